From an optimization exercise on the open Yosys and OpenROAD flow, aimed at small area; shortcuts taken in it are not production practice.
RTL that was checked went through simulation tests only; none was proved equivalent to the original.
The runs stand in the order in which they began. Some may have run side by side, so a run need not build on the results above it, and the first need not be the original design.
Not every run is shown, and edits may drop behaviour that the tests do not exercise.
The RTL of runs 1, 12 and 13 was laid out without a check of its function.

**design/flow/design.v**
```verilog
module rom256x12 (
	address,
	clock,
	q);
	input	[7:0]  address;
	input	  clock;
	output	[11:0]  q;
	reg [11:0] mem [0:255];
	initial $readmemh("sine256.hex", mem);
	reg [7:0] address_reg;
	always @(posedge clock)
		address_reg <= address;
	assign q = mem[address_reg];
endmodule
module audio_generator_12b_unsigned (Clock, nStart, Select, Out);
	input Clock, nStart;
	input 	   [11:0] Select;
	output reg [11:0] Out;
	parameter C    = 32'd22474, C_sh = 32'd23810, D    = 32'd25225, D_sh = 32'd26726, E    = 32'd28315, F = 32'd29999, 
			  F_sh = 32'd31782, G    = 32'd33673, G_sh = 32'd35674, A    = 32'd37796, A_sh = 32'd40043, B = 32'd42424;
	reg [3:0] sum;
	integer i;
	always@(*)
	begin
		sum = 0;
		for (i = 0; i < 12; i = i + 1)
			sum = sum + Select[i];
	end
	wire signed [11:0] amplitude [11:0];
	waveform_generator_12b W1  (Clock, nStart, C,    amplitude[0]);
	waveform_generator_12b W2  (Clock, nStart, C_sh, amplitude[1]);
	waveform_generator_12b W3  (Clock, nStart, D,    amplitude[2]);
	waveform_generator_12b W4  (Clock, nStart, D_sh, amplitude[3]);
	waveform_generator_12b W5  (Clock, nStart, E,    amplitude[4]);
	waveform_generator_12b W6  (Clock, nStart, F,    amplitude[5]);
	waveform_generator_12b W7  (Clock, nStart, F_sh, amplitude[6]);
	waveform_generator_12b W8  (Clock, nStart, G,    amplitude[7]);
	waveform_generator_12b W9  (Clock, nStart, G_sh, amplitude[8]);
	waveform_generator_12b W10 (Clock, nStart, A,    amplitude[9]);
	waveform_generator_12b W11 (Clock, nStart, A_sh, amplitude[10]);
	waveform_generator_12b W12 (Clock, nStart, B,    amplitude[11]);
	reg signed [31:0] amplitude_sum;
	integer j;
	always@(posedge Clock)
	begin
		amplitude_sum = 0;
		for (j = 0; j < 12; j = j + 1)
		begin
			if (Select[j]) amplitude_sum = amplitude_sum + amplitude[j];
		end
		if (sum != 0) Out <= amplitude_sum >>> 1;
		else Out <= 0;
	end
endmodule
module waveform_generator_12b (Clock, nStart, phase_increment, amplitude);
	input Clock, nStart;
	input [31:0] phase_increment;
	output signed [31:0] amplitude;
	wire [31:0] phase_angle;
	numerically_controlled_oscillator_12b N1 (Clock, nStart, phase_increment, phase_angle);
	rom256x12 U1 (phase_angle[31:20], Clock, amplitude);
endmodule
module numerically_controlled_oscillator_12b (Clock, nStart, phase_increment, phase_angle);
	input Clock, nStart;
	input [31:0] phase_increment;
	output reg [31:0] phase_angle;
	always@(posedge Clock, negedge nStart)
		if (!nStart)
			phase_angle <= 0;
		else
			phase_angle <= phase_angle + phase_increment;
endmodule
```
**design/flow/sine256.hex**
```
7ff
831
863
896
8c8
8fa
92b
95d
98e
9c0
9f1
a21
a51
a81
ab1
ae0
b0f
b3d
b6a
b98
bc4
bf0
c1c
c46
c71
c9a
cc3
ceb
d12
d38
d5e
d83
da7
dca
dec
e0d
e2e
e4d
e6c
e89
ea5
ec1
edb
ef5
f0d
f24
f3a
f4f
f63
f75
f87
f97
fa6
fb4
fc1
fcd
fd7
fe0
fe8
fef
ff5
ff9
ffc
ffe
fff
ffe
ffc
ff9
ff5
fef
fe8
fe0
fd7
fcd
fc1
fb4
fa6
f97
f87
f75
f63
f4f
f3a
f24
f0d
ef5
edb
ec1
ea5
e89
e6c
e4d
e2e
e0d
dec
dca
da7
d83
d5e
d38
d12
ceb
cc3
c9a
c71
c46
c1c
bf0
bc4
b98
b6a
b3d
b0f
ae0
ab1
a81
a51
a21
9f1
9c0
98e
95d
92b
8fa
8c8
896
863
831
7ff
7cd
79b
768
736
704
6d3
6a1
670
63e
60d
5dd
5ad
57d
54d
51e
4ef
4c1
494
466
43a
40e
3e2
3b8
38d
364
33b
313
2ec
2c6
2a0
27b
257
234
212
1f1
1d0
1b1
192
175
159
13d
123
109
0f1
0da
0c4
0af
09b
089
077
067
058
04a
03d
031
027
01e
016
00f
009
005
002
000
000
000
002
005
009
00f
016
01e
027
031
03d
04a
058
067
077
089
09b
0af
0c4
0da
0f1
109
123
13d
159
175
192
1b1
1d0
1f1
212
234
257
27b
2a0
2c6
2ec
313
33b
364
38d
3b8
3e2
40e
43a
466
494
4c1
4ef
51e
54d
57d
5ad
5dd
60d
63e
670
6a1
6d3
704
736
768
79b
7cd
```
**design/flow/run.sh**
```bash
#!/bin/bash
# synth_recipe.tcl (not shown) runs the flow's synth.tcl, then flattens the netlist and writes it again
# the make line also repeats each setting of config.mk as NAME=value (left out here)
make -C /OpenROAD-flow-scripts/flow DESIGN_CONFIG=/design/flow/config.mk WORK_HOME=/design/flow/orfs CLKGATE_MAP_FILE= SYNTH_SCRIPT=/design/flow/synth_recipe.tcl finish
```
**design/flow/config.mk**
```make
export PLATFORM = sky130hd
export DESIGN_NAME = audio_generator_12b_unsigned
export DESIGN_NICKNAME = audio_generator_12b_unsigned
export VERILOG_FILES = /design/flow/design.v
export SDC_FILE = /design/flow/constraint.sdc
export NUM_CORES = 8
export LEC_CHECK = 0
export ABC_AREA = 1
export CAP_MARGIN = 20
export CORE_MARGIN = 2
export CORE_UTILIZATION = 40
export SLEW_MARGIN = 20
```
**design/flow/constraint.sdc**
```tcl
create_clock -name core_clock -period 20.0 [get_ports {Clock}]
set_input_delay 4.0000 -clock core_clock [delete_from_list [all_inputs] [get_ports {Clock}]]
set_output_delay 4.0000 -clock core_clock [all_outputs]
set_load 0.01 [all_outputs]
```
==> results.yml, run 1 <==
run_status:
  status: "no timing/DRC/antenna violations"
worst_setup_path:
  max_stage_delay_ns: 0.93
  critPathMaxFanout: 15
  required_ns: 20.60
  path_buf_inv: 10
  critPathArrivalTime_ns: 16.75
  crit_slowest_cell: "clkdlybuf4s50_1"
  path_class: "in -> reg"
  critical_path.top_delay_family: "simple AND/OR/NAND/NOR gates"
  start_kind: "input pin"
  crit_path_end_kind: "register"
  crit_top_cell: "nand2_1"
timing:
  tns_ns: 0
  clock_skew_ns: 0.0407
  timing.final.crit_period_ns: 16.15
  setup_viol: 0
  fmax_ghz: 0.0619
  hold_viol: 0
  slew_headroom_pct: 18.3
  rsz0062_at_grt: "no"
  period_share_pct: 80.7
  worstMarginPinSlew_ns: 1.22
  fin_ws_ns: 3.85
  slew_viol_final: 0
clocking:
  clock-sinks: 482
  cts_tree: "built"
  cts_buffers: 59
  cts_setup_buffers: 0
  cts-root-buf: "clkbuf_16"
  hold_buffers: 0
  cts_resized: 0
  cts-htree-levels: 2
  cts_buffer_depth: 3
  path_clk_slew_ns: 0.06
  clock_latency_ns: 0.70
job:
  drv_cap: 0
layout:
  layout-drive-gt1-share_pct: 3.94
  fillers: 15300
  final_nets: 9377
  multi_input_area_um2: 39300
  mostFrequentLayoutCell: "nand2_1"
  stdcell_area_um2: 60900
  regArea_um2: 11300
  area_growth_pct: 7.39
  final_util_pct: 43.1
  layout_common_cells: "nand2_1 (1708), nor2_1 (1249), inv_1 (1162)"
placed_design:
  dpl_cell_area_um2: 58700
  dpl.hpwl_um: 203000
  gp_congestion: 1.06
  post-place-ws_ns: 3.30
  numPortBuffers: 25
logic_synthesis:
  synth_edf_count: 0
  ys.flop_type: "dfrtp_1"
  async_flop_share_pct: 67.6
  ys_seq_area_share_pct: 19.9
  syn_area_um2: 56700
  yosys_warnings: 5
  yosysTopAreaCell: "dfrtp_1"
  synthTopCellsByArea: "dfrtp_1 (14%), nand2_1 (11%), nor2_1 (8.3%), inv_1 (7.7%), o21ai_0 (7.2%)"
  ys_seq_elements: 482
  syn-instance-count: 9209
  synth_top_area_share_pct: 14.4
  synth_cell_types: 80
  syn_avg_cell_area_um2: 6.15
  syn_nets: 9558
global_route:
  grt_max_degree: 94
  grt_pass1_vias: 66200
  antenna_found_initial: 8
  grt_pass1_wl_um: 414000
  grt_overflow: 0
  grtUsageTotal_pct: 36.1
min_path:
  hold_path.class: "reg -> reg"
floorplanning:
  io_pins: 26
  die_h_um: 380
  die_area_um2: 145000
  start_util_pct: 40.2
  core_area_um2: 141000
  rows: 138
  die_x_um: 380
detailed_routing:
  viasPerCell: 6.43
  num_vias: 70500
  drt_first_pass_iters: 12
  antenna_left: 0
  drtIter0Drc: 11900
  finalWirelength_um: 274000
  drc: 0
  detail_route.wl_per_cell_um: 25.0
[cells in the mapped netlist (41+ instances only)]
library cell     n
nand3_1        521
a21oi_1        651
a31oi_1        136
nand4_1         78
o311ai_0        85
a211oi_1        44
o31ai_1         69
ha_1           318
dfrtp_1        326
clkinv_1        41
a221oi_1        62
nor2_1        1250
o2111ai_1       67
clkbuf_1       325
o22ai_1        117
o211ai_1       131
xnor2_1         86
o21ai_0        820
nor3_1         164
nand2_1       1708
buf_1           47
o221ai_1        78
dfxtp_1        156
xor2_1         258
inv_1         1163
[path summary, 6_finish.rpt]
path	start	end	slack, ns	depth (start not counted)
hold / removal	W12.N1.phase_angle[3]$_DFF_PN0_	W12.N1.phase_angle[3]$_DFF_PN0_	0.42	1
setup reg to reg	amplitude[1][1]$_DFF_P_	Out[11]$_SDFF_PN0_	7.59	79
setup / recovery	Select[0]	Out[11]$_SDFF_PN0_	3.85	80
max in group asynchronous	nStart	W8.N1.phase_angle[27]$_DFF_PN0_	14.61	3
hold reg to reg	W12.N1.phase_angle[3]$_DFF_PN0_	W12.N1.phase_angle[3]$_DFF_PN0_	0.42	1
min in group asynchronous	nStart	W1.N1.phase_angle[11]$_DFF_PN0_	3.29	1
[routing by layer]
metal	up-vias	routed length [µm]	track usage [%]
met2	5624	113000	54.2
met3	1362	35400	9.97
li1	31200	-	-
met5	-	41	0.0331
met4	6	17000	17.1
met1	32400	108000	47.7
[worst reg2reg max path: cells and delay by family (launching register included)]
kind | cells | cell delay, ns
flip-flops | 1 | 0.57
buffers and inverters | 9 | 0.68
adder cells (fa/ha/maj) | 11 | 3.41
AND/OR/NAND/NOR | 37 | 4.04
AO/OA/AOI/OAI | 18 | 2.95
XOR/XNOR | 4 | 0.65
[final cells by class]
| type | instances | area share (%) |
|---|---|---|
| sequential | 482 | 18.5 |
| tap | 1890 | 3.89 |
| clock inverter | 35 | 0.730 |
| inverter | 1214 | 7.49 |
| multi-input combinational | 7114 | 64.6 |
| clock buffer | 76 | 2.71 |
| timing repair buffer | 157 | 2.08 |
| antenna | 3 | 0.0123 |
[flip-flops by register name (all words and copies together), names as in the netlist, 25 cells and up]
name                cells
W1.N1.phase_angle      27
W10.N1.phase_angle     26
W11.N1.phase_angle     28
W12.N1.phase_angle     25
W2.N1.phase_angle      27
W3.N1.phase_angle      28
W4.N1.phase_angle      27
W5.N1.phase_angle      28
W6.N1.phase_angle      28
W7.N1.phase_angle      27
W8.N1.phase_angle      28
W9.N1.phase_angle      27
amplitude             132
[metrics by stage]
stage | hold slack, ns | instances
after global placement | 0.416 | 10900
after CTS | 0.425 | 11000
after global routing | 0.440 | 11000
final | 0.421 | 11000
after floorplan | 0.397 | 9209
after detailed placement | 0.417 | 10900
[cells by family after synthesis]
group	share of synthesized area (%)
adders and majority gates	7.62
DFF	19.9
buffers and inverters	10.8
and+or+nand+nor	28.4
AOI/OAI and AO/OA	28.0
xor gates and xnor gates	5.32
Power of run 1 is not shown: the default activity estimate is doubtful for this run.
==> run 2: changes to the inputs <==
==> design/flow/design.v (replaced) <==
module sine_quarter (x, z);
	input [5:0] x;
	output [10:0] z;
	wire n18, n19, n20, n21, n22, n23, n24,
	n25, n26, n27, n28, n29, n30, n31, n32,
	n33, n34, n35, n36, n37, n38, n39, n40,
	n41, n42, n43, n44, n45, n46, n47, n48,
	n49, n50, n51, n52, n53, n54, n55, n56,
	n57, n58, n59, n60, n61, n62, n63, n64,
	n65, n66, n67, n68, n69, n70, n71, n72,
	n73, n74, n75, n76, n77, n78, n79, n80,
	n81, n82, n83, n84, n85, n87, n88, n89,
	n90, n91, n92, n93, n94, n95, n96, n97,
	n98, n99, n100, n101, n102, n103, n105,
	n106, n107, n108, n109, n110, n111, n112,
	n113, n114, n115, n117, n118, n119, n120,
	n121, n122, n123, n124, n125, n126, n127,
	n128, n129, n130, n131, n132, n133, n134,
	n135, n137, n138, n139, n140, n141, n142,
	n143, n144, n145, n146, n147, n148, n150,
	n151, n152, n153, n154, n155, n156, n158,
	n159, n160, n161, n162, n163, n164, n165,
	n166, n167, n168, n169, n170, n171, n172,
	n174, n175, n176, n177, n178, n179, n180,
	n181, n182, n183, n184, n185, n186, n187,
	n188, n189, n190, n192, n193, n194, n195,
	n196, n198, n199;
	assign n18 = x[4] & x[5];
	assign n19 = x[1] & x[4];
	assign n20 = ~x[3] & ~n19;
	assign n21 = n18 & n20;
	assign n22 = ~x[4] & x[5];
	assign n23 = ~n21 & ~n22;
	assign n24 = x[1] & x[2];
	assign n25 = ~x[1] & ~x[2];
	assign n26 = ~n24 & ~n25;
	assign n27 = x[3] & ~x[4];
	assign n28 = x[3] & x[5];
	assign n29 = x[4] & ~n28;
	assign n30 = ~n27 & ~n29;
	assign n31 = ~x[0] & n25;
	assign n32 = ~x[0] & x[5];
	assign n33 = x[0] & x[4];
	assign n34 = ~n32 & ~n33;
	assign n35 = ~n31 & ~n34;
	assign n36 = n30 & n35;
	assign n37 = ~n21 & ~n36;
	assign n38 = ~n26 & n37;
	assign n39 = ~n23 & ~n38;
	assign n40 = ~x[0] & n39;
	assign n41 = x[0] & ~x[2];
	assign n42 = ~x[1] & n41;
	assign n43 = ~n40 & ~n42;
	assign n44 = ~x[3] & ~x[5];
	assign n45 = ~x[3] & x[4];
	assign n46 = ~n27 & ~n45;
	assign n47 = ~n44 & n46;
	assign n48 = ~n43 & n47;
	assign n49 = ~x[4] & ~x[5];
	assign n50 = ~n18 & ~n49;
	assign n51 = x[2] & n50;
	assign n52 = ~n30 & n51;
	assign n53 = ~n44 & ~n52;
	assign n54 = x[4] & n24;
	assign n55 = x[0] & ~x[1];
	assign n56 = ~x[0] & x[1];
	assign n57 = ~n55 & ~n56;
	assign n58 = ~n54 & ~n57;
	assign n59 = ~n53 & n58;
	assign n60 = x[5] & n59;
	assign n61 = n30 & ~n41;
	assign n62 = ~n44 & ~n61;
	assign n63 = ~x[4] & ~n41;
	assign n64 = x[1] & ~n63;
	assign n65 = ~n62 & n64;
	assign n66 = x[0] & n27;
	assign n67 = x[0] & x[1];
	assign n68 = x[1] & ~x[4];
	assign n69 = ~n67 & ~n68;
	assign n70 = ~n66 & ~n69;
	assign n71 = x[2] & ~x[5];
	assign n72 = ~x[1] & n27;
	assign n73 = n71 & ~n72;
	assign n74 = ~n70 & n73;
	assign n75 = x[2] & ~x[3];
	assign n76 = ~x[1] & x[4];
	assign n77 = n75 & n76;
	assign n78 = ~x[2] & x[3];
	assign n79 = ~x[1] & ~x[5];
	assign n80 = ~x[4] & n79;
	assign n81 = n78 & n80;
	assign n82 = ~n77 & ~n81;
	assign n83 = ~n74 & n82;
	assign n84 = ~n65 & n83;
	assign n85 = ~n60 & n84;
	assign z[0] = n48 | ~n85;
	assign n87 = ~n51 & ~n73;
	assign n88 = x[3] & ~n87;
	assign n89 = n82 & ~n88;
	assign n90 = x[0] & ~n89;
	assign n91 = x[1] & n30;
	assign n92 = x[1] & ~x[5];
	assign n93 = ~x[2] & ~n92;
	assign n94 = ~n71 & ~n93;
	assign n95 = ~x[3] & ~n94;
	assign n96 = ~n91 & ~n95;
	assign n97 = ~x[0] & ~n96;
	assign n98 = x[3] & x[4];
	assign n99 = x[1] & ~n34;
	assign n100 = ~n98 & ~n99;
	assign n101 = ~x[2] & ~n79;
	assign n102 = ~n100 & n101;
	assign n103 = ~n97 & ~n102;
	assign z[1] = ~n90 & n103;
	assign n105 = ~n28 & ~n44;
	assign n106 = ~x[0] & n105;
	assign n107 = x[2] & x[4];
	assign n108 = ~n55 & n107;
	assign n109 = ~n106 & n108;
	assign n110 = n42 & n45;
	assign n111 = n27 & n31;
	assign n112 = n46 & n92;
	assign n113 = ~n111 & ~n112;
	assign n114 = ~n110 & n113;
	assign n115 = ~n109 & n114;
	assign z[2] = n39 | ~n115;
	assign n117 = ~x[2] & ~n33;
	assign n118 = n46 & n117;
	assign n119 = ~n25 & n27;
	assign n120 = n67 & n107;
	assign n121 = ~n119 & ~n120;
	assign n122 = ~n118 & n121;
	assign n123 = x[5] & n78;
	assign n124 = n122 & n123;
	assign n125 = ~n66 & ~n77;
	assign n126 = ~n21 & n125;
	assign n127 = ~n124 & n126;
	assign n128 = ~x[5] & ~n122;
	assign n129 = ~x[5] & n76;
	assign n130 = x[2] & n18;
	assign n131 = ~n129 & ~n130;
	assign n132 = ~x[0] & ~n131;
	assign n133 = x[1] & x[3];
	assign n134 = n132 & ~n133;
	assign n135 = ~n128 & ~n134;
	assign z[3] = n127 & n135;
	assign n137 = ~n68 & ~n71;
	assign n138 = ~n76 & n137;
	assign n139 = ~x[0] & ~n20;
	assign n140 = ~n138 & n139;
	assign n141 = x[0] & ~x[3];
	assign n142 = ~n22 & n141;
	assign n143 = ~n54 & n142;
	assign n144 = ~n75 & n129;
	assign n145 = ~n67 & ~n107;
	assign n146 = n28 & ~n145;
	assign n147 = ~n144 & ~n146;
	assign n148 = ~n143 & n147;
	assign z[4] = n140 | ~n148;
	assign n150 = ~x[5] & ~n98;
	assign n151 = ~n18 & n31;
	assign n152 = ~n150 & n151;
	assign n153 = ~n41 & ~n49;
	assign n154 = n133 & ~n153;
	assign n155 = ~n152 & ~n154;
	assign n156 = n37 & n155;
	assign z[5] = n59 | ~n156;
	assign n158 = ~n56 & n71;
	assign n159 = ~n98 & ~n158;
	assign n160 = x[4] & n158;
	assign n161 = ~n159 & ~n160;
	assign n162 = n55 & ~n161;
	assign n163 = ~z[5] & n162;
	assign n164 = ~n18 & n56;
	assign n165 = ~n38 & n164;
	assign n166 = ~n55 & n161;
	assign n167 = ~x[3] & n158;
	assign n168 = n18 & ~n26;
	assign n169 = ~n146 & ~n168;
	assign n170 = ~n167 & n169;
	assign n171 = ~n166 & n170;
	assign n172 = ~n165 & n171;
	assign z[6] = n163 | ~n172;
	assign n174 = n75 & ~n92;
	assign n175 = ~n39 & n174;
	assign n176 = ~n45 & ~n132;
	assign n177 = ~x[1] & ~n176;
	assign n178 = ~x[0] & ~x[2];
	assign n179 = ~x[4] & ~n25;
	assign n180 = ~n178 & n179;
	assign n181 = n105 & n180;
	assign n182 = n44 & ~n67;
	assign n183 = ~x[2] & ~n182;
	assign n184 = ~n181 & n183;
	assign n185 = ~n177 & n184;
	assign n186 = x[3] & ~n69;
	assign n187 = ~n66 & ~n186;
	assign n188 = n71 & ~n187;
	assign n189 = ~n130 & ~n188;
	assign n190 = ~n185 & n189;
	assign z[7] = n175 | ~n190;
	assign n192 = ~x[4] & ~n24;
	assign n193 = ~n54 & ~n192;
	assign n194 = n44 & ~n193;
	assign n195 = n50 & n78;
	assign n196 = ~n181 & ~n195;
	assign z[8] = ~n194 & n196;
	assign n198 = ~n28 & ~n45;
	assign n199 = ~n181 & n198;
	assign z[9] = ~n194 & ~n199;
	assign z[10] = n54 | ~n150;
endmodule
module phase_carry (x, z);
	input [6:0] x;
	output [11:0] z;
	wire n20, n21, n22, n23, n24, n25, n26,
	n27, n28, n29, n30, n31, n32, n33, n34,
	n35, n36, n37, n38, n39, n40, n41, n42,
	n43, n44, n45, n46, n47, n48, n49, n51,
	n52, n53, n55, n56, n58, n59, n60, n61,
	n62, n63, n64, n65, n66, n67, n68, n69,
	n70, n71, n72, n73, n74, n75, n76, n77,
	n78, n79, n80, n81, n82, n83, n84, n85,
	n86, n87, n88, n89, n90, n91, n94, n95,
	n96, n97, n98, n99, n100, n101, n102,
	n103, n104, n105, n106, n107, n109, n110,
	n111, n112, n114, n115, n116, n117, n118,
	n119, n120, n121, n122, n124, n126, n127,
	n128, n129, n130, n131, n132, n133, n134,
	n135, n136, n137, n138, n139, n140, n142;
	assign n20 = x[1] & ~x[3];
	assign n21 = x[4] & n20;
	assign n22 = x[5] & n21;
	assign n23 = x[0] & ~x[5];
	assign n24 = ~x[0] & x[5];
	assign n25 = ~n23 & ~n24;
	assign n26 = x[1] & x[4];
	assign n27 = x[3] & ~n26;
	assign n28 = ~x[1] & ~x[4];
	assign n29 = x[2] & ~n28;
	assign n30 = ~n27 & ~n29;
	assign n31 = n25 & n30;
	assign n32 = ~n22 & n31;
	assign n33 = ~x[0] & ~x[2];
	assign n34 = x[0] & x[2];
	assign n35 = ~n33 & ~n34;
	assign n36 = n27 & ~n35;
	assign n37 = ~x[0] & ~x[3];
	assign n38 = x[2] & x[4];
	assign n39 = n37 & n38;
	assign n40 = ~n36 & ~n39;
	assign n41 = x[5] & ~n40;
	assign n42 = x[0] & x[3];
	assign n43 = ~n37 & ~n42;
	assign n44 = ~x[2] & ~x[4];
	assign n45 = ~n43 & ~n44;
	assign n46 = ~n29 & n43;
	assign n47 = ~x[5] & ~n46;
	assign n48 = ~n45 & n47;
	assign n49 = ~n41 & ~n48;
	assign z[0] = ~n32 & n49;
	assign n51 = x[0] & n26;
	assign n52 = x[2] & x[3];
	assign n53 = n51 & n52;
	assign z[1] = x[5] & n53;
	assign n55 = ~n26 & ~n28;
	assign n56 = n43 & n55;
	assign z[9] = n53 | n56;
	assign n58 = ~x[2] & x[6];
	assign n59 = n21 & ~n58;
	assign n60 = ~x[5] & ~x[6];
	assign n61 = ~x[1] & x[3];
	assign n62 = ~x[4] & n61;
	assign n63 = ~n60 & n62;
	assign n64 = ~n59 & ~n63;
	assign n65 = x[5] & ~x[6];
	assign n66 = ~n23 & ~n65;
	assign n67 = x[0] & ~x[6];
	assign n68 = ~n28 & n67;
	assign n69 = ~n66 & ~n68;
	assign n70 = ~n64 & n69;
	assign n71 = n64 & ~n69;
	assign n72 = ~n70 & ~n71;
	assign n73 = n25 & n55;
	assign n74 = x[2] & ~x[6];
	assign n75 = ~n58 & ~n74;
	assign n76 = n73 & ~n75;
	assign n77 = ~x[3] & ~x[5];
	assign n78 = x[3] & x[5];
	assign n79 = ~n77 & ~n78;
	assign n80 = x[0] & x[6];
	assign n81 = n79 & n80;
	assign n82 = n37 & n60;
	assign n83 = ~n81 & ~n82;
	assign n84 = n74 & ~n83;
	assign n85 = ~n76 & ~n84;
	assign n86 = ~n72 & n85;
	assign n87 = ~z[0] & ~n86;
	assign n88 = ~n20 & ~n61;
	assign n89 = n25 & n88;
	assign n90 = x[6] & n26;
	assign n91 = n89 & n90;
	assign z[4] = n87 | n91;
	assign z[2] = z[9] & z[4];
	assign n94 = ~n35 & n89;
	assign n95 = ~n37 & n94;
	assign n96 = ~n21 & ~n62;
	assign n97 = ~n25 & ~n96;
	assign n98 = ~n35 & n97;
	assign n99 = n55 & ~n88;
	assign n100 = n35 & ~n79;
	assign n101 = n99 & n100;
	assign n102 = x[0] & ~x[4];
	assign n103 = ~x[0] & x[4];
	assign n104 = ~n102 & ~n103;
	assign n105 = n89 & ~n104;
	assign n106 = ~n101 & ~n105;
	assign n107 = ~n98 & n106;
	assign z[6] = n95 | ~n107;
	assign n109 = ~n89 & ~n97;
	assign n110 = ~z[6] & ~n109;
	assign n111 = ~n35 & n79;
	assign n112 = n99 & n111;
	assign z[3] = ~n110 & ~n112;
	assign n114 = ~x[1] & n23;
	assign n115 = x[1] & n24;
	assign n116 = ~n75 & ~n115;
	assign n117 = ~n114 & n116;
	assign n118 = ~x[0] & n28;
	assign n119 = n83 & n118;
	assign n120 = ~n51 & n75;
	assign n121 = ~n73 & n120;
	assign n122 = ~n119 & n121;
	assign z[5] = ~n117 & ~n122;
	assign n124 = ~n52 & n94;
	assign z[8] = n107 & ~n124;
	assign n126 = ~n38 & ~n44;
	assign n127 = ~x[1] & n126;
	assign n128 = ~n28 & ~n126;
	assign n129 = ~n127 & ~n128;
	assign n130 = ~n83 & n129;
	assign n131 = n26 & n74;
	assign n132 = ~n127 & ~n131;
	assign n133 = ~n79 & ~n80;
	assign n134 = ~x[0] & ~x[6];
	assign n135 = ~n78 & ~n134;
	assign n136 = ~n133 & ~n135;
	assign n137 = ~n132 & n136;
	assign n138 = n56 & ~n126;
	assign n139 = n69 & n138;
	assign n140 = ~n137 & ~n139;
	assign z[10] = ~n130 & n140;
	assign n142 = ~x[1] & n33;
	assign z[11] = ~n43 & ~n142;
	assign z[7] = z[2];
endmodule
module audio_generator_12b_unsigned (Clock, nStart, Select, Out);
	input Clock, nStart;
	input [11:0] Select;
	output reg [11:0] Out;
	reg run;
	always @(posedge Clock, negedge nStart)
		if (!nStart) run <= 1'b0;
		else run <= 1'b1;
	reg [6:0] e;
	wire [6:0] e_next;
	always @(posedge Clock) e <= e_next;
	wire [11:0] cy;
	phase_carry pc (e, cy);
	reg [20:0] d0;	 
	wire [20:0] d0_next;
	always @(posedge Clock) d0 <= d0_next;
	wire [11:0] op0;
	wire cr0;
	tone_term t0 (Select[0], d0[20:13], op0, cr0);
	reg [20:0] d1;	 
	wire [20:0] d1_next;
	always @(posedge Clock) d1 <= d1_next;
	wire [11:0] op1;
	wire cr1;
	tone_term t1 (Select[1], d1[20:13], op1, cr1);
	reg [20:0] d2;	 
	wire [20:0] d2_next;
	always @(posedge Clock) d2 <= d2_next;
	wire [11:0] op2;
	wire cr2;
	tone_term t2 (Select[2], d2[20:13], op2, cr2);
	reg [20:0] d3;	 
	wire [20:0] d3_next;
	always @(posedge Clock) d3 <= d3_next;
	wire [11:0] op3;
	wire cr3;
	tone_term t3 (Select[3], d3[20:13], op3, cr3);
	reg [20:0] d4;	 
	wire [20:0] d4_next;
	always @(posedge Clock) d4 <= d4_next;
	wire [11:0] op4;
	wire cr4;
	tone_term t4 (Select[4], d4[20:13], op4, cr4);
	reg [20:0] d5;	 
	wire [20:0] d5_next;
	always @(posedge Clock) d5 <= d5_next;
	wire [11:0] op5;
	wire cr5;
	tone_term t5 (Select[5], d5[20:13], op5, cr5);
	reg [20:0] d6;	 
	wire [20:0] d6_next;
	always @(posedge Clock) d6 <= d6_next;
	wire [11:0] op6;
	wire cr6;
	tone_term t6 (Select[6], d6[20:13], op6, cr6);
	reg [20:0] d7;	 
	wire [20:0] d7_next;
	always @(posedge Clock) d7 <= d7_next;
	wire [11:0] op7;
	wire cr7;
	tone_term t7 (Select[7], d7[20:13], op7, cr7);
	reg [20:0] d8;	 
	wire [20:0] d8_next;
	always @(posedge Clock) d8 <= d8_next;
	wire [11:0] op8;
	wire cr8;
	tone_term t8 (Select[8], d8[20:13], op8, cr8);
	reg [20:0] d9;	 
	wire [20:0] d9_next;
	always @(posedge Clock) d9 <= d9_next;
	wire [11:0] op9;
	wire cr9;
	tone_term t9 (Select[9], d9[20:13], op9, cr9);
	reg [20:0] d10;	 
	wire [20:0] d10_next;
	always @(posedge Clock) d10 <= d10_next;
	wire [11:0] op10;
	wire cr10;
	tone_term t10 (Select[10], d10[20:13], op10, cr10);
	reg [20:0] d11;	 
	wire [20:0] d11_next;
	always @(posedge Clock) d11 <= d11_next;
	wire [11:0] op11;
	wire cr11;
	tone_term t11 (Select[11], d11[20:13], op11, cr11);
	wire [12:0] mix;
	wire m0, m1, m2, m3, m4, m5, m6, m7, m8, m9, m10, m11, m12, m13, m14, m15;
	wire m16, m17, m18, m19, m20, m21, m22, m23, m24, m25, m26, m27, m28, m29, m30, m31;
	wire m32, m33, m34, m35, m36, m37, m38, m39, m40, m41, m42, m43, m44, m45, m46, m47;
	wire m48, m49, m50, m51, m52, m53, m54, m55, m56, m57, m58, m59, m60, m61, m62, m63;
	wire m64, m65, m66, m67, m68, m69, m70, m71, m72, m73, m74, m75, m76, m77, m78, m79;
	wire m80, m81, m82, m83, m84, m85, m86, m87, m88, m89, m90, m91, m92, m93, m94, m95;
	wire m96, m97, m98, m99, m100, m101, m102, m103, m104, m105, m106, m107, m108, m109, m110, m111;
	wire m112, m113, m114, m115, m116, m117, m118, m119, m120, m121, m122, m123, m124, m125, m126, m127;
	wire m128, m129, m130, m131, m132, m133, m134, m135, m136, m137, m138, m139, m140, m141, m142, m143;
	wire m144, m145, m146, m147, m148, m149, m150, m151, m152, m153, m154, m155, m156, m157, m158, m159;
	wire m160, m161, m162, m163, m164, m165, m166, m167, m168, m169, m170, m171, m172, m173, m174, m175;
	wire m176, m177, m178, m179, m180, m181, m182, m183, m184, m185, m186, m187, m188, m189, m190, m191;
	wire m192, m193, m194, m195, m196, m197, m198, m199, m200, m201, m202, m203, m204, m205, m206, m207;
	wire m208, m209, m210, m211, m212, m213, m214, m215, m216, m217, m218, m219, m220, m221, m222, m223;
	wire m224, m225, m226, m227, m228, m229, m230, m231, m232, m233, m234, m235, m236, m237, m238, m239;
	wire m240, m241, m242, m243, m244, m245, m246, m247, m248, m249, m250, m251, m252, m253, m254, m255;
	wire m256, m257, m258, m259, m260, m261, m262, m263, m264, m265, m266, m267, m268, m269, m270, m271;
	wire m272, m273, m274, m275, m276, m277, m278, m279, m280, m281, m282, m283, m284, m285, m286, m287;
	wire m288, m289, m290, m291, m292, m293, m294, m295, m296, m297, m298, m299, m300, m301, m302, m303;
	wire m304, m305, m306, m307, m308, m309, m310, m311, m312, m313, m314, m315, m316, m317, m318, m319;
	wire m320, m321, m322, m323, m324, m325, m326, m327, m328, m329, m330, m331, m332, m333, m334, m335;
	wire m336, m337, m338, m339, m340, m341, m342, m343, m344, m345, m346, m347, m348, m349, m350, m351;
	wire m352, m353, m354, m355, m356, m357, m358, m359, m360, m361, m362, m363, m364, m365, m366, m367;
	wire m368, m369, m370, m371, m372, m373, m374, m375, m376, m377, m378, m379, m380, m381, m382, m383;
	wire m384, m385, m386, m387, m388, m389, m390, m391, m392, m393, m394, m395, m396, m397, m398, m399;
	wire m400, m401, m402, m403, m404, m405, m406, m407, m408, m409, m410, m411, m412, m413, m414, m415;
	wire m416, m417, m418, m419, m420, m421, m422, m423, m424, m425, m426, m427, m428, m429, m430, m431;
	wire m432, m433, m434, m435, m436, m437, m438, m439, m440, m441, m442, m443, m444, m445, m446, m447;
	wire m448, m449, m450, m451, m452, m453, m454, m455, m456, m457, m458, m459, m460, m461, m462, m463;
	wire m464, m465, m466, m467, m468, m469, m470, m471, m472, m473, m474, m475, m476, m477, m478, m479;
	wire m480, m481, m482, m483, m484, m485, m486, m487, m488, m489, m490, m491, m492, m493, m494, m495;
	wire m496, m497, m498, m499, m500, m501, m502, m503, m504, m505, m506, m507, m508, m509, m510, m511;
	wire m512, m513, m514, m515, m516, m517, m518, m519, m520, m521, m522, m523, m524, m525, m526, m527;
	wire m528, m529, m530, m531, m532, m533, m534, m535, m536, m537, m538;
	assign e_next[0] = run & (e[0] ^ 1'b1);
	assign e_next[1] = run & (e[1] ^ e[0]);
	assign m0 = e[1] & e[0];
	assign e_next[2] = run & (e[2] ^ m0);
	assign m1 = e[2] & m0;
	assign e_next[3] = run & (e[3] ^ m1);
	assign m2 = e[3] & m1;
	assign e_next[4] = run & (e[4] ^ m2);
	assign m3 = e[4] & m2;
	assign e_next[5] = run & (e[5] ^ m3);
	assign m4 = e[5] & m3;
	assign e_next[6] = run & (e[6] ^ m4);
	assign d0_next[0] = run & ~(d0[0] ^ cy[0]);
	assign m5 = d0[0] | cy[0];
	assign d0_next[1] = run & ~(d0[1] ^ m5);
	assign m6 = d0[1] | m5;
	assign d0_next[2] = run & ~(d0[2] ^ m6);
	assign m7 = d0[2] | m6;
	assign d0_next[3] = run & ~(d0[3] ^ m7);
	assign m8 = d0[3] | m7;
	assign d0_next[4] = run & (d0[4] ^ m8);
	assign m9 = d0[4] & m8;
	assign d0_next[5] = run & ~(d0[5] ^ m9);
	assign m10 = d0[5] | m9;
	assign d0_next[6] = run & (d0[6] ^ m10);
	assign m11 = d0[6] & m10;
	assign d0_next[7] = run & ~(d0[7] ^ m11);
	assign m12 = d0[7] | m11;
	assign d0_next[8] = run & (d0[8] ^ m12);
	assign m13 = d0[8] & m12;
	assign d0_next[9] = run & (d0[9] ^ m13);
	assign m14 = d0[9] & m13;
	assign d0_next[10] = run & (d0[10] ^ m14);
	assign m15 = d0[10] & m14;
	assign d0_next[11] = run & (d0[11] ^ m15);
	assign m16 = d0[11] & m15;
	assign d0_next[12] = run & (d0[12] ^ m16);
	assign m17 = d0[12] & m16;
	assign d0_next[13] = run & (d0[13] ^ m17);
	assign m18 = d0[13] & m17;
	assign d0_next[14] = run & (d0[14] ^ m18);
	assign m19 = d0[14] & m18;
	assign d0_next[15] = run & (d0[15] ^ m19);
	assign m20 = d0[15] & m19;
	assign d0_next[16] = run & (d0[16] ^ m20);
	assign m21 = d0[16] & m20;
	assign d0_next[17] = run & (d0[17] ^ m21);
	assign m22 = d0[17] & m21;
	assign d0_next[18] = run & (d0[18] ^ m22);
	assign m23 = d0[18] & m22;
	assign d0_next[19] = run & (d0[19] ^ m23);
	assign m24 = d0[19] & m23;
	assign d0_next[20] = run & (d0[20] ^ m24);
	assign d1_next[0] = run & (d1[0] ^ cy[1]);
	assign m25 = d1[0] & cy[1];
	assign d1_next[1] = run & ~(d1[1] ^ m25);
	assign m26 = d1[1] | m25;
	assign d1_next[2] = run & (d1[2] ^ m26);
	assign m27 = d1[2] & m26;
	assign d1_next[3] = run & ~(d1[3] ^ m27);
	assign m28 = d1[3] | m27;
	assign d1_next[4] = run & ~(d1[4] ^ m28);
	assign m29 = d1[4] | m28;
	assign d1_next[5] = run & ~(d1[5] ^ m29);
	assign m30 = d1[5] | m29;
	assign d1_next[6] = run & (d1[6] ^ m30);
	assign m31 = d1[6] & m30;
	assign d1_next[7] = run & ~(d1[7] ^ m31);
	assign m32 = d1[7] | m31;
	assign d1_next[8] = run & (d1[8] ^ m32);
	assign m33 = d1[8] & m32;
	assign d1_next[9] = run & (d1[9] ^ m33);
	assign m34 = d1[9] & m33;
	assign d1_next[10] = run & (d1[10] ^ m34);
	assign m35 = d1[10] & m34;
	assign d1_next[11] = run & (d1[11] ^ m35);
	assign m36 = d1[11] & m35;
	assign d1_next[12] = run & (d1[12] ^ m36);
	assign m37 = d1[12] & m36;
	assign d1_next[13] = run & (d1[13] ^ m37);
	assign m38 = d1[13] & m37;
	assign d1_next[14] = run & (d1[14] ^ m38);
	assign m39 = d1[14] & m38;
	assign d1_next[15] = run & (d1[15] ^ m39);
	assign m40 = d1[15] & m39;
	assign d1_next[16] = run & (d1[16] ^ m40);
	assign m41 = d1[16] & m40;
	assign d1_next[17] = run & (d1[17] ^ m41);
	assign m42 = d1[17] & m41;
	assign d1_next[18] = run & (d1[18] ^ m42);
	assign m43 = d1[18] & m42;
	assign d1_next[19] = run & (d1[19] ^ m43);
	assign m44 = d1[19] & m43;
	assign d1_next[20] = run & (d1[20] ^ m44);
	assign d2_next[0] = run & ~(d2[0] ^ cy[2]);
	assign m45 = d2[0] | cy[2];
	assign d2_next[1] = run & (d2[1] ^ m45);
	assign m46 = d2[1] & m45;
	assign d2_next[2] = run & ~(d2[2] ^ m46);
	assign m47 = d2[2] | m46;
	assign d2_next[3] = run & (d2[3] ^ m47);
	assign m48 = d2[3] & m47;
	assign d2_next[4] = run & (d2[4] ^ m48);
	assign m49 = d2[4] & m48;
	assign d2_next[5] = run & (d2[5] ^ m49);
	assign m50 = d2[5] & m49;
	assign d2_next[6] = run & ~(d2[6] ^ m50);
	assign m51 = d2[6] | m50;
	assign d2_next[7] = run & ~(d2[7] ^ m51);
	assign m52 = d2[7] | m51;
	assign d2_next[8] = run & (d2[8] ^ m52);
	assign m53 = d2[8] & m52;
	assign d2_next[9] = run & (d2[9] ^ m53);
	assign m54 = d2[9] & m53;
	assign d2_next[10] = run & (d2[10] ^ m54);
	assign m55 = d2[10] & m54;
	assign d2_next[11] = run & (d2[11] ^ m55);
	assign m56 = d2[11] & m55;
	assign d2_next[12] = run & (d2[12] ^ m56);
	assign m57 = d2[12] & m56;
	assign d2_next[13] = run & (d2[13] ^ m57);
	assign m58 = d2[13] & m57;
	assign d2_next[14] = run & (d2[14] ^ m58);
	assign m59 = d2[14] & m58;
	assign d2_next[15] = run & (d2[15] ^ m59);
	assign m60 = d2[15] & m59;
	assign d2_next[16] = run & (d2[16] ^ m60);
	assign m61 = d2[16] & m60;
	assign d2_next[17] = run & (d2[17] ^ m61);
	assign m62 = d2[17] & m61;
	assign d2_next[18] = run & (d2[18] ^ m62);
	assign m63 = d2[18] & m62;
	assign d2_next[19] = run & (d2[19] ^ m63);
	assign m64 = d2[19] & m63;
	assign d2_next[20] = run & (d2[20] ^ m64);
	assign d3_next[0] = run & (d3[0] ^ cy[3]);
	assign m65 = d3[0] & cy[3];
	assign d3_next[1] = run & (d3[1] ^ m65);
	assign m66 = d3[1] & m65;
	assign d3_next[2] = run & (d3[2] ^ m66);
	assign m67 = d3[2] & m66;
	assign d3_next[3] = run & (d3[3] ^ m67);
	assign m68 = d3[3] & m67;
	assign d3_next[4] = run & ~(d3[4] ^ m68);
	assign m69 = d3[4] | m68;
	assign d3_next[5] = run & (d3[5] ^ m69);
	assign m70 = d3[5] & m69;
	assign d3_next[6] = run & ~(d3[6] ^ m70);
	assign m71 = d3[6] | m70;
	assign d3_next[7] = run & ~(d3[7] ^ m71);
	assign m72 = d3[7] | m71;
	assign d3_next[8] = run & (d3[8] ^ m72);
	assign m73 = d3[8] & m72;
	assign d3_next[9] = run & (d3[9] ^ m73);
	assign m74 = d3[9] & m73;
	assign d3_next[10] = run & (d3[10] ^ m74);
	assign m75 = d3[10] & m74;
	assign d3_next[11] = run & (d3[11] ^ m75);
	assign m76 = d3[11] & m75;
	assign d3_next[12] = run & (d3[12] ^ m76);
	assign m77 = d3[12] & m76;
	assign d3_next[13] = run & (d3[13] ^ m77);
	assign m78 = d3[13] & m77;
	assign d3_next[14] = run & (d3[14] ^ m78);
	assign m79 = d3[14] & m78;
	assign d3_next[15] = run & (d3[15] ^ m79);
	assign m80 = d3[15] & m79;
	assign d3_next[16] = run & (d3[16] ^ m80);
	assign m81 = d3[16] & m80;
	assign d3_next[17] = run & (d3[17] ^ m81);
	assign m82 = d3[17] & m81;
	assign d3_next[18] = run & (d3[18] ^ m82);
	assign m83 = d3[18] & m82;
	assign d3_next[19] = run & (d3[19] ^ m83);
	assign m84 = d3[19] & m83;
	assign d3_next[20] = run & (d3[20] ^ m84);
	assign d4_next[0] = run & ~(d4[0] ^ cy[4]);
	assign m85 = d4[0] | cy[4];
	assign d4_next[1] = run & (d4[1] ^ m85);
	assign m86 = d4[1] & m85;
	assign d4_next[2] = run & ~(d4[2] ^ m86);
	assign m87 = d4[2] | m86;
	assign d4_next[3] = run & ~(d4[3] ^ m87);
	assign m88 = d4[3] | m87;
	assign d4_next[4] = run & ~(d4[4] ^ m88);
	assign m89 = d4[4] | m88;
	assign d4_next[5] = run & (d4[5] ^ m89);
	assign m90 = d4[5] & m89;
	assign d4_next[6] = run & ~(d4[6] ^ m90);
	assign m91 = d4[6] | m90;
	assign d4_next[7] = run & ~(d4[7] ^ m91);
	assign m92 = d4[7] | m91;
	assign d4_next[8] = run & (d4[8] ^ m92);
	assign m93 = d4[8] & m92;
	assign d4_next[9] = run & (d4[9] ^ m93);
	assign m94 = d4[9] & m93;
	assign d4_next[10] = run & (d4[10] ^ m94);
	assign m95 = d4[10] & m94;
	assign d4_next[11] = run & (d4[11] ^ m95);
	assign m96 = d4[11] & m95;
	assign d4_next[12] = run & (d4[12] ^ m96);
	assign m97 = d4[12] & m96;
	assign d4_next[13] = run & (d4[13] ^ m97);
	assign m98 = d4[13] & m97;
	assign d4_next[14] = run & (d4[14] ^ m98);
	assign m99 = d4[14] & m98;
	assign d4_next[15] = run & (d4[15] ^ m99);
	assign m100 = d4[15] & m99;
	assign d4_next[16] = run & (d4[16] ^ m100);
	assign m101 = d4[16] & m100;
	assign d4_next[17] = run & (d4[17] ^ m101);
	assign m102 = d4[17] & m101;
	assign d4_next[18] = run & (d4[18] ^ m102);
	assign m103 = d4[18] & m102;
	assign d4_next[19] = run & (d4[19] ^ m103);
	assign m104 = d4[19] & m103;
	assign d4_next[20] = run & (d4[20] ^ m104);
	assign d5_next[0] = run & (d5[0] ^ cy[5]);
	assign m105 = d5[0] & cy[5];
	assign d5_next[1] = run & ~(d5[1] ^ m105);
	assign m106 = d5[1] | m105;
	assign d5_next[2] = run & (d5[2] ^ m106);
	assign m107 = d5[2] & m106;
	assign d5_next[3] = run & ~(d5[3] ^ m107);
	assign m108 = d5[3] | m107;
	assign d5_next[4] = run & (d5[4] ^ m108);
	assign m109 = d5[4] & m108;
	assign d5_next[5] = run & ~(d5[5] ^ m109);
	assign m110 = d5[5] | m109;
	assign d5_next[6] = run & ~(d5[6] ^ m110);
	assign m111 = d5[6] | m110;
	assign d5_next[7] = run & ~(d5[7] ^ m111);
	assign m112 = d5[7] | m111;
	assign d5_next[8] = run & (d5[8] ^ m112);
	assign m113 = d5[8] & m112;
	assign d5_next[9] = run & (d5[9] ^ m113);
	assign m114 = d5[9] & m113;
	assign d5_next[10] = run & (d5[10] ^ m114);
	assign m115 = d5[10] & m114;
	assign d5_next[11] = run & (d5[11] ^ m115);
	assign m116 = d5[11] & m115;
	assign d5_next[12] = run & (d5[12] ^ m116);
	assign m117 = d5[12] & m116;
	assign d5_next[13] = run & (d5[13] ^ m117);
	assign m118 = d5[13] & m117;
	assign d5_next[14] = run & (d5[14] ^ m118);
	assign m119 = d5[14] & m118;
	assign d5_next[15] = run & (d5[15] ^ m119);
	assign m120 = d5[15] & m119;
	assign d5_next[16] = run & (d5[16] ^ m120);
	assign m121 = d5[16] & m120;
	assign d5_next[17] = run & (d5[17] ^ m121);
	assign m122 = d5[17] & m121;
	assign d5_next[18] = run & (d5[18] ^ m122);
	assign m123 = d5[18] & m122;
	assign d5_next[19] = run & (d5[19] ^ m123);
	assign m124 = d5[19] & m123;
	assign d5_next[20] = run & (d5[20] ^ m124);
	assign d6_next[0] = run & (d6[0] ^ cy[6]);
	assign m125 = d6[0] & cy[6];
	assign d6_next[1] = run & (d6[1] ^ m125);
	assign m126 = d6[1] & m125;
	assign d6_next[2] = run & (d6[2] ^ m126);
	assign m127 = d6[2] & m126;
	assign d6_next[3] = run & ~(d6[3] ^ m127);
	assign m128 = d6[3] | m127;
	assign d6_next[4] = run & ~(d6[4] ^ m128);
	assign m129 = d6[4] | m128;
	assign d6_next[5] = run & ~(d6[5] ^ m129);
	assign m130 = d6[5] | m129;
	assign d6_next[6] = run & ~(d6[6] ^ m130);
	assign m131 = d6[6] | m130;
	assign d6_next[7] = run & ~(d6[7] ^ m131);
	assign m132 = d6[7] | m131;
	assign d6_next[8] = run & (d6[8] ^ m132);
	assign m133 = d6[8] & m132;
	assign d6_next[9] = run & (d6[9] ^ m133);
	assign m134 = d6[9] & m133;
	assign d6_next[10] = run & (d6[10] ^ m134);
	assign m135 = d6[10] & m134;
	assign d6_next[11] = run & (d6[11] ^ m135);
	assign m136 = d6[11] & m135;
	assign d6_next[12] = run & (d6[12] ^ m136);
	assign m137 = d6[12] & m136;
	assign d6_next[13] = run & (d6[13] ^ m137);
	assign m138 = d6[13] & m137;
	assign d6_next[14] = run & (d6[14] ^ m138);
	assign m139 = d6[14] & m138;
	assign d6_next[15] = run & (d6[15] ^ m139);
	assign m140 = d6[15] & m139;
	assign d6_next[16] = run & (d6[16] ^ m140);
	assign m141 = d6[16] & m140;
	assign d6_next[17] = run & (d6[17] ^ m141);
	assign m142 = d6[17] & m141;
	assign d6_next[18] = run & (d6[18] ^ m142);
	assign m143 = d6[18] & m142;
	assign d6_next[19] = run & (d6[19] ^ m143);
	assign m144 = d6[19] & m143;
	assign d6_next[20] = run & (d6[20] ^ m144);
	assign d7_next[0] = run & ~(d7[0] ^ cy[7]);
	assign m145 = d7[0] | cy[7];
	assign d7_next[1] = run & ~(d7[1] ^ m145);
	assign m146 = d7[1] | m145;
	assign d7_next[2] = run & ~(d7[2] ^ m146);
	assign m147 = d7[2] | m146;
	assign d7_next[3] = run & (d7[3] ^ m147);
	assign m148 = d7[3] & m147;
	assign d7_next[4] = run & (d7[4] ^ m148);
	assign m149 = d7[4] & m148;
	assign d7_next[5] = run & (d7[5] ^ m149);
	assign m150 = d7[5] & m149;
	assign d7_next[6] = run & (d7[6] ^ m150);
	assign m151 = d7[6] & m150;
	assign d7_next[7] = run & (d7[7] ^ m151);
	assign m152 = d7[7] & m151;
	assign d7_next[8] = run & ~(d7[8] ^ m152);
	assign m153 = d7[8] | m152;
	assign d7_next[9] = run & (d7[9] ^ m153);
	assign m154 = d7[9] & m153;
	assign d7_next[10] = run & (d7[10] ^ m154);
	assign m155 = d7[10] & m154;
	assign d7_next[11] = run & (d7[11] ^ m155);
	assign m156 = d7[11] & m155;
	assign d7_next[12] = run & (d7[12] ^ m156);
	assign m157 = d7[12] & m156;
	assign d7_next[13] = run & (d7[13] ^ m157);
	assign m158 = d7[13] & m157;
	assign d7_next[14] = run & (d7[14] ^ m158);
	assign m159 = d7[14] & m158;
	assign d7_next[15] = run & (d7[15] ^ m159);
	assign m160 = d7[15] & m159;
	assign d7_next[16] = run & (d7[16] ^ m160);
	assign m161 = d7[16] & m160;
	assign d7_next[17] = run & (d7[17] ^ m161);
	assign m162 = d7[17] & m161;
	assign d7_next[18] = run & (d7[18] ^ m162);
	assign m163 = d7[18] & m162;
	assign d7_next[19] = run & (d7[19] ^ m163);
	assign m164 = d7[19] & m163;
	assign d7_next[20] = run & (d7[20] ^ m164);
	assign d8_next[0] = run & (d8[0] ^ cy[8]);
	assign m165 = d8[0] & cy[8];
	assign d8_next[1] = run & ~(d8[1] ^ m165);
	assign m166 = d8[1] | m165;
	assign d8_next[2] = run & ~(d8[2] ^ m166);
	assign m167 = d8[2] | m166;
	assign d8_next[3] = run & (d8[3] ^ m167);
	assign m168 = d8[3] & m167;
	assign d8_next[4] = run & ~(d8[4] ^ m168);
	assign m169 = d8[4] | m168;
	assign d8_next[5] = run & (d8[5] ^ m169);
	assign m170 = d8[5] & m169;
	assign d8_next[6] = run & (d8[6] ^ m170);
	assign m171 = d8[6] & m170;
	assign d8_next[7] = run & (d8[7] ^ m171);
	assign m172 = d8[7] & m171;
	assign d8_next[8] = run & ~(d8[8] ^ m172);
	assign m173 = d8[8] | m172;
	assign d8_next[9] = run & (d8[9] ^ m173);
	assign m174 = d8[9] & m173;
	assign d8_next[10] = run & (d8[10] ^ m174);
	assign m175 = d8[10] & m174;
	assign d8_next[11] = run & (d8[11] ^ m175);
	assign m176 = d8[11] & m175;
	assign d8_next[12] = run & (d8[12] ^ m176);
	assign m177 = d8[12] & m176;
	assign d8_next[13] = run & (d8[13] ^ m177);
	assign m178 = d8[13] & m177;
	assign d8_next[14] = run & (d8[14] ^ m178);
	assign m179 = d8[14] & m178;
	assign d8_next[15] = run & (d8[15] ^ m179);
	assign m180 = d8[15] & m179;
	assign d8_next[16] = run & (d8[16] ^ m180);
	assign m181 = d8[16] & m180;
	assign d8_next[17] = run & (d8[17] ^ m181);
	assign m182 = d8[17] & m181;
	assign d8_next[18] = run & (d8[18] ^ m182);
	assign m183 = d8[18] & m182;
	assign d8_next[19] = run & (d8[19] ^ m183);
	assign m184 = d8[19] & m183;
	assign d8_next[20] = run & (d8[20] ^ m184);
	assign d9_next[0] = run & ~(d9[0] ^ cy[9]);
	assign m185 = d9[0] | cy[9];
	assign d9_next[1] = run & ~(d9[1] ^ m185);
	assign m186 = d9[1] | m185;
	assign d9_next[2] = run & ~(d9[2] ^ m186);
	assign m187 = d9[2] | m186;
	assign d9_next[3] = run & (d9[3] ^ m187);
	assign m188 = d9[3] & m187;
	assign d9_next[4] = run & (d9[4] ^ m188);
	assign m189 = d9[4] & m188;
	assign d9_next[5] = run & ~(d9[5] ^ m189);
	assign m190 = d9[5] | m189;
	assign d9_next[6] = run & (d9[6] ^ m190);
	assign m191 = d9[6] & m190;
	assign d9_next[7] = run & (d9[7] ^ m191);
	assign m192 = d9[7] & m191;
	assign d9_next[8] = run & ~(d9[8] ^ m192);
	assign m193 = d9[8] | m192;
	assign d9_next[9] = run & (d9[9] ^ m193);
	assign m194 = d9[9] & m193;
	assign d9_next[10] = run & (d9[10] ^ m194);
	assign m195 = d9[10] & m194;
	assign d9_next[11] = run & (d9[11] ^ m195);
	assign m196 = d9[11] & m195;
	assign d9_next[12] = run & (d9[12] ^ m196);
	assign m197 = d9[12] & m196;
	assign d9_next[13] = run & (d9[13] ^ m197);
	assign m198 = d9[13] & m197;
	assign d9_next[14] = run & (d9[14] ^ m198);
	assign m199 = d9[14] & m198;
	assign d9_next[15] = run & (d9[15] ^ m199);
	assign m200 = d9[15] & m199;
	assign d9_next[16] = run & (d9[16] ^ m200);
	assign m201 = d9[16] & m200;
	assign d9_next[17] = run & (d9[17] ^ m201);
	assign m202 = d9[17] & m201;
	assign d9_next[18] = run & (d9[18] ^ m202);
	assign m203 = d9[18] & m202;
	assign d9_next[19] = run & (d9[19] ^ m203);
	assign m204 = d9[19] & m203;
	assign d9_next[20] = run & (d9[20] ^ m204);
	assign d10_next[0] = run & (d10[0] ^ cy[10]);
	assign m205 = d10[0] & cy[10];
	assign d10_next[1] = run & (d10[1] ^ m205);
	assign m206 = d10[1] & m205;
	assign d10_next[2] = run & (d10[2] ^ m206);
	assign m207 = d10[2] & m206;
	assign d10_next[3] = run & ~(d10[3] ^ m207);
	assign m208 = d10[3] | m207;
	assign d10_next[4] = run & ~(d10[4] ^ m208);
	assign m209 = d10[4] | m208;
	assign d10_next[5] = run & ~(d10[5] ^ m209);
	assign m210 = d10[5] | m209;
	assign d10_next[6] = run & (d10[6] ^ m210);
	assign m211 = d10[6] & m210;
	assign d10_next[7] = run & (d10[7] ^ m211);
	assign m212 = d10[7] & m211;
	assign d10_next[8] = run & ~(d10[8] ^ m212);
	assign m213 = d10[8] | m212;
	assign d10_next[9] = run & (d10[9] ^ m213);
	assign m214 = d10[9] & m213;
	assign d10_next[10] = run & (d10[10] ^ m214);
	assign m215 = d10[10] & m214;
	assign d10_next[11] = run & (d10[11] ^ m215);
	assign m216 = d10[11] & m215;
	assign d10_next[12] = run & (d10[12] ^ m216);
	assign m217 = d10[12] & m216;
	assign d10_next[13] = run & (d10[13] ^ m217);
	assign m218 = d10[13] & m217;
	assign d10_next[14] = run & (d10[14] ^ m218);
	assign m219 = d10[14] & m218;
	assign d10_next[15] = run & (d10[15] ^ m219);
	assign m220 = d10[15] & m219;
	assign d10_next[16] = run & (d10[16] ^ m220);
	assign m221 = d10[16] & m220;
	assign d10_next[17] = run & (d10[17] ^ m221);
	assign m222 = d10[17] & m221;
	assign d10_next[18] = run & (d10[18] ^ m222);
	assign m223 = d10[18] & m222;
	assign d10_next[19] = run & (d10[19] ^ m223);
	assign m224 = d10[19] & m223;
	assign d10_next[20] = run & (d10[20] ^ m224);
	assign d11_next[0] = run & ~(d11[0] ^ cy[11]);
	assign m225 = d11[0] | cy[11];
	assign d11_next[1] = run & ~(d11[1] ^ m225);
	assign m226 = d11[1] | m225;
	assign d11_next[2] = run & (d11[2] ^ m226);
	assign m227 = d11[2] & m226;
	assign d11_next[3] = run & ~(d11[3] ^ m227);
	assign m228 = d11[3] | m227;
	assign d11_next[4] = run & (d11[4] ^ m228);
	assign m229 = d11[4] & m228;
	assign d11_next[5] = run & (d11[5] ^ m229);
	assign m230 = d11[5] & m229;
	assign d11_next[6] = run & ~(d11[6] ^ m230);
	assign m231 = d11[6] | m230;
	assign d11_next[7] = run & (d11[7] ^ m231);
	assign m232 = d11[7] & m231;
	assign d11_next[8] = run & ~(d11[8] ^ m232);
	assign m233 = d11[8] | m232;
	assign d11_next[9] = run & (d11[9] ^ m233);
	assign m234 = d11[9] & m233;
	assign d11_next[10] = run & (d11[10] ^ m234);
	assign m235 = d11[10] & m234;
	assign d11_next[11] = run & (d11[11] ^ m235);
	assign m236 = d11[11] & m235;
	assign d11_next[12] = run & (d11[12] ^ m236);
	assign m237 = d11[12] & m236;
	assign d11_next[13] = run & (d11[13] ^ m237);
	assign m238 = d11[13] & m237;
	assign d11_next[14] = run & (d11[14] ^ m238);
	assign m239 = d11[14] & m238;
	assign d11_next[15] = run & (d11[15] ^ m239);
	assign m240 = d11[15] & m239;
	assign d11_next[16] = run & (d11[16] ^ m240);
	assign m241 = d11[16] & m240;
	assign d11_next[17] = run & (d11[17] ^ m241);
	assign m242 = d11[17] & m241;
	assign d11_next[18] = run & (d11[18] ^ m242);
	assign m243 = d11[18] & m242;
	assign d11_next[19] = run & (d11[19] ^ m243);
	assign m244 = d11[19] & m243;
	assign d11_next[20] = run & (d11[20] ^ m244);
	assign m245 = op0[0] ^ ~cr0 ^ op1[0];
	assign m246 = (op0[0] & ~cr0) | (op0[0] & op1[0]) | (~cr0 & op1[0]);
	assign m247 = ~cr1 ^ op2[0] ^ ~cr2;
	assign m248 = (~cr1 & op2[0]) | (~cr1 & ~cr2) | (op2[0] & ~cr2);
	assign m249 = op3[0] ^ ~cr3 ^ op4[0];
	assign m250 = (op3[0] & ~cr3) | (op3[0] & op4[0]) | (~cr3 & op4[0]);
	assign m251 = ~cr4 ^ op5[0] ^ ~cr5;
	assign m252 = (~cr4 & op5[0]) | (~cr4 & ~cr5) | (op5[0] & ~cr5);
	assign m253 = op6[0] ^ ~cr6 ^ op7[0];
	assign m254 = (op6[0] & ~cr6) | (op6[0] & op7[0]) | (~cr6 & op7[0]);
	assign m255 = ~cr7 ^ op8[0] ^ ~cr8;
	assign m256 = (~cr7 & op8[0]) | (~cr7 & ~cr8) | (op8[0] & ~cr8);
	assign m257 = op9[0] ^ ~cr9 ^ op10[0];
	assign m258 = (op9[0] & ~cr9) | (op9[0] & op10[0]) | (~cr9 & op10[0]);
	assign m259 = ~cr10 ^ op11[0] ^ ~cr11;
	assign m260 = (~cr10 & op11[0]) | (~cr10 & ~cr11) | (op11[0] & ~cr11);
	assign m261 = m245 ^ m247 ^ m249;
	assign m262 = (m245 & m247) | (m245 & m249) | (m247 & m249);
	assign m263 = m251 ^ m253 ^ m255;
	assign m264 = (m251 & m253) | (m251 & m255) | (m253 & m255);
	assign m265 = m257 ^ m259 ^ m261;
	assign m266 = (m257 & m259) | (m257 & m261) | (m259 & m261);
	assign m267 = m263 ^ m265;
	assign m268 = m263 & m265;
	assign m269 = op0[1] ^ op1[1] ^ op2[1];
	assign m270 = (op0[1] & op1[1]) | (op0[1] & op2[1]) | (op1[1] & op2[1]);
	assign m271 = op3[1] ^ op4[1] ^ op5[1];
	assign m272 = (op3[1] & op4[1]) | (op3[1] & op5[1]) | (op4[1] & op5[1]);
	assign m273 = op6[1] ^ op7[1] ^ op8[1];
	assign m274 = (op6[1] & op7[1]) | (op6[1] & op8[1]) | (op7[1] & op8[1]);
	assign m275 = op9[1] ^ op10[1] ^ op11[1];
	assign m276 = (op9[1] & op10[1]) | (op9[1] & op11[1]) | (op10[1] & op11[1]);
	assign m277 = m246 ^ m248 ^ m250;
	assign m278 = (m246 & m248) | (m246 & m250) | (m248 & m250);
	assign m279 = m252 ^ m254 ^ m256;
	assign m280 = (m252 & m254) | (m252 & m256) | (m254 & m256);
	assign m281 = m258 ^ m260 ^ m269;
	assign m282 = (m258 & m260) | (m258 & m269) | (m260 & m269);
	assign m283 = m271 ^ m273 ^ m275;
	assign m284 = (m271 & m273) | (m271 & m275) | (m273 & m275);
	assign m285 = m262 ^ m264 ^ m277;
	assign m286 = (m262 & m264) | (m262 & m277) | (m264 & m277);
	assign m287 = m279 ^ m281 ^ m283;
	assign m288 = (m279 & m281) | (m279 & m283) | (m281 & m283);
	assign m289 = m266 ^ m285 ^ m287;
	assign m290 = (m266 & m285) | (m266 & m287) | (m285 & m287);
	assign m291 = m268 ^ m289;
	assign m292 = m268 & m289;
	assign m293 = op0[2] ^ op1[2] ^ op2[2];
	assign m294 = (op0[2] & op1[2]) | (op0[2] & op2[2]) | (op1[2] & op2[2]);
	assign m295 = op3[2] ^ op4[2] ^ op5[2];
	assign m296 = (op3[2] & op4[2]) | (op3[2] & op5[2]) | (op4[2] & op5[2]);
	assign m297 = op6[2] ^ op7[2] ^ op8[2];
	assign m298 = (op6[2] & op7[2]) | (op6[2] & op8[2]) | (op7[2] & op8[2]);
	assign m299 = op9[2] ^ op10[2] ^ op11[2];
	assign m300 = (op9[2] & op10[2]) | (op9[2] & op11[2]) | (op10[2] & op11[2]);
	assign m301 = 1'b1 ^ m270 ^ m272;
	assign m302 = (1'b1 & m270) | (1'b1 & m272) | (m270 & m272);
	assign m303 = m274 ^ m276 ^ m293;
	assign m304 = (m274 & m276) | (m274 & m293) | (m276 & m293);
	assign m305 = m295 ^ m297 ^ m299;
	assign m306 = (m295 & m297) | (m295 & m299) | (m297 & m299);
	assign m307 = m278 ^ m280 ^ m282;
	assign m308 = (m278 & m280) | (m278 & m282) | (m280 & m282);
	assign m309 = m284 ^ m301 ^ m303;
	assign m310 = (m284 & m301) | (m284 & m303) | (m301 & m303);
	assign m311 = m305 ^ m286 ^ m288;
	assign m312 = (m305 & m286) | (m305 & m288) | (m286 & m288);
	assign m313 = m307 ^ m309 ^ m290;
	assign m314 = (m307 & m309) | (m307 & m290) | (m309 & m290);
	assign m315 = m311 ^ m292 ^ m313;
	assign m316 = (m311 & m292) | (m311 & m313) | (m292 & m313);
	assign m317 = op0[3] ^ op1[3] ^ op2[3];
	assign m318 = (op0[3] & op1[3]) | (op0[3] & op2[3]) | (op1[3] & op2[3]);
	assign m319 = op3[3] ^ op4[3] ^ op5[3];
	assign m320 = (op3[3] & op4[3]) | (op3[3] & op5[3]) | (op4[3] & op5[3]);
	assign m321 = op6[3] ^ op7[3] ^ op8[3];
	assign m322 = (op6[3] & op7[3]) | (op6[3] & op8[3]) | (op7[3] & op8[3]);
	assign m323 = op9[3] ^ op10[3] ^ op11[3];
	assign m324 = (op9[3] & op10[3]) | (op9[3] & op11[3]) | (op10[3] & op11[3]);
	assign m325 = m294 ^ m296 ^ m298;
	assign m326 = (m294 & m296) | (m294 & m298) | (m296 & m298);
	assign m327 = m300 ^ m317 ^ m319;
	assign m328 = (m300 & m317) | (m300 & m319) | (m317 & m319);
	assign m329 = m321 ^ m323 ^ m302;
	assign m330 = (m321 & m323) | (m321 & m302) | (m323 & m302);
	assign m331 = m304 ^ m306 ^ m325;
	assign m332 = (m304 & m306) | (m304 & m325) | (m306 & m325);
	assign m333 = m327 ^ m308 ^ m310;
	assign m334 = (m327 & m308) | (m327 & m310) | (m308 & m310);
	assign m335 = m329 ^ m331 ^ m312;
	assign m336 = (m329 & m331) | (m329 & m312) | (m331 & m312);
	assign m337 = m333 ^ m314 ^ m335;
	assign m338 = (m333 & m314) | (m333 & m335) | (m314 & m335);
	assign m339 = m316 ^ m337;
	assign m340 = m316 & m337;
	assign m341 = op0[4] ^ op1[4] ^ op2[4];
	assign m342 = (op0[4] & op1[4]) | (op0[4] & op2[4]) | (op1[4] & op2[4]);
	assign m343 = op3[4] ^ op4[4] ^ op5[4];
	assign m344 = (op3[4] & op4[4]) | (op3[4] & op5[4]) | (op4[4] & op5[4]);
	assign m345 = op6[4] ^ op7[4] ^ op8[4];
	assign m346 = (op6[4] & op7[4]) | (op6[4] & op8[4]) | (op7[4] & op8[4]);
	assign m347 = op9[4] ^ op10[4] ^ op11[4];
	assign m348 = (op9[4] & op10[4]) | (op9[4] & op11[4]) | (op10[4] & op11[4]);
	assign m349 = 1'b1 ^ m318 ^ m320;
	assign m350 = (1'b1 & m318) | (1'b1 & m320) | (m318 & m320);
	assign m351 = m322 ^ m324 ^ m341;
	assign m352 = (m322 & m324) | (m322 & m341) | (m324 & m341);
	assign m353 = m343 ^ m345 ^ m347;
	assign m354 = (m343 & m345) | (m343 & m347) | (m345 & m347);
	assign m355 = m326 ^ m328 ^ m349;
	assign m356 = (m326 & m328) | (m326 & m349) | (m328 & m349);
	assign m357 = m351 ^ m353 ^ m330;
	assign m358 = (m351 & m353) | (m351 & m330) | (m353 & m330);
	assign m359 = m332 ^ m355 ^ m334;
	assign m360 = (m332 & m355) | (m332 & m334) | (m355 & m334);
	assign m361 = m357 ^ m336 ^ m359;
	assign m362 = (m357 & m336) | (m357 & m359) | (m336 & m359);
	assign m363 = m338 ^ m361 ^ m340;
	assign m364 = (m338 & m361) | (m338 & m340) | (m361 & m340);
	assign m365 = op0[5] ^ op1[5] ^ op2[5];
	assign m366 = (op0[5] & op1[5]) | (op0[5] & op2[5]) | (op1[5] & op2[5]);
	assign m367 = op3[5] ^ op4[5] ^ op5[5];
	assign m368 = (op3[5] & op4[5]) | (op3[5] & op5[5]) | (op4[5] & op5[5]);
	assign m369 = op6[5] ^ op7[5] ^ op8[5];
	assign m370 = (op6[5] & op7[5]) | (op6[5] & op8[5]) | (op7[5] & op8[5]);
	assign m371 = op9[5] ^ op10[5] ^ op11[5];
	assign m372 = (op9[5] & op10[5]) | (op9[5] & op11[5]) | (op10[5] & op11[5]);
	assign m373 = 1'b1 ^ m342 ^ m344;
	assign m374 = (1'b1 & m342) | (1'b1 & m344) | (m342 & m344);
	assign m375 = m346 ^ m348 ^ m365;
	assign m376 = (m346 & m348) | (m346 & m365) | (m348 & m365);
	assign m377 = m367 ^ m369 ^ m371;
	assign m378 = (m367 & m369) | (m367 & m371) | (m369 & m371);
	assign m379 = m350 ^ m352 ^ m354;
	assign m380 = (m350 & m352) | (m350 & m354) | (m352 & m354);
	assign m381 = m373 ^ m375 ^ m377;
	assign m382 = (m373 & m375) | (m373 & m377) | (m375 & m377);
	assign m383 = m356 ^ m379 ^ m381;
	assign m384 = (m356 & m379) | (m356 & m381) | (m379 & m381);
	assign m385 = m358 ^ m383 ^ m360;
	assign m386 = (m358 & m383) | (m358 & m360) | (m383 & m360);
	assign m387 = m362 ^ m385 ^ m364;
	assign m388 = (m362 & m385) | (m362 & m364) | (m385 & m364);
	assign m389 = op0[6] ^ op1[6] ^ op2[6];
	assign m390 = (op0[6] & op1[6]) | (op0[6] & op2[6]) | (op1[6] & op2[6]);
	assign m391 = op3[6] ^ op4[6] ^ op5[6];
	assign m392 = (op3[6] & op4[6]) | (op3[6] & op5[6]) | (op4[6] & op5[6]);
	assign m393 = op6[6] ^ op7[6] ^ op8[6];
	assign m394 = (op6[6] & op7[6]) | (op6[6] & op8[6]) | (op7[6] & op8[6]);
	assign m395 = op9[6] ^ op10[6] ^ op11[6];
	assign m396 = (op9[6] & op10[6]) | (op9[6] & op11[6]) | (op10[6] & op11[6]);
	assign m397 = 1'b1 ^ m366 ^ m368;
	assign m398 = (1'b1 & m366) | (1'b1 & m368) | (m366 & m368);
	assign m399 = m370 ^ m372 ^ m389;
	assign m400 = (m370 & m372) | (m370 & m389) | (m372 & m389);
	assign m401 = m391 ^ m393 ^ m395;
	assign m402 = (m391 & m393) | (m391 & m395) | (m393 & m395);
	assign m403 = m374 ^ m376 ^ m378;
	assign m404 = (m374 & m376) | (m374 & m378) | (m376 & m378);
	assign m405 = m397 ^ m399 ^ m401;
	assign m406 = (m397 & m399) | (m397 & m401) | (m399 & m401);
	assign m407 = m380 ^ m382 ^ m403;
	assign m408 = (m380 & m382) | (m380 & m403) | (m382 & m403);
	assign m409 = m405 ^ m384 ^ m407;
	assign m410 = (m405 & m384) | (m405 & m407) | (m384 & m407);
	assign m411 = m409 ^ m386 ^ m388;
	assign m412 = (m409 & m386) | (m409 & m388) | (m386 & m388);
	assign m413 = op0[7] ^ op1[7] ^ op2[7];
	assign m414 = (op0[7] & op1[7]) | (op0[7] & op2[7]) | (op1[7] & op2[7]);
	assign m415 = op3[7] ^ op4[7] ^ op5[7];
	assign m416 = (op3[7] & op4[7]) | (op3[7] & op5[7]) | (op4[7] & op5[7]);
	assign m417 = op6[7] ^ op7[7] ^ op8[7];
	assign m418 = (op6[7] & op7[7]) | (op6[7] & op8[7]) | (op7[7] & op8[7]);
	assign m419 = op9[7] ^ op10[7] ^ op11[7];
	assign m420 = (op9[7] & op10[7]) | (op9[7] & op11[7]) | (op10[7] & op11[7]);
	assign m421 = 1'b1 ^ m390 ^ m392;
	assign m422 = (1'b1 & m390) | (1'b1 & m392) | (m390 & m392);
	assign m423 = m394 ^ m396 ^ m413;
	assign m424 = (m394 & m396) | (m394 & m413) | (m396 & m413);
	assign m425 = m415 ^ m417 ^ m419;
	assign m426 = (m415 & m417) | (m415 & m419) | (m417 & m419);
	assign m427 = m398 ^ m400 ^ m402;
	assign m428 = (m398 & m400) | (m398 & m402) | (m400 & m402);
	assign m429 = m421 ^ m423 ^ m425;
	assign m430 = (m421 & m423) | (m421 & m425) | (m423 & m425);
	assign m431 = m404 ^ m406 ^ m427;
	assign m432 = (m404 & m406) | (m404 & m427) | (m406 & m427);
	assign m433 = m429 ^ m408 ^ m431;
	assign m434 = (m429 & m408) | (m429 & m431) | (m408 & m431);
	assign m435 = m410 ^ m433 ^ m412;
	assign m436 = (m410 & m433) | (m410 & m412) | (m433 & m412);
	assign m437 = op0[8] ^ op1[8] ^ op2[8];
	assign m438 = (op0[8] & op1[8]) | (op0[8] & op2[8]) | (op1[8] & op2[8]);
	assign m439 = op3[8] ^ op4[8] ^ op5[8];
	assign m440 = (op3[8] & op4[8]) | (op3[8] & op5[8]) | (op4[8] & op5[8]);
	assign m441 = op6[8] ^ op7[8] ^ op8[8];
	assign m442 = (op6[8] & op7[8]) | (op6[8] & op8[8]) | (op7[8] & op8[8]);
	assign m443 = op9[8] ^ op10[8] ^ op11[8];
	assign m444 = (op9[8] & op10[8]) | (op9[8] & op11[8]) | (op10[8] & op11[8]);
	assign m445 = 1'b1 ^ m414 ^ m416;
	assign m446 = (1'b1 & m414) | (1'b1 & m416) | (m414 & m416);
	assign m447 = m418 ^ m420 ^ m437;
	assign m448 = (m418 & m420) | (m418 & m437) | (m420 & m437);
	assign m449 = m439 ^ m441 ^ m443;
	assign m450 = (m439 & m441) | (m439 & m443) | (m441 & m443);
	assign m451 = m422 ^ m424 ^ m426;
	assign m452 = (m422 & m424) | (m422 & m426) | (m424 & m426);
	assign m453 = m445 ^ m447 ^ m449;
	assign m454 = (m445 & m447) | (m445 & m449) | (m447 & m449);
	assign m455 = m428 ^ m430 ^ m451;
	assign m456 = (m428 & m430) | (m428 & m451) | (m430 & m451);
	assign m457 = m453 ^ m432 ^ m455;
	assign m458 = (m453 & m432) | (m453 & m455) | (m432 & m455);
	assign m459 = m434 ^ m457 ^ m436;
	assign m460 = (m434 & m457) | (m434 & m436) | (m457 & m436);
	assign m461 = op0[9] ^ op1[9] ^ op2[9];
	assign m462 = (op0[9] & op1[9]) | (op0[9] & op2[9]) | (op1[9] & op2[9]);
	assign m463 = op3[9] ^ op4[9] ^ op5[9];
	assign m464 = (op3[9] & op4[9]) | (op3[9] & op5[9]) | (op4[9] & op5[9]);
	assign m465 = op6[9] ^ op7[9] ^ op8[9];
	assign m466 = (op6[9] & op7[9]) | (op6[9] & op8[9]) | (op7[9] & op8[9]);
	assign m467 = op9[9] ^ op10[9] ^ op11[9];
	assign m468 = (op9[9] & op10[9]) | (op9[9] & op11[9]) | (op10[9] & op11[9]);
	assign m469 = 1'b1 ^ m438 ^ m440;
	assign m470 = (1'b1 & m438) | (1'b1 & m440) | (m438 & m440);
	assign m471 = m442 ^ m444 ^ m461;
	assign m472 = (m442 & m444) | (m442 & m461) | (m444 & m461);
	assign m473 = m463 ^ m465 ^ m467;
	assign m474 = (m463 & m465) | (m463 & m467) | (m465 & m467);
	assign m475 = m446 ^ m448 ^ m450;
	assign m476 = (m446 & m448) | (m446 & m450) | (m448 & m450);
	assign m477 = m469 ^ m471 ^ m473;
	assign m478 = (m469 & m471) | (m469 & m473) | (m471 & m473);
	assign m479 = m452 ^ m454 ^ m475;
	assign m480 = (m452 & m454) | (m452 & m475) | (m454 & m475);
	assign m481 = m477 ^ m456 ^ m479;
	assign m482 = (m477 & m456) | (m477 & m479) | (m456 & m479);
	assign m483 = m458 ^ m481 ^ m460;
	assign m484 = (m458 & m481) | (m458 & m460) | (m481 & m460);
	assign m485 = op0[10] ^ op1[10] ^ op2[10];
	assign m486 = (op0[10] & op1[10]) | (op0[10] & op2[10]) | (op1[10] & op2[10]);
	assign m487 = op3[10] ^ op4[10] ^ op5[10];
	assign m488 = (op3[10] & op4[10]) | (op3[10] & op5[10]) | (op4[10] & op5[10]);
	assign m489 = op6[10] ^ op7[10] ^ op8[10];
	assign m490 = (op6[10] & op7[10]) | (op6[10] & op8[10]) | (op7[10] & op8[10]);
	assign m491 = op9[10] ^ op10[10] ^ op11[10];
	assign m492 = (op9[10] & op10[10]) | (op9[10] & op11[10]) | (op10[10] & op11[10]);
	assign m493 = 1'b1 ^ m462 ^ m464;
	assign m494 = (1'b1 & m462) | (1'b1 & m464) | (m462 & m464);
	assign m495 = m466 ^ m468 ^ m485;
	assign m496 = (m466 & m468) | (m466 & m485) | (m468 & m485);
	assign m497 = m487 ^ m489 ^ m491;
	assign m498 = (m487 & m489) | (m487 & m491) | (m489 & m491);
	assign m499 = m470 ^ m472 ^ m474;
	assign m500 = (m470 & m472) | (m470 & m474) | (m472 & m474);
	assign m501 = m493 ^ m495 ^ m497;
	assign m502 = (m493 & m495) | (m493 & m497) | (m495 & m497);
	assign m503 = m476 ^ m478 ^ m499;
	assign m504 = (m476 & m478) | (m476 & m499) | (m478 & m499);
	assign m505 = m501 ^ m480 ^ m503;
	assign m506 = (m501 & m480) | (m501 & m503) | (m480 & m503);
	assign m507 = m482 ^ m505 ^ m484;
	assign m508 = (m482 & m505) | (m482 & m484) | (m505 & m484);
	assign m509 = op0[11] ^ op1[11] ^ op2[11];
	assign m510 = (op0[11] & op1[11]) | (op0[11] & op2[11]) | (op1[11] & op2[11]);
	assign m511 = op3[11] ^ op4[11] ^ op5[11];
	assign m512 = (op3[11] & op4[11]) | (op3[11] & op5[11]) | (op4[11] & op5[11]);
	assign m513 = op6[11] ^ op7[11] ^ op8[11];
	assign m514 = (op6[11] & op7[11]) | (op6[11] & op8[11]) | (op7[11] & op8[11]);
	assign m515 = op9[11] ^ op10[11] ^ op11[11];
	assign m516 = (op9[11] & op10[11]) | (op9[11] & op11[11]) | (op10[11] & op11[11]);
	assign m517 = 1'b1 ^ m486 ^ m488;
	assign m518 = (1'b1 & m486) | (1'b1 & m488) | (m486 & m488);
	assign m519 = m490 ^ m492 ^ m509;
	assign m520 = (m490 & m492) | (m490 & m509) | (m492 & m509);
	assign m521 = m511 ^ m513 ^ m515;
	assign m522 = (m511 & m513) | (m511 & m515) | (m513 & m515);
	assign m523 = m494 ^ m496 ^ m498;
	assign m524 = (m494 & m496) | (m494 & m498) | (m496 & m498);
	assign m525 = m517 ^ m519 ^ m521;
	assign m526 = (m517 & m519) | (m517 & m521) | (m519 & m521);
	assign m527 = m500 ^ m502 ^ m523;
	assign m528 = (m500 & m502) | (m500 & m523) | (m502 & m523);
	assign m529 = m525 ^ m504 ^ m527;
	assign m530 = (m525 & m504) | (m525 & m527) | (m504 & m527);
	assign m531 = m506 ^ m529 ^ m508;
	assign m532 = (m506 & m529) | (m506 & m508) | (m529 & m508);
	assign m533 = 1'b1 ^ m510 ^ m512;
	assign m534 = m514 ^ m516 ^ m518;
	assign m535 = m520 ^ m522 ^ m533;
	assign m536 = m524 ^ m526 ^ m534;
	assign m537 = m535 ^ m528 ^ m536;
	assign m538 = m530 ^ m537 ^ m532;
	assign mix[0] = m267;
	assign mix[1] = m291;
	assign mix[2] = m315;
	assign mix[3] = m339;
	assign mix[4] = m363;
	assign mix[5] = m387;
	assign mix[6] = m411;
	assign mix[7] = m435;
	assign mix[8] = m459;
	assign mix[9] = m483;
	assign mix[10] = m507;
	assign mix[11] = m531;
	assign mix[12] = m538;
	always @(posedge Clock) Out <= mix[12:1];
endmodule
module tone_term (sel, a_in, op, cr);
	input sel;
	input [7:0] a_in;
	output [11:0] op;
	output cr;
	wire [7:0] a = {a_in[7] | !sel, a_in[6] | !sel, a_in[5:0] & {6{sel}}};
	wire h = a[7];
	wire z = (a[5:0] == 6'd0);
	wire [5:0] m = a[5:0] ^ {6{a[6]}};
	wire [5:0] j;
	assign j[0] = m[0] ^ a[6];
	wire k0 = m[0] & a[6];
	assign j[1] = m[1] ^ k0;
	wire k1 = m[1] & k0;
	assign j[2] = m[2] ^ k1;
	wire k2 = m[2] & k1;
	assign j[3] = m[3] ^ k2;
	wire k3 = m[3] & k2;
	assign j[4] = m[4] ^ k3;
	wire k4 = m[4] & k3;
	assign j[5] = m[5] ^ k4;
	wire [10:0] c;
	sine_quarter q (j, c);
	wire f = z ? !a[6] : h;
	wire s = !h & !z;
	assign op = {!s, c ^ {11{f}}};
	assign cr = !h & !(z & !a[6]);
endmodule
removed: design/flow/sine256.hex
==> run 2 against run 1 <==
Net effect: still clean on timing, DRC and antenna; via count decreased by 64%; sequential share of layout area decreased by 0.96 points; worst hold slack improved by 0.10 ns; utilization increased by 0.11 points; global-route usage decreased by 16 points; final area decreased by 49%; maximum frequency increased by 14%; cell count decreased by 53%; setup slack improved by 2.0 ns; synthesized area decreased by 49%.
==> results.yml, run 2 <==
global_route:
  grt_pass1_vias: 23600
  grt_pass1_wl_um: 123000
  grt_overflow: 0
  grtUsageTotal_pct: 20.0
  antenna_found_initial: 0
  grt_max_degree: 90
timing:
  tns_ns: 0
  timing.final.crit_period_ns: 14.15
  period_share_pct: 70.8
  fmax_ghz: 0.0707
  fin_ws_ns: 5.85
  slew_headroom_pct: 35.8
  worstMarginPinSlew_ns: 0.964
  hold_slack_ns: 0.521
  slew_viol_final: 0
  setup_viol: 0
  rsz0062_at_grt: "no"
  hold_viol: 0
  clock_skew_ns: 0.0266
floorplanning:
  core_area_um2: 71700
  start_util_pct: 40.5
  io_pins: 26
  die_x_um: 274
  rows: 98
  die_h_um: 274
  die_area_um2: 74900
run_status:
  status: "no timing/DRC/antenna violations"
clocking:
  hold_buffers: 0
  cts_resized: 0
  cts_setup_buffers: 0
  path_clk_slew_ns: 0.07
  cts_buffers: 34
  cts-htree-levels: 2
  clock-sinks: 272
  cts_tree: "built"
  cts_buffer_depth: 3
  cts-root-buf: "clkbuf_16"
  clock_latency_ns: 0.56
layout:
  layout-drive-gt1-share_pct: 4.41
  antennaDiodeCount: 0
  final_nets: 4757
  stdcell_area_um2: 31000
  fillers: 7484
  layout_common_cells: "nand2_1 (938), inv_1 (801), ha_1 (438)"
  area_growth_pct: 6.72
  mostFrequentLayoutCell: "nand2_1"
worst_setup_path:
  crit_top_cell: "fa_1"
  max_stage_delay_ns: 0.62
  start_kind: "input pin"
  required_ns: 20.49
  critPathMaxFanout: 14
  critPathArrivalTime_ns: 14.64
  path_buf_inv: 9
  crit_path_end_kind: "register"
  r2r_cells: 44
  crit_slowest_cell: "clkdlybuf4s50_1"
  path_class: "in -> reg"
  critical_path.top_delay_family: "adder cells"
  cp_num_cells: 45
detailed_routing:
  antenna_left: 0
  drc: 0
  num_vias: 25600
  finalWirelength_um: 74600
  viasPerCell: 4.98
  drt_first_pass_iters: 6
  drtIter0Drc: 2560
  detail_route.wl_per_cell_um: 14.5
logic_synthesis:
  synthTopCellsByCount: "nand2_1 (938), inv_1 (801), ha_1 (438)"
  synth_edf_count: 0
  ys_seq_area_share_pct: 18.7
  synthTopCellsByArea: "ha_1 (19%), dfxtp_1 (19%), nand2_1 (12%), inv_1 (10%), fa_1 (9.1%)"
  synth_cell_types: 54
  ys_seq_elements: 272
  syn_nets: 4801
  syn-instance-count: 4217
  syn_area_um2: 29100
  synth_top_area_share_pct: 18.9
  async_flop_share_pct: 0.368
  yosys_warnings: 1
  ys.flop_type: "dfxtp_1"
  synth.most_common_cell: "nand2_1"
  yosysTopAreaCell: "ha_1"
  syn_avg_cell_area_um2: 6.89
min_path:
  hold_path.class: "reg -> reg"
  holdPathStages: 2
placed_design:
  numPortBuffers: 25
  gp_congestion: 0.955
  dpl.hpwl_um: 59100
  dpl_cell_area_um2: 29900
  post-place-ws_ns: 5.37
job:
  drv_cap: 0
[run 2: changes by cell type after synthesis, sizes merged, moves of 160 or more]
cell	delta
nor2	-844
nand2	-745
o21ai	-658
a21oi	-525
inv	-352
dfrtp	-325
clkbuf	-289
xor2	-184
nand3	-160
[run 2: final timing paths]
path                                startpoint              end  slack, ns
worst max register to register  d4[13]$_DFF_P_  Out[11]$_DFF_P_       9.62
worst max-delay path                 Select[4]  Out[11]$_DFF_P_       5.85
max in group asynchronous               nStart    run$_DFF_PN0_      16.30
worst min-delay path            d1[20]$_DFF_P_   d1[20]$_DFF_P_       0.52
worst min register to register  d1[20]$_DFF_P_   d1[20]$_DFF_P_       0.52
min in group asynchronous               nStart    run$_DFF_PN0_       3.59
[run 2: worst min-delay path: stages, from the launching register on]
cell	delay [ns]
dfxtp_1	0.35
xnor2_1	0.07
nor2_1	0.07
[run 2: per-stage QoR]
stage	util [%]	std cells
after global placement	41.7	5087
after CTS	43.3	5148
after floorplan	-	4217
final	43.3	5148
after global routing	43.3	5148
after detailed placement	41.7	5087
[run 2: final cells by class]
| cell class | count | area [µm²] | area share [%] |
|---|---|---|---|
| Tap cell | 950 | 1190 | 3.83 |
| Multi-Input combinational cell | 2999 | 19800 | 64.0 |
| Inverter | 835 | 3140 | 10.1 |
| Sequential cell | 272 | 5450 | 17.6 |
| Clock inverter | 11 | 92.6 | 0.298 |
| Timing Repair Buffer | 31 | 295 | 0.952 |
| Clock buffer | 50 | 1010 | 3.26 |
[run 2: cells by family (layout without fill, tap and decap cells)]
family	count (synthesis)	after routing	synth area share [%]
AOI/OAI and AO/OA	450	450	8.99
DFF	272	272	18.7
and+or+nand+nor	1863	1863	27.9
adders and majority gates	570	570	27.9
other	1	1	0.0129
buffers and inverters	946	927	13.0
xor gates and xnor gates	115	115	3.46
[run 2: routing by layer]
metal | vias to the layer above | wire, µm | GRT usage (%)
met5 | - | 0 | 0
met3 | 121 | 3870 | 2.38
li1 | 13200 | - | -
met4 | 0 | 2230 | 6.08
met2 | 724 | 33500 | 32.4
met1 | 11600 | 35000 | 27.6
Power of run 2 is not shown: the default activity estimate is doubtful for this run.
==> run 3: changes to the inputs <==
--- a/design/flow/design.v
+++ b/design/flow/design.v
@@ -369,74 +369,182 @@
 	phase_carry pc (e, cy);
-	reg [20:0] d0;	 
-	wire [20:0] d0_next;
-	always @(posedge Clock) d0 <= d0_next;
+	reg [12:0] d0;	 
+	reg h0, u0;	 
+	reg [5:0] j0;	 
+	wire [12:0] d0_next;
+	wire h0_next, u0_next;
+	wire [5:0] j0_next;
+	always @(posedge Clock) begin
+		d0 <= d0_next;
+		h0 <= h0_next;
+		u0 <= u0_next;
+		j0 <= j0_next;
+	end
 	wire [11:0] op0;
 	wire cr0;
-	tone_term t0 (Select[0], d0[20:13], op0, cr0);
-	reg [20:0] d1;	 
-	wire [20:0] d1_next;
-	always @(posedge Clock) d1 <= d1_next;
+	tone_term t0 (Select[0], h0, u0, j0, op0, cr0);
+	reg [12:0] d1;	 
+	reg h1, u1;	 
+	reg [5:0] j1;	 
+	wire [12:0] d1_next;
+	wire h1_next, u1_next;
+	wire [5:0] j1_next;
+	always @(posedge Clock) begin
+		d1 <= d1_next;
+		h1 <= h1_next;
+		u1 <= u1_next;
+		j1 <= j1_next;
+	end
 	wire [11:0] op1;
 	wire cr1;
-	tone_term t1 (Select[1], d1[20:13], op1, cr1);
-	reg [20:0] d2;	 
-	wire [20:0] d2_next;
-	always @(posedge Clock) d2 <= d2_next;
+	tone_term t1 (Select[1], h1, u1, j1, op1, cr1);
+	reg [12:0] d2;	 
+	reg h2, u2;	 
+	reg [5:0] j2;	 
+	wire [12:0] d2_next;
+	wire h2_next, u2_next;
+	wire [5:0] j2_next;
+	always @(posedge Clock) begin
+		d2 <= d2_next;
+		h2 <= h2_next;
+		u2 <= u2_next;
+		j2 <= j2_next;
+	end
 	wire [11:0] op2;
 	wire cr2;
-	tone_term t2 (Select[2], d2[20:13], op2, cr2);
-	reg [20:0] d3;	 
-	wire [20:0] d3_next;
-	always @(posedge Clock) d3 <= d3_next;
+	tone_term t2 (Select[2], h2, u2, j2, op2, cr2);
+	reg [12:0] d3;	 
+	reg h3, u3;	 
+	reg [5:0] j3;	 
+	wire [12:0] d3_next;
+	wire h3_next, u3_next;
+	wire [5:0] j3_next;
+	always @(posedge Clock) begin
+		d3 <= d3_next;
+		h3 <= h3_next;
+		u3 <= u3_next;
+		j3 <= j3_next;
+	end
 	wire [11:0] op3;
 	wire cr3;
-	tone_term t3 (Select[3], d3[20:13], op3, cr3);
-	reg [20:0] d4;	 
-	wire [20:0] d4_next;
-	always @(posedge Clock) d4 <= d4_next;
+	tone_term t3 (Select[3], h3, u3, j3, op3, cr3);
+	reg [12:0] d4;	 
+	reg h4, u4;	 
+	reg [5:0] j4;	 
+	wire [12:0] d4_next;
+	wire h4_next, u4_next;
+	wire [5:0] j4_next;
+	always @(posedge Clock) begin
+		d4 <= d4_next;
+		h4 <= h4_next;
+		u4 <= u4_next;
+		j4 <= j4_next;
+	end
 	wire [11:0] op4;
 	wire cr4;
-	tone_term t4 (Select[4], d4[20:13], op4, cr4);
-	reg [20:0] d5;	 
-	wire [20:0] d5_next;
-	always @(posedge Clock) d5 <= d5_next;
+	tone_term t4 (Select[4], h4, u4, j4, op4, cr4);
+	reg [12:0] d5;	 
+	reg h5, u5;	 
+	reg [5:0] j5;	 
+	wire [12:0] d5_next;
+	wire h5_next, u5_next;
+	wire [5:0] j5_next;
+	always @(posedge Clock) begin
+		d5 <= d5_next;
+		h5 <= h5_next;
+		u5 <= u5_next;
+		j5 <= j5_next;
+	end
 	wire [11:0] op5;
 	wire cr5;
-	tone_term t5 (Select[5], d5[20:13], op5, cr5);
-	reg [20:0] d6;	 
-	wire [20:0] d6_next;
-	always @(posedge Clock) d6 <= d6_next;
+	tone_term t5 (Select[5], h5, u5, j5, op5, cr5);
+	reg [12:0] d6;	 
+	reg h6, u6;	 
+	reg [5:0] j6;	 
+	wire [12:0] d6_next;
+	wire h6_next, u6_next;
+	wire [5:0] j6_next;
+	always @(posedge Clock) begin
+		d6 <= d6_next;
+		h6 <= h6_next;
+		u6 <= u6_next;
+		j6 <= j6_next;
+	end
 	wire [11:0] op6;
 	wire cr6;
-	tone_term t6 (Select[6], d6[20:13], op6, cr6);
-	reg [20:0] d7;	 
-	wire [20:0] d7_next;
-	always @(posedge Clock) d7 <= d7_next;
+	tone_term t6 (Select[6], h6, u6, j6, op6, cr6);
+	reg [12:0] d7;	 
+	reg h7, u7;	 
+	reg [5:0] j7;	 
+	wire [12:0] d7_next;
+	wire h7_next, u7_next;
+	wire [5:0] j7_next;
+	always @(posedge Clock) begin
+		d7 <= d7_next;
+		h7 <= h7_next;
+		u7 <= u7_next;
+		j7 <= j7_next;
+	end
 	wire [11:0] op7;
 	wire cr7;
-	tone_term t7 (Select[7], d7[20:13], op7, cr7);
-	reg [20:0] d8;	 
-	wire [20:0] d8_next;
-	always @(posedge Clock) d8 <= d8_next;
+	tone_term t7 (Select[7], h7, u7, j7, op7, cr7);
+	reg [12:0] d8;	 
+	reg h8, u8;	 
+	reg [5:0] j8;	 
+	wire [12:0] d8_next;
+	wire h8_next, u8_next;
+	wire [5:0] j8_next;
+	always @(posedge Clock) begin
+		d8 <= d8_next;
+		h8 <= h8_next;
+		u8 <= u8_next;
+		j8 <= j8_next;
+	end
 	wire [11:0] op8;
 	wire cr8;
-	tone_term t8 (Select[8], d8[20:13], op8, cr8);
-	reg [20:0] d9;	 
-	wire [20:0] d9_next;
-	always @(posedge Clock) d9 <= d9_next;
+	tone_term t8 (Select[8], h8, u8, j8, op8, cr8);
+	reg [12:0] d9;	 
+	reg h9, u9;	 
+	reg [5:0] j9;	 
+	wire [12:0] d9_next;
+	wire h9_next, u9_next;
+	wire [5:0] j9_next;
+	always @(posedge Clock) begin
+		d9 <= d9_next;
+		h9 <= h9_next;
+		u9 <= u9_next;
+		j9 <= j9_next;
+	end
 	wire [11:0] op9;
 	wire cr9;
-	tone_term t9 (Select[9], d9[20:13], op9, cr9);
-	reg [20:0] d10;	 
-	wire [20:0] d10_next;
-	always @(posedge Clock) d10 <= d10_next;
+	tone_term t9 (Select[9], h9, u9, j9, op9, cr9);
+	reg [12:0] d10;	 
+	reg h10, u10;	 
+	reg [5:0] j10;	 
+	wire [12:0] d10_next;
+	wire h10_next, u10_next;
+	wire [5:0] j10_next;
+	always @(posedge Clock) begin
+		d10 <= d10_next;
+		h10 <= h10_next;
+		u10 <= u10_next;
+		j10 <= j10_next;
+	end
 	wire [11:0] op10;
 	wire cr10;
-	tone_term t10 (Select[10], d10[20:13], op10, cr10);
-	reg [20:0] d11;	 
-	wire [20:0] d11_next;
-	always @(posedge Clock) d11 <= d11_next;
+	tone_term t10 (Select[10], h10, u10, j10, op10, cr10);
+	reg [12:0] d11;	 
+	reg h11, u11;	 
+	reg [5:0] j11;	 
+	wire [12:0] d11_next;
+	wire h11_next, u11_next;
+	wire [5:0] j11_next;
+	always @(posedge Clock) begin
+		d11 <= d11_next;
+		h11 <= h11_next;
+		u11 <= u11_next;
+		j11 <= j11_next;
+	end
 	wire [11:0] op11;
 	wire cr11;
-	tone_term t11 (Select[11], d11[20:13], op11, cr11);
+	tone_term t11 (Select[11], h11, u11, j11, op11, cr11);
 	wire [12:0] mix;
@@ -514,17 +622,17 @@
 	assign m17 = d0[12] & m16;
-	assign d0_next[13] = run & (d0[13] ^ m17);
-	assign m18 = d0[13] & m17;
-	assign d0_next[14] = run & (d0[14] ^ m18);
-	assign m19 = d0[14] & m18;
-	assign d0_next[15] = run & (d0[15] ^ m19);
-	assign m20 = d0[15] & m19;
-	assign d0_next[16] = run & (d0[16] ^ m20);
-	assign m21 = d0[16] & m20;
-	assign d0_next[17] = run & (d0[17] ^ m21);
-	assign m22 = d0[17] & m21;
-	assign d0_next[18] = run & (d0[18] ^ m22);
-	assign m23 = d0[18] & m22;
-	assign d0_next[19] = run & (d0[19] ^ m23);
-	assign m24 = d0[19] & m23;
-	assign d0_next[20] = run & (d0[20] ^ m24);
+	assign j0_next[0] = run & (j0[0] ^ m17);
+	assign m18 = m17 & (j0[0] ^ u0);
+	assign j0_next[1] = run & (j0[1] ^ m18);
+	assign m19 = m18 & (j0[1] ^ u0);
+	assign j0_next[2] = run & (j0[2] ^ m19);
+	assign m20 = m19 & (j0[2] ^ u0);
+	assign j0_next[3] = run & (j0[3] ^ m20);
+	assign m21 = m20 & (j0[3] ^ u0);
+	assign j0_next[4] = run & (j0[4] ^ m21);
+	assign m22 = m21 & (j0[4] ^ u0);
+	assign j0_next[5] = run & (j0[5] ^ m22);
+	assign m23 = m17 & ~u0 & (&j0);
+	assign m24 = m17 & u0 & (j0 == 6'd1);
+	assign u0_next = run & (u0 ^ (m23 | m24));
+	assign h0_next = run & (h0 ^ m24);
 	assign d1_next[0] = run & (d1[0] ^ cy[1]);
@@ -555,17 +663,17 @@
 	assign m37 = d1[12] & m36;
-	assign d1_next[13] = run & (d1[13] ^ m37);
-	assign m38 = d1[13] & m37;
-	assign d1_next[14] = run & (d1[14] ^ m38);
-	assign m39 = d1[14] & m38;
-	assign d1_next[15] = run & (d1[15] ^ m39);
-	assign m40 = d1[15] & m39;
-	assign d1_next[16] = run & (d1[16] ^ m40);
-	assign m41 = d1[16] & m40;
-	assign d1_next[17] = run & (d1[17] ^ m41);
-	assign m42 = d1[17] & m41;
-	assign d1_next[18] = run & (d1[18] ^ m42);
-	assign m43 = d1[18] & m42;
-	assign d1_next[19] = run & (d1[19] ^ m43);
-	assign m44 = d1[19] & m43;
-	assign d1_next[20] = run & (d1[20] ^ m44);
+	assign j1_next[0] = run & (j1[0] ^ m37);
+	assign m38 = m37 & (j1[0] ^ u1);
+	assign j1_next[1] = run & (j1[1] ^ m38);
+	assign m39 = m38 & (j1[1] ^ u1);
+	assign j1_next[2] = run & (j1[2] ^ m39);
+	assign m40 = m39 & (j1[2] ^ u1);
+	assign j1_next[3] = run & (j1[3] ^ m40);
+	assign m41 = m40 & (j1[3] ^ u1);
+	assign j1_next[4] = run & (j1[4] ^ m41);
+	assign m42 = m41 & (j1[4] ^ u1);
+	assign j1_next[5] = run & (j1[5] ^ m42);
+	assign m43 = m37 & ~u1 & (&j1);
+	assign m44 = m37 & u1 & (j1 == 6'd1);
+	assign u1_next = run & (u1 ^ (m43 | m44));
+	assign h1_next = run & (h1 ^ m44);
 	assign d2_next[0] = run & ~(d2[0] ^ cy[2]);
@@ -596,17 +704,17 @@
 	assign m57 = d2[12] & m56;
-	assign d2_next[13] = run & (d2[13] ^ m57);
-	assign m58 = d2[13] & m57;
-	assign d2_next[14] = run & (d2[14] ^ m58);
-	assign m59 = d2[14] & m58;
-	assign d2_next[15] = run & (d2[15] ^ m59);
-	assign m60 = d2[15] & m59;
-	assign d2_next[16] = run & (d2[16] ^ m60);
-	assign m61 = d2[16] & m60;
-	assign d2_next[17] = run & (d2[17] ^ m61);
-	assign m62 = d2[17] & m61;
-	assign d2_next[18] = run & (d2[18] ^ m62);
-	assign m63 = d2[18] & m62;
-	assign d2_next[19] = run & (d2[19] ^ m63);
-	assign m64 = d2[19] & m63;
-	assign d2_next[20] = run & (d2[20] ^ m64);
+	assign j2_next[0] = run & (j2[0] ^ m57);
+	assign m58 = m57 & (j2[0] ^ u2);
+	assign j2_next[1] = run & (j2[1] ^ m58);
+	assign m59 = m58 & (j2[1] ^ u2);
+	assign j2_next[2] = run & (j2[2] ^ m59);
+	assign m60 = m59 & (j2[2] ^ u2);
+	assign j2_next[3] = run & (j2[3] ^ m60);
+	assign m61 = m60 & (j2[3] ^ u2);
+	assign j2_next[4] = run & (j2[4] ^ m61);
+	assign m62 = m61 & (j2[4] ^ u2);
+	assign j2_next[5] = run & (j2[5] ^ m62);
+	assign m63 = m57 & ~u2 & (&j2);
+	assign m64 = m57 & u2 & (j2 == 6'd1);
+	assign u2_next = run & (u2 ^ (m63 | m64));
+	assign h2_next = run & (h2 ^ m64);
 	assign d3_next[0] = run & (d3[0] ^ cy[3]);
@@ -637,17 +745,17 @@
 	assign m77 = d3[12] & m76;
-	assign d3_next[13] = run & (d3[13] ^ m77);
-	assign m78 = d3[13] & m77;
-	assign d3_next[14] = run & (d3[14] ^ m78);
-	assign m79 = d3[14] & m78;
-	assign d3_next[15] = run & (d3[15] ^ m79);
-	assign m80 = d3[15] & m79;
-	assign d3_next[16] = run & (d3[16] ^ m80);
-	assign m81 = d3[16] & m80;
-	assign d3_next[17] = run & (d3[17] ^ m81);
-	assign m82 = d3[17] & m81;
-	assign d3_next[18] = run & (d3[18] ^ m82);
-	assign m83 = d3[18] & m82;
-	assign d3_next[19] = run & (d3[19] ^ m83);
-	assign m84 = d3[19] & m83;
-	assign d3_next[20] = run & (d3[20] ^ m84);
+	assign j3_next[0] = run & (j3[0] ^ m77);
+	assign m78 = m77 & (j3[0] ^ u3);
+	assign j3_next[1] = run & (j3[1] ^ m78);
+	assign m79 = m78 & (j3[1] ^ u3);
+	assign j3_next[2] = run & (j3[2] ^ m79);
+	assign m80 = m79 & (j3[2] ^ u3);
+	assign j3_next[3] = run & (j3[3] ^ m80);
+	assign m81 = m80 & (j3[3] ^ u3);
+	assign j3_next[4] = run & (j3[4] ^ m81);
+	assign m82 = m81 & (j3[4] ^ u3);
+	assign j3_next[5] = run & (j3[5] ^ m82);
+	assign m83 = m77 & ~u3 & (&j3);
+	assign m84 = m77 & u3 & (j3 == 6'd1);
+	assign u3_next = run & (u3 ^ (m83 | m84));
+	assign h3_next = run & (h3 ^ m84);
 	assign d4_next[0] = run & ~(d4[0] ^ cy[4]);
@@ -678,17 +786,17 @@
 	assign m97 = d4[12] & m96;
-	assign d4_next[13] = run & (d4[13] ^ m97);
-	assign m98 = d4[13] & m97;
-	assign d4_next[14] = run & (d4[14] ^ m98);
-	assign m99 = d4[14] & m98;
-	assign d4_next[15] = run & (d4[15] ^ m99);
-	assign m100 = d4[15] & m99;
-	assign d4_next[16] = run & (d4[16] ^ m100);
-	assign m101 = d4[16] & m100;
-	assign d4_next[17] = run & (d4[17] ^ m101);
-	assign m102 = d4[17] & m101;
-	assign d4_next[18] = run & (d4[18] ^ m102);
-	assign m103 = d4[18] & m102;
-	assign d4_next[19] = run & (d4[19] ^ m103);
-	assign m104 = d4[19] & m103;
-	assign d4_next[20] = run & (d4[20] ^ m104);
+	assign j4_next[0] = run & (j4[0] ^ m97);
+	assign m98 = m97 & (j4[0] ^ u4);
+	assign j4_next[1] = run & (j4[1] ^ m98);
+	assign m99 = m98 & (j4[1] ^ u4);
+	assign j4_next[2] = run & (j4[2] ^ m99);
+	assign m100 = m99 & (j4[2] ^ u4);
+	assign j4_next[3] = run & (j4[3] ^ m100);
+	assign m101 = m100 & (j4[3] ^ u4);
+	assign j4_next[4] = run & (j4[4] ^ m101);
+	assign m102 = m101 & (j4[4] ^ u4);
+	assign j4_next[5] = run & (j4[5] ^ m102);
+	assign m103 = m97 & ~u4 & (&j4);
+	assign m104 = m97 & u4 & (j4 == 6'd1);
+	assign u4_next = run & (u4 ^ (m103 | m104));
+	assign h4_next = run & (h4 ^ m104);
 	assign d5_next[0] = run & (d5[0] ^ cy[5]);
@@ -719,17 +827,17 @@
 	assign m117 = d5[12] & m116;
-	assign d5_next[13] = run & (d5[13] ^ m117);
-	assign m118 = d5[13] & m117;
-	assign d5_next[14] = run & (d5[14] ^ m118);
-	assign m119 = d5[14] & m118;
-	assign d5_next[15] = run & (d5[15] ^ m119);
-	assign m120 = d5[15] & m119;
-	assign d5_next[16] = run & (d5[16] ^ m120);
-	assign m121 = d5[16] & m120;
-	assign d5_next[17] = run & (d5[17] ^ m121);
-	assign m122 = d5[17] & m121;
-	assign d5_next[18] = run & (d5[18] ^ m122);
-	assign m123 = d5[18] & m122;
-	assign d5_next[19] = run & (d5[19] ^ m123);
-	assign m124 = d5[19] & m123;
-	assign d5_next[20] = run & (d5[20] ^ m124);
+	assign j5_next[0] = run & (j5[0] ^ m117);
+	assign m118 = m117 & (j5[0] ^ u5);
+	assign j5_next[1] = run & (j5[1] ^ m118);
+	assign m119 = m118 & (j5[1] ^ u5);
+	assign j5_next[2] = run & (j5[2] ^ m119);
+	assign m120 = m119 & (j5[2] ^ u5);
+	assign j5_next[3] = run & (j5[3] ^ m120);
+	assign m121 = m120 & (j5[3] ^ u5);
+	assign j5_next[4] = run & (j5[4] ^ m121);
+	assign m122 = m121 & (j5[4] ^ u5);
+	assign j5_next[5] = run & (j5[5] ^ m122);
+	assign m123 = m117 & ~u5 & (&j5);
+	assign m124 = m117 & u5 & (j5 == 6'd1);
+	assign u5_next = run & (u5 ^ (m123 | m124));
+	assign h5_next = run & (h5 ^ m124);
 	assign d6_next[0] = run & (d6[0] ^ cy[6]);
@@ -760,17 +868,17 @@
 	assign m137 = d6[12] & m136;
-	assign d6_next[13] = run & (d6[13] ^ m137);
-	assign m138 = d6[13] & m137;
-	assign d6_next[14] = run & (d6[14] ^ m138);
-	assign m139 = d6[14] & m138;
-	assign d6_next[15] = run & (d6[15] ^ m139);
-	assign m140 = d6[15] & m139;
-	assign d6_next[16] = run & (d6[16] ^ m140);
-	assign m141 = d6[16] & m140;
-	assign d6_next[17] = run & (d6[17] ^ m141);
-	assign m142 = d6[17] & m141;
-	assign d6_next[18] = run & (d6[18] ^ m142);
-	assign m143 = d6[18] & m142;
-	assign d6_next[19] = run & (d6[19] ^ m143);
-	assign m144 = d6[19] & m143;
-	assign d6_next[20] = run & (d6[20] ^ m144);
+	assign j6_next[0] = run & (j6[0] ^ m137);
+	assign m138 = m137 & (j6[0] ^ u6);
+	assign j6_next[1] = run & (j6[1] ^ m138);
+	assign m139 = m138 & (j6[1] ^ u6);
+	assign j6_next[2] = run & (j6[2] ^ m139);
+	assign m140 = m139 & (j6[2] ^ u6);
+	assign j6_next[3] = run & (j6[3] ^ m140);
+	assign m141 = m140 & (j6[3] ^ u6);
+	assign j6_next[4] = run & (j6[4] ^ m141);
+	assign m142 = m141 & (j6[4] ^ u6);
+	assign j6_next[5] = run & (j6[5] ^ m142);
+	assign m143 = m137 & ~u6 & (&j6);
+	assign m144 = m137 & u6 & (j6 == 6'd1);
+	assign u6_next = run & (u6 ^ (m143 | m144));
+	assign h6_next = run & (h6 ^ m144);
 	assign d7_next[0] = run & ~(d7[0] ^ cy[7]);
@@ -801,17 +909,17 @@
 	assign m157 = d7[12] & m156;
-	assign d7_next[13] = run & (d7[13] ^ m157);
-	assign m158 = d7[13] & m157;
-	assign d7_next[14] = run & (d7[14] ^ m158);
-	assign m159 = d7[14] & m158;
-	assign d7_next[15] = run & (d7[15] ^ m159);
-	assign m160 = d7[15] & m159;
-	assign d7_next[16] = run & (d7[16] ^ m160);
-	assign m161 = d7[16] & m160;
-	assign d7_next[17] = run & (d7[17] ^ m161);
-	assign m162 = d7[17] & m161;
-	assign d7_next[18] = run & (d7[18] ^ m162);
-	assign m163 = d7[18] & m162;
-	assign d7_next[19] = run & (d7[19] ^ m163);
-	assign m164 = d7[19] & m163;
-	assign d7_next[20] = run & (d7[20] ^ m164);
+	assign j7_next[0] = run & (j7[0] ^ m157);
+	assign m158 = m157 & (j7[0] ^ u7);
+	assign j7_next[1] = run & (j7[1] ^ m158);
+	assign m159 = m158 & (j7[1] ^ u7);
+	assign j7_next[2] = run & (j7[2] ^ m159);
+	assign m160 = m159 & (j7[2] ^ u7);
+	assign j7_next[3] = run & (j7[3] ^ m160);
+	assign m161 = m160 & (j7[3] ^ u7);
+	assign j7_next[4] = run & (j7[4] ^ m161);
+	assign m162 = m161 & (j7[4] ^ u7);
+	assign j7_next[5] = run & (j7[5] ^ m162);
+	assign m163 = m157 & ~u7 & (&j7);
+	assign m164 = m157 & u7 & (j7 == 6'd1);
+	assign u7_next = run & (u7 ^ (m163 | m164));
+	assign h7_next = run & (h7 ^ m164);
 	assign d8_next[0] = run & (d8[0] ^ cy[8]);
@@ -842,17 +950,17 @@
 	assign m177 = d8[12] & m176;
-	assign d8_next[13] = run & (d8[13] ^ m177);
-	assign m178 = d8[13] & m177;
-	assign d8_next[14] = run & (d8[14] ^ m178);
-	assign m179 = d8[14] & m178;
-	assign d8_next[15] = run & (d8[15] ^ m179);
-	assign m180 = d8[15] & m179;
-	assign d8_next[16] = run & (d8[16] ^ m180);
-	assign m181 = d8[16] & m180;
-	assign d8_next[17] = run & (d8[17] ^ m181);
-	assign m182 = d8[17] & m181;
-	assign d8_next[18] = run & (d8[18] ^ m182);
-	assign m183 = d8[18] & m182;
-	assign d8_next[19] = run & (d8[19] ^ m183);
-	assign m184 = d8[19] & m183;
-	assign d8_next[20] = run & (d8[20] ^ m184);
+	assign j8_next[0] = run & (j8[0] ^ m177);
+	assign m178 = m177 & (j8[0] ^ u8);
+	assign j8_next[1] = run & (j8[1] ^ m178);
+	assign m179 = m178 & (j8[1] ^ u8);
+	assign j8_next[2] = run & (j8[2] ^ m179);
+	assign m180 = m179 & (j8[2] ^ u8);
+	assign j8_next[3] = run & (j8[3] ^ m180);
+	assign m181 = m180 & (j8[3] ^ u8);
+	assign j8_next[4] = run & (j8[4] ^ m181);
+	assign m182 = m181 & (j8[4] ^ u8);
+	assign j8_next[5] = run & (j8[5] ^ m182);
+	assign m183 = m177 & ~u8 & (&j8);
+	assign m184 = m177 & u8 & (j8 == 6'd1);
+	assign u8_next = run & (u8 ^ (m183 | m184));
+	assign h8_next = run & (h8 ^ m184);
 	assign d9_next[0] = run & ~(d9[0] ^ cy[9]);
@@ -883,17 +991,17 @@
 	assign m197 = d9[12] & m196;
-	assign d9_next[13] = run & (d9[13] ^ m197);
-	assign m198 = d9[13] & m197;
-	assign d9_next[14] = run & (d9[14] ^ m198);
-	assign m199 = d9[14] & m198;
-	assign d9_next[15] = run & (d9[15] ^ m199);
-	assign m200 = d9[15] & m199;
-	assign d9_next[16] = run & (d9[16] ^ m200);
-	assign m201 = d9[16] & m200;
-	assign d9_next[17] = run & (d9[17] ^ m201);
-	assign m202 = d9[17] & m201;
-	assign d9_next[18] = run & (d9[18] ^ m202);
-	assign m203 = d9[18] & m202;
-	assign d9_next[19] = run & (d9[19] ^ m203);
-	assign m204 = d9[19] & m203;
-	assign d9_next[20] = run & (d9[20] ^ m204);
+	assign j9_next[0] = run & (j9[0] ^ m197);
+	assign m198 = m197 & (j9[0] ^ u9);
+	assign j9_next[1] = run & (j9[1] ^ m198);
+	assign m199 = m198 & (j9[1] ^ u9);
+	assign j9_next[2] = run & (j9[2] ^ m199);
+	assign m200 = m199 & (j9[2] ^ u9);
+	assign j9_next[3] = run & (j9[3] ^ m200);
+	assign m201 = m200 & (j9[3] ^ u9);
+	assign j9_next[4] = run & (j9[4] ^ m201);
+	assign m202 = m201 & (j9[4] ^ u9);
+	assign j9_next[5] = run & (j9[5] ^ m202);
+	assign m203 = m197 & ~u9 & (&j9);
+	assign m204 = m197 & u9 & (j9 == 6'd1);
+	assign u9_next = run & (u9 ^ (m203 | m204));
+	assign h9_next = run & (h9 ^ m204);
 	assign d10_next[0] = run & (d10[0] ^ cy[10]);
@@ -924,17 +1032,17 @@
 	assign m217 = d10[12] & m216;
-	assign d10_next[13] = run & (d10[13] ^ m217);
-	assign m218 = d10[13] & m217;
-	assign d10_next[14] = run & (d10[14] ^ m218);
-	assign m219 = d10[14] & m218;
-	assign d10_next[15] = run & (d10[15] ^ m219);
-	assign m220 = d10[15] & m219;
-	assign d10_next[16] = run & (d10[16] ^ m220);
-	assign m221 = d10[16] & m220;
-	assign d10_next[17] = run & (d10[17] ^ m221);
-	assign m222 = d10[17] & m221;
-	assign d10_next[18] = run & (d10[18] ^ m222);
-	assign m223 = d10[18] & m222;
-	assign d10_next[19] = run & (d10[19] ^ m223);
-	assign m224 = d10[19] & m223;
-	assign d10_next[20] = run & (d10[20] ^ m224);
+	assign j10_next[0] = run & (j10[0] ^ m217);
+	assign m218 = m217 & (j10[0] ^ u10);
+	assign j10_next[1] = run & (j10[1] ^ m218);
+	assign m219 = m218 & (j10[1] ^ u10);
+	assign j10_next[2] = run & (j10[2] ^ m219);
+	assign m220 = m219 & (j10[2] ^ u10);
+	assign j10_next[3] = run & (j10[3] ^ m220);
+	assign m221 = m220 & (j10[3] ^ u10);
+	assign j10_next[4] = run & (j10[4] ^ m221);
+	assign m222 = m221 & (j10[4] ^ u10);
+	assign j10_next[5] = run & (j10[5] ^ m222);
+	assign m223 = m217 & ~u10 & (&j10);
+	assign m224 = m217 & u10 & (j10 == 6'd1);
+	assign u10_next = run & (u10 ^ (m223 | m224));
+	assign h10_next = run & (h10 ^ m224);
 	assign d11_next[0] = run & ~(d11[0] ^ cy[11]);
@@ -965,17 +1073,17 @@
 	assign m237 = d11[12] & m236;
-	assign d11_next[13] = run & (d11[13] ^ m237);
-	assign m238 = d11[13] & m237;
-	assign d11_next[14] = run & (d11[14] ^ m238);
-	assign m239 = d11[14] & m238;
-	assign d11_next[15] = run & (d11[15] ^ m239);
-	assign m240 = d11[15] & m239;
-	assign d11_next[16] = run & (d11[16] ^ m240);
-	assign m241 = d11[16] & m240;
-	assign d11_next[17] = run & (d11[17] ^ m241);
-	assign m242 = d11[17] & m241;
-	assign d11_next[18] = run & (d11[18] ^ m242);
-	assign m243 = d11[18] & m242;
-	assign d11_next[19] = run & (d11[19] ^ m243);
-	assign m244 = d11[19] & m243;
-	assign d11_next[20] = run & (d11[20] ^ m244);
+	assign j11_next[0] = run & (j11[0] ^ m237);
+	assign m238 = m237 & (j11[0] ^ u11);
+	assign j11_next[1] = run & (j11[1] ^ m238);
+	assign m239 = m238 & (j11[1] ^ u11);
+	assign j11_next[2] = run & (j11[2] ^ m239);
+	assign m240 = m239 & (j11[2] ^ u11);
+	assign j11_next[3] = run & (j11[3] ^ m240);
+	assign m241 = m240 & (j11[3] ^ u11);
+	assign j11_next[4] = run & (j11[4] ^ m241);
+	assign m242 = m241 & (j11[4] ^ u11);
+	assign j11_next[5] = run & (j11[5] ^ m242);
+	assign m243 = m237 & ~u11 & (&j11);
+	assign m244 = m237 & u11 & (j11 == 6'd1);
+	assign u11_next = run & (u11 ^ (m243 | m244));
+	assign h11_next = run & (h11 ^ m244);
 	assign m245 = op0[0] ^ ~cr0 ^ op1[0];
@@ -1289,29 +1397,17 @@
 endmodule
-module tone_term (sel, a_in, op, cr);
-	input sel;
-	input [7:0] a_in;
+module tone_term (sel, h_in, u_in, j_in, op, cr);
+	input sel, h_in, u_in;
+	input [5:0] j_in;
 	output [11:0] op;
 	output cr;
-	wire [7:0] a = {a_in[7] | !sel, a_in[6] | !sel, a_in[5:0] & {6{sel}}};
-	wire h = a[7];
-	wire z = (a[5:0] == 6'd0);
-	wire [5:0] m = a[5:0] ^ {6{a[6]}};
-	wire [5:0] j;
-	assign j[0] = m[0] ^ a[6];
-	wire k0 = m[0] & a[6];
-	assign j[1] = m[1] ^ k0;
-	wire k1 = m[1] & k0;
-	assign j[2] = m[2] ^ k1;
-	wire k2 = m[2] & k1;
-	assign j[3] = m[3] ^ k2;
-	wire k3 = m[3] & k2;
-	assign j[4] = m[4] ^ k3;
-	wire k4 = m[4] & k3;
-	assign j[5] = m[5] ^ k4;
+	wire h = h_in | !sel;
+	wire u = u_in | !sel;
+	wire [5:0] j = j_in & {6{sel}};
+	wire z = !(|j);
 	wire [10:0] c;
 	sine_quarter q (j, c);
-	wire f = z ? !a[6] : h;
+	wire f = z ? !u : h;
 	wire s = !h & !z;
 	assign op = {!s, c ^ {11{f}}};
-	assign cr = !h & !(z & !a[6]);
+	assign cr = !h & !(z & !u);
 endmodule
--- a/design/flow/config.mk
+++ b/design/flow/config.mk
@@ -11,2 +11,3 @@
 export CORE_UTILIZATION = 40
+export CTS_BUF_LIST = sky130_fd_sc_hd__clkbuf_4
 export SLEW_MARGIN = 20
==> run 3 against run 2 <==
Net effect: via count grew 2.7%; first-iteration DRC count fell by 1.6%; clock-buffer cell count rose by 66; register-to-register slack better by 1.4 ns.
==> results.yml, run 3 <==
clocking:
  cts-htree-levels: 3
  clock-sinks: 272
  cts_resized: 0
  cts-root-buf: "clkbuf_4"
  cts_setup_buffers: 0
  path_clk_slew_ns: 0.07
  hold_buffers: 0
  cts_buffers: 83
  cts_buffer_depth: 3
  cts_tree: "built"
  clock_latency_ns: 0.91
worst_setup_path:
  path_buf_inv: 4
  required_ns: 20.73
  reg2reg_from: "j7[5]$_DFF_P_"
  rrSetupSlack_ns: 10.99
  crit_slowest_cell: "clkdlybuf4s50_1"
  crit_top_cell: "fa_1"
  critPathArrivalTime_ns: 13.06
  crit_path_end_kind: "register"
  rr_endpoint: "Out[11]$_DFF_P_"
  r2r_cells: 28
  critPathMaxFanout: 11
  critical_path.top_delay_family: "adder cells"
  start_kind: "input pin"
  max_stage_delay_ns: 0.76
  path_class: "in -> reg"
timing:
  worstMarginPinSlew_ns: 0.892
  clock_skew_ns: 0.114
  period_share_pct: 61.7
  fmax_ghz: 0.0811
  tns_ns: 0
  slew_headroom_pct: 40.2
  timing.final.crit_period_ns: 12.33
  setup_viol: 0
  hold_viol: 0
  slew_viol_final: 0
  rsz0062_at_grt: "no"
logic_synthesis:
  synthTopCellsByArea: "dfxtp_1 (20%), nand2_1 (14%), ha_1 (14%), inv_1 (9.7%), fa_1 (9.7%)"
  async_flop_share_pct: 0.368
  synthTopCellsByCount: "nand2_1 (1052), inv_1 (706), nor2_1 (416)"
  synth.most_common_cell: "nand2_1"
  ys_seq_elements: 272
  syn_avg_cell_area_um2: 6.55
  synth_top_area_share_pct: 19.9
  synth_edf_count: 0
  ys_seq_area_share_pct: 19.9
  syn_area_um2: 27300
  syn_nets: 4629
  yosysTopAreaCell: "dfxtp_1"
  syn-instance-count: 4173
  yosys_warnings: 1
  synth_cell_types: 52
  ys.flop_type: "dfxtp_1"
detailed_routing:
  drtIter0Drc: 2519
  num_vias: 26300
  viasPerCell: 5.14
  drt_first_pass_iters: 9
  drc: 0
  detail_route.wl_per_cell_um: 15.5
  finalWirelength_um: 79500
  antenna_left: 0
floorplanning:
  core_area_um2: 67400
  die_area_um2: 70400
  io_pins: 26
  die_h_um: 265
  start_util_pct: 40.5
  die_x_um: 265
  rows: 95
global_route:
  grtUsageTotal_pct: 22.7
  grt_overflow: 0
  antenna_found_initial: 4
  grt_pass1_vias: 24600
  grt_max_degree: 70
  use_met3_pct: 3.32
  grt_use_met2_pct: 37.2
  grt_pass1_wl_um: 130000
  use_met1_pct: 30.5
  grt_busiest_layer: "met2"
run_status:
  status: "no timing/DRC/antenna violations"
layout:
  layout-drive-gt1-share_pct: 5.39
  layout_common_cells: "nand2_1 (1052), inv_1 (706), nor2_1 (416)"
  fillers: 7173
  final_util_pct: 43.4
  final_nets: 4648
  instances_no_fill: 5125
  multi_input_area_um2: 18600
  area_growth_pct: 7.02
  mostFrequentLayoutCell: "nand2_1"
  regArea_um2: 5450
job:
  drv_cap: 0
placed_design:
  gp_congestion: 0.984
  numPortBuffers: 25
  dpl.hpwl_um: 62700
  dp.cells: 4980
min_path:
  holdPathEnd: "h4$_DFF_P_"
  holdPathStages: 1
  hp-start: "h4$_DFF_P_"
  hold_path.class: "reg -> reg"
run 3: changes by cell type after synthesis, moves of 15 or more:
| cell | before | now |
|---|---|---|
| nand3_1 | 347 | 278 |
| nand3b_1 | 29 | 6 |
| a21oi_1 | 122 | 235 |
| inv_1 | 801 | 706 |
| ha_1 | 438 | 310 |
| nor4_1 | 0 | 21 |
| nor3_1 | 12 | 67 |
| o211ai_1 | 33 | 18 |
| nand2_1 | 938 | 1052 |
| nor2_1 | 391 | 416 |
| o21ai_0 | 179 | 260 |
| nand3_2 | 24 | 3 |
| xor2_1 | 74 | 58 |
run 3: worst reg2reg max path, delay by kind of cell, from the launching register on:
kind / cells / cell delay [ns]
XOR/XNOR: 3 / 0.51
AO/OA/AOI/OAI: 1 / 0.71
adder cells (fa/ha/maj): 16 / 6.03
buffers and inverters: 3 / 0.40
flip-flops: 1 / 0.56
AND/OR/NAND/NOR: 5 / 0.64
run 3: layout make-up:
type	count	share of cell area, %
inverters	740	9.50
well taps	873	3.73
clock buffers	116	2.98
clock inverters	26	0.492
multi-input cells	3066	63.7
flip-flops and latches	272	18.6
diodes	3	0.0257
repair buffers	29	0.958
run 3: routing by layer:
| metal | routed length [µm] | part of all wire, % | up-vias |
|---|---|---|---|
| met5 | 12 | 0.015 | - |
| met4 | 2200 | 2.8 | 2 |
| met3 | 5330 | 6.7 | 178 |
| met2 | 35900 | 45 | 1017 |
| met1 | 36100 | 45 | 11800 |
| li1 | - | - | 13300 |
run 3: logic make-up (layout without fill, tap and decap cells):
| logic type | Yosys count | in the layout | synth area share [%] |
|---|---|---|---|
| buffers and inverters | 835 | 911 | 11.9 |
| AO/OA/AOI/OAI | 589 | 589 | 11.6 |
| other | 1 | 4 | 0.0137 |
| adder cells (fa/ha/maj) | 442 | 442 | 23.9 |
| flip-flops | 272 | 272 | 19.9 |
| AND/OR/NAND/NOR | 1947 | 1947 | 29.8 |
| XOR/XNOR | 87 | 87 | 2.79 |
run 3: worst max-delay path by stage:
stage                    from              end  slack [ns]  cells after the start
global placement    Select[1]  Out[11]$_DFF_P_        6.86                     35
global route        Select[7]  Out[11]$_DFF_P_        7.22                     29
finish              Select[7]  Out[11]$_DFF_P_        7.67                     29
CTS                 Select[7]  Out[11]$_DFF_P_        7.79                     29
floorplan           Select[0]  Out[11]$_DFF_P_        8.17                     36
detailed placement  Select[7]  Out[11]$_DFF_P_        6.90                     29
run 3: through the flow:
step / hold WS [ns] / cell area [µm²] / setup WS (ns)
2_1_floorplan: 0.415 / 27300 / 8.17
3_3_place_gp: 0.441 / 28200 / 6.86
3_5_place_dp: 0.446 / 28200 / 6.90
4_1_cts: 0.456 / 29200 / 7.79
5_1_grt: 0.480 / 29200 / 7.22
6_report: 0.455 / 29200 / 7.67
Power of run 3 is not shown: the default activity estimate is doubtful for this run.
==> run 4: changes to the inputs <==
--- a/design/flow/config.mk
+++ b/design/flow/config.mk
@@ -11,3 +11,5 @@
 export CORE_UTILIZATION = 40
-export CTS_BUF_LIST = sky130_fd_sc_hd__clkbuf_4
+export CTS_BUF_LIST = sky130_fd_sc_hd__clkbuf_8
+export CTS_CLUSTER_DIAMETER = 60
+export CTS_CLUSTER_SIZE = 20
 export SLEW_MARGIN = 20
==> run 4 against run 3 <==
Net effect: global-route usage is 0.45 points lower; clock-buffer cell count shrank 84; cell count is 1.7% lower; critical path depth unchanged; critical path type unchanged; largest cell class unchanged.
==> results.yml, run 4 <==
worst_setup_path:
  rr_endpoint: "Out[11]$_DFF_P_"
  crit_top_cell: "fa_1"
  critical_path.top_delay_family: "adder cells"
  reg2reg_from: "j7[5]$_DFF_P_"
  path_buf_inv: 4
  critPathMaxFanout: 11
  start_kind: "input pin"
  crit_slowest_cell: "clkdlybuf4s50_1"
  critPathArrivalTime_ns: 13.09
  path_class: "in -> reg"
  rrSetupSlack_ns: 11.06
  required_ns: 20.62
  r2r_cells: 28
  crit_path_end_kind: "register"
  max_stage_delay_ns: 0.77
layout:
  final_nets: 4596
  final_util_pct: 43.0
  area_growth_pct: 5.95
  layout-drive-gt1-share_pct: 3.82
  mostFrequentLayoutCell: "nand2_1"
  instances_no_fill: 5037
  layout_common_cells: "nand2_1 (1052), inv_1 (707), nor2_1 (416)"
logic_synthesis:
  syn_area_um2: 27300
  yosysTopAreaCell: "dfxtp_1"
  syn_avg_cell_area_um2: 6.55
  synth_edf_count: 0
  synthTopCellsByCount: "nand2_1 (1052), inv_1 (706), nor2_1 (416)"
  ys_seq_elements: 272
  synth.most_common_cell: "nand2_1"
  ys.flop_type: "dfxtp_1"
  synthTopCellsByArea: "dfxtp_1 (20%), nand2_1 (14%), ha_1 (14%), inv_1 (9.7%), fa_1 (9.7%)"
  synth_top_area_share_pct: 19.9
  yosys_warnings: 1
  ys_seq_area_share_pct: 19.9
  syn-instance-count: 4173
  async_flop_share_pct: 0.368
  syn_nets: 4629
  synth_cell_types: 52
timing:
  hold_viol: 0
  worstMarginPinSlew_ns: 0.898
  rsz0062_at_grt: "no"
  period_share_pct: 62.3
  fmax_ghz: 0.0802
  setup_viol: 0
  clock_skew_ns: 0.0440
  timing.final.crit_period_ns: 12.47
  tns_ns: 0
  slew_headroom_pct: 39.7
  slew_viol_final: 0
global_route:
  grtUsageTotal_pct: 22.2
  grt_max_degree: 70
  grt_pass1_vias: 24100
  grt_pass1_wl_um: 128000
  antenna_found_initial: 2
  grt_overflow: 0
detailed_routing:
  detail_route.wl_per_cell_um: 15.6
  finalWirelength_um: 78800
  viasPerCell: 5.15
  antenna_left: 0
  num_vias: 26000
  drtIter0Drc: 2385
  drt_first_pass_iters: 8
  drc: 0
clocking:
  hold_buffers: 0
  cts-root-buf: "clkbuf_8"
  clock-sinks: 272
  path_clk_slew_ns: 0.08
  cts_buffer_depth: 3
  clock_latency_ns: 0.70
  cts_tree: "built"
  cts-htree-levels: 1
  cts_resized: 0
  cts_buffers: 31
  cts_setup_buffers: 0
min_path:
  hold_path.class: "reg -> reg"
  holdPathEnd: "h6$_DFF_P_"
  holdPathStages: 1
  hp-start: "h6$_DFF_P_"
floorplanning:
  start_util_pct: 40.5
  core_area_um2: 67400
  die_area_um2: 70400
  die_x_um: 265
  die_h_um: 265
  rows: 95
  io_pins: 26
run_status:
  status: "no timing/DRC/antenna violations"
job:
  drv_cap: 0
placed_design:
  dp.cells: 4980
  gp_congestion: 0.984
  numPortBuffers: 25
  dpl.hpwl_um: 62700
[run 4: cell counts after synthesis]
Identical to the previous run, type by type.
[run 4: layout make-up]
| class | count | area (µm²) |
|---|---|---|
| Inverter | 740 | 2780 |
| Timing Repair Buffer | 29 | 280 |
| Antenna cell | 1 | 2.50 |
| Fill cell | 7149 | 38400 |
| Clock buffer | 32 | 440 |
| Sequential cell | 272 | 5450 |
| Multi-Input combinational cell | 3066 | 18600 |
| Clock inverter | 24 | 287 |
| Tap cell | 873 | 1090 |
[run 4: metal layers]
layer / track usage [%] / share of wire, %
met1: 30.7 / 46
met2: 36.9 / 45
met3: 2.42 / 5.8
met4: 5.51 / 2.7
met5: 0 / 0.015
[run 4: worst reg2reg max path, delay by kind of cell (launching register included)]
family	cells	cell delay, ns
adder cells (fa/ha/maj)	16	6.04
AND/OR/NAND/NOR	5	0.65
AO/OA/AOI/OAI	1	0.72
XOR/XNOR	3	0.50
flip-flops	1	0.57
buffers and inverters	3	0.41
[run 4: how the worst max path moves through the flow]
stage	from	to	slack [ns]	cells after the start
final	Select[7]	Out[11]$_DFF_P_	7.53	29
after global routing	Select[7]	Out[11]$_DFF_P_	7.09	29
after CTS	Select[7]	Out[11]$_DFF_P_	7.66	29
after detailed placement	Select[7]	Out[11]$_DFF_P_	6.90	29
after global placement	Select[1]	Out[11]$_DFF_P_	6.86	35
after floorplan	Select[0]	Out[11]$_DFF_P_	8.17	36
[run 4: logic make-up after synthesis]
kind of cell,synth area share [%]
other,0.0137
XOR/XNOR,2.79
AO/OA/AOI/OAI,11.6
flip-flops,19.9
buffers and inverters,11.9
adder cells (fa/ha/maj),23.9
AND/OR/NAND/NOR,29.8
[run 4: metrics by stage]
stage / area (µm²) / setup slack [ns] / hold WS, ns
finish: 29000 / 7.53 / 0.459
global route: 29000 / 7.09 / 0.485
CTS: 29000 / 7.66 / 0.460
detailed placement: 28200 / 6.90 / 0.446
global placement: 28200 / 6.86 / 0.441
floorplan: 27300 / 8.17 / 0.415
Power of run 4 is not shown: the default activity estimate is doubtful for this run.
==> run 5: changes to the inputs <==
==> design/flow/flow/run.sh (new file) <==
#!/bin/bash
# Own layout flow: the standard ORFS flow, with one change in synthesis:
# ABC maps the logic with an area-oriented script (flow/abc_area_nf.script)
# and Yosys extracts only full adders (no half adders) before ABC.
# Everything else (registers, flattening, renaming, floorplan, placement,
# CTS, routing, finish) is the standard flow as standard.sh runs it.
set -euo pipefail
W=$(pwd)
F=$W/flow
# synthesis script: ORFS's synth.tcl with the two changes above
sed -e 's|^\( *\)extract_fa {\*}\[dont_use_extract_fa_args\]|\1extract_fa -fa|' \
    -e "s|^\( *\)log_cmd abc {\*}\$abc_args|\1log_cmd abc {*}[lreplace \$abc_args 1 1 $F/abc_area_nf.script]|" \
    "$FLOW_HOME/scripts/synth.tcl" > "$W/synth_area.tcl"
grep -q "extract_fa -fa" "$W/synth_area.tcl"
grep -q "abc_area_nf.script" "$W/synth_area.tcl"
# The standard flow's synthesis wrapper, sourcing the script above instead of synth.tcl
sed -e "s|source \$::env(SCRIPTS_DIR)/synth.tcl|source $W/synth_area.tcl|" "$W/synth_recipe.tcl" > "$W/synth_recipe_area.tcl"
grep -q "synth_area.tcl" "$W/synth_recipe_area.tcl"
# standard.sh with the synthesis wrapper swapped
sed -e "s|SYNTH_SCRIPT=[^ ]*|SYNTH_SCRIPT=$W/synth_recipe_area.tcl|" "$W/standard.sh" > "$W/standard_area.sh"
grep -q "synth_recipe_area.tcl" "$W/standard_area.sh"
bash "$W/standard_area.sh" > "$W/flow_make.log" 2>&1
==> design/flow/flow/abc_area_nf.script (new file) <==
strash; &get -n; &dch; &nf -R 1000; &put; topo
==> design/flow/standard.sh (new file) <==
#!/bin/bash
# synth_recipe.tcl (not shown) runs the flow's synth.tcl, then flattens the netlist and writes it again
# the make line also repeats each setting of config.mk as NAME=value (left out here)
make -C /OpenROAD-flow-scripts/flow DESIGN_CONFIG=/design/flow/config.mk WORK_HOME=/design/flow/orfs CLKGATE_MAP_FILE= SYNTH_SCRIPT=/design/flow/synth_recipe.tcl "${@:-finish}"
--- a/design/flow/config.mk
+++ b/design/flow/config.mk
@@ -11,5 +11,2 @@
 export CORE_UTILIZATION = 40
-export CTS_BUF_LIST = sky130_fd_sc_hd__clkbuf_8
-export CTS_CLUSTER_DIAMETER = 60
-export CTS_CLUSTER_SIZE = 20
 export SLEW_MARGIN = 20
removed: design/flow/run.sh
==> run 5 against run 4 <==
Net effect: global-route usage grew 2.8 points; via count is 7.5% lower; non-clock buffer count is 8 higher; critical endpoint unchanged; first-iteration DRC count increased by 31%; die area shrank 16%; sequential share of layout area grew 2.8 points; still clean; synthesized area fell by 16%; utilization rose by 1.7 points; cell count shrank 22%; setup slack worse by 1.2 ns; critical path type unchanged.
==> results.yml, run 5 <==
layout:
  antennaDiodeCount: 0
  mostFrequentLayoutCell: "nor2_1"
  layout_common_cells: "nor2_1 (435), nand2_1 (374), o21ai_0 (294)"
  area_growth_pct: 10.2
  final_nets: 3321
  final_util_pct: 44.6
  layout-drive-gt1-share_pct: 2.13
  stdcell_area_um2: 25200
clocking:
  cts_tree: "built"
  cts-root-buf: "clkbuf_16"
  cts_buffers: 31
  hold_buffers: 0
  cts_buffer_depth: 3
  clock-sinks: 272
  clock_latency_ns: 0.61
  cts_setup_buffers: 0
  cts-htree-levels: 1
  cts_resized: 0
  path_clk_slew_ns: 0.07
timing:
  rsz0062_at_grt: "no"
  clock_skew_ns: 0.0173
  timing.final.crit_period_ns: 13.71
  slew_viol_final: 0
  tns_ns: 0
  period_share_pct: 68.6
  slew_headroom_pct: 33.4
  fmax_ghz: 0.0729
  hold_viol: 0
  setup_viol: 0
  worstMarginPinSlew_ns: 0.974
  fin_ws_ns: 6.29
run_status:
  status: "no timing/DRC/antenna violations"
logic_synthesis:
  yosysTopAreaCell: "dfxtp_1"
  synth_cell_types: 61
  syn_area_um2: 22900
  synth_edf_count: 0
  ys_seq_area_share_pct: 23.8
  syn-instance-count: 3105
  ys_seq_elements: 272
  synth.most_common_cell: "nor2_1"
  synthTopCellsByArea: "dfxtp_1 (24%), fa_1 (12%), nor2_1 (7.1%), o21ai_0 (6.4%), xor2_1 (6.4%)"
  yosys_warnings: 1
  synth_top_area_share_pct: 23.7
  syn_avg_cell_area_um2: 7.37
  ys.flop_type: "dfxtp_1"
  synthTopCellsByCount: "nor2_1 (435), nand2_1 (374), o21ai_0 (295)"
  syn_nets: 3251
  async_flop_share_pct: 0.368
worst_setup_path:
  critPathMaxFanout: 16
  crit_path_end_kind: "register"
  crit_top_cell: "fa_1"
  required_ns: 20.54
  crit_slowest_cell: "clkdlybuf4s50_1"
  start_kind: "input pin"
  max_stage_delay_ns: 0.82
  path_class: "in -> reg"
  critPathArrivalTime_ns: 14.25
detailed_routing:
  drc: 0
  num_vias: 24000
  antenna_left: 0
  detail_route.wl_per_cell_um: 19.1
  viasPerCell: 6.07
  drt_first_pass_iters: 6
  drtIter0Drc: 3118
  finalWirelength_um: 75600
floorplanning:
  start_util_pct: 40.5
  die_area_um2: 59200
  core_area_um2: 56500
  io_pins: 26
  rows: 87
  die_x_um: 243
  die_h_um: 243
placed_design:
  dpl_cell_area_um2: 24200
  post-place-ws_ns: 5.77
  gp_congestion: 0.968
  numPortBuffers: 25
  dpl.hpwl_um: 56100
job:
  drv_cap: 0
global_route:
  grtUsageTotal_pct: 25.0
  grt_overflow: 0
  grt_max_degree: 85
  grt_pass1_vias: 22100
  grt_pass1_wl_um: 122000
  antenna_found_initial: 2
min_path:
  hold_path.class: "reg -> reg"
[run 5: kinds of logic after synthesis]
group                    Yosys count  share of synthesized area (%)
flip-flops                       272                           23.8
XOR/XNOR                         301                           11.5
AO/OA/AOI/OAI                    862                           22.3
multiplexers                       8                          0.355
buffers and inverters            127                           2.08
other                              1                         0.0164
adder cells (fa/ha/maj)          132                           11.5
AND/OR/NAND/NOR                 1402                           28.4
[run 5: area by class of cell]
cell class              instances  area [µm²]
repair buffers                 37         340
well taps                     756         946
clock buffers                  40         870
multi-input cells            2706       17000
clock inverters                15         153
fillers                      5670       31300
flip-flops and latches        272        5450
inverters                     127         482
[run 5: path summary, 6_finish.rpt]
check	from	to	slack [ns]	depth (start not counted)
max in group asynchronous	nStart	run$_DFF_PN0_	16.34	1
min in group asynchronous	nStart	run$_DFF_PN0_	3.54	1
worst min register to register	d9[4]$_DFF_P_	d9[4]$_DFF_P_	0.43	2
worst max register to register	j3[4]$_DFF_P_	Out[11]$_DFF_P_	9.85	30
worst max-delay path	Select[3]	Out[11]$_DFF_P_	6.29	31
worst min-delay path	d9[4]$_DFF_P_	d9[4]$_DFF_P_	0.43	2
[run 5: worst max-delay path, delay by kind of cell]
kind	cells	cell delay [ns]
adder cells (fa/ha/maj)	14	5.77
AND/OR/NAND/NOR	4	0.98
buffers and inverters	4	1.07
XOR/XNOR	4	0.70
AO/OA/AOI/OAI	5	1.72
[run 5: through the flow]
stage	cells	hold slack (ns)
6_report	3953	0.433
3_5_place_dp	3898	0.425
5_1_grt	3953	0.460
2_1_floorplan	3105	0.412
3_3_place_gp	3898	0.419
4_1_cts	3953	0.434
[run 5: routing by layer]
layer  vias up  global-route usage [%]  wire [µm]
met3       183                    2.49       5160
met4         0                    5.45       2150
met2      1223                    40.5      34300
met5         -                       0          0
met1     11300                    35.8      34000
li1      11300                       -          -
Power of run 5 is not shown: the default activity estimate is doubtful for this run.
==> run 6: changes to the inputs <==
==> design/flow/flow/run.sh (replaced) <==
#!/bin/bash
# Own layout flow: the standard ORFS flow (standard.sh) with these changes:
# - synthesis: ABC maps the logic with an area-oriented script
#   (flow/abc_area_nf.script) and Yosys extracts only full adders (no half
#   adders) before ABC; registers, flattening and renaming are unchanged;
# - CTS and port buffering use the arguments in flow/extra_args.txt (one
#   make variable assignment per line, e.g. smaller clock buffers).
# Each tool's output goes to orfs/logs as in the standard flow; make's own
# output goes to flow_make.log here.
set -euo pipefail
W=$(pwd)
F=$W/flow
sed -e 's|^\( *\)extract_fa {\*}\[dont_use_extract_fa_args\]|\1extract_fa -fa|' \
    -e "s|^\( *\)log_cmd abc {\*}\$abc_args|\1log_cmd abc {*}[lreplace \$abc_args 1 1 $F/abc_area_nf.script]|" \
    "$FLOW_HOME/scripts/synth.tcl" > "$W/synth_area.tcl"
grep -q "extract_fa -fa" "$W/synth_area.tcl"
grep -q "abc_area_nf.script" "$W/synth_area.tcl"
sed -e "s|source \$::env(SCRIPTS_DIR)/synth.tcl|source $W/synth_area.tcl|" "$W/synth_recipe.tcl" > "$W/synth_recipe_area.tcl"
grep -q "synth_area.tcl" "$W/synth_recipe_area.tcl"
sed -e "s|SYNTH_SCRIPT=[^ ]*|SYNTH_SCRIPT=$W/synth_recipe_area.tcl|" "$W/standard.sh" > "$W/standard_area.sh"
grep -q "synth_recipe_area.tcl" "$W/standard_area.sh"
ARGS=()
if [[ -f "$F/extra_args.txt" ]]; then
  while IFS= read -r line; do
    [[ -z "$line" || "$line" == \#* ]] && continue
    ARGS+=("$line")
  done < "$F/extra_args.txt"
fi
bash "$W/standard_area.sh" "${ARGS[@]}" finish > "$W/flow_make.log" 2>&1
==> design/flow/flow/extra_args.txt (new file) <==
CTS_ARGS=-sink_clustering_enable -repair_clock_nets -dont_use_dummy_load -buf_list sky130_fd_sc_hd__clkbuf_8 -sink_clustering_size 20 -sink_clustering_max_diameter 50
BUFFER_PORTS_ARGS=-buffer_cell sky130_fd_sc_hd__buf_2
==> run 6 against run 5 <==
Net effect: die area unchanged; sequential cell count unchanged; non-clock buffer count up 2; clock skew up 0.083 ns; first-iteration DRC count up 28%; critical path type unchanged; critical endpoint unchanged; largest cell class unchanged.
==> results.yml, run 6 <==
run_status:
  status: "no timing/DRC/antenna violations"
floorplanning:
  start_util_pct: 40.5
  rows: 87
  die_area_um2: 59200
  die_h_um: 243
  die_x_um: 243
  io_pins: 26
  core_area_um2: 56500
worst_setup_path:
  crit_start: "Select[3]"
  crit_slowest_cell: "fa_1"
  max_stage_delay_ns: 0.58
  critPathMaxFanout: 16
  critical_path.top_delay_family: "adder cells"
  start_kind: "input pin"
  path_buf_inv: 4
  required_ns: 20.49
  path_class: "in -> reg"
  critPathArrivalTime_ns: 13.65
  crit_top_cell: "fa_1"
  reg2reg_from: "j3[4]$_DFF_P_"
  crit_path_end_kind: "register"
timing:
  slew_viol_final: 0
  period_share_pct: 65.8
  rsz0062_at_grt: "no"
  clock_skew_ns: 0.100
  fmax_ghz: 0.0760
  timing.final.crit_period_ns: 13.16
  slew_headroom_pct: 43.5
  hold_viol: 0
  setup_viol: 0
  worstMarginPinSlew_ns: 0.848
  tns_ns: 0
clocking:
  cts_resized: 0
  cts-root-buf: "clkbuf_8"
  clock_latency_ns: 0.63
  hold_buffers: 0
  cts_setup_buffers: 0
  cts_buffers: 38
  cts_tree: "built"
  path_clk_slew_ns: 0.08
  cts-htree-levels: 2
  clock-sinks: 272
  cts_buffer_depth: 3
job:
  drv_cap: 0
placed_design:
  dpl.hpwl_um: 55000
  numPortBuffers: 25
  dp.cells: 3900
  dpl_cell_area_um2: 24100
  gp_congestion: 0.957
global_route:
  grtUsageTotal_pct: 24.7
  antenna_found_initial: 2
  grt_overflow: 0
  grt_pass1_wl_um: 121000
  grt_pass1_vias: 22100
  grt_max_degree: 102
min_path:
  hp-start: "d5[0]$_DFF_P_"
  hold_path.class: "reg -> reg"
layout:
  final_nets: 3330
  layout_common_cells: "nor2_1 (435), nand2_1 (374), o21ai_0 (294)"
  final_util_pct: 43.6
  mostFrequentLayoutCell: "nor2_1"
  stdcell_area_um2: 24600
  fillers: 5712
  instances_no_fill: 3939
  layout-drive-gt1-share_pct: 2.55
  area_growth_pct: 7.50
detailed_routing:
  finalWirelength_um: 74000
  antenna_left: 0
  viasPerCell: 6.08
  highest_layer: "met4"
  wl_met3_um: 5840
  num_vias: 23900
  drc: 0
  wl_met2_um: 33100
  detail_route.wl_per_cell_um: 18.8
  drtIter0Drc: 4003
  met1Wirelength_um: 32800
  drt_first_pass_iters: 12
logic_synthesis:
  syn_avg_cell_area_um2: 7.37
  ys_seq_elements: 272
  synthTopCellsByCount: "nor2_1 (435), nand2_1 (374), o21ai_0 (295)"
  syn-instance-count: 3105
  yosys_warnings: 1
  syn_nets: 3251
  synth_cell_types: 61
  ys_seq_area_share_pct: 23.8
  synth.most_common_cell: "nor2_1"
  synth_edf_count: 0
  synthTopCellsByArea: "dfxtp_1 (24%), fa_1 (12%), nor2_1 (7.1%), o21ai_0 (6.4%), xor2_1 (6.4%)"
  async_flop_share_pct: 0.368
  syn_area_um2: 22900
  synth_top_area_share_pct: 23.7
  ys.flop_type: "dfxtp_1"
  yosysTopAreaCell: "dfxtp_1"
[run 6: cell counts after synthesis]
Identical to the previous run, type by type.
[run 6: worst paths after layout]
check,depth (start not counted),slack (ns),to
min in group asynchronous,1,3.13,run$_DFF_PN0_
worst max register to register,30,9.66,Out[11]$_DFF_P_
worst min-delay path,2,0.43,d5[0]$_DFF_P_
worst max-delay path,31,6.84,Out[11]$_DFF_P_
worst min register to register,2,0.43,d5[0]$_DFF_P_
max in group asynchronous,1,16.78,run$_DFF_PN0_
[run 6: cell families (layout without fill, tap and decap cells)]
kind of cell / after synthesis / after routing / synth area share [%]
AOI/OAI and AO/OA: 862 / 862 / 22.3
and+or+nand+nor: 1402 / 1402 / 28.4
muxes: 8 / 8 / 0.355
xor gates and xnor gates: 301 / 301 / 11.5
buffers and inverters: 127 / 204 / 2.08
other: 1 / 2 / 0.0164
adders and majority gates: 132 / 132 / 11.5
DFF: 272 / 272 / 23.8
[run 6: metrics by stage]
stage,worst slack [ns],hold slack (ns)
after global placement,6.38,0.419
after global routing,6.36,0.463
after detailed placement,6.30,0.425
final,6.84,0.433
after CTS,6.91,0.437
after floorplan,7.53,0.412
[run 6: layout make-up]
type	count	area, µm²	area share, %
antenna	1	2.50	0.0102
clock buffer	38	523	2.12
inverter	127	482	1.96
multi-input combinational	2706	17000	69.0
sequential	272	5450	22.2
tap	756	946	3.84
timing repair buffer	39	230	0.935
[run 6: routing by layer]
layer  up-vias  track usage (%)
li1      11300                -
met3       226             3.30
met1     11100             35.1
met4         0             6.66
met2      1291             39.3
met5         -                0
[run 6: worst reg2reg max path: cells and delay by family (launching register included)]
kind / cells / cell delay (ns)
XOR/XNOR: 4 / 0.72
adder cells (fa/ha/maj): 14 / 5.74
flip-flops: 1 / 0.71
AO/OA/AOI/OAI: 5 / 1.78
buffers and inverters: 3 / 0.26
AND/OR/NAND/NOR: 4 / 1.00
Power of run 6 is not shown: the default activity estimate is doubtful for this run.
==> run 7: changes to the inputs <==
==> design/flow/flow/extra_args.txt (replaced) <==
CTS_ARGS=-sink_clustering_enable -repair_clock_nets -dont_use_dummy_load -buf_list sky130_fd_sc_hd__clkbuf_4 -sink_clustering_size 12 -sink_clustering_max_diameter 40
BUFFER_PORTS_ARGS=-buffer_cell sky130_fd_sc_hd__buf_1
==> run 7 against run 6 <==
Net effect: via count about the same; clock-buffer cell count grew 13; die area unchanged; maximum frequency up 1.1%; largest cell class unchanged; register-to-register slack better by 0.30 ns; cell count is 0.33% higher; critical path depth stayed put; utilization shrank 0.30 points; synthesized area unchanged; global-route usage down 0.27 points; worst hold slack improved by 0.00089 ns.
==> results.yml, run 7 <==
timing:
  slew_viol_final: 0
  timing.final.crit_period_ns: 13.02
  period_share_pct: 65.1
  rsz0062_at_grt: "no"
  setup_viol: 0
  worstMarginPinSlew_ns: 0.951
  clock_skew_ns: 0.0988
  slew_headroom_pct: 35.0
  tns_ns: 0
  fmax_ghz: 0.0768
  hold_viol: 0
logic_synthesis:
  yosysTopAreaCell: "dfxtp_1"
  synth.most_common_cell: "nor2_1"
  synth_cell_types: 61
  syn_nets: 3251
  syn_area_um2: 22900
  synth_top_area_share_pct: 23.7
  syn_avg_cell_area_um2: 7.37
  async_flop_share_pct: 0.368
  ys_seq_elements: 272
  synthTopCellsByArea: "dfxtp_1 (24%), fa_1 (12%), nor2_1 (7.1%), o21ai_0 (6.4%), xor2_1 (6.4%)"
  ys_seq_area_share_pct: 23.8
  yosys_warnings: 1
  ys.flop_type: "dfxtp_1"
  synthTopCellsByCount: "nor2_1 (435), nand2_1 (374), o21ai_0 (295)"
  synth_edf_count: 0
  syn-instance-count: 3105
worst_setup_path:
  rr_endpoint: "Out[11]$_DFF_P_"
  r2r_cells: 30
  path_class: "in -> reg"
  max_stage_delay_ns: 0.59
  critPathMaxFanout: 16
  crit_path_end_kind: "register"
  crit_top_cell: "fa_1"
  required_ns: 20.65
  crit_slowest_cell: "fa_1"
  crit_start: "Select[3]"
  reg2reg_from: "j3[4]$_DFF_P_"
  rrSetupSlack_ns: 9.96
  start_kind: "input pin"
  critPathArrivalTime_ns: 13.67
floorplanning:
  io_pins: 26
  core_area_um2: 56500
  rows: 87
  start_util_pct: 40.5
  die_area_um2: 59200
  die_h_um: 243
  die_x_um: 243
min_path:
  hp-start: "d9[4]$_DFF_P_"
  hold_path.class: "reg -> reg"
  holdPathEnd: "d9[4]$_DFF_P_"
  holdPathStages: 2
detailed_routing:
  antenna_left: 0
  drt_first_pass_iters: 6
  finalWirelength_um: 73900
  detail_route.wl_per_cell_um: 18.7
  drtIter0Drc: 3329
  viasPerCell: 6.05
  num_vias: 23900
  drc: 0
clocking:
  cts_tree: "built"
  clock-sinks: 272
  cts_setup_buffers: 0
  cts_buffers: 51
  clock_latency_ns: 0.80
  path_clk_slew_ns: 0.09
  hold_buffers: 0
  cts_resized: 0
  cts-root-buf: "clkbuf_4"
  cts-htree-levels: 2
  cts_buffer_depth: 3
layout:
  layout-drive-gt1-share_pct: 2.16
  final_nets: 3343
  layout_common_cells: "nor2_1 (435), nand2_1 (374), o21ai_0 (294)"
  area_growth_pct: 6.75
  mostFrequentLayoutCell: "nor2_1"
placed_design:
  gp_congestion: 0.952
  dpl.hpwl_um: 55100
  numPortBuffers: 25
run_status:
  status: "no timing/DRC/antenna violations"
global_route:
  grt_pass1_wl_um: 120000
  grt_pass1_vias: 22100
  grt_overflow: 0
  grt_max_degree: 84
  grtUsageTotal_pct: 24.4
  antenna_found_initial: 1
job:
  drv_cap: 0
-- run 7: logic make-up after synthesis --
kind of cell,Yosys count,share of synthesized area [%]
AO/OA/AOI/OAI,862,22.3
flip-flops,272,23.8
XOR/XNOR,301,11.5
adder cells (fa/ha/maj),132,11.5
other,1,0.0164
multiplexers,8,0.355
buffers and inverters,127,2.08
AND/OR/NAND/NOR,1402,28.4
-- run 7: stage by stage --
step	cells	hold WS, ns	utilization (%)	cell area (µm²)	setup slack [ns]
after global placement	3900	0.418	42.6	24000	6.39
final	3952	0.434	43.3	24400	6.98
after CTS	3951	0.438	43.2	24400	7.15
after floorplan	3105	0.412	-	22900	7.53
after detailed placement	3900	0.424	42.6	24000	6.37
after global routing	3952	0.458	43.3	24400	6.42
-- run 7: worst max-delay path by stage --
stage                      endpoint  cells past startpoint
finish              Out[11]$_DFF_P_                     31
global route        Out[11]$_DFF_P_                     31
CTS                 Out[11]$_DFF_P_                     31
detailed placement  Out[11]$_DFF_P_                     31
global placement    Out[11]$_DFF_P_                     31
floorplan           Out[11]$_DFF_P_                     26
-- run 7: routing by layer --
| layer | GRT usage (%) | up-vias | part of all wire (%) |
|---|---|---|---|
| li1 | - | 11300 | - |
| met1 | 34.3 | 11200 | 44 |
| met2 | 39.3 | 1208 | 45 |
| met3 | 3.34 | 186 | 7.5 |
| met4 | 6.42 | 0 | 2.7 |
| met5 | 0 | - | 0 |
-- run 7: critical path, delay by kind of cell --
family,cells,cell delay (ns)
AOI/OAI and AO/OA,5,1.58
xor gates and xnor gates,4,0.71
adders and majority gates,14,5.72
buffers and inverters,4,0.68
and+or+nand+nor,4,0.99
-- run 7: final cells by class --
| class | instances | area [µm²] |
|---|---|---|
| antenna | 1 | 2.50 |
| clock buffer | 51 | 383 |
| fill | 5784 | 32100 |
| inverter | 127 | 482 |
| multi-input combinational | 2706 | 17000 |
| sequential | 272 | 5450 |
| tap | 756 | 946 |
| timing repair buffer | 39 | 199 |
Power of run 7 is not shown: the default activity estimate is doubtful for this run.
==> run 8: changes to the inputs <==
==> design/flow/flow/extra_args.txt (replaced) <==
CTS_ARGS=-sink_clustering_enable -repair_clock_nets -dont_use_dummy_load -buf_list sky130_fd_sc_hd__clkbuf_4 -sink_clustering_size 10 -sink_clustering_max_diameter 35
BUFFER_PORTS_ARGS=-buffer_cell sky130_fd_sc_hd__buf_1
==> run 8 against run 7 <==
Net effect: still clean on timing, DRC and antenna; clock-buffer cell count increased by 5; synthesized area unchanged; sequential cell count did not move; routed wire length about the same; sequential share of layout area about the same; critical path depth did not move; die area is the same; global-route usage is essentially flat; utilization grew 0.066 points; maximum frequency up 0.56%; highest routed layer unchanged.
==> results.yml, run 8 <==
run_status:
  status: "no timing/DRC/antenna violations"
detailed_routing:
  drc: 0
  drtIter0Drc: 3296
  finalWirelength_um: 73900
  detail_route.wl_per_cell_um: 18.7
  drt_first_pass_iters: 8
  num_vias: 24000
  antenna_left: 0
  viasPerCell: 6.07
worst_setup_path:
  critPathMaxFanout: 16
  path_buf_inv: 4
  start_kind: "input pin"
  reg2reg_from: "j3[4]$_DFF_P_"
  crit_slowest_cell: "fa_1"
  path_class: "in -> reg"
  required_ns: 20.70
  max_stage_delay_ns: 0.59
  crit_start: "Select[3]"
  crit_path_end_kind: "register"
  crit_top_cell: "fa_1"
  critPathArrivalTime_ns: 13.65
  critical_path.top_delay_family: "adder cells"
logic_synthesis:
  syn_area_um2: 22900
  synth_edf_count: 0
  synthTopCellsByArea: "dfxtp_1 (24%), fa_1 (12%), nor2_1 (7.1%), o21ai_0 (6.4%), xor2_1 (6.4%)"
  ys_seq_area_share_pct: 23.8
  syn-instance-count: 3105
  yosysTopAreaCell: "dfxtp_1"
  ys_seq_elements: 272
  ys.flop_type: "dfxtp_1"
  synth_top_area_share_pct: 23.7
  async_flop_share_pct: 0.368
  synth.most_common_cell: "nor2_1"
  synth_cell_types: 61
  syn_avg_cell_area_um2: 7.37
  synthTopCellsByCount: "nor2_1 (435), nand2_1 (374), o21ai_0 (295)"
  syn_nets: 3251
  yosys_warnings: 1
layout:
  layout-drive-gt1-share_pct: 2.31
  mostFrequentLayoutCell: "nor2_1"
  layout_common_cells: "nor2_1 (435), nand2_1 (374), o21ai_0 (294)"
  final_nets: 3348
  fillers: 5785
  multi_input_area_um2: 17000
  area_growth_pct: 6.92
  final_util_pct: 43.3
  regArea_um2: 5450
  stdcell_area_um2: 24500
min_path:
  hold_path.class: "reg -> reg"
  hp-start: "d9[4]$_DFF_P_"
timing:
  worstMarginPinSlew_ns: 0.973
  slew_headroom_pct: 33.4
  setup_viol: 0
  timing.final.crit_period_ns: 12.95
  clock_skew_ns: 0.127
  tns_ns: 0
  rsz0062_at_grt: "no"
  period_share_pct: 64.7
  slew_viol_final: 0
  fmax_ghz: 0.0772
  hold_viol: 0
floorplanning:
  start_util_pct: 40.5
  die_x_um: 243
  core_area_um2: 56500
  die_area_um2: 59200
  rows: 87
  io_pins: 26
  die_h_um: 243
clocking:
  cts_buffers: 56
  clock-sinks: 272
  cts-htree-levels: 2
  hold_buffers: 0
  cts-root-buf: "clkbuf_4"
  cts_resized: 0
  cts_setup_buffers: 0
  cts_tree: "built"
  clock_latency_ns: 0.81
  path_clk_slew_ns: 0.07
  cts_buffer_depth: 3
placed_design:
  dpl_cell_area_um2: 24000
  dpl.hpwl_um: 55100
  numPortBuffers: 25
  gp_congestion: 0.952
global_route:
  grtUsageTotal_pct: 24.5
  grt_pass1_wl_um: 120000
  grt_overflow: 0
  antenna_found_initial: 1
  grt_max_degree: 84
  grt_pass1_vias: 22100
job:
  drv_cap: 0
==> run 8: logic make-up after synthesis <==
logic type / share of synthesized area [%]
adders and majority gates: 11.5
AOI/OAI and AO/OA: 22.3
and+or+nand+nor: 28.4
DFF: 23.8
muxes: 0.355
buffers and inverters: 2.08
other: 0.0164
xor gates and xnor gates: 11.5
==> run 8: per-stage QoR <==
step	worst slack (ns)	cells	hold WS (ns)
after floorplan	7.53	3105	0.412
after global placement	6.39	3900	0.418
after detailed placement	6.37	3900	0.424
after CTS	7.20	3956	0.435
after global routing	6.46	3957	0.455
final	7.05	3957	0.431
==> run 8: final timing paths <==
path                              endpoint  cells past startpoint  slack, ns
min                          d9[4]$_DFF_P_                      2       0.43
min reg2reg                  d9[4]$_DFF_P_                      2       0.43
max reg2reg                Out[11]$_DFF_P_                     30      10.02
min in group asynchronous    run$_DFF_PN0_                      1       2.96
max in group asynchronous    run$_DFF_PN0_                      1      16.93
max                        Out[11]$_DFF_P_                     31       7.05
==> run 8: cell type report <==
class | count | area share [%]
multi-input combinational | 2706 | 69.3
sequential | 272 | 22.3
tap | 756 | 3.86
inverter | 127 | 1.97
clock buffer | 56 | 1.72
timing repair buffer | 39 | 0.813
antenna | 1 | 0.0102
==> run 8: routing by layer <==
layer,GRT usage [%],vias to the layer above,wire (µm)
li1,-,11300,-
met1,34.2,11200,32600
met2,39.3,1236,33400
met3,3.60,201,5810
met4,6.55,0,2100
met5,0,-,0
==> run 8: worst min-delay path, cell delays in order, from the launching register on <==
cell	delay [ns]
dfxtp_1	0.30
clkinv_1	0.04
a21oi_1	0.05
Power of run 8 is not shown: the default activity estimate is doubtful for this run.
## Run 9: large edit since run 8, in outline
design/flow/design.v: 1413 -> 1355 lines; modules unchanged: 1
  sine_quarter: edited, 212 -> 209 lines
  phase_carry: edited, 144 -> 226 lines
  audio_generator_12b_unsigned: edited, 1041 -> 898 lines, shown in part
  mix_fa: new, 6 lines
==> module sine_quarter as of run 9 <==
module sine_quarter (x, z);
	input [5:0] x;
	output [10:0] z;
	wire n18, n19, n20, n22, n23, n24, n25,
	n26, n27, n28, n29, n30, n31, n32, n33,
	n35, n36, n37, n38, n39, n40, n41, n42,
	n44, n45, n46, n47, n48, n49, n50, n51,
	n52, n53, n54, n55, n56, n57, n58, n59,
	n60, n61, n62, n63, n64, n65, n66, n67,
	n68, n69, n70, n71, n72, n73, n74, n75,
	n76, n77, n78, n79, n81, n82, n83, n84,
	n85, n86, n87, n88, n89, n90, n91, n92,
	n93, n94, n95, n96, n98, n99, n100,
	n101, n102, n103, n104, n105, n106, n107,
	n108, n109, n110, n111, n112, n113, n114,
	n115, n117, n118, n119, n120, n121, n122,
	n123, n124, n125, n126, n127, n128, n129,
	n130, n132, n133, n134, n135, n136, n137,
	n138, n139, n140, n141, n142, n143, n144,
	n145, n146, n147, n148, n149, n150, n152,
	n153, n154, n155, n156, n157, n158, n159,
	n160, n161, n162, n163, n164, n165, n167,
	n168, n169, n170, n171, n172, n173, n174,
	n175, n176, n177, n178, n179, n180, n181,
	n182, n183, n184, n185, n186, n188, n189,
	n190, n191, n192, n193, n194, n195, n196,
	n197;
	assign n18 = x[2] & x[1];
	assign n19 = ~x[3] & ~n18;
	assign n20 = x[4] & ~n19;
	assign z[10] = x[5] | n20;
	assign n22 = x[3] & ~x[2];
	assign n23 = ~x[3] & x[2];
	assign n24 = ~n22 & ~n23;
	assign n25 = x[5] & n24;
	assign n26 = ~x[5] & ~n19;
	assign n27 = ~n24 & n26;
	assign n28 = ~n25 & ~n27;
	assign n29 = ~x[2] & x[1];
	assign n30 = x[0] & n29;
	assign n31 = ~x[4] & ~n30;
	assign n32 = ~n28 & n31;
	assign n33 = x[4] & ~n27;
	assign z[8] = n32 | n33;
	assign n35 = x[4] & ~x[3];
	assign n36 = x[5] & x[3];
	assign n37 = ~n35 & ~n36;
	assign n38 = z[8] & n37;
	assign n39 = x[5] & ~x[4];
	assign n40 = ~x[4] & x[3];
	assign n41 = ~n39 & ~n40;
	assign n42 = ~z[8] & n41;
	assign z[9] = ~n38 & ~n42;
	assign n44 = ~x[4] & ~x[0];
	assign n45 = x[3] & ~n44;
	assign n46 = x[1] & ~x[0];
	assign n47 = ~x[1] & x[0];
	assign n48 = ~n46 & ~n47;
	assign n49 = ~x[4] & ~n48;
	assign n50 = ~n45 & ~n49;
	assign n51 = n22 & n50;
	assign n52 = x[4] & ~x[1];
	assign n53 = x[5] & ~n52;
	assign n54 = ~n44 & n53;
	assign n55 = ~x[3] & ~n54;
	assign n56 = x[1] & n55;
	assign n57 = x[2] & ~x[1];
	assign n58 = ~n29 & ~n57;
	assign n59 = x[5] & ~n58;
	assign n60 = ~x[4] & ~n59;
	assign n61 = ~n56 & n60;
	assign n62 = ~n51 & n61;
	assign n63 = n30 & n62;
	assign n64 = x[1] & x[0];
	assign n65 = ~x[2] & ~n64;
	assign n66 = ~n24 & n64;
	assign n67 = ~n65 & ~n66;
	assign n68 = ~x[3] & ~n53;
	assign n69 = ~n67 & n68;
	assign n70 = n39 & n67;
	assign n71 = x[4] & ~n29;
	assign n72 = x[0] & ~n57;
	assign n73 = n71 & ~n72;
	assign n74 = ~x[0] & n57;
	assign n75 = x[3] & ~n74;
	assign n76 = ~n73 & n75;
	assign n77 = n26 & ~n76;
	assign n78 = ~n70 & ~n77;
	assign n79 = ~n69 & n78;
	assign z[7] = ~n63 & n79;
	assign n81 = ~x[4] & x[1];
	assign n82 = n45 & ~n81;
	assign n83 = x[2] & ~n46;
	assign n84 = x[0] & n52;
	assign n85 = ~n83 & ~n84;
	assign n86 = n82 & n85;
	assign n87 = ~n29 & n40;
	assign n88 = ~n48 & n87;
	assign n89 = ~n50 & ~n88;
	assign n90 = ~n39 & ~n59;
	assign n91 = ~n89 & ~n90;
	assign n92 = ~n82 & n83;
	assign n93 = ~x[0] & n29;
	assign n94 = ~x[5] & ~n93;
	assign n95 = ~n92 & n94;
	assign n96 = ~n91 & ~n95;
	assign z[6] = n86 | n96;
	assign n98 = n52 & n85;
	assign n99 = ~n81 & ~n98;
	assign n100 = ~x[5] & n99;
	assign n101 = x[2] & x[0];
	assign n102 = n39 & ~n101;
	assign n103 = x[5] & ~n99;
	assign n104 = ~n102 & ~n103;
	assign n105 = ~n100 & n104;
	assign n106 = ~n30 & ~n105;
	assign n107 = x[3] & ~n106;
	assign n108 = ~n47 & n94;
	assign n109 = n55 & ~n108;
	assign n110 = n52 & n101;
	assign n111 = ~x[5] & ~x[2];
	assign n112 = n44 & ~n111;
	assign n113 = n58 & n112;
	assign n114 = ~n110 & ~n113;
	assign n115 = ~n109 & n114;
	assign z[5] = n107 | ~n115;
	assign n117 = n65 & n99;
	assign n118 = ~x[5] & ~x[0];
	assign n119 = x[5] & x[1];
	assign n120 = ~n52 & ~n119;
	assign n121 = ~n118 & n120;
	assign n122 = x[3] & ~n121;
	assign n123 = ~n117 & n122;
	assign n124 = ~n20 & ~n39;
	assign n125 = ~x[3] & x[0];
	assign n126 = n124 & n125;
	assign n127 = ~x[5] & ~n29;
	assign n128 = x[4] & ~n83;
	assign n129 = n127 & n128;
	assign n130 = ~n126 & ~n129;
	assign z[4] = n123 | ~n130;
	assign n132 = x[3] & ~n73;
	assign n133 = x[1] & ~n31;
	assign n134 = ~n57 & ~n133;
	assign n135 = ~n132 & ~n134;
	assign n136 = ~x[0] & ~n135;
	assign n137 = ~n52 & ~n128;
	assign n138 = ~n136 & ~n137;
	assign n139 = ~x[4] & ~n29;
	assign n140 = ~n24 & n139;
	assign n141 = ~n138 & ~n140;
	assign n142 = x[5] & n76;
	assign n143 = ~n141 & n142;
	assign n144 = ~x[5] & n141;
	assign n145 = x[0] & n40;
	assign n146 = ~n64 & n71;
	assign n147 = ~n75 & n146;
	assign n148 = ~n129 & n147;
	assign n149 = ~n145 & ~n148;
	assign n150 = ~n144 & n149;
	assign z[3] = ~n143 & n150;
	assign n152 = ~x[5] & n101;
	assign n153 = ~x[3] & ~n152;
	assign n154 = x[5] & ~x[0];
	assign n155 = n52 & ~n154;
	assign n156 = ~n153 & n155;
	assign n157 = x[2] & ~n154;
	assign n158 = ~x[1] & ~n118;
	assign n159 = ~n157 & ~n158;
	assign n160 = ~x[3] & ~n159;
	assign n161 = x[5] & ~x[2];
	assign n162 = x[3] & ~n161;
	assign n163 = x[4] & ~n162;
	assign n164 = ~n160 & n163;
	assign n165 = ~n156 & ~n164;
	assign z[2] = ~n62 & n165;
	assign n167 = ~x[2] & x[0];
	assign n168 = ~x[3] & ~n167;
	assign n169 = ~x[1] & ~n168;
	assign n170 = x[0] & ~n137;
	assign n171 = ~n81 & ~n161;
	assign n172 = ~n127 & n171;
	assign n173 = ~x[0] & ~n162;
	assign n174 = ~n172 & n173;
	assign n175 = ~n170 & ~n174;
	assign n176 = ~n169 & ~n175;
	assign n177 = ~x[2] & ~n124;
	assign n178 = ~n58 & n124;
	assign n179 = x[0] & ~n178;
	assign n180 = ~n177 & n179;
	assign n181 = ~x[4] & ~n180;
	assign n182 = x[5] & ~n83;
	assign n183 = n71 & ~n152;
	assign n184 = ~n182 & n183;
	assign n185 = x[3] & ~n184;
	assign n186 = ~n181 & n185;
	assign z[1] = ~n176 & ~n186;
	assign n188 = n119 & ~n167;
	assign n189 = z[5] & n188;
	assign n190 = x[5] & ~n55;
	assign n191 = n40 & ~n46;
	assign n192 = n58 & n191;
	assign n193 = ~n135 & ~n192;
	assign n194 = ~n190 & ~n193;
	assign n195 = n47 & ~n124;
	assign n196 = n193 & n195;
	assign n197 = ~n194 & ~n196;
	assign z[0] = n189 | ~n197;
endmodule
==> module phase_carry as of run 9 <==
module phase_carry (x, z);
	input [7:0] x;
	output [11:0] z;
	wire n21, n22, n23, n24, n25, n26, n27,
	n28, n29, n30, n31, n32, n33, n34, n35,
	n36, n37, n38, n39, n40, n41, n42, n43,
	n44, n45, n46, n47, n48, n49, n50, n51,
	n52, n53, n54, n55, n56, n57, n59, n60,
	n61, n62, n63, n64, n65, n66, n67, n68,
	n69, n70, n71, n72, n73, n74, n75, n76,
	n77, n78, n79, n80, n81, n82, n83, n84,
	n85, n86, n87, n88, n89, n90, n91, n92,
	n93, n94, n95, n96, n97, n98, n99,
	n100, n101, n102, n103, n104, n105, n106,
	n107, n108, n109, n111, n112, n113, n114,
	n115, n116, n117, n118, n119, n120, n121,
	n122, n123, n124, n125, n126, n127, n128,
	n129, n130, n131, n132, n133, n134, n135,
	n136, n137, n138, n139, n140, n141, n142,
	n143, n144, n147, n148, n149, n150, n151,
	n152, n153, n154, n155, n156, n158, n159,
	n160, n161, n162, n163, n164, n165, n166,
	n167, n168, n169, n170, n171, n173, n174,
	n175, n176, n177, n178, n179, n180, n181,
	n182, n183, n184, n185, n187, n188, n189,
	n190, n191, n192, n193, n194, n195, n196,
	n198, n200, n201, n202, n203, n204, n206,
	n207, n208, n209, n210, n211, n212, n213,
	n214;
	assign n21 = x[3] & ~x[6];
	assign n22 = ~x[3] & x[6];
	assign n23 = ~n21 & ~n22;
	assign n24 = ~x[2] & ~x[5];
	assign n25 = x[2] & x[5];
	assign n26 = ~n24 & ~n25;
	assign n27 = ~n23 & n26;
	assign n28 = ~x[2] & ~x[6];
	assign n29 = x[2] & x[6];
	assign n30 = ~n28 & ~n29;
	assign n31 = ~x[0] & x[5];
	assign n32 = x[0] & ~x[5];
	assign n33 = ~n31 & ~n32;
	assign n34 = x[0] & ~x[4];
	assign n35 = ~x[0] & x[4];
	assign n36 = ~n34 & ~n35;
	assign n37 = n33 & ~n36;
	assign n38 = ~x[1] & ~x[4];
	assign n39 = x[1] & x[4];
	assign n40 = ~n38 & ~n39;
	assign n41 = ~n33 & n40;
	assign n42 = ~x[1] & ~x[6];
	assign n43 = x[1] & x[6];
	assign n44 = ~n42 & ~n43;
	assign n45 = ~x[0] & ~x[6];
	assign n46 = x[0] & x[1];
	assign n47 = ~n45 & ~n46;
	assign n48 = ~n44 & n47;
	assign n49 = ~n41 & n48;
	assign n50 = ~n37 & ~n49;
	assign n51 = ~n30 & n50;
	assign n52 = ~x[0] & ~x[3];
	assign n53 = x[0] & x[3];
	assign n54 = ~n52 & ~n53;
	assign n55 = n40 & n54;
	assign n56 = ~x[2] & n38;
	assign n57 = n52 & n56;
	assign z[11] = ~n55 & ~n57;
	assign n59 = ~n51 & z[11];
	assign n60 = ~x[5] & ~n39;
	assign n61 = x[5] & ~n38;
	assign n62 = ~n60 & ~n61;
	assign n63 = ~n33 & ~n62;
	assign n64 = x[3] & x[5];
	assign n65 = ~x[3] & ~x[5];
	assign n66 = ~n64 & ~n65;
	assign n67 = ~x[3] & ~x[4];
	assign n68 = x[3] & x[4];
	assign n69 = ~n67 & ~n68;
	assign n70 = ~n66 & n69;
	assign n71 = x[1] & ~x[3];
	assign n72 = x[4] & x[6];
	assign n73 = ~n71 & n72;
	assign n74 = ~x[1] & x[3];
	assign n75 = ~x[4] & ~x[6];
	assign n76 = ~n74 & n75;
	assign n77 = ~n73 & ~n76;
	assign n78 = ~n70 & ~n77;
	assign n79 = n63 & n78;
	assign n80 = n44 & n69;
	assign n81 = n62 & n80;
	assign n82 = n33 & n77;
	assign n83 = ~n71 & ~n74;
	assign n84 = ~n66 & ~n83;
	assign n85 = n41 & n84;
	assign n86 = ~n82 & ~n85;
	assign n87 = ~n81 & n86;
	assign n88 = ~n79 & n87;
	assign n89 = ~n59 & ~n88;
	assign n90 = n66 & n69;
	assign n91 = n71 & n90;
	assign n92 = ~x[5] & n38;
	assign n93 = ~n30 & ~n92;
	assign n94 = x[3] & n92;
	assign n95 = ~n93 & ~n94;
	assign n96 = ~n91 & n95;
	assign n97 = ~n89 & n96;
	assign n98 = n27 & ~n97;
	assign n99 = x[6] & ~n74;
	assign n100 = x[5] & ~n42;
	assign n101 = ~n99 & ~n100;
	assign n102 = x[2] & ~n21;
	assign n103 = ~n101 & n102;
	assign n104 = ~x[2] & n101;
	assign n105 = ~n36 & ~n104;
	assign n106 = ~n103 & n105;
	assign n107 = ~n98 & n106;
	assign n108 = n36 & ~n96;
	assign n109 = ~n89 & n108;
	assign z[3] = n107 | n109;
	assign n111 = ~n51 & ~n62;
	assign n112 = n30 & ~n69;
	assign n113 = ~n50 & ~n112;
	assign n114 = n62 & ~n113;
	assign n115 = ~n111 & ~n114;
	assign n116 = z[3] & n115;
	assign n117 = ~x[2] & ~n70;
	assign n118 = x[2] & n70;
	assign n119 = ~n117 & ~n118;
	assign n120 = n43 & ~n119;
	assign n121 = n42 & n119;
	assign n122 = ~n26 & n69;
	assign n123 = n26 & ~n90;
	assign n124 = ~n122 & ~n123;
	assign n125 = ~n121 & ~n124;
	assign n126 = ~n120 & n125;
	assign n127 = ~n66 & ~n126;
	assign n128 = n51 & ~n127;
	assign n129 = ~n36 & ~n40;
	assign n130 = ~n55 & ~n129;
	assign n131 = n50 & ~n130;
	assign n132 = n33 & ~n55;
	assign n133 = ~n69 & ~n132;
	assign n134 = ~n131 & ~n133;
	assign n135 = ~n41 & ~n134;
	assign n136 = ~n128 & ~n135;
	assign n137 = ~n116 & n136;
	assign n138 = n54 & ~n62;
	assign n139 = ~n27 & ~n138;
	assign n140 = n137 & ~n139;
	assign n141 = ~n27 & ~n137;
	assign n142 = ~n44 & ~n70;
	assign n143 = ~n80 & ~n142;
	assign n144 = ~n141 & ~n143;
	assign z[0] = n140 | ~n144;
	assign z[1] = n46 & n116;
	assign n147 = ~n30 & ~n129;
	assign n148 = ~n63 & n147;
	assign n149 = ~z[0] & ~n148;
	assign n150 = x[2] & ~x[7];
	assign n151 = ~x[2] & x[7];
	assign n152 = ~n150 & ~n151;
	assign n153 = ~n88 & ~n152;
	assign n154 = n88 & n152;
	assign n155 = ~n153 & ~n154;
	assign n156 = ~z[1] & ~n155;
	assign z[4] = n149 | ~n156;
	assign n158 = n27 & z[4];
	assign n159 = x[6] & ~n65;
	assign n160 = ~n64 & ~n159;
	assign n161 = ~x[0] & ~x[7];
	assign n162 = x[0] & x[7];
	assign n163 = ~n161 & ~n162;
	assign n164 = x[4] & ~n163;
	assign n165 = ~x[4] & n163;
	assign n166 = ~n164 & ~n165;
	assign n167 = n160 & n166;
	assign n168 = ~n160 & ~n166;
	assign n169 = ~n27 & ~n168;
	assign n170 = ~n167 & n169;
	assign n171 = ~z[1] & ~n170;
	assign z[2] = n158 | ~n171;
	assign n173 = x[1] & ~n31;
	assign n174 = n30 & ~n173;
	assign n175 = ~x[3] & ~x[7];
	assign n176 = x[3] & x[7];
	assign n177 = ~n175 & ~n176;
	assign n178 = ~x[1] & ~n32;
	assign n179 = ~n177 & ~n178;
	assign n180 = n174 & n179;
	assign n181 = ~n44 & ~n177;
	assign n182 = n44 & n177;
	assign n183 = ~n181 & ~n182;
	assign n184 = n148 & ~n183;
	assign n185 = z[0] & n184;
	assign z[5] = n180 | n185;
	assign n187 = ~n30 & ~n62;
	assign n188 = n113 & ~n187;
	assign n189 = ~n84 & n188;
	assign n190 = ~n45 & n119;
	assign n191 = x[0] & x[6];
	assign n192 = ~n119 & ~n191;
	assign n193 = ~n190 & ~n192;
	assign n194 = n84 & ~n188;
	assign n195 = n193 & n194;
	assign n196 = ~n189 & ~n195;
	assign z[6] = z[1] | ~n196;
	assign n198 = ~n30 & n135;
	assign z[8] = ~n137 & ~n198;
	assign n200 = x[1] & n64;
	assign n201 = n124 & n200;
	assign n202 = n26 & ~n129;
	assign n203 = ~n26 & ~n130;
	assign n204 = ~n202 & ~n203;
	assign z[9] = n201 | ~n204;
	assign n206 = x[7] & ~n43;
	assign n207 = ~x[7] & ~n42;
	assign n208 = ~n206 & ~n207;
	assign n209 = n124 & n208;
	assign n210 = ~n116 & n209;
	assign n211 = n126 & ~n163;
	assign n212 = n126 & ~n193;
	assign n213 = n163 & ~n212;
	assign n214 = ~n211 & ~n213;
	assign z[10] = ~n210 & n214;
	assign z[7] = z[2];
endmodule
==> module audio_generator_12b_unsigned, changes in run 9, first 78 of 1533 lines <==
@@ -8,4 +8,4 @@
 		else run <= 1'b1;
-	reg [6:0] e;
-	wire [6:0] e_next;
+	reg [7:0] e;
+	wire [7:0] e_next;
 	always @(posedge Clock) e <= e_next;
@@ -13,6 +13,6 @@
 	phase_carry pc (e, cy);
-	reg [12:0] d0;	 
+	reg [11:0] d0;	 
 	reg h0, u0;	 
 	reg [5:0] j0;	 
-	wire [12:0] d0_next;
+	wire [11:0] d0_next;
 	wire h0_next, u0_next;
@@ -28,6 +28,6 @@
 	tone_term t0 (Select[0], h0, u0, j0, op0, cr0);
-	reg [12:0] d1;	 
+	reg [11:0] d1;	 
 	reg h1, u1;	 
 	reg [5:0] j1;	 
-	wire [12:0] d1_next;
+	wire [11:0] d1_next;
 	wire h1_next, u1_next;
@@ -43,6 +43,6 @@
 	tone_term t1 (Select[1], h1, u1, j1, op1, cr1);
-	reg [12:0] d2;	 
+	reg [11:0] d2;	 
 	reg h2, u2;	 
 	reg [5:0] j2;	 
-	wire [12:0] d2_next;
+	wire [11:0] d2_next;
 	wire h2_next, u2_next;
@@ -58,6 +58,6 @@
 	tone_term t2 (Select[2], h2, u2, j2, op2, cr2);
-	reg [12:0] d3;	 
+	reg [11:0] d3;	 
 	reg h3, u3;	 
 	reg [5:0] j3;	 
-	wire [12:0] d3_next;
+	wire [11:0] d3_next;
 	wire h3_next, u3_next;
@@ -73,6 +73,6 @@
 	tone_term t3 (Select[3], h3, u3, j3, op3, cr3);
-	reg [12:0] d4;	 
+	reg [11:0] d4;	 
 	reg h4, u4;	 
 	reg [5:0] j4;	 
-	wire [12:0] d4_next;
+	wire [11:0] d4_next;
 	wire h4_next, u4_next;
@@ -88,6 +88,6 @@
 	tone_term t4 (Select[4], h4, u4, j4, op4, cr4);
-	reg [12:0] d5;	 
+	reg [11:0] d5;	 
 	reg h5, u5;	 
 	reg [5:0] j5;	 
-	wire [12:0] d5_next;
+	wire [11:0] d5_next;
 	wire h5_next, u5_next;
@@ -103,6 +103,6 @@
 	tone_term t5 (Select[5], h5, u5, j5, op5, cr5);
-	reg [12:0] d6;	 
+	reg [11:0] d6;	 
 	reg h6, u6;	 
 	reg [5:0] j6;	 
-	wire [12:0] d6_next;
+	wire [11:0] d6_next;
 	wire h6_next, u6_next;
@@ -118,6 +118,6 @@
 	tone_term t6 (Select[6], h6, u6, j6, op6, cr6);
-	reg [12:0] d7;	 
+	reg [11:0] d7;	 
 	reg h7, u7;	 
 	reg [5:0] j7;	 
-	wire [12:0] d7_next;
+	wire [11:0] d7_next;
==> module mix_fa as of run 9 <==
module mix_fa (A, B, CIN, SUM, COUT);
	input A, B, CIN;
	output SUM, COUT;
	assign SUM = A ^ B ^ CIN;
	assign COUT = (A & B) | (A & CIN) | (B & CIN);
endmodule
removed: design/flow/flow/abc_area_nf.script
==> design/flow/flow/run.sh (replaced) <==
#!/bin/bash
# Own layout flow: the standard ORFS flow (standard.sh) with these changes.
# Synthesis (a copy of ORFS's synth.tcl, edited below):
#  - the mixer's full adders, module mix_fa in the RTL, are kept as a
#    hierarchy level and each instance becomes one sky130 fa_1 cell
#    (mix_fa has the fa_1 port names and function); Yosys's extract_fa is
#    not run;
#  - ABC maps the rest with the area-oriented script flow/abc_area.script.
#  Registers, flattening and renaming are as in the standard synthesis.
# Layout: the make variable assignments in flow/extra_args.txt (one per
# line) are passed to the standard flow (CTS and port buffer arguments).
# Each tool's output goes to orfs/logs as in the standard flow; make's
# output goes to flow_make.log here.
set -euo pipefail
W=$(pwd)
F=$W/flow
sed -e 's|^\(hierarchy -check -top \$::env(DESIGN_NAME)\)$|\1\nsetattr -mod -set keep_hierarchy 1 mix_fa|' \
    -e 's|^\( *\)extract_fa {\*}\[dont_use_extract_fa_args\]|\1chtype -map mix_fa sky130_fd_sc_hd__fa_1\n\1delete mix_fa|' \
    -e "s|^\( *\)log_cmd abc {\*}\$abc_args|\1log_cmd abc {*}[lreplace \$abc_args 1 1 $F/abc_area.script]|" \
    "$FLOW_HOME/scripts/synth.tcl" > "$W/synth_area.tcl"
grep -q "keep_hierarchy 1 mix_fa" "$W/synth_area.tcl"
grep -q "chtype -map mix_fa sky130_fd_sc_hd__fa_1" "$W/synth_area.tcl"
grep -q "abc_area.script" "$W/synth_area.tcl"
sed -e "s|source \$::env(SCRIPTS_DIR)/synth.tcl|source $W/synth_area.tcl|" "$W/synth_recipe.tcl" > "$W/synth_recipe_area.tcl"
grep -q "synth_area.tcl" "$W/synth_recipe_area.tcl"
sed -e "s|SYNTH_SCRIPT=[^ ]*|SYNTH_SCRIPT=$W/synth_recipe_area.tcl|" "$W/standard.sh" > "$W/standard_area.sh"
grep -q "synth_recipe_area.tcl" "$W/standard_area.sh"
ARGS=()
if [[ -f "$F/extra_args.txt" ]]; then
  while IFS= read -r line; do
    [[ -z "$line" || "$line" == \#* ]] && continue
    ARGS+=("$line")
  done < "$F/extra_args.txt"
fi
bash "$W/standard_area.sh" "${ARGS[@]}" finish > "$W/flow_make.log" 2>&1
==> design/flow/flow/abc_area.script (new file) <==
strash; dch; amap -m; topo
==> run 9 against run 8 <==
Net effect: critical path depth increased by 4; final area shrank 3.3%; non-clock buffer count rose by 4; sequential share of layout area down 0.20 points; setup slack improved by 0.071 ns; clock-buffer cell count is 1 lower; maximum frequency grew 0.55%; highest routed layer is now met5; sequential cell count down 11; synthesized area shrank 3.3%; synthesized cell count is 5.0% higher; critical path type unchanged; global-route usage shrank 1.6 points; cell count up 2.7%.
==> results.yml, run 9 <==
floorplanning:
  die_area_um2: 57300
  core_area_um2: 54900
  rows: 86
  die_x_um: 239
  start_util_pct: 40.4
  die_h_um: 239
  io_pins: 26
detailed_routing:
  viasPerCell: 5.87
  antenna_left: 0
  drt_first_pass_iters: 7
  num_vias: 23900
  drc: 0
  detail_route.wl_per_cell_um: 16.4
  drtIter0Drc: 2730
  finalWirelength_um: 66500
logic_synthesis:
  syn_nets: 3403
  ys_seq_area_share_pct: 23.6
  synth_top_area_share_pct: 23.5
  synth_cell_types: 49
  ys_seq_elements: 261
  yosys_warnings: 1
  ys.flop_type: "dfxtp_1"
  synth.most_common_cell: "nor2_1"
  async_flop_share_pct: 0.383
  syn_avg_cell_area_um2: 6.79
  yosysTopAreaCell: "dfxtp_1"
  syn-instance-count: 3260
  syn_area_um2: 22200
  synthTopCellsByCount: "nor2_1 (848), clkinv_1 (409), a21oi_1 (278)"
  synth_edf_count: 0
  synthTopCellsByArea: "dfxtp_1 (23%), nor2_1 (14%), fa_1 (12%), clkinv_1 (6.9%), a21oi_1 (6.3%)"
global_route:
  grt_pass1_wl_um: 108000
  grtUsageTotal_pct: 22.9
  grt_max_degree: 90
  grt_overflow: 0
  grt_pass1_vias: 21000
  antenna_found_initial: 2
clocking:
  cts_buffer_depth: 3
  clock-sinks: 261
  cts_setup_buffers: 0
  cts_tree: "built"
  cts-htree-levels: 2
  cts_buffers: 55
  clock_latency_ns: 0.81
  path_clk_slew_ns: 0.08
  hold_buffers: 0
  cts-root-buf: "clkbuf_4"
  cts_resized: 0
worst_setup_path:
  critPathArrivalTime_ns: 13.50
  crit_start: "Select[5]"
  critPathMaxFanout: 10
  start_kind: "input pin"
  path_class: "in -> reg"
  reg2reg_from: "j5[4]$_DFF_P_"
  critical_path.top_delay_family: "adder cells"
  required_ns: 20.62
  crit_path_end_kind: "register"
  max_stage_delay_ns: 0.61
  crit_slowest_cell: "nor2_1"
  path_buf_inv: 7
  crit_top_cell: "fa_1"
placed_design:
  dpl.hpwl_um: 51100
  gp_congestion: 1.00
  numPortBuffers: 25
timing:
  tns_ns: 0
  clock_skew_ns: 0.106
  hold_viol: 0
  worstMarginPinSlew_ns: 1.02
  setup_viol: 0
  slew_headroom_pct: 31.3
  slew_viol_final: 0
  fmax_ghz: 0.0777
  period_share_pct: 64.4
  rsz0062_at_grt: "no"
  timing.final.crit_period_ns: 12.88
layout:
  mostFrequentLayoutCell: "nor2_1"
  final_nets: 3503
  layout_common_cells: "nor2_1 (848), clkinv_1 (408), a21oi_1 (278)"
  fillers: 5743
  area_growth_pct: 6.92
  layout-drive-gt1-share_pct: 2.20
job:
  drv_cap: 0
run_status:
  status: "no timing/DRC/antenna violations"
min_path:
  hold_path.class: "reg -> reg"
  hp-start: "h8$_DFF_P_"
==> run 9: cell count changes after synthesis, moves of 46 or more <==
cell,previous run,this run
clkinv_1,127,409
o22ai_1,22,133
a211oi_1,30,76
xnor2_1,133,0
nand3_1,107,24
xor2_1,168,2
o221ai_1,3,70
o21ai_0,295,185
nand4_1,56,9
nor2_1,435,848
and2_0,97,28
nor3_1,140,237
nand2_1,374,177
==> run 9: final cells by class <==
type	count	area, µm²	area share, %
sequential	261	5230	22.1
inverter	409	1540	6.51
clock buffer	55	413	1.74
antenna	1	2.50	0.0106
timing repair buffer	43	229	0.967
tap	704	881	3.72
multi-input combinational	2590	15400	65.0
==> run 9: cell families (layout without fill, tap and decap cells) <==
logic type                 count (synthesis)  after routing  synth area share [%]
and+or+nand+nor                         1396           1396                  26.4
AOI/OAI and AO/OA                       1062           1062                  31.3
buffers and inverters                    409            507                  6.93
DFF                                      261            261                  23.6
adders and majority gates                129            129                  11.7
xor gates and xnor gates                   2              2                0.0791
other                                      1              2                0.0169
==> run 9: path summary, 6_finish.rpt <==
path	endpoint	slack [ns]	depth (start not counted)
max reg2reg	Out[11]$_DFF_P_	10.25	34
min reg2reg	h8$_DFF_P_	0.45	1
max	Out[11]$_DFF_P_	7.12	35
min in group asynchronous	run$_DFF_PN0_	2.97	1
max in group asynchronous	run$_DFF_PN0_	16.94	1
min	h8$_DFF_P_	0.45	1
==> run 9: per-stage QoR <==
| stage | cell area (µm²) | worst slack [ns] | std cells | util (%) | hold WS (ns) |
|---|---|---|---|---|---|
| 6_report | 23700 | 7.12 | 4063 | 43.2 | 0.451 |
| 5_1_grt | 23700 | 6.47 | 4063 | 43.2 | 0.479 |
| 4_1_cts | 23700 | 7.21 | 4062 | 43.2 | 0.453 |
| 3_5_place_dp | 23300 | 6.42 | 4007 | 42.4 | 0.440 |
| 3_3_place_gp | 23300 | 6.47 | 4007 | 42.4 | 0.438 |
| 2_1_floorplan | 22200 | 7.72 | 3260 | - | 0.424 |
==> run 9: routing by layer <==
| layer | GRT usage, % | wire (µm) | vias up |
|---|---|---|---|
| met5 | 0 | 13 | - |
| met4 | 7.73 | 2230 | 2 |
| met3 | 3.58 | 5030 | 184 |
| met2 | 36.6 | 29600 | 1143 |
| met1 | 31.4 | 29600 | 10500 |
| li1 | - | - | 12000 |
Power of run 9 is not shown: the default activity estimate is doubtful for this run.
==> run 10: changes to the inputs <==
==> design/flow/flow/abc_area.script (replaced) <==
strash; dch; amap -m -C 2000 -F 3 -A 8; topo
==> design/flow/flow/extra_args.txt (replaced) <==
CTS_ARGS=-sink_clustering_enable -repair_clock_nets -dont_use_dummy_load -buf_list sky130_fd_sc_hd__clkbuf_4
BUFFER_PORTS_ARGS=-buffer_cell sky130_fd_sc_hd__buf_1
==> run 10 against run 9 <==
Net effect: via count increased by 0.98%; utilization increased by 0.26 points; register-to-register slack got worse by 0.13 ns; critical path depth unchanged; synthesized cell count about the same; still clean; setup slack got worse by 0.043 ns; die area decreased by 0.10%; clock-buffer cell count increased by 20; routed wire length increased by 0.11%; cell count increased by 0.52%; sequential share of layout area decreased by 0.13 points.
==> results.yml, run 10 <==
clocking:
  clock-sinks: 261
  cts-htree-levels: 3
  cts_buffer_depth: 3
  clock_latency_ns: 0.81
  cts_buffers: 75
  hold_buffers: 0
  cts_setup_buffers: 0
  cts_tree: "built"
  cts_resized: 0
  cts-root-buf: "clkbuf_4"
  path_clk_slew_ns: 0.06
worst_setup_path:
  required_ns: 20.65
  max_stage_delay_ns: 0.70
  critPathMaxFanout: 12
  path_buf_inv: 6
  cp_num_cells: 35
  critPathArrivalTime_ns: 13.57
  crit_start: "Select[5]"
  crit_top_cell: "fa_1"
  crit_slowest_cell: "nor2_1"
  r2r_cells: 34
  critical_path.top_delay_family: "adder cells"
  path_class: "in -> reg"
  crit_path_end_kind: "register"
  reg2reg_from: "j2[4]$_DFF_P_"
  start_kind: "input pin"
logic_synthesis:
  synthTopCellsByArea: "dfxtp_1 (24%), nor2_1 (14%), fa_1 (12%), clkinv_1 (7.6%), a21oi_1 (7.2%)"
  syn_area_um2: 22100
  yosysTopAreaCell: "dfxtp_1"
  syn_nets: 3400
  synth_edf_count: 0
  ys_seq_area_share_pct: 23.6
  syn-instance-count: 3257
  synth_top_area_share_pct: 23.5
  synth.most_common_cell: "nor2_1"
  synthTopCellsByCount: "nor2_1 (804), clkinv_1 (446), a21oi_1 (318)"
  yosys_warnings: 1
  ys_seq_elements: 261
  async_flop_share_pct: 0.383
  ys.flop_type: "dfxtp_1"
  synth_cell_types: 50
  syn_avg_cell_area_um2: 6.79
job:
  drv_cap: 0
min_path:
  hold_path.class: "reg -> reg"
  holdPathStages: 1
  hp-start: "h4$_DFF_P_"
global_route:
  antenna_found_initial: 2
  grt_max_degree: 145
  grt_overflow: 0
  grtUsageTotal_pct: 23.2
  grt_pass1_wl_um: 109000
  grt_pass1_vias: 21300
timing:
  setup_viol: 0
  rsz0062_at_grt: "no"
  tns_ns: 0
  period_share_pct: 64.6
  slew_viol_final: 0
  hold_viol: 0
  fmax_ghz: 0.0774
  slew_headroom_pct: 37.0
  timing.final.crit_period_ns: 12.92
  clock_skew_ns: 0.0925
  worstMarginPinSlew_ns: 0.946
  hold_slack_ns: 0.446
detailed_routing:
  num_vias: 24100
  finalWirelength_um: 66500
  drtIter0Drc: 2989
  drc: 0
  detail_route.wl_per_cell_um: 16.3
  antenna_left: 0
  viasPerCell: 5.90
  drt_first_pass_iters: 8
floorplanning:
  die_x_um: 239
  die_h_um: 239
  rows: 86
  start_util_pct: 40.3
  core_area_um2: 54900
  io_pins: 26
  die_area_um2: 57200
layout:
  area_growth_pct: 7.67
  layout_common_cells: "nor2_1 (804), clkinv_1 (445), a21oi_1 (318)"
  fillers: 5787
  stdcell_area_um2: 23800
  mostFrequentLayoutCell: "nor2_1"
  layout-drive-gt1-share_pct: 2.81
  final_nets: 3521
placed_design:
  dpl.hpwl_um: 50300
  dpl_cell_area_um2: 23300
  gp_congestion: 0.995
  numPortBuffers: 25
run_status:
  status: "no timing/DRC/antenna violations"
[run 10: cell types whose count changed in the layout (fill, tap and decap cells not counted), sizes merged, moves of 21 or more]
cell,delta
a211oi,-39
a21oi,+40
a311oi,+22
a31oi,-34
and2,-25
clkinv,+37
nand2,+31
nand3,+37
nor2,-44
nor3,-162
o21a,-38
o21ai,+101
o221ai,+21
[run 10: routing by layer]
metal  part of all wire, %  up-vias  track usage (%)
met4                   3.2        0             7.46
met3                   8.1      201             4.16
met2                    44     1203             36.7
li1                      -    12100                -
met1                    45    10600             31.9
met5                     0        -                0
[run 10: path summary, 6_finish.rpt]
path                                    to  slack (ns)
setup reg to reg           Out[10]$_DFF_P_       10.12
max in group asynchronous    run$_DFF_PN0_       16.92
setup / recovery           Out[10]$_DFF_P_        7.08
min in group asynchronous    run$_DFF_PN0_        2.98
hold / removal                  h4$_DFF_P_        0.45
hold reg to reg                 h4$_DFF_P_        0.45
[run 10: worst reg2reg max path: cells and delay by family (launching register included)]
kind	cells	cell delay (ns)
fa+ha+maj	13	5.56
simple gates	10	1.61
compound gates	6	1.32
flops	1	0.36
buf+inv	5	0.90
[run 10: cell type report]
type | count | area, µm² | share of cell area [%]
multi-input cells | 2550 | 15200 | 63.9
flip-flops and latches | 261 | 5230 | 22.0
inverters | 446 | 1680 | 7.06
well taps | 704 | 881 | 3.70
clock buffers | 75 | 563 | 2.36
repair buffers | 44 | 236 | 0.993
diodes | 4 | 10.0 | 0.0420
[run 10: cell families after synthesis]
group	Yosys count	synth area share (%)
XOR/XNOR	2	0.0792
flip-flops	261	23.6
adder cells (fa/ha/maj)	129	11.7
multiplexers	1	0.0452
other	1	0.0169
AO/OA/AOI/OAI	1150	33.3
AND/OR/NAND/NOR	1267	23.6
buffers and inverters	446	7.57
[run 10: per-stage QoR]
stage | setup slack (ns) | util [%] | cells
finish | 7.08 | 43.4 | 4084
floorplan | 7.46 | - | 3257
CTS | 7.20 | 43.4 | 4080
detailed placement | 6.37 | 42.4 | 4005
global placement | 6.46 | 42.4 | 4005
global route | 6.17 | 43.4 | 4083
Power of run 10 is not shown: the default activity estimate is doubtful for this run.
==> run 11: changes to the inputs <==
==> design/flow/flow/extra_args.txt (replaced) <==
CTS_ARGS=-sink_clustering_enable -repair_clock_nets -dont_use_dummy_load -buf_list sky130_fd_sc_hd__clkbuf_4 -sink_clustering_size 14 -sink_clustering_max_diameter 40
BUFFER_PORTS_ARGS=-buffer_cell sky130_fd_sc_hd__buf_1
==> run 11 against run 10 <==
Net effect: still clean; synthesized area is the same; synthesized cell count stayed put; worst hold slack gained 0.0033 ns; non-clock buffer count stayed put; sequential share of layout area up 0.18 points; maximum frequency down 1.1%; clock-buffer cell count down 25; global-route usage is 0.32 points lower; utilization down 0.36 points; routed wire length decreased by 0.79%; final area decreased by 0.82%; highest routed layer is now met5.
==> results.yml, run 11 <==
timing:
  tns_ns: 0
  period_share_pct: 65.3
  clock_skew_ns: 0.148
  hold_slack_ns: 0.450
  setup_viol: 0
  worstMarginPinSlew_ns: 0.953
  fmax_ghz: 0.0765
  timing.final.crit_period_ns: 13.07
  slew_headroom_pct: 36.4
  fin_ws_ns: 6.93
  rsz0062_at_grt: "no"
  slew_viol_final: 0
  hold_viol: 0
worst_setup_path:
  reg2reg_from: "j5[4]$_DFF_P_"
  rrSetupSlack_ns: 9.96
  critPathArrivalTime_ns: 13.65
  start_kind: "input pin"
  critPathMaxFanout: 12
  crit_top_cell: "fa_1"
  crit_slowest_cell: "nor2_1"
  path_class: "in -> reg"
  max_stage_delay_ns: 0.73
  crit_path_end_kind: "register"
  crit_start: "Select[5]"
  required_ns: 20.59
detailed_routing:
  drtIter0Drc: 2769
  viasPerCell: 5.91
  detail_route.wl_per_cell_um: 16.3
  antenna_left: 0
  num_vias: 24000
  drt_first_pass_iters: 9
  finalWirelength_um: 66000
  drc: 0
placed_design:
  dpl.hpwl_um: 50300
  numPortBuffers: 25
  post-place-ws_ns: 6.37
  gp_congestion: 0.995
global_route:
  antenna_found_initial: 2
  grtUsageTotal_pct: 22.8
  grt_max_degree: 145
  grt_pass1_vias: 21100
  grt_overflow: 0
  grt_pass1_wl_um: 108000
clocking:
  cts_tree: "built"
  cts_resized: 0
  path_clk_slew_ns: 0.07
  clock_latency_ns: 0.83
  cts-root-buf: "clkbuf_4"
  cts_buffer_depth: 3
  cts_setup_buffers: 0
  cts-htree-levels: 2
  clock-sinks: 261
  cts_buffers: 50
  hold_buffers: 0
run_status:
  status: "no timing/DRC/antenna violations"
logic_synthesis:
  ys.flop_type: "dfxtp_1"
  syn-instance-count: 3257
  syn_nets: 3400
  synth.most_common_cell: "nor2_1"
  async_flop_share_pct: 0.383
  synth_top_area_share_pct: 23.5
  ys_seq_area_share_pct: 23.6
  synth_cell_types: 50
  syn_area_um2: 22100
  synthTopCellsByArea: "dfxtp_1 (24%), nor2_1 (14%), fa_1 (12%), clkinv_1 (7.6%), a21oi_1 (7.2%)"
  syn_avg_cell_area_um2: 6.79
  yosysTopAreaCell: "dfxtp_1"
  ys_seq_elements: 261
  synthTopCellsByCount: "nor2_1 (804), clkinv_1 (446), a21oi_1 (318)"
  synth_edf_count: 0
  yosys_warnings: 1
floorplanning:
  start_util_pct: 40.3
  die_area_um2: 57200
  io_pins: 26
  core_area_um2: 54900
  die_h_um: 239
  die_x_um: 239
  rows: 86
layout:
  mostFrequentLayoutCell: "nor2_1"
  fillers: 5794
  layout_common_cells: "nor2_1 (804), clkinv_1 (445), a21oi_1 (318)"
  layout-drive-gt1-share_pct: 2.09
  area_growth_pct: 6.79
  final_nets: 3496
min_path:
  hold_path.class: "reg -> reg"
  hp-start: "d1[0]$_DFF_P_"
job:
  drv_cap: 0
[run 11: path summary, 6_finish.rpt]
| path | end | cells past startpoint |
|---|---|---|
| max in group asynchronous | run$_DFF_PN0_ | 1 |
| worst max-delay path | Out[11]$_DFF_P_ | 35 |
| worst min-delay path | d1[0]$_DFF_P_ | 2 |
| worst max register to register | Out[11]$_DFF_P_ | 34 |
| min in group asynchronous | run$_DFF_PN0_ | 1 |
| worst min register to register | d1[0]$_DFF_P_ | 2 |
[run 11: layout make-up]
cell class              count  area [µm²]  share of cell area [%]
inverters                 446        1680                    7.12
repair buffers             44         236                    1.00
clock buffers              50         375                    1.59
flip-flops and latches    261        5230                    22.1
diodes                      1        2.50                  0.0106
multi-input cells        2550       15200                    64.4
well taps                 704         881                    3.73
[run 11: cells by family after synthesis]
group | after synthesis | synth area share, %
buffers and inverters | 446 | 7.57
flip-flops | 261 | 23.6
AO/OA/AOI/OAI | 1150 | 33.3
AND/OR/NAND/NOR | 1267 | 23.6
other | 1 | 0.0169
adder cells (fa/ha/maj) | 129 | 11.7
multiplexers | 1 | 0.0452
XOR/XNOR | 2 | 0.0792
[run 11: worst max-delay path: cells and delay by family]
kind | cells | cell delay, ns
AOI/OAI and AO/OA | 8 | 1.51
adders and majority gates | 13 | 5.50
buffers and inverters | 6 | 1.03
and+or+nand+nor | 8 | 1.60
[run 11: metrics by stage]
stage                     cells  util [%]  area (µm²)
after floorplan            3257         -       22100
after global placement     4005      42.4       23300
after detailed placement   4005      42.4       23300
after CTS                  4055      43.1       23600
after global routing       4056      43.1       23600
final                      4056      43.1       23600
[run 11: per-layer routing]
layer | routed length (µm) | track usage, %
met4 | 2200 | 7.46
met3 | 5550 | 3.25
met5 | 16 | 0
met1 | 29100 | 31.7
met2 | 29100 | 36.5
Power of run 11 is not shown: the default activity estimate is doubtful for this run.
==> run 12: changes to the inputs <==
--- a/design/flow/design.v
+++ b/design/flow/design.v
@@ -3,207 +3,196 @@
 	output [10:0] z;
-	wire n18, n19, n20, n22, n23, n24, n25,
-	n26, n27, n28, n29, n30, n31, n32, n33,
-	n35, n36, n37, n38, n39, n40, n41, n42,
-	n44, n45, n46, n47, n48, n49, n50, n51,
-	n52, n53, n54, n55, n56, n57, n58, n59,
-	n60, n61, n62, n63, n64, n65, n66, n67,
-	n68, n69, n70, n71, n72, n73, n74, n75,
-	n76, n77, n78, n79, n81, n82, n83, n84,
-	n85, n86, n87, n88, n89, n90, n91, n92,
-	n93, n94, n95, n96, n98, n99, n100,
-	n101, n102, n103, n104, n105, n106, n107,
-	n108, n109, n110, n111, n112, n113, n114,
-	n115, n117, n118, n119, n120, n121, n122,
-	n123, n124, n125, n126, n127, n128, n129,
-	n130, n132, n133, n134, n135, n136, n137,
-	n138, n139, n140, n141, n142, n143, n144,
-	n145, n146, n147, n148, n149, n150, n152,
-	n153, n154, n155, n156, n157, n158, n159,
-	n160, n161, n162, n163, n164, n165, n167,
-	n168, n169, n170, n171, n172, n173, n174,
-	n175, n176, n177, n178, n179, n180, n181,
-	n182, n183, n184, n185, n186, n188, n189,
-	n190, n191, n192, n193, n194, n195, n196,
-	n197;
-	assign n18 = x[2] & x[1];
-	assign n19 = ~x[3] & ~n18;
-	assign n20 = x[4] & ~n19;
-	assign z[10] = x[5] | n20;
-	assign n22 = x[3] & ~x[2];
-	assign n23 = ~x[3] & x[2];
-	assign n24 = ~n22 & ~n23;
-	assign n25 = x[5] & n24;
-	assign n26 = ~x[5] & ~n19;
-	assign n27 = ~n24 & n26;
-	assign n28 = ~n25 & ~n27;
-	assign n29 = ~x[2] & x[1];
-	assign n30 = x[0] & n29;
-	assign n31 = ~x[4] & ~n30;
-	assign n32 = ~n28 & n31;
-	assign n33 = x[4] & ~n27;
-	assign z[8] = n32 | n33;
-	assign n35 = x[4] & ~x[3];
-	assign n36 = x[5] & x[3];
-	assign n37 = ~n35 & ~n36;
-	assign n38 = z[8] & n37;
-	assign n39 = x[5] & ~x[4];
-	assign n40 = ~x[4] & x[3];
-	assign n41 = ~n39 & ~n40;
-	assign n42 = ~z[8] & n41;
-	assign z[9] = ~n38 & ~n42;
-	assign n44 = ~x[4] & ~x[0];
-	assign n45 = x[3] & ~n44;
-	assign n46 = x[1] & ~x[0];
-	assign n47 = ~x[1] & x[0];
-	assign n48 = ~n46 & ~n47;
-	assign n49 = ~x[4] & ~n48;
-	assign n50 = ~n45 & ~n49;
-	assign n51 = n22 & n50;
-	assign n52 = x[4] & ~x[1];
-	assign n53 = x[5] & ~n52;
-	assign n54 = ~n44 & n53;
-	assign n55 = ~x[3] & ~n54;
-	assign n56 = x[1] & n55;
-	assign n57 = x[2] & ~x[1];
-	assign n58 = ~n29 & ~n57;
-	assign n59 = x[5] & ~n58;
-	assign n60 = ~x[4] & ~n59;
-	assign n61 = ~n56 & n60;
-	assign n62 = ~n51 & n61;
-	assign n63 = n30 & n62;
-	assign n64 = x[1] & x[0];
-	assign n65 = ~x[2] & ~n64;
-	assign n66 = ~n24 & n64;
-	assign n67 = ~n65 & ~n66;
-	assign n68 = ~x[3] & ~n53;
-	assign n69 = ~n67 & n68;
-	assign n70 = n39 & n67;
-	assign n71 = x[4] & ~n29;
-	assign n72 = x[0] & ~n57;
-	assign n73 = n71 & ~n72;
-	assign n74 = ~x[0] & n57;
-	assign n75 = x[3] & ~n74;
-	assign n76 = ~n73 & n75;
-	assign n77 = n26 & ~n76;
-	assign n78 = ~n70 & ~n77;
-	assign n79 = ~n69 & n78;
-	assign z[7] = ~n63 & n79;
-	assign n81 = ~x[4] & x[1];
-	assign n82 = n45 & ~n81;
-	assign n83 = x[2] & ~n46;
-	assign n84 = x[0] & n52;
-	assign n85 = ~n83 & ~n84;
-	assign n86 = n82 & n85;
-	assign n87 = ~n29 & n40;
-	assign n88 = ~n48 & n87;
-	assign n89 = ~n50 & ~n88;
-	assign n90 = ~n39 & ~n59;
-	assign n91 = ~n89 & ~n90;
-	assign n92 = ~n82 & n83;
-	assign n93 = ~x[0] & n29;
-	assign n94 = ~x[5] & ~n93;
-	assign n95 = ~n92 & n94;
-	assign n96 = ~n91 & ~n95;
-	assign z[6] = n86 | n96;
-	assign n98 = n52 & n85;
-	assign n99 = ~n81 & ~n98;
-	assign n100 = ~x[5] & n99;
-	assign n101 = x[2] & x[0];
-	assign n102 = n39 & ~n101;
-	assign n103 = x[5] & ~n99;
-	assign n104 = ~n102 & ~n103;
-	assign n105 = ~n100 & n104;
-	assign n106 = ~n30 & ~n105;
-	assign n107 = x[3] & ~n106;
-	assign n108 = ~n47 & n94;
-	assign n109 = n55 & ~n108;
-	assign n110 = n52 & n101;
-	assign n111 = ~x[5] & ~x[2];
-	assign n112 = n44 & ~n111;
-	assign n113 = n58 & n112;
-	assign n114 = ~n110 & ~n113;
-	assign n115 = ~n109 & n114;
-	assign z[5] = n107 | ~n115;
-	assign n117 = n65 & n99;
-	assign n118 = ~x[5] & ~x[0];
-	assign n119 = x[5] & x[1];
-	assign n120 = ~n52 & ~n119;
-	assign n121 = ~n118 & n120;
-	assign n122 = x[3] & ~n121;
-	assign n123 = ~n117 & n122;
-	assign n124 = ~n20 & ~n39;
-	assign n125 = ~x[3] & x[0];
-	assign n126 = n124 & n125;
-	assign n127 = ~x[5] & ~n29;
-	assign n128 = x[4] & ~n83;
-	assign n129 = n127 & n128;
-	assign n130 = ~n126 & ~n129;
-	assign z[4] = n123 | ~n130;
-	assign n132 = x[3] & ~n73;
-	assign n133 = x[1] & ~n31;
-	assign n134 = ~n57 & ~n133;
-	assign n135 = ~n132 & ~n134;
-	assign n136 = ~x[0] & ~n135;
-	assign n137 = ~n52 & ~n128;
-	assign n138 = ~n136 & ~n137;
-	assign n139 = ~x[4] & ~n29;
-	assign n140 = ~n24 & n139;
-	assign n141 = ~n138 & ~n140;
-	assign n142 = x[5] & n76;
-	assign n143 = ~n141 & n142;
-	assign n144 = ~x[5] & n141;
-	assign n145 = x[0] & n40;
-	assign n146 = ~n64 & n71;
-	assign n147 = ~n75 & n146;
-	assign n148 = ~n129 & n147;
-	assign n149 = ~n145 & ~n148;
-	assign n150 = ~n144 & n149;
-	assign z[3] = ~n143 & n150;
-	assign n152 = ~x[5] & n101;
-	assign n153 = ~x[3] & ~n152;
-	assign n154 = x[5] & ~x[0];
-	assign n155 = n52 & ~n154;
-	assign n156 = ~n153 & n155;
-	assign n157 = x[2] & ~n154;
-	assign n158 = ~x[1] & ~n118;
-	assign n159 = ~n157 & ~n158;
-	assign n160 = ~x[3] & ~n159;
-	assign n161 = x[5] & ~x[2];
-	assign n162 = x[3] & ~n161;
-	assign n163 = x[4] & ~n162;
-	assign n164 = ~n160 & n163;
-	assign n165 = ~n156 & ~n164;
-	assign z[2] = ~n62 & n165;
-	assign n167 = ~x[2] & x[0];
-	assign n168 = ~x[3] & ~n167;
-	assign n169 = ~x[1] & ~n168;
-	assign n170 = x[0] & ~n137;
-	assign n171 = ~n81 & ~n161;
-	assign n172 = ~n127 & n171;
-	assign n173 = ~x[0] & ~n162;
-	assign n174 = ~n172 & n173;
-	assign n175 = ~n170 & ~n174;
-	assign n176 = ~n169 & ~n175;
-	assign n177 = ~x[2] & ~n124;
-	assign n178 = ~n58 & n124;
-	assign n179 = x[0] & ~n178;
-	assign n180 = ~n177 & n179;
-	assign n181 = ~x[4] & ~n180;
-	assign n182 = x[5] & ~n83;
-	assign n183 = n71 & ~n152;
-	assign n184 = ~n182 & n183;
-	assign n185 = x[3] & ~n184;
-	assign n186 = ~n181 & n185;
-	assign z[1] = ~n176 & ~n186;
-	assign n188 = n119 & ~n167;
-	assign n189 = z[5] & n188;
-	assign n190 = x[5] & ~n55;
-	assign n191 = n40 & ~n46;
-	assign n192 = n58 & n191;
-	assign n193 = ~n135 & ~n192;
-	assign n194 = ~n190 & ~n193;
-	assign n195 = n47 & ~n124;
-	assign n196 = n193 & n195;
-	assign n197 = ~n194 & ~n196;
-	assign z[0] = n189 | ~n197;
+	wire n18, n19, n20, n21, n22, n23, n24,
+	n25, n26, n27, n28, n29, n30, n31, n32,
+	n33, n34, n35, n36, n37, n38, n39, n40,
+	n41, n42, n43, n44, n45, n46, n47, n48,
+	n49, n50, n51, n52, n53, n54, n55, n56,
+	n57, n58, n59, n60, n61, n62, n63, n64,
+	n65, n66, n67, n68, n69, n70, n71, n72,
+	n73, n74, n75, n76, n77, n78, n79, n80,
+	n81, n82, n83, n84, n85, n86, n87, n88,
+	n89, n90, n91, n92, n93, n95, n96, n97,
+	n98, n99, n100, n101, n102, n103, n104,
+	n105, n106, n107, n108, n109, n110, n111,
+	n112, n113, n114, n115, n116, n117, n118,
+	n120, n121, n122, n123, n124, n125, n126,
+	n127, n128, n129, n130, n131, n133, n134,
+	n135, n136, n137, n138, n139, n140, n141,
+	n142, n143, n145, n146, n147, n148, n149,
+	n150, n151, n152, n153, n155, n157, n158,
+	n159, n160, n161, n163, n164, n165, n166,
+	n167, n168, n169, n170, n171, n172, n173,
+	n174, n175, n177, n178, n179, n180, n181,
+	n183, n184, n185, n187, n188;
+	assign n18 = x[5] & ~x[4];
+	assign n19 = x[3] & x[4];
+	assign n20 = ~x[5] & n19;
+	assign n21 = ~n18 & ~n20;
+	assign n22 = x[1] & x[0];
+	assign n23 = x[3] & ~x[4];
+	assign n24 = n22 & ~n23;
+	assign n25 = x[2] & ~n24;
+	assign n26 = ~n21 & n25;
+	assign n27 = ~x[3] & ~x[0];
+	assign n28 = x[1] & x[2];
+	assign n29 = ~n27 & n28;
+	assign n30 = ~n26 & ~n29;
+	assign n31 = ~x[3] & ~n30;
+	assign n32 = ~x[1] & x[2];
+	assign n33 = ~x[5] & ~n32;
+	assign n34 = ~x[0] & ~n33;
+	assign n35 = ~x[4] & ~x[0];
+	assign n36 = x[1] & n35;
+	assign n37 = x[4] & x[0];
+	assign n38 = n28 & n37;
+	assign n39 = ~n36 & ~n38;
+	assign n40 = ~n34 & n39;
+	assign n41 = n31 & n40;
+	assign n42 = ~x[3] & x[4];
+	assign n43 = ~x[1] & ~x[0];
+	assign n44 = ~n42 & ~n43;
+	assign n45 = ~n32 & ~n44;
+	assign n46 = x[5] & ~n45;
+	assign n47 = x[5] & n42;
+	assign n48 = ~x[1] & n47;
+	assign n49 = ~x[3] & ~x[5];
+	assign n50 = ~n48 & ~n49;
+	assign n51 = ~x[1] & ~x[2];
+	assign n52 = ~n50 & n51;
+	assign n53 = ~x[5] & ~n36;
+	assign n54 = ~n52 & n53;
+	assign n55 = ~n46 & ~n54;
+	assign n56 = x[1] & ~x[2];
+	assign n57 = x[0] & n56;
+	assign n58 = ~n32 & ~n57;
+	assign n59 = x[3] & ~n58;
+	assign n60 = ~n26 & n59;
+	assign n61 = ~n21 & n22;
+	assign n62 = ~x[2] & n20;
+	assign n63 = ~x[0] & n62;
+	assign n64 = ~n61 & ~n63;
+	assign n65 = ~n60 & n64;
+	assign n66 = ~n55 & n65;
+	assign n67 = ~n41 & n66;
+	assign n68 = x[3] & x[5];
+	assign n69 = x[4] & ~x[0];
+	assign n70 = n56 & n69;
+	assign n71 = ~x[4] & n28;
+	assign n72 = ~n70 & ~n71;
+	assign n73 = n67 & ~n72;
+	assign n74 = ~n49 & ~n68;
+	assign n75 = x[2] & ~n74;
+	assign n76 = ~x[2] & ~n22;
+	assign n77 = n74 & n76;
+	assign n78 = ~x[4] & ~n77;
+	assign n79 = ~n75 & n78;
+	assign n80 = n32 & ~n79;
+	assign n81 = x[3] & n56;
+	assign n82 = ~n52 & ~n81;
+	assign n83 = ~n80 & n82;
+	assign n84 = x[0] & ~n83;
+	assign n85 = x[4] & n46;
+	assign n86 = ~n18 & ~n48;
+	assign n87 = n27 & ~n86;
+	assign n88 = ~n21 & n45;
+	assign n89 = ~n87 & ~n88;
+	assign n90 = ~n85 & n89;
+	assign n91 = ~n84 & n90;
+	assign n92 = ~n73 & n91;
+	assign n93 = n68 & n92;
+	assign z[0] = n67 & ~n93;
+	assign n95 = ~x[2] & n68;
+	assign n96 = ~n23 & ~n95;
+	assign n97 = x[0] & ~n96;
+	assign n98 = ~n28 & n79;
+	assign n99 = n97 & ~n98;
+	assign n100 = x[2] & ~x[5];
+	assign n101 = x[0] & n100;
+	assign n102 = ~n56 & ~n101;
+	assign n103 = n19 & ~n102;
+	assign n104 = ~n19 & ~n56;
+	assign n105 = x[4] & ~n28;
+	assign n106 = n104 & ~n105;
+	assign n107 = ~n32 & n34;
+	assign n108 = ~n106 & n107;
+	assign n109 = ~n103 & ~n108;
+	assign n110 = ~x[5] & ~n56;
+	assign n111 = ~x[4] & ~n32;
+	assign n112 = ~n110 & ~n111;
+	assign n113 = n27 & ~n112;
+	assign n114 = ~n28 & ~n51;
+	assign n115 = ~x[3] & n37;
+	assign n116 = n114 & n115;
+	assign n117 = ~n113 & ~n116;
+	assign n118 = n109 & n117;
+	assign z[1] = ~n99 & n118;
+	assign n120 = ~n38 & ~n48;
+	assign n121 = n18 & ~n51;
+	assign n122 = ~n29 & n121;
+	assign n123 = x[1] & ~x[5];
+	assign n124 = ~n23 & ~n42;
+	assign n125 = n123 & n124;
+	assign n126 = ~n122 & ~n125;
+	assign n127 = n120 & n126;
+	assign n128 = ~n27 & n104;
+	assign n129 = n45 & n128;
+	assign n130 = n69 & n75;
+	assign n131 = ~n129 & ~n130;
+	assign z[2] = ~n127 | ~n131;
+	assign n133 = n23 & n55;
+	assign n134 = n69 & ~n123;
+	assign n135 = n109 & n134;
+	assign n136 = ~n38 & ~n79;
+	assign n137 = ~x[5] & ~n136;
+	assign n138 = n42 & n101;
+	assign n139 = ~n48 & ~n138;
+	assign n140 = ~n63 & n139;
+	assign n141 = ~n97 & n140;
+	assign n142 = ~n137 & n141;
+	assign n143 = ~n135 & n142;
+	assign z[3] = ~n133 & n143;
+	assign n145 = ~n18 & ~n97;
+	assign n146 = x[1] & n68;
+	assign n147 = ~n145 & ~n146;
+	assign n148 = ~x[3] & ~n40;
+	assign n149 = n20 & n22;
+	assign n150 = n35 & n51;
+	assign n151 = ~n70 & ~n150;
+	assign n152 = ~n149 & n151;
+	assign n153 = ~n148 & n152;
+	assign z[4] = ~n147 & n153;
+	assign n155 = n36 & ~n67;
+	assign z[5] = ~n92 | n155;
+	assign n157 = ~n35 & ~n49;
+	assign n158 = ~n114 & ~n157;
+	assign n159 = ~n31 & n158;
+	assign n160 = ~x[3] & ~n28;
+	assign n161 = x[4] & ~n160;
+	assign z[10] = x[5] | n161;
+	assign n163 = n56 & ~z[10];
+	assign n164 = n20 & ~n56;
+	assign n165 = n23 & n32;
+	assign n166 = ~n164 & ~n165;
+	assign n167 = ~n163 & n166;
+	assign n168 = x[0] & ~n167;
+	assign n169 = ~x[3] & n22;
+	assign n170 = ~n43 & ~n169;
+	assign n171 = n18 & ~n170;
+	assign n172 = ~n47 & ~n164;
+	assign n173 = n114 & ~n172;
+	assign n174 = ~n171 & ~n173;
+	assign n175 = ~n168 & n174;
+	assign z[6] = ~n159 & n175;
+	assign n177 = n57 & n147;
+	assign n178 = n43 & ~n167;
+	assign n179 = ~n50 & n58;
+	assign n180 = ~n26 & ~n179;
+	assign n181 = ~n178 & n180;
+	assign z[7] = ~n177 & n181;
+	assign n183 = n49 & ~n71;
+	assign n184 = ~n105 & n183;
+	assign n185 = ~n62 & ~n184;
+	assign z[8] = ~n79 & n185;
+	assign n187 = ~n42 & ~n68;
+	assign n188 = ~n79 & n187;
+	assign z[9] = ~n184 & ~n188;
 endmodule
==> design/flow/flow/extra_args.txt (replaced) <==
CTS_ARGS=-sink_clustering_enable -repair_clock_nets -dont_use_dummy_load -buf_list sky130_fd_sc_hd__clkbuf_4 -sink_clustering_size 10 -sink_clustering_max_diameter 35
BUFFER_PORTS_ARGS=-buffer_cell sky130_fd_sc_hd__buf_1
--- a/design/flow/config.mk
+++ b/design/flow/config.mk
@@ -8,5 +8,5 @@
 export ABC_AREA = 1
-export CAP_MARGIN = 20
+export CAP_MARGIN = 10
 export CORE_MARGIN = 2
-export CORE_UTILIZATION = 40
-export SLEW_MARGIN = 20
+export CORE_UTILIZATION = 60
+export SLEW_MARGIN = 10
==> run 12 against run 11 <==
Net effect: still clean on timing, DRC and antenna; clock skew decreased by 0.060 ns; maximum frequency increased by 1.5%; highest routed layer unchanged; sequential share of layout area increased by 0.50 points; utilization increased by 21 points; die area decreased by 33%; critical path type unchanged.
==> results.yml, run 12 <==
placed_design:
  dp.cells: 3788
  dpl.hpwl_um: 55900
  gp_congestion: 1.14
  numPortBuffers: 25
global_route:
  antenna_found_initial: 4
  grtUsageTotal_pct: 38.0
  grt_overflow: 0
  grt_pass1_vias: 23900
  grt_max_degree: 142
  grt_pass1_wl_um: 119000
timing:
  rsz0062_at_grt: "no"
  worstMarginPinSlew_ns: 1.16
  slew_headroom_pct: 22.9
  timing.final.crit_period_ns: 12.87
  slew_viol_final: 0
  setup_viol: 0
  fmax_ghz: 0.0777
  hold_viol: 0
  clock_skew_ns: 0.0879
  period_share_pct: 64.4
  tns_ns: 0
logic_synthesis:
  synthTopCellsByCount: "nor2_1 (788), clkinv_1 (496), o21ai_0 (283)"
  async_flop_share_pct: 0.383
  synthTopCellsByArea: "dfxtp_1 (24%), nor2_1 (13%), fa_1 (12%), clkinv_1 (8.5%), o21ai_0 (6.4%)"
  ys.flop_type: "dfxtp_1"
  yosys.area_share.simple_pct: 25.9
  ys_seq_area_share_pct: 23.7
  yosysTopAreaCell: "dfxtp_1"
  syn_nets: 3435
  synthMuxAreaShare_pct: 0
  synth_top_family_by_area: "compound AO/OA/AOI/OAI gates"
  synth_edf_count: 0
  syn-instance-count: 3292
  synth.most_common_cell: "nor2_1"
  syn_avg_cell_area_um2: 6.69
  synth_top_area_share_pct: 23.6
  synth_compound_area_share_pct: 30.1
  synth_cell_types: 50
  ys_seq_elements: 261
  syn_area_um2: 22000
  yosys_warnings: 1
  synth_xor_area_share_pct: 0.0795
  synth_fa_ha_area_share_pct: 11.7
worst_setup_path:
  path_class: "in -> reg"
  rrSetupSlack_ns: 9.93
  reg2reg_from: "j6[4]$_DFF_P_"
  critPathArrivalTime_ns: 13.50
  rr_endpoint: "Out[11]$_DFF_P_"
  start_kind: "input pin"
  required_ns: 20.63
  max_stage_delay_ns: 0.60
  crit_top_cell: "fa_1"
  crit_path_end_kind: "register"
  crit_slowest_cell: "nor3_1"
  r2r_cells: 33
  critPathMaxFanout: 7
clocking:
  cts_resized: 0
  path_clk_slew_ns: 0.10
  clock_latency_ns: 0.82
  clock-sinks: 261
  cts-root-buf: "clkbuf_4"
  cts_buffer_depth: 3
  cts_setup_buffers: 0
  cts_buffers: 49
  cts-htree-levels: 2
  cts_tree: "built"
  hold_buffers: 0
layout:
  layout-drive-gt1-share_pct: 1.57
  multi_input_area_um2: 14900
  final_nets: 3514
  mostFrequentLayoutCell: "nor2_1"
  fillers: 3108
  regArea_um2: 5230
  layout_common_cells: "nor2_1 (788), clkinv_1 (495), o21ai_0 (283)"
  area_growth_pct: 4.91
  instances_no_fill: 3839
run_status:
  status: "no timing/DRC/antenna violations"
floorplanning:
  rows: 70
  die_area_um2: 38300
  start_util_pct: 60.6
  die_h_um: 196
  io_pins: 26
  die_x_um: 196
  core_area_um2: 36300
detailed_routing:
  viasPerCell: 6.71
  num_vias: 25700
  antenna_left: 0
  drt_first_pass_iters: 13
  drc: 0
  finalWirelength_um: 73000
  drtIter0Drc: 3642
  detail_route.wl_per_cell_um: 19.0
min_path:
  hp-start: "d2[6]$_DFF_P_"
  holdPathEnd: "d2[6]$_DFF_P_"
  hold_path.class: "reg -> reg"
  holdPathStages: 2
job:
  drv_cap: 0
==> run 12: changes by cell type in the layout (fill, tap and decap cells not counted), sizes merged, moves of 16 or more <==
cell and change:
nor3 +94, o22ai -67, nand2 +61, a21oi -56
clkinv +50, a211oi +26, a22oi +23, or3 -21
a311oi -17, o31ai -17, buf -16, nor2 -16
==> run 12: worst max-delay path by stage <==
stage	startpoint	to	cells past startpoint
final	Select[6]	Out[11]$_DFF_P_	34
after floorplan	Select[1]	Out[11]$_DFF_P_	30
after global placement	Select[6]	Out[11]$_DFF_P_	34
after CTS	Select[2]	Out[11]$_DFF_P_	33
after detailed placement	Select[6]	Out[11]$_DFF_P_	34
after global routing	Select[6]	Out[11]$_DFF_P_	34
==> run 12: cell families (layout without fill, tap and decap cells) <==
logic type | after synthesis | count (layout)
compound gates | 1026 | 1026
xor+xnor | 2 | 2
fa+ha+maj | 129 | 129
buf+inv | 496 | 573
flops | 261 | 261
other cells | 1 | 3
simple gates | 1377 | 1377
==> run 12: through the flow <==
stage	utilization (%)	hold slack, ns	setup WS, ns	instance area (µm²)
2_1_floorplan	-	0.424	7.81	22000
3_3_place_gp	62.6	0.437	6.63	22700
3_5_place_dp	62.6	0.444	6.59	22700
4_1_cts	63.6	0.458	7.38	23100
5_1_grt	63.6	0.478	6.59	23100
6_report	63.6	0.455	7.13	23100
==> run 12: area by class of cell <==
cell class | count | area share [%]
timing repair buffer | 28 | 0.504
sequential | 261 | 22.6
inverter | 496 | 8.09
multi-input combinational | 2535 | 64.6
tap | 468 | 2.53
clock buffer | 49 | 1.59
antenna | 2 | 0.0217
==> run 12: critical path, delay by kind of cell <==
kind,cells,cell delay [ns]
AO/OA/AOI/OAI,9,1.62
buffers and inverters,6,0.88
adder cells (fa/ha/maj),13,5.56
AND/OR/NAND/NOR,6,1.45
==> run 12: metal layers <==
layer | part of all wire (%) | routed length, µm | vias up | global-route usage [%]
li1 | - | - | 11900 | -
met1 | 37 | 26800 | 11300 | 46.4
met2 | 45 | 32900 | 1954 | 63.0
met3 | 11 | 7930 | 563 | 7.25
met4 | 7.3 | 5340 | 2 | 21.5
met5 | 0.015 | 11 | - | 0
Power of run 12 is not shown: the default activity estimate is doubtful for this run.
==> run 13: changes to the inputs <==
--- a/design/flow/config.mk
+++ b/design/flow/config.mk
@@ -10,3 +10,3 @@
 export CORE_MARGIN = 2
-export CORE_UTILIZATION = 60
+export CORE_UTILIZATION = 40
 export SLEW_MARGIN = 10
==> run 13 against run 12 <==
Net effect: via count is 5.3% lower; critical path type unchanged; maximum frequency grew 0.79%; clock-buffer cell count increased by 11; final area grew 1.7%; highest routed layer unchanged; critical path depth down 1; critical endpoint unchanged; clock skew rose by 0.023 ns; synthesized area unchanged; sequential cell count unchanged; largest cell class unchanged.
==> results.yml, run 13 <==
global_route:
  antenna_found_initial: 3
  grt_pass1_vias: 22000
  grt_pass1_wl_um: 118000
  grt_overflow: 0
  grtUsageTotal_pct: 25.4
  grt_max_degree: 151
layout:
  layout_common_cells: "nor2_1 (788), clkinv_1 (495), o21ai_0 (283)"
  area_growth_pct: 6.73
  layout-drive-gt1-share_pct: 1.98
  mostFrequentLayoutCell: "nor2_1"
  fillers: 5705
  final_nets: 3528
worst_setup_path:
  required_ns: 20.63
  r2r_cells: 33
  max_stage_delay_ns: 0.58
  crit_slowest_cell: "nor2_1"
  rrSetupSlack_ns: 10.15
  start_kind: "input pin"
  crit_path_end_kind: "register"
  critPathMaxFanout: 8
  rr_endpoint: "Out[11]$_DFF_P_"
  critPathArrivalTime_ns: 13.40
  reg2reg_from: "j7[4]$_DFF_P_"
  path_class: "in -> reg"
  crit_top_cell: "fa_1"
timing:
  hold_viol: 0
  slew_headroom_pct: 31.2
  rsz0062_at_grt: "no"
  fin_ws_ns: 7.23
  slew_viol_final: 0
  setup_viol: 0
  timing.final.crit_period_ns: 12.77
  tns_ns: 0
  period_share_pct: 63.9
  fmax_ghz: 0.0783
  clock_skew_ns: 0.111
  worstMarginPinSlew_ns: 1.02
clocking:
  clock_latency_ns: 0.84
  hold_buffers: 0
  cts_setup_buffers: 0
  cts_buffers: 60
  cts_resized: 0
  cts-root-buf: "clkbuf_4"
  path_clk_slew_ns: 0.05
  cts_tree: "built"
  clock-sinks: 261
  cts_buffer_depth: 3
  cts-htree-levels: 2
detailed_routing:
  detail_route.wl_per_cell_um: 17.8
  finalWirelength_um: 72800
  drtIter0Drc: 2896
  num_vias: 24400
  drt_first_pass_iters: 13
  viasPerCell: 5.97
  drc: 0
  antenna_left: 0
placed_design:
  post-place-ws_ns: 6.57
  gp_congestion: 1.04
  numPortBuffers: 25
  dpl.hpwl_um: 56600
logic_synthesis:
  yosys_warnings: 1
  syn_nets: 3435
  synth_cell_types: 50
  syn_avg_cell_area_um2: 6.69
  synth_edf_count: 0
  ys_seq_area_share_pct: 23.7
  synthTopCellsByCount: "nor2_1 (788), clkinv_1 (496), o21ai_0 (283)"
  ys_seq_elements: 261
  synth.most_common_cell: "nor2_1"
  yosysTopAreaCell: "dfxtp_1"
  synthTopCellsByArea: "dfxtp_1 (24%), nor2_1 (13%), fa_1 (12%), clkinv_1 (8.5%), o21ai_0 (6.4%)"
  synth_top_area_share_pct: 23.6
  async_flop_share_pct: 0.383
  syn-instance-count: 3292
  ys.flop_type: "dfxtp_1"
  syn_area_um2: 22000
job:
  drv_cap: 0
min_path:
  hold_path.class: "reg -> reg"
  holdPathEnd: "d3[6]$_DFF_P_"
  hp-start: "d3[6]$_DFF_P_"
  holdPathStages: 2
floorplanning:
  io_pins: 26
  start_util_pct: 40.2
  rows: 86
  die_x_um: 239
  die_h_um: 239
  core_area_um2: 54800
  die_area_um2: 57000
run_status:
  status: "no timing/DRC/antenna violations"
[run 13: cell types whose count changed in the layout (fill, tap and decap cells not counted), sizes merged]
cell / previous run / this run
clkbuf: 49 / 60
buf: 28 / 31
[run 13: cell type report]
type | instances | area [µm²] | share of cell area, %
clock buffers | 60 | 450 | 1.92
multi-input cells | 2535 | 14900 | 63.5
repair buffers | 31 | 139 | 0.591
well taps | 704 | 881 | 3.75
flip-flops and latches | 261 | 5230 | 22.2
inverters | 496 | 1870 | 7.95
diodes | 2 | 5.00 | 0.0213
[run 13: worst max path at each step]
| stage | start | end | slack (ns) | depth (start not counted) |
|---|---|---|---|---|
| after floorplan | Select[1] | Out[11]$_DFF_P_ | 7.81 | 30 |
| after global placement | Select[4] | Out[11]$_DFF_P_ | 6.45 | 33 |
| after detailed placement | Select[1] | Out[11]$_DFF_P_ | 6.57 | 31 |
| after CTS | Select[1] | Out[11]$_DFF_P_ | 7.38 | 31 |
| after global routing | Select[1] | Out[10]$_DFF_P_ | 6.74 | 31 |
| final | Select[4] | Out[11]$_DFF_P_ | 7.23 | 33 |
[run 13: worst max-delay path: cells and delay by family]
kind / cells / cell delay [ns]
AND/OR/NAND/NOR: 8 / 1.51
buffers and inverters: 5 / 0.86
adder cells (fa/ha/maj): 13 / 5.49
AO/OA/AOI/OAI: 7 / 1.55
[run 13: stage by stage]
stage               hold WS, ns  utilization (%)  std cells  area, µm²
finish                    0.450             42.9       4089      23500
global route              0.483             42.9       4089      23500
CTS                       0.452             42.9       4087      23500
detailed placement        0.444             42.1       4027      23100
global placement          0.438             42.1       4027      23100
floorplan                 0.424                -       3292      22000
[run 13: cell families after synthesis]
logic type               count (synthesis)  share of synthesized area [%]
AO/OA/AOI/OAI                         1026                           30.1
XOR/XNOR                                 2                         0.0795
adder cells (fa/ha/maj)                129                           11.7
buffers and inverters                  496                           8.45
flip-flops                             261                           23.7
other                                    1                         0.0170
AND/OR/NAND/NOR                       1377                           25.9
[run 13: routing by layer]
layer | global-route usage (%) | routed length [µm]
met1 | 34.2 | 31300
met2 | 41.3 | 32400
met3 | 4.01 | 5810
met4 | 8.84 | 3200
met5 | 0 | 13
Power of run 13 is not shown: the default activity estimate is doubtful for this run.
==> run 14: changes to the inputs <==
--- a/design/flow/design.v
+++ b/design/flow/design.v
@@ -617,4 +617,3 @@
 	tone_term t11 (Select[11], h11, u11, j11, op11, cr11);
-	wire [12:0] opsum, mix;
-	wire [3:0] ncr;
+	wire [12:0] mix;
 	wire m0, m1, m2, m3, m4, m5, m6, m7, m8, m9, m10, m11, m12, m13, m14, m15;
@@ -651,3 +650,3 @@
 	wire m496, m497, m498, m499, m500, m501, m502, m503, m504, m505, m506, m507, m508, m509, m510, m511;
-	wire m512, m513, m514, m515, m516, m517, m518;
+	wire m512, m513, m514, m515, m516, m517, m518, m519, m520, m521, m522, m523, m524, m525, m526, m527;
 	assign e_next[0] = run & (e[0] ^ 1'b1);
@@ -1138,184 +1137,173 @@
 	mix_fa fa3 (.A(op9[0]), .B(op10[0]), .CIN(op11[0]), .SUM(m240), .COUT(m241));
-	mix_fa fa4 (.A(m234), .B(m236), .CIN(m238), .SUM(m242), .COUT(m243));
-	assign m244 = m240 ^ m242;
-	assign m245 = m240 & m242;
-	mix_fa fa5 (.A(op0[1]), .B(op1[1]), .CIN(op2[1]), .SUM(m246), .COUT(m247));
-	mix_fa fa6 (.A(op3[1]), .B(op4[1]), .CIN(op5[1]), .SUM(m248), .COUT(m249));
-	mix_fa fa7 (.A(op6[1]), .B(op7[1]), .CIN(op8[1]), .SUM(m250), .COUT(m251));
-	mix_fa fa8 (.A(op9[1]), .B(op10[1]), .CIN(op11[1]), .SUM(m252), .COUT(m253));
-	mix_fa fa9 (.A(m235), .B(m237), .CIN(m239), .SUM(m254), .COUT(m255));
-	mix_fa fa10 (.A(m241), .B(m246), .CIN(m248), .SUM(m256), .COUT(m257));
-	mix_fa fa11 (.A(m250), .B(m252), .CIN(m243), .SUM(m258), .COUT(m259));
-	mix_fa fa12 (.A(m254), .B(m256), .CIN(m245), .SUM(m260), .COUT(m261));
-	assign m262 = m258 ^ m260;
-	assign m263 = m258 & m260;
-	mix_fa fa13 (.A(op0[2]), .B(op1[2]), .CIN(op2[2]), .SUM(m264), .COUT(m265));
-	mix_fa fa14 (.A(op3[2]), .B(op4[2]), .CIN(op5[2]), .SUM(m266), .COUT(m267));
-	mix_fa fa15 (.A(op6[2]), .B(op7[2]), .CIN(op8[2]), .SUM(m268), .COUT(m269));
-	mix_fa fa16 (.A(op9[2]), .B(op10[2]), .CIN(op11[2]), .SUM(m270), .COUT(m271));
-	mix_fa fa17 (.A(m247), .B(m249), .CIN(m251), .SUM(m272), .COUT(m273));
-	mix_fa fa18 (.A(m253), .B(m264), .CIN(m266), .SUM(m274), .COUT(m275));
-	mix_fa fa19 (.A(m268), .B(m270), .CIN(m255), .SUM(m276), .COUT(m277));
-	mix_fa fa20 (.A(m257), .B(m272), .CIN(m274), .SUM(m278), .COUT(m279));
-	mix_fa fa21 (.A(m259), .B(m276), .CIN(m278), .SUM(m280), .COUT(m281));
-	mix_fa fa22 (.A(m261), .B(m280), .CIN(m263), .SUM(m282), .COUT(m283));
-	mix_fa fa23 (.A(op0[3]), .B(op1[3]), .CIN(op2[3]), .SUM(m284), .COUT(m285));
-	mix_fa fa24 (.A(op3[3]), .B(op4[3]), .CIN(op5[3]), .SUM(m286), .COUT(m287));
-	mix_fa fa25 (.A(op6[3]), .B(op7[3]), .CIN(op8[3]), .SUM(m288), .COUT(m289));
-	mix_fa fa26 (.A(op9[3]), .B(op10[3]), .CIN(op11[3]), .SUM(m290), .COUT(m291));
-	mix_fa fa27 (.A(m265), .B(m267), .CIN(m269), .SUM(m292), .COUT(m293));
-	mix_fa fa28 (.A(m271), .B(m284), .CIN(m286), .SUM(m294), .COUT(m295));
-	mix_fa fa29 (.A(m288), .B(m290), .CIN(m273), .SUM(m296), .COUT(m297));
-	mix_fa fa30 (.A(m275), .B(m292), .CIN(m294), .SUM(m298), .COUT(m299));
-	mix_fa fa31 (.A(m277), .B(m279), .CIN(m296), .SUM(m300), .COUT(m301));
-	mix_fa fa32 (.A(m298), .B(m281), .CIN(m300), .SUM(m302), .COUT(m303));
-	assign m304 = m302 ^ m283;
-	assign m305 = m302 & m283;
-	mix_fa fa33 (.A(op0[4]), .B(op1[4]), .CIN(op2[4]), .SUM(m306), .COUT(m307));
-	mix_fa fa34 (.A(op3[4]), .B(op4[4]), .CIN(op5[4]), .SUM(m308), .COUT(m309));
-	mix_fa fa35 (.A(op6[4]), .B(op7[4]), .CIN(op8[4]), .SUM(m310), .COUT(m311));
-	mix_fa fa36 (.A(op9[4]), .B(op10[4]), .CIN(op11[4]), .SUM(m312), .COUT(m313));
-	mix_fa fa37 (.A(m285), .B(m287), .CIN(m289), .SUM(m314), .COUT(m315));
-	mix_fa fa38 (.A(m291), .B(m306), .CIN(m308), .SUM(m316), .COUT(m317));
-	mix_fa fa39 (.A(m310), .B(m312), .CIN(m293), .SUM(m318), .COUT(m319));
-	mix_fa fa40 (.A(m295), .B(m314), .CIN(m316), .SUM(m320), .COUT(m321));
-	mix_fa fa41 (.A(m297), .B(m299), .CIN(m318), .SUM(m322), .COUT(m323));
-	mix_fa fa42 (.A(m320), .B(m301), .CIN(m322), .SUM(m324), .COUT(m325));
-	mix_fa fa43 (.A(m303), .B(m324), .CIN(m305), .SUM(m326), .COUT(m327));
-	mix_fa fa44 (.A(op0[5]), .B(op1[5]), .CIN(op2[5]), .SUM(m328), .COUT(m329));
-	mix_fa fa45 (.A(op3[5]), .B(op4[5]), .CIN(op5[5]), .SUM(m330), .COUT(m331));
-	mix_fa fa46 (.A(op6[5]), .B(op7[5]), .CIN(op8[5]), .SUM(m332), .COUT(m333));
-	mix_fa fa47 (.A(op9[5]), .B(op10[5]), .CIN(op11[5]), .SUM(m334), .COUT(m335));
-	mix_fa fa48 (.A(m307), .B(m309), .CIN(m311), .SUM(m336), .COUT(m337));
-	mix_fa fa49 (.A(m313), .B(m328), .CIN(m330), .SUM(m338), .COUT(m339));
-	mix_fa fa50 (.A(m332), .B(m334), .CIN(m315), .SUM(m340), .COUT(m341));
-	mix_fa fa51 (.A(m317), .B(m336), .CIN(m338), .SUM(m342), .COUT(m343));
-	mix_fa fa52 (.A(m319), .B(m321), .CIN(m340), .SUM(m344), .COUT(m345));
-	mix_fa fa53 (.A(m342), .B(m323), .CIN(m344), .SUM(m346), .COUT(m347));
-	mix_fa fa54 (.A(m325), .B(m346), .CIN(m327), .SUM(m348), .COUT(m349));
-	mix_fa fa55 (.A(op0[6]), .B(op1[6]), .CIN(op2[6]), .SUM(m350), .COUT(m351));
-	mix_fa fa56 (.A(op3[6]), .B(op4[6]), .CIN(op5[6]), .SUM(m352), .COUT(m353));
-	mix_fa fa57 (.A(op6[6]), .B(op7[6]), .CIN(op8[6]), .SUM(m354), .COUT(m355));
-	mix_fa fa58 (.A(op9[6]), .B(op10[6]), .CIN(op11[6]), .SUM(m356), .COUT(m357));
-	mix_fa fa59 (.A(m329), .B(m331), .CIN(m333), .SUM(m358), .COUT(m359));
-	mix_fa fa60 (.A(m335), .B(m350), .CIN(m352), .SUM(m360), .COUT(m361));
-	mix_fa fa61 (.A(m354), .B(m356), .CIN(m337), .SUM(m362), .COUT(m363));
-	mix_fa fa62 (.A(m339), .B(m358), .CIN(m360), .SUM(m364), .COUT(m365));
-	mix_fa fa63 (.A(m341), .B(m343), .CIN(m362), .SUM(m366), .COUT(m367));
-	mix_fa fa64 (.A(m364), .B(m345), .CIN(m366), .SUM(m368), .COUT(m369));
-	mix_fa fa65 (.A(m347), .B(m368), .CIN(m349), .SUM(m370), .COUT(m371));
-	mix_fa fa66 (.A(op0[7]), .B(op1[7]), .CIN(op2[7]), .SUM(m372), .COUT(m373));
-	mix_fa fa67 (.A(op3[7]), .B(op4[7]), .CIN(op5[7]), .SUM(m374), .COUT(m375));
-	mix_fa fa68 (.A(op6[7]), .B(op7[7]), .CIN(op8[7]), .SUM(m376), .COUT(m377));
-	mix_fa fa69 (.A(op9[7]), .B(op10[7]), .CIN(op11[7]), .SUM(m378), .COUT(m379));
-	mix_fa fa70 (.A(m351), .B(m353), .CIN(m355), .SUM(m380), .COUT(m381));
-	mix_fa fa71 (.A(m357), .B(m372), .CIN(m374), .SUM(m382), .COUT(m383));
-	mix_fa fa72 (.A(m376), .B(m378), .CIN(m359), .SUM(m384), .COUT(m385));
-	mix_fa fa73 (.A(m361), .B(m380), .CIN(m382), .SUM(m386), .COUT(m387));
-	mix_fa fa74 (.A(m363), .B(m365), .CIN(m384), .SUM(m388), .COUT(m389));
-	mix_fa fa75 (.A(m386), .B(m367), .CIN(m388), .SUM(m390), .COUT(m391));
-	mix_fa fa76 (.A(m369), .B(m390), .CIN(m371), .SUM(m392), .COUT(m393));
-	mix_fa fa77 (.A(op0[8]), .B(op1[8]), .CIN(op2[8]), .SUM(m394), .COUT(m395));
-	mix_fa fa78 (.A(op3[8]), .B(op4[8]), .CIN(op5[8]), .SUM(m396), .COUT(m397));
-	mix_fa fa79 (.A(op6[8]), .B(op7[8]), .CIN(op8[8]), .SUM(m398), .COUT(m399));
-	mix_fa fa80 (.A(op9[8]), .B(op10[8]), .CIN(op11[8]), .SUM(m400), .COUT(m401));
-	mix_fa fa81 (.A(m373), .B(m375), .CIN(m377), .SUM(m402), .COUT(m403));
-	mix_fa fa82 (.A(m379), .B(m394), .CIN(m396), .SUM(m404), .COUT(m405));
-	mix_fa fa83 (.A(m398), .B(m400), .CIN(m381), .SUM(m406), .COUT(m407));
-	mix_fa fa84 (.A(m383), .B(m402), .CIN(m404), .SUM(m408), .COUT(m409));
-	mix_fa fa85 (.A(m385), .B(m387), .CIN(m406), .SUM(m410), .COUT(m411));
-	mix_fa fa86 (.A(m408), .B(m389), .CIN(m410), .SUM(m412), .COUT(m413));
-	mix_fa fa87 (.A(m391), .B(m412), .CIN(m393), .SUM(m414), .COUT(m415));
-	mix_fa fa88 (.A(op0[9]), .B(op1[9]), .CIN(op2[9]), .SUM(m416), .COUT(m417));
-	mix_fa fa89 (.A(op3[9]), .B(op4[9]), .CIN(op5[9]), .SUM(m418), .COUT(m419));
-	mix_fa fa90 (.A(op6[9]), .B(op7[9]), .CIN(op8[9]), .SUM(m420), .COUT(m421));
-	mix_fa fa91 (.A(op9[9]), .B(op10[9]), .CIN(op11[9]), .SUM(m422), .COUT(m423));
-	mix_fa fa92 (.A(m395), .B(m397), .CIN(m399), .SUM(m424), .COUT(m425));
-	mix_fa fa93 (.A(m401), .B(m416), .CIN(m418), .SUM(m426), .COUT(m427));
-	mix_fa fa94 (.A(m420), .B(m422), .CIN(m403), .SUM(m428), .COUT(m429));
-	mix_fa fa95 (.A(m405), .B(m424), .CIN(m426), .SUM(m430), .COUT(m431));
-	mix_fa fa96 (.A(m407), .B(m409), .CIN(m428), .SUM(m432), .COUT(m433));
-	mix_fa fa97 (.A(m430), .B(m411), .CIN(m432), .SUM(m434), .COUT(m435));
-	mix_fa fa98 (.A(m413), .B(m434), .CIN(m415), .SUM(m436), .COUT(m437));
-	mix_fa fa99 (.A(op0[10]), .B(op1[10]), .CIN(op2[10]), .SUM(m438), .COUT(m439));
-	mix_fa fa100 (.A(op3[10]), .B(op4[10]), .CIN(op5[10]), .SUM(m440), .COUT(m441));
-	mix_fa fa101 (.A(op6[10]), .B(op7[10]), .CIN(op8[10]), .SUM(m442), .COUT(m443));
-	mix_fa fa102 (.A(op9[10]), .B(op10[10]), .CIN(op11[10]), .SUM(m444), .COUT(m445));
-	mix_fa fa103 (.A(m417), .B(m419), .CIN(m421), .SUM(m446), .COUT(m447));
-	mix_fa fa104 (.A(m423), .B(m438), .CIN(m440), .SUM(m448), .COUT(m449));
-	mix_fa fa105 (.A(m442), .B(m444), .CIN(m425), .SUM(m450), .COUT(m451));
-	mix_fa fa106 (.A(m427), .B(m446), .CIN(m448), .SUM(m452), .COUT(m453));
-	mix_fa fa107 (.A(m429), .B(m431), .CIN(m450), .SUM(m454), .COUT(m455));
-	mix_fa fa108 (.A(m452), .B(m433), .CIN(m454), .SUM(m456), .COUT(m457));
-	mix_fa fa109 (.A(m435), .B(m456), .CIN(m437), .SUM(m458), .COUT(m459));
-	mix_fa fa110 (.A(op0[11]), .B(op1[11]), .CIN(op2[11]), .SUM(m460), .COUT(m461));
-	mix_fa fa111 (.A(op3[11]), .B(op4[11]), .CIN(op5[11]), .SUM(m462), .COUT(m463));
-	mix_fa fa112 (.A(op6[11]), .B(op7[11]), .CIN(op8[11]), .SUM(m464), .COUT(m465));
-	mix_fa fa113 (.A(op9[11]), .B(op10[11]), .CIN(op11[11]), .SUM(m466), .COUT(m467));
-	mix_fa fa114 (.A(m439), .B(m441), .CIN(m443), .SUM(m468), .COUT(m469));
-	mix_fa fa115 (.A(m445), .B(m460), .CIN(m462), .SUM(m470), .COUT(m471));
-	mix_fa fa116 (.A(m464), .B(m466), .CIN(m447), .SUM(m472), .COUT(m473));
-	mix_fa fa117 (.A(m449), .B(m468), .CIN(m470), .SUM(m474), .COUT(m475));
-	mix_fa fa118 (.A(m451), .B(m453), .CIN(m472), .SUM(m476), .COUT(m477));
-	mix_fa fa119 (.A(m474), .B(m455), .CIN(m476), .SUM(m478), .COUT(m479));
-	mix_fa fa120 (.A(m457), .B(m478), .CIN(m459), .SUM(m480), .COUT(m481));
-	assign m482 = m461 ^ m463 ^ m465;
-	assign m483 = m467 ^ m469 ^ m471;
-	assign m484 = m482 ^ m473 ^ m475;
-	assign m485 = m483 ^ m477 ^ m484;
-	assign m486 = m479 ^ m485 ^ m481;
-	mix_fa fa121 (.A(cr0), .B(cr1), .CIN(cr2), .SUM(m487), .COUT(m488));
-	mix_fa fa122 (.A(cr3), .B(cr4), .CIN(cr5), .SUM(m489), .COUT(m490));
-	mix_fa fa123 (.A(cr6), .B(cr7), .CIN(cr8), .SUM(m491), .COUT(m492));
-	mix_fa fa124 (.A(cr9), .B(cr10), .CIN(cr11), .SUM(m493), .COUT(m494));
-	mix_fa fa125 (.A(m487), .B(m489), .CIN(m491), .SUM(m495), .COUT(m496));
-	assign m497 = m493 ^ m495;
-	assign m498 = m493 & m495;
-	mix_fa fa126 (.A(m488), .B(m490), .CIN(m492), .SUM(m499), .COUT(m500));
-	mix_fa fa127 (.A(m494), .B(m496), .CIN(m499), .SUM(m501), .COUT(m502));
-	assign m503 = m498 ^ m501;
-	assign m504 = m498 & m501;
-	mix_fa fa128 (.A(m500), .B(m502), .CIN(m504), .SUM(m505), .COUT(m506));
-	assign opsum[0] = m244;
-	assign opsum[1] = m262;
-	assign opsum[2] = m282;
-	assign opsum[3] = m304;
-	assign opsum[4] = m326;
-	assign opsum[5] = m348;
-	assign opsum[6] = m370;
-	assign opsum[7] = m392;
-	assign opsum[8] = m414;
-	assign opsum[9] = m436;
-	assign opsum[10] = m458;
-	assign opsum[11] = m480;
-	assign opsum[12] = m486;
-	assign ncr[0] = m497;
-	assign ncr[1] = m503;
-	assign ncr[2] = m505;
-	assign ncr[3] = m506;
-	assign mix[0] = opsum[0] ^ ncr[0];
-	assign m507 = ~opsum[0] & ncr[0];
-	assign mix[1] = opsum[1] ^ ncr[1] ^ m507;
-	assign m508 = (~opsum[1] & ncr[1]) | (~opsum[1] & m507) | (ncr[1] & m507);
-	assign mix[2] = opsum[2] ^ ncr[2] ^ m508;
-	assign m509 = (~opsum[2] & ncr[2]) | (~opsum[2] & m508) | (ncr[2] & m508);
-	assign mix[3] = opsum[3] ^ ncr[3] ^ m509;
-	assign m510 = (~opsum[3] & ncr[3]) | (~opsum[3] & m509) | (ncr[3] & m509);
-	assign mix[4] = opsum[4] ^ m510;
-	assign m511 = ~opsum[4] & m510;
-	assign mix[5] = opsum[5] ^ m511;
-	assign m512 = ~opsum[5] & m511;
-	assign mix[6] = opsum[6] ^ m512;
-	assign m513 = ~opsum[6] & m512;
-	assign mix[7] = opsum[7] ^ m513;
-	assign m514 = ~opsum[7] & m513;
-	assign mix[8] = opsum[8] ^ m514;
-	assign m515 = ~opsum[8] & m514;
-	assign mix[9] = opsum[9] ^ m515;
-	assign m516 = ~opsum[9] & m515;
-	assign mix[10] = opsum[10] ^ m516;
-	assign m517 = ~opsum[10] & m516;
-	assign mix[11] = opsum[11] ^ m517;
-	assign m518 = ~opsum[11] & m517;
-	assign mix[12] = opsum[12] ^ m518;
+	mix_fa fa4 (.A(~cr0), .B(~cr1), .CIN(~cr2), .SUM(m242), .COUT(m243));
+	mix_fa fa5 (.A(~cr3), .B(~cr4), .CIN(~cr5), .SUM(m244), .COUT(m245));
+	mix_fa fa6 (.A(~cr6), .B(~cr7), .CIN(~cr8), .SUM(m246), .COUT(m247));
+	mix_fa fa7 (.A(~cr9), .B(~cr10), .CIN(~cr11), .SUM(m248), .COUT(m249));
+	mix_fa fa8 (.A(m234), .B(m236), .CIN(m238), .SUM(m250), .COUT(m251));
+	mix_fa fa9 (.A(m240), .B(m242), .CIN(m244), .SUM(m252), .COUT(m253));
+	mix_fa fa10 (.A(m246), .B(m248), .CIN(m250), .SUM(m254), .COUT(m255));
+	assign m256 = m252 ^ m254;
+	assign m257 = m252 & m254;
+	mix_fa fa11 (.A(op0[1]), .B(op1[1]), .CIN(op2[1]), .SUM(m258), .COUT(m259));
+	mix_fa fa12 (.A(op3[1]), .B(op4[1]), .CIN(op5[1]), .SUM(m260), .COUT(m261));
+	mix_fa fa13 (.A(op6[1]), .B(op7[1]), .CIN(op8[1]), .SUM(m262), .COUT(m263));
+	mix_fa fa14 (.A(op9[1]), .B(op10[1]), .CIN(op11[1]), .SUM(m264), .COUT(m265));
+	mix_fa fa15 (.A(m235), .B(m237), .CIN(m239), .SUM(m266), .COUT(m267));
+	mix_fa fa16 (.A(m241), .B(m243), .CIN(m245), .SUM(m268), .COUT(m269));
+	mix_fa fa17 (.A(m247), .B(m249), .CIN(m258), .SUM(m270), .COUT(m271));
+	mix_fa fa18 (.A(m260), .B(m262), .CIN(m264), .SUM(m272), .COUT(m273));
+	mix_fa fa19 (.A(m251), .B(m253), .CIN(m266), .SUM(m274), .COUT(m275));
+	mix_fa fa20 (.A(m268), .B(m270), .CIN(m272), .SUM(m276), .COUT(m277));
+	mix_fa fa21 (.A(m255), .B(m274), .CIN(m276), .SUM(m278), .COUT(m279));
+	assign m280 = m257 ^ m278;
+	assign m281 = m257 & m278;
+	assign m282 = ~(op0[2] ^ op1[2]);
+	assign m283 = op0[2] | op1[2];
+	mix_fa fa22 (.A(op2[2]), .B(op3[2]), .CIN(op4[2]), .SUM(m284), .COUT(m285));
+	mix_fa fa23 (.A(op5[2]), .B(op6[2]), .CIN(op7[2]), .SUM(m286), .COUT(m287));
+	mix_fa fa24 (.A(op8[2]), .B(op9[2]), .CIN(op10[2]), .SUM(m288), .COUT(m289));
+	mix_fa fa25 (.A(op11[2]), .B(m259), .CIN(m261), .SUM(m290), .COUT(m291));
+	mix_fa fa26 (.A(m263), .B(m265), .CIN(m282), .SUM(m292), .COUT(m293));
+	mix_fa fa27 (.A(m284), .B(m286), .CIN(m288), .SUM(m294), .COUT(m295));
+	mix_fa fa28 (.A(m267), .B(m269), .CIN(m271), .SUM(m296), .COUT(m297));
+	mix_fa fa29 (.A(m273), .B(m290), .CIN(m292), .SUM(m298), .COUT(m299));
+	mix_fa fa30 (.A(m294), .B(m275), .CIN(m277), .SUM(m300), .COUT(m301));
+	mix_fa fa31 (.A(m296), .B(m298), .CIN(m279), .SUM(m302), .COUT(m303));
+	mix_fa fa32 (.A(m300), .B(m281), .CIN(m302), .SUM(m304), .COUT(m305));
+	mix_fa fa33 (.A(op0[3]), .B(op1[3]), .CIN(op2[3]), .SUM(m306), .COUT(m307));
+	mix_fa fa34 (.A(op3[3]), .B(op4[3]), .CIN(op5[3]), .SUM(m308), .COUT(m309));
+	mix_fa fa35 (.A(op6[3]), .B(op7[3]), .CIN(op8[3]), .SUM(m310), .COUT(m311));
+	mix_fa fa36 (.A(op9[3]), .B(op10[3]), .CIN(op11[3]), .SUM(m312), .COUT(m313));
+	mix_fa fa37 (.A(m283), .B(m285), .CIN(m287), .SUM(m314), .COUT(m315));
+	mix_fa fa38 (.A(m289), .B(m306), .CIN(m308), .SUM(m316), .COUT(m317));
+	mix_fa fa39 (.A(m310), .B(m312), .CIN(m291), .SUM(m318), .COUT(m319));
+	mix_fa fa40 (.A(m293), .B(m295), .CIN(m314), .SUM(m320), .COUT(m321));
+	mix_fa fa41 (.A(m316), .B(m297), .CIN(m299), .SUM(m322), .COUT(m323));
+	mix_fa fa42 (.A(m318), .B(m320), .CIN(m301), .SUM(m324), .COUT(m325));
+	mix_fa fa43 (.A(m322), .B(m303), .CIN(m324), .SUM(m326), .COUT(m327));
+	assign m328 = m305 ^ m326;
+	assign m329 = m305 & m326;
+	assign m330 = ~(op0[4] ^ op1[4]);
+	assign m331 = op0[4] | op1[4];
+	mix_fa fa44 (.A(op2[4]), .B(op3[4]), .CIN(op4[4]), .SUM(m332), .COUT(m333));
+	mix_fa fa45 (.A(op5[4]), .B(op6[4]), .CIN(op7[4]), .SUM(m334), .COUT(m335));
+	mix_fa fa46 (.A(op8[4]), .B(op9[4]), .CIN(op10[4]), .SUM(m336), .COUT(m337));
+	mix_fa fa47 (.A(op11[4]), .B(m307), .CIN(m309), .SUM(m338), .COUT(m339));
+	mix_fa fa48 (.A(m311), .B(m313), .CIN(m330), .SUM(m340), .COUT(m341));
+	mix_fa fa49 (.A(m332), .B(m334), .CIN(m336), .SUM(m342), .COUT(m343));
+	mix_fa fa50 (.A(m315), .B(m317), .CIN(m338), .SUM(m344), .COUT(m345));
+	mix_fa fa51 (.A(m340), .B(m342), .CIN(m319), .SUM(m346), .COUT(m347));
+	mix_fa fa52 (.A(m321), .B(m344), .CIN(m323), .SUM(m348), .COUT(m349));
+	mix_fa fa53 (.A(m346), .B(m325), .CIN(m348), .SUM(m350), .COUT(m351));
+	mix_fa fa54 (.A(m327), .B(m350), .CIN(m329), .SUM(m352), .COUT(m353));
+	assign m354 = ~(op0[5] ^ op1[5]);
+	assign m355 = op0[5] | op1[5];
+	mix_fa fa55 (.A(op2[5]), .B(op3[5]), .CIN(op4[5]), .SUM(m356), .COUT(m357));
+	mix_fa fa56 (.A(op5[5]), .B(op6[5]), .CIN(op7[5]), .SUM(m358), .COUT(m359));
+	mix_fa fa57 (.A(op8[5]), .B(op9[5]), .CIN(op10[5]), .SUM(m360), .COUT(m361));
+	mix_fa fa58 (.A(op11[5]), .B(m331), .CIN(m333), .SUM(m362), .COUT(m363));
+	mix_fa fa59 (.A(m335), .B(m337), .CIN(m354), .SUM(m364), .COUT(m365));
+	mix_fa fa60 (.A(m356), .B(m358), .CIN(m360), .SUM(m366), .COUT(m367));
+	mix_fa fa61 (.A(m339), .B(m341), .CIN(m343), .SUM(m368), .COUT(m369));
+	mix_fa fa62 (.A(m362), .B(m364), .CIN(m366), .SUM(m370), .COUT(m371));
+	mix_fa fa63 (.A(m345), .B(m368), .CIN(m370), .SUM(m372), .COUT(m373));
+	mix_fa fa64 (.A(m347), .B(m372), .CIN(m349), .SUM(m374), .COUT(m375));
+	mix_fa fa65 (.A(m351), .B(m374), .CIN(m353), .SUM(m376), .COUT(m377));
+	assign m378 = ~(op0[6] ^ op1[6]);
+	assign m379 = op0[6] | op1[6];
+	mix_fa fa66 (.A(op2[6]), .B(op3[6]), .CIN(op4[6]), .SUM(m380), .COUT(m381));
+	mix_fa fa67 (.A(op5[6]), .B(op6[6]), .CIN(op7[6]), .SUM(m382), .COUT(m383));
+	mix_fa fa68 (.A(op8[6]), .B(op9[6]), .CIN(op10[6]), .SUM(m384), .COUT(m385));
+	mix_fa fa69 (.A(op11[6]), .B(m355), .CIN(m357), .SUM(m386), .COUT(m387));
+	mix_fa fa70 (.A(m359), .B(m361), .CIN(m378), .SUM(m388), .COUT(m389));
+	mix_fa fa71 (.A(m380), .B(m382), .CIN(m384), .SUM(m390), .COUT(m391));
+	mix_fa fa72 (.A(m363), .B(m365), .CIN(m367), .SUM(m392), .COUT(m393));
+	mix_fa fa73 (.A(m386), .B(m388), .CIN(m390), .SUM(m394), .COUT(m395));
+	mix_fa fa74 (.A(m369), .B(m371), .CIN(m392), .SUM(m396), .COUT(m397));
+	mix_fa fa75 (.A(m394), .B(m373), .CIN(m396), .SUM(m398), .COUT(m399));
+	mix_fa fa76 (.A(m398), .B(m375), .CIN(m377), .SUM(m400), .COUT(m401));
+	assign m402 = ~(op0[7] ^ op1[7]);
+	assign m403 = op0[7] | op1[7];
+	mix_fa fa77 (.A(op2[7]), .B(op3[7]), .CIN(op4[7]), .SUM(m404), .COUT(m405));
+	mix_fa fa78 (.A(op5[7]), .B(op6[7]), .CIN(op7[7]), .SUM(m406), .COUT(m407));
+	mix_fa fa79 (.A(op8[7]), .B(op9[7]), .CIN(op10[7]), .SUM(m408), .COUT(m409));
+	mix_fa fa80 (.A(op11[7]), .B(m379), .CIN(m381), .SUM(m410), .COUT(m411));
+	mix_fa fa81 (.A(m383), .B(m385), .CIN(m402), .SUM(m412), .COUT(m413));
+	mix_fa fa82 (.A(m404), .B(m406), .CIN(m408), .SUM(m414), .COUT(m415));
+	mix_fa fa83 (.A(m387), .B(m389), .CIN(m391), .SUM(m416), .COUT(m417));
+	mix_fa fa84 (.A(m410), .B(m412), .CIN(m414), .SUM(m418), .COUT(m419));
+	mix_fa fa85 (.A(m393), .B(m395), .CIN(m416), .SUM(m420), .COUT(m421));
+	mix_fa fa86 (.A(m418), .B(m397), .CIN(m420), .SUM(m422), .COUT(m423));
+	mix_fa fa87 (.A(m399), .B(m422), .CIN(m401), .SUM(m424), .COUT(m425));
+	assign m426 = ~(op0[8] ^ op1[8]);
+	assign m427 = op0[8] | op1[8];
+	mix_fa fa88 (.A(op2[8]), .B(op3[8]), .CIN(op4[8]), .SUM(m428), .COUT(m429));
+	mix_fa fa89 (.A(op5[8]), .B(op6[8]), .CIN(op7[8]), .SUM(m430), .COUT(m431));
+	mix_fa fa90 (.A(op8[8]), .B(op9[8]), .CIN(op10[8]), .SUM(m432), .COUT(m433));
+	mix_fa fa91 (.A(op11[8]), .B(m403), .CIN(m405), .SUM(m434), .COUT(m435));
+	mix_fa fa92 (.A(m407), .B(m409), .CIN(m426), .SUM(m436), .COUT(m437));
+	mix_fa fa93 (.A(m428), .B(m430), .CIN(m432), .SUM(m438), .COUT(m439));
+	mix_fa fa94 (.A(m411), .B(m413), .CIN(m415), .SUM(m440), .COUT(m441));
+	mix_fa fa95 (.A(m434), .B(m436), .CIN(m438), .SUM(m442), .COUT(m443));
+	mix_fa fa96 (.A(m417), .B(m419), .CIN(m440), .SUM(m444), .COUT(m445));
+	mix_fa fa97 (.A(m442), .B(m421), .CIN(m444), .SUM(m446), .COUT(m447));
+	mix_fa fa98 (.A(m423), .B(m446), .CIN(m425), .SUM(m448), .COUT(m449));
+	assign m450 = ~(op0[9] ^ op1[9]);
+	assign m451 = op0[9] | op1[9];
+	mix_fa fa99 (.A(op2[9]), .B(op3[9]), .CIN(op4[9]), .SUM(m452), .COUT(m453));
+	mix_fa fa100 (.A(op5[9]), .B(op6[9]), .CIN(op7[9]), .SUM(m454), .COUT(m455));
+	mix_fa fa101 (.A(op8[9]), .B(op9[9]), .CIN(op10[9]), .SUM(m456), .COUT(m457));
+	mix_fa fa102 (.A(op11[9]), .B(m427), .CIN(m429), .SUM(m458), .COUT(m459));
+	mix_fa fa103 (.A(m431), .B(m433), .CIN(m450), .SUM(m460), .COUT(m461));
+	mix_fa fa104 (.A(m452), .B(m454), .CIN(m456), .SUM(m462), .COUT(m463));
+	mix_fa fa105 (.A(m435), .B(m437), .CIN(m439), .SUM(m464), .COUT(m465));
+	mix_fa fa106 (.A(m458), .B(m460), .CIN(m462), .SUM(m466), .COUT(m467));
+	mix_fa fa107 (.A(m441), .B(m443), .CIN(m464), .SUM(m468), .COUT(m469));
+	mix_fa fa108 (.A(m466), .B(m445), .CIN(m468), .SUM(m470), .COUT(m471));
+	mix_fa fa109 (.A(m447), .B(m470), .CIN(m449), .SUM(m472), .COUT(m473));
+	assign m474 = ~(op0[10] ^ op1[10]);
+	assign m475 = op0[10] | op1[10];
+	mix_fa fa110 (.A(op2[10]), .B(op3[10]), .CIN(op4[10]), .SUM(m476), .COUT(m477));
+	mix_fa fa111 (.A(op5[10]), .B(op6[10]), .CIN(op7[10]), .SUM(m478), .COUT(m479));
+	mix_fa fa112 (.A(op8[10]), .B(op9[10]), .CIN(op10[10]), .SUM(m480), .COUT(m481));
+	mix_fa fa113 (.A(op11[10]), .B(m451), .CIN(m453), .SUM(m482), .COUT(m483));
+	mix_fa fa114 (.A(m455), .B(m457), .CIN(m474), .SUM(m484), .COUT(m485));
+	mix_fa fa115 (.A(m476), .B(m478), .CIN(m480), .SUM(m486), .COUT(m487));
+	mix_fa fa116 (.A(m459), .B(m461), .CIN(m463), .SUM(m488), .COUT(m489));
+	mix_fa fa117 (.A(m482), .B(m484), .CIN(m486), .SUM(m490), .COUT(m491));
+	mix_fa fa118 (.A(m465), .B(m467), .CIN(m488), .SUM(m492), .COUT(m493));
+	mix_fa fa119 (.A(m490), .B(m469), .CIN(m492), .SUM(m494), .COUT(m495));
+	mix_fa fa120 (.A(m471), .B(m494), .CIN(m473), .SUM(m496), .COUT(m497));
+	assign m498 = ~(op0[11] ^ op1[11]);
+	assign m499 = op0[11] | op1[11];
+	mix_fa fa121 (.A(op2[11]), .B(op3[11]), .CIN(op4[11]), .SUM(m500), .COUT(m501));
+	mix_fa fa122 (.A(op5[11]), .B(op6[11]), .CIN(op7[11]), .SUM(m502), .COUT(m503));
+	mix_fa fa123 (.A(op8[11]), .B(op9[11]), .CIN(op10[11]), .SUM(m504), .COUT(m505));
+	mix_fa fa124 (.A(op11[11]), .B(m475), .CIN(m477), .SUM(m506), .COUT(m507));
+	mix_fa fa125 (.A(m479), .B(m481), .CIN(m498), .SUM(m508), .COUT(m509));
+	mix_fa fa126 (.A(m500), .B(m502), .CIN(m504), .SUM(m510), .COUT(m511));
+	mix_fa fa127 (.A(m483), .B(m485), .CIN(m487), .SUM(m512), .COUT(m513));
+	mix_fa fa128 (.A(m506), .B(m508), .CIN(m510), .SUM(m514), .COUT(m515));
+	mix_fa fa129 (.A(m489), .B(m491), .CIN(m512), .SUM(m516), .COUT(m517));
+	mix_fa fa130 (.A(m514), .B(m493), .CIN(m516), .SUM(m518), .COUT(m519));
+	mix_fa fa131 (.A(m495), .B(m518), .CIN(m497), .SUM(m520), .COUT(m521));
+	assign m522 = ~(m499 ^ m501);
+	assign m523 = m503 ^ m505 ^ m507;
+	assign m524 = m509 ^ m511 ^ m522;
+	assign m525 = m513 ^ m515 ^ m523;
+	assign m526 = m524 ^ m517 ^ m525;
+	assign m527 = m519 ^ m526 ^ m521;
+	assign mix[0] = m256;
+	assign mix[1] = m280;
+	assign mix[2] = m304;
+	assign mix[3] = m328;
+	assign mix[4] = m352;
+	assign mix[5] = m376;
+	assign mix[6] = m400;
+	assign mix[7] = m424;
+	assign mix[8] = m448;
+	assign mix[9] = m472;
+	assign mix[10] = m496;
+	assign mix[11] = m520;
+	assign mix[12] = m527;
 	always @(posedge Clock) Out <= mix[12:1];
--- a/design/flow/config.mk
+++ b/design/flow/config.mk
@@ -10,3 +10,3 @@
 export CORE_MARGIN = 2
-export CORE_UTILIZATION = 40
+export CORE_UTILIZATION = 60
 export SLEW_MARGIN = 10
==> run 14 against run 13 <==
Net effect: maximum frequency shrank 5.3%; die area shrank 33%; register-to-register slack got worse by 0.80 ns; clock skew shrank 0.034 ns; synthesized cell count down 0.43%; sequential share of layout area up 0.35 points; critical path depth unchanged; non-clock buffer count is 3 higher; worst hold slack improved by 0.0030 ns; first-iteration DRC count grew 37%; synthesized area down 0.15%; critical path type unchanged; highest routed layer is now met4.
==> results.yml, run 14 <==
detailed_routing:
  drtIter0Drc: 3958
  drt_first_pass_iters: 14
  num_vias: 25800
  finalWirelength_um: 73000
  viasPerCell: 6.74
  antenna_left: 0
  detail_route.wl_per_cell_um: 19.0
  drc: 0
run_status:
  status: "no timing/DRC/antenna violations"
clocking:
  cts_buffer_depth: 3
  cts_buffers: 53
  clock-sinks: 261
  cts-htree-levels: 2
  hold_buffers: 0
  cts_setup_buffers: 0
  cts_tree: "built"
  path_clk_slew_ns: 0.10
  cts_resized: 0
  cts-root-buf: "clkbuf_4"
  clock_latency_ns: 0.79
timing:
  slew_headroom_pct: 25.5
  clock_skew_ns: 0.0769
  setup_viol: 0
  worstMarginPinSlew_ns: 1.12
  period_share_pct: 67.4
  timing.final.crit_period_ns: 13.49
  fmax_ghz: 0.0741
  tns_ns: 0
  rsz0062_at_grt: "no"
  slew_viol_final: 0
  hold_viol: 0
worst_setup_path:
  required_ns: 20.67
  crit_slowest_cell: "nor3_1"
  r2r_cells: 32
  start_kind: "input pin"
  rrSetupSlack_ns: 9.35
  crit_top_cell: "fa_1"
  crit_path_end_kind: "register"
  reg2reg_from: "j10[4]$_DFF_P_"
  critPathMaxFanout: 8
  max_stage_delay_ns: 0.64
  critPathArrivalTime_ns: 14.16
  path_class: "in -> reg"
  rr_endpoint: "Out[11]$_DFF_P_"
layout:
  final_nets: 3513
  stdcell_area_um2: 23100
  mostFrequentLayoutCell: "nor2_1"
  area_growth_pct: 5.25
  layout_common_cells: "nor2_1 (745), clkinv_1 (506), o21ai_0 (286), nand2_1 (286), dfxtp_1 (260)"
  instances_no_fill: 3834
  layout-drive-gt1-share_pct: 1.87
floorplanning:
  die_h_um: 195
  die_area_um2: 38200
  core_area_um2: 36300
  die_x_um: 195
  rows: 70
  io_pins: 26
  start_util_pct: 60.5
logic_synthesis:
  yosysTopAreaCell: "dfxtp_1"
  synthTopCellsByArea: "dfxtp_1 (24%), nor2_1 (13%), fa_1 (12%), clkinv_1 (8.7%), o21ai_0 (6.6%)"
  synth_cell_types: 49
  synth.most_common_cell: "nor2_1"
  synth_edf_count: 0
  syn_nets: 3424
  synthTopCellsByCount: "nor2_1 (745), clkinv_1 (507), o21ai_0 (289)"
  syn_avg_cell_area_um2: 6.71
  syn_area_um2: 22000
  async_flop_share_pct: 0.383
  syn-instance-count: 3278
  ys_seq_area_share_pct: 23.8
  ys.flop_type: "dfxtp_1"
  synth_top_area_share_pct: 23.7
  ys_seq_elements: 261
  yosys_warnings: 1
placed_design:
  dpl_cell_area_um2: 22700
  dpl.hpwl_um: 56400
  dp.cells: 3780
  gp_congestion: 1.12
  numPortBuffers: 25
global_route:
  antenna_found_initial: 1
  grtUsageTotal_pct: 37.6
  grt_pass1_vias: 23600
  grt_max_degree: 130
  grt_pass1_wl_um: 118000
  grt_overflow: 0
min_path:
  hold_path.class: "reg -> reg"
  holdPathStages: 2
  holdPathEnd: "d3[6]$_DFF_P_"
  hp-start: "d3[6]$_DFF_P_"
job:
  drv_cap: 0
==> run 14: worst max-delay path, delay by kind of cell <==
family                   cells  cell delay [ns]
AND/OR/NAND/NOR              5             1.50
adder cells (fa/ha/maj)     14             6.00
buffers and inverters        5             0.88
AO/OA/AOI/OAI                9             1.74
==> run 14: worst max-delay path by stage <==
stage | from | end | slack (ns)
finish | Select[10] | Out[11]$_DFF_P_ | 6.51
global placement | Select[10] | Out[11]$_DFF_P_ | 6.18
detailed placement | Select[10] | Out[11]$_DFF_P_ | 6.09
global route | Select[10] | Out[11]$_DFF_P_ | 6.29
CTS | Select[10] | Out[11]$_DFF_P_ | 6.91
floorplan | Select[11] | Out[11]$_DFF_P_ | 7.46
==> run 14: layer usage <==
metal / GRT usage (%) / up-vias / share of wire [%]
met5: 0 / - / 0
met4: 20.6 / 0 / 7.1
met3: 7.44 / 569 / 11
met2: 61.7 / 2045 / 44
met1: 46.7 / 11400 / 37
li1: - / 11800 / -
==> run 14: kinds of logic after synthesis <==
group / Yosys count / share of synthesized area (%)
and+or+nand+nor: 1365 / 25.8
adders and majority gates: 132 / 12.0
buffers and inverters: 507 / 8.65
xor gates and xnor gates: 1 / 0.0398
AOI/OAI and AO/OA: 1011 / 29.7
other: 1 / 0.0171
DFF: 261 / 23.8
==> run 14: layout make-up <==
| class | count | area [µm²] |
|---|---|---|
| multi-input cells | 2510 | 14900 |
| fillers | 3195 | 13200 |
| flip-flops and latches | 261 | 5230 |
| inverters | 507 | 1910 |
| well taps | 468 | 586 |
| clock buffers | 53 | 398 |
| repair buffers | 34 | 161 |
| diodes | 1 | 2.50 |
==> run 14: metrics by stage <==
| step | setup slack [ns] | utilization [%] | hold WS, ns |
|---|---|---|---|
| final | 6.51 | 63.7 | 0.453 |
| after global routing | 6.29 | 63.7 | 0.478 |
| after CTS | 6.91 | 63.7 | 0.458 |
| after detailed placement | 6.09 | 62.6 | 0.445 |
| after global placement | 6.18 | 62.6 | 0.437 |
| after floorplan | 7.46 | - | 0.424 |
Power of run 14 is not shown: the default activity estimate is doubtful for this run.
==> run 15: changes to the inputs <==
--- a/design/flow/design.v
+++ b/design/flow/design.v
@@ -667,24 +667,24 @@
 	assign m6 = d0[0] | cy[0];
-	assign d0_next[1] = run & ~(d0[1] ^ m6);
-	assign m7 = d0[1] | m6;
+	assign d0_next[1] = ~(run & ~(~d0[1] ^ m6));
+	assign m7 = ~d0[1] | m6;
 	assign d0_next[2] = run & ~(d0[2] ^ m7);
 	assign m8 = d0[2] | m7;
-	assign d0_next[3] = run & (d0[3] ^ m8);
-	assign m9 = d0[3] & m8;
+	assign d0_next[3] = ~(run & (~d0[3] ^ m8));
+	assign m9 = ~d0[3] & m8;
 	assign d0_next[4] = run & ~(d0[4] ^ m9);
 	assign m10 = d0[4] | m9;
-	assign d0_next[5] = run & (d0[5] ^ m10);
-	assign m11 = d0[5] & m10;
+	assign d0_next[5] = ~(run & (~d0[5] ^ m10));
+	assign m11 = ~d0[5] & m10;
 	assign d0_next[6] = run & ~(d0[6] ^ m11);
 	assign m12 = d0[6] | m11;
-	assign d0_next[7] = run & (d0[7] ^ m12);
-	assign m13 = d0[7] & m12;
+	assign d0_next[7] = ~(run & (~d0[7] ^ m12));
+	assign m13 = ~d0[7] & m12;
 	assign d0_next[8] = run & (d0[8] ^ m13);
 	assign m14 = d0[8] & m13;
-	assign d0_next[9] = run & (d0[9] ^ m14);
-	assign m15 = d0[9] & m14;
+	assign d0_next[9] = ~(run & (~d0[9] ^ m14));
+	assign m15 = ~d0[9] & m14;
 	assign d0_next[10] = run & (d0[10] ^ m15);
 	assign m16 = d0[10] & m15;
-	assign d0_next[11] = run & (d0[11] ^ m16);
-	assign m17 = d0[11] & m16;
+	assign d0_next[11] = ~(run & (~d0[11] ^ m16));
+	assign m17 = ~d0[11] & m16;
 	assign j0_next[0] = run & (j0[0] ^ m17);
@@ -706,24 +706,24 @@
 	assign m25 = d1[0] | cy[1];
-	assign d1_next[1] = run & (d1[1] ^ m25);
-	assign m26 = d1[1] & m25;
+	assign d1_next[1] = ~(run & (~d1[1] ^ m25));
+	assign m26 = ~d1[1] & m25;
 	assign d1_next[2] = run & ~(d1[2] ^ m26);
 	assign m27 = d1[2] | m26;
-	assign d1_next[3] = run & ~(d1[3] ^ m27);
-	assign m28 = d1[3] | m27;
+	assign d1_next[3] = ~(run & ~(~d1[3] ^ m27));
+	assign m28 = ~d1[3] | m27;
 	assign d1_next[4] = run & ~(d1[4] ^ m28);
 	assign m29 = d1[4] | m28;
-	assign d1_next[5] = run & (d1[5] ^ m29);
-	assign m30 = d1[5] & m29;
+	assign d1_next[5] = ~(run & (~d1[5] ^ m29));
+	assign m30 = ~d1[5] & m29;
 	assign d1_next[6] = run & ~(d1[6] ^ m30);
 	assign m31 = d1[6] | m30;
-	assign d1_next[7] = run & (d1[7] ^ m31);
-	assign m32 = d1[7] & m31;
+	assign d1_next[7] = ~(run & (~d1[7] ^ m31));
+	assign m32 = ~d1[7] & m31;
 	assign d1_next[8] = run & (d1[8] ^ m32);
 	assign m33 = d1[8] & m32;
-	assign d1_next[9] = run & (d1[9] ^ m33);
-	assign m34 = d1[9] & m33;
+	assign d1_next[9] = ~(run & (~d1[9] ^ m33));
+	assign m34 = ~d1[9] & m33;
 	assign d1_next[10] = run & (d1[10] ^ m34);
 	assign m35 = d1[10] & m34;
-	assign d1_next[11] = run & (d1[11] ^ m35);
-	assign m36 = d1[11] & m35;
+	assign d1_next[11] = ~(run & (~d1[11] ^ m35));
+	assign m36 = ~d1[11] & m35;
 	assign j1_next[0] = run & (j1[0] ^ m36);
@@ -745,24 +745,24 @@
 	assign m44 = d2[0] & cy[2];
-	assign d2_next[1] = run & ~(d2[1] ^ m44);
-	assign m45 = d2[1] | m44;
+	assign d2_next[1] = ~(run & ~(~d2[1] ^ m44));
+	assign m45 = ~d2[1] | m44;
 	assign d2_next[2] = run & (d2[2] ^ m45);
 	assign m46 = d2[2] & m45;
-	assign d2_next[3] = run & (d2[3] ^ m46);
-	assign m47 = d2[3] & m46;
+	assign d2_next[3] = ~(run & (~d2[3] ^ m46));
+	assign m47 = ~d2[3] & m46;
 	assign d2_next[4] = run & (d2[4] ^ m47);
 	assign m48 = d2[4] & m47;
-	assign d2_next[5] = run & ~(d2[5] ^ m48);
-	assign m49 = d2[5] | m48;
+	assign d2_next[5] = ~(run & ~(~d2[5] ^ m48));
+	assign m49 = ~d2[5] | m48;
 	assign d2_next[6] = run & ~(d2[6] ^ m49);
 	assign m50 = d2[6] | m49;
-	assign d2_next[7] = run & (d2[7] ^ m50);
-	assign m51 = d2[7] & m50;
+	assign d2_next[7] = ~(run & (~d2[7] ^ m50));
+	assign m51 = ~d2[7] & m50;
 	assign d2_next[8] = run & (d2[8] ^ m51);
 	assign m52 = d2[8] & m51;
-	assign d2_next[9] = run & (d2[9] ^ m52);
-	assign m53 = d2[9] & m52;
+	assign d2_next[9] = ~(run & (~d2[9] ^ m52));
+	assign m53 = ~d2[9] & m52;
 	assign d2_next[10] = run & (d2[10] ^ m53);
 	assign m54 = d2[10] & m53;
-	assign d2_next[11] = run & (d2[11] ^ m54);
-	assign m55 = d2[11] & m54;
+	assign d2_next[11] = ~(run & (~d2[11] ^ m54));
+	assign m55 = ~d2[11] & m54;
 	assign j2_next[0] = run & (j2[0] ^ m55);
@@ -784,24 +784,24 @@
 	assign m63 = d3[0] & cy[3];
-	assign d3_next[1] = run & (d3[1] ^ m63);
-	assign m64 = d3[1] & m63;
+	assign d3_next[1] = ~(run & (~d3[1] ^ m63));
+	assign m64 = ~d3[1] & m63;
 	assign d3_next[2] = run & (d3[2] ^ m64);
 	assign m65 = d3[2] & m64;
-	assign d3_next[3] = run & ~(d3[3] ^ m65);
-	assign m66 = d3[3] | m65;
+	assign d3_next[3] = ~(run & ~(~d3[3] ^ m65));
+	assign m66 = ~d3[3] | m65;
 	assign d3_next[4] = run & (d3[4] ^ m66);
 	assign m67 = d3[4] & m66;
-	assign d3_next[5] = run & ~(d3[5] ^ m67);
-	assign m68 = d3[5] | m67;
+	assign d3_next[5] = ~(run & ~(~d3[5] ^ m67));
+	assign m68 = ~d3[5] | m67;
 	assign d3_next[6] = run & ~(d3[6] ^ m68);
 	assign m69 = d3[6] | m68;
-	assign d3_next[7] = run & (d3[7] ^ m69);
-	assign m70 = d3[7] & m69;
+	assign d3_next[7] = ~(run & (~d3[7] ^ m69));
+	assign m70 = ~d3[7] & m69;
 	assign d3_next[8] = run & (d3[8] ^ m70);
 	assign m71 = d3[8] & m70;
-	assign d3_next[9] = run & (d3[9] ^ m71);
-	assign m72 = d3[9] & m71;
+	assign d3_next[9] = ~(run & (~d3[9] ^ m71));
+	assign m72 = ~d3[9] & m71;
 	assign d3_next[10] = run & (d3[10] ^ m72);
 	assign m73 = d3[10] & m72;
-	assign d3_next[11] = run & (d3[11] ^ m73);
-	assign m74 = d3[11] & m73;
+	assign d3_next[11] = ~(run & (~d3[11] ^ m73));
+	assign m74 = ~d3[11] & m73;
 	assign j3_next[0] = run & (j3[0] ^ m74);
@@ -823,24 +823,24 @@
 	assign m82 = d4[0] & cy[4];
-	assign d4_next[1] = run & ~(d4[1] ^ m82);
-	assign m83 = d4[1] | m82;
+	assign d4_next[1] = ~(run & ~(~d4[1] ^ m82));
+	assign m83 = ~d4[1] | m82;
 	assign d4_next[2] = run & ~(d4[2] ^ m83);
 	assign m84 = d4[2] | m83;
-	assign d4_next[3] = run & ~(d4[3] ^ m84);
-	assign m85 = d4[3] | m84;
+	assign d4_next[3] = ~(run & ~(~d4[3] ^ m84));
+	assign m85 = ~d4[3] | m84;
 	assign d4_next[4] = run & (d4[4] ^ m85);
 	assign m86 = d4[4] & m85;
-	assign d4_next[5] = run & ~(d4[5] ^ m86);
-	assign m87 = d4[5] | m86;
+	assign d4_next[5] = ~(run & ~(~d4[5] ^ m86));
+	assign m87 = ~d4[5] | m86;
 	assign d4_next[6] = run & ~(d4[6] ^ m87);
 	assign m88 = d4[6] | m87;
-	assign d4_next[7] = run & (d4[7] ^ m88);
-	assign m89 = d4[7] & m88;
+	assign d4_next[7] = ~(run & (~d4[7] ^ m88));
+	assign m89 = ~d4[7] & m88;
 	assign d4_next[8] = run & (d4[8] ^ m89);
 	assign m90 = d4[8] & m89;
-	assign d4_next[9] = run & (d4[9] ^ m90);
-	assign m91 = d4[9] & m90;
+	assign d4_next[9] = ~(run & (~d4[9] ^ m90));
+	assign m91 = ~d4[9] & m90;
 	assign d4_next[10] = run & (d4[10] ^ m91);
 	assign m92 = d4[10] & m91;
-	assign d4_next[11] = run & (d4[11] ^ m92);
-	assign m93 = d4[11] & m92;
+	assign d4_next[11] = ~(run & (~d4[11] ^ m92));
+	assign m93 = ~d4[11] & m92;
 	assign j4_next[0] = run & (j4[0] ^ m93);
@@ -862,24 +862,24 @@
 	assign m101 = d5[0] | cy[5];
-	assign d5_next[1] = run & (d5[1] ^ m101);
-	assign m102 = d5[1] & m101;
+	assign d5_next[1] = ~(run & (~d5[1] ^ m101));
+	assign m102 = ~d5[1] & m101;
 	assign d5_next[2] = run & ~(d5[2] ^ m102);
 	assign m103 = d5[2] | m102;
-	assign d5_next[3] = run & (d5[3] ^ m103);
-	assign m104 = d5[3] & m103;
+	assign d5_next[3] = ~(run & (~d5[3] ^ m103));
+	assign m104 = ~d5[3] & m103;
 	assign d5_next[4] = run & ~(d5[4] ^ m104);
 	assign m105 = d5[4] | m104;
-	assign d5_next[5] = run & ~(d5[5] ^ m105);
-	assign m106 = d5[5] | m105;
+	assign d5_next[5] = ~(run & ~(~d5[5] ^ m105));
+	assign m106 = ~d5[5] | m105;
 	assign d5_next[6] = run & ~(d5[6] ^ m106);
 	assign m107 = d5[6] | m106;
-	assign d5_next[7] = run & (d5[7] ^ m107);
-	assign m108 = d5[7] & m107;
+	assign d5_next[7] = ~(run & (~d5[7] ^ m107));
+	assign m108 = ~d5[7] & m107;
 	assign d5_next[8] = run & (d5[8] ^ m108);
 	assign m109 = d5[8] & m108;
-	assign d5_next[9] = run & (d5[9] ^ m109);
-	assign m110 = d5[9] & m109;
+	assign d5_next[9] = ~(run & (~d5[9] ^ m109));
+	assign m110 = ~d5[9] & m109;
 	assign d5_next[10] = run & (d5[10] ^ m110);
 	assign m111 = d5[10] & m110;
-	assign d5_next[11] = run & (d5[11] ^ m111);
-	assign m112 = d5[11] & m111;
+	assign d5_next[11] = ~(run & (~d5[11] ^ m111));
+	assign m112 = ~d5[11] & m111;
 	assign j5_next[0] = run & (j5[0] ^ m112);
@@ -901,24 +901,24 @@
 	assign m120 = d6[0] & cy[6];
-	assign d6_next[1] = run & (d6[1] ^ m120);
-	assign m121 = d6[1] & m120;
+	assign d6_next[1] = ~(run & (~d6[1] ^ m120));
+	assign m121 = ~d6[1] & m120;
 	assign d6_next[2] = run & ~(d6[2] ^ m121);
 	assign m122 = d6[2] | m121;
-	assign d6_next[3] = run & ~(d6[3] ^ m122);
-	assign m123 = d6[3] | m122;
+	assign d6_next[3] = ~(run & ~(~d6[3] ^ m122));
+	assign m123 = ~d6[3] | m122;
 	assign d6_next[4] = run & ~(d6[4] ^ m123);
 	assign m124 = d6[4] | m123;
-	assign d6_next[5] = run & ~(d6[5] ^ m124);
-	assign m125 = d6[5] | m124;
+	assign d6_next[5] = ~(run & ~(~d6[5] ^ m124));
+	assign m125 = ~d6[5] | m124;
 	assign d6_next[6] = run & ~(d6[6] ^ m125);
 	assign m126 = d6[6] | m125;
-	assign d6_next[7] = run & (d6[7] ^ m126);
-	assign m127 = d6[7] & m126;
+	assign d6_next[7] = ~(run & (~d6[7] ^ m126));
+	assign m127 = ~d6[7] & m126;
 	assign d6_next[8] = run & (d6[8] ^ m127);
 	assign m128 = d6[8] & m127;
-	assign d6_next[9] = run & (d6[9] ^ m128);
-	assign m129 = d6[9] & m128;
+	assign d6_next[9] = ~(run & (~d6[9] ^ m128));
+	assign m129 = ~d6[9] & m128;
 	assign d6_next[10] = run & (d6[10] ^ m129);
 	assign m130 = d6[10] & m129;
-	assign d6_next[11] = run & (d6[11] ^ m130);
-	assign m131 = d6[11] & m130;
+	assign d6_next[11] = ~(run & (~d6[11] ^ m130));
+	assign m131 = ~d6[11] & m130;
 	assign j6_next[0] = run & (j6[0] ^ m131);
@@ -940,24 +940,24 @@
 	assign m139 = d7[0] | cy[7];
-	assign d7_next[1] = run & ~(d7[1] ^ m139);
-	assign m140 = d7[1] | m139;
+	assign d7_next[1] = ~(run & ~(~d7[1] ^ m139));
+	assign m140 = ~d7[1] | m139;
 	assign d7_next[2] = run & (d7[2] ^ m140);
 	assign m141 = d7[2] & m140;
-	assign d7_next[3] = run & (d7[3] ^ m141);
-	assign m142 = d7[3] & m141;
+	assign d7_next[3] = ~(run & (~d7[3] ^ m141));
+	assign m142 = ~d7[3] & m141;
 	assign d7_next[4] = run & (d7[4] ^ m142);
 	assign m143 = d7[4] & m142;
-	assign d7_next[5] = run & (d7[5] ^ m143);
-	assign m144 = d7[5] & m143;
+	assign d7_next[5] = ~(run & (~d7[5] ^ m143));
+	assign m144 = ~d7[5] & m143;
 	assign d7_next[6] = run & (d7[6] ^ m144);
 	assign m145 = d7[6] & m144;
-	assign d7_next[7] = run & ~(d7[7] ^ m145);
-	assign m146 = d7[7] | m145;
+	assign d7_next[7] = ~(run & ~(~d7[7] ^ m145));
+	assign m146 = ~d7[7] | m145;
 	assign d7_next[8] = run & (d7[8] ^ m146);
 	assign m147 = d7[8] & m146;
-	assign d7_next[9] = run & (d7[9] ^ m147);
-	assign m148 = d7[9] & m147;
+	assign d7_next[9] = ~(run & (~d7[9] ^ m147));
+	assign m148 = ~d7[9] & m147;
 	assign d7_next[10] = run & (d7[10] ^ m148);
 	assign m149 = d7[10] & m148;
-	assign d7_next[11] = run & (d7[11] ^ m149);
-	assign m150 = d7[11] & m149;
+	assign d7_next[11] = ~(run & (~d7[11] ^ m149));
+	assign m150 = ~d7[11] & m149;
 	assign j7_next[0] = run & (j7[0] ^ m150);
@@ -979,24 +979,24 @@
 	assign m158 = d8[0] | cy[8];
-	assign d8_next[1] = run & ~(d8[1] ^ m158);
-	assign m159 = d8[1] | m158;
+	assign d8_next[1] = ~(run & ~(~d8[1] ^ m158));
+	assign m159 = ~d8[1] | m158;
 	assign d8_next[2] = run & (d8[2] ^ m159);
 	assign m160 = d8[2] & m159;
-	assign d8_next[3] = run & ~(d8[3] ^ m160);
-	assign m161 = d8[3] | m160;
+	assign d8_next[3] = ~(run & ~(~d8[3] ^ m160));
+	assign m161 = ~d8[3] | m160;
 	assign d8_next[4] = run & (d8[4] ^ m161);
 	assign m162 = d8[4] & m161;
-	assign d8_next[5] = run & (d8[5] ^ m162);
-	assign m163 = d8[5] & m162;
+	assign d8_next[5] = ~(run & (~d8[5] ^ m162));
+	assign m163 = ~d8[5] & m162;
 	assign d8_next[6] = run & (d8[6] ^ m163);
 	assign m164 = d8[6] & m163;
-	assign d8_next[7] = run & ~(d8[7] ^ m164);
-	assign m165 = d8[7] | m164;
+	assign d8_next[7] = ~(run & ~(~d8[7] ^ m164));
+	assign m165 = ~d8[7] | m164;
 	assign d8_next[8] = run & (d8[8] ^ m165);
 	assign m166 = d8[8] & m165;
-	assign d8_next[9] = run & (d8[9] ^ m166);
-	assign m167 = d8[9] & m166;
+	assign d8_next[9] = ~(run & (~d8[9] ^ m166));
+	assign m167 = ~d8[9] & m166;
 	assign d8_next[10] = run & (d8[10] ^ m167);
 	assign m168 = d8[10] & m167;
-	assign d8_next[11] = run & (d8[11] ^ m168);
-	assign m169 = d8[11] & m168;
+	assign d8_next[11] = ~(run & (~d8[11] ^ m168));
+	assign m169 = ~d8[11] & m168;
 	assign j8_next[0] = run & (j8[0] ^ m169);
@@ -1018,24 +1018,24 @@
 	assign m177 = d9[0] | cy[9];
-	assign d9_next[1] = run & ~(d9[1] ^ m177);
-	assign m178 = d9[1] | m177;
+	assign d9_next[1] = ~(run & ~(~d9[1] ^ m177));
+	assign m178 = ~d9[1] | m177;
 	assign d9_next[2] = run & (d9[2] ^ m178);
 	assign m179 = d9[2] & m178;
-	assign d9_next[3] = run & (d9[3] ^ m179);
-	assign m180 = d9[3] & m179;
+	assign d9_next[3] = ~(run & (~d9[3] ^ m179));
+	assign m180 = ~d9[3] & m179;
 	assign d9_next[4] = run & ~(d9[4] ^ m180);
 	assign m181 = d9[4] | m180;
-	assign d9_next[5] = run & (d9[5] ^ m181);
-	assign m182 = d9[5] & m181;
+	assign d9_next[5] = ~(run & (~d9[5] ^ m181));
+	assign m182 = ~d9[5] & m181;
 	assign d9_next[6] = run & (d9[6] ^ m182);
 	assign m183 = d9[6] & m182;
-	assign d9_next[7] = run & ~(d9[7] ^ m183);
-	assign m184 = d9[7] | m183;
+	assign d9_next[7] = ~(run & ~(~d9[7] ^ m183));
+	assign m184 = ~d9[7] | m183;
 	assign d9_next[8] = run & (d9[8] ^ m184);
 	assign m185 = d9[8] & m184;
-	assign d9_next[9] = run & (d9[9] ^ m185);
-	assign m186 = d9[9] & m185;
+	assign d9_next[9] = ~(run & (~d9[9] ^ m185));
+	assign m186 = ~d9[9] & m185;
 	assign d9_next[10] = run & (d9[10] ^ m186);
 	assign m187 = d9[10] & m186;
-	assign d9_next[11] = run & (d9[11] ^ m187);
-	assign m188 = d9[11] & m187;
+	assign d9_next[11] = ~(run & (~d9[11] ^ m187));
+	assign m188 = ~d9[11] & m187;
 	assign j9_next[0] = run & (j9[0] ^ m188);
@@ -1057,24 +1057,24 @@
 	assign m196 = d10[0] & cy[10];
-	assign d10_next[1] = run & (d10[1] ^ m196);
-	assign m197 = d10[1] & m196;
+	assign d10_next[1] = ~(run & (~d10[1] ^ m196));
+	assign m197 = ~d10[1] & m196;
 	assign d10_next[2] = run & ~(d10[2] ^ m197);
 	assign m198 = d10[2] | m197;
-	assign d10_next[3] = run & ~(d10[3] ^ m198);
-	assign m199 = d10[3] | m198;
+	assign d10_next[3] = ~(run & ~(~d10[3] ^ m198));
+	assign m199 = ~d10[3] | m198;
 	assign d10_next[4] = run & ~(d10[4] ^ m199);
 	assign m200 = d10[4] | m199;
-	assign d10_next[5] = run & (d10[5] ^ m200);
-	assign m201 = d10[5] & m200;
+	assign d10_next[5] = ~(run & (~d10[5] ^ m200));
+	assign m201 = ~d10[5] & m200;
 	assign d10_next[6] = run & (d10[6] ^ m201);
 	assign m202 = d10[6] & m201;
-	assign d10_next[7] = run & ~(d10[7] ^ m202);
-	assign m203 = d10[7] | m202;
+	assign d10_next[7] = ~(run & ~(~d10[7] ^ m202));
+	assign m203 = ~d10[7] | m202;
 	assign d10_next[8] = run & (d10[8] ^ m203);
 	assign m204 = d10[8] & m203;
-	assign d10_next[9] = run & (d10[9] ^ m204);
-	assign m205 = d10[9] & m204;
+	assign d10_next[9] = ~(run & (~d10[9] ^ m204));
+	assign m205 = ~d10[9] & m204;
 	assign d10_next[10] = run & (d10[10] ^ m205);
 	assign m206 = d10[10] & m205;
-	assign d10_next[11] = run & (d10[11] ^ m206);
-	assign m207 = d10[11] & m206;
+	assign d10_next[11] = ~(run & (~d10[11] ^ m206));
+	assign m207 = ~d10[11] & m206;
 	assign j10_next[0] = run & (j10[0] ^ m207);
@@ -1096,24 +1096,24 @@
 	assign m215 = d11[0] | cy[11];
-	assign d11_next[1] = run & (d11[1] ^ m215);
-	assign m216 = d11[1] & m215;
+	assign d11_next[1] = ~(run & (~d11[1] ^ m215));
+	assign m216 = ~d11[1] & m215;
 	assign d11_next[2] = run & ~(d11[2] ^ m216);
 	assign m217 = d11[2] | m216;
-	assign d11_next[3] = run & (d11[3] ^ m217);
-	assign m218 = d11[3] & m217;
+	assign d11_next[3] = ~(run & (~d11[3] ^ m217));
+	assign m218 = ~d11[3] & m217;
 	assign d11_next[4] = run & (d11[4] ^ m218);
 	assign m219 = d11[4] & m218;
-	assign d11_next[5] = run & ~(d11[5] ^ m219);
-	assign m220 = d11[5] | m219;
+	assign d11_next[5] = ~(run & ~(~d11[5] ^ m219));
+	assign m220 = ~d11[5] | m219;
 	assign d11_next[6] = run & (d11[6] ^ m220);
 	assign m221 = d11[6] & m220;
-	assign d11_next[7] = run & ~(d11[7] ^ m221);
-	assign m222 = d11[7] | m221;
+	assign d11_next[7] = ~(run & ~(~d11[7] ^ m221));
+	assign m222 = ~d11[7] | m221;
 	assign d11_next[8] = run & (d11[8] ^ m222);
 	assign m223 = d11[8] & m222;
-	assign d11_next[9] = run & (d11[9] ^ m223);
-	assign m224 = d11[9] & m223;
+	assign d11_next[9] = ~(run & (~d11[9] ^ m223));
+	assign m224 = ~d11[9] & m223;
 	assign d11_next[10] = run & (d11[10] ^ m224);
 	assign m225 = d11[10] & m224;
-	assign d11_next[11] = run & (d11[11] ^ m225);
-	assign m226 = d11[11] & m225;
+	assign d11_next[11] = ~(run & (~d11[11] ^ m225));
+	assign m226 = ~d11[11] & m225;
 	assign j11_next[0] = run & (j11[0] ^ m226);
==> run 15 against run 14 <==
Net effect: critical path type unchanged; sequential cell count is the same; highest routed layer unchanged; clock-buffer cell count shrank 4; critical path depth grew 1; worst hold slack gained 0.011 ns; still clean.
==> results.yml, run 15 <==
timing:
  slew_viol_final: 0
  timing.final.crit_period_ns: 13.25
  fmax_ghz: 0.0755
  clock_skew_ns: 0.108
  worstMarginPinSlew_ns: 1.18
  period_share_pct: 66.3
  hold_viol: 0
  slew_headroom_pct: 20.9
  setup_viol: 0
  tns_ns: 0
  rsz0062_at_grt: "no"
layout:
  area_growth_pct: 5.18
  layout_common_cells: "nor2_1 (795), clkinv_1 (444), nand2_1 (318)"
  mostFrequentLayoutCell: "nor2_1"
  final_nets: 3467
  stdcell_area_um2: 22800
  layout-drive-gt1-share_pct: 1.81
placed_design:
  numPortBuffers: 25
  dpl.hpwl_um: 55700
  dpl_cell_area_um2: 22400
  gp_congestion: 1.08
logic_synthesis:
  syn_nets: 3382
  ys.flop_type: "dfxtp_1"
  synthTopCellsByArea: "dfxtp_1 (24%), nor2_1 (14%), fa_1 (12%), clkinv_1 (7.7%), a21oi_1 (6.5%)"
  synth_cell_types: 51
  synth_top_area_share_pct: 24.0
  synth_top_family_by_area: "compound AO/OA/AOI/OAI gates"
  async_flop_share_pct: 0.383
  yosys.area_share.simple_pct: 26.4
  ys_seq_elements: 261
  syn-instance-count: 3236
  syn_avg_cell_area_um2: 6.69
  synthMuxAreaShare_pct: 0
  synth_edf_count: 0
  syn_area_um2: 21700
  synth.most_common_cell: "nor2_1"
  synth_fa_ha_area_share_pct: 12.2
  synthTopCellsByCount: "nor2_1 (795), clkinv_1 (445), nand2_1 (318)"
  yosys_warnings: 1
  ys_seq_area_share_pct: 24.1
  yosysTopAreaCell: "dfxtp_1"
  synth_compound_area_share_pct: 29.5
  synth_xor_area_share_pct: 0.0404
global_route:
  grt_max_degree: 85
  grt_pass1_vias: 23400
  grt_overflow: 0
  antenna_found_initial: 4
  grt_pass1_wl_um: 117000
  grtUsageTotal_pct: 37.7
worst_setup_path:
  crit_start: "Select[10]"
  start_kind: "input pin"
  max_stage_delay_ns: 0.59
  r2r_cells: 33
  critPathArrivalTime_ns: 13.94
  reg2reg_from: "j10[4]$_DFF_P_"
  rrSetupSlack_ns: 9.64
  crit_path_end_kind: "register"
  crit_top_cell: "fa_1"
  required_ns: 20.68
  crit_slowest_cell: "nor3_1"
  cp-endpoint: "Out[11]$_DFF_P_"
  rr_endpoint: "Out[11]$_DFF_P_"
  path_class: "in -> reg"
  critPathMaxFanout: 9
clocking:
  cts_resized: 0
  clock_latency_ns: 0.82
  cts_tree: "built"
  path_clk_slew_ns: 0.05
  cts_setup_buffers: 0
  cts-root-buf: "clkbuf_4"
  hold_buffers: 0
  cts_buffers: 49
  cts_buffer_depth: 3
  clock-sinks: 261
  cts-htree-levels: 2
floorplanning:
  io_pins: 26
  die_area_um2: 37600
  rows: 69
  core_area_um2: 35600
  start_util_pct: 60.9
  die_h_um: 194
  die_x_um: 194
detailed_routing:
  detail_route.wl_per_cell_um: 19.1
  num_vias: 25300
  viasPerCell: 6.68
  drt_first_pass_iters: 15
  drtIter0Drc: 3423
  antenna_left: 0
  drc: 0
  finalWirelength_um: 72100
job:
  drv_cap: 0
run_status:
  status: "no timing/DRC/antenna violations"
min_path:
  hold_path.class: "reg -> reg"
[run 15: cell types whose count changed in the layout (fill, tap and decap cells not counted), sizes merged, moves of 5 or more]
cell and change:
clkinv -62, nor2 +50, a21oi +34, nand2 +32, o21ai -23, nand3 -22
nand2b -15, a21o -8, or3 -8, o221ai -6, or2 -5
[run 15: kinds of logic (layout without fill, tap and decap cells)]
kind of cell | Yosys count | count (layout)
AOI/OAI and AO/OA | 997 | 997
buffers and inverters | 445 | 528
other | 1 | 4
xor gates and xnor gates | 1 | 1
adders and majority gates | 132 | 132
DFF | 261 | 261
and+or+nand+nor | 1399 | 1399
[run 15: area by class of cell]
class	count	area, µm²
Multi-Input combinational cell	2530	14800
Fill cell	3036	12800
Sequential cell	261	5230
Inverter	445	1680
Tap cell	461	577
Clock buffer	49	368
Timing Repair Buffer	34	161
Antenna cell	3	7.51
[run 15: worst max-delay path, delay by kind of cell]
kind | cells | cell delay (ns)
AOI/OAI and AO/OA | 9 | 1.52
adders and majority gates | 14 | 6.08
buffers and inverters | 5 | 0.93
and+or+nand+nor | 6 | 1.42
[run 15: worst min path at each step]
stage	from	endpoint	slack [ns]	cells past startpoint
finish	d5[3]$_DFF_P_	d5[3]$_DFF_P_	0.46	2
detailed placement	h1$_DFF_P_	h1$_DFF_P_	0.45	1
floorplan	h7$_DFF_P_	h7$_DFF_P_	0.43	1
global route	d5[1]$_DFF_P_	d5[1]$_DFF_P_	0.49	2
CTS	d5[3]$_DFF_P_	d5[3]$_DFF_P_	0.46	2
global placement	h1$_DFF_P_	h1$_DFF_P_	0.45	1
[run 15: stage by stage]
stage                     setup slack (ns)  instances  hold slack, ns  util (%)
after floorplan                       7.46       3236           0.427         -
after global placement                6.33       3731           0.446      63.0
after detailed placement              6.16       3731           0.452      63.0
after CTS                             7.02       3780           0.465      64.0
after global routing                  6.38       3782           0.490      64.0
final                                 6.75       3783           0.464      64.1
[run 15: layer usage]
metal | vias to the layer above | share of wire (%) | GRT usage, %
li1 | 11700 | - | -
met1 | 11100 | 38 | 47.9
met2 | 2007 | 44 | 60.9
met3 | 519 | 12 | 8.40
met4 | 0 | 6.6 | 18.3
met5 | - | 0 | 0
Power of run 15 is not shown: the default activity estimate is doubtful for this run.
==> run 16: changes to the inputs <==
==> design/flow/flow/extra_args.txt (replaced) <==
CTS_ARGS=-sink_clustering_enable -repair_clock_nets -dont_use_dummy_load -buf_list sky130_fd_sc_hd__clkbuf_4 -sink_clustering_size 12 -sink_clustering_max_diameter 30
BUFFER_PORTS_ARGS=-buffer_cell sky130_fd_sc_hd__buf_1
==> run 16 against run 15 <==
Net effect: still clean on timing, DRC and antenna; synthesized area unchanged; die area unchanged; sequential share of layout area down 0.055 points; sequential cell count unchanged; non-clock buffer count unchanged; largest cell class unchanged.
==> results.yml, run 16 <==
clocking:
  clock-sinks: 261
  cts_buffers: 56
  path_clk_slew_ns: 0.04
  clock_latency_ns: 0.90
  cts-htree-levels: 2
  cts_setup_buffers: 0
  cts_buffer_depth: 3
  hold_buffers: 0
  cts-root-buf: "clkbuf_4"
  cts_resized: 0
  cts_tree: "built"
worst_setup_path:
  crit_start: "Select[10]"
  crit_slowest_cell: "nor3_1"
  rrSetupSlack_ns: 9.67
  rr_endpoint: "Out[11]$_DFF_P_"
  crit_path_end_kind: "register"
  start_kind: "input pin"
  critPathArrivalTime_ns: 13.87
  reg2reg_from: "j10[4]$_DFF_P_"
  path_buf_inv: 5
  max_stage_delay_ns: 0.56
  critPathMaxFanout: 9
  critical_path.top_delay_family: "adder cells"
  crit_top_cell: "fa_1"
  r2r_cells: 33
  cp-endpoint: "Out[11]$_DFF_P_"
  path_class: "in -> reg"
  cp_num_cells: 34
  required_ns: 20.72
timing:
  timing.final.crit_period_ns: 13.15
  period_share_pct: 65.7
  slew_viol_final: 0
  hold_viol: 0
  fmax_ghz: 0.0761
  clock_skew_ns: 0.138
  tns_ns: 0
  rsz0062_at_grt: "no"
  setup_viol: 0
  slew_headroom_pct: 18.5
  worstMarginPinSlew_ns: 1.21
detailed_routing:
  antenna_left: 0
  finalWirelength_um: 71700
  drc: 0
  viasPerCell: 6.68
  num_vias: 25300
  detail_route.wl_per_cell_um: 18.9
  drtIter0Drc: 3365
  drt_first_pass_iters: 10
global_route:
  grt_use_met2_pct: 60.4
  grt_max_degree: 85
  grt_overflow: 0
  use_met3_pct: 8.14
  antenna_found_initial: 2
  grtUsageTotal_pct: 37.5
  grt_busiest_layer: "met2"
  grt_pass1_vias: 23500
  grt_pass1_wl_um: 117000
  use_met1_pct: 47.8
logic_synthesis:
  syn-instance-count: 3236
  synthTopCellsByCount: "nor2_1 (795), clkinv_1 (445), nand2_1 (318)"
  syn_nets: 3382
  ys.flop_type: "dfxtp_1"
  synth_top_area_share_pct: 24.0
  synth_edf_count: 0
  yosysTopAreaCell: "dfxtp_1"
  synth.most_common_cell: "nor2_1"
  yosys_warnings: 1
  ys_seq_elements: 261
  syn_area_um2: 21700
  synth_cell_types: 51
  syn_avg_cell_area_um2: 6.69
  async_flop_share_pct: 0.383
  ys_seq_area_share_pct: 24.1
  synthTopCellsByArea: "dfxtp_1 (24%), nor2_1 (14%), fa_1 (12%), clkinv_1 (7.7%), a21oi_1 (6.5%)"
layout:
  area_growth_pct: 5.44
  mostFrequentLayoutCell: "nor2_1"
  layout-drive-gt1-share_pct: 2.01
  stdcell_area_um2: 22800
  layout_common_cells: "nor2_1 (795), clkinv_1 (444), nand2_1 (318)"
  final_nets: 3474
placed_design:
  gp_congestion: 1.08
  numPortBuffers: 25
  dpl.hpwl_um: 55700
  dpl_cell_area_um2: 22400
floorplanning:
  start_util_pct: 60.9
  rows: 69
  die_area_um2: 37600
  io_pins: 26
  die_x_um: 194
  die_h_um: 194
  core_area_um2: 35600
run_status:
  status: "no timing/DRC/antenna violations"
job:
  drv_cap: 0
min_path:
  hold_path.class: "reg -> reg"
run 16: cell counts after synthesis:
No cell type changed its count.
run 16: logic make-up (layout without fill, tap and decap cells):
kind of cell             count (synthesis)  count (layout)  share of synthesized area (%)
AO/OA/AOI/OAI                          997             997                           29.5
XOR/XNOR                                 1               1                         0.0404
adder cells (fa/ha/maj)                132             132                           12.2
buffers and inverters                  445             535                           7.71
flip-flops                             261             261                           24.1
other                                    1               5                         0.0173
AND/OR/NAND/NOR                       1399            1399                           26.4
run 16: per-layer routing:
layer | part of all wire [%] | up-vias
met1 | 38 | 11100
li1 | - | 11700
met4 | 6.7 | 0
met3 | 11 | 506
met2 | 44 | 2004
met5 | 0 | -
run 16: worst min-delay path by stage:
stage / to / start / cells after the start
finish: d4[11]$_DFF_P_ / d4[11]$_DFF_P_ / 2
global route: d2[7]$_DFF_P_ / d2[7]$_DFF_P_ / 2
CTS: d5[7]$_DFF_P_ / d5[7]$_DFF_P_ / 2
detailed placement: h1$_DFF_P_ / h1$_DFF_P_ / 1
global placement: h1$_DFF_P_ / h1$_DFF_P_ / 1
floorplan: h7$_DFF_P_ / h7$_DFF_P_ / 1
run 16: worst reg2reg max path, delay by kind of cell (launching register included):
kind | cells | cell delay, ns
AO/OA/AOI/OAI | 9 | 1.51
buffers and inverters | 4 | 0.77
adder cells (fa/ha/maj) | 14 | 6.08
AND/OR/NAND/NOR | 6 | 1.34
flip-flops | 1 | 0.51
run 16: final cells by class:
class	count	area (µm²)
Multi-Input combinational cell	2530	14800
Clock buffer	56	420
Tap cell	461	577
Fill cell	3038	12700
Timing Repair Buffer	34	161
Inverter	445	1680
Antenna cell	4	10.0
Sequential cell	261	5230
run 16: stage by stage:
step                      utilization, %  setup WS (ns)  std cells  hold WS, ns
final                               64.2           6.85       3791        0.463
after global placement              63.0           6.33       3731        0.446
after CTS                           64.2           7.07       3787        0.464
after detailed placement            63.0           6.16       3731        0.452
after floorplan                        -           7.46       3236        0.427
after global routing                64.2           6.44       3791        0.486
Power of run 16 is not shown: the default activity estimate is doubtful for this run.
==> run 17: changes to the inputs <==
==> design/flow/flow/extra_args.txt (replaced) <==
CTS_ARGS=-sink_clustering_enable -repair_clock_nets -dont_use_dummy_load -buf_list sky130_fd_sc_hd__clkbuf_4 -sink_clustering_size 10 -sink_clustering_max_diameter 35
BUFFER_PORTS_ARGS=-buffer_cell sky130_fd_sc_hd__buf_1
--- a/design/flow/config.mk
+++ b/design/flow/config.mk
@@ -11,2 +11,3 @@
 export CORE_UTILIZATION = 60
+export GPL_TIMING_DRIVEN = 0
 export SLEW_MARGIN = 10
==> run 17 against run 16 <==
Net effect: critical path depth is 1 lower; synthesized cell count did not move; clock skew fell by 0.0025 ns; highest routed layer unchanged; non-clock buffer count decreased by 3.
==> results.yml, run 17 <==
floorplanning:
  io_pins: 26
  die_area_um2: 37600
  start_util_pct: 60.9
  die_h_um: 194
  core_area_um2: 35600
  rows: 69
  die_x_um: 194
timing:
  tns_ns: 0
  timing.final.crit_period_ns: 13.86
  hold_viol: 0
  rsz0062_at_grt: "no"
  worstMarginPinSlew_ns: 1.17
  setup_viol: 0
  slew_headroom_pct: 21.2
  slew_viol_final: 0
  fmax_ghz: 0.0722
  period_share_pct: 69.3
  clock_skew_ns: 0.136
logic_synthesis:
  synth_xor_area_share_pct: 0.0404
  ys_seq_area_share_pct: 24.1
  ys_seq_elements: 261
  ys.flop_type: "dfxtp_1"
  yosysTopAreaCell: "dfxtp_1"
  synthTopCellsByArea: "dfxtp_1 (24%), nor2_1 (14%), fa_1 (12%), clkinv_1 (7.7%), a21oi_1 (6.5%)"
  synth_top_family_by_area: "compound AO/OA/AOI/OAI gates"
  synth_top_area_share_pct: 24.0
  synth_edf_count: 0
  yosys.area_share.simple_pct: 26.4
  synthTopCellsByCount: "nor2_1 (795), clkinv_1 (445), nand2_1 (318)"
  synthMuxAreaShare_pct: 0
  synth_fa_ha_area_share_pct: 12.2
  synth.most_common_cell: "nor2_1"
  syn_area_um2: 21700
  syn_avg_cell_area_um2: 6.69
  async_flop_share_pct: 0.383
  yosys_warnings: 1
  syn-instance-count: 3236
  synth_cell_types: 51
  syn_nets: 3382
  synth_compound_area_share_pct: 29.5
clocking:
  cts_setup_buffers: 0
  hold_buffers: 0
  cts_buffers: 50
  clock-sinks: 261
  cts-root-buf: "clkbuf_4"
  cts_tree: "built"
  cts_resized: 0
  path_clk_slew_ns: 0.10
  cts-htree-levels: 2
  cts_buffer_depth: 3
  clock_latency_ns: 0.83
layout:
  area_growth_pct: 5.27
  mostFrequentLayoutCell: "nor2_1"
  layout-drive-gt1-share_pct: 1.75
  regArea_um2: 5230
  layout_common_cells: "nor2_1 (795), clkinv_1 (444), nand2_1 (318)"
  multi_input_area_um2: 14800
  final_nets: 3465
  instances_no_fill: 3782
  fillers: 3154
worst_setup_path:
  start_kind: "input pin"
  critPathMaxFanout: 9
  required_ns: 20.66
  critPathArrivalTime_ns: 14.51
  path_class: "in -> reg"
  critical_path.top_delay_family: "adder cells"
  path_buf_inv: 5
  crit_start: "Select[10]"
  rrSetupSlack_ns: 8.99
  max_stage_delay_ns: 0.54
  crit_top_cell: "fa_1"
  crit_slowest_cell: "fa_1"
  reg2reg_from: "j10[4]$_DFF_P_"
  crit_path_end_kind: "register"
placed_design:
  dp.cells: 3728
  gp_congestion: 1.12
  dpl.hpwl_um: 54600
  numPortBuffers: 25
global_route:
  antenna_found_initial: 4
  grt_pass1_wl_um: 114000
  grtUsageTotal_pct: 36.4
  grt_pass1_vias: 23000
  grt_overflow: 0
  grt_max_degree: 86
detailed_routing:
  drc: 0
  viasPerCell: 6.68
  detail_route.wl_per_cell_um: 18.6
  antenna_left: 0
  finalWirelength_um: 70300
  drtIter0Drc: 3437
  drt_first_pass_iters: 12
  num_vias: 25300
job:
  drv_cap: 0
min_path:
  hold_path.class: "reg -> reg"
  hp-start: "h1$_DFF_P_"
run_status:
  status: "no timing/DRC/antenna violations"
[run 17: area by class of cell]
type | count | share of cell area [%]
inverters | 445 | 7.35
well taps | 461 | 2.53
clock buffers | 50 | 1.65
diodes | 4 | 0.0439
flip-flops and latches | 261 | 23.0
repair buffers | 31 | 0.752
multi-input cells | 2530 | 64.7
[run 17: worst paths after layout]
path,to,cells past startpoint
worst max-delay path,Out[11]$_DFF_P_,33
worst min-delay path,h1$_DFF_P_,1
worst max register to register,Out[11]$_DFF_P_,32
worst min register to register,h1$_DFF_P_,1
max in group asynchronous,run$_DFF_PN0_,1
min in group asynchronous,run$_DFF_PN0_,1
[run 17: kinds of logic after synthesis]
| family | Yosys count |
|---|---|
| flip-flops | 261 |
| buffers and inverters | 445 |
| adder cells (fa/ha/maj) | 132 |
| XOR/XNOR | 1 |
| AO/OA/AOI/OAI | 997 |
| AND/OR/NAND/NOR | 1399 |
| other | 1 |
[run 17: through the flow]
stage	setup WS [ns]	cell area, µm²	hold WS (ns)	util [%]
after floorplan	7.46	21700	0.427	-
after global placement	5.66	22300	0.445	62.8
after detailed placement	5.73	22400	0.452	63.0
after CTS	6.59	22800	0.467	64.1
after global routing	5.93	22800	0.488	64.1
final	6.14	22800	0.463	64.1
[run 17: per-layer routing]
| metal | routed length [µm] | vias up | GRT usage (%) |
|---|---|---|---|
| li1 | - | 11800 | - |
| met5 | 0 | - | 0 |
| met4 | 4100 | 0 | 15.7 |
| met3 | 8650 | 482 | 9.45 |
| met2 | 30700 | 1924 | 58.2 |
| met1 | 26900 | 11100 | 46.7 |
Power of run 17 is not shown: the default activity estimate is doubtful for this run.
==> run 18: changes to the inputs <==
==> design/flow/flow/extra_args.txt (replaced) <==
CTS_ARGS=-sink_clustering_enable -repair_clock_nets -dont_use_dummy_load -buf_list sky130_fd_sc_hd__clkbuf_2 -root_buf sky130_fd_sc_hd__clkbuf_4 -tree_buf sky130_fd_sc_hd__clkbuf_4 -sink_clustering_size 5 -sink_clustering_max_diameter 20
BUFFER_PORTS_ARGS=-buffer_cell sky130_fd_sc_hd__buf_1
--- a/design/flow/config.mk
+++ b/design/flow/config.mk
@@ -11,3 +11,2 @@
 export CORE_UTILIZATION = 60
-export GPL_TIMING_DRIVEN = 0
 export SLEW_MARGIN = 10
==> run 18 against run 17 <==
Net effect: still clean; critical endpoint unchanged; cell count rose by 1.0%; critical path depth rose by 1; maximum frequency rose by 4.1%; first-iteration DRC count rose by 10%; critical path type unchanged; register-to-register slack improved by 0.59 ns; final area rose by 0.30%; via count rose by 1.2%; die area did not move; global-route usage rose by 1.5 points; synthesized cell count did not move; clock-buffer cell count rose by 36; routed wire length rose by 3.1%.
==> results.yml, run 18 <==
run_status:
  status: "no timing/DRC/antenna violations"
clocking:
  cts_resized: 0
  cts_setup_buffers: 0
  cts_buffer_depth: 3
  cts-root-buf: "clkbuf_4"
  clock_latency_ns: 0.79
  path_clk_slew_ns: 0.05
  cts_tree: "built"
  hold_buffers: 0
  cts_buffers: 86
  cts-htree-levels: 3
  clock-sinks: 261
logic_synthesis:
  ys_seq_area_share_pct: 24.1
  yosysTopAreaCell: "dfxtp_1"
  yosys.area_share.simple_pct: 26.4
  synthTopCellsByArea: "dfxtp_1 (24%), nor2_1 (14%), fa_1 (12%), clkinv_1 (7.7%), a21oi_1 (6.5%)"
  synthMuxAreaShare_pct: 0
  syn-instance-count: 3236
  syn_avg_cell_area_um2: 6.69
  synth_top_family_by_area: "compound AO/OA/AOI/OAI gates"
  synth_top_area_share_pct: 24.0
  syn_area_um2: 21700
  synth_cell_types: 51
  ys.flop_type: "dfxtp_1"
  synthTopCellsByCount: "nor2_1 (795), clkinv_1 (445), nand2_1 (318)"
  syn_nets: 3382
  synth.most_common_cell: "nor2_1"
  synth_compound_area_share_pct: 29.5
  async_flop_share_pct: 0.383
  yosys_warnings: 1
  synth_edf_count: 0
  ys_seq_elements: 261
  synth_xor_area_share_pct: 0.0404
  synth_fa_ha_area_share_pct: 12.2
timing:
  timing.final.crit_period_ns: 13.31
  tns_ns: 0
  slew_viol_final: 0
  setup_viol: 0
  clock_skew_ns: 0.105
  period_share_pct: 66.5
  fmax_ghz: 0.0751
  hold_viol: 0
  slew_headroom_pct: 20.6
  rsz0062_at_grt: "no"
  worstMarginPinSlew_ns: 1.18
min_path:
  holdPathStages: 2
  hold_path.class: "reg -> reg"
  holdPathEnd: "d4[11]$_DFF_P_"
  hp-start: "d4[11]$_DFF_P_"
floorplanning:
  die_h_um: 194
  rows: 69
  core_area_um2: 35600
  die_x_um: 194
  start_util_pct: 60.9
  io_pins: 26
  die_area_um2: 37600
placed_design:
  dpl.hpwl_um: 55700
  gp_congestion: 1.08
  numPortBuffers: 25
worst_setup_path:
  path_class: "in -> reg"
  crit_path_end_kind: "register"
  required_ns: 20.65
  rrSetupSlack_ns: 9.58
  critPathArrivalTime_ns: 13.96
  r2r_cells: 33
  max_stage_delay_ns: 0.60
  reg2reg_from: "j10[4]$_DFF_P_"
  crit_slowest_cell: "nor3_1"
  start_kind: "input pin"
  critPathMaxFanout: 9
  crit_top_cell: "fa_1"
  rr_endpoint: "Out[11]$_DFF_P_"
detailed_routing:
  viasPerCell: 6.69
  drc: 0
  drt_first_pass_iters: 10
  detail_route.wl_per_cell_um: 19.0
  finalWirelength_um: 72500
  drtIter0Drc: 3779
  num_vias: 25600
  antenna_left: 0
global_route:
  grt_max_degree: 85
  grt_pass1_vias: 23800
  grt_overflow: 0
  grt_pass1_wl_um: 118000
  grtUsageTotal_pct: 38.0
  antenna_found_initial: 3
layout:
  area_growth_pct: 5.59
  final_nets: 3504
  layout_common_cells: "nor2_1 (795), clkinv_1 (444), nand2_1 (318)"
  layout-drive-gt1-share_pct: 2.89
  mostFrequentLayoutCell: "nor2_1"
job:
  drv_cap: 0
-- run 18: worst max path at each step --
stage | startpoint | to | cells past startpoint
6_report | Select[10] | Out[11]$_DFF_P_ | 34
5_1_grt | Select[10] | Out[11]$_DFF_P_ | 34
4_1_cts | Select[10] | Out[11]$_DFF_P_ | 34
3_5_place_dp | Select[10] | Out[11]$_DFF_P_ | 34
3_3_place_gp | Select[10] | Out[11]$_DFF_P_ | 32
2_1_floorplan | Select[11] | Out[11]$_DFF_P_ | 27
-- run 18: cell families after synthesis --
logic type | Yosys count
AOI/OAI and AO/OA | 997
buffers and inverters | 445
and+or+nand+nor | 1399
DFF | 261
xor gates and xnor gates | 1
other | 1
adders and majority gates | 132
-- run 18: layout make-up --
class	instances	area, µm²
fillers	3042	12700
flip-flops and latches	261	5230
inverters	445	1680
well taps	461	577
multi-input cells	2530	14800
repair buffers	34	161
clock buffers	86	453
diodes	4	10.0
-- run 18: metal layers --
metal | wire [µm] | track usage, % | part of all wire [%] | up-vias
li1 | - | - | - | 11800
met3 | 8550 | 8.71 | 12 | 541
met1 | 27200 | 47.7 | 37 | 11200
met2 | 32000 | 61.5 | 44 | 2042
met5 | 0 | 0 | 0 | -
met4 | 4740 | 19.1 | 6.5 | 0
-- run 18: worst max-delay path: cells and delay by family --
kind            cells  cell delay [ns]
simple gates        6             1.43
buf+inv             5             0.90
fa+ha+maj          14             6.08
compound gates      9             1.54
-- run 18: through the flow --
step	hold WS (ns)	std cells	util, %	cell area, µm²	setup slack [ns]
global placement	0.446	3731	63.0	22400	6.33
CTS	0.468	3817	64.3	22900	7.00
finish	0.465	3821	64.3	22900	6.69
global route	0.487	3820	64.3	22900	6.37
floorplan	0.427	3236	-	21700	7.46
detailed placement	0.452	3731	63.0	22400	6.16
Power of run 18 is not shown: the default activity estimate is doubtful for this run.
==> run 19: changes to the inputs <==
--- a/design/flow/design.v
+++ b/design/flow/design.v
@@ -451,3 +451,4 @@
 	wire cr0;
-	tone_term t0 (Select[0], h0, u0, j0, op0, cr0);
+	wire [5:0] jm0;
+	tone_term t0 (Select[0], h0, u0, jm0, op0, cr0);
 	reg [11:0] d1;	 
@@ -466,3 +467,4 @@
 	wire cr1;
-	tone_term t1 (Select[1], h1, u1, j1, op1, cr1);
+	wire [5:0] jm1;
+	tone_term t1 (Select[1], h1, u1, jm1, op1, cr1);
 	reg [11:0] d2;	 
@@ -481,3 +483,4 @@
 	wire cr2;
-	tone_term t2 (Select[2], h2, u2, j2, op2, cr2);
+	wire [5:0] jm2;
+	tone_term t2 (Select[2], h2, u2, jm2, op2, cr2);
 	reg [11:0] d3;	 
@@ -496,3 +499,4 @@
 	wire cr3;
-	tone_term t3 (Select[3], h3, u3, j3, op3, cr3);
+	wire [5:0] jm3;
+	tone_term t3 (Select[3], h3, u3, jm3, op3, cr3);
 	reg [11:0] d4;	 
@@ -511,3 +515,4 @@
 	wire cr4;
-	tone_term t4 (Select[4], h4, u4, j4, op4, cr4);
+	wire [5:0] jm4;
+	tone_term t4 (Select[4], h4, u4, jm4, op4, cr4);
 	reg [11:0] d5;	 
@@ -526,3 +531,4 @@
 	wire cr5;
-	tone_term t5 (Select[5], h5, u5, j5, op5, cr5);
+	wire [5:0] jm5;
+	tone_term t5 (Select[5], h5, u5, jm5, op5, cr5);
 	reg [11:0] d6;	 
@@ -541,3 +547,4 @@
 	wire cr6;
-	tone_term t6 (Select[6], h6, u6, j6, op6, cr6);
+	wire [5:0] jm6;
+	tone_term t6 (Select[6], h6, u6, jm6, op6, cr6);
 	reg [11:0] d7;	 
@@ -556,3 +563,4 @@
 	wire cr7;
-	tone_term t7 (Select[7], h7, u7, j7, op7, cr7);
+	wire [5:0] jm7;
+	tone_term t7 (Select[7], h7, u7, jm7, op7, cr7);
 	reg [11:0] d8;	 
@@ -571,3 +579,4 @@
 	wire cr8;
-	tone_term t8 (Select[8], h8, u8, j8, op8, cr8);
+	wire [5:0] jm8;
+	tone_term t8 (Select[8], h8, u8, jm8, op8, cr8);
 	reg [11:0] d9;	 
@@ -586,3 +595,4 @@
 	wire cr9;
-	tone_term t9 (Select[9], h9, u9, j9, op9, cr9);
+	wire [5:0] jm9;
+	tone_term t9 (Select[9], h9, u9, jm9, op9, cr9);
 	reg [11:0] d10;	 
@@ -601,3 +611,4 @@
 	wire cr10;
-	tone_term t10 (Select[10], h10, u10, j10, op10, cr10);
+	wire [5:0] jm10;
+	tone_term t10 (Select[10], h10, u10, jm10, op10, cr10);
 	reg [11:0] d11;	 
@@ -616,3 +627,4 @@
 	wire cr11;
-	tone_term t11 (Select[11], h11, u11, j11, op11, cr11);
+	wire [5:0] jm11;
+	tone_term t11 (Select[11], h11, u11, jm11, op11, cr11);
 	wire [12:0] mix;
@@ -650,3 +662,3 @@
 	wire m496, m497, m498, m499, m500, m501, m502, m503, m504, m505, m506, m507, m508, m509, m510, m511;
-	wire m512, m513, m514, m515, m516, m517, m518, m519, m520, m521, m522, m523, m524, m525, m526, m527;
+	wire m512, m513, m514, m515, m516, m517, m518, m519, m520, m521, m522, m523, m524, m525, m526;
 	assign e_next[0] = run & (e[0] ^ 1'b1);
@@ -690,16 +702,17 @@
 	assign j0_next[0] = run & (j0[0] ^ m17);
-	assign m18 = m17 & (j0[0] ^ u0);
+	assign m18 = m17 & j0[0];
 	assign j0_next[1] = run & (j0[1] ^ m18);
-	assign m19 = m18 & (j0[1] ^ u0);
+	assign m19 = m18 & j0[1];
 	assign j0_next[2] = run & (j0[2] ^ m19);
-	assign m20 = m19 & (j0[2] ^ u0);
+	assign m20 = m19 & j0[2];
 	assign j0_next[3] = run & (j0[3] ^ m20);
-	assign m21 = m20 & (j0[3] ^ u0);
+	assign m21 = m20 & j0[3];
 	assign j0_next[4] = run & (j0[4] ^ m21);
-	assign m22 = m21 & (j0[4] ^ u0);
+	assign m22 = m21 & j0[4];
 	assign j0_next[5] = run & (j0[5] ^ m22);
-	assign m23 = m17 & ~u0 & (&j0);
-	assign m24 = m17 & u0 & (j0 == 6'd1);
-	assign u0_next = run & (u0 ^ (m23 | m24));
+	assign m23 = m22 & j0[5];
+	assign u0_next = run & (u0 ^ m23);
+	assign m24 = m23 & u0;
 	assign h0_next = run & (h0 ^ m24);
+	assign jm0 = u0 ? 6'd0 - j0 : j0;
 	assign d1_next[0] = run & ~(d1[0] ^ cy[1]);
@@ -729,16 +742,17 @@
 	assign j1_next[0] = run & (j1[0] ^ m36);
-	assign m37 = m36 & (j1[0] ^ u1);
+	assign m37 = m36 & j1[0];
 	assign j1_next[1] = run & (j1[1] ^ m37);
-	assign m38 = m37 & (j1[1] ^ u1);
+	assign m38 = m37 & j1[1];
 	assign j1_next[2] = run & (j1[2] ^ m38);
-	assign m39 = m38 & (j1[2] ^ u1);
+	assign m39 = m38 & j1[2];
 	assign j1_next[3] = run & (j1[3] ^ m39);
-	assign m40 = m39 & (j1[3] ^ u1);
+	assign m40 = m39 & j1[3];
 	assign j1_next[4] = run & (j1[4] ^ m40);
-	assign m41 = m40 & (j1[4] ^ u1);
+	assign m41 = m40 & j1[4];
 	assign j1_next[5] = run & (j1[5] ^ m41);
-	assign m42 = m36 & ~u1 & (&j1);
-	assign m43 = m36 & u1 & (j1 == 6'd1);
-	assign u1_next = run & (u1 ^ (m42 | m43));
+	assign m42 = m41 & j1[5];
+	assign u1_next = run & (u1 ^ m42);
+	assign m43 = m42 & u1;
 	assign h1_next = run & (h1 ^ m43);
+	assign jm1 = u1 ? 6'd0 - j1 : j1;
 	assign d2_next[0] = run & (d2[0] ^ cy[2]);
@@ -768,16 +782,17 @@
 	assign j2_next[0] = run & (j2[0] ^ m55);
-	assign m56 = m55 & (j2[0] ^ u2);
+	assign m56 = m55 & j2[0];
 	assign j2_next[1] = run & (j2[1] ^ m56);
-	assign m57 = m56 & (j2[1] ^ u2);
+	assign m57 = m56 & j2[1];
 	assign j2_next[2] = run & (j2[2] ^ m57);
-	assign m58 = m57 & (j2[2] ^ u2);
+	assign m58 = m57 & j2[2];
 	assign j2_next[3] = run & (j2[3] ^ m58);
-	assign m59 = m58 & (j2[3] ^ u2);
+	assign m59 = m58 & j2[3];
 	assign j2_next[4] = run & (j2[4] ^ m59);
-	assign m60 = m59 & (j2[4] ^ u2);
+	assign m60 = m59 & j2[4];
 	assign j2_next[5] = run & (j2[5] ^ m60);
-	assign m61 = m55 & ~u2 & (&j2);
-	assign m62 = m55 & u2 & (j2 == 6'd1);
-	assign u2_next = run & (u2 ^ (m61 | m62));
+	assign m61 = m60 & j2[5];
+	assign u2_next = run & (u2 ^ m61);
+	assign m62 = m61 & u2;
 	assign h2_next = run & (h2 ^ m62);
+	assign jm2 = u2 ? 6'd0 - j2 : j2;
 	assign d3_next[0] = run & (d3[0] ^ cy[3]);
@@ -807,16 +822,17 @@
 	assign j3_next[0] = run & (j3[0] ^ m74);
-	assign m75 = m74 & (j3[0] ^ u3);
+	assign m75 = m74 & j3[0];
 	assign j3_next[1] = run & (j3[1] ^ m75);
-	assign m76 = m75 & (j3[1] ^ u3);
+	assign m76 = m75 & j3[1];
 	assign j3_next[2] = run & (j3[2] ^ m76);
-	assign m77 = m76 & (j3[2] ^ u3);
+	assign m77 = m76 & j3[2];
 	assign j3_next[3] = run & (j3[3] ^ m77);
-	assign m78 = m77 & (j3[3] ^ u3);
+	assign m78 = m77 & j3[3];
 	assign j3_next[4] = run & (j3[4] ^ m78);
-	assign m79 = m78 & (j3[4] ^ u3);
+	assign m79 = m78 & j3[4];
 	assign j3_next[5] = run & (j3[5] ^ m79);
-	assign m80 = m74 & ~u3 & (&j3);
-	assign m81 = m74 & u3 & (j3 == 6'd1);
-	assign u3_next = run & (u3 ^ (m80 | m81));
+	assign m80 = m79 & j3[5];
+	assign u3_next = run & (u3 ^ m80);
+	assign m81 = m80 & u3;
 	assign h3_next = run & (h3 ^ m81);
+	assign jm3 = u3 ? 6'd0 - j3 : j3;
 	assign d4_next[0] = run & (d4[0] ^ cy[4]);
@@ -846,16 +862,17 @@
 	assign j4_next[0] = run & (j4[0] ^ m93);
-	assign m94 = m93 & (j4[0] ^ u4);
+	assign m94 = m93 & j4[0];
 	assign j4_next[1] = run & (j4[1] ^ m94);
-	assign m95 = m94 & (j4[1] ^ u4);
+	assign m95 = m94 & j4[1];
 	assign j4_next[2] = run & (j4[2] ^ m95);
-	assign m96 = m95 & (j4[2] ^ u4);
+	assign m96 = m95 & j4[2];
 	assign j4_next[3] = run & (j4[3] ^ m96);
-	assign m97 = m96 & (j4[3] ^ u4);
+	assign m97 = m96 & j4[3];
 	assign j4_next[4] = run & (j4[4] ^ m97);
-	assign m98 = m97 & (j4[4] ^ u4);
+	assign m98 = m97 & j4[4];
 	assign j4_next[5] = run & (j4[5] ^ m98);
-	assign m99 = m93 & ~u4 & (&j4);
-	assign m100 = m93 & u4 & (j4 == 6'd1);
-	assign u4_next = run & (u4 ^ (m99 | m100));
+	assign m99 = m98 & j4[5];
+	assign u4_next = run & (u4 ^ m99);
+	assign m100 = m99 & u4;
 	assign h4_next = run & (h4 ^ m100);
+	assign jm4 = u4 ? 6'd0 - j4 : j4;
 	assign d5_next[0] = run & ~(d5[0] ^ cy[5]);
@@ -885,16 +902,17 @@
 	assign j5_next[0] = run & (j5[0] ^ m112);
-	assign m113 = m112 & (j5[0] ^ u5);
+	assign m113 = m112 & j5[0];
 	assign j5_next[1] = run & (j5[1] ^ m113);
-	assign m114 = m113 & (j5[1] ^ u5);
+	assign m114 = m113 & j5[1];
 	assign j5_next[2] = run & (j5[2] ^ m114);
-	assign m115 = m114 & (j5[2] ^ u5);
+	assign m115 = m114 & j5[2];
 	assign j5_next[3] = run & (j5[3] ^ m115);
-	assign m116 = m115 & (j5[3] ^ u5);
+	assign m116 = m115 & j5[3];
 	assign j5_next[4] = run & (j5[4] ^ m116);
-	assign m117 = m116 & (j5[4] ^ u5);
+	assign m117 = m116 & j5[4];
 	assign j5_next[5] = run & (j5[5] ^ m117);
-	assign m118 = m112 & ~u5 & (&j5);
-	assign m119 = m112 & u5 & (j5 == 6'd1);
-	assign u5_next = run & (u5 ^ (m118 | m119));
+	assign m118 = m117 & j5[5];
+	assign u5_next = run & (u5 ^ m118);
+	assign m119 = m118 & u5;
 	assign h5_next = run & (h5 ^ m119);
+	assign jm5 = u5 ? 6'd0 - j5 : j5;
 	assign d6_next[0] = run & (d6[0] ^ cy[6]);
@@ -924,16 +942,17 @@
 	assign j6_next[0] = run & (j6[0] ^ m131);
-	assign m132 = m131 & (j6[0] ^ u6);
+	assign m132 = m131 & j6[0];
 	assign j6_next[1] = run & (j6[1] ^ m132);
-	assign m133 = m132 & (j6[1] ^ u6);
+	assign m133 = m132 & j6[1];
 	assign j6_next[2] = run & (j6[2] ^ m133);
-	assign m134 = m133 & (j6[2] ^ u6);
+	assign m134 = m133 & j6[2];
 	assign j6_next[3] = run & (j6[3] ^ m134);
-	assign m135 = m134 & (j6[3] ^ u6);
+	assign m135 = m134 & j6[3];
 	assign j6_next[4] = run & (j6[4] ^ m135);
-	assign m136 = m135 & (j6[4] ^ u6);
+	assign m136 = m135 & j6[4];
 	assign j6_next[5] = run & (j6[5] ^ m136);
-	assign m137 = m131 & ~u6 & (&j6);
-	assign m138 = m131 & u6 & (j6 == 6'd1);
-	assign u6_next = run & (u6 ^ (m137 | m138));
+	assign m137 = m136 & j6[5];
+	assign u6_next = run & (u6 ^ m137);
+	assign m138 = m137 & u6;
 	assign h6_next = run & (h6 ^ m138);
+	assign jm6 = u6 ? 6'd0 - j6 : j6;
 	assign d7_next[0] = run & ~(d7[0] ^ cy[7]);
@@ -963,16 +982,17 @@
 	assign j7_next[0] = run & (j7[0] ^ m150);
-	assign m151 = m150 & (j7[0] ^ u7);
+	assign m151 = m150 & j7[0];
 	assign j7_next[1] = run & (j7[1] ^ m151);
-	assign m152 = m151 & (j7[1] ^ u7);
+	assign m152 = m151 & j7[1];
 	assign j7_next[2] = run & (j7[2] ^ m152);
-	assign m153 = m152 & (j7[2] ^ u7);
+	assign m153 = m152 & j7[2];
 	assign j7_next[3] = run & (j7[3] ^ m153);
-	assign m154 = m153 & (j7[3] ^ u7);
+	assign m154 = m153 & j7[3];
 	assign j7_next[4] = run & (j7[4] ^ m154);
-	assign m155 = m154 & (j7[4] ^ u7);
+	assign m155 = m154 & j7[4];
 	assign j7_next[5] = run & (j7[5] ^ m155);
-	assign m156 = m150 & ~u7 & (&j7);
-	assign m157 = m150 & u7 & (j7 == 6'd1);
-	assign u7_next = run & (u7 ^ (m156 | m157));
+	assign m156 = m155 & j7[5];
+	assign u7_next = run & (u7 ^ m156);
+	assign m157 = m156 & u7;
 	assign h7_next = run & (h7 ^ m157);
+	assign jm7 = u7 ? 6'd0 - j7 : j7;
 	assign d8_next[0] = run & ~(d8[0] ^ cy[8]);
@@ -1002,16 +1022,17 @@
 	assign j8_next[0] = run & (j8[0] ^ m169);
-	assign m170 = m169 & (j8[0] ^ u8);
+	assign m170 = m169 & j8[0];
 	assign j8_next[1] = run & (j8[1] ^ m170);
-	assign m171 = m170 & (j8[1] ^ u8);
+	assign m171 = m170 & j8[1];
 	assign j8_next[2] = run & (j8[2] ^ m171);
-	assign m172 = m171 & (j8[2] ^ u8);
+	assign m172 = m171 & j8[2];
 	assign j8_next[3] = run & (j8[3] ^ m172);
-	assign m173 = m172 & (j8[3] ^ u8);
+	assign m173 = m172 & j8[3];
 	assign j8_next[4] = run & (j8[4] ^ m173);
-	assign m174 = m173 & (j8[4] ^ u8);
+	assign m174 = m173 & j8[4];
 	assign j8_next[5] = run & (j8[5] ^ m174);
-	assign m175 = m169 & ~u8 & (&j8);
-	assign m176 = m169 & u8 & (j8 == 6'd1);
-	assign u8_next = run & (u8 ^ (m175 | m176));
+	assign m175 = m174 & j8[5];
+	assign u8_next = run & (u8 ^ m175);
+	assign m176 = m175 & u8;
 	assign h8_next = run & (h8 ^ m176);
+	assign jm8 = u8 ? 6'd0 - j8 : j8;
 	assign d9_next[0] = run & ~(d9[0] ^ cy[9]);
@@ -1041,16 +1062,17 @@
 	assign j9_next[0] = run & (j9[0] ^ m188);
-	assign m189 = m188 & (j9[0] ^ u9);
+	assign m189 = m188 & j9[0];
 	assign j9_next[1] = run & (j9[1] ^ m189);
-	assign m190 = m189 & (j9[1] ^ u9);
+	assign m190 = m189 & j9[1];
 	assign j9_next[2] = run & (j9[2] ^ m190);
-	assign m191 = m190 & (j9[2] ^ u9);
+	assign m191 = m190 & j9[2];
 	assign j9_next[3] = run & (j9[3] ^ m191);
-	assign m192 = m191 & (j9[3] ^ u9);
+	assign m192 = m191 & j9[3];
 	assign j9_next[4] = run & (j9[4] ^ m192);
-	assign m193 = m192 & (j9[4] ^ u9);
+	assign m193 = m192 & j9[4];
 	assign j9_next[5] = run & (j9[5] ^ m193);
-	assign m194 = m188 & ~u9 & (&j9);
-	assign m195 = m188 & u9 & (j9 == 6'd1);
-	assign u9_next = run & (u9 ^ (m194 | m195));
+	assign m194 = m193 & j9[5];
+	assign u9_next = run & (u9 ^ m194);
+	assign m195 = m194 & u9;
 	assign h9_next = run & (h9 ^ m195);
+	assign jm9 = u9 ? 6'd0 - j9 : j9;
 	assign d10_next[0] = run & (d10[0] ^ cy[10]);
@@ -1080,16 +1102,17 @@
 	assign j10_next[0] = run & (j10[0] ^ m207);
-	assign m208 = m207 & (j10[0] ^ u10);
+	assign m208 = m207 & j10[0];
 	assign j10_next[1] = run & (j10[1] ^ m208);
-	assign m209 = m208 & (j10[1] ^ u10);
+	assign m209 = m208 & j10[1];
 	assign j10_next[2] = run & (j10[2] ^ m209);
-	assign m210 = m209 & (j10[2] ^ u10);
+	assign m210 = m209 & j10[2];
 	assign j10_next[3] = run & (j10[3] ^ m210);
-	assign m211 = m210 & (j10[3] ^ u10);
+	assign m211 = m210 & j10[3];
 	assign j10_next[4] = run & (j10[4] ^ m211);
-	assign m212 = m211 & (j10[4] ^ u10);
+	assign m212 = m211 & j10[4];
 	assign j10_next[5] = run & (j10[5] ^ m212);
-	assign m213 = m207 & ~u10 & (&j10);
-	assign m214 = m207 & u10 & (j10 == 6'd1);
-	assign u10_next = run & (u10 ^ (m213 | m214));
+	assign m213 = m212 & j10[5];
+	assign u10_next = run & (u10 ^ m213);
+	assign m214 = m213 & u10;
 	assign h10_next = run & (h10 ^ m214);
+	assign jm10 = u10 ? 6'd0 - j10 : j10;
 	assign d11_next[0] = run & ~(d11[0] ^ cy[11]);
@@ -1119,16 +1142,17 @@
 	assign j11_next[0] = run & (j11[0] ^ m226);
-	assign m227 = m226 & (j11[0] ^ u11);
+	assign m227 = m226 & j11[0];
 	assign j11_next[1] = run & (j11[1] ^ m227);
-	assign m228 = m227 & (j11[1] ^ u11);
+	assign m228 = m227 & j11[1];
 	assign j11_next[2] = run & (j11[2] ^ m228);
-	assign m229 = m228 & (j11[2] ^ u11);
+	assign m229 = m228 & j11[2];
 	assign j11_next[3] = run & (j11[3] ^ m229);
-	assign m230 = m229 & (j11[3] ^ u11);
+	assign m230 = m229 & j11[3];
 	assign j11_next[4] = run & (j11[4] ^ m230);
-	assign m231 = m230 & (j11[4] ^ u11);
+	assign m231 = m230 & j11[4];
 	assign j11_next[5] = run & (j11[5] ^ m231);
-	assign m232 = m226 & ~u11 & (&j11);
-	assign m233 = m226 & u11 & (j11 == 6'd1);
-	assign u11_next = run & (u11 ^ (m232 | m233));
+	assign m232 = m231 & j11[5];
+	assign u11_next = run & (u11 ^ m232);
+	assign m233 = m232 & u11;
 	assign h11_next = run & (h11 ^ m233);
+	assign jm11 = u11 ? 6'd0 - j11 : j11;
 	mix_fa fa0 (.A(op0[0]), .B(op1[0]), .CIN(op2[0]), .SUM(m234), .COUT(m235));
@@ -1144,166 +1168,165 @@
 	mix_fa fa10 (.A(m246), .B(m248), .CIN(m250), .SUM(m254), .COUT(m255));
-	assign m256 = m252 ^ m254;
-	assign m257 = m252 & m254;
-	mix_fa fa11 (.A(op0[1]), .B(op1[1]), .CIN(op2[1]), .SUM(m258), .COUT(m259));
-	mix_fa fa12 (.A(op3[1]), .B(op4[1]), .CIN(op5[1]), .SUM(m260), .COUT(m261));
-	mix_fa fa13 (.A(op6[1]), .B(op7[1]), .CIN(op8[1]), .SUM(m262), .COUT(m263));
-	mix_fa fa14 (.A(op9[1]), .B(op10[1]), .CIN(op11[1]), .SUM(m264), .COUT(m265));
-	mix_fa fa15 (.A(m235), .B(m237), .CIN(m239), .SUM(m266), .COUT(m267));
-	mix_fa fa16 (.A(m241), .B(m243), .CIN(m245), .SUM(m268), .COUT(m269));
-	mix_fa fa17 (.A(m247), .B(m249), .CIN(m258), .SUM(m270), .COUT(m271));
-	mix_fa fa18 (.A(m260), .B(m262), .CIN(m264), .SUM(m272), .COUT(m273));
-	mix_fa fa19 (.A(m251), .B(m253), .CIN(m266), .SUM(m274), .COUT(m275));
-	mix_fa fa20 (.A(m268), .B(m270), .CIN(m272), .SUM(m276), .COUT(m277));
-	mix_fa fa21 (.A(m255), .B(m274), .CIN(m276), .SUM(m278), .COUT(m279));
-	assign m280 = m257 ^ m278;
-	assign m281 = m257 & m278;
-	assign m282 = ~(op0[2] ^ op1[2]);
-	assign m283 = op0[2] | op1[2];
-	mix_fa fa22 (.A(op2[2]), .B(op3[2]), .CIN(op4[2]), .SUM(m284), .COUT(m285));
-	mix_fa fa23 (.A(op5[2]), .B(op6[2]), .CIN(op7[2]), .SUM(m286), .COUT(m287));
-	mix_fa fa24 (.A(op8[2]), .B(op9[2]), .CIN(op10[2]), .SUM(m288), .COUT(m289));
-	mix_fa fa25 (.A(op11[2]), .B(m259), .CIN(m261), .SUM(m290), .COUT(m291));
-	mix_fa fa26 (.A(m263), .B(m265), .CIN(m282), .SUM(m292), .COUT(m293));
-	mix_fa fa27 (.A(m284), .B(m286), .CIN(m288), .SUM(m294), .COUT(m295));
-	mix_fa fa28 (.A(m267), .B(m269), .CIN(m271), .SUM(m296), .COUT(m297));
-	mix_fa fa29 (.A(m273), .B(m290), .CIN(m292), .SUM(m298), .COUT(m299));
-	mix_fa fa30 (.A(m294), .B(m275), .CIN(m277), .SUM(m300), .COUT(m301));
-	mix_fa fa31 (.A(m296), .B(m298), .CIN(m279), .SUM(m302), .COUT(m303));
-	mix_fa fa32 (.A(m300), .B(m281), .CIN(m302), .SUM(m304), .COUT(m305));
-	mix_fa fa33 (.A(op0[3]), .B(op1[3]), .CIN(op2[3]), .SUM(m306), .COUT(m307));
-	mix_fa fa34 (.A(op3[3]), .B(op4[3]), .CIN(op5[3]), .SUM(m308), .COUT(m309));
-	mix_fa fa35 (.A(op6[3]), .B(op7[3]), .CIN(op8[3]), .SUM(m310), .COUT(m311));
-	mix_fa fa36 (.A(op9[3]), .B(op10[3]), .CIN(op11[3]), .SUM(m312), .COUT(m313));
-	mix_fa fa37 (.A(m283), .B(m285), .CIN(m287), .SUM(m314), .COUT(m315));
-	mix_fa fa38 (.A(m289), .B(m306), .CIN(m308), .SUM(m316), .COUT(m317));
-	mix_fa fa39 (.A(m310), .B(m312), .CIN(m291), .SUM(m318), .COUT(m319));
-	mix_fa fa40 (.A(m293), .B(m295), .CIN(m314), .SUM(m320), .COUT(m321));
-	mix_fa fa41 (.A(m316), .B(m297), .CIN(m299), .SUM(m322), .COUT(m323));
-	mix_fa fa42 (.A(m318), .B(m320), .CIN(m301), .SUM(m324), .COUT(m325));
-	mix_fa fa43 (.A(m322), .B(m303), .CIN(m324), .SUM(m326), .COUT(m327));
-	assign m328 = m305 ^ m326;
-	assign m329 = m305 & m326;
-	assign m330 = ~(op0[4] ^ op1[4]);
-	assign m331 = op0[4] | op1[4];
-	mix_fa fa44 (.A(op2[4]), .B(op3[4]), .CIN(op4[4]), .SUM(m332), .COUT(m333));
-	mix_fa fa45 (.A(op5[4]), .B(op6[4]), .CIN(op7[4]), .SUM(m334), .COUT(m335));
-	mix_fa fa46 (.A(op8[4]), .B(op9[4]), .CIN(op10[4]), .SUM(m336), .COUT(m337));
-	mix_fa fa47 (.A(op11[4]), .B(m307), .CIN(m309), .SUM(m338), .COUT(m339));
-	mix_fa fa48 (.A(m311), .B(m313), .CIN(m330), .SUM(m340), .COUT(m341));
-	mix_fa fa49 (.A(m332), .B(m334), .CIN(m336), .SUM(m342), .COUT(m343));
-	mix_fa fa50 (.A(m315), .B(m317), .CIN(m338), .SUM(m344), .COUT(m345));
-	mix_fa fa51 (.A(m340), .B(m342), .CIN(m319), .SUM(m346), .COUT(m347));
-	mix_fa fa52 (.A(m321), .B(m344), .CIN(m323), .SUM(m348), .COUT(m349));
-	mix_fa fa53 (.A(m346), .B(m325), .CIN(m348), .SUM(m350), .COUT(m351));
-	mix_fa fa54 (.A(m327), .B(m350), .CIN(m329), .SUM(m352), .COUT(m353));
-	assign m354 = ~(op0[5] ^ op1[5]);
-	assign m355 = op0[5] | op1[5];
-	mix_fa fa55 (.A(op2[5]), .B(op3[5]), .CIN(op4[5]), .SUM(m356), .COUT(m357));
-	mix_fa fa56 (.A(op5[5]), .B(op6[5]), .CIN(op7[5]), .SUM(m358), .COUT(m359));
-	mix_fa fa57 (.A(op8[5]), .B(op9[5]), .CIN(op10[5]), .SUM(m360), .COUT(m361));
-	mix_fa fa58 (.A(op11[5]), .B(m331), .CIN(m333), .SUM(m362), .COUT(m363));
-	mix_fa fa59 (.A(m335), .B(m337), .CIN(m354), .SUM(m364), .COUT(m365));
-	mix_fa fa60 (.A(m356), .B(m358), .CIN(m360), .SUM(m366), .COUT(m367));
-	mix_fa fa61 (.A(m339), .B(m341), .CIN(m343), .SUM(m368), .COUT(m369));
-	mix_fa fa62 (.A(m362), .B(m364), .CIN(m366), .SUM(m370), .COUT(m371));
-	mix_fa fa63 (.A(m345), .B(m368), .CIN(m370), .SUM(m372), .COUT(m373));
-	mix_fa fa64 (.A(m347), .B(m372), .CIN(m349), .SUM(m374), .COUT(m375));
-	mix_fa fa65 (.A(m351), .B(m374), .CIN(m353), .SUM(m376), .COUT(m377));
-	assign m378 = ~(op0[6] ^ op1[6]);
-	assign m379 = op0[6] | op1[6];
-	mix_fa fa66 (.A(op2[6]), .B(op3[6]), .CIN(op4[6]), .SUM(m380), .COUT(m381));
-	mix_fa fa67 (.A(op5[6]), .B(op6[6]), .CIN(op7[6]), .SUM(m382), .COUT(m383));
-	mix_fa fa68 (.A(op8[6]), .B(op9[6]), .CIN(op10[6]), .SUM(m384), .COUT(m385));
-	mix_fa fa69 (.A(op11[6]), .B(m355), .CIN(m357), .SUM(m386), .COUT(m387));
-	mix_fa fa70 (.A(m359), .B(m361), .CIN(m378), .SUM(m388), .COUT(m389));
-	mix_fa fa71 (.A(m380), .B(m382), .CIN(m384), .SUM(m390), .COUT(m391));
-	mix_fa fa72 (.A(m363), .B(m365), .CIN(m367), .SUM(m392), .COUT(m393));
-	mix_fa fa73 (.A(m386), .B(m388), .CIN(m390), .SUM(m394), .COUT(m395));
-	mix_fa fa74 (.A(m369), .B(m371), .CIN(m392), .SUM(m396), .COUT(m397));
-	mix_fa fa75 (.A(m394), .B(m373), .CIN(m396), .SUM(m398), .COUT(m399));
-	mix_fa fa76 (.A(m398), .B(m375), .CIN(m377), .SUM(m400), .COUT(m401));
-	assign m402 = ~(op0[7] ^ op1[7]);
-	assign m403 = op0[7] | op1[7];
-	mix_fa fa77 (.A(op2[7]), .B(op3[7]), .CIN(op4[7]), .SUM(m404), .COUT(m405));
-	mix_fa fa78 (.A(op5[7]), .B(op6[7]), .CIN(op7[7]), .SUM(m406), .COUT(m407));
-	mix_fa fa79 (.A(op8[7]), .B(op9[7]), .CIN(op10[7]), .SUM(m408), .COUT(m409));
-	mix_fa fa80 (.A(op11[7]), .B(m379), .CIN(m381), .SUM(m410), .COUT(m411));
-	mix_fa fa81 (.A(m383), .B(m385), .CIN(m402), .SUM(m412), .COUT(m413));
-	mix_fa fa82 (.A(m404), .B(m406), .CIN(m408), .SUM(m414), .COUT(m415));
-	mix_fa fa83 (.A(m387), .B(m389), .CIN(m391), .SUM(m416), .COUT(m417));
-	mix_fa fa84 (.A(m410), .B(m412), .CIN(m414), .SUM(m418), .COUT(m419));
-	mix_fa fa85 (.A(m393), .B(m395), .CIN(m416), .SUM(m420), .COUT(m421));
-	mix_fa fa86 (.A(m418), .B(m397), .CIN(m420), .SUM(m422), .COUT(m423));
-	mix_fa fa87 (.A(m399), .B(m422), .CIN(m401), .SUM(m424), .COUT(m425));
-	assign m426 = ~(op0[8] ^ op1[8]);
-	assign m427 = op0[8] | op1[8];
-	mix_fa fa88 (.A(op2[8]), .B(op3[8]), .CIN(op4[8]), .SUM(m428), .COUT(m429));
-	mix_fa fa89 (.A(op5[8]), .B(op6[8]), .CIN(op7[8]), .SUM(m430), .COUT(m431));
-	mix_fa fa90 (.A(op8[8]), .B(op9[8]), .CIN(op10[8]), .SUM(m432), .COUT(m433));
-	mix_fa fa91 (.A(op11[8]), .B(m403), .CIN(m405), .SUM(m434), .COUT(m435));
-	mix_fa fa92 (.A(m407), .B(m409), .CIN(m426), .SUM(m436), .COUT(m437));
-	mix_fa fa93 (.A(m428), .B(m430), .CIN(m432), .SUM(m438), .COUT(m439));
-	mix_fa fa94 (.A(m411), .B(m413), .CIN(m415), .SUM(m440), .COUT(m441));
-	mix_fa fa95 (.A(m434), .B(m436), .CIN(m438), .SUM(m442), .COUT(m443));
-	mix_fa fa96 (.A(m417), .B(m419), .CIN(m440), .SUM(m444), .COUT(m445));
-	mix_fa fa97 (.A(m442), .B(m421), .CIN(m444), .SUM(m446), .COUT(m447));
-	mix_fa fa98 (.A(m423), .B(m446), .CIN(m425), .SUM(m448), .COUT(m449));
-	assign m450 = ~(op0[9] ^ op1[9]);
-	assign m451 = op0[9] | op1[9];
-	mix_fa fa99 (.A(op2[9]), .B(op3[9]), .CIN(op4[9]), .SUM(m452), .COUT(m453));
-	mix_fa fa100 (.A(op5[9]), .B(op6[9]), .CIN(op7[9]), .SUM(m454), .COUT(m455));
-	mix_fa fa101 (.A(op8[9]), .B(op9[9]), .CIN(op10[9]), .SUM(m456), .COUT(m457));
-	mix_fa fa102 (.A(op11[9]), .B(m427), .CIN(m429), .SUM(m458), .COUT(m459));
-	mix_fa fa103 (.A(m431), .B(m433), .CIN(m450), .SUM(m460), .COUT(m461));
-	mix_fa fa104 (.A(m452), .B(m454), .CIN(m456), .SUM(m462), .COUT(m463));
-	mix_fa fa105 (.A(m435), .B(m437), .CIN(m439), .SUM(m464), .COUT(m465));
-	mix_fa fa106 (.A(m458), .B(m460), .CIN(m462), .SUM(m466), .COUT(m467));
-	mix_fa fa107 (.A(m441), .B(m443), .CIN(m464), .SUM(m468), .COUT(m469));
-	mix_fa fa108 (.A(m466), .B(m445), .CIN(m468), .SUM(m470), .COUT(m471));
-	mix_fa fa109 (.A(m447), .B(m470), .CIN(m449), .SUM(m472), .COUT(m473));
-	assign m474 = ~(op0[10] ^ op1[10]);
-	assign m475 = op0[10] | op1[10];
-	mix_fa fa110 (.A(op2[10]), .B(op3[10]), .CIN(op4[10]), .SUM(m476), .COUT(m477));
-	mix_fa fa111 (.A(op5[10]), .B(op6[10]), .CIN(op7[10]), .SUM(m478), .COUT(m479));
-	mix_fa fa112 (.A(op8[10]), .B(op9[10]), .CIN(op10[10]), .SUM(m480), .COUT(m481));
-	mix_fa fa113 (.A(op11[10]), .B(m451), .CIN(m453), .SUM(m482), .COUT(m483));
-	mix_fa fa114 (.A(m455), .B(m457), .CIN(m474), .SUM(m484), .COUT(m485));
-	mix_fa fa115 (.A(m476), .B(m478), .CIN(m480), .SUM(m486), .COUT(m487));
-	mix_fa fa116 (.A(m459), .B(m461), .CIN(m463), .SUM(m488), .COUT(m489));
-	mix_fa fa117 (.A(m482), .B(m484), .CIN(m486), .SUM(m490), .COUT(m491));
-	mix_fa fa118 (.A(m465), .B(m467), .CIN(m488), .SUM(m492), .COUT(m493));
-	mix_fa fa119 (.A(m490), .B(m469), .CIN(m492), .SUM(m494), .COUT(m495));
-	mix_fa fa120 (.A(m471), .B(m494), .CIN(m473), .SUM(m496), .COUT(m497));
-	assign m498 = ~(op0[11] ^ op1[11]);
-	assign m499 = op0[11] | op1[11];
-	mix_fa fa121 (.A(op2[11]), .B(op3[11]), .CIN(op4[11]), .SUM(m500), .COUT(m501));
-	mix_fa fa122 (.A(op5[11]), .B(op6[11]), .CIN(op7[11]), .SUM(m502), .COUT(m503));
-	mix_fa fa123 (.A(op8[11]), .B(op9[11]), .CIN(op10[11]), .SUM(m504), .COUT(m505));
-	mix_fa fa124 (.A(op11[11]), .B(m475), .CIN(m477), .SUM(m506), .COUT(m507));
-	mix_fa fa125 (.A(m479), .B(m481), .CIN(m498), .SUM(m508), .COUT(m509));
-	mix_fa fa126 (.A(m500), .B(m502), .CIN(m504), .SUM(m510), .COUT(m511));
-	mix_fa fa127 (.A(m483), .B(m485), .CIN(m487), .SUM(m512), .COUT(m513));
-	mix_fa fa128 (.A(m506), .B(m508), .CIN(m510), .SUM(m514), .COUT(m515));
-	mix_fa fa129 (.A(m489), .B(m491), .CIN(m512), .SUM(m516), .COUT(m517));
-	mix_fa fa130 (.A(m514), .B(m493), .CIN(m516), .SUM(m518), .COUT(m519));
-	mix_fa fa131 (.A(m495), .B(m518), .CIN(m497), .SUM(m520), .COUT(m521));
-	assign m522 = ~(m499 ^ m501);
-	assign m523 = m503 ^ m505 ^ m507;
-	assign m524 = m509 ^ m511 ^ m522;
-	assign m525 = m513 ^ m515 ^ m523;
-	assign m526 = m524 ^ m517 ^ m525;
-	assign m527 = m519 ^ m526 ^ m521;
-	assign mix[0] = m256;
-	assign mix[1] = m280;
-	assign mix[2] = m304;
-	assign mix[3] = m328;
-	assign mix[4] = m352;
-	assign mix[5] = m376;
-	assign mix[6] = m400;
-	assign mix[7] = m424;
-	assign mix[8] = m448;
-	assign mix[9] = m472;
-	assign mix[10] = m496;
-	assign mix[11] = m520;
-	assign mix[12] = m527;
+	assign m256 = m252 & m254;
+	mix_fa fa11 (.A(op0[1]), .B(op1[1]), .CIN(op2[1]), .SUM(m257), .COUT(m258));
+	mix_fa fa12 (.A(op3[1]), .B(op4[1]), .CIN(op5[1]), .SUM(m259), .COUT(m260));
+	mix_fa fa13 (.A(op6[1]), .B(op7[1]), .CIN(op8[1]), .SUM(m261), .COUT(m262));
+	mix_fa fa14 (.A(op9[1]), .B(op10[1]), .CIN(op11[1]), .SUM(m263), .COUT(m264));
+	mix_fa fa15 (.A(m235), .B(m237), .CIN(m239), .SUM(m265), .COUT(m266));
+	mix_fa fa16 (.A(m241), .B(m243), .CIN(m245), .SUM(m267), .COUT(m268));
+	mix_fa fa17 (.A(m247), .B(m249), .CIN(m257), .SUM(m269), .COUT(m270));
+	mix_fa fa18 (.A(m259), .B(m261), .CIN(m263), .SUM(m271), .COUT(m272));
+	mix_fa fa19 (.A(m251), .B(m253), .CIN(m265), .SUM(m273), .COUT(m274));
+	mix_fa fa20 (.A(m267), .B(m269), .CIN(m271), .SUM(m275), .COUT(m276));
+	mix_fa fa21 (.A(m255), .B(m273), .CIN(m275), .SUM(m277), .COUT(m278));
+	assign m279 = m256 ^ m277;
+	assign m280 = m256 & m277;
+	assign m281 = ~(op0[2] ^ op1[2]);
+	assign m282 = op0[2] | op1[2];
+	mix_fa fa22 (.A(op2[2]), .B(op3[2]), .CIN(op4[2]), .SUM(m283), .COUT(m284));
+	mix_fa fa23 (.A(op5[2]), .B(op6[2]), .CIN(op7[2]), .SUM(m285), .COUT(m286));
+	mix_fa fa24 (.A(op8[2]), .B(op9[2]), .CIN(op10[2]), .SUM(m287), .COUT(m288));
+	mix_fa fa25 (.A(op11[2]), .B(m258), .CIN(m260), .SUM(m289), .COUT(m290));
+	mix_fa fa26 (.A(m262), .B(m264), .CIN(m281), .SUM(m291), .COUT(m292));
+	mix_fa fa27 (.A(m283), .B(m285), .CIN(m287), .SUM(m293), .COUT(m294));
+	mix_fa fa28 (.A(m266), .B(m268), .CIN(m270), .SUM(m295), .COUT(m296));
+	mix_fa fa29 (.A(m272), .B(m289), .CIN(m291), .SUM(m297), .COUT(m298));
+	mix_fa fa30 (.A(m293), .B(m274), .CIN(m276), .SUM(m299), .COUT(m300));
+	mix_fa fa31 (.A(m295), .B(m297), .CIN(m278), .SUM(m301), .COUT(m302));
+	mix_fa fa32 (.A(m299), .B(m280), .CIN(m301), .SUM(m303), .COUT(m304));
+	mix_fa fa33 (.A(op0[3]), .B(op1[3]), .CIN(op2[3]), .SUM(m305), .COUT(m306));
+	mix_fa fa34 (.A(op3[3]), .B(op4[3]), .CIN(op5[3]), .SUM(m307), .COUT(m308));
+	mix_fa fa35 (.A(op6[3]), .B(op7[3]), .CIN(op8[3]), .SUM(m309), .COUT(m310));
+	mix_fa fa36 (.A(op9[3]), .B(op10[3]), .CIN(op11[3]), .SUM(m311), .COUT(m312));
+	mix_fa fa37 (.A(m282), .B(m284), .CIN(m286), .SUM(m313), .COUT(m314));
+	mix_fa fa38 (.A(m288), .B(m305), .CIN(m307), .SUM(m315), .COUT(m316));
+	mix_fa fa39 (.A(m309), .B(m311), .CIN(m290), .SUM(m317), .COUT(m318));
+	mix_fa fa40 (.A(m292), .B(m294), .CIN(m313), .SUM(m319), .COUT(m320));
+	mix_fa fa41 (.A(m315), .B(m296), .CIN(m298), .SUM(m321), .COUT(m322));
+	mix_fa fa42 (.A(m317), .B(m319), .CIN(m300), .SUM(m323), .COUT(m324));
+	mix_fa fa43 (.A(m321), .B(m302), .CIN(m323), .SUM(m325), .COUT(m326));
+	assign m327 = m304 ^ m325;
+	assign m328 = m304 & m325;
+	assign m329 = ~(op0[4] ^ op1[4]);
+	assign m330 = op0[4] | op1[4];
+	mix_fa fa44 (.A(op2[4]), .B(op3[4]), .CIN(op4[4]), .SUM(m331), .COUT(m332));
+	mix_fa fa45 (.A(op5[4]), .B(op6[4]), .CIN(op7[4]), .SUM(m333), .COUT(m334));
+	mix_fa fa46 (.A(op8[4]), .B(op9[4]), .CIN(op10[4]), .SUM(m335), .COUT(m336));
+	mix_fa fa47 (.A(op11[4]), .B(m306), .CIN(m308), .SUM(m337), .COUT(m338));
+	mix_fa fa48 (.A(m310), .B(m312), .CIN(m329), .SUM(m339), .COUT(m340));
+	mix_fa fa49 (.A(m331), .B(m333), .CIN(m335), .SUM(m341), .COUT(m342));
+	mix_fa fa50 (.A(m314), .B(m316), .CIN(m337), .SUM(m343), .COUT(m344));
+	mix_fa fa51 (.A(m339), .B(m341), .CIN(m318), .SUM(m345), .COUT(m346));
+	mix_fa fa52 (.A(m320), .B(m343), .CIN(m322), .SUM(m347), .COUT(m348));
+	mix_fa fa53 (.A(m345), .B(m324), .CIN(m347), .SUM(m349), .COUT(m350));
+	mix_fa fa54 (.A(m326), .B(m349), .CIN(m328), .SUM(m351), .COUT(m352));
+	assign m353 = ~(op0[5] ^ op1[5]);
+	assign m354 = op0[5] | op1[5];
+	mix_fa fa55 (.A(op2[5]), .B(op3[5]), .CIN(op4[5]), .SUM(m355), .COUT(m356));
+	mix_fa fa56 (.A(op5[5]), .B(op6[5]), .CIN(op7[5]), .SUM(m357), .COUT(m358));
+	mix_fa fa57 (.A(op8[5]), .B(op9[5]), .CIN(op10[5]), .SUM(m359), .COUT(m360));
+	mix_fa fa58 (.A(op11[5]), .B(m330), .CIN(m332), .SUM(m361), .COUT(m362));
+	mix_fa fa59 (.A(m334), .B(m336), .CIN(m353), .SUM(m363), .COUT(m364));
+	mix_fa fa60 (.A(m355), .B(m357), .CIN(m359), .SUM(m365), .COUT(m366));
+	mix_fa fa61 (.A(m338), .B(m340), .CIN(m342), .SUM(m367), .COUT(m368));
+	mix_fa fa62 (.A(m361), .B(m363), .CIN(m365), .SUM(m369), .COUT(m370));
+	mix_fa fa63 (.A(m344), .B(m367), .CIN(m369), .SUM(m371), .COUT(m372));
+	mix_fa fa64 (.A(m346), .B(m371), .CIN(m348), .SUM(m373), .COUT(m374));
+	mix_fa fa65 (.A(m350), .B(m373), .CIN(m352), .SUM(m375), .COUT(m376));
+	assign m377 = ~(op0[6] ^ op1[6]);
+	assign m378 = op0[6] | op1[6];
+	mix_fa fa66 (.A(op2[6]), .B(op3[6]), .CIN(op4[6]), .SUM(m379), .COUT(m380));
+	mix_fa fa67 (.A(op5[6]), .B(op6[6]), .CIN(op7[6]), .SUM(m381), .COUT(m382));
+	mix_fa fa68 (.A(op8[6]), .B(op9[6]), .CIN(op10[6]), .SUM(m383), .COUT(m384));
+	mix_fa fa69 (.A(op11[6]), .B(m354), .CIN(m356), .SUM(m385), .COUT(m386));
+	mix_fa fa70 (.A(m358), .B(m360), .CIN(m377), .SUM(m387), .COUT(m388));
+	mix_fa fa71 (.A(m379), .B(m381), .CIN(m383), .SUM(m389), .COUT(m390));
+	mix_fa fa72 (.A(m362), .B(m364), .CIN(m366), .SUM(m391), .COUT(m392));
+	mix_fa fa73 (.A(m385), .B(m387), .CIN(m389), .SUM(m393), .COUT(m394));
+	mix_fa fa74 (.A(m368), .B(m370), .CIN(m391), .SUM(m395), .COUT(m396));
+	mix_fa fa75 (.A(m393), .B(m372), .CIN(m395), .SUM(m397), .COUT(m398));
+	mix_fa fa76 (.A(m397), .B(m374), .CIN(m376), .SUM(m399), .COUT(m400));
+	assign m401 = ~(op0[7] ^ op1[7]);
+	assign m402 = op0[7] | op1[7];
+	mix_fa fa77 (.A(op2[7]), .B(op3[7]), .CIN(op4[7]), .SUM(m403), .COUT(m404));
+	mix_fa fa78 (.A(op5[7]), .B(op6[7]), .CIN(op7[7]), .SUM(m405), .COUT(m406));
+	mix_fa fa79 (.A(op8[7]), .B(op9[7]), .CIN(op10[7]), .SUM(m407), .COUT(m408));
+	mix_fa fa80 (.A(op11[7]), .B(m378), .CIN(m380), .SUM(m409), .COUT(m410));
+	mix_fa fa81 (.A(m382), .B(m384), .CIN(m401), .SUM(m411), .COUT(m412));
+	mix_fa fa82 (.A(m403), .B(m405), .CIN(m407), .SUM(m413), .COUT(m414));
+	mix_fa fa83 (.A(m386), .B(m388), .CIN(m390), .SUM(m415), .COUT(m416));
+	mix_fa fa84 (.A(m409), .B(m411), .CIN(m413), .SUM(m417), .COUT(m418));
+	mix_fa fa85 (.A(m392), .B(m394), .CIN(m415), .SUM(m419), .COUT(m420));
+	mix_fa fa86 (.A(m417), .B(m396), .CIN(m419), .SUM(m421), .COUT(m422));
+	mix_fa fa87 (.A(m398), .B(m421), .CIN(m400), .SUM(m423), .COUT(m424));
+	assign m425 = ~(op0[8] ^ op1[8]);
+	assign m426 = op0[8] | op1[8];
+	mix_fa fa88 (.A(op2[8]), .B(op3[8]), .CIN(op4[8]), .SUM(m427), .COUT(m428));
+	mix_fa fa89 (.A(op5[8]), .B(op6[8]), .CIN(op7[8]), .SUM(m429), .COUT(m430));
+	mix_fa fa90 (.A(op8[8]), .B(op9[8]), .CIN(op10[8]), .SUM(m431), .COUT(m432));
+	mix_fa fa91 (.A(op11[8]), .B(m402), .CIN(m404), .SUM(m433), .COUT(m434));
+	mix_fa fa92 (.A(m406), .B(m408), .CIN(m425), .SUM(m435), .COUT(m436));
+	mix_fa fa93 (.A(m427), .B(m429), .CIN(m431), .SUM(m437), .COUT(m438));
+	mix_fa fa94 (.A(m410), .B(m412), .CIN(m414), .SUM(m439), .COUT(m440));
+	mix_fa fa95 (.A(m433), .B(m435), .CIN(m437), .SUM(m441), .COUT(m442));
+	mix_fa fa96 (.A(m416), .B(m418), .CIN(m439), .SUM(m443), .COUT(m444));
+	mix_fa fa97 (.A(m441), .B(m420), .CIN(m443), .SUM(m445), .COUT(m446));
+	mix_fa fa98 (.A(m422), .B(m445), .CIN(m424), .SUM(m447), .COUT(m448));
+	assign m449 = ~(op0[9] ^ op1[9]);
+	assign m450 = op0[9] | op1[9];
+	mix_fa fa99 (.A(op2[9]), .B(op3[9]), .CIN(op4[9]), .SUM(m451), .COUT(m452));
+	mix_fa fa100 (.A(op5[9]), .B(op6[9]), .CIN(op7[9]), .SUM(m453), .COUT(m454));
+	mix_fa fa101 (.A(op8[9]), .B(op9[9]), .CIN(op10[9]), .SUM(m455), .COUT(m456));
+	mix_fa fa102 (.A(op11[9]), .B(m426), .CIN(m428), .SUM(m457), .COUT(m458));
+	mix_fa fa103 (.A(m430), .B(m432), .CIN(m449), .SUM(m459), .COUT(m460));
+	mix_fa fa104 (.A(m451), .B(m453), .CIN(m455), .SUM(m461), .COUT(m462));
+	mix_fa fa105 (.A(m434), .B(m436), .CIN(m438), .SUM(m463), .COUT(m464));
+	mix_fa fa106 (.A(m457), .B(m459), .CIN(m461), .SUM(m465), .COUT(m466));
+	mix_fa fa107 (.A(m440), .B(m442), .CIN(m463), .SUM(m467), .COUT(m468));
+	mix_fa fa108 (.A(m465), .B(m444), .CIN(m467), .SUM(m469), .COUT(m470));
+	mix_fa fa109 (.A(m446), .B(m469), .CIN(m448), .SUM(m471), .COUT(m472));
+	assign m473 = ~(op0[10] ^ op1[10]);
+	assign m474 = op0[10] | op1[10];
+	mix_fa fa110 (.A(op2[10]), .B(op3[10]), .CIN(op4[10]), .SUM(m475), .COUT(m476));
+	mix_fa fa111 (.A(op5[10]), .B(op6[10]), .CIN(op7[10]), .SUM(m477), .COUT(m478));
+	mix_fa fa112 (.A(op8[10]), .B(op9[10]), .CIN(op10[10]), .SUM(m479), .COUT(m480));
+	mix_fa fa113 (.A(op11[10]), .B(m450), .CIN(m452), .SUM(m481), .COUT(m482));
+	mix_fa fa114 (.A(m454), .B(m456), .CIN(m473), .SUM(m483), .COUT(m484));
+	mix_fa fa115 (.A(m475), .B(m477), .CIN(m479), .SUM(m485), .COUT(m486));
+	mix_fa fa116 (.A(m458), .B(m460), .CIN(m462), .SUM(m487), .COUT(m488));
+	mix_fa fa117 (.A(m481), .B(m483), .CIN(m485), .SUM(m489), .COUT(m490));
+	mix_fa fa118 (.A(m464), .B(m466), .CIN(m487), .SUM(m491), .COUT(m492));
+	mix_fa fa119 (.A(m489), .B(m468), .CIN(m491), .SUM(m493), .COUT(m494));
+	mix_fa fa120 (.A(m470), .B(m493), .CIN(m472), .SUM(m495), .COUT(m496));
+	assign m497 = ~(op0[11] ^ op1[11]);
+	assign m498 = op0[11] | op1[11];
+	mix_fa fa121 (.A(op2[11]), .B(op3[11]), .CIN(op4[11]), .SUM(m499), .COUT(m500));
+	mix_fa fa122 (.A(op5[11]), .B(op6[11]), .CIN(op7[11]), .SUM(m501), .COUT(m502));
+	mix_fa fa123 (.A(op8[11]), .B(op9[11]), .CIN(op10[11]), .SUM(m503), .COUT(m504));
+	mix_fa fa124 (.A(op11[11]), .B(m474), .CIN(m476), .SUM(m505), .COUT(m506));
+	mix_fa fa125 (.A(m478), .B(m480), .CIN(m497), .SUM(m507), .COUT(m508));
+	mix_fa fa126 (.A(m499), .B(m501), .CIN(m503), .SUM(m509), .COUT(m510));
+	mix_fa fa127 (.A(m482), .B(m484), .CIN(m486), .SUM(m511), .COUT(m512));
+	mix_fa fa128 (.A(m505), .B(m507), .CIN(m509), .SUM(m513), .COUT(m514));
+	mix_fa fa129 (.A(m488), .B(m490), .CIN(m511), .SUM(m515), .COUT(m516));
+	mix_fa fa130 (.A(m513), .B(m492), .CIN(m515), .SUM(m517), .COUT(m518));
+	mix_fa fa131 (.A(m494), .B(m517), .CIN(m496), .SUM(m519), .COUT(m520));
+	assign m521 = ~(m498 ^ m500);
+	assign m522 = m502 ^ m504 ^ m506;
+	assign m523 = m508 ^ m510 ^ m521;
+	assign m524 = m512 ^ m514 ^ m522;
+	assign m525 = m523 ^ m516 ^ m524;
+	assign m526 = m518 ^ m525 ^ m520;
+	assign mix[0] = 1'b0;
+	assign mix[1] = m279;
+	assign mix[2] = m303;
+	assign mix[3] = m327;
+	assign mix[4] = m351;
+	assign mix[5] = m375;
+	assign mix[6] = m399;
+	assign mix[7] = m423;
+	assign mix[8] = m447;
+	assign mix[9] = m471;
+	assign mix[10] = m495;
+	assign mix[11] = m519;
+	assign mix[12] = m526;
 	always @(posedge Clock) Out <= mix[12:1];
==> design/flow/flow/extra_args.txt (replaced) <==
CTS_ARGS=-sink_clustering_enable -repair_clock_nets -dont_use_dummy_load -buf_list sky130_fd_sc_hd__clkbuf_4 -sink_clustering_size 10 -sink_clustering_max_diameter 35
BUFFER_PORTS_ARGS=-buffer_cell sky130_fd_sc_hd__buf_1
==> run 19 against run 18 <==
Net effect: largest cell class unchanged; sequential cell count is the same; synthesized area shrank 0.36%; utilization grew 0.15 points; clock skew grew 0.044 ns; maximum frequency shrank 7.6%; cell count grew 2.3%.
==> results.yml, run 19 <==
timing:
  timing.final.crit_period_ns: 14.40
  hold_slack_ns: 0.467
  rsz0062_at_grt: "no"
  fin_ws_ns: 5.60
  hold_viol: 0
  clock_skew_ns: 0.149
  tns_ns: 0
  period_share_pct: 72.0
  slew_headroom_pct: 21.3
  worstMarginPinSlew_ns: 1.17
  fmax_ghz: 0.0694
  slew_viol_final: 0
  setup_viol: 0
floorplanning:
  rows: 69
  io_pins: 26
  core_area_um2: 35500
  die_area_um2: 37500
  die_x_um: 194
  die_h_um: 194
  start_util_pct: 60.8
global_route:
  antenna_found_initial: 2
  grt_pass1_wl_um: 115000
  grt_overflow: 0
  grt_pass1_vias: 23400
  grt_max_degree: 92
  grtUsageTotal_pct: 36.4
placed_design:
  post-place-ws_ns: 5.21
  gp_congestion: 1.13
  dpl.hpwl_um: 54000
  numPortBuffers: 25
detailed_routing:
  viasPerCell: 6.43
  num_vias: 25100
  drtIter0Drc: 3611
  drt_first_pass_iters: 15
  finalWirelength_um: 69600
  antenna_left: 0
  detail_route.wl_per_cell_um: 17.8
  drc: 0
logic_synthesis:
  yosys_warnings: 1
  ys_seq_area_share_pct: 24.2
  synth_top_area_share_pct: 24.1
  syn_area_um2: 21600
  synth_cell_types: 41
  ys.flop_type: "dfxtp_1"
  syn-instance-count: 3336
  syn_nets: 3482
  synthTopCellsByArea: "dfxtp_1 (24%), nor2_1 (14%), fa_1 (12%), o21ai_0 (10%), clkinv_1 (7.6%)"
  async_flop_share_pct: 0.383
  synthTopCellsByCount: "nor2_1 (803), o21ai_0 (451), clkinv_1 (438)"
  yosysTopAreaCell: "dfxtp_1"
  syn_avg_cell_area_um2: 6.47
  ys_seq_elements: 261
  synth_edf_count: 0
  synth.most_common_cell: "nor2_1"
layout:
  layout-drive-gt1-share_pct: 2.38
  fillers: 3035
  regArea_um2: 5230
  mostFrequentLayoutCell: "nor2_1"
  layout_common_cells: "nor2_1 (803), o21ai_0 (451), clkinv_1 (437)"
  area_growth_pct: 5.97
  final_nets: 3589
  multi_input_area_um2: 14700
min_path:
  hp-start: "h5$_DFF_P_"
  hold_path.class: "reg -> reg"
  holdPathEnd: "h5$_DFF_P_"
  holdPathStages: 1
worst_setup_path:
  reg2reg_from: "u0$_DFF_P_"
  critPathMaxFanout: 8
  crit_top_cell: "fa_1"
  start_kind: "input pin"
  crit_path_end_kind: "register"
  critPathArrivalTime_ns: 15.10
  max_stage_delay_ns: 0.61
  path_class: "in -> reg"
  rr_endpoint: "Out[11]$_DFF_P_"
  r2r_cells: 39
  rrSetupSlack_ns: 7.95
  crit_slowest_cell: "a2111oi_0"
  required_ns: 20.70
clocking:
  clock-sinks: 261
  cts_resized: 0
  hold_buffers: 0
  path_clk_slew_ns: 0.07
  cts_buffer_depth: 3
  cts-root-buf: "clkbuf_4"
  clock_latency_ns: 0.83
  cts_setup_buffers: 0
  cts_tree: "built"
  cts_buffers: 45
  cts-htree-levels: 2
run_status:
  status: "no timing/DRC/antenna violations"
job:
  drv_cap: 0
[run 19: changes by cell type in the layout (fill, tap and decap cells not counted), moves of 36 or more]
cell / previous run / this run
o21ai_0: 262 / 451
nand2_1: 318 / 399
clkbuf_2: 77 / 1
o221ai_1: 84 / 10
a221oi_1: 58 / 7
clkbuf_4: 9 / 45
[run 19: cell type report]
cell class	count	area share (%)
clock buffer	45	1.48
timing repair buffer	60	1.55
antenna	5	0.0547
multi-input combinational	2637	64.3
sequential	261	22.9
tap	461	2.52
inverter	438	7.21
[run 19: per-layer routing]
| metal | track usage [%] | wire (µm) |
|---|---|---|
| met4 | 17.6 | 4180 |
| met3 | 7.65 | 7340 |
| met1 | 45.7 | 26700 |
| met2 | 60.0 | 31400 |
| met5 | 0 | 0 |
[run 19: metrics by stage]
stage                     utilization [%]  instances  cell area [µm²]
after floorplan                         -       3336            21600
after global placement               63.5       3856            22500
after detailed placement             63.5       3856            22500
after CTS                            64.4       3901            22900
after global routing                 64.5       3907            22900
final                                64.5       3907            22900
[run 19: logic make-up after synthesis]
group,Yosys count,synth area share (%)
buffers and inverters,438,7.62
AOI/OAI and AO/OA,1093,29.9
DFF,261,24.2
and+or+nand+nor,1410,26.0
muxes,1,0.0464
adders and majority gates,132,12.2
other,1,0.0174
[run 19: how the worst max path moves through the flow]
stage	slack (ns)	startpoint	depth (start not counted)	endpoint
final	5.60	Select[10]	41	Out[11]$_DFF_P_
after global routing	5.16	Select[10]	41	Out[11]$_DFF_P_
after CTS	6.05	Select[10]	41	Out[11]$_DFF_P_
after detailed placement	5.21	Select[9]	41	Out[11]$_DFF_P_
after global placement	5.34	Select[10]	38	Out[11]$_DFF_P_
after floorplan	6.77	Select[10]	37	Out[11]$_DFF_P_
[run 19: worst max-delay path, delay by kind of cell]
kind	cells	cell delay (ns)
fa+ha+maj	14	6.10
compound gates	14	3.17
simple gates	9	1.00
buf+inv	4	0.83
Power of run 19 is not shown: the default activity estimate is doubtful for this run.

-- static timing again, ports no longer ideal --
The flow's constraints put no driver on any port. The routed layouts listed below were extracted and timed again, unchanged, in two steps. Step 1 assumes that a clkbuf_16 drives the clock port and a buf_2 every other input. Step 2 adds t to the input delays and takes it off the output delays; t is the mean of the earliest and latest rising clock arrival at the registers after step 1. Input paths then give back, and output paths get back, about the clock's delay inside the block. a / b / c = ideal / step 1 / step 2; a / b = the first two.
run | t, ns | setup WS [ns] | worst setup path at the end | worst slew at a driven data input, ns
run 1 | 0.748 | 3.850 / 3.840 / 3.092 | input to register | 0.11
run 2 | 0.615 | 5.848 / 5.854 / 5.238 | input to register | 0.07
run 3 | 0.911 | 7.667 / 7.700 / 6.789 | input to register | 0.07
run 4 | 0.736 | 7.533 / 7.559 / 6.823 | input to register | 0.07
run 5 | 0.661 | 6.288 / 6.305 / 5.644 | input to register | 0.06
run 6 | 0.631 | 6.837 / 6.845 / 6.214 | input to register | 0.05
run 7 | 0.801 | 6.979 / 6.971 / 6.170 | input to register | 0.05
run 8 | 0.812 | 7.051 / 7.044 / 6.232 | input to register | 0.05
run 9 | 0.810 | 7.123 / 7.151 / 6.341 | input to register | 0.07
run 10 | 0.819 | 7.080 / 7.100 / 6.282 | input to register | 0.05
run 11 | 0.806 | 6.935 / 6.959 / 6.153 | input to register | 0.05
run 12 | 0.831 | 7.125 / 7.156 / 6.326 | input to register | 0.10
run 13 | 0.851 | 7.226 / 7.255 / 6.405 | input to register | 0.06
run 14 | 0.808 | 6.510 / 6.539 / 5.731 | input to register | 0.06
run 15 | 0.837 | 6.747 / 6.780 / 5.943 | input to register | 0.04
run 16 | 0.865 | 6.853 / 6.885 / 6.021 | input to register | 0.04
run 17 | 0.827 | 6.145 / 6.175 / 5.348 | input to register | 0.05
run 18 | 0.795 | 6.690 / 6.720 / 5.925 | input to register | 0.04
run 19 | 0.814 | 5.596 / 5.625 / 4.812 | input to register | 0.06
After both steps every run listed still meets setup and hold. For run 3, which loses most, drivers alone change the setup slack by +0.033 ns; drivers and shift together by -0.878 ns.
